Source: an optimization exercise on an open RTL-to-GDS flow (aim: small area). Production flows keep margins and buffers that such runs may drop.
Where RTL was checked, it was by simulation tests only, not by an equivalence proof against the original.
The runs stand in the order in which they began. Some may have run side by side, so a run need not build on the results above it, and the first need not be the original design.
The series may have gaps, and a smaller design here may also do less where the tests do not look.
The RTL of runs 4 to 7, 11 to 23, 28, 29 and 34 was laid out without a check of its function.

**design.v**
```verilog
module decodeAndMap(drawX, drawY, drawColour, WE, resetn, clock, shapeselect, inputColour, vs_n, rotateX, rotateY, rotateZ, invert, pitch, roll, yaw, doneShape);
    input clock, resetn, vs_n, invert, rotateX, rotateY, rotateZ;
    input [1:0] shapeselect;
    input [2:0] inputColour;
    output [8:0] drawX, drawY;
    output [2:0] drawColour;
    output WE;
    output reg [7:0] pitch, roll, yaw;
    output doneShape;
    localparam S_CLEAR = 4'd0, S_CAPS = 4'd1, S_CAPE = 4'd2, S_INIT = 4'd3, S_DRAW = 4'd4,
               S_ROTW = 4'd5, S_ROT = 4'd6, S_WAIT = 4'd7, S_DONE = 4'd8;
    reg [3:0] st;
    reg [1:0] shp;
    reg lvs_n;
    wire restart = ~resetn | (shapeselect != shp);
    reg [3:0] bi, wi;
    wire bend = (bi == 4'd15);
    wire wend = (wi == 4'd11);
    reg load;
    reg [191:0] rx, ry, rz;
    wire [2:0] vbit;
    wire [3:0] ea, eb;
    wire elast;
    reg [4:0] ei;
    shapeTypeLUT lut(shp, wi, bi, ei, vbit, ea, eb, elast);
    reg [2:0] rs;         
    reg [1:0] wax;        
    reg win;              
    reg sa, sb;           
    reg [1:0] cA, cB;     
    reg coA, coB;         
    wire odd = rs[2] | (rs[1] & rs[0]);
    wire head = (wi[0] == odd);
    wire [4:0] ii = {~head, bi};
    reg a0, a2, a6, a11, b0, b2, b6, b11;
    always @(*) begin
        case (wax)
            2'd0: begin
                a0 = ry[0]; a2 = ry[2]; a6 = ry[6]; a11 = ry[11];
                b0 = rz[0]; b2 = rz[2]; b6 = rz[6]; b11 = rz[11];
            end
            2'd1: begin
                a0 = rz[0]; a2 = rz[2]; a6 = rz[6]; a11 = rz[11];
                b0 = rx[0]; b2 = rx[2]; b6 = rx[6]; b11 = rx[11];
            end
            default: begin
                a0 = rx[0]; a2 = rx[2]; a6 = rx[6]; a11 = rx[11];
                b0 = ry[0]; b2 = ry[2]; b6 = ry[6]; b11 = ry[11];
            end
        endcase
    end
    wire lt2 = (bi < 4'd2);
    wire lt6 = (bi < 4'd6);
    wire qA1 = head ? b0 : sb;
    wire qA4 = head ? (lt2 ? 1'b0 : b2) : (lt2 ? b2 : sb);
    wire qA64 = head ? (lt6 ? 1'b0 : b6) : (lt6 ? b6 : sb);
    wire pA = head ? a0 : sa;
    wire qB1 = head ? a0 : sa;
    wire qB4 = head ? (lt2 ? 1'b0 : a2) : (lt2 ? a2 : sa);
    wire qB64 = head ? (lt6 ? 1'b0 : a6) : (lt6 ? a6 : sa);
    wire pB = head ? b0 : sb;
    wire nA = ~invert;
    wire nB = invert;
    wire i0 = (ii == 5'd0);
    wire i11 = (ii == 5'd11);
    wire [1:0] cinA = i0 ? {1'b1, nA} : cA;
    wire [1:0] cinB = i0 ? {1'b1, nB} : cB;
    wire oA1 = qA64 ^ nA, oA2 = ~(qA4 ^ nA), oA3 = qA1 ^ nA, oA4 = ~pA;
    wire oB1 = qB64 ^ nB, oB2 = ~(qB4 ^ nB), oB3 = qB1 ^ nB, oB4 = ~pB;
    wire [2:0] sumA = oA1 + oA2 + oA3 + oA4 + cinA;
    wire [2:0] sumB = oB1 + oB2 + oB3 + oB4 + cinB;
    wire dA = sumA[0];
    wire dB = sumB[0];
    wire oinA = i11 ? 1'b0 : coA;
    wire oinB = i11 ? 1'b0 : coB;
    wire [1:0] outA = a11 + dA + oinA;
    wire [1:0] outB = b11 + dB + oinB;
    wire wact = win & (head ? (bi >= 4'd11) : (bi <= 4'd10));
    wire wrx = wact & (wax == 2'd1 | wax == 2'd2);
    wire wry = wact & (wax == 2'd0 | wax == 2'd2);
    wire wrz = wact & (wax == 2'd0 | wax == 2'd1);
    wire nbx = (wax == 2'd1) ? outB[0] : outA[0];
    wire nby = (wax == 2'd0) ? outA[0] : outB[0];
    wire nbz = (wax == 2'd0) ? outB[0] : outA[0];
    wire [3:0] nw = wend ? 4'd0 : wi + 4'd1;
    wire [2:0] rs_n = wend ? rs + 3'd1 : rs;
    wire odd_n = rs_n[2] | (rs_n[1] & rs_n[0]);
    wire next_head = (nw[0] == odd_n);
    wire [1:0] ax_n = (rs_n == 3'd0 || rs_n == 3'd3) ? 2'd0 : ((rs_n == 3'd1 || rs_n == 3'd4) ? 2'd1 : 2'd2);
    wire en_n = (ax_n == 2'd0) ? rotateX : ((ax_n == 2'd1) ? rotateY : rotateZ);
    reg [8:0] PX, PY, DX, DY, N;
    reg signed [10:0] ERR;
    reg XINC;
    wire [8:0] Ex = {rx[0], rx[1], rx[2], rx[3], rx[4], rx[5], rx[6], rx[7], rx[8]};
    wire [8:0] Ey = {ry[0], ry[1], ry[2], ry[3], ry[4], ry[5], ry[6], ry[7], ry[8]};
    wire [9:0] mxw = {1'b0, Ex} - {1'b0, PX};
    wire [9:0] myw = {1'b0, Ey} - {1'b0, PY};
    wire wEx = (Ex >= 9'd202), wSx = (PX >= 9'd202);
    wire wEy = (Ey >= 9'd242), wSy = (PY >= 9'd242);
    wire ltx = (wEx ^ wSx) ? wEx : mxw[9];
    wire lty = (wEy ^ wSy) ? wEy : myw[9];
    wire [8:0] adx = ltx ? (9'd0 - mxw[8:0]) : mxw[8:0];
    wire [8:0] ady = lty ? (9'd0 - myw[8:0]) : myw[8:0];
    wire signed [11:0] e2 = {ERR, 1'b0};
    wire signed [11:0] dx12 = {3'b000, DX};
    wire signed [11:0] dy12 = {3'b000, DY};
    wire signed [11:0] e2dy = e2 + dy12;
    wire mX = ~e2dy[11];
    wire mY = e2 <= dx12;
    wire signed [10:0] dxs = {2'b00, DX};
    wire signed [10:0] dys = {2'b00, DY};
    wire signed [10:0] errn = ERR + (mX ? -dys : 11'sd0) + (mY ? dxs : 11'sd0);
    wire signed [10:0] err0 = dxs - dys;
    wire cap = (bi == 4'd11);
    always @(posedge clock) begin
        lvs_n <= vs_n;
        rx <= {rx[190:12], wrx ? nbx : rx[11], rx[10:1], load ? vbit[2] : rx[0], rx[191]};
        ry <= {ry[190:12], wry ? nby : ry[11], ry[10:1], load ? vbit[1] : ry[0], ry[191]};
        rz <= {rz[190:12], wrz ? nbz : rz[11], rz[10:1], load ? vbit[0] : rz[0], rz[191]};
        if (head & (bi == 4'd15)) begin
            sa <= a0;
            sb <= b0;
        end
        cA <= sumA[2:1];
        cB <= sumB[2:1];
        coA <= outA[1];
        coB <= outB[1];
        if (restart) begin
            st <= S_CLEAR;
            shp <= shapeselect;
            bi <= 4'd0;
            wi <= 4'd0;
            load <= 1'b1;
            PX <= 9'd352;
            PY <= 9'd392;
            pitch <= 8'd0;
            roll <= 8'd0;
            yaw <= 8'd0;
            win <= 1'b0;
            ei <= 5'd0;
        end else begin
            bi <= bi + 4'd1;
            if (bend) wi <= nw;
            if (load & bend & wend) load <= 1'b0;
            case (st)
                S_CLEAR: begin
                    if (PX == 9'd159) begin
                        PX <= 9'd352;
                        if (PY == 9'd119) begin
                            st <= S_CAPS;
                            ei <= 5'd0;
                        end else
                            PY <= PY + 9'd1;
                    end else
                        PX <= PX + 9'd1;
                end
                S_CAPS: begin
                    if (cap && wi == ea) begin
                        PX <= Ex;
                        PY <= Ey;
                        st <= S_CAPE;
                    end
                end
                S_CAPE: begin
                    if (cap && wi == eb) begin
                        DX <= adx;
                        DY <= ady;
                        XINC <= ~(ltx ^ lty);
                        if (lty) begin
                            PX <= Ex;
                            PY <= Ey;
                        end
                        st <= S_INIT;
                    end
                end
                S_INIT: begin
                    ERR <= err0;
                    N <= err0[10] ? DY : DX;
                    st <= S_DRAW;
                end
                S_DRAW: begin
                    if (N == 9'd0) begin
                        if (elast) begin
                            st <= S_ROTW;
                            if (rotateX) pitch <= invert ? pitch - 8'd1 : pitch + 8'd1;
                            if (rotateY) roll <= invert ? roll - 8'd1 : roll + 8'd1;
                            if (rotateZ) yaw <= invert ? yaw - 8'd1 : yaw + 8'd1;
                        end else begin
                            ei <= ei + 5'd1;
                            st <= S_CAPS;
                        end
                    end else begin
                        N <= N - 9'd1;
                        ERR <= errn;
                        if (mX) PX <= XINC ? PX + 9'd1 : PX - 9'd1;
                        if (mY) PY <= PY + 9'd1;
                    end
                end
                S_ROTW: begin
                    if (bend & wend) begin
                        st <= S_ROT;
                        rs <= 3'd0;
                        win <= rotateX;
                        wax <= 2'd0;
                    end
                end
                S_ROT: begin
                    if (bend) begin
                        rs <= rs_n;
                        if (next_head) begin
                            win <= (rs_n <= 3'd5) & en_n;
                            wax <= ax_n;
                        end else if (!head)
                            win <= 1'b0;
                        if (rs_n == 3'd6 && nw == 4'd1)
                            st <= S_WAIT;
                    end
                end
                S_WAIT: begin
                    if (lvs_n & ~vs_n) st <= S_DONE;
                end
                default: begin  
                    st <= S_CLEAR;
                    PX <= 9'd352;
                    PY <= 9'd392;
                end
            endcase
        end
    end
    assign drawX = PX + 9'd160;
    assign drawY = PY + 9'd120;
    wire drawing = (st == S_DRAW);
    assign WE = (st == S_CLEAR) | (drawing & (drawX != 9'd0) & (drawY != 9'd0));
    assign drawColour = drawing ? inputColour : 3'd0;
    assign doneShape = (st == S_DONE);
endmodule
module shapeTypeLUT (
    input wire [1:0] shapeselect,
    input wire [3:0] vi,       
    input wire [3:0] bi,       
    input wire [4:0] ei,       
    output reg [2:0] vbit,     
    output reg [3:0] ea,       
    output reg [3:0] eb,       
    output reg elast           
);
    reg [47:0] w;
    always @(*) begin
        case ({shapeselect, vi})
            6'd0: w = 48'h0000000001A2;
            6'd1: w = 48'hFE00FED8FE5E;
            6'd2: w = 48'h0200FED8FE5E;
            6'd3: w = 48'h0000024FFE5E;
            6'd16: w = 48'h000000000200;
            6'd17: w = 48'h00000000FE00;
            6'd18: w = 48'h000002000000;
            6'd19: w = 48'h0000FE000000;
            6'd20: w = 48'h020000000000;
            6'd21: w = 48'hFE0000000000;
            6'd32: w = 48'hFE00FE00FE00;
            6'd33: w = 48'hFE00FE000200;
            6'd34: w = 48'hFE000200FE00;
            6'd35: w = 48'h0200FE00FE00;
            6'd36: w = 48'h02000200FE00;
            6'd37: w = 48'h0200FE000200;
            6'd38: w = 48'h020002000200;
            6'd39: w = 48'hFE0002000200;
            6'd48: w = 48'h020000000000;
            6'd49: w = 48'h00E501CA0000;
            6'd50: w = 48'h00E5008E01B4;
            6'd51: w = 48'h00E5FE8E010D;
            6'd52: w = 48'h00E5FE8EFEF3;
            6'd53: w = 48'h00E5008EFE4C;
            6'd54: w = 48'hFE0000000000;
            6'd55: w = 48'hFF1BFE360000;
            6'd56: w = 48'hFF1BFF73FE4C;
            6'd57: w = 48'hFF1B0172FEF3;
            6'd58: w = 48'hFF1B0172010D;
            6'd59: w = 48'hFF1BFF7301B4;
            default: w = 48'h0;
        endcase
        vbit = {w[32 + bi], w[16 + bi], w[bi]};
    end
    always @(*) begin
        case ({shapeselect, ei})
            7'd0: begin ea = 4'd0; eb = 4'd1; elast = 1'b0; end
            7'd1: begin ea = 4'd0; eb = 4'd2; elast = 1'b0; end
            7'd2: begin ea = 4'd0; eb = 4'd3; elast = 1'b0; end
            7'd3: begin ea = 4'd1; eb = 4'd2; elast = 1'b0; end
            7'd4: begin ea = 4'd1; eb = 4'd3; elast = 1'b0; end
            7'd5: begin ea = 4'd2; eb = 4'd3; elast = 1'b1; end
            7'd32: begin ea = 4'd0; eb = 4'd3; elast = 1'b0; end
            7'd33: begin ea = 4'd0; eb = 4'd2; elast = 1'b0; end
            7'd34: begin ea = 4'd0; eb = 4'd5; elast = 1'b0; end
            7'd35: begin ea = 4'd0; eb = 4'd4; elast = 1'b0; end
            7'd36: begin ea = 4'd1; eb = 4'd3; elast = 1'b0; end
            7'd37: begin ea = 4'd1; eb = 4'd5; elast = 1'b0; end
            7'd38: begin ea = 4'd1; eb = 4'd2; elast = 1'b0; end
            7'd39: begin ea = 4'd1; eb = 4'd4; elast = 1'b0; end
            7'd40: begin ea = 4'd3; eb = 4'd4; elast = 1'b0; end
            7'd41: begin ea = 4'd3; eb = 4'd5; elast = 1'b0; end
            7'd42: begin ea = 4'd2; eb = 4'd5; elast = 1'b0; end
            7'd43: begin ea = 4'd2; eb = 4'd4; elast = 1'b1; end
            7'd64: begin ea = 4'd0; eb = 4'd2; elast = 1'b0; end
            7'd65: begin ea = 4'd0; eb = 4'd3; elast = 1'b0; end
            7'd66: begin ea = 4'd0; eb = 4'd1; elast = 1'b0; end
            7'd67: begin ea = 4'd1; eb = 4'd7; elast = 1'b0; end
            7'd68: begin ea = 4'd1; eb = 4'd5; elast = 1'b0; end
            7'd69: begin ea = 4'd2; eb = 4'd4; elast = 1'b0; end
            7'd70: begin ea = 4'd2; eb = 4'd7; elast = 1'b0; end
            7'd71: begin ea = 4'd3; eb = 4'd4; elast = 1'b0; end
            7'd72: begin ea = 4'd3; eb = 4'd5; elast = 1'b0; end
            7'd73: begin ea = 4'd4; eb = 4'd6; elast = 1'b0; end
            7'd74: begin ea = 4'd5; eb = 4'd6; elast = 1'b0; end
            7'd75: begin ea = 4'd6; eb = 4'd7; elast = 1'b1; end
            7'd96: begin ea = 4'd0; eb = 4'd5; elast = 1'b0; end
            7'd97: begin ea = 4'd0; eb = 4'd4; elast = 1'b0; end
            7'd98: begin ea = 4'd0; eb = 4'd1; elast = 1'b0; end
            7'd99: begin ea = 4'd0; eb = 4'd2; elast = 1'b0; end
            7'd100: begin ea = 4'd0; eb = 4'd3; elast = 1'b0; end
            7'd101: begin ea = 4'd1; eb = 4'd5; elast = 1'b0; end
            7'd102: begin ea = 4'd1; eb = 4'd9; elast = 1'b0; end
            7'd103: begin ea = 4'd1; eb = 4'd10; elast = 1'b0; end
            7'd104: begin ea = 4'd1; eb = 4'd2; elast = 1'b0; end
            7'd105: begin ea = 4'd2; eb = 4'd3; elast = 1'b0; end
            7'd106: begin ea = 4'd2; eb = 4'd10; elast = 1'b0; end
            7'd107: begin ea = 4'd2; eb = 4'd11; elast = 1'b0; end
            7'd108: begin ea = 4'd3; eb = 4'd7; elast = 1'b0; end
            7'd109: begin ea = 4'd3; eb = 4'd11; elast = 1'b0; end
            7'd110: begin ea = 4'd3; eb = 4'd4; elast = 1'b0; end
            7'd111: begin ea = 4'd4; eb = 4'd7; elast = 1'b0; end
            7'd112: begin ea = 4'd4; eb = 4'd5; elast = 1'b0; end
            7'd113: begin ea = 4'd4; eb = 4'd8; elast = 1'b0; end
            7'd114: begin ea = 4'd5; eb = 4'd8; elast = 1'b0; end
            7'd115: begin ea = 4'd5; eb = 4'd9; elast = 1'b0; end
            7'd116: begin ea = 4'd6; eb = 4'd7; elast = 1'b0; end
            7'd117: begin ea = 4'd6; eb = 4'd8; elast = 1'b0; end
            7'd118: begin ea = 4'd6; eb = 4'd9; elast = 1'b0; end
            7'd119: begin ea = 4'd6; eb = 4'd10; elast = 1'b0; end
            7'd120: begin ea = 4'd6; eb = 4'd11; elast = 1'b0; end
            7'd121: begin ea = 4'd7; eb = 4'd8; elast = 1'b0; end
            7'd122: begin ea = 4'd7; eb = 4'd11; elast = 1'b0; end
            7'd123: begin ea = 4'd8; eb = 4'd9; elast = 1'b0; end
            7'd124: begin ea = 4'd9; eb = 4'd10; elast = 1'b0; end
            7'd125: begin ea = 4'd10; eb = 4'd11; elast = 1'b1; end
            default: begin ea = 4'd0; eb = 4'd0; elast = 1'b1; end
        endcase
    end
endmodule
```
**run.sh**
```bash
#!/bin/bash
# synth_recipe.tcl (not shown) runs the flow's synth.tcl, then flattens the netlist and writes it again
# the make line also repeats each setting of config.mk as NAME=value (left out here)
make -C /OpenROAD-flow-scripts/flow DESIGN_CONFIG=/design/flow/config.mk WORK_HOME=/design/flow/orfs CLKGATE_MAP_FILE= SYNTH_SCRIPT=/design/flow/synth_recipe.tcl finish
```
**config.mk**
```make
export PLATFORM = sky130hd
export DESIGN_NAME = decodeAndMap
export DESIGN_NICKNAME = decodeAndMap
export VERILOG_FILES = /design/flow/design.v
export SDC_FILE = /design/flow/constraint.sdc
export NUM_CORES = 8
export LEC_CHECK = 0
export CAP_MARGIN = 30
export CORE_MARGIN = 2
export CORE_UTILIZATION = 40
export SLEW_MARGIN = 20
```
**constraint.sdc**
```tcl
create_clock -name core_clock -period 12.0 [get_ports {clock}]
set_input_delay 2.4000 -clock core_clock [delete_from_list [all_inputs] [get_ports {clock}]]
set_output_delay 2.4000 -clock core_clock [all_outputs]
set_load 0.01 [all_outputs]
```
==> results of run 1 <==
[layer usage]
layer	GRT usage (%)	vias to the layer above	routed length, um
met2	24.0	401	20800
met1	22.3	7192	23000
li1	-	7427	-
met5	0	-	0
met3	3.11	83	2570
met4	5.44	0	1240
[sequential cells by signal, indices dropped and copies added, names as in the netlist, 2 cells and up]
signal / cells
st: 4
ERR: 11
ry: 192
rs: 3
shp: 2
N: 9
PX: 9
wax: 2
cA: 2
rx: 192
DY: 9
bi: 4
PY: 9
pitch: 8
DX: 9
ei: 5
yaw: 8
cB: 2
roll: 8
rz: 192
wi: 4
[worst max-delay path, cell delays in order]
cell and delay [ps]:
clkdlybuf4s50_1 460, and3_1 150, clkdlybuf4s50_1 540
[cell families after synthesis]
group	count (synthesis)	synth area share [%]
compound gates	442	12.3
xor+xnor	98	3.64
fa+ha+maj	138	8.09
buf+inv	202	3.47
flops	692	60.9
mux	21	0.924
simple gates	516	10.7
[cell type report]
| type | count | share of cell area [%] |
|---|---|---|
| clock inverters | 28 | 1.48 |
| multi-input cells | 1215 | 30.8 |
| well taps | 765 | 3.51 |
| flip-flops and latches | 692 | 52.5 |
| clock buffers | 102 | 7.53 |
| repair buffers | 75 | 2.62 |
| inverters | 112 | 1.54 |
[metrics by stage]
stage               area, sq um  hold slack (ps)  setup slack [ps]  utilization, %  std cells
CTS                       27300              317              6040            47.1       2988
global route              27300              327              6000            47.1       2989
detailed placement        24800              312              6040            42.9       2858
global placement          24800              312              6080            42.9       2858
finish                    27300              317              6050            47.1       2989
floorplan                 23600              310              6870               -       2109
[final timing paths]
| check | slack, ps | startpoint | end |
|---|---|---|---|
| setup / recovery | 6050 | inputColour[2] | drawColour[2] |
| hold / removal | 320 | rx[16]$_DFF_P_ | rx[17]$_DFF_P_ |
| setup reg to reg | 6640 | DX[3]$_DFFE_PP_ | ERR[10]$_DFFE_PP_ |
| hold reg to reg | 320 | rx[16]$_DFF_P_ | rx[17]$_DFF_P_ |
[cell usage in the layout (no fill, tap or decap), types with 16 or more instances in the layout]
cell type          n
dfxtp_1          644
inv_1            106
buf_4             16
nand2_1          113
clkdlybuf4s50_1   58
a31oi_1           22
nor3_1            44
a21oi_1          138
nor2_1           156
and3_1            20
clkbuf_1          18
o21ai_0           86
nand2b_1          16
a21o_1            16
nand3_1           39
clkbuf_16         74
xor2_1            17
xnor2_1           81
ha_1             113
nor2b_1           36
edfxtp_1          48
a22oi_1           17
fa_1              24
==> impl_metrics.ini, run 1 <==
[cts]
cts_buffers = 71
cts_tree = yes
cts.repair.resized = 0
cts_htree_levels = 3
clock-sinks = 692
cts-root-buf = clkbuf_16
clock_latency_ps = 610
cts_setup_buffers = 0
clockBufferDepth = 3
clk_pin_slew_ps = 60
hold_buffers = 0

[placement]
place.gp.congestion = 0.876
place.detailed.hpwl_mm = 31.6
port_buffers = 58

[sta]
fmax_ghz = 0.168
relSlewSlack_pct = 36.0
maxSlewViolCount = 0
fin_crit_ps = 5950
hold_viol = 0
rsz0062_at_grt = no
skew_ps = 29.2
tightestPinTransition_ps = 959
fin_crit_sh_pct = 49.6
setup_viol = 0
setup_tns_ps = 0

[die]
ios = 59
die_h_um = 247
dieArea_sq_um = 60800
die_w_um = 247
start_util_pct = 40.7
core_area_sq_um = 57900
num_rows = 88

[worst_setup_path]
end_kind = output port
worstPathMaxFanout = 1
crit_required_ps = 9600
cp.arrival_ps = 3550
path_class = in -> out
critPathLaunchType = input pin
rr_worst_depth = 19

[hold_path]
hold_path_depth = 0
min_path_type = reg -> reg

[synth]
ys_types = 80
synthTopCellsByArea = dfxtp_1 (55%), edfxtp_1 (6.1%), ha_1 (6.0%)
ys_dominant_reg_cell = dfxtp_1
synth_most_common_cell = dfxtp_1
syn_area_per_cell_sq_um = 11.2
yosys.area.top_type = dfxtp_1
syn_inst = 2109
synth_nets = 2258
synth.top_cell.area_share_pct = 54.7
mappedNetlistArea_sq_um = 23600
async_reset_ff_share_pct = 0
yosys_warnings = 2
ys_seq_elements = 692
synth_common_cells = dfxtp_1 (644), nor2_1 (156), a21oi_1 (138)
synth_edf_count = 48
ys_seq_area_share_pct = 60.9

[outcome]
status = no timing/DRC/antenna violations

[finish]
seqCellArea_sq_um = 14300
diodes = 0
syn_to_final_growth_pct = 15.9
drive_gt1_share_pct = 7.24
fin_nets = 2316
n_fill_cell = 5306
multi_input_area_sq_um = 8410

[global_routing]
grt_pass1_vias = 14900
grt_util_all_layers_pct = 15.8
overflow = 0
grt_pass1_wl_mm = 77.7
grt_antenna_before_repair = 0
grt_max_degree = 42

[route]
first_pass_iters = 6
drc = 0
drtIter0Drc = 978
routed_wl_mm = 47.7
vias = 15100
routedWlPerCell_um = 15.9
viasPerCell = 5.05
ant_nets = 0

[run]
max-cap-violations = 0
Power of run 1 is not shown: the default activity estimate is doubtful for this run.
==> run 2, diff against run 1 <==
--- a/config.mk
+++ b/config.mk
@@ -8,4 +8,5 @@
 export CAP_MARGIN = 30
 export CORE_MARGIN = 2
 export CORE_UTILIZATION = 40
+export CTS_BUF_LIST = sky130_fd_sc_hd__clkbuf_4
 export SLEW_MARGIN = 20
==> impl_metrics.ini, run 2 <==
[outcome]
status = no timing/DRC/antenna violations

[worst_setup_path]
slowest_stage = dfxtp_1
rrSetupSlack_ps = 6660
cp_slowest_stage_delay_ps = 670
path_class = reg -> out
end_kind = output port
regToRegStartpoint = DX[5]$_DFFE_PP_
crit_top_cell = o21ai_0
critPathLaunchType = flip-flop
cp.arrival_ps = 3600
crit_required_ps = 9600
r2r_end = ERR[10]$_DFFE_PP_
path_cells = inv_1 > ha_1 > or4_1 > o21ai_0 > o21ai_0 > clkdlybuf4s50_1
rr_worst_depth = 19
worstPathMaxFanout = 16

[cts]
clock_latency_ps = 950
clk_pin_slew_ps = 60
cts_tree = yes
cts_htree_levels = 4
cts.repair.resized = 0
cts_buffers = 167
cts_setup_buffers = 0
clock-sinks = 692
cts-root-buf = clkbuf_4
clockBufferDepth = 3
hold_buffers = 0

[sta]
hold_viol = 0
rsz0062_at_grt = no
tightestPinTransition_ps = 949
relSlewSlack_pct = 36.7
fin_crit_ps = 6000
setup_tns_ps = 0
setup_viol = 0
skew_ps = 99.9
fin_crit_sh_pct = 50.0
maxSlewViolCount = 0
fmax_ghz = 0.167

[route]
viasPerCell = 4.98
drc = 0
vias = 15700
ant_nets = 0
first_pass_iters = 5
drtIter0Drc = 995
routedWlPerCell_um = 15.4
routed_wl_mm = 48.7

[global_routing]
grt_util_all_layers_pct = 16.3
grt_antenna_before_repair = 2
grt_max_degree = 42
overflow = 0
grt_pass1_wl_mm = 79.9
grt_pass1_vias = 15800

[die]
core_area_sq_um = 57900
die_h_um = 247
num_rows = 88
start_util_pct = 40.7
dieArea_sq_um = 60800
die_w_um = 247
ios = 59

[finish]
fin_nets = 2412
drive_gt1_share_pct = 13.3
top_regs = rx: 192 flops, ry: 192 flops, rz: 192 flops
syn_to_final_growth_pct = 14.6
layout_commonest_cell = dfxtp_1
mostFrequentLayoutCells = dfxtp_1 (644), clkbuf_4 (254), nor2_1 (156)

[synth]
synth_most_common_cell = dfxtp_1
yosys.area.top_type = dfxtp_1
mappedNetlistArea_sq_um = 23600
synth_common_cells = dfxtp_1 (644), nor2_1 (156), a21oi_1 (138)
async_reset_ff_share_pct = 0
ys_types = 80
syn_inst = 2109
yosys_warnings = 2
synthTopCellsByArea = dfxtp_1 (55%), edfxtp_1 (6.1%), ha_1 (6.0%)
ys_dominant_reg_cell = dfxtp_1
syn_area_per_cell_sq_um = 11.2
ys_seq_area_share_pct = 60.9
ys_seq_elements = 692
synth_edf_count = 48
synth.top_cell.area_share_pct = 54.7
synth_nets = 2258

[placement]
place.detailed.hpwl_mm = 31.6
port_buffers = 58
place.gp.congestion = 0.876

[hold_path]
hp-start = ry[33]$_DFF_P_
hold_end = ry[34]$_DFF_P_
min_path_type = reg -> reg
hold_path_depth = 0

[run]
max-cap-violations = 0
[run 2: per-layer routing]
layer / vias to the layer above / global-route usage, % / part of all wire, %
met4: 0 / 7.64 / 2.9
li1: 7713 / - / -
met1: 7479 / 21.9 / 48
met3: 100 / 4.63 / 5.8
met2: 439 / 24.3 / 44
met5: - / 0 / 0
[run 2: cell type report]
cell class	count	area, sq um
fill	5461	30900
sequential	692	14300
multi-input combinational	1215	8410
clock buffer	254	1910
tap	765	957
timing repair buffer	75	716
inverter	112	420
clock inverter	46	239
antenna	1	2.50
[run 2: worst max-delay path by stage]
| stage | start | slack, ps | to |
|---|---|---|---|
| 2_1_floorplan | shapeselect[0] | 6870 | ERR[0]$_DFFE_PP_ |
| 3_3_place_gp | inputColour[0] | 6080 | drawColour[0] |
| 3_5_place_dp | inputColour[2] | 6040 | drawColour[2] |
| 4_1_cts | PX[5]$_SDFFE_PP1P_ | 5890 | WE |
| 5_1_grt | PX[5]$_SDFFE_PP1P_ | 5740 | WE |
| 6_report | PX[5]$_SDFFE_PP1P_ | 6000 | WE |
[run 2: cell families (layout without fill, tap and decap cells)]
logic type	Yosys count	count (layout)	synth area share, %
xor gates and xnor gates	98	98	3.64
other	0	1	0
adders and majority gates	138	138	8.09
AOI/OAI and AO/OA	442	442	12.3
buffers and inverters	202	487	3.47
DFF	692	692	60.9
muxes	21	21	0.924
and+or+nand+nor	516	516	10.7
[run 2: per-stage QoR]
stage	hold slack (ps)	util, %	area [sq um]	std cells	setup WS (ps)
after detailed placement	312	42.9	24800	2858	6040
after global placement	312	42.9	24800	2858	6080
after global routing	293	46.6	27000	3160	5740
final	285	46.6	27000	3160	6000
after CTS	285	46.6	27000	3158	5890
after floorplan	310	-	23600	2109	6870
[run 2: worst max-delay path, delay by kind of cell, from the launching register on]
family                   cells  cell delay [ps]
flip-flops                   1              670
AO/OA/AOI/OAI                2              350
AND/OR/NAND/NOR              1              500
adder cells (fa/ha/maj)      1              370
buffers and inverters        2              850
Power of run 2 is not shown: the default activity estimate is doubtful for this run.
==> run 3, diff against run 2 <==
--- a/config.mk
+++ b/config.mk
@@ -8,5 +8,5 @@
 export CAP_MARGIN = 30
 export CORE_MARGIN = 2
 export CORE_UTILIZATION = 40
-export CTS_BUF_LIST = sky130_fd_sc_hd__clkbuf_4
+export CTS_BUF_LIST = sky130_fd_sc_hd__clkbuf_8
 export SLEW_MARGIN = 20
==> impl_metrics.ini, run 3 <==
[finish]
fin_nets = 2349
drive_gt1_share_pct = 8.64
top_regs = rx: 192 flops, ry: 192 flops, rz: 192 flops
n_fill_cell = 5373
diodes = 0
layout_commonest_cell = dfxtp_1
syn_to_final_growth_pct = 14.8
mostFrequentLayoutCells = dfxtp_1 (644), nor2_1 (156), inv_1 (145)

[synth]
ys_types = 80
synth.top_cell.area_share_pct = 54.7
synth_nets = 2258
yosys.area.top_type = dfxtp_1
syn_area_per_cell_sq_um = 11.2
synth_most_common_cell = dfxtp_1
synth_edf_count = 48
mappedNetlistArea_sq_um = 23600
ys_seq_area_share_pct = 60.9
syn_inst = 2109
synth_common_cells = dfxtp_1 (644), nor2_1 (156), a21oi_1 (138)
ys_seq_elements = 692
async_reset_ff_share_pct = 0
synthTopCellsByArea = dfxtp_1 (55%), edfxtp_1 (6.1%), ha_1 (6.0%)
ys_dominant_reg_cell = dfxtp_1
yosys_warnings = 2

[global_routing]
grt_util_all_layers_pct = 15.8
grt_pass1_vias = 15200
grt_max_degree = 42
grt_antenna_before_repair = 0
overflow = 0
grt_pass1_wl_mm = 78.3

[sta]
tightestPinTransition_ps = 947
fin_crit_ps = 5950
maxSlewViolCount = 0
setup_tns_ps = 0
fin_crit_sh_pct = 49.6
fmax_ghz = 0.168
hold_viol = 0
skew_ps = 56.9
setup_viol = 0
whs_ps = 291
relSlewSlack_pct = 36.8
rsz0062_at_grt = no

[worst_setup_path]
crit_top_cell = clkdlybuf4s50_1
rrSetupSlack_ps = 6660
worstPathMaxFanout = 1
crit_required_ps = 9600
end_kind = output port
path_class = in -> out
cp.arrival_ps = 3550
cp_slowest_stage_delay_ps = 540
slowest_stage = clkdlybuf4s50_1
path_cells = clkdlybuf4s50_1 > and3_1 > clkdlybuf4s50_1
critPathLaunchType = input pin

[die]
dieArea_sq_um = 60800
ios = 59
start_util_pct = 40.7
core_area_sq_um = 57900
die_h_um = 247
die_w_um = 247
num_rows = 88

[cts]
clock_latency_ps = 710
cts.repair.resized = 0
clock-sinks = 692
cts_setup_buffers = 0
hold_buffers = 0
clk_pin_slew_ps = 60
clockBufferDepth = 3
cts_htree_levels = 3
cts_buffers = 104
cts_tree = yes
cts-root-buf = clkbuf_8

[route]
routedWlPerCell_um = 15.7
first_pass_iters = 6
drtIter0Drc = 993
routed_wl_mm = 48.0
ant_nets = 0
viasPerCell = 5.01
drc = 0
vias = 15300

[placement]
place.gp.congestion = 0.876
port_buffers = 58
place.detailed.hpwl_mm = 31.6

[outcome]
status = no timing/DRC/antenna violations

[hold_path]
min_path_type = reg -> reg

[run]
max-cap-violations = 0
==> run 3: cell counts after synthesis <==
Identical to the previous run, type by type.
==> run 3: metal layers <==
| metal | vias to the layer above | routed length (um) | GRT usage, % |
|---|---|---|---|
| met1 | 7271 | 23000 | 22.0 |
| met5 | - | 0 | 0 |
| li1 | 7506 | - | - |
| met3 | 94 | 2710 | 3.49 |
| met4 | 0 | 1130 | 5.85 |
| met2 | 382 | 21100 | 24.1 |
==> run 3: logic make-up after synthesis <==
logic type	Yosys count	synth area share, %
multiplexers	21	0.924
buffers and inverters	202	3.47
AND/OR/NAND/NOR	516	10.7
flip-flops	692	60.9
adder cells (fa/ha/maj)	138	8.09
AO/OA/AOI/OAI	442	12.3
XOR/XNOR	98	3.64
==> run 3: worst paths after layout <==
| check | start | endpoint | depth (start not counted) |
|---|---|---|---|
| setup / recovery | inputColour[2] | drawColour[2] | 3 |
| hold / removal | rz[13]$_DFF_P_ | rz[14]$_DFF_P_ | 0 |
| setup reg to reg | DX[3]$_DFFE_PP_ | ERR[10]$_DFFE_PP_ | 19 |
| hold reg to reg | rz[13]$_DFF_P_ | rz[14]$_DFF_P_ | 0 |
==> run 3: critical path, delay by kind of cell <==
family / cells / cell delay, ps
and+or+nand+nor: 1 / 150
buffers and inverters: 2 / 1000
==> run 3: area by class of cell <==
| type | instances | area, sq um | area share [%] |
|---|---|---|---|
| Clock buffer | 121 | 1670 | 6.16 |
| Multi-Input combinational cell | 1215 | 8410 | 31.1 |
| Sequential cell | 692 | 14300 | 53.0 |
| Clock inverter | 66 | 529 | 1.96 |
| Timing Repair Buffer | 75 | 716 | 2.65 |
| Tap cell | 765 | 957 | 3.54 |
| Inverter | 112 | 420 | 1.55 |
==> run 3: per-stage QoR <==
step	area, sq um	cells	worst slack, ps	util [%]
5_1_grt	27000	3046	6000	46.7
3_5_place_dp	24800	2858	6040	42.9
2_1_floorplan	23600	2109	6870	-
4_1_cts	27000	3045	6040	46.7
3_3_place_gp	24800	2858	6080	42.9
6_report	27000	3046	6050	46.7
Power of run 3 is not shown: the default activity estimate is doubtful for this run.
==> run 4, diff against run 3 <==
--- a/design.v
+++ b/design.v
@@ -7,8 +7,23 @@
     output WE;
     output reg [7:0] pitch, roll, yaw;
     output doneShape;
-    localparam S_CLEAR = 4'd0, S_CAPS = 4'd1, S_CAPE = 4'd2, S_INIT = 4'd3, S_DRAW = 4'd4,
-               S_ROTW = 4'd5, S_ROT = 4'd6, S_WAIT = 4'd7, S_DONE = 4'd8;
+    function [12:0] rca;
+        input [11:0] a, b;
+        input ci;
+        integer k;
+        reg c;
+        begin
+            c = ci;
+            for (k = 0; k < 12; k = k + 1) begin
+                rca[k] = a[k] ^ b[k] ^ c;
+                c = (a[k] & b[k]) | (a[k] & c) | (b[k] & c);
+            end
+            rca[12] = c;
+        end
+    endfunction
+    localparam S_CLEAR = 4'd0, S_CAPS = 4'd1, S_CAPE = 4'd2, S_INIT1 = 4'd3, S_INIT2 = 4'd4,
+               S_INIT3 = 4'd5, S_DRAW = 4'd6, S_ROTW = 4'd7, S_ROT = 4'd8, S_WAIT = 4'd9,
+               S_DONE = 4'd10;
     reg [3:0] st;
     reg [1:0] shp;
     reg lvs_n;
@@ -23,6 +38,9 @@
     wire elast;
     reg [4:0] ei;
     shapeTypeLUT lut(shp, wi, bi, ei, vbit, ea, eb, elast);
+    wire [12:0] bi_inc = rca({8'd0, bi}, 12'd0, 1'b1);
+    wire [12:0] wi_inc = rca({8'd0, wi}, 12'd0, 1'b1);
+    wire [3:0] nw = wend ? 4'd0 : wi_inc[3:0];
     reg [2:0] rs;         
     reg [1:0] wax;        
     reg win;              
@@ -31,7 +49,6 @@
     reg coA, coB;         
     wire odd = rs[2] | (rs[1] & rs[0]);
     wire head = (wi[0] == odd);
-    wire [4:0] ii = {~head, bi};
     reg a0, a2, a6, a11, b0, b2, b6, b11;
     always @(*) begin
         case (wax)
@@ -49,82 +66,91 @@
             end
         endcase
     end
-    wire lt2 = (bi < 4'd2);
-    wire lt6 = (bi < 4'd6);
+    wire lt2 = ~bi[3] & ~bi[2] & ~bi[1];
+    wire lt6 = ~bi[3] & ~(bi[2] & bi[1]);
     wire qA1 = head ? b0 : sb;
-    wire qA4 = head ? (lt2 ? 1'b0 : b2) : (lt2 ? b2 : sb);
-    wire qA64 = head ? (lt6 ? 1'b0 : b6) : (lt6 ? b6 : sb);
+    wire qA4 = head ? (~lt2 & b2) : (lt2 ? b2 : sb);
+    wire qA64 = head ? (~lt6 & b6) : (lt6 ? b6 : sb);
     wire pA = head ? a0 : sa;
     wire qB1 = head ? a0 : sa;
-    wire qB4 = head ? (lt2 ? 1'b0 : a2) : (lt2 ? a2 : sa);
-    wire qB64 = head ? (lt6 ? 1'b0 : a6) : (lt6 ? a6 : sa);
+    wire qB4 = head ? (~lt2 & a2) : (lt2 ? a2 : sa);
+    wire qB64 = head ? (~lt6 & a6) : (lt6 ? a6 : sa);
     wire pB = head ? b0 : sb;
     wire nA = ~invert;
     wire nB = invert;
-    wire i0 = (ii == 5'd0);
-    wire i11 = (ii == 5'd11);
+    wire i0 = head & (bi == 4'd0);
+    wire i11 = head & (bi == 4'd11);
     wire [1:0] cinA = i0 ? {1'b1, nA} : cA;
     wire [1:0] cinB = i0 ? {1'b1, nB} : cB;
     wire oA1 = qA64 ^ nA, oA2 = ~(qA4 ^ nA), oA3 = qA1 ^ nA, oA4 = ~pA;
     wire oB1 = qB64 ^ nB, oB2 = ~(qB4 ^ nB), oB3 = qB1 ^ nB, oB4 = ~pB;
-    wire [2:0] sumA = oA1 + oA2 + oA3 + oA4 + cinA;
-    wire [2:0] sumB = oB1 + oB2 + oB3 + oB4 + cinB;
-    wire dA = sumA[0];
-    wire dB = sumB[0];
-    wire oinA = i11 ? 1'b0 : coA;
-    wire oinB = i11 ? 1'b0 : coB;
-    wire [1:0] outA = a11 + dA + oinA;
-    wire [1:0] outB = b11 + dB + oinB;
-    wire wact = win & (head ? (bi >= 4'd11) : (bi <= 4'd10));
-    wire wrx = wact & (wax == 2'd1 | wax == 2'd2);
-    wire wry = wact & (wax == 2'd0 | wax == 2'd2);
-    wire wrz = wact & (wax == 2'd0 | wax == 2'd1);
-    wire nbx = (wax == 2'd1) ? outB[0] : outA[0];
-    wire nby = (wax == 2'd0) ? outA[0] : outB[0];
-    wire nbz = (wax == 2'd0) ? outB[0] : outA[0];
-    wire [3:0] nw = wend ? 4'd0 : wi + 4'd1;
+    wire sA1 = oA1 ^ oA2 ^ oA3, kA1 = (oA1 & oA2) | (oA1 & oA3) | (oA2 & oA3);
+    wire sA2 = sA1 ^ oA4 ^ cinA[0], kA2 = (sA1 & oA4) | (sA1 & cinA[0]) | (oA4 & cinA[0]);
+    wire dA = sA2;
+    wire [1:0] cAn = {kA1 & (kA2 | cinA[1]) | (kA2 & cinA[1]), kA1 ^ kA2 ^ cinA[1]};
+    wire sB1 = oB1 ^ oB2 ^ oB3, kB1 = (oB1 & oB2) | (oB1 & oB3) | (oB2 & oB3);
+    wire sB2 = sB1 ^ oB4 ^ cinB[0], kB2 = (sB1 & oB4) | (sB1 & cinB[0]) | (oB4 & cinB[0]);
+    wire dB = sB2;
+    wire [1:0] cBn = {kB1 & (kB2 | cinB[1]) | (kB2 & cinB[1]), kB1 ^ kB2 ^ cinB[1]};
+    wire oinA = ~i11 & coA;
+    wire oinB = ~i11 & coB;
+    wire nbA = a11 ^ dA ^ oinA, coAn = (a11 & dA) | (a11 & oinA) | (dA & oinA);
+    wire nbB = b11 ^ dB ^ oinB, coBn = (b11 & dB) | (b11 & oinB) | (dB & oinB);
+    wire wact = win & (head ? (bi[3] & (bi[2] | (bi[1] & bi[0]))) : ~(bi[3] & (bi[2] | (bi[1] & bi[0]))));
+    wire wrx = wact & (wax[1] | wax[0]);
+    wire wry = wact & ~wax[0];
+    wire wrz = wact & ~wax[1];
+    wire nbx = wax[1] ? nbA : nbB;
+    wire nby = wax[1] ? nbB : nbA;
+    wire nbz = wax[0] ? nbA : nbB;
     wire [2:0] rs_n = wend ? rs + 3'd1 : rs;
     wire odd_n = rs_n[2] | (rs_n[1] & rs_n[0]);
     wire next_head = (nw[0] == odd_n);
     wire [1:0] ax_n = (rs_n == 3'd0 || rs_n == 3'd3) ? 2'd0 : ((rs_n == 3'd1 || rs_n == 3'd4) ? 2'd1 : 2'd2);
     wire en_n = (ax_n == 2'd0) ? rotateX : ((ax_n == 2'd1) ? rotateY : rotateZ);
-    reg [8:0] PX, PY, DX, DY, N;
-    reg signed [10:0] ERR;
-    reg XINC;
+    reg [8:0] PX, PY, K, M, N;
+    reg [9:0] H;
+    reg XINC, MAJX, SWP;
     wire [8:0] Ex = {rx[0], rx[1], rx[2], rx[3], rx[4], rx[5], rx[6], rx[7], rx[8]};
     wire [8:0] Ey = {ry[0], ry[1], ry[2], ry[3], ry[4], ry[5], ry[6], ry[7], ry[8]};
-    wire [9:0] mxw = {1'b0, Ex} - {1'b0, PX};
-    wire [9:0] myw = {1'b0, Ey} - {1'b0, PY};
-    wire wEx = (Ex >= 9'd202), wSx = (PX >= 9'd202);
-    wire wEy = (Ey >= 9'd242), wSy = (PY >= 9'd242);
-    wire ltx = (wEx ^ wSx) ? wEx : mxw[9];
-    wire lty = (wEy ^ wSy) ? wEy : myw[9];
-    wire [8:0] adx = ltx ? (9'd0 - mxw[8:0]) : mxw[8:0];
-    wire [8:0] ady = lty ? (9'd0 - myw[8:0]) : myw[8:0];
-    wire signed [11:0] e2 = {ERR, 1'b0};
-    wire signed [11:0] dx12 = {3'b000, DX};
-    wire signed [11:0] dy12 = {3'b000, DY};
-    wire signed [11:0] e2dy = e2 + dy12;
-    wire mX = ~e2dy[11];
-    wire mY = e2 <= dx12;
-    wire signed [10:0] dxs = {2'b00, DX};
-    wire signed [10:0] dys = {2'b00, DY};
-    wire signed [10:0] errn = ERR + (mX ? -dys : 11'sd0) + (mY ? dxs : 11'sd0);
-    wire signed [10:0] err0 = dxs - dys;
+    wire [12:0] mxw = rca({3'd0, Ex}, {3'd0, ~PX}, 1'b1);
+    wire [12:0] myw = rca({3'd0, Ey}, {3'd0, ~PY}, 1'b1);
+    wire wEx = Ex[8] | (Ex[7] & Ex[6] & (Ex[5] | Ex[4] | (Ex[3] & (Ex[2] | Ex[1]))));    
+    wire wSx = PX[8] | (PX[7] & PX[6] & (PX[5] | PX[4] | (PX[3] & (PX[2] | PX[1]))));
+    wire wEy = Ey[8] | (Ey[7] & Ey[6] & Ey[5] & Ey[4] & (Ey[3] | Ey[2] | Ey[1]));       
+    wire wSy = PY[8] | (PY[7] & PY[6] & PY[5] & PY[4] & (PY[3] | PY[2] | PY[1]));
+    wire ltx = (wEx ^ wSx) ? wEx : ~mxw[9];
+    wire lty = (wEy ^ wSy) ? wEy : ~myw[9];
+    wire [12:0] adx = rca({3'd0, mxw[8:0] ^ {9{ltx}}}, 12'd0, ltx);
+    wire [12:0] ady = rca({3'd0, myw[8:0] ^ {9{lty}}}, 12'd0, lty);
+    wire minor = H[9];
+    wire drawing = (st == S_DRAW);
+    wire init3 = (st == S_INIT3);
+    wire [9:0] aop = drawing ? H : (init3 ? {2'b00, N[8:1]} : {1'b0, K});
+    wire [9:0] bop = (drawing & minor) ? {1'b0, K} : ~{1'b0, M};
+    wire aci = drawing ? ~minor : (init3 ? N[0] : 1'b1);
+    wire [12:0] asum = rca({2'b00, aop}, {2'b00, bop}, aci);
+    wire [12:0] pxs = rca({3'd0, PX}, {3'd0, {9{~XINC & drawing}}}, XINC | ~drawing);
+    wire [12:0] pys = rca({3'd0, PY}, 12'd0, 1'b1);
+    wire [12:0] nds = rca({3'd0, N}, 12'h1ff, 1'b0);
     wire cap = (bi == 4'd11);
+    wire [12:0] ei_inc = rca({7'd0, ei}, 12'd0, 1'b1);
+    wire [12:0] pitch_n = rca({4'd0, pitch}, {4'd0, {8{invert}}}, ~invert);
+    wire [12:0] roll_n = rca({4'd0, roll}, {4'd0, {8{invert}}}, ~invert);
+    wire [12:0] yaw_n = rca({4'd0, yaw}, {4'd0, {8{invert}}}, ~invert);
     always @(posedge clock) begin
         lvs_n <= vs_n;
         rx <= {rx[190:12], wrx ? nbx : rx[11], rx[10:1], load ? vbit[2] : rx[0], rx[191]};
         ry <= {ry[190:12], wry ? nby : ry[11], ry[10:1], load ? vbit[1] : ry[0], ry[191]};
         rz <= {rz[190:12], wrz ? nbz : rz[11], rz[10:1], load ? vbit[0] : rz[0], rz[191]};
-        if (head & (bi == 4'd15)) begin
+        if (head & bend) begin
             sa <= a0;
             sb <= b0;
         end
-        cA <= sumA[2:1];
-        cB <= sumB[2:1];
-        coA <= outA[1];
-        coB <= outB[1];
+        cA <= cAn;
+        cB <= cBn;
+        coA <= coAn;
+        coB <= coBn;
         if (restart) begin
             st <= S_CLEAR;
             shp <= shapeselect;
@@ -139,7 +165,7 @@
             win <= 1'b0;
             ei <= 5'd0;
         end else begin
-            bi <= bi + 4'd1;
+            bi <= bi_inc[3:0];
             if (bend) wi <= nw;
             if (load & bend & wend) load <= 1'b0;
             case (st)
@@ -150,9 +176,9 @@
                             st <= S_CAPS;
                             ei <= 5'd0;
                         end else
-                            PY <= PY + 9'd1;
+                            PY <= pys[8:0];
                     end else
-                        PX <= PX + 9'd1;
+                        PX <= pxs[8:0];
                 end
                 S_CAPS: begin
                     if (cap && wi == ea) begin
@@ -163,37 +189,49 @@
                 end
                 S_CAPE: begin
                     if (cap && wi == eb) begin
-                        DX <= adx;
-                        DY <= ady;
+                        K <= adx[8:0];
+                        M <= ady[8:0];
                         XINC <= ~(ltx ^ lty);
                         if (lty) begin
                             PX <= Ex;
                             PY <= Ey;
                         end
-                        st <= S_INIT;
+                        SWP <= 1'b0;
+                        st <= S_INIT1;
                     end
                 end
-                S_INIT: begin
-                    ERR <= err0;
-                    N <= err0[10] ? DY : DX;
+                S_INIT1: begin
+                    if (~asum[9]) begin
+                        N <= K;
+                        K <= asum[8:0];
+                        st <= S_INIT3;
+                    end else begin
+                        K <= M;
+                        M <= K;
+                        SWP <= 1'b1;
+                    end
+                    if (~SWP) MAJX <= ~asum[9];
+                end
+                S_INIT3: begin
+                    H <= asum[9:0];
                     st <= S_DRAW;
                 end
                 S_DRAW: begin
                     if (N == 9'd0) begin
                         if (elast) begin
                             st <= S_ROTW;
-                            if (rotateX) pitch <= invert ? pitch - 8'd1 : pitch + 8'd1;
-                            if (rotateY) roll <= invert ? roll - 8'd1 : roll + 8'd1;
-                            if (rotateZ) yaw <= invert ? yaw - 8'd1 : yaw + 8'd1;
+                            if (rotateX) pitch <= pitch_n[7:0];
+                            if (rotateY) roll <= roll_n[7:0];
+                            if (rotateZ) yaw <= yaw_n[7:0];
                         end else begin
-                            ei <= ei + 5'd1;
+                            ei <= ei_inc[4:0];
                             st <= S_CAPS;
                         end
                     end else begin
-                        N <= N - 9'd1;
-                        ERR <= errn;
-                        if (mX) PX <= XINC ? PX + 9'd1 : PX - 9'd1;
-                        if (mY) PY <= PY + 9'd1;
+                        N <= nds[8:0];
+                        H <= asum[9:0];
+                        if (MAJX | minor) PX <= pxs[8:0];
+                        if (~MAJX | minor) PY <= pys[8:0];
                     end
                 end
                 S_ROTW: begin
@@ -227,10 +265,11 @@
             endcase
         end
     end
-    assign drawX = PX + 9'd160;
-    assign drawY = PY + 9'd120;
-    wire drawing = (st == S_DRAW);
-    assign WE = (st == S_CLEAR) | (drawing & (drawX != 9'd0) & (drawY != 9'd0));
+    wire [12:0] sx = rca({3'd0, PX}, 12'd160, 1'b0);
+    wire [12:0] sy = rca({3'd0, PY}, 12'd120, 1'b0);
+    assign drawX = sx[8:0];
+    assign drawY = sy[8:0];
+    assign WE = (st == S_CLEAR) | (drawing & (PX != 9'd352) & (PY != 9'd392));
     assign drawColour = drawing ? inputColour : 3'd0;
     assign doneShape = (st == S_DONE);
 endmodule
--- a/config.mk
+++ b/config.mk
@@ -8,5 +8,7 @@
 export CAP_MARGIN = 30
 export CORE_MARGIN = 2
 export CORE_UTILIZATION = 40
-export CTS_BUF_LIST = sky130_fd_sc_hd__clkbuf_8
+export CTS_BUF_LIST = sky130_fd_sc_hd__clkbuf_4 sky130_fd_sc_hd__clkbuf_8 sky130_fd_sc_hd__clkbuf_16
+export CTS_CLUSTER_DIAMETER = 100
+export CTS_CLUSTER_SIZE = 30
 export SLEW_MARGIN = 20
==> impl_metrics.ini, run 4 <==
[outcome]
status = no timing/DRC/antenna violations

[synth]
synth_common_cells = dfxtp_1 (644), nand2_1 (137), nor2_1 (110)
yosys_warnings = 2
mappedNetlistArea_sq_um = 21900
syn_inst = 1773
async_reset_ff_share_pct = 0
synth_edf_count = 49
ys_seq_area_share_pct = 65.6
ys_types = 72
yosys.area.top_type = dfxtp_1
synth_nets = 1911
ys_dominant_reg_cell = dfxtp_1
syn_area_per_cell_sq_um = 12.3
synth.top_cell.area_share_pct = 58.9
synth_most_common_cell = dfxtp_1
synthTopCellsByArea = dfxtp_1 (59%), edfxtp_1 (6.7%), fa_1 (5.3%)
ys_seq_elements = 693

[placement]
dp.cells = 2458
placed_cell_area_sq_um = 23100
place.gp.congestion = 0.875
port_buffers = 58
place.detailed.hpwl_mm = 25.8

[cts]
clock-sinks = 693
cts-root-buf = clkbuf_16
clock_latency_ps = 630
hold_buffers = 0
cts_tree = yes
cts_htree_levels = 1
clockBufferDepth = 3
cts.repair.resized = 0
clk_pin_slew_ps = 100
cts_buffers = 30
cts_setup_buffers = 0

[sta]
tightestPinTransition_ps = 908
fmax_ghz = 0.149
relSlewSlack_pct = 39.4
fin_crit_sh_pct = 55.8
maxSlewViolCount = 0
rsz0062_at_grt = no
setup_tns_ps = 0
fin_crit_ps = 6690
setup_viol = 0
hold_viol = 0
skew_ps = 27.2

[route]
viasPerCell = 4.80
routedWlPerCell_um = 15.4
routed_wl_mm = 38.6
first_pass_iters = 5
vias = 12000
ant_nets = 0
drtIter0Drc = 700
drc = 0

[global_routing]
grt_antenna_before_repair = 0
overflow = 0
grt_util_all_layers_pct = 13.9
grt_pass1_wl_mm = 64.0
grt_pass1_vias = 11900
grt_max_degree = 56

[worst_setup_path]
path_depth = 20
cp_slowest_stage_delay_ps = 570
critPathTopFamily = adder cells
critPathBufInv = 2
rrSetupSlack_ps = 5310
crit_required_ps = 12540
crit_top_cell = fa_1
r2r_end = st[0]$_SDFFE_PP0P_
worstPathMaxFanout = 19
path_class = reg -> reg
cp-endpoint = st[0]$_SDFFE_PP0P_
cp.arrival_ps = 7230
critPathLaunchType = flip-flop
slowest_stage = dfxtp_1
rr_worst_depth = 20
regToRegStartpoint = st[1]$_SDFFE_PP0P_
end_kind = flip-flop
path_cells = nand2b_1 > nor2_2 > and2_1 > o21ai_0 > fa_1 > fa_1 > fa_1 > fa_1 > fa_1 > fa_1 > fa_1 > fa_1 > inv_1 > fa_1 > inv_1 > o22a_1 > nor3b_1 > nor4_2 > o2111a_1 > a211oi_1
startpoint = st[1]$_SDFFE_PP0P_

[finish]
drive_gt1_share_pct = 4.37
instances_no_fill = 2505
final_area_sq_um = 24100
diodes = 0
layout_commonest_cell = dfxtp_1
n_fill_cell = 4920
mostFrequentLayoutCells = dfxtp_1 (644), nand2_1 (137), nor2_1 (109)
fin_nets = 1937
syn_to_final_growth_pct = 10.2
top_regs = rx: 192 flops, ry: 192 flops, rz: 192 flops

[die]
core_area_sq_um = 53900
num_rows = 85
ios = 59
die_w_um = 238
die_h_um = 238
dieArea_sq_um = 56600
start_util_pct = 40.6

[run]
max-cap-violations = 0

[hold_path]
min_path_type = reg -> reg
==> run 4: cell count changes in the layout (fill, tap and decap cells not counted), moves of 45 or more <==
| cell | before | now |
|---|---|---|
| a21oi_1 | 138 | 58 |
| clkbuf_8 | 121 | 0 |
| ha_1 | 113 | 68 |
| inv_1 | 145 | 81 |
| mux2i_1 | 15 | 66 |
| nor2_1 | 156 | 109 |
| xnor2_1 | 81 | 31 |
==> run 4: metal layers <==
metal | track usage (%) | share of wire, % | up-vias
met5 | 0 | 0 | -
met4 | 3.53 | 2.0 | 0
met3 | 2.07 | 4.7 | 51
met2 | 21.2 | 43 | 268
met1 | 20.5 | 50 | 5759
li1 | - | - | 5951
==> run 4: stage by stage <==
stage / setup WS (ps) / util (%) / hold WS (ps)
after floorplan: 5620 / - / 310
after global placement: 5590 / 42.8 / 311
after detailed placement: 5350 / 42.8 / 312
after CTS: 5310 / 44.6 / 316
after global routing: 4770 / 44.7 / 322
final: 5310 / 44.7 / 316
==> run 4: kinds of logic (layout without fill, tap and decap cells) <==
| group | count (synthesis) | count (layout) | synth area share (%) |
|---|---|---|---|
| buffers and inverters | 166 | 202 | 3.12 |
| DFF | 693 | 693 | 65.6 |
| muxes | 74 | 74 | 3.60 |
| AOI/OAI and AO/OA | 270 | 270 | 7.90 |
| and+or+nand+nor | 385 | 385 | 8.22 |
| xor gates and xnor gates | 57 | 57 | 2.28 |
| adders and majority gates | 128 | 128 | 9.28 |
==> run 4: worst min path at each step <==
stage / end / start / slack [ps] / depth (start not counted)
final: rx[34]$_DFF_P_ / rx[33]$_DFF_P_ / 320 / 0
after global routing: rx[37]$_DFF_P_ / rx[36]$_DFF_P_ / 320 / 0
after CTS: rx[34]$_DFF_P_ / rx[33]$_DFF_P_ / 320 / 0
after detailed placement: rx[157]$_DFF_P_ / rx[156]$_DFF_P_ / 310 / 0
after global placement: rx[105]$_DFF_P_ / rx[104]$_DFF_P_ / 310 / 0
after floorplan: rx[0]$_DFF_P_ / rx[191]$_DFF_P_ / 310 / 0
==> run 4: worst register-to-register path: stages, from the launching register on <==
cell and delay, ps:
dfxtp_1 570, nand2b_1 240, nor2_2 170, and2_1 460, o21ai_0 200, fa_1 450, fa_1 390, fa_1 380
fa_1 390, fa_1 390, fa_1 380, fa_1 380, fa_1 360, inv_1 80, fa_1 560, inv_1 210
o22a_1 200, nor3b_1 260, nor4_2 140, o2111a_1 180, a211oi_1 200
==> run 4: cell type report <==
cell class                      instances  area, sq um  area share [%]
Sequential cell                       693        14400            59.5
Tap cell                              696          871            3.61
Inverter                               86          323            1.34
Timing Repair Buffer                   74          726            3.01
Clock inverter                         10          220           0.913
Clock buffer                           32          766            3.17
Multi-Input combinational cell        914         6850            28.4
Power of run 4 is not shown: the default activity estimate is doubtful for this run.
==> run 5, diff against run 4 <==
--- a/config.mk
+++ b/config.mk
@@ -8,7 +8,4 @@
 export CAP_MARGIN = 30
 export CORE_MARGIN = 2
 export CORE_UTILIZATION = 40
-export CTS_BUF_LIST = sky130_fd_sc_hd__clkbuf_4 sky130_fd_sc_hd__clkbuf_8 sky130_fd_sc_hd__clkbuf_16
-export CTS_CLUSTER_DIAMETER = 100
-export CTS_CLUSTER_SIZE = 30
 export SLEW_MARGIN = 20
==> impl_metrics.ini, run 5 <==
[outcome]
status = no timing/DRC/antenna violations

[hold_path]
min_path_type = reg -> reg
hold_path_depth = 0

[global_routing]
grt_max_degree = 56
overflow = 0
grt_util_all_layers_pct = 14.4
grt_pass1_vias = 12400
grt_pass1_wl_mm = 65.7
grt_antenna_before_repair = 0

[die]
ios = 59
start_util_pct = 40.6
die_w_um = 238
core_area_sq_um = 53900
dieArea_sq_um = 56600
num_rows = 85
die_h_um = 238

[cts]
cts_tree = yes
cts.repair.resized = 0
clk_pin_slew_ps = 60
clock_latency_ps = 590
clock-sinks = 693
cts_setup_buffers = 0
cts-root-buf = clkbuf_16
cts_buffers = 68
clockBufferDepth = 3
cts_htree_levels = 3
hold_buffers = 0

[synth]
ys_dominant_reg_cell = dfxtp_1
synth.top_cell.area_share_pct = 58.9
synth_nets = 1911
async_reset_ff_share_pct = 0
ys_seq_area_share_pct = 65.6
mappedNetlistArea_sq_um = 21900
synth_common_cells = dfxtp_1 (644), nand2_1 (137), nor2_1 (110)
syn_inst = 1773
syn_area_per_cell_sq_um = 12.3
synth_most_common_cell = dfxtp_1
ys_types = 72
yosys_warnings = 2
synth_edf_count = 49
ys_seq_elements = 693
yosys.area.top_type = dfxtp_1
synthTopCellsByArea = dfxtp_1 (59%), edfxtp_1 (6.7%), fa_1 (5.3%)

[route]
wl_met3_mm = 2.05
met2_wirelength_mm = 17.1
first_pass_iters = 5
routed_wl_mm = 39.7
routedWlPerCell_um = 15.4
vias = 12300
wl_met1_mm = 19.5
drc = 0
route.top_layer_used = met4
viasPerCell = 4.77
ant_nets = 0
drtIter0Drc = 725

[finish]
layout_commonest_cell = dfxtp_1
syn_to_final_growth_pct = 15.7
drive_gt1_share_pct = 7.31
mostFrequentLayoutCells = dfxtp_1 (644), nand2_1 (137), nor2_1 (109)
fin_nets = 1975
top_regs = rx: 192 flops, ry: 192 flops, rz: 192 flops
instances_no_fill = 2584
diodes = 0

[worst_setup_path]
path_depth = 20
critPathTopFamily = adder cells
crit_top_cell = fa_1
cp.arrival_ps = 7150
crit_required_ps = 12500
rr_worst_depth = 20
cp_slowest_stage_delay_ps = 560
slowest_stage = fa_1
critPathLaunchType = flip-flop
critPathBufInv = 2
worstPathMaxFanout = 19
path_cells = nand2b_1 > nor2_2 > and2_1 > o21ai_0 > fa_1 > fa_1 > fa_1 > fa_1 > fa_1 > fa_1 > fa_1 > fa_1 > inv_1 > fa_1 > inv_1 > o22a_1 > nor3b_1 > nor4_2 > o2111a_1 > a211oi_1
path_class = reg -> reg
end_kind = flip-flop

[sta]
hold_viol = 0
relSlewSlack_pct = 40.7
tightestPinTransition_ps = 890
setup_tns_ps = 0
fin_crit_ps = 6650
skew_ps = 17.0
setup_viol = 0
rsz0062_at_grt = no
fmax_ghz = 0.150
maxSlewViolCount = 0
fin_crit_sh_pct = 55.5

[placement]
port_buffers = 58
place.gp.congestion = 0.875
place.detailed.hpwl_mm = 25.8
dp.cells = 2458

[run]
max-cap-violations = 0
## run 5: metrics by stage
step | setup WS [ps] | hold WS, ps | util (%) | area, sq um
final | 5350 | 317 | 47.0 | 25300
after global placement | 5590 | 311 | 42.8 | 23100
after global routing | 4780 | 325 | 47.0 | 25300
after CTS | 5330 | 318 | 46.9 | 25300
after detailed placement | 5350 | 312 | 42.8 | 23100
after floorplan | 5620 | 310 | - | 21900
## run 5: logic make-up (layout without fill, tap and decap cells)
group | Yosys count | after routing | share of synthesized area (%)
AOI/OAI and AO/OA | 270 | 270 | 7.90
xor gates and xnor gates | 57 | 57 | 2.28
adders and majority gates | 128 | 128 | 9.28
buffers and inverters | 166 | 281 | 3.12
DFF | 693 | 693 | 65.6
muxes | 74 | 74 | 3.60
and+or+nand+nor | 385 | 385 | 8.22
## run 5: routing by layer
metal / GRT usage, % / vias to the layer above
met1: 20.3 / 5871
met4: 4.94 / 0
met2: 21.8 / 285
met3: 3.49 / 75
li1: - / 6083
met5: 0 / -
## run 5: cell type report
type	instances	area, sq um
clock buffer	93	1890
multi-input combinational	914	6850
clock inverter	28	322
fill	4821	28600
sequential	693	14400
inverter	86	323
timing repair buffer	74	726
tap	696	871
## run 5: path summary, 6_finish.rpt
kind                            from                  to  slack [ps]
hold reg to reg      ry[130]$_DFF_P_     ry[131]$_DFF_P_         320
setup / recovery  st[1]$_SDFFE_PP0P_  st[0]$_SDFFE_PP0P_        5350
hold / removal       ry[130]$_DFF_P_     ry[131]$_DFF_P_         320
setup reg to reg  st[1]$_SDFFE_PP0P_  st[0]$_SDFFE_PP0P_        5350
## run 5: worst reg2reg max path, stage by stage, from the launching register on
cell,delay (ps)
dfxtp_1,550
nand2b_1,230
nor2_2,160
and2_1,460
o21ai_0,200
fa_1,460
fa_1,390
fa_1,380
fa_1,390
fa_1,390
fa_1,380
fa_1,380
fa_1,360
inv_1,80
fa_1,560
inv_1,210
o22a_1,200
nor3b_1,260
nor4_2,140
o2111a_1,180
a211oi_1,200
Power of run 5 is not shown: the default activity estimate is doubtful for this run.
--- run 6: outline of the changes from run 5 ---
design.v: 388 -> 693 lines; modules unchanged: 0
  decodeAndMap: edited, 275 -> 352 lines, shown in part
  shapeTypeLUT: edited, 113 -> 341 lines, not shown
==> module decodeAndMap, changes in run 6, first 47 of 306 lines <==
@@ -5,7 +5,7 @@
     output [8:0] drawX, drawY;
     output [2:0] drawColour;
     output WE;
-    output reg [7:0] pitch, roll, yaw;
+    output [7:0] pitch, roll, yaw;
     output doneShape;
     function [12:0] rca;
         input [11:0] a, b;
@@ -21,9 +21,9 @@
             rca[12] = c;
         end
     endfunction
-    localparam S_CLEAR = 4'd0, S_CAPS = 4'd1, S_CAPE = 4'd2, S_INIT1 = 4'd3, S_INIT2 = 4'd4,
-               S_INIT3 = 4'd5, S_DRAW = 4'd6, S_ROTW = 4'd7, S_ROT = 4'd8, S_WAIT = 4'd9,
-               S_DONE = 4'd10;
+    localparam S_CLEAR = 4'd0, S_PAIR = 4'd1, S_W1 = 4'd2, S_C1 = 4'd3, S_W2 = 4'd4,
+               S_C2 = 4'd5, S_NEG = 4'd6, S_SWP = 4'd7, S_DRAW = 4'd8, S_ROTW = 4'd9,
+               S_ROT = 4'd10, S_WAIT = 4'd11, S_WAIT2 = 4'd12, S_DONE = 4'd13;
     reg [3:0] st;
     reg [1:0] shp;
     reg lvs_n;
@@ -33,14 +33,18 @@
     wire wend = (wi == 4'd11);
     reg load;
     reg [191:0] rx, ry, rz;
+    reg [3:0] ea, eb;
     wire [2:0] vbit;
-    wire [3:0] ea, eb;
-    wire elast;
-    reg [4:0] ei;
-    shapeTypeLUT lut(shp, wi, bi, ei, vbit, ea, eb, elast);
+    wire edge_ab;
+    shapeTypeLUT lut(shp, wi, bi, ea, eb, vbit, edge_ab);
     wire [12:0] bi_inc = rca({8'd0, bi}, 12'd0, 1'b1);
     wire [12:0] wi_inc = rca({8'd0, wi}, 12'd0, 1'b1);
     wire [3:0] nw = wend ? 4'd0 : wi_inc[3:0];
+    wire [12:0] ea_inc = rca({8'd0, ea}, 12'd0, 1'b1);
+    wire [12:0] eb_inc = rca({8'd0, eb}, 12'd0, 1'b1);
+    wire [12:0] ea_inc2 = rca({8'd0, ea}, 12'd1, 1'b1);
+    wire eb_last = (eb == 4'd11);
+    wire pair_last = eb_last & (ea == 4'd10);
     reg [2:0] rs;         
     reg [1:0] wax;        
     reg win;              
@@ -108,36 +112,52 @@
     wire next_head = (nw[0] == odd_n);
--- a/config.mk
+++ b/config.mk
@@ -8,4 +8,7 @@
 export CAP_MARGIN = 30
 export CORE_MARGIN = 2
 export CORE_UTILIZATION = 40
+export CTS_BUF_LIST = sky130_fd_sc_hd__clkbuf_4 sky130_fd_sc_hd__clkbuf_8 sky130_fd_sc_hd__clkbuf_16
+export CTS_CLUSTER_DIAMETER = 100
+export CTS_CLUSTER_SIZE = 30
 export SLEW_MARGIN = 20
==> impl_metrics.ini, run 6 <==
[finish]
top_regs = rx: 192 flops, ry: 192 flops, rz: 192 flops
diodes = 0
drive_gt1_share_pct = 4.44
syn_to_final_growth_pct = 9.32
n_fill_cell = 4718
fin_nets = 1751
mostFrequentLayoutCells = dfxtp_1 (642), nand2_1 (97), nor2_1 (91)
layout_commonest_cell = dfxtp_1

[synth]
synth_edf_count = 60
synth_nets = 1734
yosys_warnings = 2
ys_seq_elements = 702
ys_types = 84
synth_common_cells = dfxtp_1 (642), nand2_1 (97), nor2_1 (91)
ys_seq_area_share_pct = 70.1
yosys.area.top_type = dfxtp_1
synthTopCellsByArea = dfxtp_1 (61%), edfxtp_1 (8.6%), ha_1 (2.9%)
ys_dominant_reg_cell = dfxtp_1
synth.top_cell.area_share_pct = 61.5
async_reset_ff_share_pct = 0
mappedNetlistArea_sq_um = 20900
syn_inst = 1644
synth_most_common_cell = dfxtp_1
syn_area_per_cell_sq_um = 12.7

[global_routing]
grt_util_all_layers_pct = 13.1
grt_max_degree = 38
grt_antenna_before_repair = 0
overflow = 0
grt_pass1_wl_mm = 58.3
grt_pass1_vias = 11000

[worst_setup_path]
rrSetupSlack_ps = 7150
cp.arrival_ps = 3480
worstPathMaxFanout = 1
end_kind = output port
critPathLaunchType = input pin
crit_required_ps = 9600
path_class = in -> out
slowest_stage = clkdlybuf4s50_1
path_cells = clkdlybuf4s50_1 > and2_1 > clkdlybuf4s50_1
cp_slowest_stage_delay_ps = 520
crit_top_cell = clkdlybuf4s50_1

[sta]
fmax_ghz = 0.170
fin_crit_sh_pct = 49.0
relSlewSlack_pct = 46.5
fin_crit_ps = 5880
skew_ps = 20.3
hold_viol = 0
tightestPinTransition_ps = 795
setup_tns_ps = 0
setup_viol = 0
maxSlewViolCount = 0
rsz0062_at_grt = no

[die]
ios = 59
core_area_sq_um = 51500
num_rows = 83
die_w_um = 233
dieArea_sq_um = 54100
die_h_um = 233
start_util_pct = 40.6

[placement]
port_buffers = 58
place.detailed.hpwl_mm = 22.6
place.gp.congestion = 0.838

[route]
drc = 0
routedWlPerCell_um = 14.9
vias = 11200
first_pass_iters = 5
viasPerCell = 4.78
ant_nets = 0
drtIter0Drc = 782
routed_wl_mm = 34.9

[cts]
cts_htree_levels = 1
clockBufferDepth = 3
cts_setup_buffers = 0
hold_buffers = 0
cts-root-buf = clkbuf_16
cts_tree = yes
clk_pin_slew_ps = 110
cts.repair.resized = 0
cts_buffers = 28
clock_latency_ps = 600
clock-sinks = 702

[hold_path]
min_path_type = reg -> reg

[outcome]
status = no timing/DRC/antenna violations

[run]
max-cap-violations = 0
[run 6: changes by cell type after synthesis, sizes merged, moves of 7 or more]
cell    change
mux2i      -34
nor2b       -9
o21ai      -12
fa         -29
a31oi       +7
buf        +10
ha         -19
and2       +17
inv         -8
edfxtp     +11
nand2      -40
nor2       -18
[run 6: per-layer routing]
| metal | vias up | part of all wire (%) | global-route usage (%) |
|---|---|---|---|
| met2 | 255 | 41 | 19.2 |
| met4 | 0 | 1.8 | 2.67 |
| met5 | - | 0 | 0 |
| li1 | 5553 | - | - |
| met1 | 5359 | 52 | 20.3 |
| met3 | 45 | 5.1 | 2.30 |
[run 6: worst max-delay path, delay by kind of cell]
family / cells / cell delay, ps
buf+inv: 2 / 980
simple gates: 1 / 110
[run 6: worst paths after layout]
kind	startpoint	end	depth (start not counted)
max	inputColour[2]	drawColour[2]	3
min	ry[43]$_DFF_P_	ry[44]$_DFF_P_	0
max reg2reg	st[0]$_SDFFE_PP0P_	PX[8]$_SDFFE_PP1P_	15
min reg2reg	ry[43]$_DFF_P_	ry[44]$_DFF_P_	0
[run 6: through the flow]
| step | utilization (%) | hold slack, ps | area, sq um | worst slack (ps) | std cells |
|---|---|---|---|---|---|
| after floorplan | - | 310 | 20900 | 6530 | 1644 |
| after global placement | 42.7 | 311 | 22000 | 6110 | 2309 |
| after detailed placement | 42.7 | 312 | 22000 | 5900 | 2309 |
| after CTS | 44.3 | 328 | 22800 | 6110 | 2345 |
| after global routing | 44.4 | 336 | 22900 | 6070 | 2347 |
| final | 44.4 | 324 | 22900 | 6120 | 2347 |
[run 6: cell families after synthesis]
group / count (synthesis) / synth area share [%]
muxes: 34 / 1.64
adders and majority gates: 79 / 5.76
AOI/OAI and AO/OA: 270 / 8.55
DFF: 702 / 70.1
and+or+nand+nor: 349 / 8.47
xor gates and xnor gates: 48 / 2.08
buffers and inverters: 162 / 3.41
[run 6: layout make-up]
class	count	area (sq um)	area share, %
inverter	78	293	1.28
sequential	702	14700	64.1
tap	680	851	3.72
clock buffer	30	716	3.13
timing repair buffer	71	678	2.97
multi-input combinational	780	5560	24.3
clock inverter	6	100	0.438
Power of run 6 is not shown: the default activity estimate is doubtful for this run.
==> run 7, diff against run 6 <==
--- a/config.mk
+++ b/config.mk
@@ -7,7 +7,7 @@
 export LEC_CHECK = 0
 export CAP_MARGIN = 30
 export CORE_MARGIN = 2
-export CORE_UTILIZATION = 40
+export CORE_UTILIZATION = 60
 export CTS_BUF_LIST = sky130_fd_sc_hd__clkbuf_4 sky130_fd_sc_hd__clkbuf_8 sky130_fd_sc_hd__clkbuf_16
 export CTS_CLUSTER_DIAMETER = 100
 export CTS_CLUSTER_SIZE = 30
==> impl_metrics.ini, run 7 <==
[finish]
n_fill_cell = 2640
fin_nets = 1752
layout_commonest_cell = dfxtp_1
diodes = 0
mostFrequentLayoutCells = dfxtp_1 (642), nand2_1 (97), nor2_1 (91)
syn_to_final_growth_pct = 7.82
top_regs = rx: 192 flops, ry: 192 flops, rz: 192 flops
drive_gt1_share_pct = 4.38

[die]
die_w_um = 191
ios = 59
die_h_um = 191
start_util_pct = 60.7
dieArea_sq_um = 36400
core_area_sq_um = 34500
num_rows = 68

[cts]
clockBufferDepth = 3
hold_buffers = 0
clock_latency_ps = 590
clock-sinks = 702
cts-root-buf = clkbuf_16
cts.repair.resized = 0
cts_htree_levels = 1
cts_setup_buffers = 0
cts_tree = yes
clk_pin_slew_ps = 110
cts_buffers = 28

[worst_setup_path]
startpoint = inputColour[1]
crit_top_cell = clkdlybuf4s50_1
critPathLaunchType = input pin
cp-endpoint = drawColour[1]
critPathBufInv = 2
rr_worst_depth = 13
end_kind = output port
worstPathMaxFanout = 1
path_class = in -> out
cp.arrival_ps = 3500
critPathTopFamily = buffers and inverters
path_cells = clkdlybuf4s50_1 > and2_1 > clkdlybuf4s50_1
r2r_end = H[8]$_DFFE_PP_
regToRegStartpoint = H[9]$_DFFE_PP_
slowest_stage = clkdlybuf4s50_1
crit_required_ps = 9600
path_depth = 3
rrSetupSlack_ps = 7180
cp_slowest_stage_delay_ps = 530

[sta]
relSlewSlack_pct = 44.9
setup_tns_ps = 0
fin_crit_ps = 5900
hold_viol = 0
maxSlewViolCount = 0
fmax_ghz = 0.170
rsz0062_at_grt = no
fin_crit_sh_pct = 49.2
setup_viol = 0
skew_ps = 16.0
tightestPinTransition_ps = 823

[route]
routed_wl_mm = 34.3
routedWlPerCell_um = 16.1
drc = 0
viasPerCell = 5.27
vias = 11200
drtIter0Drc = 706
ant_nets = 0
first_pass_iters = 5

[synth]
synth_edf_count = 60
synth_most_common_cell = dfxtp_1
yosys.area.top_type = dfxtp_1
ys_types = 84
synth_common_cells = dfxtp_1 (642), nand2_1 (97), nor2_1 (91)
yosys_warnings = 2
async_reset_ff_share_pct = 0
synthTopCellsByArea = dfxtp_1 (61%), edfxtp_1 (8.6%), ha_1 (2.9%)
synth.top_cell.area_share_pct = 61.5
syn_inst = 1644
ys_seq_area_share_pct = 70.1
synth_nets = 1734
mappedNetlistArea_sq_um = 20900
syn_area_per_cell_sq_um = 12.7
ys_seq_elements = 702
ys_dominant_reg_cell = dfxtp_1

[hold_path]
hold_path_depth = 0
min_path_type = reg -> reg
hp-start = rz[3]$_DFF_P_

[placement]
place.detailed.hpwl_mm = 22.1
place.gp.congestion = 0.868
port_buffers = 58

[outcome]
status = no timing/DRC/antenna violations

[global_routing]
grt_util_all_layers_pct = 19.2
grt_pass1_wl_mm = 56.4
grt_antenna_before_repair = 0
grt_max_degree = 38
grt_pass1_vias = 10800
overflow = 0

[run]
max-cap-violations = 0
## run 7: how the worst min path moves through the flow
stage,end
final,rz[4]$_DFF_P_
after global routing,rz[4]$_DFF_P_
after CTS,rz[4]$_DFF_P_
after detailed placement,ry[39]$_DFF_P_
after global placement,rz[11]$_DFF_P_
after floorplan,rx[0]$_DFF_P_
## run 7: layout make-up
class / instances / area [sq um] / area share, %
clock buffer: 30 / 716 / 3.18
clock inverter: 5 / 70.1 / 0.311
inverter: 78 / 293 / 1.30
multi-input combinational: 780 / 5560 / 24.7
sequential: 702 / 14700 / 65.0
tap: 455 / 569 / 2.53
timing repair buffer: 72 / 681 / 3.02
## run 7: metrics by stage
stage | instance area (sq um) | util (%) | hold WS [ps] | cells | setup slack, ps
final | 22500 | 65.4 | 325 | 2122 | 6100
after global routing | 22500 | 65.4 | 329 | 2122 | 6060
after CTS | 22500 | 65.4 | 324 | 2120 | 6080
after floorplan | 20900 | - | 310 | 1644 | 6530
after detailed placement | 21700 | 63.1 | 312 | 2085 | 6080
after global placement | 21700 | 63.1 | 311 | 2084 | 6110
## run 7: cells by family (layout without fill, tap and decap cells)
kind of cell	after synthesis	in the layout	synth area share, %
muxes	34	34	1.64
buffers and inverters	162	185	3.41
and+or+nand+nor	349	349	8.47
AOI/OAI and AO/OA	270	270	8.55
DFF	702	702	70.1
xor gates and xnor gates	48	48	2.08
adders and majority gates	79	79	5.76
## run 7: per-layer routing
metal | track usage [%] | share of wire [%] | up-vias
met4 | 5.31 | 2.4 | 0
met2 | 29.3 | 44 | 264
li1 | - | - | 5566
met1 | 29.0 | 49 | 5301
met3 | 2.15 | 4.6 | 59
met5 | 0 | 0 | -
Power of run 7 is not shown: the default activity estimate is doubtful for this run.
==> run 8, diff against run 7 <==
--- a/design.v
+++ b/design.v
@@ -46,30 +46,15 @@
     wire eb_last = (eb == 4'd11);
     wire pair_last = eb_last & (ea == 4'd10);
     reg [2:0] rs;         
-    reg [1:0] wax;        
     reg win;              
+    reg wen;              
     reg sa, sb;           
     reg [1:0] cA, cB;     
     reg coA, coB;         
     wire odd = rs[2] | (rs[1] & rs[0]);
     wire head = (wi[0] == odd);
-    reg a0, a2, a6, a11, b0, b2, b6, b11;
-    always @(*) begin
-        case (wax)
-            2'd0: begin
-                a0 = ry[0]; a2 = ry[2]; a6 = ry[6]; a11 = ry[11];
-                b0 = rz[0]; b2 = rz[2]; b6 = rz[6]; b11 = rz[11];
-            end
-            2'd1: begin
-                a0 = rz[0]; a2 = rz[2]; a6 = rz[6]; a11 = rz[11];
-                b0 = rx[0]; b2 = rx[2]; b6 = rx[6]; b11 = rx[11];
-            end
-            default: begin
-                a0 = rx[0]; a2 = rx[2]; a6 = rx[6]; a11 = rx[11];
-                b0 = ry[0]; b2 = ry[2]; b6 = ry[6]; b11 = ry[11];
-            end
-        endcase
-    end
+    wire a0 = ry[0], a2 = ry[2], a6 = ry[6], a11 = ry[11];
+    wire b0 = rz[0], b2 = rz[2], b6 = rz[6], b11 = rz[11];
     wire lt2 = ~bi[3] & ~bi[2] & ~bi[1];
     wire lt6 = ~bi[3] & ~(bi[2] & bi[1]);
     wire qA1 = head ? b0 : sb;
@@ -90,23 +75,17 @@
     wire oB1 = qB64 ^ nB, oB2 = ~(qB4 ^ nB), oB3 = qB1 ^ nB, oB4 = ~pB;
     wire sA1 = oA1 ^ oA2 ^ oA3, kA1 = (oA1 & oA2) | (oA1 & oA3) | (oA2 & oA3);
     wire sA2 = sA1 ^ oA4 ^ cinA[0], kA2 = (sA1 & oA4) | (sA1 & cinA[0]) | (oA4 & cinA[0]);
-    wire dA = sA2;
+    wire dA = sA2 & wen;
     wire [1:0] cAn = {kA1 & (kA2 | cinA[1]) | (kA2 & cinA[1]), kA1 ^ kA2 ^ cinA[1]};
     wire sB1 = oB1 ^ oB2 ^ oB3, kB1 = (oB1 & oB2) | (oB1 & oB3) | (oB2 & oB3);
     wire sB2 = sB1 ^ oB4 ^ cinB[0], kB2 = (sB1 & oB4) | (sB1 & cinB[0]) | (oB4 & cinB[0]);
-    wire dB = sB2;
+    wire dB = sB2 & wen;
     wire [1:0] cBn = {kB1 & (kB2 | cinB[1]) | (kB2 & cinB[1]), kB1 ^ kB2 ^ cinB[1]};
     wire oinA = ~i11 & coA;
     wire oinB = ~i11 & coB;
     wire nbA = a11 ^ dA ^ oinA, coAn = (a11 & dA) | (a11 & oinA) | (dA & oinA);
     wire nbB = b11 ^ dB ^ oinB, coBn = (b11 & dB) | (b11 & oinB) | (dB & oinB);
     wire wact = win & (head ? (bi[3] & (bi[2] | (bi[1] & bi[0]))) : ~(bi[3] & (bi[2] | (bi[1] & bi[0]))));
-    wire wrx = wact & (wax[1] | wax[0]);
-    wire wry = wact & ~wax[0];
-    wire wrz = wact & ~wax[1];
-    wire nbx = wax[1] ? nbA : nbB;
-    wire nby = wax[1] ? nbB : nbA;
-    wire nbz = wax[0] ? nbA : nbB;
     wire [2:0] rs_n = wend ? rs + 3'd1 : rs;
     wire odd_n = rs_n[2] | (rs_n[1] & rs_n[0]);
     wire next_head = (nw[0] == odd_n);
@@ -160,9 +139,9 @@
     wire hit2 = (bi == 4'd3) & (wi == (fb ? ea : eb));
     always @(posedge clock) begin
         lvs_n <= vs_n;
-        rx <= {rx[190:12], wrx ? nbx : rx[11], rx[10:1], load ? vbit[2] : rx[0], rx[191]};
-        ry <= {ry[190:12], wry ? nby : ry[11], ry[10:1], load ? vbit[1] : ry[0], ry[191]};
-        rz <= {rz[190:12], wrz ? nbz : rz[11], rz[10:1], load ? vbit[0] : rz[0], rz[191]};
+        rx <= {rx[190:12], wact ? nbA : rx[11], rx[10:1], load ? vbit[2] : rx[0], rx[191]};
+        ry <= {ry[190:12], wact ? nbB : ry[11], ry[10:1], load ? vbit[1] : ry[0], ry[191]};
+        rz <= {rz[190:12], wact ? rx[11] : rz[11], rz[10:1], load ? vbit[0] : rz[0], rz[191]};
         if (head & bend) begin
             sa <= a0;
             sb <= b0;
@@ -312,16 +291,16 @@
                     if (bend & wend) begin
                         st <= S_ROT;
                         rs <= 3'd0;
-                        win <= rotateX;
-                        wax <= 2'd0;
+                        win <= 1'b1;
+                        wen <= rotateX;
                     end
                 end
                 S_ROT: begin
                     if (bend) begin
                         rs <= rs_n;
                         if (next_head) begin
-                            win <= (rs_n <= 3'd5) & en_n;
-                            wax <= ax_n;
+                            win <= (rs_n <= 3'd5);
+                            wen <= en_n;
                         end else if (!head)
                             win <= 1'b0;
                         if (rs_n == 3'd6 && nw == 4'd1)
==> impl_metrics.ini, run 8 <==
[outcome]
status = no timing/DRC/antenna violations

[worst_setup_path]
end_kind = output port
rrSetupSlack_ps = 7220
crit_required_ps = 9600
cp.arrival_ps = 3480
worstPathMaxFanout = 1
path_class = in -> out
critPathLaunchType = input pin

[sta]
maxSlewViolCount = 0
fin_crit_sh_pct = 49.0
rsz0062_at_grt = no
fmax_ghz = 0.170
relSlewSlack_pct = 40.8
fin_crit_ps = 5880
setup_tns_ps = 0
skew_ps = 23.1
tightestPinTransition_ps = 885
setup_viol = 0
hold_viol = 0

[placement]
place.detailed.hpwl_mm = 21.6
port_buffers = 58
place.gp.congestion = 0.875
placed_cell_area_sq_um = 21500

[route]
viasPerCell = 5.20
ant_nets = 0
routedWlPerCell_um = 16.1
first_pass_iters = 5
drtIter0Drc = 688
vias = 10900
drc = 0
routed_wl_mm = 33.5

[cts]
cts_tree = yes
clock_latency_ps = 600
cts_htree_levels = 1
clock-sinks = 701
clk_pin_slew_ps = 110
cts_buffers = 28
cts_setup_buffers = 0
cts.repair.resized = 0
hold_buffers = 0
cts-root-buf = clkbuf_16
clockBufferDepth = 3

[finish]
mostFrequentLayoutCells = dfxtp_1 (642), nand2_1 (91), nor2_1 (84)
top_regs = rx: 192 flops, ry: 192 flops, rz: 192 flops
fin_nets = 1725
drive_gt1_share_pct = 5.00
syn_to_final_growth_pct = 8.35
diodes = 0
n_fill_cell = 2544
final_area_sq_um = 22400
layout_commonest_cell = dfxtp_1

[synth]
yosys.area.top_type = dfxtp_1
ys_types = 74
synth_nets = 1703
synth_common_cells = dfxtp_1 (642), nand2_1 (91), nor2_1 (84)
synthTopCellsByArea = dfxtp_1 (62%), edfxtp_1 (8.6%), ha_1 (3.0%)
ys_seq_elements = 701
syn_area_per_cell_sq_um = 12.8
synth.top_cell.area_share_pct = 62.2
async_reset_ff_share_pct = 0
ys_dominant_reg_cell = dfxtp_1
syn_inst = 1613
synth_edf_count = 59
ys_seq_area_share_pct = 70.8
synth_most_common_cell = dfxtp_1
mappedNetlistArea_sq_um = 20700
yosys_warnings = 2

[die]
start_util_pct = 61.3
core_area_sq_um = 33700
die_w_um = 190
num_rows = 67
die_h_um = 190
ios = 59
dieArea_sq_um = 35900

[run]
max-cap-violations = 0

[global_routing]
overflow = 0
grt_util_all_layers_pct = 18.9
grt_max_degree = 41
grt_pass1_wl_mm = 55.2
grt_pass1_vias = 10500
grt_antenna_before_repair = 0

[hold_path]
min_path_type = reg -> reg
[run 8: routing by layer]
layer | global-route usage [%] | part of all wire [%]
met5 | 0 | 0
met4 | 4.20 | 2.2
met3 | 2.37 | 5.1
met2 | 28.8 | 42
met1 | 29.1 | 51
[run 8: area by class of cell]
cell class	instances	area (sq um)	area share [%]
clock buffer	32	748	3.34
clock inverter	4	87.6	0.391
inverter	85	319	1.43
multi-input combinational	747	5360	23.9
sequential	701	14600	65.4
tap	448	561	2.51
timing repair buffer	72	681	3.04
[run 8: metrics by stage]
| stage | hold slack (ps) | setup slack, ps | cells | utilization (%) |
|---|---|---|---|---|
| final | 325 | 6120 | 2089 | 66.4 |
| after global routing | 331 | 6080 | 2089 | 66.4 |
| after CTS | 325 | 6110 | 2089 | 66.4 |
| after detailed placement | 312 | 6110 | 2053 | 63.9 |
| after global placement | 311 | 6110 | 2051 | 63.9 |
| after floorplan | 310 | 6780 | 1613 | - |
[run 8: cell families (layout without fill, tap and decap cells)]
group | count (synthesis) | after routing | share of synthesized area, %
AND/OR/NAND/NOR | 347 | 347 | 8.63
adder cells (fa/ha/maj) | 80 | 80 | 5.90
flip-flops | 701 | 701 | 70.8
XOR/XNOR | 47 | 47 | 1.99
multiplexers | 30 | 30 | 1.48
buffers and inverters | 165 | 193 | 3.31
AO/OA/AOI/OAI | 243 | 243 | 7.88
[run 8: worst paths after layout]
path | from | endpoint | cells past startpoint
setup / recovery | inputColour[0] | drawColour[0] | 3
hold / removal | rx[168]$_DFF_P_ | rx[169]$_DFF_P_ | 0
setup reg to reg | H[9]$_DFFE_PP_ | H[8]$_DFFE_PP_ | 13
hold reg to reg | rx[168]$_DFF_P_ | rx[169]$_DFF_P_ | 0
[run 8: worst max-delay path, stage by stage]
cell,delay (ps)
clkdlybuf4s50_1,450
and2_1,110
clkdlybuf4s50_1,520
Power of run 8 is not shown: the default activity estimate is doubtful for this run.
==> run 9, diff against run 8 <==
--- a/config.mk
+++ b/config.mk
@@ -5,9 +5,10 @@
 export SDC_FILE = /design/flow/constraint.sdc
 export NUM_CORES = 8
 export LEC_CHECK = 0
+export ABC_AREA = 1
 export CAP_MARGIN = 30
 export CORE_MARGIN = 2
-export CORE_UTILIZATION = 60
+export CORE_UTILIZATION = 75
 export CTS_BUF_LIST = sky130_fd_sc_hd__clkbuf_4 sky130_fd_sc_hd__clkbuf_8 sky130_fd_sc_hd__clkbuf_16
 export CTS_CLUSTER_DIAMETER = 100
 export CTS_CLUSTER_SIZE = 30
==> impl_metrics.ini, run 9 <==
[die]
ios = 59
die_w_um = 170
start_util_pct = 76.6
die_h_um = 170
num_rows = 60
core_area_sq_um = 27000
dieArea_sq_um = 28900

[placement]
place.gp.congestion = 0.919
port_buffers = 58
place.detailed.hpwl_mm = 30.3

[worst_setup_path]
slowest_stage = clkdlybuf4s50_1
cp.arrival_ps = 3560
cp_slowest_stage_delay_ps = 560
worstPathMaxFanout = 1
path_cells = clkdlybuf4s50_1 > inv_1 > nor2_1 > clkdlybuf4s50_1
crit_required_ps = 9600
critPathLaunchType = input pin
rr_worst_depth = 15
path_class = in -> out
end_kind = output port
crit_top_cell = clkdlybuf4s50_1

[cts]
cts_setup_buffers = 0
clock-sinks = 701
clk_pin_slew_ps = 120
clockBufferDepth = 3
clock_latency_ps = 610
cts_htree_levels = 1
cts_buffers = 27
cts_tree = yes
hold_buffers = 0
cts-root-buf = clkbuf_16
cts.repair.resized = 0

[synth]
synth_nets = 1914
ys_seq_elements = 701
syn_inst = 1824
mappedNetlistArea_sq_um = 20600
synth_most_common_cell = dfxtp_1
ys_seq_area_share_pct = 70.8
synthTopCellsByArea = dfxtp_1 (62%), edfxtp_1 (8.6%), nand2_1 (5.2%)
synth_edf_count = 59
yosys.area.top_type = dfxtp_1
async_reset_ff_share_pct = 0
synth.top_cell.area_share_pct = 62.3
ys_dominant_reg_cell = dfxtp_1
synth_common_cells = dfxtp_1 (642), nand2_1 (288), inv_1 (189)
ys_types = 47
yosys_warnings = 2
syn_area_per_cell_sq_um = 11.3

[finish]
top_regs = rx: 192 flops, ry: 192 flops, rz: 192 flops
n_fill_cell = 1321
syn_to_final_growth_pct = 7.65
layout_commonest_cell = dfxtp_1
seqCellArea_sq_um = 14600
diodes = 0
mostFrequentLayoutCells = dfxtp_1 (642), nand2_1 (288), inv_1 (189)
multi_input_area_sq_um = 5010
fin_nets = 1969
drive_gt1_share_pct = 5.20

[global_routing]
grt_antenna_before_repair = 0
grt_util_all_layers_pct = 34.8
grt_pass1_wl_mm = 75.8
grt_max_degree = 46
grt_pass1_vias = 13200
overflow = 0

[route]
vias = 13000
first_pass_iters = 7
drc = 0
viasPerCell = 5.85
routed_wl_mm = 48.7
drtIter0Drc = 1474
routedWlPerCell_um = 21.9
ant_nets = 0

[hold_path]
min_path_type = reg -> reg
hold_path_depth = 0

[sta]
skew_ps = 20.5
tightestPinTransition_ps = 979
fin_crit_sh_pct = 49.6
maxSlewViolCount = 0
fin_crit_ps = 5960
relSlewSlack_pct = 34.2
setup_viol = 0
fmax_ghz = 0.168
hold_viol = 0
setup_tns_ps = 0
rsz0062_at_grt = no

[outcome]
status = no timing/DRC/antenna violations

[run]
max-cap-violations = 0
-- run 9: cell count changes in the layout (fill, tap and decap cells not counted), sizes merged, moves of 10 or more --
cell	previous run	this run
o21ai	59	118
and3	10	0
inv	84	212
a31oi	18	4
xnor2	26	10
nand2b	13	0
a211oi	19	4
mux2i	26	0
nand3	13	61
nor3	27	17
nor2	84	144
and2	35	0
nand2	91	298
nor2b	14	0
-- run 9: layout make-up --
type / instances / area share [%]
Inverter: 211 / 3.59
Tap cell: 341 / 1.92
Timing Repair Buffer: 64 / 2.80
Sequential cell: 701 / 65.8
Clock inverter: 3 / 0.203
Multi-Input combinational cell: 874 / 22.5
Clock buffer: 30 / 3.14
-- run 9: worst max-delay path, delay by kind of cell --
family	cells	cell delay, ps
and+or+nand+nor	1	100
buffers and inverters	3	1050
-- run 9: routing by layer --
metal | vias up | track usage [%] | share of wire, %
met1 | 6130 | 42.8 | 37
met2 | 806 | 59.7 | 49
li1 | 5860 | - | -
met5 | - | 0 | 0
met3 | 217 | 5.86 | 7.7
met4 | 0 | 17.5 | 5.7
-- run 9: stage by stage --
stage	std cells	util, %	hold WS [ps]	area (sq um)	setup WS, ps
2_1_floorplan	1824	-	310	20600	6850
3_3_place_gp	2189	79.6	311	21500	6070
3_5_place_dp	2190	79.7	312	21500	6020
4_1_cts	2223	82.4	327	22200	6020
5_1_grt	2224	82.4	329	22200	6020
6_report	2224	82.4	327	22200	6040
-- run 9: worst paths after layout --
path                                        to  slack (ps)          startpoint
worst max-delay path             drawColour[0]        6040      inputColour[0]
worst min-delay path            ry[30]$_DFF_P_         330      ry[29]$_DFF_P_
worst max register to register  ry[12]$_DFF_P_        6680  wi[0]$_SDFFE_PP0P_
worst min register to register  ry[30]$_DFF_P_         330      ry[29]$_DFF_P_
-- run 9: kinds of logic after synthesis --
family          share of synthesized area (%)
xor+xnor                                 1.32
simple gates                             11.2
fa+ha+maj                                5.83
compound gates                           5.90
buf+inv                                  4.93
flops                                    70.8
Power of run 9 is not shown: the default activity estimate is doubtful for this run.
==> run 10, diff against run 9 <==
--- a/design.v
+++ b/design.v
@@ -40,11 +40,8 @@
     wire [12:0] bi_inc = rca({8'd0, bi}, 12'd0, 1'b1);
     wire [12:0] wi_inc = rca({8'd0, wi}, 12'd0, 1'b1);
     wire [3:0] nw = wend ? 4'd0 : wi_inc[3:0];
-    wire [12:0] ea_inc = rca({8'd0, ea}, 12'd0, 1'b1);
-    wire [12:0] eb_inc = rca({8'd0, eb}, 12'd0, 1'b1);
-    wire [12:0] ea_inc2 = rca({8'd0, ea}, 12'd1, 1'b1);
-    wire eb_last = (eb == 4'd11);
-    wire pair_last = eb_last & (ea == 4'd10);
+    wire [12:0] pc_inc = rca({4'd0, ea, eb}, 12'd0, 1'b1);
+    wire pair_last = ({ea, eb} == 8'hAB);
     reg [2:0] rs;         
     reg win;              
     reg wen;              
@@ -135,8 +132,9 @@
     wire [12:0] pxs = rca({3'd0, PX}, {3'd0, {9{~xinc & drawing}}}, xinc | ~drawing);
     wire [12:0] pys = rca({3'd0, PY}, 12'd0, 1'b1);
     wire [12:0] nds = rca({3'd0, N}, 12'h1ff, 1'b0);
-    wire hit1 = (bi == 4'd3) & ((wi == ea) | (wi == eb));
-    wire hit2 = (bi == 4'd3) & (wi == (fb ? ea : eb));
+    wire mA = (wi == ea), mB = (wi == eb);
+    wire hit1 = (bi == 4'd3) & (mA | mB);
+    wire hit2 = (bi == 4'd3) & (fb ? mA : mB);
     always @(posedge clock) begin
         lvs_n <= vs_n;
         rx <= {rx[190:12], wact ? nbA : rx[11], rx[10:1], load ? vbit[2] : rx[0], rx[191]};
@@ -182,7 +180,7 @@
                         if (PY == 9'd119) begin
                             st <= S_PAIR;
                             ea <= 4'd0;
-                            eb <= 4'd1;
+                            eb <= 4'd0;
                         end else
                             PY <= pys[8:0];
                     end else
@@ -193,17 +191,14 @@
                         st <= S_W1;
                     else if (pair_last)
                         st <= S_ROTW;
-                    else if (eb_last) begin
-                        ea <= ea_inc[3:0];
-                        eb <= ea_inc2[3:0];
-                    end else
-                        eb <= eb_inc[3:0];
+                    else
+                        {ea, eb} <= pc_inc[7:0];
                 end
                 S_W1: begin
                     if (hit1) begin
                         K <= {tx, K[8:1]};
                         M <= {ty, M[8:1]};
-                        fb <= (wi == eb);
+                        fb <= mB;
                         st <= S_C1;
                     end
                 end
@@ -274,11 +269,7 @@
                             st <= S_ROTW;
                         else begin
                             st <= S_PAIR;
-                            if (eb_last) begin
-                                ea <= ea_inc[3:0];
-                                eb <= ea_inc2[3:0];
-                            end else
-                                eb <= eb_inc[3:0];
+                            {ea, eb} <= pc_inc[7:0];
                         end
                     end else begin
                         N <= nds[8:0];
@@ -414,34 +405,34 @@
             10'd525: vbit = 3'd7;
             10'd526: vbit = 3'd7;
             10'd527: vbit = 3'd7;
-            10'd537: vbit = 3'd7;
-            10'd538: vbit = 3'd6;
-            10'd539: vbit = 3'd6;
-            10'd540: vbit = 3'd6;
-            10'd541: vbit = 3'd6;
-            10'd542: vbit = 3'd6;
-            10'd543: vbit = 3'd6;
             10'd553: vbit = 3'd7;
-            10'd554: vbit = 3'd5;
-            10'd555: vbit = 3'd5;
-            10'd556: vbit = 3'd5;
-            10'd557: vbit = 3'd5;
-            10'd558: vbit = 3'd5;
-            10'd559: vbit = 3'd5;
-            10'd569: vbit = 3'd7;
-            10'd570: vbit = 3'd3;
-            10'd571: vbit = 3'd3;
-            10'd572: vbit = 3'd3;
-            10'd573: vbit = 3'd3;
-            10'd574: vbit = 3'd3;
-            10'd575: vbit = 3'd3;
+            10'd554: vbit = 3'd6;
+            10'd555: vbit = 3'd6;
+            10'd556: vbit = 3'd6;
+            10'd557: vbit = 3'd6;
+            10'd558: vbit = 3'd6;
+            10'd559: vbit = 3'd6;
             10'd585: vbit = 3'd7;
-            10'd586: vbit = 3'd1;
-            10'd587: vbit = 3'd1;
-            10'd588: vbit = 3'd1;
-            10'd589: vbit = 3'd1;
-            10'd590: vbit = 3'd1;
-            10'd591: vbit = 3'd1;
+            10'd586: vbit = 3'd5;
+            10'd587: vbit = 3'd5;
+            10'd588: vbit = 3'd5;
+            10'd589: vbit = 3'd5;
+            10'd590: vbit = 3'd5;
+            10'd591: vbit = 3'd5;
+            10'd617: vbit = 3'd7;
+            10'd618: vbit = 3'd3;
+            10'd619: vbit = 3'd3;
+            10'd620: vbit = 3'd3;
+            10'd621: vbit = 3'd3;
+            10'd622: vbit = 3'd3;
+            10'd623: vbit = 3'd3;
+            10'd569: vbit = 3'd7;
+            10'd570: vbit = 3'd1;
+            10'd571: vbit = 3'd1;
+            10'd572: vbit = 3'd1;
+            10'd573: vbit = 3'd1;
+            10'd574: vbit = 3'd1;
+            10'd575: vbit = 3'd1;
             10'd601: vbit = 3'd7;
             10'd602: vbit = 3'd2;
             10'd603: vbit = 3'd2;
@@ -449,7 +440,7 @@
             10'd605: vbit = 3'd2;
             10'd606: vbit = 3'd2;
             10'd607: vbit = 3'd2;
-            10'd617: vbit = 3'd7;
+            10'd537: vbit = 3'd7;
             10'd633: vbit = 3'd7;
             10'd634: vbit = 3'd4;
             10'd635: vbit = 3'd4;
@@ -458,133 +449,133 @@
             10'd638: vbit = 3'd4;
             10'd639: vbit = 3'd4;
             10'd777: vbit = 3'd4;
-            10'd784: vbit = 3'd4;
-            10'd785: vbit = 3'd2;
-            10'd786: vbit = 3'd4;
-            10'd787: vbit = 3'd2;
-            10'd789: vbit = 3'd4;
-            10'd790: vbit = 3'd6;
-            10'd791: vbit = 3'd6;
-            10'd792: vbit = 3'd2;
             10'd800: vbit = 3'd4;
             10'd801: vbit = 3'd2;
-            10'd802: vbit = 3'd7;
+            10'd802: vbit = 3'd4;
             10'd803: vbit = 3'd2;
-            10'd804: vbit = 3'd1;
-            10'd805: vbit = 3'd5;
-            10'd806: vbit = 3'd4;
-            10'd807: vbit = 3'd7;
-            10'd808: vbit = 3'd1;
-            10'd816: vbit = 3'd5;
-            10'd817: vbit = 3'd2;
-            10'd818: vbit = 3'd7;
-            10'd819: vbit = 3'd3;
-            10'd821: vbit = 3'd4;
-            10'd822: vbit = 3'd4;
-            10'd823: vbit = 3'd6;
-            10'd824: vbit = 3'd1;
-            10'd825: vbit = 3'd2;
-            10'd826: vbit = 3'd2;
-            10'd827: vbit = 3'd2;
-            10'd828: vbit = 3'd2;
-            10'd829: vbit = 3'd2;
-            10'd830: vbit = 3'd2;
-            10'd831: vbit = 3'd2;
-            10'd832: vbit = 3'd5;
-            10'd833: vbit = 3'd3;
-            10'd834: vbit = 3'd6;
+            10'd805: vbit = 3'd4;
+            10'd806: vbit = 3'd6;
+            10'd807: vbit = 3'd6;
+            10'd808: vbit = 3'd2;
+            10'd832: vbit = 3'd4;
+            10'd833: vbit = 3'd2;
+            10'd834: vbit = 3'd7;
             10'd835: vbit = 3'd2;
             10'd836: vbit = 3'd1;
             10'd837: vbit = 3'd5;
-            10'd838: vbit = 3'd5;
+            10'd838: vbit = 3'd4;
             10'd839: vbit = 3'd7;
-            10'd841: vbit = 3'd3;
-            10'd842: vbit = 3'd3;
-            10'd843: vbit = 3'd3;
-            10'd844: vbit = 3'd3;
-            10'd845: vbit = 3'd3;
-            10'd846: vbit = 3'd3;
-            10'd847: vbit = 3'd3;
-            10'd848: vbit = 3'd4;
-            10'd849: vbit = 3'd2;
-            10'd850: vbit = 3'd7;
-            10'd851: vbit = 3'd3;
-            10'd853: vbit = 3'd4;
-            10'd854: vbit = 3'd5;
-            10'd855: vbit = 3'd6;
-            10'd857: vbit = 3'd1;
-            10'd858: vbit = 3'd1;
-            10'd859: vbit = 3'd1;
-            10'd860: vbit = 3'd1;
-            10'd861: vbit = 3'd1;
-            10'd862: vbit = 3'd1;
-            10'd863: vbit = 3'd1;
-            10'd873: vbit = 3'd4;
-            10'd874: vbit = 3'd4;
-            10'd875: vbit = 3'd4;
-            10'd876: vbit = 3'd4;
-            10'd877: vbit = 3'd4;
-            10'd878: vbit = 3'd4;
-            10'd879: vbit = 3'd4;
-            10'd880: vbit = 3'd4;
-            10'd881: vbit = 3'd6;
-            10'd882: vbit = 3'd2;
+            10'd840: vbit = 3'd1;
+            10'd864: vbit = 3'd5;
+            10'd865: vbit = 3'd2;
+            10'd866: vbit = 3'd7;
+            10'd867: vbit = 3'd3;
+            10'd869: vbit = 3'd4;
+            10'd870: vbit = 3'd4;
+            10'd871: vbit = 3'd6;
+            10'd872: vbit = 3'd1;
+            10'd873: vbit = 3'd2;
+            10'd874: vbit = 3'd2;
+            10'd875: vbit = 3'd2;
+            10'd876: vbit = 3'd2;
+            10'd877: vbit = 3'd2;
+            10'd878: vbit = 3'd2;
+            10'd879: vbit = 3'd2;
+            10'd896: vbit = 3'd5;
+            10'd897: vbit = 3'd3;
+            10'd898: vbit = 3'd6;
+            10'd899: vbit = 3'd2;
+            10'd900: vbit = 3'd1;
+            10'd901: vbit = 3'd5;
+            10'd902: vbit = 3'd5;
+            10'd903: vbit = 3'd7;
+            10'd905: vbit = 3'd3;
+            10'd906: vbit = 3'd3;
+            10'd907: vbit = 3'd3;
+            10'd908: vbit = 3'd3;
+            10'd909: vbit = 3'd3;
+            10'd910: vbit = 3'd3;
+            10'd911: vbit = 3'd3;
+            10'd928: vbit = 3'd4;
+            10'd929: vbit = 3'd2;
+            10'd930: vbit = 3'd7;
+            10'd931: vbit = 3'd3;
+            10'd933: vbit = 3'd4;
+            10'd934: vbit = 3'd5;
+            10'd935: vbit = 3'd6;
+            10'd937: vbit = 3'd1;
+            10'd938: vbit = 3'd1;
+            10'd939: vbit = 3'd1;
+            10'd940: vbit = 3'd1;
+            10'd941: vbit = 3'd1;
+            10'd942: vbit = 3'd1;
+            10'd943: vbit = 3'd1;
+            10'd793: vbit = 3'd4;
+            10'd794: vbit = 3'd4;
+            10'd795: vbit = 3'd4;
+            10'd796: vbit = 3'd4;
+            10'd797: vbit = 3'd4;
+            10'd798: vbit = 3'd4;
+            10'd799: vbit = 3'd4;
+            10'd816: vbit = 3'd4;
+            10'd817: vbit = 3'd6;
+            10'd818: vbit = 3'd2;
+            10'd819: vbit = 3'd4;
+            10'd820: vbit = 3'd6;
+            10'd821: vbit = 3'd2;
+            10'd824: vbit = 3'd4;
+            10'd825: vbit = 3'd6;
+            10'd826: vbit = 3'd6;
+            10'd827: vbit = 3'd6;
+            10'd828: vbit = 3'd6;
+            10'd829: vbit = 3'd6;
+            10'd830: vbit = 3'd6;
+            10'd831: vbit = 3'd6;
+            10'd848: vbit = 3'd6;
+            10'd849: vbit = 3'd6;
+            10'd850: vbit = 3'd1;
+            10'd851: vbit = 3'd5;
+            10'd852: vbit = 3'd6;
+            10'd853: vbit = 3'd2;
+            10'd854: vbit = 3'd3;
+            10'd856: vbit = 3'd6;
+            10'd857: vbit = 3'd7;
+            10'd858: vbit = 3'd7;
+            10'd859: vbit = 3'd7;
+            10'd860: vbit = 3'd7;
+            10'd861: vbit = 3'd7;
+            10'd862: vbit = 3'd7;
+            10'd863: vbit = 3'd7;
+            10'd880: vbit = 3'd5;
+            10'd881: vbit = 3'd7;
             10'd883: vbit = 3'd4;
-            10'd884: vbit = 3'd6;
-            10'd885: vbit = 3'd2;
-            10'd888: vbit = 3'd4;
-            10'd889: vbit = 3'd6;
-            10'd890: vbit = 3'd6;
-            10'd891: vbit = 3'd6;
-            10'd892: vbit = 3'd6;
-            10'd893: vbit = 3'd6;
-            10'd894: vbit = 3'd6;
-            10'd895: vbit = 3'd6;
-            10'd896: vbit = 3'd6;
-            10'd897: vbit = 3'd6;
-            10'd898: vbit = 3'd1;
-            10'd899: vbit = 3'd5;
-            10'd900: vbit = 3'd6;
-            10'd901: vbit = 3'd2;
-            10'd902: vbit = 3'd3;
-            10'd904: vbit = 3'd6;
-            10'd905: vbit = 3'd7;
-            10'd906: vbit = 3'd7;
-            10'd907: vbit = 3'd7;
-            10'd908: vbit = 3'd7;
-            10'd909: vbit = 3'd7;
-            10'd910: vbit = 3'd7;
-            10'd911: vbit = 3'd7;
+            10'd884: vbit = 3'd7;
+            10'd885: vbit = 3'd3;
+            10'd886: vbit = 3'd3;
+            10'd887: vbit = 3'd1;
+            10'd888: vbit = 3'd6;
+            10'd889: vbit = 3'd5;
+            10'd890: vbit = 3'd5;
+            10'd891: vbit = 3'd5;
+            10'd892: vbit = 3'd5;
+            10'd893: vbit = 3'd5;
+            10'd894: vbit = 3'd5;
+            10'd895: vbit = 3'd5;
             10'd912: vbit = 3'd5;
-            10'd913: vbit = 3'd7;
-            10'd915: vbit = 3'd4;
-            10'd916: vbit = 3'd7;
-            10'd917: vbit = 3'd3;
-            10'd918: vbit = 3'd3;
-            10'd919: vbit = 3'd1;
-            10'd920: vbit = 3'd6;
-            10'd921: vbit = 3'd5;
-            10'd922: vbit = 3'd5;
-            10'd923: vbit = 3'd5;
-            10'd924: vbit = 3'd5;
-            10'd925: vbit = 3'd5;
-            10'd926: vbit = 3'd5;
-            10'd927: vbit = 3'd5;
-            10'd928: vbit = 3'd5;
-            10'd929: vbit = 3'd6;
-            10'd930: vbit = 3'd1;
-            10'd931: vbit = 3'd5;
-            10'd932: vbit = 3'd6;
-            10'd933: vbit = 3'd2;
-            10'd934: vbit = 3'd2;
-            10'd936: vbit = 3'd7;
-            10'd937: vbit = 3'd4;
-            10'd938: vbit = 3'd4;
-            10'd939: vbit = 3'd4;
-            10'd940: vbit = 3'd4;
-            10'd941: vbit = 3'd4;
-            10'd942: vbit = 3'd4;
-            10'd943: vbit = 3'd4;
+            10'd913: vbit = 3'd6;
+            10'd914: vbit = 3'd1;
+            10'd915: vbit = 3'd5;
+            10'd916: vbit = 3'd6;
+            10'd917: vbit = 3'd2;
+            10'd918: vbit = 3'd2;
+            10'd920: vbit = 3'd7;
+            10'd921: vbit = 3'd4;
+            10'd922: vbit = 3'd4;
+            10'd923: vbit = 3'd4;
+            10'd924: vbit = 3'd4;
+            10'd925: vbit = 3'd4;
+            10'd926: vbit = 3'd4;
+            10'd927: vbit = 3'd4;
             10'd944: vbit = 3'd6;
             10'd945: vbit = 3'd6;
             10'd946: vbit = 3'd1;
@@ -604,69 +595,17 @@
             default: vbit = 3'd0;
         endcase
     end
+    wire [2:0] pa = ea[3:1], pb = eb[3:1];
+    wire par = ea[0] ^ eb[0];
+    wire [2:0] d = pb - pa;
+    wire plt = pa < pb;
+    wire sgi = (pa != 3'd0) & ((d == 3'd2) | (d == 3'd3));
     always @(*) begin
-        case ({shapeselect, ea, eb})
-            10'd1: edge_ab = 1'b1;
-            10'd2: edge_ab = 1'b1;
-            10'd3: edge_ab = 1'b1;
-            10'd18: edge_ab = 1'b1;
-            10'd19: edge_ab = 1'b1;
-            10'd35: edge_ab = 1'b1;
-            10'd258: edge_ab = 1'b1;
-            10'd259: edge_ab = 1'b1;
-            10'd260: edge_ab = 1'b1;
-            10'd261: edge_ab = 1'b1;
-            10'd274: edge_ab = 1'b1;
-            10'd275: edge_ab = 1'b1;
-            10'd276: edge_ab = 1'b1;
-            10'd277: edge_ab = 1'b1;
-            10'd292: edge_ab = 1'b1;
-            10'd293: edge_ab = 1'b1;
-            10'd308: edge_ab = 1'b1;
-            10'd309: edge_ab = 1'b1;
-            10'd513: edge_ab = 1'b1;
-            10'd514: edge_ab = 1'b1;
-            10'd515: edge_ab = 1'b1;
-            10'd533: edge_ab = 1'b1;
-            10'd535: edge_ab = 1'b1;
-            10'd548: edge_ab = 1'b1;
-            10'd551: edge_ab = 1'b1;
-            10'd564: edge_ab = 1'b1;
-            10'd565: edge_ab = 1'b1;
-            10'd582: edge_ab = 1'b1;
-            10'd598: edge_ab = 1'b1;
-            10'd615: edge_ab = 1'b1;
-            10'd769: edge_ab = 1'b1;
-            10'd770: edge_ab = 1'b1;
-            10'd771: edge_ab = 1'b1;
-            10'd772: edge_ab = 1'b1;
-            10'd773: edge_ab = 1'b1;
-            10'd786: edge_ab = 1'b1;
-            10'd789: edge_ab = 1'b1;
-            10'd793: edge_ab = 1'b1;
-            10'd794: edge_ab = 1'b1;
-            10'd803: edge_ab = 1'b1;
-            10'd810: edge_ab = 1'b1;
-            10'd811: edge_ab = 1'b1;
-            10'd820: edge_ab = 1'b1;
-            10'd823: edge_ab = 1'b1;
-            10'd827: edge_ab = 1'b1;
-            10'd837: edge_ab = 1'b1;
-            10'd839: edge_ab = 1'b1;
-            10'd840: edge_ab = 1'b1;
-            10'd856: edge_ab = 1'b1;
-            10'd857: edge_ab = 1'b1;
-            10'd871: edge_ab = 1'b1;
-            10'd872: edge_ab = 1'b1;
-            10'd873: edge_ab = 1'b1;
-            10'd874: edge_ab = 1'b1;
-            10'd875: edge_ab = 1'b1;
-            10'd888: edge_ab = 1'b1;
-            10'd891: edge_ab = 1'b1;
-            10'd905: edge_ab = 1'b1;
-            10'd922: edge_ab = 1'b1;
-            10'd939: edge_ab = 1'b1;
-            default: edge_ab = 1'b0;
+        case (shapeselect)
+            2'd0: edge_ab = (ea < eb) & ~eb[3] & ~eb[2];
+            2'd1: edge_ab = plt & (pb < 3'd3);
+            2'd2: edge_ab = plt & ~eb[3] & (par == (pa != 3'd0));
+            default: edge_ab = plt & (pb < 3'd6) & (par == sgi);
         endcase
     end
 endmodule
--- a/config.mk
+++ b/config.mk
@@ -5,10 +5,9 @@
 export SDC_FILE = /design/flow/constraint.sdc
 export NUM_CORES = 8
 export LEC_CHECK = 0
-export ABC_AREA = 1
 export CAP_MARGIN = 30
 export CORE_MARGIN = 2
-export CORE_UTILIZATION = 75
+export CORE_UTILIZATION = 60
 export CTS_BUF_LIST = sky130_fd_sc_hd__clkbuf_4 sky130_fd_sc_hd__clkbuf_8 sky130_fd_sc_hd__clkbuf_16
 export CTS_CLUSTER_DIAMETER = 100
 export CTS_CLUSTER_SIZE = 30
==> impl_metrics.ini, run 10 <==
[outcome]
status = no timing/DRC/antenna violations

[placement]
place.gp.congestion = 0.881
place.detailed.hpwl_mm = 20.8
port_buffers = 58

[cts]
cts_buffers = 28
cts_tree = yes
cts_htree_levels = 1
hold_buffers = 0
clockBufferDepth = 3
cts-root-buf = clkbuf_16
cts.repair.resized = 0
clk_pin_slew_ps = 100
clock_latency_ps = 610
clock-sinks = 701
cts_setup_buffers = 0

[global_routing]
overflow = 0
grt_pass1_wl_mm = 52.7
grt_max_degree = 40
grt_antenna_before_repair = 0
grt_pass1_vias = 10000
grt_util_all_layers_pct = 18.4

[hold_path]
hold_path_depth = 0
hp-start = rx[47]$_DFF_P_
min_path_type = reg -> reg
hold_end = rx[48]$_DFF_P_

[synth]
async_reset_ff_share_pct = 0
syn_inst = 1540
synthTopCellsByArea = dfxtp_1 (64%), edfxtp_1 (8.8%), ha_1 (3.2%)
mappedNetlistArea_sq_um = 20100
ys_seq_elements = 701
synth.top_cell.area_share_pct = 63.8
synth_fa_ha_area_share_pct = 6.20
ys_dominant_reg_cell = dfxtp_1
synth_nets = 1633
synth_edf_count = 59
syn_area_per_cell_sq_um = 13.1
synthSimpleGateAreaFrac_pct = 7.93
synth_compound_area_share_pct = 7.33
ys_types = 75
yosys.area.top_type = dfxtp_1
yosys_warnings = 2
synth_common_cells = dfxtp_1 (642), inv_1 (84), nor2_1 (80)
synth_xor_area_share_pct = 1.83
synth_top_family_by_area = simple AND/OR/NAND/NOR gates
synth_most_common_cell = dfxtp_1
synth_mux_area_share_pct = 1.01
ys_seq_area_share_pct = 72.6

[run]
max-cap-violations = 0

[finish]
drive_gt1_share_pct = 4.36
mostFrequentLayoutCells = dfxtp_1 (642), inv_1 (84), nor2_1 (80)
layout_commonest_cell = dfxtp_1
fin_nets = 1670
top_regs = rx: 192 flops, ry: 192 flops, rz: 192 flops
syn_to_final_growth_pct = 8.71
diodes = 0

[die]
num_rows = 67
die_h_um = 187
die_w_um = 187
start_util_pct = 60.5
dieArea_sq_um = 35000
ios = 59
core_area_sq_um = 33300

[sta]
fin_crit_ps = 5900
fin_crit_sh_pct = 49.2
rsz0062_at_grt = no
relSlewSlack_pct = 42.6
fmax_ghz = 0.169
setup_viol = 0
setup_tns_ps = 0
tightestPinTransition_ps = 854
hold_viol = 0
skew_ps = 34.9
maxSlewViolCount = 0

[worst_setup_path]
cp.arrival_ps = 3500
rr_worst_depth = 13
path_class = in -> out
worstPathMaxFanout = 1
rrSetupSlack_ps = 7140
regToRegStartpoint = H[9]$_DFFE_PP_
critPathLaunchType = input pin
crit_required_ps = 9600
end_kind = output port
r2r_end = H[8]$_DFFE_PP_
startpoint = inputColour[1]

[route]
routedWlPerCell_um = 15.9
drc = 0
routed_wl_mm = 32.2
ant_nets = 0
drtIter0Drc = 696
viasPerCell = 5.13
vias = 10400
first_pass_iters = 6
## run 10: worst max path at each step
stage	to	slack, ps	cells after the start
2_1_floorplan	K[0]$_DFFE_PP_	6640	6
3_3_place_gp	drawColour[2]	6110	3
3_5_place_dp	drawColour[1]	6090	3
4_1_cts	drawColour[1]	6090	3
5_1_grt	drawColour[0]	6080	3
6_report	drawColour[1]	6100	3
## run 10: cell type report
class | instances | area [sq um]
Clock buffer | 30 | 716
Clock inverter | 5 | 93.8
Fill cell | 2525 | 11400
Inverter | 88 | 330
Multi-Input combinational cell | 689 | 4910
Sequential cell | 701 | 14600
Tap cell | 448 | 561
Timing Repair Buffer | 69 | 664
## run 10: cells by family (layout without fill, tap and decap cells)
kind of cell	Yosys count	after routing
buffers and inverters	150	192
multiplexers	20	20
AO/OA/AOI/OAI	230	230
XOR/XNOR	42	42
AND/OR/NAND/NOR	315	315
adder cells (fa/ha/maj)	82	82
flip-flops	701	701
## run 10: stage by stage
step	instances	setup slack (ps)	utilization, %	instance area, sq um	hold slack (ps)
detailed placement	1993	6090	63.3	21100	312
floorplan	1540	6640	-	20100	310
finish	2030	6100	65.8	21900	318
global placement	1993	6110	63.3	21100	311
global route	2030	6080	65.8	21900	325
CTS	2028	6090	65.7	21900	306
## run 10: per-layer routing
layer	GRT usage, %	part of all wire [%]	vias to the layer above
met5	0	0	-
met4	4.79	2.4	0
met3	2.63	4.6	52
met2	28.1	43	215
met1	27.9	50	4959
li1	-	-	5198
## run 10: critical path, cell delays in order
cell,delay (ps)
clkdlybuf4s50_1,450
and2_1,120
clkdlybuf4s50_1,530
Power of run 10 is not shown: the default activity estimate is doubtful for this run.
==> run 11, diff against run 10 <==
--- a/design.v
+++ b/design.v
@@ -148,15 +148,9 @@
         cB <= cBn;
         coA <= coAn;
         coB <= coBn;
-        if (restart) begin
-            rp <= 8'd0;
-            rr <= 8'd0;
-            ry8 <= 8'd0;
-        end else begin
-            rp <= {rp[0] ^ op ^ ip, rp[7:1]};
-            rr <= {rr[0] ^ or_ ^ ir, rr[7:1]};
-            ry8 <= {ry8[0] ^ oy ^ iy, ry8[7:1]};
-        end
+        rp <= {(rp[0] ^ op ^ ip) & ~load, rp[7:1]};
+        rr <= {(rr[0] ^ or_ ^ ir) & ~load, rr[7:1]};
+        ry8 <= {(ry8[0] ^ oy ^ iy) & ~load, ry8[7:1]};
         cp <= (rp[0] & op) | (rp[0] & ip) | (op & ip);
         cr <= (rr[0] & or_) | (rr[0] & ir) | (or_ & ir);
         cy <= (ry8[0] & oy) | (ry8[0] & iy) | (oy & iy);
==> impl_metrics.ini, run 11 <==
[outcome]
status = no timing/DRC/antenna violations

[finish]
drive_gt1_share_pct = 3.65
top_regs = rx: 192 flops, ry: 192 flops, rz: 192 flops
layout_commonest_cell = dfxtp_1
diodes = 0
n_fill_cell = 2512
final_area_sq_um = 21800
seqCellArea_sq_um = 14600
syn_to_final_growth_pct = 8.29
final_core_util_pct = 65.5
fin_nets = 1652
mostFrequentLayoutCells = dfxtp_1 (642), inv_1 (94), nand2_1 (80)
multi_input_area_sq_um = 4840

[route]
drc = 0
first_pass_iters = 6
routed_wl_mm = 31.8
vias = 10300
drtIter0Drc = 653
routedWlPerCell_um = 15.8
ant_nets = 0
viasPerCell = 5.10

[global_routing]
grt_max_degree = 40
grt_antenna_before_repair = 0
globalRouteMet1Util_pct = 27.7
grt_use_met2_pct = 27.6
grt_pass1_vias = 9842
grt_pass1_wl_mm = 52.3
use_met3_pct = 3.02
grt_util_all_layers_pct = 18.3
overflow = 0
grt.busiest_layer = met1

[hold_path]
min_path_type = reg -> reg
hp-start = rx[52]$_DFF_P_

[cts]
cts_tree = yes
cts-root-buf = clkbuf_16
clock-sinks = 701
cts.repair.resized = 0
hold_buffers = 0
cts_htree_levels = 1
clk_pin_slew_ps = 100
cts_setup_buffers = 0
cts_buffers = 27
clockBufferDepth = 3
clock_latency_ps = 600

[worst_setup_path]
regToRegStartpoint = st[0]$_SDFFE_PP0P_
crit_required_ps = 9600
cp.arrival_ps = 3520
path_class = in -> out
end_kind = output port
critPathLaunchType = input pin
worstPathMaxFanout = 1
startpoint = inputColour[1]

[sta]
maxSlewViolCount = 0
relSlewSlack_pct = 45.4
fin_crit_sh_pct = 49.3
fin_crit_ps = 5920
whs_ps = 324
setup_viol = 0
tightestPinTransition_ps = 816
skew_ps = 30.7
fmax_ghz = 0.169
hold_viol = 0
setup_tns_ps = 0
rsz0062_at_grt = no

[synth]
synthTopCellsByArea = dfxtp_1 (64%), edfxtp_1 (8.8%), ha_1 (3.2%)
ys_types = 77
synth_nets = 1620
ys_seq_elements = 701
mappedNetlistArea_sq_um = 20100
syn_inst = 1527
async_reset_ff_share_pct = 0
synth.top_cell.area_share_pct = 63.8
syn_area_per_cell_sq_um = 13.2
ys_dominant_reg_cell = dfxtp_1
synth_edf_count = 59
synth_common_cells = dfxtp_1 (642), inv_1 (94), nand2_1 (80)
synth_most_common_cell = dfxtp_1
yosys.area.top_type = dfxtp_1
ys_seq_area_share_pct = 72.7
yosys_warnings = 2

[die]
die_h_um = 187
ios = 59
core_area_sq_um = 33300
dieArea_sq_um = 35000
start_util_pct = 60.5
die_w_um = 187
num_rows = 67

[placement]
placed_cell_area_sq_um = 21100
port_buffers = 58
place.gp.congestion = 0.859
place.detailed.hpwl_mm = 20.8

[run]
max-cap-violations = 0
## run 11: cell types whose count changed in the layout (fill, tap and decap cells not counted), sizes merged, moves of 5 or more
cell and change:
inv +8, o21ai +6, a31oi -5, a21oi -11, nand2b +5, nor2 -11
xnor2 -10, nand4 -7, and2 -19, nor3 -9, or2 -5, xor2 +9
## run 11: cell families (layout without fill, tap and decap cells)
family          count (synthesis)  count (layout)  share of synthesized area (%)
compound gates                240             240                           8.03
xor+xnor                       41              41                           1.78
fa+ha+maj                      82              82                           6.20
buf+inv                       162             198                           3.33
flops                         701             701                           72.7
mux                            18              18                          0.907
simple gates                  283             283                           7.09
## run 11: per-stage QoR
| step | setup slack (ps) | cells |
|---|---|---|
| 3_3_place_gp | 6090 | 1978 |
| 2_1_floorplan | 6670 | 1527 |
| 3_5_place_dp | 6080 | 1978 |
| 4_1_cts | 6080 | 2011 |
| 6_report | 6080 | 2011 |
| 5_1_grt | 6060 | 2011 |
## run 11: routing by layer
layer	share of wire (%)	wire length (um)	up-vias
met2	43	13500	211
met3	5.6	1790	43
li1	-	-	5158
met1	50	15900	4838
met4	1.8	588	0
met5	0	0	-
## run 11: cell type report
type                    instances  area share [%]
repair buffers                 70            3.08
clock buffers                  30            3.23
multi-input cells             664            22.2
clock inverters                 3           0.189
flip-flops and latches        701            67.1
well taps                     448            2.57
inverters                      95            1.64
## run 11: worst paths after layout
| path | end | cells after the start | slack, ps |
|---|---|---|---|
| hold / removal | rx[53]$_DFF_P_ | 0 | 320 |
| hold reg to reg | rx[53]$_DFF_P_ | 0 | 320 |
| setup reg to reg | PX[8]$_SDFFE_PP1P_ | 15 | 6890 |
| setup / recovery | drawColour[1] | 3 | 6080 |
## run 11: worst max-delay path, cell delays in order
cell	delay, ps
clkdlybuf4s50_1	450
and3_1	130
clkdlybuf4s50_1	530
Power of run 11 is not shown: the default activity estimate is doubtful for this run.
==> run 12, diff against run 11 <==
--- a/config.mk
+++ b/config.mk
@@ -7,7 +7,7 @@
 export LEC_CHECK = 0
 export CAP_MARGIN = 30
 export CORE_MARGIN = 2
-export CORE_UTILIZATION = 60
+export CORE_UTILIZATION = 65
 export CTS_BUF_LIST = sky130_fd_sc_hd__clkbuf_4 sky130_fd_sc_hd__clkbuf_8 sky130_fd_sc_hd__clkbuf_16
 export CTS_CLUSTER_DIAMETER = 100
 export CTS_CLUSTER_SIZE = 30
==> impl_metrics.ini, run 12 <==
[route]
drc = 0
routedWlPerCell_um = 17.3
routed_wl_mm = 33.8
viasPerCell = 5.29
first_pass_iters = 5
vias = 10400
ant_nets = 0
drtIter0Drc = 580

[die]
core_area_sq_um = 30500
ios = 59
dieArea_sq_um = 32400
num_rows = 64
start_util_pct = 66.0
die_h_um = 180
die_w_um = 180

[worst_setup_path]
critPathLaunchType = input pin
cp.arrival_ps = 3530
regToRegStartpoint = st[0]$_SDFFE_PP0P_
r2r_end = PX[8]$_SDFFE_PP1P_
path_cells = clkdlybuf4s50_1 > and3_1 > clkdlybuf4s50_1
slowest_stage = clkdlybuf4s50_1
worstPathMaxFanout = 1
path_class = in -> out
critPathBufInv = 2
end_kind = output port
crit_required_ps = 9600
critPathTopFamily = buffers and inverters
rrSetupSlack_ps = 6870
rr_worst_depth = 15
cp_slowest_stage_delay_ps = 540
crit_top_cell = clkdlybuf4s50_1

[synth]
mappedNetlistArea_sq_um = 20100
synthTopCellsByArea = dfxtp_1 (64%), edfxtp_1 (8.8%), ha_1 (3.2%)
synth.top_cell.area_share_pct = 63.8
ys_dominant_reg_cell = dfxtp_1
syn_area_per_cell_sq_um = 13.2
synth_most_common_cell = dfxtp_1
synth_common_cells = dfxtp_1 (642), inv_1 (94), nand2_1 (80)
async_reset_ff_share_pct = 0
synth_edf_count = 59
yosys.area.top_type = dfxtp_1
synth_nets = 1620
yosys_warnings = 2
syn_inst = 1527
ys_types = 77
ys_seq_elements = 701
ys_seq_area_share_pct = 72.7

[sta]
relSlewSlack_pct = 44.2
setup_tns_ps = 0
layout_setup_ws_ps = 6070
tightestPinTransition_ps = 836
fmax_ghz = 0.169
maxSlewViolCount = 0
skew_ps = 19.2
hold_viol = 0
fin_crit_ps = 5930
fin_crit_sh_pct = 49.4
rsz0062_at_grt = no
setup_viol = 0

[hold_path]
hold_path_depth = 0
hp-start = ry[21]$_DFF_P_
min_path_type = reg -> reg
hold_end = ry[22]$_DFF_P_

[finish]
syn_to_final_growth_pct = 7.92
mostFrequentLayoutCells = dfxtp_1 (642), inv_1 (94), nand2_1 (80)
diodes = 0
layout_commonest_cell = dfxtp_1
top_regs = rx: 192 flops, ry: 192 flops, rz: 192 flops
fin_nets = 1650
drive_gt1_share_pct = 3.52

[cts]
clock-sinks = 701
cts_htree_levels = 1
clk_pin_slew_ps = 100
clockBufferDepth = 3
hold_buffers = 0
cts-root-buf = clkbuf_16
clock_latency_ps = 590
cts_buffers = 27
cts_tree = yes
cts.repair.resized = 0
cts_setup_buffers = 0

[global_routing]
grt_max_degree = 37
overflow = 0
grt_antenna_before_repair = 0
grt_util_all_layers_pct = 21.0
grt_pass1_wl_mm = 55.2
grt_pass1_vias = 10200

[placement]
place.gp.congestion = 0.885
place.detailed.hpwl_mm = 21.1
port_buffers = 58
pre_cts_slack_ps = 6080

[run]
max-cap-violations = 0

[outcome]
status = no timing/DRC/antenna violations
run 12: per-layer routing:
layer,track usage (%),up-vias,routed length (um)
li1,-,5145,-
met1,31.1,4952,16400
met2,32.8,216,15000
met3,3.53,48,1710
met4,4.55,0,655
met5,0,-,0
run 12: how the worst max path moves through the flow:
stage	start	to	slack [ps]	depth (start not counted)
2_1_floorplan	shapeselect[0]	K[0]$_DFFE_PP_	6670	6
3_3_place_gp	inputColour[0]	drawColour[0]	6090	3
3_5_place_dp	inputColour[1]	drawColour[1]	6080	3
4_1_cts	inputColour[1]	drawColour[1]	6070	3
5_1_grt	inputColour[1]	drawColour[1]	6030	3
6_report	inputColour[1]	drawColour[1]	6070	3
run 12: final cells by class:
cell class	instances	area, sq um
Timing Repair Buffer	68	663
Clock inverter	3	45.0
Sequential cell	701	14600
Tap cell	396	495
Fill cell	2076	8790
Clock buffer	30	698
Inverter	95	357
Multi-Input combinational cell	664	4840
run 12: cells by family after synthesis:
kind of cell / count (synthesis) / synth area share (%)
compound gates: 240 / 8.03
fa+ha+maj: 82 / 6.20
flops: 701 / 72.7
simple gates: 283 / 7.09
buf+inv: 162 / 3.33
xor+xnor: 41 / 1.78
mux: 18 / 0.907
run 12: stage by stage:
stage	cells	hold slack [ps]	area [sq um]	utilization (%)
CTS	1957	324	21700	71.2
global placement	1923	310	21000	68.7
finish	1957	319	21700	71.2
floorplan	1527	310	20100	-
global route	1957	321	21700	71.2
detailed placement	1924	312	21000	68.8
Power of run 12 is not shown: the default activity estimate is doubtful for this run.
==> run 13, diff against run 12 <==
==> config.mk (replaced) <==
export PLATFORM = sky130hd
export DESIGN_NAME = decodeAndMap
export DESIGN_NICKNAME = decodeAndMap
export VERILOG_FILES = /design/flow/design.v
export SDC_FILE = /design/flow/constraint.sdc
export NUM_CORES = 8
export LEC_CHECK = 0
export CAP_MARGIN = 30
export CORE_MARGIN = 2
export CORE_UTILIZATION = 60
export CTS_BUF_LIST = sky130_fd_sc_hd__clkbuf_16
export CTS_CLUSTER_DIAMETER = 60
export CTS_CLUSTER_SIZE = 30
export SLEW_MARGIN = 20
==> impl_metrics.ini, run 13 <==
[finish]
drive_gt1_share_pct = 4.67
layout_commonest_cell = dfxtp_1
fin_nets = 1661
syn_to_final_growth_pct = 10.2
mostFrequentLayoutCells = dfxtp_1 (642), inv_1 (98), nand2_1 (80)
top_regs = rx: 192 flops, ry: 192 flops, rz: 192 flops
diodes = 0

[route]
met2_wirelength_mm = 13.8
drc = 0
ant_nets = 0
first_pass_iters = 5
route.top_layer_used = met4
wl_met3_mm = 1.62
wl_met1_mm = 16.1
routed_wl_mm = 32.2
routedWlPerCell_um = 15.8
drtIter0Drc = 701
viasPerCell = 5.09
vias = 10400

[cts]
cts-root-buf = clkbuf_16
cts_htree_levels = 2
cts_setup_buffers = 0
cts.repair.resized = 0
clock_latency_ps = 540
clock-sinks = 701
clockBufferDepth = 3
hold_buffers = 0
clk_pin_slew_ps = 100
cts_tree = yes
cts_buffers = 36

[sta]
fmax_ghz = 0.169
setup_tns_ps = 0
fin_crit_sh_pct = 49.3
rsz0062_at_grt = no
tightestPinTransition_ps = 825
skew_ps = 51.3
setup_viol = 0
hold_viol = 0
fin_crit_ps = 5920
maxSlewViolCount = 0
relSlewSlack_pct = 44.8

[die]
num_rows = 67
dieArea_sq_um = 35000
core_area_sq_um = 33300
die_w_um = 187
ios = 59
start_util_pct = 60.5
die_h_um = 187

[synth]
syn_inst = 1527
synth_nets = 1620
ys_types = 77
ys_dominant_reg_cell = dfxtp_1
ys_seq_elements = 701
synth_edf_count = 59
mappedNetlistArea_sq_um = 20100
synth_most_common_cell = dfxtp_1
ys_seq_area_share_pct = 72.7
yosys.area.top_type = dfxtp_1
synthTopCellsByArea = dfxtp_1 (64%), edfxtp_1 (8.8%), ha_1 (3.2%)
synth.top_cell.area_share_pct = 63.8
syn_area_per_cell_sq_um = 13.2
async_reset_ff_share_pct = 0
yosys_warnings = 2
synth_common_cells = dfxtp_1 (642), inv_1 (94), nand2_1 (80)

[outcome]
status = no timing/DRC/antenna violations

[global_routing]
grt_max_degree = 40
grt_util_all_layers_pct = 18.5
grt_antenna_before_repair = 0
grt_pass1_vias = 10000
overflow = 0
grt_pass1_wl_mm = 52.8

[placement]
port_buffers = 58
place.gp.congestion = 0.859
place.detailed.hpwl_mm = 20.8

[worst_setup_path]
cp.arrival_ps = 3520
crit_required_ps = 9600
critPathLaunchType = input pin
worstPathMaxFanout = 1
path_class = in -> out
end_kind = output port

[run]
max-cap-violations = 0

[hold_path]
min_path_type = reg -> reg
==> run 13: cell counts after synthesis <==
No cell type changed its count.
==> run 13: final timing paths <==
path                      start                 end  slack (ps)  cells after the start
max              inputColour[1]       drawColour[1]        6080                      3
min             ry[149]$_DFF_P_     ry[150]$_DFF_P_         300                      0
max reg2reg  st[0]$_SDFFE_PP0P_  PX[8]$_SDFFE_PP1P_        6900                     15
min reg2reg     ry[149]$_DFF_P_     ry[150]$_DFF_P_         300                      0
==> run 13: layout make-up <==
class	count	area [sq um]
Multi-Input combinational cell	664	4840
Inverter	95	357
Tap cell	448	561
Timing Repair Buffer	70	671
Clock inverter	17	174
Clock buffer	38	951
Sequential cell	701	14600
Fill cell	2466	11100
==> run 13: per-stage QoR <==
| stage | instance area, sq um | hold WS, ps | setup slack, ps | utilization (%) | instances |
|---|---|---|---|---|---|
| 2_1_floorplan | 20100 | 310 | 6670 | - | 1527 |
| 3_3_place_gp | 21100 | 311 | 6090 | 63.3 | 1978 |
| 3_5_place_dp | 21100 | 312 | 6080 | 63.3 | 1978 |
| 4_1_cts | 22200 | 297 | 6080 | 66.6 | 2033 |
| 5_1_grt | 22200 | 297 | 6060 | 66.6 | 2033 |
| 6_report | 22200 | 300 | 6080 | 66.6 | 2033 |
==> run 13: critical path, cell delays in order <==
cell	delay, ps
clkdlybuf4s50_1	450
and3_1	130
clkdlybuf4s50_1	530
==> run 13: logic make-up after synthesis <==
group                      Yosys count  share of synthesized area (%)
adders and majority gates           82                           6.20
and+or+nand+nor                    283                           7.09
muxes                               18                          0.907
DFF                                701                           72.7
AOI/OAI and AO/OA                  240                           8.03
buffers and inverters              162                           3.33
xor gates and xnor gates            41                           1.78
==> run 13: per-layer routing <==
| metal | up-vias | track usage, % |
|---|---|---|
| li1 | 5196 | - |
| met1 | 4909 | 27.6 |
| met2 | 201 | 28.1 |
| met3 | 47 | 3.26 |
| met4 | 0 | 5.19 |
| met5 | - | 0 |
Power of run 13 is not shown: the default activity estimate is doubtful for this run.
==> run 14, diff against run 13 <==
--- a/config.mk
+++ b/config.mk
@@ -7,8 +7,8 @@
 export LEC_CHECK = 0
 export CAP_MARGIN = 30
 export CORE_MARGIN = 2
-export CORE_UTILIZATION = 60
-export CTS_BUF_LIST = sky130_fd_sc_hd__clkbuf_16
-export CTS_CLUSTER_DIAMETER = 60
-export CTS_CLUSTER_SIZE = 30
+export CORE_UTILIZATION = 65
+export CTS_BUF_LIST = sky130_fd_sc_hd__clkbuf_8 sky130_fd_sc_hd__clkbuf_16
+export CTS_CLUSTER_DIAMETER = 50
+export CTS_CLUSTER_SIZE = 20
 export SLEW_MARGIN = 20
==> impl_metrics.ini, run 14 <==
[outcome]
status = no timing/DRC/antenna violations

[route]
drc = 0
vias = 10600
ant_nets = 0
first_pass_iters = 5
routedWlPerCell_um = 18.1
drtIter0Drc = 606
routed_wl_mm = 36.0
viasPerCell = 5.34

[global_routing]
grt_util_all_layers_pct = 22.5
grt_pass1_wl_mm = 58.6
grt_pass1_vias = 10800
grt_antenna_before_repair = 0
grt_max_degree = 37
overflow = 0

[cts]
cts_setup_buffers = 0
hold_buffers = 0
cts_htree_levels = 2
cts.repair.resized = 0
clockBufferDepth = 3
cts_tree = yes
cts-root-buf = clkbuf_16
clock_latency_ps = 570
clock-sinks = 701
clk_pin_slew_ps = 80
cts_buffers = 48

[placement]
dp.cells = 1924
place.detailed.hpwl_mm = 21.1
place.gp.congestion = 0.885
port_buffers = 58

[worst_setup_path]
critPathLaunchType = input pin
critPathTopFamily = buffers and inverters
crit_required_ps = 9600
path_class = in -> out
cp_slowest_stage_delay_ps = 540
cp.arrival_ps = 3530
slowest_stage = clkdlybuf4s50_1
critPathBufInv = 2
worstPathMaxFanout = 1
end_kind = output port
path_cells = clkdlybuf4s50_1 > and3_1 > clkdlybuf4s50_1
crit_top_cell = clkdlybuf4s50_1

[die]
num_rows = 64
start_util_pct = 66.0
core_area_sq_um = 30500
dieArea_sq_um = 32400
ios = 59
die_h_um = 180
die_w_um = 180

[sta]
hold_viol = 0
setup_viol = 0
fmax_ghz = 0.169
relSlewSlack_pct = 44.0
tightestPinTransition_ps = 839
fin_crit_sh_pct = 49.4
rsz0062_at_grt = no
fin_crit_ps = 5930
maxSlewViolCount = 0
setup_tns_ps = 0
skew_ps = 40.2

[hold_path]
min_path_type = reg -> reg

[synth]
syn_inst = 1527
ys_types = 77
mappedNetlistArea_sq_um = 20100
yosys_warnings = 2
ys_seq_area_share_pct = 72.7
synthTopCellsByArea = dfxtp_1 (64%), edfxtp_1 (8.8%), ha_1 (3.2%)
ys_seq_elements = 701
syn_area_per_cell_sq_um = 13.2
synth_most_common_cell = dfxtp_1
synth.top_cell.area_share_pct = 63.8
synth_edf_count = 59
async_reset_ff_share_pct = 0
synth_nets = 1620
synth_common_cells = dfxtp_1 (642), inv_1 (94), nand2_1 (80)
ys_dominant_reg_cell = dfxtp_1
yosys.area.top_type = dfxtp_1

[finish]
n_fill_cell = 1962
seqCellArea_sq_um = 14600
mostFrequentLayoutCells = dfxtp_1 (642), inv_1 (96), nand2_1 (80)
layout_commonest_cell = dfxtp_1
fin_nets = 1671
instances_no_fill = 1990
top_regs = rx: 192 flops, ry: 192 flops, rz: 192 flops
drive_gt1_share_pct = 5.33
syn_to_final_growth_pct = 11.2
diodes = 0
multi_input_area_sq_um = 4840

[run]
max-cap-violations = 0
## run 14: cell families after synthesis
logic type | after synthesis | synth area share, %
flops | 701 | 72.7
simple gates | 283 | 7.09
compound gates | 240 | 8.03
buf+inv | 162 | 3.33
fa+ha+maj | 82 | 6.20
xor+xnor | 41 | 1.78
mux | 18 | 0.907
## run 14: stage by stage
| stage | util (%) | instance area (sq um) | setup slack (ps) | hold slack (ps) |
|---|---|---|---|---|
| after floorplan | - | 20100 | 6670 | 310 |
| after global placement | 68.7 | 21000 | 6090 | 310 |
| after detailed placement | 68.8 | 21000 | 6080 | 312 |
| after CTS | 73.4 | 22400 | 6070 | 294 |
| after global routing | 73.4 | 22400 | 6030 | 294 |
| final | 73.4 | 22400 | 6070 | 296 |
## run 14: final cells by class
| type | instances | area share (%) |
|---|---|---|
| Multi-Input combinational cell | 664 | 21.6 |
| Clock buffer | 50 | 5.54 |
| Tap cell | 396 | 2.21 |
| Timing Repair Buffer | 68 | 2.96 |
| Clock inverter | 16 | 0.760 |
| Inverter | 95 | 1.59 |
| Sequential cell | 701 | 65.3 |
## run 14: worst paths after layout
| kind | startpoint | endpoint | slack, ps | cells after the start |
|---|---|---|---|---|
| max reg2reg | st[0]$_SDFFE_PP0P_ | PX[8]$_SDFFE_PP1P_ | 6930 | 15 |
| min reg2reg | rx[186]$_DFF_P_ | rx[187]$_DFF_P_ | 300 | 0 |
| max | inputColour[1] | drawColour[1] | 6070 | 3 |
| min | rx[186]$_DFF_P_ | rx[187]$_DFF_P_ | 300 | 0 |
## run 14: routing by layer
metal  global-route usage [%]  vias up  share of wire, %
met4                     5.14        0               1.7
li1                         -     5208                 -
met5                        0        -                 0
met1                     31.8     5144                46
met2                     36.4      226                47
met3                     4.15       51               5.0
Power of run 14 is not shown: the default activity estimate is doubtful for this run.
==> run 15, diff against run 14 <==
--- a/config.mk
+++ b/config.mk
@@ -9,6 +9,6 @@
 export CORE_MARGIN = 2
 export CORE_UTILIZATION = 65
 export CTS_BUF_LIST = sky130_fd_sc_hd__clkbuf_8 sky130_fd_sc_hd__clkbuf_16
-export CTS_CLUSTER_DIAMETER = 50
-export CTS_CLUSTER_SIZE = 20
+export CTS_CLUSTER_DIAMETER = 60
+export CTS_CLUSTER_SIZE = 25
 export SLEW_MARGIN = 20
==> impl_metrics.ini, run 15 <==
[synth]
synth_most_common_cell = dfxtp_1
synth.top_cell.area_share_pct = 63.8
synth_mux_area_share_pct = 0.908
ys_seq_area_share_pct = 72.7
synth_xor_area_share_pct = 1.78
synth_fa_ha_area_share_pct = 6.20
synthSimpleGateAreaFrac_pct = 7.09
async_reset_ff_share_pct = 0
yosys.area.top_type = dfxtp_1
ys_types = 77
yosys_warnings = 2
synth_nets = 1620
ys_seq_elements = 701
synth_top_family_by_area = compound AO/OA/AOI/OAI gates
syn_area_per_cell_sq_um = 13.2
ys_dominant_reg_cell = dfxtp_1
synthTopCellsByArea = dfxtp_1 (64%), edfxtp_1 (8.8%), ha_1 (3.2%)
syn_inst = 1527
synth_common_cells = dfxtp_1 (642), inv_1 (94), nand2_1 (80)
synth_compound_area_share_pct = 8.03
synth_edf_count = 59
mappedNetlistArea_sq_um = 20100

[worst_setup_path]
critPathLaunchType = input pin
cp.arrival_ps = 3530
crit_required_ps = 9600
path_class = in -> out
end_kind = output port
worstPathMaxFanout = 1

[finish]
top_regs = rx: 192 flops, ry: 192 flops, rz: 192 flops
final_core_util_pct = 72.8
diodes = 0
fin_nets = 1663
instances_no_fill = 1979
drive_gt1_share_pct = 4.86
mostFrequentLayoutCells = dfxtp_1 (642), inv_1 (94), nand2_1 (80)
layout_commonest_cell = dfxtp_1
syn_to_final_growth_pct = 10.3

[cts]
cts-root-buf = clkbuf_16
clk_pin_slew_ps = 80
clockBufferDepth = 3
cts_buffers = 40
clock_latency_ps = 540
cts.repair.resized = 0
cts_htree_levels = 2
hold_buffers = 0
cts_tree = yes
clock-sinks = 701
cts_setup_buffers = 0

[route]
drc = 0
viasPerCell = 5.35
routedWlPerCell_um = 17.4
wl_met1_mm = 16.4
vias = 10600
met2_wirelength_mm = 15.4
drtIter0Drc = 597
wl_met3_mm = 1.78
route.top_layer_used = met4
ant_nets = 0
routed_wl_mm = 34.5
first_pass_iters = 6

[sta]
maxSlewViolCount = 0
setup_viol = 0
rsz0062_at_grt = no
setup_tns_ps = 0
tightestPinTransition_ps = 865
relSlewSlack_pct = 42.2
hold_viol = 0
fmax_ghz = 0.169
fin_crit_sh_pct = 49.4
fin_crit_ps = 5930
skew_ps = 27.1

[die]
start_util_pct = 66.0
die_w_um = 180
ios = 59
die_h_um = 180
dieArea_sq_um = 32400
num_rows = 64
core_area_sq_um = 30500

[global_routing]
grt_pass1_vias = 10600
grt_pass1_wl_mm = 56.5
overflow = 0
grt_util_all_layers_pct = 21.5
grt_max_degree = 37
grt_antenna_before_repair = 0

[placement]
place.detailed.hpwl_mm = 21.1
dp.cells = 1924
place.gp.congestion = 0.885
port_buffers = 58

[outcome]
status = no timing/DRC/antenna violations

[hold_path]
min_path_type = reg -> reg

[run]
max-cap-violations = 0
run 15: stage by stage:
step,cell area [sq um],setup WS [ps],hold WS [ps]
6_report,22200,6070,310
5_1_grt,22200,6030,293
4_1_cts,22200,6070,300
3_5_place_dp,21000,6080,312
3_3_place_gp,21000,6090,310
2_1_floorplan,20100,6670,310
run 15: path summary, 6_finish.rpt:
check / from / endpoint / slack, ps / cells after the start
max: inputColour[1] / drawColour[1] / 6070 / 3
min: rx[186]$_DFF_P_ / rx[187]$_DFF_P_ / 310 / 0
max reg2reg: st[0]$_SDFFE_PP0P_ / PX[8]$_SDFFE_PP1P_ / 6940 / 15
min reg2reg: rx[186]$_DFF_P_ / rx[187]$_DFF_P_ / 310 / 0
run 15: layout make-up:
class	instances	area [sq um]
Clock inverter	12	174
Tap cell	396	495
Timing Repair Buffer	68	663
Fill cell	2009	8300
Inverter	95	357
Sequential cell	701	14600
Multi-Input combinational cell	664	4840
Clock buffer	43	1050
run 15: cells by family (layout without fill, tap and decap cells):
kind of cell	count (synthesis)	after routing
AOI/OAI and AO/OA	240	240
xor gates and xnor gates	41	41
adders and majority gates	82	82
buffers and inverters	162	218
DFF	701	701
muxes	18	18
and+or+nand+nor	283	283
run 15: per-layer routing:
| metal | vias to the layer above | GRT usage (%) |
|---|---|---|
| li1 | 5204 | - |
| met2 | 227 | 33.3 |
| met3 | 69 | 4.09 |
| met1 | 5084 | 31.3 |
| met4 | 0 | 6.28 |
| met5 | - | 0 |
run 15: critical path, cell delays in order:
cell and delay [ps]:
clkdlybuf4s50_1 450, and3_1 140, clkdlybuf4s50_1 540
Power of run 15 is not shown: the default activity estimate is doubtful for this run.
==> run 16, diff against run 15 <==
--- a/config.mk
+++ b/config.mk
@@ -8,7 +8,7 @@
 export CAP_MARGIN = 30
 export CORE_MARGIN = 2
 export CORE_UTILIZATION = 65
-export CTS_BUF_LIST = sky130_fd_sc_hd__clkbuf_8 sky130_fd_sc_hd__clkbuf_16
-export CTS_CLUSTER_DIAMETER = 60
-export CTS_CLUSTER_SIZE = 25
+export CTS_BUF_LIST = sky130_fd_sc_hd__clkbuf_16
+export CTS_CLUSTER_DIAMETER = 40
+export CTS_CLUSTER_SIZE = 40
 export SLEW_MARGIN = 20
==> impl_metrics.ini, run 16 <==
[sta]
setup_tns_ps = 0
maxSlewViolCount = 0
layout_setup_ws_ps = 6070
fin_crit_sh_pct = 49.4
fmax_ghz = 0.169
rsz0062_at_grt = no
fin_crit_ps = 5930
tightestPinTransition_ps = 846
whs_ps = 280
setup_viol = 0
hold_viol = 0
skew_ps = 61.0
relSlewSlack_pct = 43.5

[die]
core_area_sq_um = 30500
dieArea_sq_um = 32400
ios = 59
num_rows = 64
start_util_pct = 66.0
die_w_um = 180
die_h_um = 180

[cts]
cts-root-buf = clkbuf_16
cts_setup_buffers = 0
clock-sinks = 701
clockBufferDepth = 3
cts_htree_levels = 2
cts_buffers = 51
cts_tree = yes
clk_pin_slew_ps = 90
cts.repair.resized = 0
hold_buffers = 0
clock_latency_ps = 600

[worst_setup_path]
path_cells = clkdlybuf4s50_1 > and3_1 > clkdlybuf4s50_1
critPathBufInv = 2
worstPathMaxFanout = 1
cp_slowest_stage_delay_ps = 540
critPathLaunchType = input pin
end_kind = output port
slowest_stage = clkdlybuf4s50_1
cp.arrival_ps = 3530
crit_top_cell = clkdlybuf4s50_1
path_class = in -> out
crit_required_ps = 9600
critPathTopFamily = buffers and inverters

[route]
routed_wl_mm = 36.8
vias = 10700
first_pass_iters = 5
drc = 0
viasPerCell = 5.30
drtIter0Drc = 555
routedWlPerCell_um = 18.2
ant_nets = 0

[synth]
syn_inst = 1527
yosys_warnings = 2
synthTopCellsByArea = dfxtp_1 (64%), edfxtp_1 (8.8%), ha_1 (3.2%)
synth.top_cell.area_share_pct = 63.8
synth_common_cells = dfxtp_1 (642), inv_1 (94), nand2_1 (80)
ys_dominant_reg_cell = dfxtp_1
ys_seq_elements = 701
ys_types = 77
synth_nets = 1620
yosys.area.top_type = dfxtp_1
synth_most_common_cell = dfxtp_1
syn_area_per_cell_sq_um = 13.2
synth_edf_count = 59
async_reset_ff_share_pct = 0
ys_seq_area_share_pct = 72.7
mappedNetlistArea_sq_um = 20100

[finish]
diodes = 0
instances_no_fill = 2020
layout_commonest_cell = dfxtp_1
mostFrequentLayoutCells = dfxtp_1 (642), inv_1 (94), nand2_1 (80)
drive_gt1_share_pct = 7.20
fin_nets = 1674
syn_to_final_growth_pct = 14.1
top_regs = rx: 192 flops, ry: 192 flops, rz: 192 flops

[placement]
port_buffers = 58
pre_cts_slack_ps = 6080
place.detailed.hpwl_mm = 21.1
place.gp.congestion = 0.885
dp.cells = 1924

[global_routing]
grt_util_all_layers_pct = 23.0
grt_antenna_before_repair = 1
grt_max_degree = 37
grt_pass1_vias = 11100
grt_pass1_wl_mm = 59.8
overflow = 0

[run]
max-cap-violations = 0

[outcome]
status = no timing/DRC/antenna violations

[hold_path]
min_path_type = reg -> reg
run 16: through the flow:
| step | util (%) | area (sq um) |
|---|---|---|
| after CTS | 75.3 | 23000 |
| final | 75.3 | 23000 |
| after floorplan | - | 20100 |
| after global placement | 68.7 | 21000 |
| after global routing | 75.3 | 23000 |
| after detailed placement | 68.8 | 21000 |
run 16: cells by family (layout without fill, tap and decap cells):
| kind of cell | after synthesis | count (layout) | share of synthesized area [%] |
|---|---|---|---|
| adders and majority gates | 82 | 82 | 6.20 |
| buffers and inverters | 162 | 259 | 3.33 |
| and+or+nand+nor | 283 | 283 | 7.09 |
| muxes | 18 | 18 | 0.907 |
| AOI/OAI and AO/OA | 240 | 240 | 8.03 |
| xor gates and xnor gates | 41 | 41 | 1.78 |
| DFF | 701 | 701 | 72.7 |
run 16: cell type report:
type	instances	area [sq um]
clock inverters	44	684
inverters	95	357
multi-input cells	664	4840
repair buffers	68	663
clock buffers	52	1300
flip-flops and latches	701	14600
well taps	396	495
fillers	1860	7540
run 16: worst register-to-register path: stages, from the launching register on:
cell	delay, ps
dfxtp_1	750
nor2_1	370
and2_1	320
nand2_1	200
inv_1	230
fa_1	460
fa_1	390
fa_1	400
fa_1	390
fa_1	390
fa_1	400
xnor2_1	180
xnor2_1	140
o22ai_1	90
mux2i_1	160
nand2_1	60
run 16: per-layer routing:
layer,vias to the layer above,GRT usage [%],share of wire (%)
met5,-,0,0.035
met4,2,6.73,2.5
met3,77,4.25,5.2
met2,261,36.7,46
met1,5107,32.5,46
li1,5263,-,-
run 16: final timing paths:
kind	slack, ps	to	from	cells after the start
setup / recovery	6070	drawColour[1]	inputColour[1]	3
hold / removal	280	rx[187]$_DFF_P_	rx[186]$_DFF_P_	0
setup reg to reg	6960	PX[8]$_SDFFE_PP1P_	st[0]$_SDFFE_PP0P_	15
hold reg to reg	280	rx[187]$_DFF_P_	rx[186]$_DFF_P_	0
Power of run 16 is not shown: the default activity estimate is doubtful for this run.
==> run 17, diff against run 16 <==
--- a/config.mk
+++ b/config.mk
@@ -9,6 +9,6 @@
 export CORE_MARGIN = 2
 export CORE_UTILIZATION = 65
 export CTS_BUF_LIST = sky130_fd_sc_hd__clkbuf_16
-export CTS_CLUSTER_DIAMETER = 40
-export CTS_CLUSTER_SIZE = 40
+export CTS_CLUSTER_DIAMETER = 50
+export CTS_CLUSTER_SIZE = 36
 export SLEW_MARGIN = 20
==> impl_metrics.ini, run 17 <==
[outcome]
status = no timing/DRC/antenna violations

[die]
ios = 59
die_h_um = 180
die_w_um = 180
num_rows = 64
dieArea_sq_um = 32400
start_util_pct = 66.0
core_area_sq_um = 30500

[route]
ant_nets = 0
drc = 0
drtIter0Drc = 596
routedWlPerCell_um = 17.6
routed_wl_mm = 35.1
first_pass_iters = 5
vias = 10600
viasPerCell = 5.31

[sta]
relSlewSlack_pct = 43.7
layout_setup_ws_ps = 6070
setup_tns_ps = 0
fin_crit_sh_pct = 49.4
hold_viol = 0
rsz0062_at_grt = no
fin_crit_ps = 5930
fmax_ghz = 0.169
tightestPinTransition_ps = 841
maxSlewViolCount = 0
setup_viol = 0
skew_ps = 70.4

[finish]
mostFrequentLayoutCells = dfxtp_1 (642), inv_1 (94), nand2_1 (80)
seqCellArea_sq_um = 14600
top_regs = rx: 192 flops, ry: 192 flops, rz: 192 flops
n_fill_cell = 1992
fin_nets = 1662
syn_to_final_growth_pct = 11.6
drive_gt1_share_pct = 5.75
multi_input_area_sq_um = 4840
layout_commonest_cell = dfxtp_1
diodes = 0
final_area_sq_um = 22500

[run]
max-cap-violations = 0

[synth]
mappedNetlistArea_sq_um = 20100
async_reset_ff_share_pct = 0
ys_types = 77
synth_common_cells = dfxtp_1 (642), inv_1 (94), nand2_1 (80)
syn_inst = 1527
ys_dominant_reg_cell = dfxtp_1
synth_edf_count = 59
ys_seq_area_share_pct = 72.7
syn_area_per_cell_sq_um = 13.2
yosys_warnings = 2
ys_seq_elements = 701
synth_nets = 1620
synth_most_common_cell = dfxtp_1
yosys.area.top_type = dfxtp_1
synthTopCellsByArea = dfxtp_1 (64%), edfxtp_1 (8.8%), ha_1 (3.2%)
synth.top_cell.area_share_pct = 63.8

[worst_setup_path]
regToRegStartpoint = st[0]$_SDFFE_PP0P_
critPathLaunchType = input pin
cp.arrival_ps = 3530
worstPathMaxFanout = 1
path_class = in -> out
crit_required_ps = 9600
rrSetupSlack_ps = 6930
end_kind = output port
startpoint = inputColour[1]

[global_routing]
overflow = 0
grt_util_all_layers_pct = 21.9
grt_antenna_before_repair = 0
grt_pass1_vias = 10600
grt_max_degree = 37
grt_pass1_wl_mm = 57.5

[cts]
clock-sinks = 701
cts_buffers = 39
cts-root-buf = clkbuf_16
cts_setup_buffers = 0
hold_buffers = 0
clock_latency_ps = 580
cts.repair.resized = 0
clk_pin_slew_ps = 120
cts_tree = yes
clockBufferDepth = 3
cts_htree_levels = 2

[placement]
pre_cts_slack_ps = 6080
place.detailed.hpwl_mm = 21.1
port_buffers = 58
placed_cell_area_sq_um = 21000
place.gp.congestion = 0.885

[hold_path]
min_path_type = reg -> reg
hp-start = ry[8]$_DFF_P_
[run 17: cell counts after synthesis]
No cell type changed its count.
[run 17: worst max-delay path: stages]
cell,delay [ps]
clkdlybuf4s50_1,450
and3_1,140
clkdlybuf4s50_1,540
[run 17: cells by family after synthesis]
| group | count (synthesis) | synth area share, % |
|---|---|---|
| adder cells (fa/ha/maj) | 82 | 6.20 |
| buffers and inverters | 162 | 3.33 |
| multiplexers | 18 | 0.907 |
| AND/OR/NAND/NOR | 283 | 7.09 |
| AO/OA/AOI/OAI | 240 | 8.03 |
| XOR/XNOR | 41 | 1.78 |
| flip-flops | 701 | 72.7 |
[run 17: final timing paths]
| path | to | cells after the start |
|---|---|---|
| hold / removal | ry[9]$_DFF_P_ | 0 |
| setup reg to reg | PX[8]$_SDFFE_PP1P_ | 15 |
| hold reg to reg | ry[9]$_DFF_P_ | 0 |
| setup / recovery | drawColour[1] | 3 |
[run 17: per-stage QoR]
stage                     instances  utilization (%)  hold slack (ps)
after floorplan                1527                -              310
after global placement         1923             68.7              310
after detailed placement       1924             68.8              312
after CTS                      1995             73.6              317
after global routing           1995             73.6              307
final                          1995             73.6              309
[run 17: cell type report]
type,count,share of cell area [%]
clock buffer,39,4.35
timing repair buffer,68,2.95
multi-input combinational,664,21.6
clock inverter,32,2.23
inverter,95,1.59
tap,396,2.21
sequential,701,65.1
[run 17: per-layer routing]
metal  vias to the layer above  global-route usage (%)  wire length [um]
met3                        54                    4.05              1760
met5                         -                       0                 0
met4                         0                    6.15               717
met2                       229                    34.3             16000
met1                      5091                    31.8             16700
li1                       5220                       -                 -
Power of run 17 is not shown: the default activity estimate is doubtful for this run.
==> run 18, diff against run 17 <==
==> config.mk (replaced) <==
export PLATFORM = sky130hd
export DESIGN_NAME = decodeAndMap
export DESIGN_NICKNAME = decodeAndMap
export VERILOG_FILES = /design/flow/design.v
export SDC_FILE = /design/flow/constraint.sdc
export NUM_CORES = 8
export LEC_CHECK = 0
export ABC_AREA = 1
export CAP_MARGIN = 30
export CORE_MARGIN = 2
export CORE_UTILIZATION = 65
export CTS_BUF_LIST = sky130_fd_sc_hd__clkbuf_4 sky130_fd_sc_hd__clkbuf_8 sky130_fd_sc_hd__clkbuf_16
export CTS_CLUSTER_DIAMETER = 100
export CTS_CLUSTER_SIZE = 30
export SLEW_MARGIN = 20
==> impl_metrics.ini, run 18 <==
[synth]
synth_nets = 1767
synth.top_cell.area_share_pct = 64.2
synth_common_cells = dfxtp_1 (642), nand2_1 (251), inv_1 (147)
synth_compound_area_share_pct = 5.62
async_reset_ff_share_pct = 0
synth_top_family_by_area = simple AND/OR/NAND/NOR gates
synth_xor_area_share_pct = 0.787
ys_dominant_reg_cell = dfxtp_1
ys_types = 52
synth_fa_ha_area_share_pct = 6.23
yosys.area.top_type = dfxtp_1
synthTopCellsByArea = dfxtp_1 (64%), edfxtp_1 (8.8%), nand2_1 (4.7%)
synth_most_common_cell = dfxtp_1
ys_seq_area_share_pct = 73.0
yosys_warnings = 2
synthSimpleGateAreaFrac_pct = 10.1
syn_inst = 1674
synth_mux_area_share_pct = 0.106
mappedNetlistArea_sq_um = 20000
ys_seq_elements = 701
synth_edf_count = 59
syn_area_per_cell_sq_um = 12.0

[global_routing]
grt_pass1_wl_mm = 57.1
grt_max_degree = 37
grt_antenna_before_repair = 1
grt_pass1_vias = 10600
overflow = 0
grt_util_all_layers_pct = 21.9

[sta]
rsz0062_at_grt = no
hold_viol = 0
maxSlewViolCount = 0
relSlewSlack_pct = 35.1
layout_setup_ws_ps = 6040
fin_crit_ps = 5960
setup_tns_ps = 0
skew_ps = 26.4
fin_crit_sh_pct = 49.6
setup_viol = 0
fmax_ghz = 0.168
tightestPinTransition_ps = 969
whs_ps = 318

[hold_path]
hp-start = ry[191]$_DFF_P_
min_path_type = reg -> reg

[finish]
syn_to_final_growth_pct = 8.31
seqCellArea_sq_um = 14600
layout_commonest_cell = dfxtp_1
fin_nets = 1824
instances_no_fill = 2133
mostFrequentLayoutCells = dfxtp_1 (642), nand2_1 (251), inv_1 (147)
top_regs = rx: 192 flops, ry: 192 flops, rz: 192 flops
diodes = 0
drive_gt1_share_pct = 5.24
multi_input_area_sq_um = 4590
n_fill_cell = 2093

[route]
drc = 0
viasPerCell = 5.11
wl_met3_mm = 1.35
routedWlPerCell_um = 16.4
vias = 10900
ant_nets = 0
routed_wl_mm = 35.0
route.top_layer_used = met4
wl_met1_mm = 16.4
drtIter0Drc = 753
met2_wirelength_mm = 16.6
first_pass_iters = 6

[cts]
cts-root-buf = clkbuf_16
clk_pin_slew_ps = 110
cts_buffers = 27
clockBufferDepth = 3
clock-sinks = 701
cts.repair.resized = 0
cts_setup_buffers = 0
cts_htree_levels = 1
hold_buffers = 0
cts_tree = yes
clock_latency_ps = 570

[die]
die_h_um = 180
die_w_um = 180
dieArea_sq_um = 32200
num_rows = 64
start_util_pct = 65.7
core_area_sq_um = 30500
ios = 59

[worst_setup_path]
crit_required_ps = 9600
cp.arrival_ps = 3560
critPathLaunchType = input pin
path_class = in -> out
regToRegStartpoint = H[9]$_DFFE_PP_
end_kind = output port
startpoint = inputColour[1]
worstPathMaxFanout = 1

[placement]
dp.cells = 2098
pre_cts_slack_ps = 6030
place.gp.congestion = 0.888
place.detailed.hpwl_mm = 22.3
port_buffers = 58

[run]
max-cap-violations = 0

[outcome]
status = no timing/DRC/antenna violations
-- run 18: area by class of cell --
| class | count | area share [%] |
|---|---|---|
| clock inverters | 3 | 0.127 |
| flip-flops and latches | 701 | 67.4 |
| clock buffers | 32 | 3.29 |
| well taps | 396 | 2.28 |
| inverters | 170 | 2.95 |
| repair buffers | 61 | 2.78 |
| multi-input cells | 770 | 21.2 |
-- run 18: through the flow --
step                cell area (sq um)  util, %
floorplan                       20000        -
global placement                21000     68.7
detailed placement              21000     68.7
CTS                             21700     71.1
global route                    21700     71.1
finish                          21700     71.1
-- run 18: path summary, 6_finish.rpt --
path                    endpoint  slack (ps)  cells after the start
setup / recovery   drawColour[1]        6040                      4
hold reg to reg    ry[0]$_DFF_P_         320                      0
hold / removal     ry[0]$_DFF_P_         320                      0
setup reg to reg  H[8]$_DFFE_PP_        7070                     14
-- run 18: cells by family (layout without fill, tap and decap cells) --
| logic type | count (synthesis) | count (layout) |
|---|---|---|
| buf+inv | 203 | 266 |
| compound gates | 199 | 199 |
| mux | 2 | 2 |
| simple gates | 469 | 469 |
| flops | 701 | 701 |
| fa+ha+maj | 82 | 82 |
| xor+xnor | 18 | 18 |
-- run 18: worst max-delay path, cell delays in order --
cell and delay (ps):
clkdlybuf4s50_1 460, inv_1 40, nor2_1 100, clkdlybuf4s50_1 560
-- run 18: layer usage --
metal,global-route usage [%],vias to the layer above
li1,-,5442
met1,31.4,5179
met2,36.2,220
met3,2.63,53
met4,4.52,0
met5,0,-
Power of run 18 is not shown: the default activity estimate is doubtful for this run.
==> run 19, diff against run 18 <==
--- a/design.v
+++ b/design.v
@@ -21,9 +21,9 @@
             rca[12] = c;
         end
     endfunction
-    localparam S_CLEAR = 4'd0, S_PAIR = 4'd1, S_W1 = 4'd2, S_C1 = 4'd3, S_W2 = 4'd4,
-               S_C2 = 4'd5, S_NEG = 4'd6, S_SWP = 4'd7, S_DRAW = 4'd8, S_ROTW = 4'd9,
-               S_ROT = 4'd10, S_WAIT = 4'd11, S_WAIT2 = 4'd12, S_DONE = 4'd13;
+    localparam S_CLEAR = 4'd0, S_PAIR = 4'd1, S_W1 = 4'd2, S_W2 = 4'd3,
+               S_NEG = 4'd4, S_SWP = 4'd5, S_DRAW = 4'd6, S_ROTW = 4'd7,
+               S_ROT = 4'd8, S_WAIT = 4'd9, S_WAIT2 = 4'd10, S_DONE = 4'd11;
     reg [3:0] st;
     reg [1:0] shp;
     reg lvs_n;
@@ -133,8 +133,9 @@
     wire [12:0] pys = rca({3'd0, PY}, 12'd0, 1'b1);
     wire [12:0] nds = rca({3'd0, N}, 12'h1ff, 1'b0);
     wire mA = (wi == ea), mB = (wi == eb);
-    wire hit1 = (bi == 4'd3) & (mA | mB);
-    wire hit2 = (bi == 4'd3) & (fb ? mA : mB);
+    wire cwin = bi[3] ? ~bi[2] : (bi[2] | (bi[1] & bi[0]));
+    wire hit1 = cwin & (mA | mB);
+    wire hit2 = cwin & (fb ? mA : mB);
     always @(posedge clock) begin
         lvs_n <= vs_n;
         rx <= {rx[190:12], wact ? nbA : rx[11], rx[10:1], load ? vbit[2] : rx[0], rx[191]};
@@ -181,8 +182,9 @@
                         PX <= pxs[8:0];
                 end
                 S_PAIR: begin
-                    if (edge_ab)
-                        st <= S_W1;
+                    if (edge_ab) begin
+                        if (bi == 4'd2) st <= S_W1;
+                    end
                     else if (pair_last)
                         st <= S_ROTW;
                     else
@@ -193,46 +195,34 @@
                         K <= {tx, K[8:1]};
                         M <= {ty, M[8:1]};
                         fb <= mB;
-                        st <= S_C1;
-                    end
-                end
-                S_C1: begin
-                    K <= {tx, K[8:1]};
-                    M <= {ty, M[8:1]};
-                    if (bi == 4'd11) begin
-                        PX <= Ex;
-                        PY <= Ey;
-                        st <= S_W2;
+                        if (bi == 4'd11) begin
+                            PX <= Ex;
+                            PY <= Ey;
+                            st <= S_W2;
+                        end
                     end
                 end
                 S_W2: begin
-                    if (hit2) begin
+                    if (~hit2) begin
+                        bx <= 1'b0;
+                        by <= 1'b0;
+                    end else begin
                         K <= {dxb, K[8:1]};
                         M <= {dyb, M[8:1]};
                         bx <= bxn;
                         by <= byn;
-                        st <= S_C2;
-                    end else begin
-                        bx <= 1'b0;
-                        by <= 1'b0;
-                    end
-                end
-                S_C2: begin
-                    K <= {dxb, K[8:1]};
-                    M <= {dyb, M[8:1]};
-                    bx <= bxn;
-                    by <= byn;
-                    if (bi == 4'd11) begin
-                        ltx <= ltx_n;
-                        lty <= lty_n;
-                        if (lty_n) begin
-                            PX <= Ex;
-                            PY <= Ey;
+                        if (bi == 4'd11) begin
+                            ltx <= ltx_n;
+                            lty <= lty_n;
+                            if (lty_n) begin
+                                PX <= Ex;
+                                PY <= Ey;
+                            end
+                            bx <= 1'b0;
+                            by <= 1'b0;
+                            ge <= 1'b1;
+                            st <= S_NEG;
                         end
-                        bx <= 1'b0;
-                        by <= 1'b0;
-                        ge <= 1'b1;
-                        st <= S_NEG;
                     end
                 end
                 S_NEG: begin
--- a/config.mk
+++ b/config.mk
@@ -5,7 +5,6 @@
 export SDC_FILE = /design/flow/constraint.sdc
 export NUM_CORES = 8
 export LEC_CHECK = 0
-export ABC_AREA = 1
 export CAP_MARGIN = 30
 export CORE_MARGIN = 2
 export CORE_UTILIZATION = 65
==> impl_metrics.ini, run 19 <==
[synth]
synth_edf_count = 59
ys_dominant_reg_cell = dfxtp_1
synth.top_cell.area_share_pct = 64.0
ys_seq_elements = 701
syn_area_per_cell_sq_um = 13.1
async_reset_ff_share_pct = 0
synth_most_common_cell = dfxtp_1
yosys.area.top_type = dfxtp_1
mappedNetlistArea_sq_um = 20100
ys_seq_area_share_pct = 72.9
synth_nets = 1622
synthTopCellsByArea = dfxtp_1 (64%), edfxtp_1 (8.8%), ha_1 (3.2%)
syn_inst = 1529
yosys_warnings = 2
ys_types = 76
synth_common_cells = dfxtp_1 (642), nand2_1 (92), inv_1 (81)

[global_routing]
grt_util_all_layers_pct = 20.1
grt_antenna_before_repair = 0
grt_pass1_wl_mm = 53.1
grt_max_degree = 37
grt_pass1_vias = 9920
overflow = 0

[route]
drc = 0
routedWlPerCell_um = 16.6
routed_wl_mm = 32.6
ant_nets = 0
wl_met3_mm = 1.28
viasPerCell = 5.22
vias = 10300
met2_wirelength_mm = 14.6
wl_met1_mm = 16.1
first_pass_iters = 5
drtIter0Drc = 642
route.top_layer_used = met4

[placement]
place.detailed.hpwl_mm = 20.4
pre_cts_slack_ps = 5830
place.gp.congestion = 0.854
dp.cells = 1925
port_buffers = 58

[sta]
layout_setup_ws_ps = 6110
setup_viol = 0
relSlewSlack_pct = 36.6
rsz0062_at_grt = no
setup_tns_ps = 0
tightestPinTransition_ps = 943
maxSlewViolCount = 0
fin_crit_sh_pct = 49.1
fin_crit_ps = 5890
hold_viol = 0
fmax_ghz = 0.170
skew_ps = 21.0

[worst_setup_path]
path_class = in -> out
critPathLaunchType = input pin
rrSetupSlack_ps = 7130
path_cells = clkdlybuf4s50_1 > and2_1 > clkdlybuf4s50_1
worstPathMaxFanout = 1
cp_slowest_stage_delay_ps = 530
end_kind = output port
cp.arrival_ps = 3490
critPathBufInv = 2
critPathTopFamily = buffers and inverters
crit_required_ps = 9600
crit_top_cell = clkdlybuf4s50_1
slowest_stage = clkdlybuf4s50_1

[finish]
multi_input_area_sq_um = 4870
top_regs = rx: 192 flops, ry: 192 flops, rz: 192 flops
drive_gt1_share_pct = 4.27
layout_commonest_cell = dfxtp_1
mostFrequentLayoutCells = dfxtp_1 (642), nand2_1 (92), inv_1 (81)
seqCellArea_sq_um = 14600
diodes = 0
n_fill_cell = 2078
syn_to_final_growth_pct = 8.26
fin_nets = 1654
instances_no_fill = 1964

[die]
die_w_um = 180
core_area_sq_um = 30500
ios = 59
start_util_pct = 65.8
die_h_um = 180
num_rows = 64
dieArea_sq_um = 32300

[cts]
cts_setup_buffers = 0
clk_pin_slew_ps = 110
cts_htree_levels = 1
clock-sinks = 701
hold_buffers = 0
cts_buffers = 27
clockBufferDepth = 3
clock_latency_ps = 600
cts.repair.resized = 0
cts_tree = yes
cts-root-buf = clkbuf_16

[outcome]
status = no timing/DRC/antenna violations

[run]
max-cap-violations = 0

[hold_path]
min_path_type = reg -> reg
[run 19: changes by cell type in the layout (fill, tap and decap cells not counted), moves of 16 or more]
cell      previous run  this run
xnor2_1              4        23
inv_2               20         1
nand2_1            251        92
a22oi_1              2        18
inv_1              147        81
a211oi_1             1        24
nand2b_1             0        20
nor2_1              91        73
nand3_1             55        27
o21ai_0             97        58
[run 19: cells by family (layout without fill, tap and decap cells)]
| kind of cell | after synthesis | count (layout) | synth area share (%) |
|---|---|---|---|
| mux | 18 | 18 | 0.910 |
| buf+inv | 149 | 188 | 2.99 |
| compound gates | 228 | 228 | 7.45 |
| flops | 701 | 701 | 72.9 |
| simple gates | 310 | 310 | 7.77 |
| fa+ha+maj | 82 | 82 | 6.22 |
| xor+xnor | 41 | 41 | 1.79 |
[run 19: cell type report]
class	count	share of cell area, %
sequential	701	67.3
multi-input combinational	679	22.4
clock buffer	34	3.35
timing repair buffer	68	3.01
tap	396	2.28
inverter	84	1.45
clock inverter	2	0.184
[run 19: per-layer routing]
metal | global-route usage, % | vias to the layer above
li1 | - | 5151
met1 | 30.3 | 4881
met2 | 31.5 | 179
met3 | 2.80 | 39
met4 | 4.10 | 0
met5 | 0 | -
[run 19: path summary, 6_finish.rpt]
kind,startpoint,to,cells past startpoint
min,rx[170]$_DFF_P_,rx[171]$_DFF_P_,0
max reg2reg,H[9]$_DFFE_PP_,H[8]$_DFFE_PP_,13
min reg2reg,rx[170]$_DFF_P_,rx[171]$_DFF_P_,0
max,inputColour[0],drawColour[0],3
[run 19: stage by stage]
stage	util (%)	instance area, sq um	hold slack [ps]
3_5_place_dp	68.6	20900	312
6_report	71.2	21700	321
4_1_cts	71.1	21700	325
2_1_floorplan	-	20100	310
5_1_grt	71.2	21700	325
3_3_place_gp	68.6	20900	310
Power of run 19 is not shown: the default activity estimate is doubtful for this run.
==> run 20, diff against run 19 <==
--- a/design.v
+++ b/design.v
@@ -40,8 +40,8 @@
     wire [12:0] bi_inc = rca({8'd0, bi}, 12'd0, 1'b1);
     wire [12:0] wi_inc = rca({8'd0, wi}, 12'd0, 1'b1);
     wire [3:0] nw = wend ? 4'd0 : wi_inc[3:0];
-    wire [12:0] pc_inc = rca({4'd0, ea, eb}, 12'd0, 1'b1);
-    wire pair_last = ({ea, eb} == 8'hAB);
+    wire [7:0] pc_inc = {ea[2:0], eb, ea[3] ^ ea[1] ^ ea[0] ^ eb[3]};
+    wire pair_last = ({ea, eb} == 8'h80);
     reg [2:0] rs;         
     reg win;              
     reg wen;              
@@ -175,7 +175,7 @@
                         if (PY == 9'd119) begin
                             st <= S_PAIR;
                             ea <= 4'd0;
-                            eb <= 4'd0;
+                            eb <= 4'd1;
                         end else
                             PY <= pys[8:0];
                     end else
@@ -188,7 +188,7 @@
                     else if (pair_last)
                         st <= S_ROTW;
                     else
-                        {ea, eb} <= pc_inc[7:0];
+                        {ea, eb} <= pc_inc;
                 end
                 S_W1: begin
                     if (hit1) begin
@@ -253,7 +253,7 @@
                             st <= S_ROTW;
                         else begin
                             st <= S_PAIR;
-                            {ea, eb} <= pc_inc[7:0];
+                            {ea, eb} <= pc_inc;
                         end
                     end else begin
                         N <= nds[8:0];
==> impl_metrics.ini, run 20 <==
[die]
die_h_um = 179
die_w_um = 179
ios = 59
num_rows = 64
start_util_pct = 65.6
core_area_sq_um = 30400
dieArea_sq_um = 32100

[worst_setup_path]
critPathLaunchType = input pin
worstPathMaxFanout = 1
end_kind = output port
rrSetupSlack_ps = 7100
crit_required_ps = 9600
path_cells = clkdlybuf4s50_1 > and2_1 > clkdlybuf4s50_1
cp_slowest_stage_delay_ps = 540
path_class = in -> out
crit_top_cell = clkdlybuf4s50_1
critPathTopFamily = buffers and inverters
slowest_stage = clkdlybuf4s50_1
cp.arrival_ps = 3510
critPathBufInv = 2

[synth]
ys_seq_elements = 701
syn_inst = 1527
ys_types = 66
ys_dominant_reg_cell = dfxtp_1
synth_common_cells = dfxtp_1 (642), nand2_1 (124), inv_1 (85)
synth_edf_count = 59
synthTopCellsByArea = dfxtp_1 (64%), edfxtp_1 (8.9%), fa_1 (3.0%)
mappedNetlistArea_sq_um = 20000
synth_most_common_cell = dfxtp_1
yosys.area.top_type = dfxtp_1
yosys_warnings = 2
syn_area_per_cell_sq_um = 13.1
async_reset_ff_share_pct = 0
synth_nets = 1614
ys_seq_area_share_pct = 73.2
synth.top_cell.area_share_pct = 64.3

[finish]
top_regs = rx: 192 flops, ry: 192 flops, rz: 192 flops
n_fill_cell = 2059
diodes = 0
drive_gt1_share_pct = 3.69
syn_to_final_growth_pct = 8.60
layout_commonest_cell = dfxtp_1
mostFrequentLayoutCells = dfxtp_1 (642), nand2_1 (124), inv_1 (85)
fin_nets = 1653

[global_routing]
grt_max_degree = 46
grt_util_all_layers_pct = 20.5
grt_pass1_wl_mm = 52.2
grt.busiest_layer = met2
globalRouteMet1Util_pct = 30.2
overflow = 0
use_met3_pct = 2.74
grt_use_met2_pct = 32.0
grt_pass1_vias = 9988
grt_antenna_before_repair = 0

[route]
ant_nets = 0
routed_wl_mm = 32.5
routedWlPerCell_um = 16.5
viasPerCell = 5.22
drtIter0Drc = 738
vias = 10300
drc = 0
first_pass_iters = 5

[sta]
rsz0062_at_grt = no
hold_viol = 0
relSlewSlack_pct = 42.4
fin_crit_sh_pct = 49.3
fmax_ghz = 0.169
skew_ps = 21.7
tightestPinTransition_ps = 861
maxSlewViolCount = 0
setup_viol = 0
setup_tns_ps = 0
fin_crit_ps = 5910

[placement]
place.gp.congestion = 0.878
place.detailed.hpwl_mm = 20.8
port_buffers = 58

[cts]
cts_setup_buffers = 0
cts_tree = yes
hold_buffers = 0
clockBufferDepth = 3
clock-sinks = 701
clock_latency_ps = 600
cts_buffers = 28
cts_htree_levels = 1
clk_pin_slew_ps = 110
cts-root-buf = clkbuf_16
cts.repair.resized = 0

[outcome]
status = no timing/DRC/antenna violations

[run]
max-cap-violations = 0

[hold_path]
min_path_type = reg -> reg
-- run 20: logic make-up after synthesis --
group / share of synthesized area [%]
flip-flops: 73.2
AND/OR/NAND/NOR: 7.51
AO/OA/AOI/OAI: 6.90
buffers and inverters: 2.99
adder cells (fa/ha/maj): 5.88
XOR/XNOR: 1.88
multiplexers: 1.62
-- run 20: final timing paths --
path	start	cells after the start	end
setup / recovery	inputColour[2]	3	drawColour[2]
hold / removal	ry[33]$_DFF_P_	0	ry[34]$_DFF_P_
setup reg to reg	H[9]$_DFFE_PP_	13	H[8]$_DFFE_PP_
hold reg to reg	ry[33]$_DFF_P_	0	ry[34]$_DFF_P_
-- run 20: stage by stage --
step                hold slack [ps]  cell area, sq um  util [%]  setup WS, ps  cells
CTS                             311             21700      71.3          6080   1968
floorplan                       310             20000         -          5680   1527
finish                          311             21700      71.3          6090   1968
global route                    319             21700      71.3          6040   1968
global placement                311             20900      68.5          6110   1931
detailed placement              312             20900      68.6          6090   1932
-- run 20: routing by layer --
metal | up-vias | share of wire [%]
li1 | 5129 | -
met1 | 4862 | 48
met2 | 227 | 44
met3 | 51 | 4.7
met4 | 0 | 3.0
met5 | - | 0
-- run 20: cell type report --
cell class	count	area [sq um]	share of cell area (%)
sequential	701	14600	67.4
multi-input combinational	682	4770	22.0
clock buffer	32	737	3.40
timing repair buffer	68	656	3.02
tap	396	495	2.28
inverter	85	319	1.47
clock inverter	4	92.6	0.427
-- run 20: worst register-to-register path, delay by kind of cell, from the launching register on --
family / cells / cell delay, ps
adder cells (fa/ha/maj): 9 / 3390
buffers and inverters: 2 / 130
flip-flops: 1 / 840
multiplexers: 1 / 220
AO/OA/AOI/OAI: 1 / 90
Power of run 20 is not shown: the default activity estimate is doubtful for this run.
==> run 21, diff against run 20 <==
--- a/config.mk
+++ b/config.mk
@@ -7,7 +7,7 @@
 export LEC_CHECK = 0
 export CAP_MARGIN = 30
 export CORE_MARGIN = 2
-export CORE_UTILIZATION = 65
+export CORE_UTILIZATION = 70
 export CTS_BUF_LIST = sky130_fd_sc_hd__clkbuf_4 sky130_fd_sc_hd__clkbuf_8 sky130_fd_sc_hd__clkbuf_16
 export CTS_CLUSTER_DIAMETER = 100
 export CTS_CLUSTER_SIZE = 30
==> impl_metrics.ini, run 21 <==
[outcome]
status = no timing/DRC/antenna violations

[synth]
synth_edf_count = 59
synth_most_common_cell = dfxtp_1
synth_nets = 1614
synth_compound_area_share_pct = 6.90
synthSimpleGateAreaFrac_pct = 7.51
synth.top_cell.area_share_pct = 64.3
syn_inst = 1527
async_reset_ff_share_pct = 0
yosys_warnings = 2
ys_types = 66
syn_area_per_cell_sq_um = 13.1
yosys.area.top_type = dfxtp_1
ys_seq_elements = 701
ys_dominant_reg_cell = dfxtp_1
synthTopCellsByArea = dfxtp_1 (64%), edfxtp_1 (8.9%), fa_1 (3.0%)
synth_xor_area_share_pct = 1.88
synth_top_family_by_area = simple AND/OR/NAND/NOR gates
mappedNetlistArea_sq_um = 20000
synth_mux_area_share_pct = 1.62
ys_seq_area_share_pct = 73.2
synth_fa_ha_area_share_pct = 5.88
synth_common_cells = dfxtp_1 (642), nand2_1 (124), inv_1 (85)

[global_routing]
grt_pass1_wl_mm = 59.9
grt_util_all_layers_pct = 25.3
grt_pass1_vias = 10800
grt_antenna_before_repair = 0
overflow = 0
grt_max_degree = 45

[sta]
maxSlewViolCount = 0
rsz0062_at_grt = no
relSlewSlack_pct = 43.3
setup_viol = 0
fin_crit_ps = 5900
skew_ps = 34.4
tightestPinTransition_ps = 850
fmax_ghz = 0.169
hold_viol = 0
fin_crit_sh_pct = 49.2
setup_tns_ps = 0

[worst_setup_path]
end_kind = output port
cp_slowest_stage_delay_ps = 530
path_class = in -> out
crit_top_cell = clkdlybuf4s50_1
critPathLaunchType = input pin
crit_required_ps = 9600
path_cells = clkdlybuf4s50_1 > and2_1 > clkdlybuf4s50_1
cp.arrival_ps = 3500
worstPathMaxFanout = 1
startpoint = inputColour[0]
slowest_stage = clkdlybuf4s50_1
critPathBufInv = 2
critPathTopFamily = buffers and inverters
regToRegStartpoint = H[9]$_DFFE_PP_

[finish]
fin_nets = 1653
drive_gt1_share_pct = 3.56
syn_to_final_growth_pct = 8.14
top_regs = rx: 192 flops, ry: 192 flops, rz: 192 flops
layout_commonest_cell = dfxtp_1
n_fill_cell = 1623
multi_input_area_sq_um = 4760
mostFrequentLayoutCells = dfxtp_1 (642), nand2_1 (124), inv_1 (85)
seqCellArea_sq_um = 14600
diodes = 0

[cts]
cts_tree = yes
cts-root-buf = clkbuf_16
clock-sinks = 701
cts_htree_levels = 1
clk_pin_slew_ps = 110
cts_setup_buffers = 0
clock_latency_ps = 600
clockBufferDepth = 3
cts.repair.resized = 0
hold_buffers = 0
cts_buffers = 27

[die]
dieArea_sq_um = 29900
num_rows = 61
start_util_pct = 71.5
die_h_um = 173
ios = 59
core_area_sq_um = 27900
die_w_um = 173

[route]
routedWlPerCell_um = 19.1
first_pass_iters = 5
ant_nets = 0
viasPerCell = 5.43
drc = 0
drtIter0Drc = 800
routed_wl_mm = 37.2
vias = 10600

[run]
max-cap-violations = 0

[hold_path]
hp-start = rz[150]$_DFF_P_
min_path_type = reg -> reg

[placement]
port_buffers = 58
place.detailed.hpwl_mm = 23.1
place.gp.congestion = 0.893
-- run 21: worst paths after layout --
check	depth (start not counted)	slack [ps]	to
worst max-delay path	3	6100	drawColour[0]
worst min-delay path	0	320	rz[151]$_DFF_P_
worst max register to register	13	7160	H[8]$_DFFE_PP_
worst min register to register	0	320	rz[151]$_DFF_P_
-- run 21: cells by family after synthesis --
group,after synthesis
AND/OR/NAND/NOR,316
AO/OA/AOI/OAI,216
flip-flops,701
multiplexers,32
adder cells (fa/ha/maj),76
buffers and inverters,144
XOR/XNOR,42
-- run 21: through the flow --
step / setup slack (ps) / utilization (%) / cell area, sq um / cells / hold WS, ps
after global routing: 6060 / 77.3 / 21600 / 1949 / 328
after global placement: 6110 / 74.6 / 20800 / 1913 / 310
after CTS: 6090 / 77.3 / 21600 / 1949 / 326
after detailed placement: 6100 / 74.6 / 20800 / 1915 / 312
final: 6100 / 77.3 / 21600 / 1949 / 322
after floorplan: 5680 / - / 20000 / 1527 / 310
-- run 21: per-layer routing --
metal	part of all wire, %	vias up	GRT usage (%)
met3	5.0	67	3.23
met2	49	311	43.4
met4	2.5	0	6.50
met1	43	5094	34.6
met5	0	-	0
li1	-	5114	-
-- run 21: area by class of cell --
class / instances / share of cell area, %
sequential: 701 / 67.7
clock buffer: 30 / 3.23
timing repair buffer: 69 / 3.06
multi-input combinational: 682 / 22.1
clock inverter: 4 / 0.290
inverter: 85 / 1.48
tap: 378 / 2.19
Power of run 21 is not shown: the default activity estimate is doubtful for this run.
==> run 22, diff against run 21 <==
--- a/config.mk
+++ b/config.mk
@@ -7,7 +7,7 @@
 export LEC_CHECK = 0
 export CAP_MARGIN = 30
 export CORE_MARGIN = 2
-export CORE_UTILIZATION = 70
+export CORE_UTILIZATION = 75
 export CTS_BUF_LIST = sky130_fd_sc_hd__clkbuf_4 sky130_fd_sc_hd__clkbuf_8 sky130_fd_sc_hd__clkbuf_16
 export CTS_CLUSTER_DIAMETER = 100
 export CTS_CLUSTER_SIZE = 30
==> impl_metrics.ini, run 22 <==
[die]
die_w_um = 167
core_area_sq_um = 26100
ios = 59
start_util_pct = 76.4
num_rows = 59
die_h_um = 167
dieArea_sq_um = 28000

[worst_setup_path]
rr_worst_depth = 14
r2r_end = PX[8]$_SDFFE_PP1P_
path_class = in -> out
crit_required_ps = 9600
rrSetupSlack_ps = 7080
worstPathMaxFanout = 1
critPathLaunchType = input pin
cp.arrival_ps = 3490
regToRegStartpoint = st[0]$_SDFFE_PP0P_
end_kind = output port

[global_routing]
grt_pass1_vias = 11400
grt_max_degree = 45
overflow = 0
grt_pass1_wl_mm = 67.0
grt_util_all_layers_pct = 31.3
grt_antenna_before_repair = 1

[sta]
maxSlewViolCount = 0
hold_viol = 0
setup_tns_ps = 0
fin_crit_ps = 5890
relSlewSlack_pct = 28.1
tightestPinTransition_ps = 1070
fmax_ghz = 0.170
fin_crit_sh_pct = 49.1
rsz0062_at_grt = no
skew_ps = 29.4
setup_viol = 0

[placement]
port_buffers = 58
place.detailed.hpwl_mm = 26.1
place.gp.congestion = 0.906

[synth]
synth_top_family_by_area = simple AND/OR/NAND/NOR gates
synth_compound_area_share_pct = 6.90
ys_seq_elements = 701
syn_inst = 1527
synthSimpleGateAreaFrac_pct = 7.51
synth_xor_area_share_pct = 1.88
async_reset_ff_share_pct = 0
yosys.area.top_type = dfxtp_1
synth_edf_count = 59
yosys_warnings = 2
synthTopCellsByArea = dfxtp_1 (64%), edfxtp_1 (8.9%), fa_1 (3.0%)
mappedNetlistArea_sq_um = 20000
synth_common_cells = dfxtp_1 (642), nand2_1 (124), inv_1 (85)
synth_mux_area_share_pct = 1.62
syn_area_per_cell_sq_um = 13.1
ys_seq_area_share_pct = 73.2
ys_dominant_reg_cell = dfxtp_1
synth_fa_ha_area_share_pct = 5.88
synth_most_common_cell = dfxtp_1
synth.top_cell.area_share_pct = 64.3
synth_nets = 1614
ys_types = 66

[hold_path]
min_path_type = reg -> reg
hp-start = rx[96]$_DFF_P_
hold_path_depth = 0
hold_end = rx[97]$_DFF_P_

[cts]
cts_setup_buffers = 0
hold_buffers = 0
cts.repair.resized = 0
cts_htree_levels = 1
cts_buffers = 27
clock_latency_ps = 610
clockBufferDepth = 3
clk_pin_slew_ps = 120
clock-sinks = 701
cts_tree = yes
cts-root-buf = clkbuf_16

[route]
routed_wl_mm = 43.4
ant_nets = 0
drtIter0Drc = 1171
viasPerCell = 5.93
routedWlPerCell_um = 22.7
first_pass_iters = 17
drc = 0
vias = 11300

[finish]
drive_gt1_share_pct = 3.63
layout_commonest_cell = dfxtp_1
diodes = 0
syn_to_final_growth_pct = 7.95
mostFrequentLayoutCells = dfxtp_1 (642), nand2_1 (124), inv_1 (85)
top_regs = rx: 192 flops, ry: 192 flops, rz: 192 flops
fin_nets = 1653
n_fill_cell = 1248

[run]
max-cap-violations = 0

[outcome]
status = no timing/DRC/antenna violations
-- run 22: cell counts after synthesis --
No cell type changed its count.
-- run 22: worst max path at each step --
| stage | from | end | slack [ps] | cells past startpoint |
|---|---|---|---|---|
| final | inputColour[2] | drawColour[2] | 6110 | 3 |
| after global routing | inputColour[0] | drawColour[0] | 6070 | 3 |
| after CTS | inputColour[2] | drawColour[2] | 6090 | 3 |
| after detailed placement | inputColour[2] | drawColour[2] | 6090 | 3 |
| after global placement | inputColour[1] | drawColour[1] | 6110 | 3 |
| after floorplan | shapeselect[0] | K[0]$_DFFE_PP_ | 5680 | 5 |
-- run 22: kinds of logic after synthesis --
logic type | Yosys count
adder cells (fa/ha/maj) | 76
XOR/XNOR | 42
AND/OR/NAND/NOR | 316
multiplexers | 32
flip-flops | 701
buffers and inverters | 144
AO/OA/AOI/OAI | 216
-- run 22: layer usage --
metal,routed length [um],GRT usage (%),part of all wire (%)
met5,12,0,0.028
met4,2160,13.4,5.0
met3,3110,4.87,7.2
met2,21500,54.5,50
met1,16600,39.3,38
-- run 22: cell type report --
type / count / area, sq um / share of cell area, %
clock buffer: 31 / 706 / 3.27
clock inverter: 4 / 70.1 / 0.325
inverter: 85 / 319 / 1.48
multi-input combinational: 682 / 4760 / 22.1
sequential: 701 / 14600 / 67.8
tap: 335 / 419 / 1.94
timing repair buffer: 69 / 661 / 3.06
-- run 22: stage by stage --
stage / hold WS [ps] / setup slack, ps / cell area [sq um] / util, % / instances
after floorplan: 310 / 5680 / 20000 / - / 1527
after global placement: 310 / 6110 / 20800 / 79.5 / 1870
after detailed placement: 312 / 6090 / 20800 / 79.5 / 1872
after CTS: 327 / 6090 / 21600 / 82.5 / 1907
after global routing: 334 / 6070 / 21600 / 82.5 / 1907
final: 318 / 6110 / 21600 / 82.5 / 1907
-- run 22: worst max-delay path, cell delays in order --
cell,delay (ps)
clkdlybuf4s50_1,450
and2_1,110
clkdlybuf4s50_1,530
Power of run 22 is not shown: the default activity estimate is doubtful for this run.
==> run 23, diff against run 22 <==
--- a/config.mk
+++ b/config.mk
@@ -7,8 +7,8 @@
 export LEC_CHECK = 0
 export CAP_MARGIN = 30
 export CORE_MARGIN = 2
-export CORE_UTILIZATION = 75
-export CTS_BUF_LIST = sky130_fd_sc_hd__clkbuf_4 sky130_fd_sc_hd__clkbuf_8 sky130_fd_sc_hd__clkbuf_16
+export CORE_UTILIZATION = 70
+export CTS_BUF_LIST = sky130_fd_sc_hd__clkbuf_16
 export CTS_CLUSTER_DIAMETER = 100
 export CTS_CLUSTER_SIZE = 30
 export SLEW_MARGIN = 20
==> impl_metrics.ini, run 23 <==
[outcome]
status = no timing/DRC/antenna violations

[cts]
clockBufferDepth = 3
hold_buffers = 0
cts_setup_buffers = 0
clk_pin_slew_ps = 110
cts_htree_levels = 1
clock_latency_ps = 600
cts_tree = yes
cts-root-buf = clkbuf_16
clock-sinks = 701
cts_buffers = 27
cts.repair.resized = 0

[finish]
fin_nets = 1653
drive_gt1_share_pct = 3.37
layout_commonest_cell = dfxtp_1
top_regs = rx: 192 flops, ry: 192 flops, rz: 192 flops
multi_input_area_sq_um = 4760
mostFrequentLayoutCells = dfxtp_1 (642), nand2_1 (124), inv_1 (88)
seqCellArea_sq_um = 14600
n_fill_cell = 1613
diodes = 0
syn_to_final_growth_pct = 8.09

[sta]
maxSlewViolCount = 0
skew_ps = 26.0
relSlewSlack_pct = 43.0
rsz0062_at_grt = no
fmax_ghz = 0.169
hold_viol = 0
tightestPinTransition_ps = 854
setup_tns_ps = 0
fin_crit_ps = 5900
fin_crit_sh_pct = 49.2
setup_viol = 0

[route]
viasPerCell = 5.49
drtIter0Drc = 779
drc = 0
first_pass_iters = 5
routedWlPerCell_um = 19.4
vias = 10700
routed_wl_mm = 37.8
ant_nets = 0

[global_routing]
grt_antenna_before_repair = 0
grt_pass1_wl_mm = 60.5
grt_util_all_layers_pct = 25.8
use_met3_pct = 3.89
grt.busiest_layer = met2
grt_max_degree = 45
overflow = 0
globalRouteMet1Util_pct = 35.1
grt_use_met2_pct = 43.5
grt_pass1_vias = 10800

[placement]
place.gp.congestion = 0.893
port_buffers = 58
place.detailed.hpwl_mm = 23.1

[hold_path]
min_path_type = reg -> reg

[worst_setup_path]
crit_required_ps = 9600
cp.arrival_ps = 3500
worstPathMaxFanout = 1
critPathLaunchType = input pin
path_class = in -> out
end_kind = output port
rrSetupSlack_ps = 7150

[die]
die_w_um = 173
start_util_pct = 71.5
ios = 59
die_h_um = 173
core_area_sq_um = 27900
num_rows = 61
dieArea_sq_um = 29900

[synth]
synth_compound_area_share_pct = 6.90
mappedNetlistArea_sq_um = 20000
yosys_warnings = 2
synth.top_cell.area_share_pct = 64.3
synth_fa_ha_area_share_pct = 5.88
ys_seq_elements = 701
ys_types = 66
synth_xor_area_share_pct = 1.88
synthSimpleGateAreaFrac_pct = 7.51
synthTopCellsByArea = dfxtp_1 (64%), edfxtp_1 (8.9%), fa_1 (3.0%)
syn_area_per_cell_sq_um = 13.1
yosys.area.top_type = dfxtp_1
synth_most_common_cell = dfxtp_1
async_reset_ff_share_pct = 0
synth_edf_count = 59
ys_dominant_reg_cell = dfxtp_1
synth_common_cells = dfxtp_1 (642), nand2_1 (124), inv_1 (85)
synth_top_family_by_area = simple AND/OR/NAND/NOR gates
synth_nets = 1614
ys_seq_area_share_pct = 73.2
synth_mux_area_share_pct = 1.62
syn_inst = 1527

[run]
max-cap-violations = 0
[run 23: cell counts after synthesis]
Identical to the previous run, type by type.
[run 23: worst paths after layout]
check,to,cells after the start,from
setup / recovery,drawColour[0],3,inputColour[0]
hold / removal,ry[24]$_DFF_P_,0,ry[23]$_DFF_P_
setup reg to reg,H[8]$_DFFE_PP_,13,H[9]$_DFFE_PP_
hold reg to reg,ry[24]$_DFF_P_,0,ry[23]$_DFF_P_
[run 23: area by class of cell]
class | count | share of cell area, %
tap | 378 | 2.19
multi-input combinational | 682 | 22.1
clock inverter | 7 | 0.342
timing repair buffer | 69 | 3.06
inverter | 85 | 1.48
sequential | 701 | 67.7
clock buffer | 27 | 3.13
[run 23: through the flow]
step	worst slack [ps]	utilization, %	cell area (sq um)	instances	hold WS [ps]
6_report	6100	77.3	21600	1949	323
5_1_grt	6060	77.3	21600	1949	328
4_1_cts	6090	77.3	21600	1949	324
3_5_place_dp	6100	74.6	20800	1915	312
3_3_place_gp	6110	74.6	20800	1913	310
2_1_floorplan	5680	-	20000	1527	310
[run 23: logic make-up after synthesis]
group / Yosys count
compound gates: 216
xor+xnor: 42
fa+ha+maj: 76
buf+inv: 144
flops: 701
mux: 32
simple gates: 316
[run 23: per-layer routing]
metal  vias up  wire length (um)
li1       5114                 -
met1      5166             16200
met2       336             18400
met3        82              2140
met4         0              1080
met5         -                 0
[run 23: critical path, cell delays in order]
cell	delay (ps)
clkdlybuf4s50_1	460
and2_1	120
clkdlybuf4s50_1	530
Power of run 23 is not shown: the default activity estimate is doubtful for this run.
==> run 24, diff against run 23 <==
--- a/design.v
+++ b/design.v
@@ -89,13 +89,17 @@
     wire [1:0] ax_n = (rs_n == 3'd0 || rs_n == 3'd3) ? 2'd0 : ((rs_n == 3'd1 || rs_n == 3'd4) ? 2'd1 : 2'd2);
     wire en_n = (ax_n == 2'd0) ? rotateX : ((ax_n == 2'd1) ? rotateY : rotateZ);
     reg [7:0] rp, rr, ry8;
-    reg cp, cr, cy;
-    wire upd = (st == S_ROT) & (rs == 3'd0) & (wi == 4'd0) & ~bi[3];
+    reg cc;
+    wire upd0 = (st == S_ROT) & (rs == 3'd0) & ~wi[3] & ~wi[2] & ~wi[1];
+    wire updP = upd0 & ~wi[0] & ~bi[3];
+    wire updR = upd0 & ~wi[0] & bi[3];
+    wire updY = upd0 & wi[0] & ~bi[3];
     wire lsb = (bi[2:0] == 3'd0);
-    wire op = upd & rotateX & invert, or_ = upd & rotateY & invert, oy = upd & rotateZ & invert;
-    wire ip = upd & (lsb ? (rotateX & ~invert) : cp);
-    wire ir = upd & (lsb ? (rotateY & ~invert) : cr);
-    wire iy = upd & (lsb ? (rotateZ & ~invert) : cy);
+    wire cen = (updP & rotateX) | (updR & rotateY) | (updY & rotateZ);
+    wire csrc = updP ? rp[0] : (updR ? rr[0] : ry8[0]);
+    wire co = cen & invert;
+    wire ci = cen & (lsb ? ~invert : cc);
+    wire csum = csrc ^ co ^ ci;
     assign pitch = rp;
     assign roll = rr;
     assign yaw = ry8;
@@ -145,16 +149,18 @@
             sa <= a0;
             sb <= b0;
         end
+        H <= (st == S_SWP) ? {hb, H[9:1]} : asum[9:0];
+        N <= ((st == S_SWP) & ~swp9) ? {mjb, N[8:1]} : nds[8:0];
         cA <= cAn;
         cB <= cBn;
         coA <= coAn;
         coB <= coBn;
-        rp <= {(rp[0] ^ op ^ ip) & ~load, rp[7:1]};
-        rr <= {(rr[0] ^ or_ ^ ir) & ~load, rr[7:1]};
-        ry8 <= {(ry8[0] ^ oy ^ iy) & ~load, ry8[7:1]};
-        cp <= (rp[0] & op) | (rp[0] & ip) | (op & ip);
-        cr <= (rr[0] & or_) | (rr[0] & ir) | (or_ & ir);
-        cy <= (ry8[0] & oy) | (ry8[0] & iy) | (oy & iy);
+        rp <= {(updP ? csum : rp[0]) & ~load, rp[7:1]};
+        rr <= {(updR ? csum : rr[0]) & ~load, rr[7:1]};
+        ry8 <= {(updY ? csum : ry8[0]) & ~load, ry8[7:1]};
+        cc <= (csrc & co) | (csrc & ci) | (co & ci);
+        bx <= 1'b0;
+        by <= 1'b0;
         if (restart) begin
             st <= S_CLEAR;
             shp <= shapeselect;
@@ -203,10 +209,7 @@
                     end
                 end
                 S_W2: begin
-                    if (~hit2) begin
-                        bx <= 1'b0;
-                        by <= 1'b0;
-                    end else begin
+                    if (hit2) begin
                         K <= {dxb, K[8:1]};
                         M <= {dyb, M[8:1]};
                         bx <= bxn;
@@ -240,15 +243,13 @@
                     if (~swp9) begin
                         K <= {dkb, K[8:1]};
                         M <= {mnb, M[8:1]};
-                        N <= {mjb, N[8:1]};
                     end
                     bx <= bkn;
                     by <= hcn;
-                    H <= {hb, H[9:1]};
                     if (swp9) st <= S_DRAW;
                 end
                 S_DRAW: begin
-                    if (N == 9'd0) begin
+                    if (&N) begin
                         if (pair_last)
                             st <= S_ROTW;
                         else begin
@@ -256,8 +257,6 @@
                             {ea, eb} <= pc_inc;
                         end
                     end else begin
-                        N <= nds[8:0];
-                        H <= asum[9:0];
                         if (ge | minor) PX <= pxs[8:0];
                         if (~ge | minor) PY <= pys[8:0];
                     end
==> impl_metrics.ini, run 24 <==
[placement]
place.detailed.hpwl_mm = 21.5
place.gp.congestion = 0.895
port_buffers = 58

[route]
vias = 10600
routedWlPerCell_um = 17.9
first_pass_iters = 5
ant_nets = 0
drc = 0
routed_wl_mm = 34.8
drtIter0Drc = 1073
viasPerCell = 5.48

[cts]
cts_buffers = 27
clk_pin_slew_ps = 110
cts_tree = yes
hold_buffers = 0
cts.repair.resized = 0
cts-root-buf = clkbuf_16
clock_latency_ps = 610
cts_htree_levels = 1
cts_setup_buffers = 0
clock-sinks = 699
clockBufferDepth = 3

[sta]
whs_ps = 307
hold_viol = 0
maxSlewViolCount = 0
tightestPinTransition_ps = 854
fmax_ghz = 0.169
fin_crit_sh_pct = 49.3
setup_tns_ps = 0
fin_crit_ps = 5920
setup_viol = 0
relSlewSlack_pct = 42.6
rsz0062_at_grt = no
skew_ps = 33.5

[synth]
synth_nets = 1602
ys_types = 71
synth_most_common_cell = dfxtp_1
synth_mux_area_share_pct = 1.24
mappedNetlistArea_sq_um = 19700
synth_common_cells = dfxtp_1 (661), nor2_1 (88), a21oi_1 (84)
synthTopCellsByArea = dfxtp_1 (67%), edfxtp_1 (5.8%), ha_1 (2.9%)
async_reset_ff_share_pct = 0
yosys_warnings = 2
ys_seq_area_share_pct = 73.1
synthSimpleGateAreaFrac_pct = 7.62
synth_top_family_by_area = simple AND/OR/NAND/NOR gates
synth_xor_area_share_pct = 1.87
synth_compound_area_share_pct = 7.48
ys_seq_elements = 699
synth_edf_count = 38
ys_dominant_reg_cell = dfxtp_1
yosys.area.top_type = dfxtp_1
syn_inst = 1517
synth_fa_ha_area_share_pct = 5.77
synth.top_cell.area_share_pct = 67.3
syn_area_per_cell_sq_um = 13.0

[worst_setup_path]
critPathLaunchType = input pin
cp_slowest_stage_delay_ps = 540
crit_required_ps = 9600
slowest_stage = clkdlybuf4s50_1
critPathTopFamily = buffers and inverters
critPathBufInv = 2
path_cells = clkdlybuf4s50_1 > and2_1 > clkdlybuf4s50_1
worstPathMaxFanout = 1
end_kind = output port
path_class = in -> out
crit_top_cell = clkdlybuf4s50_1
cp.arrival_ps = 3520

[finish]
top_regs = rx: 192 flops, ry: 192 flops, rz: 192 flops
drive_gt1_share_pct = 3.91
layout_commonest_cell = dfxtp_1
mostFrequentLayoutCells = dfxtp_1 (660), nor2_1 (88), inv_1 (86)
n_fill_cell = 1696
diodes = 0
syn_to_final_growth_pct = 8.38
fin_nets = 1639

[die]
core_area_sq_um = 27700
die_w_um = 172
die_h_um = 172
start_util_pct = 71.0
num_rows = 61
dieArea_sq_um = 29400
ios = 59

[global_routing]
grt_pass1_wl_mm = 55.5
grt_pass1_vias = 10600
grt_util_all_layers_pct = 24.2
overflow = 0
grt_antenna_before_repair = 0
grt_max_degree = 40

[hold_path]
min_path_type = reg -> reg

[run]
max-cap-violations = 0

[outcome]
status = no timing/DRC/antenna violations
run 24: cell count changes in the layout (fill, tap and decap cells not counted), moves of 9 or more:
cell and delta:
dfxtp_1 +18, a22oi_1 +9, nor2_1 +18, edfxtp_1 -21
a21oi_1 +26, nand2_1 -50, xor2_1 -11, o21ai_0 -17
a22o_1 -11, xnor2_1 +12
run 24: worst paths after layout:
check | to | start | slack, ps | depth (start not counted)
max | drawColour[1] | inputColour[1] | 6080 | 3
min | rz[42]$_DFF_P_ | rz[41]$_DFF_P_ | 310 | 0
max reg2reg | PX[8]$_SDFFE_PP1P_ | st[3]$_SDFFE_PP0P_ | 7090 | 14
min reg2reg | rz[42]$_DFF_P_ | rz[41]$_DFF_P_ | 310 | 0
run 24: layer usage:
metal  GRT usage (%)  wire length (um)  part of all wire (%)  vias to the layer above
met5               0                 0                     0                        -
met4            8.14              1140                   3.3                        0
met2            40.0             16200                    47                      404
met1            32.7             15200                    44                     4999
met3            4.10              2160                   6.2                       93
li1                -                 -                     -                     5122
run 24: stage by stage:
step / std cells / setup slack (ps) / instance area, sq um / utilization (%)
floorplan: 1517 / 6710 / 19700 / -
global placement: 1902 / 6120 / 20500 / 74.1
detailed placement: 1902 / 6100 / 20500 / 74.1
CTS: 1937 / 6080 / 21300 / 76.9
global route: 1938 / 6030 / 21300 / 76.9
finish: 1938 / 6080 / 21300 / 76.9
run 24: final cells by class:
| class | instances | area (sq um) | share of cell area (%) |
|---|---|---|---|
| multi-input cells | 674 | 4730 | 22.2 |
| inverters | 84 | 315 | 1.48 |
| repair buffers | 68 | 656 | 3.08 |
| clock inverters | 7 | 55.1 | 0.258 |
| well taps | 378 | 473 | 2.22 |
| flip-flops and latches | 699 | 14400 | 67.5 |
| clock buffers | 28 | 701 | 3.29 |
run 24: kinds of logic after synthesis:
group                      count (synthesis)
muxes                                     24
and+or+nand+nor                          302
AOI/OAI and AO/OA                        232
DFF                                      699
xor gates and xnor gates                  42
adders and majority gates                 74
buffers and inverters                    144
Power of run 24 is not shown: the default activity estimate is doubtful for this run.
==> run 25, diff against run 24 <==
--- a/design.v
+++ b/design.v
@@ -318,19 +318,6 @@
             10'd5: vbit = 3'd1;
             10'd7: vbit = 3'd1;
             10'd8: vbit = 3'd1;
-            10'd17: vbit = 3'd1;
-            10'd18: vbit = 3'd1;
-            10'd19: vbit = 3'd3;
-            10'd20: vbit = 3'd3;
-            10'd22: vbit = 3'd3;
-            10'd23: vbit = 3'd2;
-            10'd25: vbit = 3'd7;
-            10'd26: vbit = 3'd7;
-            10'd27: vbit = 3'd7;
-            10'd28: vbit = 3'd7;
-            10'd29: vbit = 3'd7;
-            10'd30: vbit = 3'd7;
-            10'd31: vbit = 3'd7;
             10'd33: vbit = 3'd1;
             10'd34: vbit = 3'd1;
             10'd35: vbit = 3'd3;
@@ -338,25 +325,38 @@
             10'd38: vbit = 3'd3;
             10'd39: vbit = 3'd2;
             10'd41: vbit = 3'd7;
-            10'd42: vbit = 3'd3;
-            10'd43: vbit = 3'd3;
-            10'd44: vbit = 3'd3;
-            10'd45: vbit = 3'd3;
-            10'd46: vbit = 3'd3;
-            10'd47: vbit = 3'd3;
-            10'd48: vbit = 3'd2;
-            10'd49: vbit = 3'd3;
-            10'd50: vbit = 3'd3;
-            10'd51: vbit = 3'd3;
-            10'd52: vbit = 3'd1;
-            10'd54: vbit = 3'd3;
-            10'd57: vbit = 3'd3;
-            10'd58: vbit = 3'd1;
-            10'd59: vbit = 3'd1;
-            10'd60: vbit = 3'd1;
-            10'd61: vbit = 3'd1;
-            10'd62: vbit = 3'd1;
-            10'd63: vbit = 3'd1;
+            10'd42: vbit = 3'd7;
+            10'd43: vbit = 3'd7;
+            10'd44: vbit = 3'd7;
+            10'd45: vbit = 3'd7;
+            10'd46: vbit = 3'd7;
+            10'd47: vbit = 3'd7;
+            10'd65: vbit = 3'd1;
+            10'd66: vbit = 3'd1;
+            10'd67: vbit = 3'd3;
+            10'd68: vbit = 3'd3;
+            10'd70: vbit = 3'd3;
+            10'd71: vbit = 3'd2;
+            10'd73: vbit = 3'd7;
+            10'd74: vbit = 3'd3;
+            10'd75: vbit = 3'd3;
+            10'd76: vbit = 3'd3;
+            10'd77: vbit = 3'd3;
+            10'd78: vbit = 3'd3;
+            10'd79: vbit = 3'd3;
+            10'd96: vbit = 3'd2;
+            10'd97: vbit = 3'd3;
+            10'd98: vbit = 3'd3;
+            10'd99: vbit = 3'd3;
+            10'd100: vbit = 3'd1;
+            10'd102: vbit = 3'd3;
+            10'd105: vbit = 3'd3;
+            10'd106: vbit = 3'd1;
+            10'd107: vbit = 3'd1;
+            10'd108: vbit = 3'd1;
+            10'd109: vbit = 3'd1;
+            10'd110: vbit = 3'd1;
+            10'd111: vbit = 3'd1;
             10'd265: vbit = 3'd1;
             10'd281: vbit = 3'd1;
             10'd282: vbit = 3'd1;
@@ -585,7 +585,7 @@
     wire sgi = (pa != 3'd0) & ((d == 3'd2) | (d == 3'd3));
     always @(*) begin
         case (shapeselect)
-            2'd0: edge_ab = (ea < eb) & ~eb[3] & ~eb[2];
+            2'd0: edge_ab = plt & ~pb[2] & ~ea[0] & ~eb[0];
             2'd1: edge_ab = plt & (pb < 3'd3);
             2'd2: edge_ab = plt & ~eb[3] & (par == (pa != 3'd0));
             default: edge_ab = plt & (pb < 3'd6) & (par == sgi);
--- a/config.mk
+++ b/config.mk
@@ -5,6 +5,7 @@
 export SDC_FILE = /design/flow/constraint.sdc
 export NUM_CORES = 8
 export LEC_CHECK = 0
+export ABC_AREA = 1
 export CAP_MARGIN = 30
 export CORE_MARGIN = 2
 export CORE_UTILIZATION = 70
==> impl_metrics.ini, run 25 <==
[outcome]
status = no timing/DRC/antenna violations

[run]
max-cap-violations = 0

[die]
num_rows = 61
die_w_um = 172
ios = 59
start_util_pct = 71.3
die_h_um = 172
core_area_sq_um = 27900
dieArea_sq_um = 29800

[route]
routedWlPerCell_um = 18.5
viasPerCell = 5.37
drtIter0Drc = 1028
ant_nets = 0
drc = 0
first_pass_iters = 7
vias = 11400
routed_wl_mm = 39.2

[synth]
ys_types = 54
synth.top_cell.area_share_pct = 66.6
synth_nets = 1756
yosys_warnings = 2
ys_seq_elements = 699
synthTopCellsByArea = dfxtp_1 (67%), edfxtp_1 (5.7%), nand2_1 (4.8%)
syn_area_per_cell_sq_um = 11.9
synth_common_cells = dfxtp_1 (661), nand2_1 (256), inv_1 (146)
syn_inst = 1675
synth_most_common_cell = dfxtp_1
ys_dominant_reg_cell = dfxtp_1
ys_seq_area_share_pct = 72.3
mappedNetlistArea_sq_um = 19900
async_reset_ff_share_pct = 0
yosys.area.top_type = dfxtp_1
synth_edf_count = 38

[finish]
syn_to_final_growth_pct = 8.24
fin_nets = 1819
top_regs = rx: 192 flops, ry: 192 flops, rz: 192 flops
drive_gt1_share_pct = 6.71
diodes = 0
layout_commonest_cell = dfxtp_1
mostFrequentLayoutCells = dfxtp_1 (661), nand2_1 (256), inv_1 (150)

[cts]
clk_pin_slew_ps = 120
cts_buffers = 27
cts.repair.resized = 0
clock-sinks = 699
cts_htree_levels = 1
cts_tree = yes
cts-root-buf = clkbuf_16
clockBufferDepth = 3
hold_buffers = 0
cts_setup_buffers = 0
clock_latency_ps = 600

[sta]
rsz0062_at_grt = no
skew_ps = 18.3
tightestPinTransition_ps = 854
setup_tns_ps = 0
maxSlewViolCount = 0
fin_crit_ps = 5930
fmax_ghz = 0.169
hold_viol = 0
relSlewSlack_pct = 42.4
fin_crit_sh_pct = 49.4
setup_viol = 0

[global_routing]
grt_util_all_layers_pct = 27.2
overflow = 0
grt_max_degree = 32
grt_pass1_wl_mm = 62.2
grt_pass1_vias = 11500
grt_antenna_before_repair = 0

[worst_setup_path]
critPathLaunchType = input pin
cp.arrival_ps = 3530
worstPathMaxFanout = 1
rrSetupSlack_ps = 7320
regToRegStartpoint = H[9]$_DFF_P_
r2r_end = H[8]$_DFF_P_
crit_required_ps = 9600
end_kind = output port
path_class = in -> out
rr_worst_depth = 15

[hold_path]
hold_end = ry[190]$_DFF_P_
min_path_type = reg -> reg
hp-start = ry[189]$_DFF_P_
hold_path_depth = 0

[placement]
port_buffers = 58
place.gp.congestion = 0.898
place.detailed.hpwl_mm = 24.2
==> run 25: kinds of logic (layout without fill, tap and decap cells) <==
| kind of cell | count (synthesis) | in the layout | share of synthesized area (%) |
|---|---|---|---|
| xor gates and xnor gates | 24 | 24 | 1.10 |
| AOI/OAI and AO/OA | 179 | 179 | 5.19 |
| adders and majority gates | 70 | 70 | 5.45 |
| DFF | 699 | 699 | 72.3 |
| and+or+nand+nor | 507 | 507 | 11.7 |
| buffers and inverters | 196 | 265 | 4.19 |
==> run 25: per-layer routing <==
| metal | wire length, um | track usage (%) | up-vias |
|---|---|---|---|
| li1 | - | - | 5413 |
| met1 | 16600 | 36.0 | 5409 |
| met2 | 18900 | 46.3 | 465 |
| met3 | 2340 | 3.89 | 115 |
| met4 | 1410 | 9.54 | 0 |
| met5 | 0 | 0 | - |
==> run 25: how the worst max path moves through the flow <==
| stage | startpoint | end | slack, ps | cells after the start |
|---|---|---|---|---|
| after floorplan | resetn | K[0]$_DFFE_PP_ | 6720 | 5 |
| after detailed placement | inputColour[1] | drawColour[1] | 6060 | 4 |
| after global routing | inputColour[2] | drawColour[2] | 5950 | 4 |
| final | inputColour[1] | drawColour[1] | 6070 | 4 |
| after CTS | inputColour[1] | drawColour[1] | 6070 | 4 |
| after global placement | inputColour[2] | drawColour[2] | 6090 | 4 |
==> run 25: through the flow <==
| step | hold slack, ps | cell area (sq um) | utilization [%] | cells | setup slack, ps |
|---|---|---|---|---|---|
| 3_3_place_gp | 311 | 20800 | 74.5 | 2086 | 6090 |
| 2_1_floorplan | 310 | 19900 | - | 1675 | 6720 |
| 4_1_cts | 324 | 21500 | 77.2 | 2121 | 6070 |
| 5_1_grt | 331 | 21500 | 77.2 | 2122 | 5950 |
| 6_report | 325 | 21500 | 77.2 | 2122 | 6070 |
| 3_5_place_dp | 312 | 20800 | 74.5 | 2086 | 6060 |
==> run 25: cell type report <==
cell class | count | area, sq um
clock buffers | 27 | 676
clock inverters | 8 | 63.8
fillers | 1633 | 6350
inverters | 169 | 649
multi-input cells | 780 | 4670
flip-flops and latches | 699 | 14400
well taps | 378 | 473
repair buffers | 61 | 601
==> run 25: critical path: stages <==
cell,delay (ps)
clkdlybuf4s50_1,450
inv_1,40
nor2_1,90
clkdlybuf4s50_1,540
Power of run 25 is not shown: the default activity estimate is doubtful for this run.
==> run 26, diff against run 25 <==
--- a/config.mk
+++ b/config.mk
@@ -5,10 +5,9 @@
 export SDC_FILE = /design/flow/constraint.sdc
 export NUM_CORES = 8
 export LEC_CHECK = 0
-export ABC_AREA = 1
 export CAP_MARGIN = 30
 export CORE_MARGIN = 2
-export CORE_UTILIZATION = 70
+export CORE_UTILIZATION = 75
 export CTS_BUF_LIST = sky130_fd_sc_hd__clkbuf_16
 export CTS_CLUSTER_DIAMETER = 100
 export CTS_CLUSTER_SIZE = 30
==> impl_metrics.ini, run 26 <==
[route]
first_pass_iters = 9
routed_wl_mm = 40.8
drtIter0Drc = 1329
ant_nets = 0
routedWlPerCell_um = 21.8
drc = 0
vias = 11100
viasPerCell = 5.94

[global_routing]
grt_pass1_wl_mm = 65.1
grt_antenna_before_repair = 1
grt_max_degree = 41
overflow = 0
grt_util_all_layers_pct = 30.0
grt_pass1_vias = 11300

[placement]
place.detailed.hpwl_mm = 23.4
pre_cts_slack_ps = 6100
place.gp.congestion = 0.902
port_buffers = 58

[cts]
clockBufferDepth = 3
cts_htree_levels = 1
cts_setup_buffers = 0
clock-sinks = 699
cts-root-buf = clkbuf_16
clk_pin_slew_ps = 100
cts.repair.resized = 0
cts_buffers = 27
cts_tree = yes
clock_latency_ps = 600
hold_buffers = 0

[sta]
rsz0062_at_grt = no
maxSlewViolCount = 0
tightestPinTransition_ps = 990
fin_crit_sh_pct = 49.1
layout_setup_ws_ps = 6100
setup_viol = 0
hold_viol = 0
skew_ps = 18.4
fmax_ghz = 0.170
fin_crit_ps = 5900
setup_tns_ps = 0
relSlewSlack_pct = 34.0

[synth]
mappedNetlistArea_sq_um = 19700
async_reset_ff_share_pct = 0
yosys.area.top_type = dfxtp_1
syn_inst = 1504
synth_mux_area_share_pct = 1.02
ys_seq_area_share_pct = 73.0
synth_edf_count = 38
synth.top_cell.area_share_pct = 67.2
ys_dominant_reg_cell = dfxtp_1
synth_top_family_by_area = compound AO/OA/AOI/OAI gates
ys_seq_elements = 699
synthTopCellsByArea = dfxtp_1 (67%), edfxtp_1 (5.8%), fa_1 (2.8%)
synth_xor_area_share_pct = 2.04
synthSimpleGateAreaFrac_pct = 7.33
synth_compound_area_share_pct = 7.84
syn_area_per_cell_sq_um = 13.1
synth_nets = 1585
synth_common_cells = dfxtp_1 (661), inv_1 (82), nor2_1 (81)
ys_types = 82
synth_most_common_cell = dfxtp_1
yosys_warnings = 2
synth_fa_ha_area_share_pct = 5.50

[finish]
syn_to_final_growth_pct = 7.42
layout_commonest_cell = dfxtp_1
fin_nets = 1610
drive_gt1_share_pct = 3.65
diodes = 0
mostFrequentLayoutCells = dfxtp_1 (661), inv_1 (87), nor2_1 (81)
top_regs = rx: 192 flops, ry: 192 flops, rz: 192 flops
n_fill_cell = 1219

[worst_setup_path]
path_cells = clkdlybuf4s50_1 > and2_1 > clkdlybuf4s50_1
crit_top_cell = clkdlybuf4s50_1
cp_slowest_stage_delay_ps = 530
crit_required_ps = 9600
rr_worst_depth = 15
critPathLaunchType = input pin
worstPathMaxFanout = 1
path_class = in -> out
slowest_stage = clkdlybuf4s50_1
end_kind = output port
cp.arrival_ps = 3500

[die]
core_area_sq_um = 25900
start_util_pct = 76.0
dieArea_sq_um = 27600
ios = 59
die_w_um = 166
die_h_um = 166
num_rows = 59

[outcome]
status = no timing/DRC/antenna violations

[run]
max-cap-violations = 0

[hold_path]
hold_path_depth = 0
min_path_type = reg -> reg
-- run 26: cell count changes in the layout (fill, tap and decap cells not counted), moves of 17 or more --
cell and delta:
nand3_1 -65, nor2_1 -21, o21ai_0 -43, nand2b_1 +19, a21oi_1 +30, mux2i_1 +19
inv_2 -17, nand2_1 -181, xnor2_1 +31, inv_1 -63
-- run 26: critical path, delay by kind of cell --
family | cells | cell delay (ps)
AND/OR/NAND/NOR | 1 | 110
buffers and inverters | 2 | 980
-- run 26: metal layers --
| metal | global-route usage [%] | routed length, um | up-vias |
|---|---|---|---|
| li1 | - | - | 5046 |
| met1 | 39.1 | 16000 | 5293 |
| met2 | 50.0 | 19800 | 596 |
| met3 | 6.05 | 3150 | 168 |
| met4 | 11.8 | 1860 | 2 |
| met5 | 0 | 13 | - |
-- run 26: layout make-up --
class,instances,area [sq um],share of cell area [%]
Sequential cell,699,14400,68.0
Multi-Input combinational cell,654,4680,22.1
Clock buffer,27,676,3.19
Timing Repair Buffer,64,626,2.96
Tap cell,335,419,1.98
Inverter,83,312,1.47
Clock inverter,9,65.1,0.308
-- run 26: per-stage QoR --
step | util, % | hold WS (ps) | instances | area, sq um
after floorplan | - | 310 | 1504 | 19700
after global placement | 78.7 | 310 | 1834 | 20400
after detailed placement | 78.8 | 312 | 1835 | 20400
after CTS | 81.6 | 331 | 1871 | 21200
after global routing | 81.6 | 338 | 1871 | 21200
final | 81.6 | 327 | 1871 | 21200
-- run 26: cell families after synthesis --
family                     Yosys count
adders and majority gates           70
muxes                               20
buffers and inverters              151
AOI/OAI and AO/OA                  232
DFF                                699
and+or+nand+nor                    287
xor gates and xnor gates            45
-- run 26: worst paths after layout --
kind / slack [ps] / to / start
hold / removal: 330 / rz[164]$_DFF_P_ / rz[163]$_DFF_P_
setup / recovery: 6100 / drawColour[0] / inputColour[0]
setup reg to reg: 7100 / PX[8]$_SDFFE_PP1P_ / st[0]$_SDFFE_PP0P_
hold reg to reg: 330 / rz[164]$_DFF_P_ / rz[163]$_DFF_P_
Power of run 26 is not shown: the default activity estimate is doubtful for this run.
==> run 27, diff against run 26 <==
--- a/config.mk
+++ b/config.mk
@@ -11,4 +11,5 @@
 export CTS_BUF_LIST = sky130_fd_sc_hd__clkbuf_16
 export CTS_CLUSTER_DIAMETER = 100
 export CTS_CLUSTER_SIZE = 30
+export PLACE_DENSITY = 0.85
 export SLEW_MARGIN = 20
==> impl_metrics.ini, run 27 <==
[global_routing]
overflow = 0
grt_max_degree = 40
grt_util_all_layers_pct = 31.7
grt_antenna_before_repair = 1
grt_pass1_vias = 11500
grt_pass1_wl_mm = 67.7

[synth]
synth.top_cell.area_share_pct = 67.2
synth_most_common_cell = dfxtp_1
async_reset_ff_share_pct = 0
syn_inst = 1504
ys_types = 82
synth_common_cells = dfxtp_1 (661), inv_1 (82), nor2_1 (81)
yosys.area.top_type = dfxtp_1
synthTopCellsByArea = dfxtp_1 (67%), edfxtp_1 (5.8%), fa_1 (2.8%)
ys_seq_elements = 699
syn_area_per_cell_sq_um = 13.1
mappedNetlistArea_sq_um = 19700
synth_edf_count = 38
ys_seq_area_share_pct = 73.0
yosys_warnings = 2
synth_nets = 1585
ys_dominant_reg_cell = dfxtp_1

[cts]
cts_tree = yes
clock_latency_ps = 600
clk_pin_slew_ps = 120
hold_buffers = 0
cts-root-buf = clkbuf_16
cts_setup_buffers = 0
cts.repair.resized = 0
clockBufferDepth = 3
clock-sinks = 699
cts_htree_levels = 1
cts_buffers = 27

[route]
routed_wl_mm = 43.3
drtIter0Drc = 1589
first_pass_iters = 8
vias = 11300
viasPerCell = 6.05
routedWlPerCell_um = 23.1
drc = 0
ant_nets = 0

[finish]
diodes = 0
drive_gt1_share_pct = 3.65
syn_to_final_growth_pct = 7.49
layout_commonest_cell = dfxtp_1
top_regs = rx: 192 flops, ry: 192 flops, rz: 192 flops
fin_nets = 1611
mostFrequentLayoutCells = dfxtp_1 (661), inv_1 (87), nor2_1 (81)
instances_no_fill = 1871

[die]
die_w_um = 166
core_area_sq_um = 25900
die_h_um = 166
ios = 59
num_rows = 59
start_util_pct = 76.0
dieArea_sq_um = 27600

[worst_setup_path]
worstPathMaxFanout = 1
cp.arrival_ps = 3500
rrSetupSlack_ps = 6710
critPathLaunchType = input pin
crit_required_ps = 9600
end_kind = output port
path_class = in -> out

[sta]
fin_crit_sh_pct = 49.1
layout_setup_ws_ps = 6100
tightestPinTransition_ps = 1090
relSlewSlack_pct = 27.1
maxSlewViolCount = 0
fin_crit_ps = 5900
whs_ps = 319
skew_ps = 22.0
setup_tns_ps = 0
rsz0062_at_grt = no
setup_viol = 0
hold_viol = 0
fmax_ghz = 0.170

[placement]
place.detailed.hpwl_mm = 25.3
dp.cells = 1836
pre_cts_slack_ps = 6100
port_buffers = 58
place.gp.congestion = 0.932

[outcome]
status = no timing/DRC/antenna violations

[hold_path]
min_path_type = reg -> reg

[run]
max-cap-violations = 0
==> run 27: cell types whose count changed in the layout (fill, tap and decap cells not counted) <==
| cell | before | now |
|---|---|---|
| clkinv_1 | 1 | 0 |
| nor3_2 | 1 | 0 |
| nor3_4 | 0 | 1 |
| clkdlybuf4s15_2 | 0 | 1 |
| clkinv_8 | 0 | 1 |
| a311oi_2 | 1 | 0 |
| a311oi_1 | 3 | 4 |
| inv_8 | 2 | 1 |
==> run 27: path summary, 6_finish.rpt <==
kind                        from        endpoint  cells past startpoint
max               inputColour[2]   drawColour[2]                      3
min               rz[63]$_DFF_P_  rz[64]$_DFF_P_                      0
max reg2reg  rs[0]$_SDFFCE_PN0P_  rx[12]$_DFF_P_                     14
min reg2reg       rz[63]$_DFF_P_  rz[64]$_DFF_P_                      0
==> run 27: kinds of logic (layout without fill, tap and decap cells) <==
group / count (synthesis) / count (layout) / synth area share, %
DFF: 699 / 699 / 73.0
muxes: 20 / 20 / 1.02
AOI/OAI and AO/OA: 232 / 232 / 7.84
buffers and inverters: 151 / 183 / 3.26
adders and majority gates: 70 / 70 / 5.50
and+or+nand+nor: 287 / 287 / 7.33
xor gates and xnor gates: 45 / 45 / 2.04
==> run 27: cell type report <==
class                           count  area, sq um
Sequential cell                   699        14400
Tap cell                          335          419
Inverter                           83          312
Timing Repair Buffer               65          637
Multi-Input combinational cell    654         4680
Fill cell                        1222         4750
Clock buffer                       27          676
Clock inverter                      8         66.3
==> run 27: metrics by stage <==
step	cell area, sq um	utilization (%)
2_1_floorplan	19700	-
3_3_place_gp	20400	78.7
3_5_place_dp	20400	78.8
4_1_cts	21200	81.7
5_1_grt	21200	81.7
6_report	21200	81.7
==> run 27: critical path, cell delays in order <==
cell and delay (ps):
clkdlybuf4s50_1 450, and2_1 110, clkdlybuf4s50_1 530
==> run 27: metal layers <==
metal  vias to the layer above  track usage (%)  routed length (um)  part of all wire (%)
met5                         -                0                   0                     0
met3                       201             6.22                3810                   8.8
met1                      5349             41.4               16700                    39
li1                       5045                -                   -                     -
met4                         0             13.5                2250                   5.2
met2                       727             52.6               20500                    47
Power of run 27 is not shown: the default activity estimate is doubtful for this run.
==> run 28, diff against run 27 <==
--- a/design.v
+++ b/design.v
@@ -33,15 +33,17 @@
     wire wend = (wi == 4'd11);
     reg load;
     reg [191:0] rx, ry, rz;
-    reg [3:0] ea, eb;
+    reg [7:0] pq;
+    wire [3:0] ea = {pq[5], pq[6], pq[0], pq[4]};
+    wire [3:0] eb = {pq[3], pq[7], pq[2], pq[1]};
     wire [2:0] vbit;
     wire edge_ab;
     shapeTypeLUT lut(shp, wi, bi, ea, eb, vbit, edge_ab);
     wire [12:0] bi_inc = rca({8'd0, bi}, 12'd0, 1'b1);
     wire [12:0] wi_inc = rca({8'd0, wi}, 12'd0, 1'b1);
     wire [3:0] nw = wend ? 4'd0 : wi_inc[3:0];
-    wire [7:0] pc_inc = {ea[2:0], eb, ea[3] ^ ea[1] ^ ea[0] ^ eb[3]};
-    wire pair_last = ({ea, eb} == 8'h80);
+    wire [7:0] pc_inc = {pq[6:0], pq[7] ^ pq[5] ^ pq[4] ^ pq[1]};
+    wire pair_last = (pq == 8'h80);
     reg [2:0] rs;         
     reg win;              
     reg wen;              
@@ -180,8 +182,7 @@
                         PX <= 9'd352;
                         if (PY == 9'd119) begin
                             st <= S_PAIR;
-                            ea <= 4'd0;
-                            eb <= 4'd1;
+                            pq <= 8'h01;
                         end else
                             PY <= pys[8:0];
                     end else
@@ -194,7 +195,7 @@
                     else if (pair_last)
                         st <= S_ROTW;
                     else
-                        {ea, eb} <= pc_inc;
+                        pq <= pc_inc;
                 end
                 S_W1: begin
                     if (hit1) begin
@@ -254,7 +255,7 @@
                             st <= S_ROTW;
                         else begin
                             st <= S_PAIR;
-                            {ea, eb} <= pc_inc;
+                            pq <= pc_inc;
                         end
                     end else begin
                         if (ge | minor) PX <= pxs[8:0];
--- a/config.mk
+++ b/config.mk
@@ -7,9 +7,8 @@
 export LEC_CHECK = 0
 export CAP_MARGIN = 30
 export CORE_MARGIN = 2
-export CORE_UTILIZATION = 75
+export CORE_UTILIZATION = 70
 export CTS_BUF_LIST = sky130_fd_sc_hd__clkbuf_16
 export CTS_CLUSTER_DIAMETER = 100
 export CTS_CLUSTER_SIZE = 30
-export PLACE_DENSITY = 0.85
 export SLEW_MARGIN = 20
==> impl_metrics.ini, run 28 <==
[outcome]
status = no timing/DRC/antenna violations

[die]
num_rows = 61
dieArea_sq_um = 29600
start_util_pct = 71.2
core_area_sq_um = 27800
ios = 59
die_w_um = 172
die_h_um = 172

[synth]
mappedNetlistArea_sq_um = 19800
synth_most_common_cell = dfxtp_1
ys_dominant_reg_cell = dfxtp_1
async_reset_ff_share_pct = 0
synthTopCellsByArea = dfxtp_1 (67%), edfxtp_1 (5.8%), fa_1 (2.8%)
syn_area_per_cell_sq_um = 13.1
synth_nets = 1594
ys_seq_elements = 699
yosys_warnings = 2
ys_types = 80
ys_seq_area_share_pct = 72.6
synth_edf_count = 38
syn_inst = 1513
synth_common_cells = dfxtp_1 (661), nor2_1 (91), inv_1 (81)
yosys.area.top_type = dfxtp_1
synth.top_cell.area_share_pct = 66.9

[worst_setup_path]
end_kind = output port
worstPathMaxFanout = 1
r2r_end = PX[8]$_SDFFE_PP1P_
rrSetupSlack_ps = 7010
crit_required_ps = 9600
rr_worst_depth = 15
cp.arrival_ps = 3530
path_class = in -> out
critPathLaunchType = input pin
regToRegStartpoint = st[3]$_SDFFE_PP0P_

[cts]
clockBufferDepth = 3
clock_latency_ps = 580
cts_buffers = 27
clk_pin_slew_ps = 110
cts_setup_buffers = 0
cts.repair.resized = 0
cts_htree_levels = 1
cts-root-buf = clkbuf_16
clock-sinks = 699
cts_tree = yes
hold_buffers = 0

[hold_path]
min_path_type = reg -> reg
hold_end = rz[175]$_DFF_P_
hp-start = rz[174]$_DFF_P_
hold_path_depth = 0

[route]
vias = 10400
first_pass_iters = 5
drc = 0
drtIter0Drc = 1073
routedWlPerCell_um = 18.8
viasPerCell = 5.45
ant_nets = 0
routed_wl_mm = 36.0

[sta]
maxSlewViolCount = 0
rsz0062_at_grt = no
skew_ps = 16.7
fmax_ghz = 0.169
tightestPinTransition_ps = 808
fin_crit_ps = 5930
fin_crit_sh_pct = 49.4
relSlewSlack_pct = 45.7
setup_tns_ps = 0
hold_viol = 0
setup_viol = 0

[finish]
fin_nets = 1614
syn_to_final_growth_pct = 7.42
instances_no_fill = 1916
diodes = 0
mostFrequentLayoutCells = dfxtp_1 (661), nor2_1 (91), inv_1 (84)
drive_gt1_share_pct = 4.03
top_regs = rx: 192 flops, ry: 192 flops, rz: 192 flops
layout_commonest_cell = dfxtp_1

[placement]
port_buffers = 58
dp.cells = 1882
place.detailed.hpwl_mm = 22.0
place.gp.congestion = 0.876

[global_routing]
grt_antenna_before_repair = 0
grt_pass1_wl_mm = 57.0
grt_pass1_vias = 10300
grt_max_degree = 39
overflow = 0
grt_util_all_layers_pct = 24.7

[run]
max-cap-violations = 0
-- run 28: cell count changes in the layout (fill, tap and decap cells not counted), sizes merged, moves of 7 or more --
cell and delta:
a21oi +8, nand4 -8, xnor2 -15, o21ai -14
xor2 +16, a221oi -7, nor2 +10
-- run 28: layout make-up --
type / instances / area (sq um)
Timing Repair Buffer: 65 / 633
Multi-Input combinational cell: 659 / 4750
Clock buffer: 27 / 676
Clock inverter: 7 / 47.5
Tap cell: 378 / 473
Sequential cell: 699 / 14400
Fill cell: 1681 / 6530
Inverter: 81 / 304
-- run 28: worst max path at each step --
stage                         startpoint  cells past startpoint  slack (ps)             to
after floorplan           inputColour[0]                      1        7030  drawColour[0]
after global placement    inputColour[1]                      3        6080  drawColour[1]
after detailed placement  inputColour[1]                      3        6060  drawColour[1]
after CTS                 inputColour[1]                      3        6060  drawColour[1]
after global routing      inputColour[1]                      3        6030  drawColour[1]
final                     inputColour[1]                      3        6070  drawColour[1]
-- run 28: per-stage QoR --
stage	area, sq um	setup WS, ps	util (%)	hold slack, ps
after global routing	21300	6030	76.5	337
after global placement	20500	6080	73.9	310
final	21300	6070	76.5	319
after floorplan	19800	7030	-	310
after detailed placement	20500	6060	73.9	312
after CTS	21300	6060	76.5	326
-- run 28: cells by family after synthesis --
logic type	after synthesis	share of synthesized area [%]
buf+inv	155	3.39
simple gates	289	7.42
xor+xnor	46	2.04
compound gates	229	7.75
mux	25	1.28
fa+ha+maj	70	5.48
flops	699	72.6
-- run 28: critical path, stage by stage --
cell and delay, ps:
clkdlybuf4s50_1 460, and3_1 140, clkdlybuf4s50_1 530
-- run 28: routing by layer --
layer	track usage (%)	vias up	wire, um
met1	34.7	5015	16100
li1	-	5052	-
met4	4.79	0	592
met3	3.30	45	1920
met2	41.9	337	17500
met5	0	-	0
Power of run 28 is not shown: the default activity estimate is doubtful for this run.
==> run 29, diff against run 28 <==
--- a/config.mk
+++ b/config.mk
@@ -7,7 +7,7 @@
 export LEC_CHECK = 0
 export CAP_MARGIN = 30
 export CORE_MARGIN = 2
-export CORE_UTILIZATION = 70
+export CORE_UTILIZATION = 75
 export CTS_BUF_LIST = sky130_fd_sc_hd__clkbuf_16
 export CTS_CLUSTER_DIAMETER = 100
 export CTS_CLUSTER_SIZE = 30
==> impl_metrics.ini, run 29 <==
[worst_setup_path]
rrSetupSlack_ps = 6780
startpoint = inputColour[1]
cp.arrival_ps = 3510
crit_required_ps = 9600
regToRegStartpoint = st[3]$_SDFFE_PP0P_
worstPathMaxFanout = 1
critPathLaunchType = input pin
path_class = in -> out
end_kind = output port

[sta]
relSlewSlack_pct = 46.2
rsz0062_at_grt = no
skew_ps = 21.8
setup_viol = 0
setup_tns_ps = 0
fmax_ghz = 0.169
tightestPinTransition_ps = 801
whs_ps = 316
fin_crit_sh_pct = 49.3
maxSlewViolCount = 0
hold_viol = 0
fin_crit_ps = 5910

[synth]
ys_dominant_reg_cell = dfxtp_1
yosys_warnings = 2
synth_edf_count = 38
mappedNetlistArea_sq_um = 19800
synthTopCellsByArea = dfxtp_1 (67%), edfxtp_1 (5.8%), fa_1 (2.8%)
synth_nets = 1594
synth_common_cells = dfxtp_1 (661), nor2_1 (91), inv_1 (81)
synth_most_common_cell = dfxtp_1
ys_seq_elements = 699
synth.top_cell.area_share_pct = 66.9
syn_inst = 1513
ys_types = 80
ys_seq_area_share_pct = 72.6
async_reset_ff_share_pct = 0
yosys.area.top_type = dfxtp_1
syn_area_per_cell_sq_um = 13.1

[cts]
cts_tree = yes
cts_buffers = 27
cts.repair.resized = 0
hold_buffers = 0
clock-sinks = 699
clock_latency_ps = 590
cts_htree_levels = 1
cts-root-buf = clkbuf_16
clk_pin_slew_ps = 110
cts_setup_buffers = 0
clockBufferDepth = 3

[placement]
port_buffers = 58
placed_cell_area_sq_um = 20500
place.gp.congestion = 0.913
place.detailed.hpwl_mm = 23.6

[route]
ant_nets = 0
first_pass_iters = 6
routed_wl_mm = 38.9
viasPerCell = 5.82
drc = 0
routedWlPerCell_um = 20.8
vias = 10900
drtIter0Drc = 1145

[finish]
n_fill_cell = 1313
diodes = 0
seqCellArea_sq_um = 14400
syn_to_final_growth_pct = 7.22
layout_commonest_cell = dfxtp_1
final_area_sq_um = 21200
mostFrequentLayoutCells = dfxtp_1 (661), nor2_1 (91), inv_1 (86)
fin_nets = 1613
drive_gt1_share_pct = 3.90
multi_input_area_sq_um = 4750
top_regs = rx: 192 flops, ry: 192 flops, rz: 192 flops
final_core_util_pct = 81.6

[die]
die_w_um = 166
die_h_um = 166
ios = 59
core_area_sq_um = 26000
dieArea_sq_um = 27700
num_rows = 59
start_util_pct = 76.1

[hold_path]
hp-start = rz[166]$_DFF_P_
min_path_type = reg -> reg

[global_routing]
grt_max_degree = 39
grt_antenna_before_repair = 0
overflow = 0
grt_pass1_vias = 11100
grt_util_all_layers_pct = 28.3
grt_pass1_wl_mm = 61.9

[run]
max-cap-violations = 0

[outcome]
status = no timing/DRC/antenna violations
[run 29: worst paths after layout]
kind / endpoint / cells after the start
max: drawColour[1] / 3
min reg2reg: rz[167]$_DFF_P_ / 0
min: rz[167]$_DFF_P_ / 0
max reg2reg: PX[8]$_SDFFE_PP1P_ / 15
[run 29: layout make-up]
cell class | count | area share, %
flip-flops and latches | 699 | 67.8
well taps | 335 | 1.98
inverters | 81 | 1.43
multi-input cells | 659 | 22.4
clock inverters | 8 | 0.301
repair buffers | 64 | 2.95
clock buffers | 27 | 3.18
[run 29: metrics by stage]
stage | instances | setup WS (ps)
2_1_floorplan | 1513 | 7030
3_3_place_gp | 1838 | 6080
3_5_place_dp | 1838 | 6080
4_1_cts | 1873 | 6080
5_1_grt | 1873 | 6050
6_report | 1873 | 6090
[run 29: cell families after synthesis]
logic type      Yosys count  share of synthesized area (%)
flops                   699                           72.6
simple gates            289                           7.42
compound gates          229                           7.75
buf+inv                 155                           3.39
fa+ha+maj                70                           5.48
xor+xnor                 46                           2.04
mux                      25                           1.28
[run 29: routing by layer]
| layer | share of wire, % | global-route usage (%) | vias up |
|---|---|---|---|
| met4 | 3.5 | 10.1 | 0 |
| met3 | 7.2 | 4.47 | 133 |
| met1 | 41 | 38.1 | 5157 |
| li1 | - | - | 5055 |
| met2 | 48 | 47.2 | 557 |
| met5 | 0 | 0 | - |
[run 29: worst max-delay path: stages]
cell and delay, ps:
clkdlybuf4s50_1 450, and3_1 140, clkdlybuf4s50_1 530
Power of run 29 is not shown: the default activity estimate is doubtful for this run.
==> run 30, diff against run 29 <==
--- a/design.v
+++ b/design.v
@@ -33,17 +33,15 @@
     wire wend = (wi == 4'd11);
     reg load;
     reg [191:0] rx, ry, rz;
-    reg [7:0] pq;
-    wire [3:0] ea = {pq[5], pq[6], pq[0], pq[4]};
-    wire [3:0] eb = {pq[3], pq[7], pq[2], pq[1]};
+    reg [3:0] ea, eb;
     wire [2:0] vbit;
     wire edge_ab;
     shapeTypeLUT lut(shp, wi, bi, ea, eb, vbit, edge_ab);
     wire [12:0] bi_inc = rca({8'd0, bi}, 12'd0, 1'b1);
     wire [12:0] wi_inc = rca({8'd0, wi}, 12'd0, 1'b1);
     wire [3:0] nw = wend ? 4'd0 : wi_inc[3:0];
-    wire [7:0] pc_inc = {pq[6:0], pq[7] ^ pq[5] ^ pq[4] ^ pq[1]};
-    wire pair_last = (pq == 8'h80);
+    wire [7:0] pc_inc = {ea[2:0], eb, ea[3] ^ ea[1] ^ ea[0] ^ eb[3]};
+    wire pair_last = ({ea, eb} == 8'h80);
     reg [2:0] rs;         
     reg win;              
     reg wen;              
@@ -182,7 +180,8 @@
                         PX <= 9'd352;
                         if (PY == 9'd119) begin
                             st <= S_PAIR;
-                            pq <= 8'h01;
+                            ea <= 4'd0;
+                            eb <= 4'd1;
                         end else
                             PY <= pys[8:0];
                     end else
@@ -195,7 +194,7 @@
                     else if (pair_last)
                         st <= S_ROTW;
                     else
-                        pq <= pc_inc;
+                        {ea, eb} <= pc_inc;
                 end
                 S_W1: begin
                     if (hit1) begin
@@ -255,7 +254,7 @@
                             st <= S_ROTW;
                         else begin
                             st <= S_PAIR;
-                            pq <= pc_inc;
+                            {ea, eb} <= pc_inc;
                         end
                     end else begin
                         if (ge | minor) PX <= pxs[8:0];
--- a/config.mk
+++ b/config.mk
@@ -6,6 +6,8 @@
 export NUM_CORES = 8
 export LEC_CHECK = 0
 export CAP_MARGIN = 30
+export CELL_PAD_IN_SITES_DETAIL_PLACEMENT = 0
+export CELL_PAD_IN_SITES_GLOBAL_PLACEMENT = 0
 export CORE_MARGIN = 2
 export CORE_UTILIZATION = 75
 export CTS_BUF_LIST = sky130_fd_sc_hd__clkbuf_16
==> impl_metrics.ini, run 30 <==
[worst_setup_path]
crit_required_ps = 9600
cp.arrival_ps = 3500
critPathLaunchType = input pin
crit_top_cell = clkdlybuf4s50_1
cp_slowest_stage_delay_ps = 530
r2r_end = PX[8]$_SDFFE_PP1P_
rrSetupSlack_ps = 7100
worstPathMaxFanout = 1
path_class = in -> out
path_cells = clkdlybuf4s50_1 > and2_1 > clkdlybuf4s50_1
rr_worst_depth = 15
slowest_stage = clkdlybuf4s50_1
end_kind = output port
regToRegStartpoint = st[0]$_SDFFE_PP0P_

[route]
routedWlPerCell_um = 21.8
first_pass_iters = 9
drtIter0Drc = 1329
vias = 11100
routed_wl_mm = 40.8
drc = 0
viasPerCell = 5.94
ant_nets = 0

[cts]
cts_htree_levels = 1
cts_setup_buffers = 0
clock-sinks = 699
cts_tree = yes
cts-root-buf = clkbuf_16
clockBufferDepth = 3
cts_buffers = 27
clk_pin_slew_ps = 100
clock_latency_ps = 600
hold_buffers = 0
cts.repair.resized = 0

[finish]
diodes = 0
layout_commonest_cell = dfxtp_1
top_regs = rx: 192 flops, ry: 192 flops, rz: 192 flops
drive_gt1_share_pct = 3.65
syn_to_final_growth_pct = 7.42
fin_nets = 1610
mostFrequentLayoutCells = dfxtp_1 (661), inv_1 (87), nor2_1 (81)
final_area_sq_um = 21200

[synth]
ys_seq_area_share_pct = 73.0
synth_nets = 1585
syn_area_per_cell_sq_um = 13.1
synth_edf_count = 38
synth.top_cell.area_share_pct = 67.2
synth_most_common_cell = dfxtp_1
yosys_warnings = 2
async_reset_ff_share_pct = 0
yosys.area.top_type = dfxtp_1
synthTopCellsByArea = dfxtp_1 (67%), edfxtp_1 (5.8%), fa_1 (2.8%)
syn_inst = 1504
ys_types = 82
ys_dominant_reg_cell = dfxtp_1
mappedNetlistArea_sq_um = 19700
ys_seq_elements = 699
synth_common_cells = dfxtp_1 (661), inv_1 (82), nor2_1 (81)

[die]
die_w_um = 166
dieArea_sq_um = 27600
die_h_um = 166
core_area_sq_um = 25900
start_util_pct = 76.0
num_rows = 59
ios = 59

[global_routing]
grt_util_all_layers_pct = 30.0
grt_pass1_wl_mm = 65.1
grt_antenna_before_repair = 1
overflow = 0
grt_pass1_vias = 11300
grt_max_degree = 41

[hold_path]
min_path_type = reg -> reg
hp-start = rz[163]$_DFF_P_
hold_path_depth = 0
hold_end = rz[164]$_DFF_P_

[sta]
fin_crit_sh_pct = 49.1
fin_crit_ps = 5900
rsz0062_at_grt = no
layout_setup_ws_ps = 6100
fmax_ghz = 0.170
whs_ps = 327
setup_viol = 0
hold_viol = 0
maxSlewViolCount = 0
tightestPinTransition_ps = 990
setup_tns_ps = 0
skew_ps = 18.4
relSlewSlack_pct = 34.0

[outcome]
status = no timing/DRC/antenna violations

[placement]
port_buffers = 58
placed_cell_area_sq_um = 20400
place.detailed.hpwl_mm = 23.4
pre_cts_slack_ps = 6100
place.gp.congestion = 0.902

[run]
max-cap-violations = 0
-- run 30: changes by cell type in the layout (fill, tap and decap cells not counted), sizes merged, moves of 7 or more --
| cell | delta |
|---|---|
| a21oi | -8 |
| a221oi | +7 |
| nand4 | +8 |
| nor2 | -10 |
| o21ai | +14 |
| xnor2 | +15 |
| xor2 | -16 |
-- run 30: kinds of logic (layout without fill, tap and decap cells) --
group	count (synthesis)	after routing	share of synthesized area, %
buf+inv	151	183	3.26
mux	20	20	1.02
xor+xnor	45	45	2.04
compound gates	232	232	7.84
fa+ha+maj	70	70	5.50
simple gates	287	287	7.33
flops	699	699	73.0
-- run 30: final cells by class --
| cell class | count | area, sq um |
|---|---|---|
| Fill cell | 1219 | 4760 |
| Multi-Input combinational cell | 654 | 4680 |
| Inverter | 83 | 312 |
| Tap cell | 335 | 419 |
| Clock inverter | 9 | 65.1 |
| Sequential cell | 699 | 14400 |
| Timing Repair Buffer | 64 | 626 |
| Clock buffer | 27 | 676 |
-- run 30: worst max path at each step --
stage	start	to	slack [ps]	depth (start not counted)
after global placement	inputColour[2]	drawColour[2]	6110	3
after CTS	inputColour[0]	drawColour[0]	6090	3
final	inputColour[0]	drawColour[0]	6100	3
after floorplan	inputColour[0]	drawColour[0]	7050	1
after detailed placement	inputColour[0]	drawColour[0]	6100	3
after global routing	inputColour[2]	drawColour[2]	6060	3
-- run 30: metal layers --
metal | part of all wire, % | vias up | global-route usage, % | routed length [um]
met5 | 0.032 | - | 0 | 13
met4 | 4.6 | 2 | 11.8 | 1860
met3 | 7.7 | 168 | 6.05 | 3150
met2 | 48 | 596 | 50.0 | 19800
met1 | 39 | 5293 | 39.1 | 16000
li1 | - | 5046 | - | -
-- run 30: metrics by stage --
step           utilization (%)  std cells
2_1_floorplan                -       1504
3_3_place_gp              78.7       1834
3_5_place_dp              78.8       1835
4_1_cts                   81.6       1871
5_1_grt                   81.6       1871
6_report                  81.6       1871
-- run 30: worst max-delay path, delay by kind of cell --
kind,cells,cell delay (ps)
buf+inv,2,980
simple gates,1,110
Power of run 30 is not shown: the default activity estimate is doubtful for this run.
==> run 31, diff against run 30 <==
--- a/design.v
+++ b/design.v
@@ -45,9 +45,8 @@
     reg [2:0] rs;         
     reg win;              
     reg wen;              
-    reg sa, sb;           
-    reg [1:0] cA, cB;     
-    reg coA, coB;         
+    wire sa, sb, coA, coB;
+    wire [1:0] cA, cB;
     wire odd = rs[2] | (rs[1] & rs[0]);
     wire head = (wi[0] == odd);
     wire a0 = ry[0], a2 = ry[2], a6 = ry[6], a11 = ry[11];
@@ -89,7 +88,7 @@
     wire [1:0] ax_n = (rs_n == 3'd0 || rs_n == 3'd3) ? 2'd0 : ((rs_n == 3'd1 || rs_n == 3'd4) ? 2'd1 : 2'd2);
     wire en_n = (ax_n == 2'd0) ? rotateX : ((ax_n == 2'd1) ? rotateY : rotateZ);
     reg [7:0] rp, rr, ry8;
-    reg cc;
+    wire cc;
     wire upd0 = (st == S_ROT) & (rs == 3'd0) & ~wi[3] & ~wi[2] & ~wi[1];
     wire updP = upd0 & ~wi[0] & ~bi[3];
     wire updR = upd0 & ~wi[0] & bi[3];
@@ -100,11 +99,15 @@
     wire co = cen & invert;
     wire ci = cen & (lsb ? ~invert : cc);
     wire csum = csrc ^ co ^ ci;
+    wire ccn = (csrc & co) | (csrc & ci) | (co & ci);
     assign pitch = rp;
     assign roll = rr;
     assign yaw = ry8;
     reg [8:0] PX, PY, K, M, N;
     reg [9:0] H;
+    assign {cc, coB, coA, cB, cA} = H[6:0];
+    assign {sb, sa} = N[1:0];
+    wire rot = (st == S_ROT);
     reg ltx, lty, ge, bx, by, fb;
     wire tx = rx[0], ty = ry[0];
     wire [8:0] Ex = {rx[0], rx[1], rx[2], rx[3], rx[4], rx[5], rx[6], rx[7], rx[8]};
@@ -145,20 +148,14 @@
         rx <= {rx[190:12], wact ? nbA : rx[11], rx[10:1], load ? vbit[2] : rx[0], rx[191]};
         ry <= {ry[190:12], wact ? nbB : ry[11], ry[10:1], load ? vbit[1] : ry[0], ry[191]};
         rz <= {rz[190:12], wact ? rx[11] : rz[11], rz[10:1], load ? vbit[0] : rz[0], rz[191]};
-        if (head & bend) begin
-            sa <= a0;
-            sb <= b0;
-        end
-        H <= (st == S_SWP) ? {hb, H[9:1]} : asum[9:0];
-        N <= ((st == S_SWP) & ~swp9) ? {mjb, N[8:1]} : nds[8:0];
-        cA <= cAn;
-        cB <= cBn;
-        coA <= coAn;
-        coB <= coBn;
+        H[9:7] <= (st == S_SWP) ? {hb, H[9:8]} : asum[9:7];
+        H[6:0] <= rot ? {ccn, coBn, coAn, cBn, cAn} : ((st == S_SWP) ? H[7:1] : asum[6:0]);
+        N[8:2] <= ((st == S_SWP) & ~swp9) ? {mjb, N[8:3]} : nds[8:2];
+        N[1:0] <= rot ? ((head & bend) ? {b0, a0} : {sb, sa}) :
+                  (((st == S_SWP) & ~swp9) ? N[2:1] : nds[1:0]);
         rp <= {(updP ? csum : rp[0]) & ~load, rp[7:1]};
         rr <= {(updR ? csum : rr[0]) & ~load, rr[7:1]};
         ry8 <= {(updY ? csum : ry8[0]) & ~load, ry8[7:1]};
-        cc <= (csrc & co) | (csrc & ci) | (co & ci);
         bx <= 1'b0;
         by <= 1'b0;
         if (restart) begin
--- a/config.mk
+++ b/config.mk
@@ -6,10 +6,8 @@
 export NUM_CORES = 8
 export LEC_CHECK = 0
 export CAP_MARGIN = 30
-export CELL_PAD_IN_SITES_DETAIL_PLACEMENT = 0
-export CELL_PAD_IN_SITES_GLOBAL_PLACEMENT = 0
 export CORE_MARGIN = 2
-export CORE_UTILIZATION = 75
+export CORE_UTILIZATION = 70
 export CTS_BUF_LIST = sky130_fd_sc_hd__clkbuf_16
 export CTS_CLUSTER_DIAMETER = 100
 export CTS_CLUSTER_SIZE = 30
==> impl_metrics.ini, run 31 <==
[cts]
cts-root-buf = clkbuf_16
cts_buffers = 27
clock-sinks = 690
cts_setup_buffers = 0
cts.repair.resized = 0
hold_buffers = 0
clk_pin_slew_ps = 110
clock_latency_ps = 590
clockBufferDepth = 3
cts_tree = yes
cts_htree_levels = 1

[synth]
ys_seq_elements = 690
yosys.area.top_type = dfxtp_1
mappedNetlistArea_sq_um = 19600
synth_nets = 1592
yosys_warnings = 2
syn_area_per_cell_sq_um = 13.0
ys_seq_area_share_pct = 72.5
syn_inst = 1511
synth_common_cells = dfxtp_1 (652), nand2_1 (87), nor2_1 (86)
async_reset_ff_share_pct = 0
synth_most_common_cell = dfxtp_1
ys_dominant_reg_cell = dfxtp_1
synth_edf_count = 38
ys_types = 81
synth.top_cell.area_share_pct = 66.7
synthTopCellsByArea = dfxtp_1 (67%), edfxtp_1 (5.8%), fa_1 (2.9%)

[sta]
fin_crit_sh_pct = 49.1
tightestPinTransition_ps = 937
fin_crit_ps = 5890
skew_ps = 18.4
setup_tns_ps = 0
hold_viol = 0
setup_viol = 0
relSlewSlack_pct = 37.4
maxSlewViolCount = 0
fmax_ghz = 0.170
rsz0062_at_grt = no

[route]
drc = 0
routedWlPerCell_um = 19.3
drtIter0Drc = 953
routed_wl_mm = 37.1
ant_nets = 0
first_pass_iters = 5
vias = 10700
viasPerCell = 5.57

[global_routing]
grt.busiest_layer = met2
globalRouteMet1Util_pct = 36.1
use_met3_pct = 2.69
grt_use_met2_pct = 42.8
grt_pass1_wl_mm = 57.9
grt_util_all_layers_pct = 25.7
grt_antenna_before_repair = 1
grt_max_degree = 38
overflow = 0
grt_pass1_vias = 10400

[worst_setup_path]
worstPathMaxFanout = 1
cp.arrival_ps = 3490
critPathTopFamily = buffers and inverters
rr_worst_depth = 14
startpoint = inputColour[1]
cp-endpoint = drawColour[1]
crit_top_cell = clkdlybuf4s50_1
cp_slowest_stage_delay_ps = 530
path_class = in -> out
crit_required_ps = 9600
path_depth = 3
path_cells = clkdlybuf4s50_1 > and2_1 > clkdlybuf4s50_1
end_kind = output port
r2r_end = PX[8]$_SDFFE_PP1P_
regToRegStartpoint = st[0]$_SDFFE_PP0P_
slowest_stage = clkdlybuf4s50_1
rrSetupSlack_ps = 6930
critPathLaunchType = input pin
critPathBufInv = 2

[die]
core_area_sq_um = 27600
die_w_um = 171
die_h_um = 171
num_rows = 61
ios = 59
dieArea_sq_um = 29300
start_util_pct = 70.9

[finish]
n_fill_cell = 1662
diodes = 0
drive_gt1_share_pct = 3.94
instances_no_fill = 1927
mostFrequentLayoutCells = dfxtp_1 (652), nand2_1 (87), nor2_1 (86)
multi_input_area_sq_um = 4840
seqCellArea_sq_um = 14200
fin_nets = 1622
layout_commonest_cell = dfxtp_1
syn_to_final_growth_pct = 8.07
top_regs = rx: 192 flops, ry: 192 flops, rz: 192 flops
final_area_sq_um = 21200

[placement]
place.detailed.hpwl_mm = 22.8
place.gp.congestion = 0.914
placed_cell_area_sq_um = 20400
port_buffers = 58
dp.cells = 1887

[hold_path]
min_path_type = reg -> reg

[outcome]
status = no timing/DRC/antenna violations

[run]
max-cap-violations = 0
run 31: area by class of cell:
| cell class | count | area share (%) |
|---|---|---|
| clock buffer | 27 | 3.19 |
| clock inverter | 10 | 0.319 |
| inverter | 66 | 1.17 |
| multi-input combinational | 687 | 22.9 |
| sequential | 690 | 67.1 |
| tap | 378 | 2.24 |
| timing repair buffer | 69 | 3.12 |
run 31: through the flow:
stage	worst slack, ps	hold WS, ps	utilization [%]
6_report	6110	324	76.6
3_5_place_dp	6110	312	73.8
5_1_grt	6070	335	76.6
4_1_cts	6100	332	76.5
2_1_floorplan	7050	310	-
3_3_place_gp	6110	310	73.8
run 31: metal layers:
layer | wire, um | vias up | share of wire (%)
met5 | 0 | - | 0
met4 | 1060 | 0 | 2.9
met3 | 2130 | 69 | 5.7
met2 | 17700 | 365 | 48
met1 | 16300 | 5189 | 44
li1 | - | 5103 | -
run 31: logic make-up (layout without fill, tap and decap cells):
family,after synthesis,count (layout),share of synthesized area [%]
AO/OA/AOI/OAI,237,237,8.06
XOR/XNOR,49,49,2.19
adder cells (fa/ha/maj),70,70,5.53
multiplexers,21,21,1.10
buffers and inverters,134,172,2.81
AND/OR/NAND/NOR,310,310,7.80
flip-flops,690,690,72.5
run 31: how the worst min path moves through the flow:
stage / cells after the start / end / from
after floorplan: 0 / rx[0]$_DFF_P_ / rx[191]$_DFF_P_
after global placement: 0 / rx[0]$_DFF_P_ / rx[191]$_DFF_P_
after detailed placement: 0 / rx[189]$_DFF_P_ / rx[188]$_DFF_P_
after CTS: 0 / rz[35]$_DFF_P_ / rz[34]$_DFF_P_
after global routing: 0 / ry[177]$_DFF_P_ / ry[176]$_DFF_P_
final: 0 / ry[177]$_DFF_P_ / ry[176]$_DFF_P_
run 31: worst reg2reg max path, cell delays in order (launching register included):
cell and delay (ps):
dfxtp_1 770, nor4bb_1 280, nand2_1 280, inv_1 260, fa_1 470, fa_1 400
fa_1 390, fa_1 420, fa_1 410, fa_1 400, xor2_1 250, xnor2_1 120
a221o_1 300, mux2i_1 140, nand2_1 60
Power of run 31 is not shown: the default activity estimate is doubtful for this run.
==> run 32, diff against run 31 <==
==> design.v: back to that of run 25 <==
--- a/config.mk
+++ b/config.mk
@@ -7,8 +7,9 @@
 export LEC_CHECK = 0
 export CAP_MARGIN = 30
 export CORE_MARGIN = 2
-export CORE_UTILIZATION = 70
+export CORE_UTILIZATION = 75
 export CTS_BUF_LIST = sky130_fd_sc_hd__clkbuf_16
 export CTS_CLUSTER_DIAMETER = 100
 export CTS_CLUSTER_SIZE = 30
+export GPL_ROUTABILITY_DRIVEN = 0
 export SLEW_MARGIN = 20
==> impl_metrics.ini, run 32 <==
[sta]
setup_viol = 0
layout_setup_ws_ps = 6090
skew_ps = 20.6
rsz0062_at_grt = no
hold_viol = 0
relSlewSlack_pct = 33.9
maxSlewViolCount = 0
fin_crit_ps = 5910
fmax_ghz = 0.169
fin_crit_sh_pct = 49.2
whs_ps = 324
tightestPinTransition_ps = 985
setup_tns_ps = 0

[die]
ios = 59
die_h_um = 166
start_util_pct = 76.0
die_w_um = 166
num_rows = 59
dieArea_sq_um = 27600
core_area_sq_um = 25900

[worst_setup_path]
worstPathMaxFanout = 1
critPathLaunchType = input pin
cp.arrival_ps = 3510
crit_required_ps = 9600
rrSetupSlack_ps = 6890
regToRegStartpoint = rs[0]$_SDFFCE_PN0P_
path_class = in -> out
r2r_end = rx[12]$_DFF_P_
rr_worst_depth = 14
end_kind = output port

[route]
ant_nets = 0
first_pass_iters = 8
routed_wl_mm = 40.6
viasPerCell = 5.89
drc = 0
routedWlPerCell_um = 21.7
drtIter0Drc = 1263
vias = 11000

[global_routing]
grt_util_all_layers_pct = 30.0
grt_antenna_before_repair = 1
grt_pass1_wl_mm = 65.1
overflow = 0
grt_max_degree = 41
grt_pass1_vias = 11200

[cts]
cts_htree_levels = 1
cts_buffers = 27
clock_latency_ps = 610
cts.repair.resized = 0
cts-root-buf = clkbuf_16
cts_tree = yes
clk_pin_slew_ps = 120
clock-sinks = 699
cts_setup_buffers = 0
clockBufferDepth = 3
hold_buffers = 0

[synth]
synth_nets = 1585
yosys.area.top_type = dfxtp_1
synthTopCellsByArea = dfxtp_1 (67%), edfxtp_1 (5.8%), fa_1 (2.8%)
synth_edf_count = 38
yosys_warnings = 2
async_reset_ff_share_pct = 0
syn_area_per_cell_sq_um = 13.1
ys_types = 82
synth.top_cell.area_share_pct = 67.2
ys_seq_area_share_pct = 73.0
mappedNetlistArea_sq_um = 19700
syn_inst = 1504
synth_most_common_cell = dfxtp_1
ys_dominant_reg_cell = dfxtp_1
synth_common_cells = dfxtp_1 (661), inv_1 (82), nor2_1 (81)
ys_seq_elements = 699

[placement]
dp.cells = 1834
port_buffers = 58
place.detailed.hpwl_mm = 22.5
pre_cts_slack_ps = 6080

[hold_path]
min_path_type = reg -> reg
hold_path_depth = 0
hold_end = rz[4]$_DFF_P_
hp-start = rz[3]$_DFF_P_

[finish]
instances_no_fill = 1870
layout_commonest_cell = dfxtp_1
fin_nets = 1609
top_regs = rx: 192 flops, ry: 192 flops, rz: 192 flops
drive_gt1_share_pct = 3.58
diodes = 0
mostFrequentLayoutCells = dfxtp_1 (661), inv_1 (88), nor2_1 (81)
syn_to_final_growth_pct = 7.42

[outcome]
status = no timing/DRC/antenna violations

[run]
max-cap-violations = 0
[run 32: through the flow]
step / utilization, % / cell area, sq um
6_report: 81.6 / 21100
5_1_grt: 81.6 / 21100
4_1_cts: 81.6 / 21100
3_5_place_dp: 78.7 / 20400
3_3_place_gp: 78.7 / 20400
2_1_floorplan: - / 19700
[run 32: layer usage]
layer / GRT usage (%) / share of wire, %
met1: 40.0 / 40
met3: 4.93 / 7.6
met2: 50.0 / 48
met4: 11.1 / 4.2
met5: 0 / 0
[run 32: worst max-delay path by stage]
stage                     cells after the start  slack, ps            end      startpoint
after global placement                        3       6110  drawColour[1]  inputColour[1]
after detailed placement                      3       6080  drawColour[2]  inputColour[2]
after floorplan                               1       7050  drawColour[0]  inputColour[0]
final                                         3       6090  drawColour[1]  inputColour[1]
after CTS                                     3       6070  drawColour[2]  inputColour[2]
after global routing                          3       6040  drawColour[1]  inputColour[1]
[run 32: kinds of logic after synthesis]
| family | synth area share (%) |
|---|---|
| flip-flops | 73.0 |
| adder cells (fa/ha/maj) | 5.50 |
| AND/OR/NAND/NOR | 7.33 |
| multiplexers | 1.02 |
| XOR/XNOR | 2.04 |
| buffers and inverters | 3.26 |
| AO/OA/AOI/OAI | 7.84 |
[run 32: final cells by class]
cell class              count  area, sq um
well taps                 335          419
inverters                  83          312
clock buffers              27          676
clock inverters             9         65.1
fillers                  1236         4760
multi-input cells         654         4690
repair buffers             63          618
flip-flops and latches    699        14400
[run 32: worst max-delay path, stage by stage]
cell and delay, ps:
clkdlybuf4s50_1 460, and2_1 120, clkdlybuf4s50_1 530
Power of run 32 is not shown: the default activity estimate is doubtful for this run.
==> run 33, diff against run 32 <==
==> design.v: back to that of run 31 <==
--- a/config.mk
+++ b/config.mk
@@ -11,5 +11,4 @@
 export CTS_BUF_LIST = sky130_fd_sc_hd__clkbuf_16
 export CTS_CLUSTER_DIAMETER = 100
 export CTS_CLUSTER_SIZE = 30
-export GPL_ROUTABILITY_DRIVEN = 0
 export SLEW_MARGIN = 20
==> impl_metrics.ini, run 33 <==
[outcome]
status = no timing/DRC/antenna violations

[finish]
fin_nets = 1620
layout_commonest_cell = dfxtp_1
n_fill_cell = 1385
mostFrequentLayoutCells = dfxtp_1 (652), nand2_1 (87), nor2_1 (86)
multi_input_area_sq_um = 4850
syn_to_final_growth_pct = 7.61
top_regs = rx: 192 flops, ry: 192 flops, rz: 192 flops
seqCellArea_sq_um = 14200
drive_gt1_share_pct = 3.76
diodes = 0

[worst_setup_path]
crit_top_cell = clkdlybuf4s50_1
path_cells = clkdlybuf4s50_1 > and2_1 > clkdlybuf4s50_1
cp.arrival_ps = 3610
worstPathMaxFanout = 1
critPathLaunchType = input pin
end_kind = output port
critPathTopFamily = buffers and inverters
crit_required_ps = 9600
path_class = in -> out
regToRegStartpoint = st[0]$_SDFFE_PP0P_
startpoint = inputColour[1]
slowest_stage = clkdlybuf4s50_1
cp_slowest_stage_delay_ps = 560
critPathBufInv = 2

[cts]
hold_buffers = 0
cts_setup_buffers = 0
cts_buffers = 26
cts_tree = yes
clock-sinks = 690
cts.repair.resized = 0
cts_htree_levels = 1
clk_pin_slew_ps = 100
clock_latency_ps = 580
cts-root-buf = clkbuf_16
clockBufferDepth = 3

[global_routing]
grt_max_degree = 38
grt_antenna_before_repair = 0
grt_util_all_layers_pct = 28.0
grt_pass1_vias = 10800
grt_pass1_wl_mm = 58.8
overflow = 0

[sta]
skew_ps = 14.6
setup_tns_ps = 0
rsz0062_at_grt = no
fin_crit_sh_pct = 50.1
tightestPinTransition_ps = 826
fin_crit_ps = 6010
fmax_ghz = 0.166
maxSlewViolCount = 0
setup_viol = 0
relSlewSlack_pct = 44.5
hold_viol = 0

[placement]
place.detailed.hpwl_mm = 23.0
place.gp.congestion = 0.940
port_buffers = 58

[die]
die_h_um = 166
dieArea_sq_um = 27400
start_util_pct = 75.8
die_w_um = 166
ios = 59
num_rows = 59
core_area_sq_um = 25800

[synth]
syn_area_per_cell_sq_um = 13.0
synth_most_common_cell = dfxtp_1
ys_types = 81
syn_inst = 1511
synth_nets = 1592
async_reset_ff_share_pct = 0
synth.top_cell.area_share_pct = 66.7
synthTopCellsByArea = dfxtp_1 (67%), edfxtp_1 (5.8%), fa_1 (2.9%)
synth_edf_count = 38
yosys_warnings = 2
mappedNetlistArea_sq_um = 19600
ys_seq_elements = 690
yosys.area.top_type = dfxtp_1
synth_common_cells = dfxtp_1 (652), nand2_1 (87), nor2_1 (86)
ys_dominant_reg_cell = dfxtp_1
ys_seq_area_share_pct = 72.5

[hold_path]
min_path_type = reg -> reg
hp-start = rz[58]$_DFF_P_

[route]
viasPerCell = 5.74
ant_nets = 0
first_pass_iters = 5
routed_wl_mm = 37.7
drtIter0Drc = 1055
vias = 10800
routedWlPerCell_um = 20.1
drc = 0

[run]
max-cap-violations = 0
run 33: cell count changes in the layout (fill, tap and decap cells not counted), sizes merged, moves of 5 or more:
cell	change
nand2b	-7
nand2	+12
a21oi	+5
inv	-20
a31oi	-5
nor3	+9
buf	+5
dfxtp	-9
o211ai	+7
nand3	+6
nand4	-5
nor2	+5
a221oi	-7
a211oi	-5
run 33: cell type report:
type / count / area share, %
Sequential cell: 690 / 67.4
Multi-Input combinational cell: 687 / 23.0
Timing Repair Buffer: 68 / 3.17
Clock buffer: 26 / 3.09
Tap cell: 335 / 1.99
Inverter: 66 / 1.18
Clock inverter: 7 / 0.184
run 33: stage by stage:
step / hold WS (ps) / instances / cell area, sq um / utilization, % / setup WS, ps
finish: 326 / 1879 / 21100 / 81.5 / 5990
floorplan: 310 / 1511 / 19600 / - / 7050
global route: 327 / 1879 / 21100 / 81.5 / 5960
global placement: 311 / 1843 / 20300 / 78.7 / 6000
detailed placement: 312 / 1844 / 20300 / 78.7 / 5990
CTS: 329 / 1877 / 21000 / 81.4 / 5990
run 33: cells by family after synthesis:
group / share of synthesized area [%]
DFF: 72.5
and+or+nand+nor: 7.80
AOI/OAI and AO/OA: 8.06
buffers and inverters: 2.81
adders and majority gates: 5.53
xor gates and xnor gates: 2.19
muxes: 1.10
run 33: layer usage:
metal | vias to the layer above | part of all wire, % | wire (um) | global-route usage, %
li1 | 5097 | - | - | -
met4 | 0 | 3.2 | 1200 | 9.21
met3 | 98 | 6.2 | 2330 | 3.87
met2 | 403 | 48 | 18000 | 46.7
met1 | 5183 | 43 | 16200 | 38.3
met5 | - | 0 | 0 | 0
run 33: worst register-to-register path, stage by stage, from the launching register on:
cell and delay (ps):
dfxtp_1 770, nor4bb_1 240, buf_4 220, nand2_1 190, inv_1 250, fa_1 470
fa_1 420, fa_1 420, fa_1 420, fa_1 410, fa_1 410, xor2_1 170
xnor2_1 140, a221o_1 300, mux2i_1 130, nand2_1 70
run 33: worst paths after layout:
check                  endpoint  slack (ps)  depth (start not counted)
min              rz[59]$_DFF_P_         330                          0
max               drawColour[1]        5990                          3
max reg2reg  PX[8]$_SDFFE_PP1P_        6860                         15
min reg2reg      rz[59]$_DFF_P_         330                          0
Power of run 33 is not shown: the default activity estimate is doubtful for this run.
==> run 34, diff against run 33 <==
--- a/design.v
+++ b/design.v
@@ -108,7 +108,8 @@
     assign {cc, coB, coA, cB, cA} = H[6:0];
     assign {sb, sa} = N[1:0];
     wire rot = (st == S_ROT);
-    reg ltx, lty, ge, bx, by, fb;
+    reg bx, by;
+    wire fb = rs[0], ltx = rs[1], lty = rs[2], ge = wen;
     wire tx = rx[0], ty = ry[0];
     wire [8:0] Ex = {rx[0], rx[1], rx[2], rx[3], rx[4], rx[5], rx[6], rx[7], rx[8]};
     wire [8:0] Ey = {ry[0], ry[1], ry[2], ry[3], ry[4], ry[5], ry[6], ry[7], ry[8]};
@@ -197,7 +198,7 @@
                     if (hit1) begin
                         K <= {tx, K[8:1]};
                         M <= {ty, M[8:1]};
-                        fb <= mB;
+                        rs[0] <= mB;
                         if (bi == 4'd11) begin
                             PX <= Ex;
                             PY <= Ey;
@@ -212,15 +213,15 @@
                         bx <= bxn;
                         by <= byn;
                         if (bi == 4'd11) begin
-                            ltx <= ltx_n;
-                            lty <= lty_n;
+                            rs[1] <= ltx_n;
+                            rs[2] <= lty_n;
                             if (lty_n) begin
                                 PX <= Ex;
                                 PY <= Ey;
                             end
                             bx <= 1'b0;
                             by <= 1'b0;
-                            ge <= 1'b1;
+                            wen <= 1'b1;
                             st <= S_NEG;
                         end
                     end
@@ -230,7 +231,7 @@
                     M <= {nmb, M[8:1]};
                     bx <= bx | K[0];
                     by <= by | M[0];
-                    if (nkb ^ nmb) ge <= nkb;
+                    if (nkb ^ nmb) wen <= nkb;
                     if (bi == 4'd4) begin
                         bx <= 1'b0;
                         st <= S_SWP;
--- a/config.mk
+++ b/config.mk
@@ -7,7 +7,7 @@
 export LEC_CHECK = 0
 export CAP_MARGIN = 30
 export CORE_MARGIN = 2
-export CORE_UTILIZATION = 75
+export CORE_UTILIZATION = 70
 export CTS_BUF_LIST = sky130_fd_sc_hd__clkbuf_16
 export CTS_CLUSTER_DIAMETER = 100
 export CTS_CLUSTER_SIZE = 30
==> impl_metrics.ini, run 34 <==
[global_routing]
overflow = 0
grt_util_all_layers_pct = 26.4
use_met3_pct = 4.35
grt.busiest_layer = met2
grt_max_degree = 37
grt_pass1_vias = 11000
grt_antenna_before_repair = 1
grt_pass1_wl_mm = 59.9
globalRouteMet1Util_pct = 35.8
grt_use_met2_pct = 44.1

[cts]
clock_latency_ps = 590
clock-sinks = 686
cts.repair.resized = 0
cts_buffers = 27
hold_buffers = 0
clockBufferDepth = 3
cts_tree = yes
cts-root-buf = clkbuf_16
cts_htree_levels = 1
clk_pin_slew_ps = 120
cts_setup_buffers = 0

[route]
routedWlPerCell_um = 19.6
vias = 10900
drtIter0Drc = 848
drc = 0
viasPerCell = 5.58
ant_nets = 0
routed_wl_mm = 38.1
first_pass_iters = 5

[worst_setup_path]
end_kind = output port
regToRegStartpoint = st[3]$_SDFFE_PP0P_
r2r_end = PX[8]$_SDFFE_PP1P_
crit_top_cell = clkdlybuf4s50_1
crit_required_ps = 9600
rrSetupSlack_ps = 6940
path_cells = clkdlybuf4s50_1 > and2_1 > clkdlybuf4s50_1
cp.arrival_ps = 3530
rr_worst_depth = 18
cp_slowest_stage_delay_ps = 530
path_depth = 3
cp-endpoint = drawColour[2]
startpoint = inputColour[2]
critPathBufInv = 2
path_class = in -> out
slowest_stage = clkdlybuf4s50_1
critPathLaunchType = input pin
worstPathMaxFanout = 1
critPathTopFamily = buffers and inverters

[placement]
place.detailed.hpwl_mm = 23.1
port_buffers = 58
place.gp.congestion = 0.921

[sta]
fmax_ghz = 0.169
setup_viol = 0
rsz0062_at_grt = no
hold_viol = 0
relSlewSlack_pct = 43.8
fin_crit_sh_pct = 49.4
tightestPinTransition_ps = 841
fin_crit_ps = 5930
setup_tns_ps = 0
maxSlewViolCount = 0
skew_ps = 20.4
whs_ps = 326

[die]
start_util_pct = 71.0
core_area_sq_um = 27700
die_w_um = 172
ios = 59
die_h_um = 172
dieArea_sq_um = 29500
num_rows = 61

[synth]
synth_edf_count = 34
yosys.area.top_type = dfxtp_1
ys_types = 79
mappedNetlistArea_sq_um = 19700
syn_inst = 1535
async_reset_ff_share_pct = 0
ys_seq_area_share_pct = 71.5
synth_nets = 1616
ys_dominant_reg_cell = dfxtp_1
synth_most_common_cell = dfxtp_1
synth.top_cell.area_share_pct = 66.3
yosys_warnings = 2
ys_seq_elements = 686
synthTopCellsByArea = dfxtp_1 (66%), edfxtp_1 (5.2%), fa_1 (2.8%)
syn_area_per_cell_sq_um = 12.8
synth_common_cells = dfxtp_1 (652), inv_1 (79), nand2_1 (79), nor2_1 (79), a21oi_1 (74)

[hold_path]
min_path_type = reg -> reg

[finish]
diodes = 0
drive_gt1_share_pct = 4.20
top_regs = rx: 192 flops, ry: 192 flops, rz: 192 flops
multi_input_area_sq_um = 4980
fin_nets = 1645
seqCellArea_sq_um = 14100
final_core_util_pct = 76.8
n_fill_cell = 1593
mostFrequentLayoutCells = dfxtp_1 (652), inv_1 (82), nor2_1 (79), nand2_1 (79), a21oi_1 (74)
syn_to_final_growth_pct = 8.16
layout_commonest_cell = dfxtp_1

[run]
max-cap-violations = 0

[outcome]
status = no timing/DRC/antenna violations
## run 34: cell types whose count changed after synthesis, moves of 8 or more
| cell | change |
|---|---|
| nand2b_1 | +9 |
| nand2_1 | -8 |
| a22oi_1 | -10 |
| nor3_1 | -10 |
| inv_1 | +15 |
| nor4_1 | +10 |
| mux2i_1 | +9 |
## run 34: kinds of logic after synthesis
group / after synthesis / synth area share, %
xor+xnor: 45 / 2.00
mux: 29 / 1.49
flops: 686 / 71.5
fa+ha+maj: 70 / 5.51
buf+inv: 152 / 3.29
compound gates: 245 / 8.28
simple gates: 308 / 7.91
## run 34: stage by stage
step	area [sq um]	cells	setup slack [ps]
floorplan	19700	1535	7020
global placement	20500	1911	6110
detailed placement	20500	1911	6060
CTS	21300	1946	6060
global route	21300	1948	6030
finish	21300	1948	6070
## run 34: how the worst min path moves through the flow
stage	startpoint	endpoint	slack, ps	depth (start not counted)
final	rx[71]$_DFF_P_	rx[72]$_DFF_P_	330	0
after global routing	rx[21]$_DFF_P_	rx[22]$_DFF_P_	330	0
after floorplan	rx[191]$_DFF_P_	rx[0]$_DFF_P_	310	0
after CTS	rx[21]$_DFF_P_	rx[22]$_DFF_P_	320	0
after detailed placement	rx[111]$_DFF_P_	rx[112]$_DFF_P_	310	0
after global placement	rz[190]$_DFF_P_	rz[191]$_DFF_P_	310	0
## run 34: routing by layer
layer  vias to the layer above  routed length (um)  part of all wire [%]
li1                       5190                   -                     -
met1                      5231               16300                    43
met2                       353               18500                    49
met3                        91                2280                   6.0
met4                         0                1070                   2.8
met5                         -                   0                     0
## run 34: final cells by class
| class | count | share of cell area, % |
|---|---|---|
| sequential | 686 | 66.1 |
| multi-input combinational | 697 | 23.4 |
| timing repair buffer | 72 | 3.21 |
| clock buffer | 27 | 3.17 |
| tap | 378 | 2.22 |
| inverter | 80 | 1.41 |
| clock inverter | 8 | 0.494 |
Power of run 34 is not shown: the default activity estimate is doubtful for this run.
==> run 35, diff against run 34 <==
--- a/design.v
+++ b/design.v
@@ -108,8 +108,7 @@
     assign {cc, coB, coA, cB, cA} = H[6:0];
     assign {sb, sa} = N[1:0];
     wire rot = (st == S_ROT);
-    reg bx, by;
-    wire fb = rs[0], ltx = rs[1], lty = rs[2], ge = wen;
+    reg ltx, lty, ge, bx, by, fb;
     wire tx = rx[0], ty = ry[0];
     wire [8:0] Ex = {rx[0], rx[1], rx[2], rx[3], rx[4], rx[5], rx[6], rx[7], rx[8]};
     wire [8:0] Ey = {ry[0], ry[1], ry[2], ry[3], ry[4], ry[5], ry[6], ry[7], ry[8]};
@@ -198,7 +197,7 @@
                     if (hit1) begin
                         K <= {tx, K[8:1]};
                         M <= {ty, M[8:1]};
-                        rs[0] <= mB;
+                        fb <= mB;
                         if (bi == 4'd11) begin
                             PX <= Ex;
                             PY <= Ey;
@@ -213,15 +212,15 @@
                         bx <= bxn;
                         by <= byn;
                         if (bi == 4'd11) begin
-                            rs[1] <= ltx_n;
-                            rs[2] <= lty_n;
+                            ltx <= ltx_n;
+                            lty <= lty_n;
                             if (lty_n) begin
                                 PX <= Ex;
                                 PY <= Ey;
                             end
                             bx <= 1'b0;
                             by <= 1'b0;
-                            wen <= 1'b1;
+                            ge <= 1'b1;
                             st <= S_NEG;
                         end
                     end
@@ -231,7 +230,7 @@
                     M <= {nmb, M[8:1]};
                     bx <= bx | K[0];
                     by <= by | M[0];
-                    if (nkb ^ nmb) wen <= nkb;
+                    if (nkb ^ nmb) ge <= nkb;
                     if (bi == 4'd4) begin
                         bx <= 1'b0;
                         st <= S_SWP;
--- a/config.mk
+++ b/config.mk
@@ -7,8 +7,8 @@
 export LEC_CHECK = 0
 export CAP_MARGIN = 30
 export CORE_MARGIN = 2
-export CORE_UTILIZATION = 70
+export CORE_UTILIZATION = 75
 export CTS_BUF_LIST = sky130_fd_sc_hd__clkbuf_16
-export CTS_CLUSTER_DIAMETER = 100
+export CTS_CLUSTER_DIAMETER = 150
 export CTS_CLUSTER_SIZE = 30
 export SLEW_MARGIN = 20
==> impl_metrics.ini, run 35 <==
[outcome]
status = no timing/DRC/antenna violations

[cts]
clock-sinks = 690
cts_htree_levels = 1
cts_buffers = 26
cts-root-buf = clkbuf_16
clk_pin_slew_ps = 100
cts_setup_buffers = 0
cts_tree = yes
clockBufferDepth = 3
clock_latency_ps = 580
cts.repair.resized = 0
hold_buffers = 0

[placement]
place.detailed.hpwl_mm = 23.0
port_buffers = 58
place.gp.congestion = 0.940
pre_cts_slack_ps = 5990

[die]
dieArea_sq_um = 27400
num_rows = 59
ios = 59
core_area_sq_um = 25800
die_w_um = 166
die_h_um = 166
start_util_pct = 75.8

[sta]
hold_viol = 0
setup_tns_ps = 0
setup_viol = 0
fmax_ghz = 0.166
fin_crit_ps = 6010
fin_crit_sh_pct = 50.1
rsz0062_at_grt = no
tightestPinTransition_ps = 831
layout_setup_ws_ps = 5990
maxSlewViolCount = 0
relSlewSlack_pct = 44.2
skew_ps = 21.9

[route]
vias = 10900
routed_wl_mm = 37.1
first_pass_iters = 8
viasPerCell = 5.80
drtIter0Drc = 1091
ant_nets = 0
drc = 0
routedWlPerCell_um = 19.8

[run]
max-cap-violations = 0

[finish]
drive_gt1_share_pct = 3.76
diodes = 0
final_core_util_pct = 81.5
n_fill_cell = 1376
syn_to_final_growth_pct = 7.61
mostFrequentLayoutCells = dfxtp_1 (652), nand2_1 (87), nor2_1 (86)
top_regs = rx: 192 flops, ry: 192 flops, rz: 192 flops
fin_nets = 1620
layout_commonest_cell = dfxtp_1

[worst_setup_path]
end_kind = output port
critPathTopFamily = buffers and inverters
rrSetupSlack_ps = 6820
crit_required_ps = 9600
rr_worst_depth = 15
regToRegStartpoint = st[0]$_SDFFE_PP0P_
worstPathMaxFanout = 1
critPathLaunchType = input pin
cp.arrival_ps = 3610
path_class = in -> out
crit_top_cell = clkdlybuf4s50_1
path_cells = clkdlybuf4s50_1 > and2_1 > clkdlybuf4s50_1
slowest_stage = clkdlybuf4s50_1
critPathBufInv = 2
r2r_end = PX[8]$_SDFFE_PP1P_
cp_slowest_stage_delay_ps = 560

[synth]
synthTopCellsByArea = dfxtp_1 (67%), edfxtp_1 (5.8%), fa_1 (2.9%)
async_reset_ff_share_pct = 0
synth_edf_count = 38
synth_mux_area_share_pct = 1.10
synth.top_cell.area_share_pct = 66.7
syn_area_per_cell_sq_um = 13.0
synth_most_common_cell = dfxtp_1
yosys.area.top_type = dfxtp_1
synth_common_cells = dfxtp_1 (652), nand2_1 (87), nor2_1 (86)
ys_seq_area_share_pct = 72.5
syn_inst = 1511
ys_dominant_reg_cell = dfxtp_1
synth_fa_ha_area_share_pct = 5.53
ys_seq_elements = 690
ys_types = 81
synthSimpleGateAreaFrac_pct = 7.80
synth_nets = 1592
synth_top_family_by_area = compound AO/OA/AOI/OAI gates
synth_compound_area_share_pct = 8.06
yosys_warnings = 2
mappedNetlistArea_sq_um = 19600
synth_xor_area_share_pct = 2.19

[hold_path]
hp-start = rz[51]$_DFF_P_
hold_path_depth = 0
min_path_type = reg -> reg
hold_end = rz[52]$_DFF_P_

[global_routing]
grt_antenna_before_repair = 1
grt_pass1_wl_mm = 57.7
overflow = 0
grt_pass1_vias = 10500
grt_util_all_layers_pct = 27.4
grt_max_degree = 38
-- run 35: changes by cell type after synthesis, sizes merged, moves of 5 or more --
cell and change:
clkbuf +6, inv -13, nand2 +8, buf -10, mux2i -9, nor4 -10
nand2b -10, nor3 +12, a22o -5, a22oi +10, o22ai -5, nor2 +7
-- run 35: area by class of cell --
type / instances / area (sq um) / area share, %
timing repair buffer: 68 / 667 / 3.17
multi-input combinational: 687 / 4850 / 23.0
inverter: 66 / 248 / 1.18
clock inverter: 7 / 38.8 / 0.184
clock buffer: 26 / 651 / 3.09
sequential: 690 / 14200 / 67.4
tap: 335 / 419 / 1.99
-- run 35: per-layer routing --
layer  global-route usage (%)  up-vias  routed length (um)
met2                     46.3      473               17900
met3                     3.57       87                2300
met5                        0        -                   0
li1                         -     5111                   -
met1                     38.0     5232               15900
met4                     6.90        0                1070
-- run 35: cells by family after synthesis --
logic type	Yosys count
muxes	21
and+or+nand+nor	310
adders and majority gates	70
xor gates and xnor gates	49
buffers and inverters	134
DFF	690
AOI/OAI and AO/OA	237
-- run 35: worst reg2reg max path, cell delays in order (launching register included) --
cell and delay [ps]:
dfxtp_1 780, nor4bb_1 250, buf_4 220, nand2_1 190
inv_1 260, fa_1 470, fa_1 410, fa_1 420
fa_1 430, fa_1 410, fa_1 410, xor2_1 160
xnor2_1 140, a221o_1 300, mux2i_1 140, nand2_1 70
-- run 35: worst max-delay path by stage --
stage / start / to / cells past startpoint
after floorplan: inputColour[0] / drawColour[0] / 1
after global placement: inputColour[0] / drawColour[0] / 3
after detailed placement: inputColour[2] / drawColour[2] / 3
after CTS: inputColour[2] / drawColour[2] / 3
after global routing: inputColour[2] / drawColour[2] / 3
final: inputColour[2] / drawColour[2] / 3
-- run 35: stage by stage --
step	cells	cell area, sq um	hold slack, ps
finish	1879	21100	329
global route	1879	21100	335
global placement	1843	20300	311
detailed placement	1844	20300	312
CTS	1877	21000	323
floorplan	1511	19600	310
Power of run 35 is not shown: the default activity estimate is doubtful for this run.
==> run 36, diff against run 35 <==
--- a/config.mk
+++ b/config.mk
@@ -9,6 +9,6 @@
 export CORE_MARGIN = 2
 export CORE_UTILIZATION = 75
 export CTS_BUF_LIST = sky130_fd_sc_hd__clkbuf_16
-export CTS_CLUSTER_DIAMETER = 150
+export CTS_CLUSTER_DIAMETER = 120
 export CTS_CLUSTER_SIZE = 30
 export SLEW_MARGIN = 20
==> impl_metrics.ini, run 36 <==
[worst_setup_path]
critPathBufInv = 2
path_cells = clkdlybuf4s50_1 > and2_1 > clkdlybuf4s50_1
cp.arrival_ps = 3610
critPathTopFamily = buffers and inverters
path_class = in -> out
crit_required_ps = 9600
slowest_stage = clkdlybuf4s50_1
worstPathMaxFanout = 1
end_kind = output port
critPathLaunchType = input pin
cp_slowest_stage_delay_ps = 560
crit_top_cell = clkdlybuf4s50_1

[finish]
n_fill_cell = 1376
fin_nets = 1620
drive_gt1_share_pct = 3.76
diodes = 0
layout_commonest_cell = dfxtp_1
syn_to_final_growth_pct = 7.61
top_regs = rx: 192 flops, ry: 192 flops, rz: 192 flops
mostFrequentLayoutCells = dfxtp_1 (652), nand2_1 (87), nor2_1 (86)
instances_no_fill = 1879

[hold_path]
min_path_type = reg -> reg

[cts]
cts-root-buf = clkbuf_16
cts.repair.resized = 0
clk_pin_slew_ps = 100
cts_htree_levels = 1
cts_setup_buffers = 0
clock-sinks = 690
clock_latency_ps = 580
hold_buffers = 0
clockBufferDepth = 3
cts_buffers = 26
cts_tree = yes

[global_routing]
grt_max_degree = 38
grt_util_all_layers_pct = 27.4
overflow = 0
grt_antenna_before_repair = 1
grt_pass1_vias = 10500
grt_pass1_wl_mm = 57.7

[route]
vias = 10900
ant_nets = 0
viasPerCell = 5.80
routedWlPerCell_um = 19.8
drc = 0
routed_wl_mm = 37.1
first_pass_iters = 8
drtIter0Drc = 1091

[sta]
tightestPinTransition_ps = 831
relSlewSlack_pct = 44.2
hold_viol = 0
layout_setup_ws_ps = 5990
fmax_ghz = 0.166
fin_crit_ps = 6010
rsz0062_at_grt = no
fin_crit_sh_pct = 50.1
setup_tns_ps = 0
skew_ps = 21.9
maxSlewViolCount = 0
setup_viol = 0

[die]
dieArea_sq_um = 27400
core_area_sq_um = 25800
die_h_um = 166
die_w_um = 166
start_util_pct = 75.8
ios = 59
num_rows = 59

[synth]
synth_nets = 1592
syn_area_per_cell_sq_um = 13.0
syn_inst = 1511
synth_edf_count = 38
async_reset_ff_share_pct = 0
yosys.area.top_type = dfxtp_1
synthTopCellsByArea = dfxtp_1 (67%), edfxtp_1 (5.8%), fa_1 (2.9%)
ys_types = 81
synth_common_cells = dfxtp_1 (652), nand2_1 (87), nor2_1 (86)
synth_most_common_cell = dfxtp_1
ys_dominant_reg_cell = dfxtp_1
yosys_warnings = 2
ys_seq_area_share_pct = 72.5
synth.top_cell.area_share_pct = 66.7
mappedNetlistArea_sq_um = 19600
ys_seq_elements = 690

[placement]
port_buffers = 58
dp.cells = 1844
place.gp.congestion = 0.940
place.detailed.hpwl_mm = 23.0
pre_cts_slack_ps = 5990

[outcome]
status = no timing/DRC/antenna violations

[run]
max-cap-violations = 0
run 36: cell counts in the layout (fill, tap and decap cells not counted):
No cell type changed its count.
run 36: per-stage QoR:
| stage | utilization, % | instance area [sq um] | hold slack [ps] |
|---|---|---|---|
| floorplan | - | 19600 | 310 |
| global placement | 78.7 | 20300 | 311 |
| detailed placement | 78.7 | 20300 | 312 |
| CTS | 81.4 | 21000 | 323 |
| global route | 81.5 | 21100 | 335 |
| finish | 81.5 | 21100 | 329 |
run 36: per-layer routing:
metal	vias up	wire (um)	part of all wire (%)	GRT usage, %
met4	0	1070	2.9	6.90
met5	-	0	0	0
met1	5232	15900	43	38.0
met3	87	2300	6.2	3.57
met2	473	17900	48	46.3
li1	5111	-	-	-
run 36: final cells by class:
class                   count  area, sq um  share of cell area [%]
well taps                 335          419                    1.99
clock inverters             7         38.8                   0.184
multi-input cells         687         4850                    23.0
inverters                  66          248                    1.18
flip-flops and latches    690        14200                    67.4
repair buffers             68          667                    3.17
clock buffers              26          651                    3.09
run 36: worst register-to-register path: cells and delay by family (launching register included):
| family | cells | cell delay [ps] |
|---|---|---|
| AO/OA/AOI/OAI | 1 | 300 |
| XOR/XNOR | 2 | 300 |
| adder cells (fa/ha/maj) | 6 | 2550 |
| flip-flops | 1 | 780 |
| multiplexers | 1 | 140 |
| AND/OR/NAND/NOR | 3 | 510 |
| buffers and inverters | 2 | 480 |
run 36: kinds of logic (layout without fill, tap and decap cells):
| logic type | Yosys count | after routing | synth area share (%) |
|---|---|---|---|
| xor+xnor | 49 | 49 | 2.19 |
| mux | 21 | 21 | 1.10 |
| compound gates | 237 | 237 | 8.06 |
| fa+ha+maj | 70 | 70 | 5.53 |
| flops | 690 | 690 | 72.5 |
| simple gates | 310 | 310 | 7.80 |
| buf+inv | 134 | 167 | 2.81 |
run 36: path summary, 6_finish.rpt:
check	from	to	slack [ps]	cells past startpoint
worst max-delay path	inputColour[2]	drawColour[2]	5990	3
worst min-delay path	rz[51]$_DFF_P_	rz[52]$_DFF_P_	330	0
worst max register to register	st[0]$_SDFFE_PP0P_	PX[8]$_SDFFE_PP1P_	6820	15
worst min register to register	rz[51]$_DFF_P_	rz[52]$_DFF_P_	330	0
Power of run 36 is not shown: the default activity estimate is doubtful for this run.
==> run 37, diff against run 36 <==
--- a/config.mk
+++ b/config.mk
@@ -6,9 +6,10 @@
 export NUM_CORES = 8
 export LEC_CHECK = 0
 export CAP_MARGIN = 30
+export CORE_ASPECT_RATIO = 0.6
 export CORE_MARGIN = 2
 export CORE_UTILIZATION = 75
 export CTS_BUF_LIST = sky130_fd_sc_hd__clkbuf_16
-export CTS_CLUSTER_DIAMETER = 120
+export CTS_CLUSTER_DIAMETER = 100
 export CTS_CLUSTER_SIZE = 30
 export SLEW_MARGIN = 20
==> impl_metrics.ini, run 37 <==
[placement]
pre_cts_slack_ps = 6090
place.gp.congestion = 0.931
place.detailed.hpwl_mm = 27.2
dp.cells = 1864
port_buffers = 58

[cts]
clock-sinks = 690
cts.repair.resized = 0
cts_tree = yes
clock_latency_ps = 600
clk_pin_slew_ps = 110
hold_buffers = 0
cts_htree_levels = 1
cts_setup_buffers = 0
clockBufferDepth = 3
cts-root-buf = clkbuf_16
cts_buffers = 26

[sta]
tightestPinTransition_ps = 941
rsz0062_at_grt = no
relSlewSlack_pct = 36.8
skew_ps = 36.8
whs_ps = 315
layout_setup_ws_ps = 6090
fin_crit_ps = 5910
setup_viol = 0
maxSlewViolCount = 0
fin_crit_sh_pct = 49.2
setup_tns_ps = 0
hold_viol = 0
fmax_ghz = 0.169

[synth]
async_reset_ff_share_pct = 0
syn_inst = 1511
synth_most_common_cell = dfxtp_1
yosys_warnings = 2
synthTopCellsByArea = dfxtp_1 (67%), edfxtp_1 (5.8%), fa_1 (2.9%)
synth_common_cells = dfxtp_1 (652), nand2_1 (87), nor2_1 (86)
synth_edf_count = 38
ys_seq_elements = 690
synth_nets = 1592
ys_seq_area_share_pct = 72.5
yosys.area.top_type = dfxtp_1
ys_dominant_reg_cell = dfxtp_1
synth.top_cell.area_share_pct = 66.7
syn_area_per_cell_sq_um = 13.0
mappedNetlistArea_sq_um = 19600
ys_types = 81

[route]
routed_wl_mm = 45.9
drtIter0Drc = 1502
viasPerCell = 6.18
drc = 0
routedWlPerCell_um = 24.2
first_pass_iters = 8
ant_nets = 0
vias = 11800

[worst_setup_path]
rrSetupSlack_ps = 6460
critPathLaunchType = input pin
end_kind = output port
regToRegStartpoint = H[9]$_DFF_P_
path_class = in -> out
worstPathMaxFanout = 1
cp.arrival_ps = 3510
crit_required_ps = 9600
startpoint = inputColour[0]

[die]
die_h_um = 129
ios = 59
dieArea_sq_um = 27500
num_rows = 45
die_w_um = 213
start_util_pct = 76.9
core_area_sq_um = 25400

[global_routing]
grt_max_degree = 37
overflow = 0
grt_pass1_vias = 11800
grt_pass1_wl_mm = 70.4
grt_antenna_before_repair = 1
grt_util_all_layers_pct = 34.3

[outcome]
status = no timing/DRC/antenna violations

[finish]
layout_commonest_cell = dfxtp_1
top_regs = rx: 192 flops, ry: 192 flops, rz: 192 flops
syn_to_final_growth_pct = 7.78
mostFrequentLayoutCells = dfxtp_1 (652), nand2_1 (87), nor2_1 (86)
instances_no_fill = 1901
fin_nets = 1624
drive_gt1_share_pct = 3.94
diodes = 0

[run]
max-cap-violations = 0

[hold_path]
hp-start = rz[65]$_DFF_P_
min_path_type = reg -> reg
run 37: per-layer routing:
layer,vias to the layer above,part of all wire (%),GRT usage (%)
li1,5099,-,-
met1,5527,39,45.2
met2,892,44,53.7
met3,230,11,9.62
met4,2,5.6,16.1
met5,-,0.015,0
run 37: cell families after synthesis:
logic type / Yosys count / synth area share (%)
xor+xnor: 49 / 2.19
simple gates: 310 / 7.80
buf+inv: 134 / 2.81
compound gates: 237 / 8.06
fa+ha+maj: 70 / 5.53
mux: 21 / 1.10
flops: 690 / 72.5
run 37: final timing paths:
kind,endpoint,depth (start not counted)
min,rz[66]$_DFF_P_,0
min reg2reg,rz[66]$_DFF_P_,0
max,drawColour[0],3
max reg2reg,H[8]$_DFF_P_,13
run 37: critical path, cell delays in order:
cell,delay [ps]
clkdlybuf4s50_1,460
and2_1,110
clkdlybuf4s50_1,540
run 37: cell type report:
cell class	instances	area, sq um
Tap cell	352	440
Clock buffer	26	651
Sequential cell	690	14200
Clock inverter	8	42.5
Fill cell	1205	4350
Multi-Input combinational cell	687	4840
Timing Repair Buffer	72	681
Inverter	66	248
run 37: stage by stage:
step	util [%]	area (sq um)
3_3_place_gp	80.1	20400
4_1_cts	82.8	21100
2_1_floorplan	-	19600
3_5_place_dp	80.1	20400
6_report	82.9	21100
5_1_grt	82.9	21100
Power of run 37 is not shown: the default activity estimate is doubtful for this run.
==> run 38, diff against run 37 <==
--- a/config.mk
+++ b/config.mk
@@ -6,7 +6,7 @@
 export NUM_CORES = 8
 export LEC_CHECK = 0
 export CAP_MARGIN = 30
-export CORE_ASPECT_RATIO = 0.6
+export CORE_ASPECT_RATIO = 1.6
 export CORE_MARGIN = 2
 export CORE_UTILIZATION = 75
 export CTS_BUF_LIST = sky130_fd_sc_hd__clkbuf_16
==> impl_metrics.ini, run 38 <==
[placement]
place.gp.congestion = 0.888
placed_cell_area_sq_um = 20400
port_buffers = 58
place.detailed.hpwl_mm = 24.1

[route]
vias = 11100
routedWlPerCell_um = 21.0
drtIter0Drc = 1038
ant_nets = 0
first_pass_iters = 6
viasPerCell = 5.87
drc = 0
routed_wl_mm = 39.6

[synth]
ys_seq_elements = 690
syn_area_per_cell_sq_um = 13.0
ys_types = 81
yosys_warnings = 2
ys_dominant_reg_cell = dfxtp_1
synth.top_cell.area_share_pct = 66.7
mappedNetlistArea_sq_um = 19600
async_reset_ff_share_pct = 0
ys_seq_area_share_pct = 72.5
synthTopCellsByArea = dfxtp_1 (67%), edfxtp_1 (5.8%), fa_1 (2.9%)
yosys.area.top_type = dfxtp_1
synth_most_common_cell = dfxtp_1
synth_common_cells = dfxtp_1 (652), nand2_1 (87), nor2_1 (86)
synth_edf_count = 38
synth_nets = 1592
syn_inst = 1511

[sta]
fin_crit_ps = 5920
relSlewSlack_pct = 40.2
whs_ps = 315
fmax_ghz = 0.169
rsz0062_at_grt = no
tightestPinTransition_ps = 884
maxSlewViolCount = 0
setup_viol = 0
hold_viol = 0
skew_ps = 28.0
setup_tns_ps = 0
fin_crit_sh_pct = 49.4

[cts]
clk_pin_slew_ps = 120
cts_tree = yes
cts_buffers = 26
cts_htree_levels = 1
cts_setup_buffers = 0
clockBufferDepth = 3
clock_latency_ps = 610
clock-sinks = 690
cts.repair.resized = 0
hold_buffers = 0
cts-root-buf = clkbuf_16

[finish]
fin_nets = 1618
diodes = 0
syn_to_final_growth_pct = 7.70
layout_commonest_cell = dfxtp_1
drive_gt1_share_pct = 3.69
final_area_sq_um = 21100
top_regs = rx: 192 flops, ry: 192 flops, rz: 192 flops
mostFrequentLayoutCells = dfxtp_1 (652), nand2_1 (87), nor2_1 (86)
final_core_util_pct = 82.2

[run]
max-cap-violations = 0

[hold_path]
min_path_type = reg -> reg
hp-start = rz[7]$_DFF_P_
hold_path_depth = 0
hold_end = rz[8]$_DFF_P_

[worst_setup_path]
rrSetupSlack_ps = 6790
end_kind = output port
cp.arrival_ps = 3520
path_class = in -> out
crit_required_ps = 9600
r2r_end = PX[8]$_SDFFE_PP1P_
critPathLaunchType = input pin
rr_worst_depth = 15
worstPathMaxFanout = 1
regToRegStartpoint = st[0]$_SDFFE_PP0P_

[global_routing]
overflow = 0
grt_antenna_before_repair = 2
grt_pass1_vias = 11300
grt_max_degree = 37
grt_util_all_layers_pct = 29.5
grt_pass1_wl_mm = 63.3

[outcome]
status = no timing/DRC/antenna violations

[die]
num_rows = 74
ios = 59
die_w_um = 132
die_h_um = 208
dieArea_sq_um = 27400
start_util_pct = 76.3
core_area_sq_um = 25600
run 38: worst max-delay path, stage by stage:
cell             delay (ps)
clkdlybuf4s50_1         460
and2_1                  120
clkdlybuf4s50_1         540
run 38: final cells by class:
cell class	count	area [sq um]
Sequential cell	690	14200
Clock buffer	27	676
Fill cell	1253	4560
Timing Repair Buffer	66	644
Tap cell	342	428
Multi-Input combinational cell	687	4870
Clock inverter	7	26.3
Inverter	66	248
run 38: metrics by stage:
step,setup slack [ps],instances
finish,6080,1885
global route,6040,1885
CTS,6070,1885
detailed placement,6070,1851
global placement,6110,1850
floorplan,7050,1511
run 38: worst max path at each step:
stage          depth (start not counted)       endpoint  slack (ps)      startpoint
3_3_place_gp                           3  drawColour[0]        6110  inputColour[0]
4_1_cts                                3  drawColour[2]        6070  inputColour[2]
5_1_grt                                3  drawColour[2]        6040  inputColour[2]
2_1_floorplan                          1  drawColour[0]        7050  inputColour[0]
6_report                               3  drawColour[2]        6080  inputColour[2]
3_5_place_dp                           3  drawColour[0]        6070  inputColour[0]
run 38: per-layer routing:
layer	up-vias	track usage, %	share of wire (%)	wire [um]
met3	143	3.61	5.4	2130
met5	-	0	0.018	7
met1	5359	37.4	39	15500
met4	2	14.7	5.4	2120
li1	5091	-	-	-
met2	462	50.3	50	19900
run 38: cell families (layout without fill, tap and decap cells):
| group | count (synthesis) | after routing | synth area share [%] |
|---|---|---|---|
| compound gates | 237 | 237 | 8.06 |
| xor+xnor | 49 | 49 | 2.19 |
| fa+ha+maj | 70 | 70 | 5.53 |
| buf+inv | 134 | 166 | 2.81 |
| flops | 690 | 690 | 72.5 |
| mux | 21 | 21 | 1.10 |
| simple gates | 310 | 310 | 7.80 |
Power of run 38 is not shown: the default activity estimate is doubtful for this run.
==> run 39, diff against run 38 <==
--- a/design.v
+++ b/design.v
@@ -22,8 +22,8 @@
         end
     endfunction
     localparam S_CLEAR = 4'd0, S_PAIR = 4'd1, S_W1 = 4'd2, S_W2 = 4'd3,
-               S_NEG = 4'd4, S_SWP = 4'd5, S_DRAW = 4'd6, S_ROTW = 4'd7,
-               S_ROT = 4'd8, S_WAIT = 4'd9, S_WAIT2 = 4'd10, S_DONE = 4'd11;
+               S_NEG = 4'd4, S_SWP = 4'd5, S_DRAW = 4'd6, S_CNT0 = 4'd7,
+               S_CNT1 = 4'd8, S_CNT2 = 4'd12, S_WAIT = 4'd9, S_WAIT2 = 4'd10, S_DONE = 4'd11;
     reg [3:0] st;
     reg [1:0] shp;
     reg lvs_n;
@@ -42,6 +42,9 @@
     wire [3:0] nw = wend ? 4'd0 : wi_inc[3:0];
     wire [7:0] pc_inc = {ea[2:0], eb, ea[3] ^ ea[1] ^ ea[0] ^ eb[3]};
     wire pair_last = ({ea, eb} == 8'h80);
+    reg rot;              
+    reg pend;             
+    reg lrx, lry, lrz, linv;
     reg [2:0] rs;         
     reg win;              
     reg wen;              
@@ -61,8 +64,8 @@
     wire qB4 = head ? (~lt2 & a2) : (lt2 ? a2 : sa);
     wire qB64 = head ? (~lt6 & a6) : (lt6 ? a6 : sa);
     wire pB = head ? b0 : sb;
-    wire nA = ~invert;
-    wire nB = invert;
+    wire nA = ~linv;
+    wire nB = linv;
     wire i0 = head & (bi == 4'd0);
     wire i11 = head & (bi == 4'd11);
     wire [1:0] cinA = i0 ? {1'b1, nA} : cA;
@@ -86,13 +89,12 @@
     wire odd_n = rs_n[2] | (rs_n[1] & rs_n[0]);
     wire next_head = (nw[0] == odd_n);
     wire [1:0] ax_n = (rs_n == 3'd0 || rs_n == 3'd3) ? 2'd0 : ((rs_n == 3'd1 || rs_n == 3'd4) ? 2'd1 : 2'd2);
-    wire en_n = (ax_n == 2'd0) ? rotateX : ((ax_n == 2'd1) ? rotateY : rotateZ);
+    wire en_n = (ax_n == 2'd0) ? lrx : ((ax_n == 2'd1) ? lry : lrz);
     reg [7:0] rp, rr, ry8;
     wire cc;
-    wire upd0 = (st == S_ROT) & (rs == 3'd0) & ~wi[3] & ~wi[2] & ~wi[1];
-    wire updP = upd0 & ~wi[0] & ~bi[3];
-    wire updR = upd0 & ~wi[0] & bi[3];
-    wire updY = upd0 & wi[0] & ~bi[3];
+    wire updP = (st == S_CNT1) & ~bi[3];
+    wire updR = (st == S_CNT1) & bi[3];
+    wire updY = (st == S_CNT2) & ~bi[3];
     wire lsb = (bi[2:0] == 3'd0);
     wire cen = (updP & rotateX) | (updR & rotateY) | (updY & rotateZ);
     wire csrc = updP ? rp[0] : (updR ? rr[0] : ry8[0]);
@@ -107,7 +109,7 @@
     reg [9:0] H;
     assign {cc, coB, coA, cB, cA} = H[6:0];
     assign {sb, sa} = N[1:0];
-    wire rot = (st == S_ROT);
+    wire hmode = rot | (st == S_CNT1) | (st == S_CNT2);
     reg ltx, lty, ge, bx, by, fb;
     wire tx = rx[0], ty = ry[0];
     wire [8:0] Ex = {rx[0], rx[1], rx[2], rx[3], rx[4], rx[5], rx[6], rx[7], rx[8]};
@@ -149,7 +151,7 @@
         ry <= {ry[190:12], wact ? nbB : ry[11], ry[10:1], load ? vbit[1] : ry[0], ry[191]};
         rz <= {rz[190:12], wact ? rx[11] : rz[11], rz[10:1], load ? vbit[0] : rz[0], rz[191]};
         H[9:7] <= (st == S_SWP) ? {hb, H[9:8]} : asum[9:7];
-        H[6:0] <= rot ? {ccn, coBn, coAn, cBn, cAn} : ((st == S_SWP) ? H[7:1] : asum[6:0]);
+        H[6:0] <= hmode ? {ccn, coBn, coAn, cBn, cAn} : ((st == S_SWP) ? H[7:1] : asum[6:0]);
         N[8:2] <= ((st == S_SWP) & ~swp9) ? {mjb, N[8:3]} : nds[8:2];
         N[1:0] <= rot ? ((head & bend) ? {b0, a0} : {sb, sa}) :
                   (((st == S_SWP) & ~swp9) ? N[2:1] : nds[1:0]);
@@ -167,10 +169,30 @@
             PX <= 9'd352;
             PY <= 9'd392;
             win <= 1'b0;
+            rot <= 1'b0;
+            pend <= 1'b0;
         end else begin
             bi <= bi_inc[3:0];
             if (bend) wi <= nw;
             if (load & bend & wend) load <= 1'b0;
+            if (~rot) begin
+                if (pend & (st == S_CLEAR) & bend & wend) begin
+                    rot <= 1'b1;
+                    pend <= 1'b0;
+                    rs <= 3'd0;
+                    win <= 1'b1;
+                    wen <= lrx;
+                end
+            end else if (bend) begin
+                rs <= rs_n;
+                if (next_head) begin
+                    win <= (rs_n <= 3'd5);
+                    wen <= en_n;
+                end else if (!head)
+                    win <= 1'b0;
+                if (rs_n == 3'd6 && nw == 4'd1)
+                    rot <= 1'b0;
+            end
             case (st)
                 S_CLEAR: begin
                     if (PX == 9'd159) begin
@@ -189,7 +211,7 @@
                         if (bi == 4'd2) st <= S_W1;
                     end
                     else if (pair_last)
-                        st <= S_ROTW;
+                        st <= S_CNT0;
                     else
                         {ea, eb} <= pc_inc;
                 end
@@ -248,7 +270,7 @@
                 S_DRAW: begin
                     if (&N) begin
                         if (pair_last)
-                            st <= S_ROTW;
+                            st <= S_CNT0;
                         else begin
                             st <= S_PAIR;
                             {ea, eb} <= pc_inc;
@@ -258,24 +280,20 @@
                         if (~ge | minor) PY <= pys[8:0];
                     end
                 end
-                S_ROTW: begin
-                    if (bend & wend) begin
-                        st <= S_ROT;
-                        rs <= 3'd0;
-                        win <= 1'b1;
-                        wen <= rotateX;
-                    end
+                S_CNT0: begin
+                    if (bend) st <= S_CNT1;
+                end
+                S_CNT1: begin
+                    if (bend) st <= S_CNT2;
                 end
-                S_ROT: begin
-                    if (bend) begin
-                        rs <= rs_n;
-                        if (next_head) begin
-                            win <= (rs_n <= 3'd5);
-                            wen <= en_n;
-                        end else if (!head)
-                            win <= 1'b0;
-                        if (rs_n == 3'd6 && nw == 4'd1)
-                            st <= S_WAIT;
+                S_CNT2: begin
+                    if (bi == 4'd7) begin
+                        st <= S_WAIT;
+                        pend <= 1'b1;
+                        lrx <= rotateX;
+                        lry <= rotateY;
+                        lrz <= rotateZ;
+                        linv <= invert;
                     end
                 end
                 S_WAIT: begin
--- a/config.mk
+++ b/config.mk
@@ -6,9 +6,8 @@
 export NUM_CORES = 8
 export LEC_CHECK = 0
 export CAP_MARGIN = 30
-export CORE_ASPECT_RATIO = 1.6
 export CORE_MARGIN = 2
-export CORE_UTILIZATION = 75
+export CORE_UTILIZATION = 70
 export CTS_BUF_LIST = sky130_fd_sc_hd__clkbuf_16
 export CTS_CLUSTER_DIAMETER = 100
 export CTS_CLUSTER_SIZE = 30
==> impl_metrics.ini, run 39 <==
[route]
routed_wl_mm = 36.3
ant_nets = 0
first_pass_iters = 5
vias = 10400
drtIter0Drc = 759
viasPerCell = 5.48
drc = 0
routedWlPerCell_um = 19.1

[synth]
ys_seq_elements = 696
mappedNetlistArea_sq_um = 19600
synthSimpleGateAreaFrac_pct = 7.04
synth_fa_ha_area_share_pct = 5.48
async_reset_ff_share_pct = 0
ys_types = 71
syn_area_per_cell_sq_um = 13.1
ys_seq_area_share_pct = 73.4
yosys.area.top_type = dfxtp_1
synth_most_common_cell = dfxtp_1
synth_xor_area_share_pct = 2.10
synthTopCellsByArea = dfxtp_1 (67%), edfxtp_1 (6.4%), fa_1 (2.9%)
synth_nets = 1568
synth_compound_area_share_pct = 7.30
syn_inst = 1488
synth_edf_count = 42
synth_mux_area_share_pct = 1.68
synth_top_family_by_area = compound AO/OA/AOI/OAI gates
yosys_warnings = 2
synth.top_cell.area_share_pct = 66.9
synth_common_cells = dfxtp_1 (654), nand2_1 (79), nor2_1 (78)
ys_dominant_reg_cell = dfxtp_1

[worst_setup_path]
cp_slowest_stage_delay_ps = 530
path_cells = clkdlybuf4s50_1 > and2_1 > clkdlybuf4s50_1
crit_required_ps = 9600
critPathTopFamily = buffers and inverters
worstPathMaxFanout = 1
end_kind = output port
path_class = in -> out
crit_top_cell = clkdlybuf4s50_1
critPathLaunchType = input pin
critPathBufInv = 2
cp.arrival_ps = 3490
slowest_stage = clkdlybuf4s50_1

[global_routing]
grt_util_all_layers_pct = 25.3
grt_pass1_wl_mm = 57.3
overflow = 0
grt_antenna_before_repair = 1
grt_max_degree = 40
grt_pass1_vias = 10500

[placement]
port_buffers = 58
place.detailed.hpwl_mm = 21.6
placed_cell_area_sq_um = 20400
place.gp.congestion = 0.882

[finish]
syn_to_final_growth_pct = 8.08
final_core_util_pct = 76.5
fin_nets = 1600
seqCellArea_sq_um = 14400
layout_commonest_cell = dfxtp_1
drive_gt1_share_pct = 3.99
n_fill_cell = 1602
final_area_sq_um = 21100
multi_input_area_sq_um = 4640
top_regs = rx: 192 flops, ry: 192 flops, rz: 192 flops
mostFrequentLayoutCells = dfxtp_1 (654), nand2_1 (79), nor2_1 (78)
diodes = 0

[cts]
clk_pin_slew_ps = 110
clockBufferDepth = 3
cts.repair.resized = 0
cts_setup_buffers = 0
cts_tree = yes
cts_buffers = 27
hold_buffers = 0
cts-root-buf = clkbuf_16
cts_htree_levels = 1
clock_latency_ps = 600
clock-sinks = 696

[sta]
fin_crit_ps = 5890
setup_tns_ps = 0
relSlewSlack_pct = 44.2
fin_crit_sh_pct = 49.0
skew_ps = 23.2
rsz0062_at_grt = no
tightestPinTransition_ps = 836
fmax_ghz = 0.170
maxSlewViolCount = 0
hold_viol = 0
setup_viol = 0

[die]
ios = 59
dieArea_sq_um = 29300
die_h_um = 171
die_w_um = 171
core_area_sq_um = 27600
num_rows = 61
start_util_pct = 70.8

[run]
max-cap-violations = 0

[outcome]
status = no timing/DRC/antenna violations

[hold_path]
min_path_type = reg -> reg
## run 39: worst reg2reg max path, stage by stage, from the launching register on
cell	delay, ps
dfxtp_1	870
mux2i_1	200
fa_1	440
fa_1	410
fa_1	390
fa_1	410
fa_1	420
fa_1	410
fa_1	390
fa_1	380
fa_1	370
nand2_1	80
o21ai_0	120
## run 39: logic make-up after synthesis
logic type / after synthesis
flip-flops: 696
AND/OR/NAND/NOR: 283
AO/OA/AOI/OAI: 223
buffers and inverters: 138
adder cells (fa/ha/maj): 69
XOR/XNOR: 47
multiplexers: 32
## run 39: worst paths after layout
kind                                      start               to  slack, ps  depth (start not counted)
worst max-delay path             inputColour[1]    drawColour[1]       6110                          3
worst min-delay path            rz[134]$_DFF_P_  rz[135]$_DFF_P_        310                          0
worst max register to register     H[9]$_DFF_P_     H[9]$_DFF_P_       6980                         12
worst min register to register  rz[134]$_DFF_P_  rz[135]$_DFF_P_        310                          0
## run 39: metal layers
| layer | routed length, um | GRT usage [%] | up-vias |
|---|---|---|---|
| met3 | 2000 | 3.19 | 79 |
| met5 | 0 | 0 | - |
| li1 | - | - | 5007 |
| met2 | 17300 | 41.7 | 382 |
| met4 | 1140 | 8.81 | 0 |
| met1 | 15800 | 34.9 | 4973 |
## run 39: through the flow
stage	setup WS, ps	instances	hold WS [ps]
floorplan	7050	1488	310
global placement	6110	1866	311
detailed placement	6110	1866	312
CTS	6110	1902	309
global route	6070	1905	315
finish	6110	1905	312
## run 39: layout make-up
type,instances,share of cell area (%)
clock buffers,27,3.20
clock inverters,9,0.320
inverters,73,1.30
multi-input cells,654,21.9
flip-flops and latches,696,67.9
well taps,378,2.24
repair buffers,68,3.11
Power of run 39 is not shown: the default activity estimate is doubtful for this run.
==> run 40, diff against run 39 <==
--- a/config.mk
+++ b/config.mk
@@ -7,8 +7,8 @@
 export LEC_CHECK = 0
 export CAP_MARGIN = 30
 export CORE_MARGIN = 2
-export CORE_UTILIZATION = 70
+export CORE_UTILIZATION = 75
 export CTS_BUF_LIST = sky130_fd_sc_hd__clkbuf_16
 export CTS_CLUSTER_DIAMETER = 100
-export CTS_CLUSTER_SIZE = 30
+export CTS_CLUSTER_SIZE = 28
 export SLEW_MARGIN = 20
==> impl_metrics.ini, run 40 <==
[outcome]
status = no timing/DRC/antenna violations

[route]
drc = 0
first_pass_iters = 5
drtIter0Drc = 1306
viasPerCell = 5.97
vias = 11100
ant_nets = 0
routedWlPerCell_um = 22.9
routed_wl_mm = 42.7

[cts]
cts.repair.resized = 0
cts_setup_buffers = 0
clock_latency_ps = 620
cts_buffers = 28
hold_buffers = 0
cts_tree = yes
clock-sinks = 696
clockBufferDepth = 3
cts_htree_levels = 1
cts-root-buf = clkbuf_16
clk_pin_slew_ps = 110

[sta]
rsz0062_at_grt = no
setup_tns_ps = 0
relSlewSlack_pct = 40.4
hold_viol = 0
fmax_ghz = 0.170
tightestPinTransition_ps = 893
skew_ps = 29.1
setup_viol = 0
maxSlewViolCount = 0
fin_crit_sh_pct = 49.1
fin_crit_ps = 5890

[worst_setup_path]
crit_required_ps = 9600
regToRegStartpoint = H[9]$_DFF_P_
cp.arrival_ps = 3490
worstPathMaxFanout = 1
startpoint = inputColour[2]
path_class = in -> out
critPathLaunchType = input pin
end_kind = output port

[finish]
layout_commonest_cell = dfxtp_1
final_core_util_pct = 81.8
syn_to_final_growth_pct = 8.06
multi_input_area_sq_um = 4650
mostFrequentLayoutCells = dfxtp_1 (654), inv_1 (79), nand2_1 (79)
top_regs = rx: 192 flops, ry: 192 flops, rz: 192 flops
drive_gt1_share_pct = 3.86
seqCellArea_sq_um = 14400
n_fill_cell = 1226
fin_nets = 1599

[synth]
synthTopCellsByArea = dfxtp_1 (67%), edfxtp_1 (6.4%), fa_1 (2.9%)
mappedNetlistArea_sq_um = 19600
async_reset_ff_share_pct = 0
ys_seq_area_share_pct = 73.4
ys_types = 71
synth_common_cells = dfxtp_1 (654), nand2_1 (79), nor2_1 (78)
yosys_warnings = 2
syn_area_per_cell_sq_um = 13.1
synth_nets = 1568
synth.top_cell.area_share_pct = 66.9
yosys.area.top_type = dfxtp_1
synth_edf_count = 42
syn_inst = 1488
ys_seq_elements = 696
ys_dominant_reg_cell = dfxtp_1
synth_most_common_cell = dfxtp_1

[die]
num_rows = 59
die_h_um = 165
dieArea_sq_um = 27400
ios = 59
die_w_um = 165
start_util_pct = 75.7
core_area_sq_um = 25800

[global_routing]
overflow = 0
grt_pass1_vias = 11100
grt_util_all_layers_pct = 31.9
grt_antenna_before_repair = 3
grt_pass1_wl_mm = 65.6
grt_max_degree = 40

[placement]
port_buffers = 58
place.detailed.hpwl_mm = 24.0
place.gp.congestion = 0.892

[hold_path]
min_path_type = reg -> reg
hp-start = rx[17]$_DFF_P_

[run]
max-cap-violations = 0
-- run 40: final cells by class --
cell class / instances / share of cell area, %
diodes: 1 / 0.0118
clock buffers: 28 / 3.32
clock inverters: 10 / 0.426
inverters: 73 / 1.30
multi-input cells: 654 / 22.0
flip-flops and latches: 696 / 67.9
well taps: 335 / 1.98
repair buffers: 66 / 3.05
-- run 40: final timing paths --
check / slack [ps] / endpoint / cells past startpoint
hold / removal: 310 / rx[18]$_DFF_P_ / 0
hold reg to reg: 310 / rx[18]$_DFF_P_ / 0
setup / recovery: 6110 / drawColour[2] / 3
setup reg to reg: 6840 / H[8]$_DFF_P_ / 11
-- run 40: metal layers --
layer	share of wire, %	GRT usage (%)	wire length (um)
met5	0.066	0	28
met4	4.8	13.4	2050
met3	8.8	6.57	3740
met2	48	53.5	20500
met1	38	40.8	16300
-- run 40: kinds of logic after synthesis --
family / count (synthesis) / synth area share [%]
simple gates: 283 / 7.04
xor+xnor: 47 / 2.10
mux: 32 / 1.68
buf+inv: 138 / 3.01
fa+ha+maj: 69 / 5.48
flops: 696 / 73.4
compound gates: 223 / 7.30
-- run 40: critical path, cell delays in order --
cell             delay [ps]
clkdlybuf4s50_1         450
and2_1                  110
clkdlybuf4s50_1         530
-- run 40: through the flow --
stage	cell area [sq um]	hold slack (ps)	instances	setup slack, ps
final	21100	314	1863	6110
after detailed placement	20300	312	1822	6100
after global placement	20300	310	1822	6100
after global routing	21100	322	1862	6050
after CTS	21100	320	1860	6100
after floorplan	19600	310	1488	7050
Power of run 40 is not shown: the default activity estimate is doubtful for this run.
==> run 41, diff against run 40 <==
--- a/design.v
+++ b/design.v
@@ -22,8 +22,8 @@
         end
     endfunction
     localparam S_CLEAR = 4'd0, S_PAIR = 4'd1, S_W1 = 4'd2, S_W2 = 4'd3,
-               S_NEG = 4'd4, S_SWP = 4'd5, S_DRAW = 4'd6, S_CNT0 = 4'd7,
-               S_CNT1 = 4'd8, S_CNT2 = 4'd12, S_WAIT = 4'd9, S_WAIT2 = 4'd10, S_DONE = 4'd11;
+               S_NEG = 4'd4, S_SWP = 4'd5, S_DRAW = 4'd6, S_ROTW = 4'd7,
+               S_ROT = 4'd8, S_WAIT = 4'd9, S_WAIT2 = 4'd10, S_DONE = 4'd11;
     reg [3:0] st;
     reg [1:0] shp;
     reg lvs_n;
@@ -33,18 +33,18 @@
     wire wend = (wi == 4'd11);
     reg load;
     reg [191:0] rx, ry, rz;
-    reg [3:0] ea, eb;
+    reg [6:0] pq;
+    wire [2:0] pa = pq[6:4], pb = pq[3:1];
     wire [2:0] vbit;
-    wire edge_ab;
-    shapeTypeLUT lut(shp, wi, bi, ea, eb, vbit, edge_ab);
+    wire edge_ab, ey;
+    shapeTypeLUT lut(shp, wi, bi, pa, pb, pq[0], vbit, ey, edge_ab);
+    wire [3:0] ea = {pa, pq[0]};
+    wire [3:0] eb = {pb, ey};
     wire [12:0] bi_inc = rca({8'd0, bi}, 12'd0, 1'b1);
     wire [12:0] wi_inc = rca({8'd0, wi}, 12'd0, 1'b1);
     wire [3:0] nw = wend ? 4'd0 : wi_inc[3:0];
-    wire [7:0] pc_inc = {ea[2:0], eb, ea[3] ^ ea[1] ^ ea[0] ^ eb[3]};
-    wire pair_last = ({ea, eb} == 8'h80);
-    reg rot;              
-    reg pend;             
-    reg lrx, lry, lrz, linv;
+    wire [6:0] pc_inc = {pq[5:0], pq[6] ^ pq[5]};
+    wire pair_last = (pq == 7'h40);
     reg [2:0] rs;         
     reg win;              
     reg wen;              
@@ -64,8 +64,8 @@
     wire qB4 = head ? (~lt2 & a2) : (lt2 ? a2 : sa);
     wire qB64 = head ? (~lt6 & a6) : (lt6 ? a6 : sa);
     wire pB = head ? b0 : sb;
-    wire nA = ~linv;
-    wire nB = linv;
+    wire nA = ~invert;
+    wire nB = invert;
     wire i0 = head & (bi == 4'd0);
     wire i11 = head & (bi == 4'd11);
     wire [1:0] cinA = i0 ? {1'b1, nA} : cA;
@@ -89,12 +89,13 @@
     wire odd_n = rs_n[2] | (rs_n[1] & rs_n[0]);
     wire next_head = (nw[0] == odd_n);
     wire [1:0] ax_n = (rs_n == 3'd0 || rs_n == 3'd3) ? 2'd0 : ((rs_n == 3'd1 || rs_n == 3'd4) ? 2'd1 : 2'd2);
-    wire en_n = (ax_n == 2'd0) ? lrx : ((ax_n == 2'd1) ? lry : lrz);
+    wire en_n = (ax_n == 2'd0) ? rotateX : ((ax_n == 2'd1) ? rotateY : rotateZ);
     reg [7:0] rp, rr, ry8;
     wire cc;
-    wire updP = (st == S_CNT1) & ~bi[3];
-    wire updR = (st == S_CNT1) & bi[3];
-    wire updY = (st == S_CNT2) & ~bi[3];
+    wire upd0 = (st == S_ROT) & (rs == 3'd0) & ~wi[3] & ~wi[2] & ~wi[1];
+    wire updP = upd0 & ~wi[0] & ~bi[3];
+    wire updR = upd0 & ~wi[0] & bi[3];
+    wire updY = upd0 & wi[0] & ~bi[3];
     wire lsb = (bi[2:0] == 3'd0);
     wire cen = (updP & rotateX) | (updR & rotateY) | (updY & rotateZ);
     wire csrc = updP ? rp[0] : (updR ? rr[0] : ry8[0]);
@@ -109,7 +110,7 @@
     reg [9:0] H;
     assign {cc, coB, coA, cB, cA} = H[6:0];
     assign {sb, sa} = N[1:0];
-    wire hmode = rot | (st == S_CNT1) | (st == S_CNT2);
+    wire rot = (st == S_ROT);
     reg ltx, lty, ge, bx, by, fb;
     wire tx = rx[0], ty = ry[0];
     wire [8:0] Ex = {rx[0], rx[1], rx[2], rx[3], rx[4], rx[5], rx[6], rx[7], rx[8]};
@@ -151,7 +152,7 @@
         ry <= {ry[190:12], wact ? nbB : ry[11], ry[10:1], load ? vbit[1] : ry[0], ry[191]};
         rz <= {rz[190:12], wact ? rx[11] : rz[11], rz[10:1], load ? vbit[0] : rz[0], rz[191]};
         H[9:7] <= (st == S_SWP) ? {hb, H[9:8]} : asum[9:7];
-        H[6:0] <= hmode ? {ccn, coBn, coAn, cBn, cAn} : ((st == S_SWP) ? H[7:1] : asum[6:0]);
+        H[6:0] <= rot ? {ccn, coBn, coAn, cBn, cAn} : ((st == S_SWP) ? H[7:1] : asum[6:0]);
         N[8:2] <= ((st == S_SWP) & ~swp9) ? {mjb, N[8:3]} : nds[8:2];
         N[1:0] <= rot ? ((head & bend) ? {b0, a0} : {sb, sa}) :
                   (((st == S_SWP) & ~swp9) ? N[2:1] : nds[1:0]);
@@ -169,38 +170,17 @@
             PX <= 9'd352;
             PY <= 9'd392;
             win <= 1'b0;
-            rot <= 1'b0;
-            pend <= 1'b0;
         end else begin
             bi <= bi_inc[3:0];
             if (bend) wi <= nw;
             if (load & bend & wend) load <= 1'b0;
-            if (~rot) begin
-                if (pend & (st == S_CLEAR) & bend & wend) begin
-                    rot <= 1'b1;
-                    pend <= 1'b0;
-                    rs <= 3'd0;
-                    win <= 1'b1;
-                    wen <= lrx;
-                end
-            end else if (bend) begin
-                rs <= rs_n;
-                if (next_head) begin
-                    win <= (rs_n <= 3'd5);
-                    wen <= en_n;
-                end else if (!head)
-                    win <= 1'b0;
-                if (rs_n == 3'd6 && nw == 4'd1)
-                    rot <= 1'b0;
-            end
             case (st)
                 S_CLEAR: begin
                     if (PX == 9'd159) begin
                         PX <= 9'd352;
                         if (PY == 9'd119) begin
                             st <= S_PAIR;
-                            ea <= 4'd0;
-                            eb <= 4'd1;
+                            pq <= 7'h01;
                         end else
                             PY <= pys[8:0];
                     end else
@@ -211,9 +191,9 @@
                         if (bi == 4'd2) st <= S_W1;
                     end
                     else if (pair_last)
-                        st <= S_CNT0;
+                        st <= S_ROTW;
                     else
-                        {ea, eb} <= pc_inc;
+                        pq <= pc_inc;
                 end
                 S_W1: begin
                     if (hit1) begin
@@ -270,30 +250,34 @@
                 S_DRAW: begin
                     if (&N) begin
                         if (pair_last)
-                            st <= S_CNT0;
+                            st <= S_ROTW;
                         else begin
                             st <= S_PAIR;
-                            {ea, eb} <= pc_inc;
+                            pq <= pc_inc;
                         end
                     end else begin
                         if (ge | minor) PX <= pxs[8:0];
                         if (~ge | minor) PY <= pys[8:0];
                     end
                 end
-                S_CNT0: begin
-                    if (bend) st <= S_CNT1;
-                end
-                S_CNT1: begin
-                    if (bend) st <= S_CNT2;
+                S_ROTW: begin
+                    if (bend & wend) begin
+                        st <= S_ROT;
+                        rs <= 3'd0;
+                        win <= 1'b1;
+                        wen <= rotateX;
+                    end
                 end
-                S_CNT2: begin
-                    if (bi == 4'd7) begin
-                        st <= S_WAIT;
-                        pend <= 1'b1;
-                        lrx <= rotateX;
-                        lry <= rotateY;
-                        lrz <= rotateZ;
-                        linv <= invert;
+                S_ROT: begin
+                    if (bend) begin
+                        rs <= rs_n;
+                        if (next_head) begin
+                            win <= (rs_n <= 3'd5);
+                            wen <= en_n;
+                        end else if (!head)
+                            win <= 1'b0;
+                        if (rs_n == 3'd6 && nw == 4'd1)
+                            st <= S_WAIT;
                     end
                 end
                 S_WAIT: begin
@@ -322,9 +306,11 @@
     input wire [1:0] shapeselect,
     input wire [3:0] vi,       
     input wire [3:0] bi,       
-    input wire [3:0] ea,       
-    input wire [3:0] eb,
+    input wire [2:0] pa,       
+    input wire [2:0] pb,       
+    input wire x,
     output reg [2:0] vbit,     
+    output wire y,             
     output reg edge_ab         
 );
     always @(*) begin
@@ -373,29 +359,29 @@
             10'd110: vbit = 3'd1;
             10'd111: vbit = 3'd1;
             10'd265: vbit = 3'd1;
-            10'd281: vbit = 3'd1;
-            10'd282: vbit = 3'd1;
-            10'd283: vbit = 3'd1;
-            10'd284: vbit = 3'd1;
-            10'd285: vbit = 3'd1;
-            10'd286: vbit = 3'd1;
-            10'd287: vbit = 3'd1;
-            10'd297: vbit = 3'd2;
-            10'd313: vbit = 3'd2;
-            10'd314: vbit = 3'd2;
-            10'd315: vbit = 3'd2;
-            10'd316: vbit = 3'd2;
-            10'd317: vbit = 3'd2;
-            10'd318: vbit = 3'd2;
-            10'd319: vbit = 3'd2;
-            10'd329: vbit = 3'd4;
-            10'd345: vbit = 3'd4;
-            10'd346: vbit = 3'd4;
-            10'd347: vbit = 3'd4;
-            10'd348: vbit = 3'd4;
-            10'd349: vbit = 3'd4;
-            10'd350: vbit = 3'd4;
-            10'd351: vbit = 3'd4;
+            10'd297: vbit = 3'd1;
+            10'd298: vbit = 3'd1;
+            10'd299: vbit = 3'd1;
+            10'd300: vbit = 3'd1;
+            10'd301: vbit = 3'd1;
+            10'd302: vbit = 3'd1;
+            10'd303: vbit = 3'd1;
+            10'd329: vbit = 3'd2;
+            10'd361: vbit = 3'd2;
+            10'd362: vbit = 3'd2;
+            10'd363: vbit = 3'd2;
+            10'd364: vbit = 3'd2;
+            10'd365: vbit = 3'd2;
+            10'd366: vbit = 3'd2;
+            10'd367: vbit = 3'd2;
+            10'd393: vbit = 3'd4;
+            10'd425: vbit = 3'd4;
+            10'd426: vbit = 3'd4;
+            10'd427: vbit = 3'd4;
+            10'd428: vbit = 3'd4;
+            10'd429: vbit = 3'd4;
+            10'd430: vbit = 3'd4;
+            10'd431: vbit = 3'd4;
             10'd521: vbit = 3'd7;
             10'd522: vbit = 3'd7;
             10'd523: vbit = 3'd7;
@@ -593,17 +579,16 @@
             default: vbit = 3'd0;
         endcase
     end
-    wire [2:0] pa = ea[3:1], pb = eb[3:1];
-    wire par = ea[0] ^ eb[0];
     wire [2:0] d = pb - pa;
     wire plt = pa < pb;
     wire sgi = (pa != 3'd0) & ((d == 3'd2) | (d == 3'd3));
+    assign y = x ^ (shapeselect[1] & (shapeselect[0] ? sgi : (pa != 3'd0)));
     always @(*) begin
         case (shapeselect)
-            2'd0: edge_ab = plt & ~pb[2] & ~ea[0] & ~eb[0];
-            2'd1: edge_ab = plt & (pb < 3'd3);
-            2'd2: edge_ab = plt & ~eb[3] & (par == (pa != 3'd0));
-            default: edge_ab = plt & (pb < 3'd6) & (par == sgi);
+            2'd0: edge_ab = plt & ~pb[2] & ~x;
+            2'd1: edge_ab = plt & (pb < 3'd6) & ~x & (pa[2:1] != pb[2:1]);
+            2'd2: edge_ab = plt & ~pb[2];
+            default: edge_ab = plt & (pb < 3'd6);
         endcase
     end
 endmodule
--- a/config.mk
+++ b/config.mk
@@ -7,8 +7,8 @@
 export LEC_CHECK = 0
 export CAP_MARGIN = 30
 export CORE_MARGIN = 2
-export CORE_UTILIZATION = 75
+export CORE_UTILIZATION = 70
 export CTS_BUF_LIST = sky130_fd_sc_hd__clkbuf_16
 export CTS_CLUSTER_DIAMETER = 100
-export CTS_CLUSTER_SIZE = 28
+export CTS_CLUSTER_SIZE = 30
 export SLEW_MARGIN = 20
==> impl_metrics.ini, run 41 <==
[synth]
synth_nets = 1582
ys_dominant_reg_cell = dfxtp_1
syn_area_per_cell_sq_um = 12.9
syn_inst = 1501
synthTopCellsByArea = dfxtp_1 (67%), edfxtp_1 (5.7%), fa_1 (2.9%)
mappedNetlistArea_sq_um = 19400
ys_seq_elements = 689
synth_common_cells = dfxtp_1 (652), nor2_1 (92), nand2_1 (88)
yosys.area.top_type = dfxtp_1
ys_types = 75
async_reset_ff_share_pct = 0
ys_seq_area_share_pct = 72.9
synth.top_cell.area_share_pct = 67.2
synth_edf_count = 37
synth_most_common_cell = dfxtp_1
yosys_warnings = 2

[sta]
hold_viol = 0
fin_crit_ps = 5900
fin_crit_sh_pct = 49.2
setup_viol = 0
tightestPinTransition_ps = 896
maxSlewViolCount = 0
rsz0062_at_grt = no
fmax_ghz = 0.169
skew_ps = 20.7
relSlewSlack_pct = 39.4
setup_tns_ps = 0

[finish]
diodes = 0
seqCellArea_sq_um = 14200
top_regs = rx: 192 flops, ry: 192 flops, rz: 192 flops
syn_to_final_growth_pct = 7.95
fin_nets = 1612
mostFrequentLayoutCells = dfxtp_1 (652), nor2_1 (92), nand2_1 (88)
multi_input_area_sq_um = 4700
drive_gt1_share_pct = 3.38
n_fill_cell = 1536
layout_commonest_cell = dfxtp_1

[placement]
port_buffers = 58
place.detailed.hpwl_mm = 22.0
place.gp.congestion = 0.883

[cts]
cts_setup_buffers = 0
cts_buffers = 26
clk_pin_slew_ps = 120
cts_tree = yes
clock_latency_ps = 600
cts-root-buf = clkbuf_16
hold_buffers = 0
cts_htree_levels = 1
clockBufferDepth = 3
cts.repair.resized = 0
clock-sinks = 689

[die]
dieArea_sq_um = 29100
die_w_um = 171
num_rows = 60
ios = 59
core_area_sq_um = 27100
die_h_um = 171
start_util_pct = 71.7

[worst_setup_path]
regToRegStartpoint = H[9]$_DFF_P_
cp.arrival_ps = 3500
end_kind = output port
path_class = in -> out
critPathLaunchType = input pin
r2r_end = H[8]$_DFF_P_
rrSetupSlack_ps = 6930
rr_worst_depth = 11
crit_required_ps = 9600
worstPathMaxFanout = 1

[route]
vias = 10500
routedWlPerCell_um = 19.2
drtIter0Drc = 826
routed_wl_mm = 36.6
first_pass_iters = 5
drc = 0
viasPerCell = 5.52
ant_nets = 0

[global_routing]
grt_pass1_wl_mm = 58.0
grt_pass1_vias = 10600
overflow = 0
grt_util_all_layers_pct = 25.7
grt_max_degree = 36
grt_antenna_before_repair = 2

[outcome]
status = no timing/DRC/antenna violations

[hold_path]
hold_path_depth = 0
min_path_type = reg -> reg
hp-start = ry[66]$_DFF_P_
hold_end = ry[67]$_DFF_P_

[run]
max-cap-violations = 0
## run 41: layer usage
layer  GRT usage, %  vias to the layer above  wire length, um
li1               -                     5038                -
met1           35.3                     5054            16000
met2           42.1                      367            17300
met3           4.83                       72             2310
met4           7.66                        0              983
met5              0                        -                0
## run 41: how the worst max path moves through the flow
stage	start	end	slack, ps	cells past startpoint
after floorplan	inputColour[0]	drawColour[0]	7050	1
after global placement	inputColour[2]	drawColour[2]	6100	3
after detailed placement	inputColour[2]	drawColour[2]	6090	3
after CTS	inputColour[1]	drawColour[1]	6090	3
after global routing	inputColour[2]	drawColour[2]	6040	3
final	inputColour[1]	drawColour[1]	6100	3
## run 41: kinds of logic after synthesis
group | after synthesis | share of synthesized area [%]
xor+xnor | 41 | 1.85
buf+inv | 140 | 2.95
simple gates | 302 | 7.40
compound gates | 233 | 7.92
fa+ha+maj | 70 | 5.58
mux | 26 | 1.37
flops | 689 | 72.9
## run 41: critical path, cell delays in order
cell	delay, ps
clkdlybuf4s50_1	460
and2_1	110
clkdlybuf4s50_1	530
## run 41: per-stage QoR
stage	cells	setup slack, ps	hold WS [ps]	instance area [sq um]	util, %
2_1_floorplan	1501	7050	310	19400	-
3_3_place_gp	1873	6100	310	20200	74.7
3_5_place_dp	1874	6090	312	20300	74.7
4_1_cts	1908	6090	320	21000	77.3
5_1_grt	1909	6040	323	21000	77.4
6_report	1909	6100	316	21000	77.4
## run 41: cell type report
class	count	share of cell area, %
Sequential cell	689	67.6
Multi-Input combinational cell	672	22.4
Timing Repair Buffer	69	3.14
Clock buffer	26	3.10
Tap cell	372	2.22
Inverter	73	1.31
Clock inverter	8	0.269
Power of run 41 is not shown: the default activity estimate is doubtful for this run.
==> run 42, diff against run 41 <==
--- a/design.v
+++ b/design.v
@@ -22,8 +22,8 @@
         end
     endfunction
     localparam S_CLEAR = 4'd0, S_PAIR = 4'd1, S_W1 = 4'd2, S_W2 = 4'd3,
-               S_NEG = 4'd4, S_SWP = 4'd5, S_DRAW = 4'd6, S_ROTW = 4'd7,
-               S_ROT = 4'd8, S_WAIT = 4'd9, S_WAIT2 = 4'd10, S_DONE = 4'd11;
+               S_NEG = 4'd4, S_SWP = 4'd5, S_DRAW = 4'd6, S_CNT0 = 4'd7,
+               S_CNT1 = 4'd8, S_CNT2 = 4'd12, S_WAIT = 4'd9, S_WAIT2 = 4'd10, S_DONE = 4'd11;
     reg [3:0] st;
     reg [1:0] shp;
     reg lvs_n;
@@ -45,6 +45,9 @@
     wire [3:0] nw = wend ? 4'd0 : wi_inc[3:0];
     wire [6:0] pc_inc = {pq[5:0], pq[6] ^ pq[5]};
     wire pair_last = (pq == 7'h40);
+    reg rot;              
+    reg pend;             
+    reg lrx, lry, lrz, linv;
     reg [2:0] rs;         
     reg win;              
     reg wen;              
@@ -64,8 +67,8 @@
     wire qB4 = head ? (~lt2 & a2) : (lt2 ? a2 : sa);
     wire qB64 = head ? (~lt6 & a6) : (lt6 ? a6 : sa);
     wire pB = head ? b0 : sb;
-    wire nA = ~invert;
-    wire nB = invert;
+    wire nA = ~linv;
+    wire nB = linv;
     wire i0 = head & (bi == 4'd0);
     wire i11 = head & (bi == 4'd11);
     wire [1:0] cinA = i0 ? {1'b1, nA} : cA;
@@ -89,13 +92,12 @@
     wire odd_n = rs_n[2] | (rs_n[1] & rs_n[0]);
     wire next_head = (nw[0] == odd_n);
     wire [1:0] ax_n = (rs_n == 3'd0 || rs_n == 3'd3) ? 2'd0 : ((rs_n == 3'd1 || rs_n == 3'd4) ? 2'd1 : 2'd2);
-    wire en_n = (ax_n == 2'd0) ? rotateX : ((ax_n == 2'd1) ? rotateY : rotateZ);
+    wire en_n = (ax_n == 2'd0) ? lrx : ((ax_n == 2'd1) ? lry : lrz);
     reg [7:0] rp, rr, ry8;
     wire cc;
-    wire upd0 = (st == S_ROT) & (rs == 3'd0) & ~wi[3] & ~wi[2] & ~wi[1];
-    wire updP = upd0 & ~wi[0] & ~bi[3];
-    wire updR = upd0 & ~wi[0] & bi[3];
-    wire updY = upd0 & wi[0] & ~bi[3];
+    wire updP = (st == S_CNT1) & ~bi[3];
+    wire updR = (st == S_CNT1) & bi[3];
+    wire updY = (st == S_CNT2) & ~bi[3];
     wire lsb = (bi[2:0] == 3'd0);
     wire cen = (updP & rotateX) | (updR & rotateY) | (updY & rotateZ);
     wire csrc = updP ? rp[0] : (updR ? rr[0] : ry8[0]);
@@ -110,7 +112,7 @@
     reg [9:0] H;
     assign {cc, coB, coA, cB, cA} = H[6:0];
     assign {sb, sa} = N[1:0];
-    wire rot = (st == S_ROT);
+    wire hmode = rot | (st == S_CNT1) | (st == S_CNT2);
     reg ltx, lty, ge, bx, by, fb;
     wire tx = rx[0], ty = ry[0];
     wire [8:0] Ex = {rx[0], rx[1], rx[2], rx[3], rx[4], rx[5], rx[6], rx[7], rx[8]};
@@ -152,7 +154,7 @@
         ry <= {ry[190:12], wact ? nbB : ry[11], ry[10:1], load ? vbit[1] : ry[0], ry[191]};
         rz <= {rz[190:12], wact ? rx[11] : rz[11], rz[10:1], load ? vbit[0] : rz[0], rz[191]};
         H[9:7] <= (st == S_SWP) ? {hb, H[9:8]} : asum[9:7];
-        H[6:0] <= rot ? {ccn, coBn, coAn, cBn, cAn} : ((st == S_SWP) ? H[7:1] : asum[6:0]);
+        H[6:0] <= hmode ? {ccn, coBn, coAn, cBn, cAn} : ((st == S_SWP) ? H[7:1] : asum[6:0]);
         N[8:2] <= ((st == S_SWP) & ~swp9) ? {mjb, N[8:3]} : nds[8:2];
         N[1:0] <= rot ? ((head & bend) ? {b0, a0} : {sb, sa}) :
                   (((st == S_SWP) & ~swp9) ? N[2:1] : nds[1:0]);
@@ -170,10 +172,30 @@
             PX <= 9'd352;
             PY <= 9'd392;
             win <= 1'b0;
+            rot <= 1'b0;
+            pend <= 1'b0;
         end else begin
             bi <= bi_inc[3:0];
             if (bend) wi <= nw;
             if (load & bend & wend) load <= 1'b0;
+            if (~rot) begin
+                if (pend & (st == S_CLEAR) & bend & wend) begin
+                    rot <= 1'b1;
+                    pend <= 1'b0;
+                    rs <= 3'd0;
+                    win <= 1'b1;
+                    wen <= lrx;
+                end
+            end else if (bend) begin
+                rs <= rs_n;
+                if (next_head) begin
+                    win <= (rs_n <= 3'd5);
+                    wen <= en_n;
+                end else if (!head)
+                    win <= 1'b0;
+                if (rs_n == 3'd6 && nw == 4'd1)
+                    rot <= 1'b0;
+            end
             case (st)
                 S_CLEAR: begin
                     if (PX == 9'd159) begin
@@ -191,7 +213,7 @@
                         if (bi == 4'd2) st <= S_W1;
                     end
                     else if (pair_last)
-                        st <= S_ROTW;
+                        st <= S_CNT0;
                     else
                         pq <= pc_inc;
                 end
@@ -250,7 +272,7 @@
                 S_DRAW: begin
                     if (&N) begin
                         if (pair_last)
-                            st <= S_ROTW;
+                            st <= S_CNT0;
                         else begin
                             st <= S_PAIR;
                             pq <= pc_inc;
@@ -260,24 +282,20 @@
                         if (~ge | minor) PY <= pys[8:0];
                     end
                 end
-                S_ROTW: begin
-                    if (bend & wend) begin
-                        st <= S_ROT;
-                        rs <= 3'd0;
-                        win <= 1'b1;
-                        wen <= rotateX;
-                    end
+                S_CNT0: begin
+                    if (bend) st <= S_CNT1;
+                end
+                S_CNT1: begin
+                    if (bend) st <= S_CNT2;
                 end
-                S_ROT: begin
-                    if (bend) begin
-                        rs <= rs_n;
-                        if (next_head) begin
-                            win <= (rs_n <= 3'd5);
-                            wen <= en_n;
-                        end else if (!head)
-                            win <= 1'b0;
-                        if (rs_n == 3'd6 && nw == 4'd1)
-                            st <= S_WAIT;
+                S_CNT2: begin
+                    if (bi == 4'd7) begin
+                        st <= S_WAIT;
+                        pend <= 1'b1;
+                        lrx <= rotateX;
+                        lry <= rotateY;
+                        lrz <= rotateZ;
+                        linv <= invert;
                     end
                 end
                 S_WAIT: begin
--- a/config.mk
+++ b/config.mk
@@ -7,7 +7,7 @@
 export LEC_CHECK = 0
 export CAP_MARGIN = 30
 export CORE_MARGIN = 2
-export CORE_UTILIZATION = 70
+export CORE_UTILIZATION = 65
 export CTS_BUF_LIST = sky130_fd_sc_hd__clkbuf_16
 export CTS_CLUSTER_DIAMETER = 100
 export CTS_CLUSTER_SIZE = 30
==> impl_metrics.ini, run 42 <==
[cts]
cts_tree = yes
cts_buffers = 27
cts_htree_levels = 1
cts_setup_buffers = 0
clk_pin_slew_ps = 100
hold_buffers = 0
clock-sinks = 695
clockBufferDepth = 3
clock_latency_ps = 600
cts.repair.resized = 0
cts-root-buf = clkbuf_16

[sta]
relSlewSlack_pct = 39.9
setup_tns_ps = 0
fin_crit_sh_pct = 49.3
fmax_ghz = 0.169
setup_viol = 0
skew_ps = 24.2
maxSlewViolCount = 0
rsz0062_at_grt = no
fin_crit_ps = 5910
tightestPinTransition_ps = 894
hold_viol = 0

[finish]
n_fill_cell = 1956
fin_nets = 1602
seqCellArea_sq_um = 14300
final_core_util_pct = 71.4
top_regs = rx: 192 flops, ry: 192 flops, rz: 192 flops
layout_commonest_cell = dfxtp_1
multi_input_area_sq_um = 4800
diodes = 0
instances_no_fill = 1917
mostFrequentLayoutCells = dfxtp_1 (654), nand2_1 (80), inv_1 (79)
syn_to_final_growth_pct = 7.94
drive_gt1_share_pct = 4.98

[route]
first_pass_iters = 5
ant_nets = 0
vias = 10200
routedWlPerCell_um = 17.6
routed_wl_mm = 33.8
drtIter0Drc = 779
drc = 0
viasPerCell = 5.32

[placement]
place.detailed.hpwl_mm = 21.3
place.gp.congestion = 0.856
port_buffers = 58
dp.cells = 1883

[synth]
synth.top_cell.area_share_pct = 66.4
syn_inst = 1488
ys_seq_elements = 695
async_reset_ff_share_pct = 0
ys_types = 89
synth_common_cells = dfxtp_1 (654), nand2_1 (80), inv_1 (75)
ys_dominant_reg_cell = dfxtp_1
synth_edf_count = 41
synth_nets = 1568
synth_most_common_cell = dfxtp_1
synthTopCellsByArea = dfxtp_1 (66%), edfxtp_1 (6.2%), fa_1 (2.8%)
syn_area_per_cell_sq_um = 13.3
mappedNetlistArea_sq_um = 19700
yosys.area.top_type = dfxtp_1
ys_seq_area_share_pct = 72.6
yosys_warnings = 2

[die]
die_w_um = 178
ios = 59
dieArea_sq_um = 31700
die_h_um = 178
core_area_sq_um = 29800
start_util_pct = 66.2
num_rows = 63

[worst_setup_path]
slowest_stage = clkdlybuf4s50_1
worstPathMaxFanout = 1
rrSetupSlack_ps = 7090
crit_required_ps = 9600
critPathBufInv = 2
critPathTopFamily = buffers and inverters
end_kind = output port
critPathLaunchType = input pin
cp_slowest_stage_delay_ps = 550
path_class = in -> out
crit_top_cell = clkdlybuf4s50_1
path_cells = clkdlybuf4s50_1 > and2_1 > clkdlybuf4s50_1
cp.arrival_ps = 3510

[global_routing]
grt_antenna_before_repair = 0
grt_max_degree = 35
grt_pass1_wl_mm = 54.5
overflow = 0
grt_pass1_vias = 10100
grt_util_all_layers_pct = 21.9

[hold_path]
min_path_type = reg -> reg

[run]
max-cap-violations = 0

[outcome]
status = no timing/DRC/antenna violations
-- run 42: cell count changes after synthesis, moves of 7 or more --
cell / before / now
a211oi_1: 26 / 10
a21oi_1: 66 / 55
buf_2: 13 / 6
buf_4: 8 / 16
nand2_1: 88 / 80
nor2_1: 92 / 65
-- run 42: routing by layer --
layer / share of wire, % / global-route usage [%] / vias up
li1: - / - / 5038
met1: 48 / 32.3 / 4862
met2: 45 / 34.4 / 235
met3: 4.5 / 2.83 / 54
met4: 2.4 / 5.69 / 0
met5: 0 / 0 / -
-- run 42: cell families after synthesis --
family | after synthesis | share of synthesized area [%]
mux | 27 | 1.50
simple gates | 288 | 7.59
xor+xnor | 43 | 1.91
buf+inv | 139 | 3.06
fa+ha+maj | 69 | 5.43
compound gates | 227 | 7.87
flops | 695 | 72.6
-- run 42: area by class of cell --
type	count	area share, %
flip-flops and latches	695	67.3
clock inverters	7	0.294
clock buffers	27	3.17
well taps	390	2.29
repair buffers	66	3.01
inverters	78	1.38
multi-input cells	654	22.6
-- run 42: worst paths after layout --
| kind | to | cells past startpoint | startpoint |
|---|---|---|---|
| setup / recovery | drawColour[2] | 3 | inputColour[2] |
| setup reg to reg | PX[8]$_SDFFE_PP1P_ | 15 | st[3]$_SDFFE_PP0P_ |
| hold / removal | rx[100]$_DFF_P_ | 0 | rx[99]$_DFF_P_ |
| hold reg to reg | rx[100]$_DFF_P_ | 0 | rx[99]$_DFF_P_ |
-- run 42: worst reg2reg max path, stage by stage, from the launching register on --
cell and delay, ps:
dfxtp_1 730, or2b_1 270, nor2_1 190, nand2_1 240
inv_1 250, fa_1 470, fa_1 390, fa_1 410
fa_1 400, fa_1 390, fa_1 400, xor2_1 170
nand3_1 110, o221ai_1 120, o21ai_1 140, o211ai_1 100
-- run 42: through the flow --
| stage | hold WS, ps | setup slack, ps | instance area [sq um] |
|---|---|---|---|
| global placement | 310 | 6110 | 20500 |
| detailed placement | 312 | 6080 | 20500 |
| global route | 316 | 6050 | 21300 |
| CTS | 320 | 6080 | 21300 |
| finish | 316 | 6090 | 21300 |
| floorplan | 310 | 7050 | 19700 |
Power of run 42 is not shown: the default activity estimate is doubtful for this run.
==> run 43, diff against run 42 <==
==> design.v: back to that of run 41 <==
--- a/config.mk
+++ b/config.mk
@@ -7,7 +7,7 @@
 export LEC_CHECK = 0
 export CAP_MARGIN = 30
 export CORE_MARGIN = 2
-export CORE_UTILIZATION = 65
+export CORE_UTILIZATION = 72
 export CTS_BUF_LIST = sky130_fd_sc_hd__clkbuf_16
 export CTS_CLUSTER_DIAMETER = 100
 export CTS_CLUSTER_SIZE = 30
==> impl_metrics.ini, run 43 <==
[global_routing]
grt_pass1_vias = 10600
grt_antenna_before_repair = 3
overflow = 0
grt_max_degree = 39
grt_pass1_wl_mm = 59.1
grt_util_all_layers_pct = 26.8

[worst_setup_path]
cp.arrival_ps = 3490
path_cells = clkdlybuf4s50_1 > and2_1 > clkdlybuf4s50_1
worstPathMaxFanout = 1
end_kind = output port
critPathLaunchType = input pin
slowest_stage = clkdlybuf4s50_1
startpoint = inputColour[1]
crit_top_cell = clkdlybuf4s50_1
cp_slowest_stage_delay_ps = 530
crit_required_ps = 9600
regToRegStartpoint = H[9]$_DFF_P_
path_class = in -> out

[sta]
hold_viol = 0
fin_crit_sh_pct = 49.1
rsz0062_at_grt = no
setup_viol = 0
skew_ps = 16.0
maxSlewViolCount = 0
fmax_ghz = 0.170
relSlewSlack_pct = 38.0
tightestPinTransition_ps = 930
layout_setup_ws_ps = 6110
setup_tns_ps = 0
whs_ps = 318
fin_crit_ps = 5890

[finish]
top_regs = rx: 192 flops, ry: 192 flops, rz: 192 flops
final_area_sq_um = 21000
syn_to_final_growth_pct = 8.01
mostFrequentLayoutCells = dfxtp_1 (652), nor2_1 (92), nand2_1 (88)
layout_commonest_cell = dfxtp_1
drive_gt1_share_pct = 3.57
fin_nets = 1612

[route]
routedWlPerCell_um = 19.8
ant_nets = 0
drtIter0Drc = 960
drc = 0
routed_wl_mm = 37.3
first_pass_iters = 5
vias = 10700
viasPerCell = 5.68

[cts]
cts_buffers = 27
cts.repair.resized = 0
cts_setup_buffers = 0
clock_latency_ps = 590
cts_tree = yes
hold_buffers = 0
cts-root-buf = clkbuf_16
cts_htree_levels = 1
clk_pin_slew_ps = 110
clockBufferDepth = 3
clock-sinks = 689

[synth]
syn_area_per_cell_sq_um = 12.9
synthTopCellsByArea = dfxtp_1 (67%), edfxtp_1 (5.7%), fa_1 (2.9%)
yosys.area.top_type = dfxtp_1
mappedNetlistArea_sq_um = 19400
ys_seq_area_share_pct = 72.9
synth_common_cells = dfxtp_1 (652), nor2_1 (92), nand2_1 (88)
synth_most_common_cell = dfxtp_1
synth_edf_count = 37
ys_dominant_reg_cell = dfxtp_1
syn_inst = 1501
async_reset_ff_share_pct = 0
ys_seq_elements = 689
synth.top_cell.area_share_pct = 67.2
yosys_warnings = 2
synth_nets = 1582
ys_types = 75

[placement]
place.gp.congestion = 0.873
placed_cell_area_sq_um = 20200
port_buffers = 58
pre_cts_slack_ps = 6110
place.detailed.hpwl_mm = 22.4

[die]
ios = 59
num_rows = 60
core_area_sq_um = 26700
start_util_pct = 72.7
die_h_um = 168
dieArea_sq_um = 28300
die_w_um = 168

[hold_path]
hp-start = rz[119]$_DFF_P_
min_path_type = reg -> reg

[run]
max-cap-violations = 0

[outcome]
status = no timing/DRC/antenna violations
## run 43: worst paths after layout
path                      to  slack, ps  cells after the start
max            drawColour[1]       6110                      3
min          rz[120]$_DFF_P_        320                      0
max reg2reg     H[8]$_DFF_P_       6800                     11
min reg2reg  rz[120]$_DFF_P_        320                      0
## run 43: cell type report
class	instances	area, sq um
Inverter	73	274
Clock inverter	10	80.1
Clock buffer	27	676
Antenna cell	1	2.50
Tap cell	341	427
Timing Repair Buffer	68	657
Fill cell	1485	5750
Multi-Input combinational cell	672	4700
Sequential cell	689	14200
## run 43: worst max-delay path, delay by kind of cell
kind                   cells  cell delay [ps]
buffers and inverters      2              970
and+or+nand+nor            1              110
## run 43: logic make-up (layout without fill, tap and decap cells)
logic type	after synthesis	after routing	share of synthesized area, %
buffers and inverters	140	178	2.95
multiplexers	26	26	1.37
AO/OA/AOI/OAI	233	233	7.92
AND/OR/NAND/NOR	302	302	7.40
XOR/XNOR	41	41	1.85
adder cells (fa/ha/maj)	70	70	5.58
flip-flops	689	689	72.9
other	0	1	0
## run 43: layer usage
| layer | vias to the layer above | GRT usage [%] | share of wire, % |
|---|---|---|---|
| met4 | 0 | 8.51 | 2.8 |
| li1 | 5041 | - | - |
| met1 | 5105 | 36.8 | 43 |
| met2 | 449 | 44.7 | 48 |
| met5 | - | 0 | 0 |
| met3 | 95 | 3.78 | 6.3 |
## run 43: through the flow
step	cells	utilization, %
2_1_floorplan	1501	-
3_3_place_gp	1841	75.6
3_5_place_dp	1842	75.6
4_1_cts	1879	78.4
5_1_grt	1880	78.5
6_report	1881	78.5
Power of run 43 is not shown: the default activity estimate is doubtful for this run.
==> run 44, diff against run 43 <==
--- a/config.mk
+++ b/config.mk
@@ -7,8 +7,8 @@
 export LEC_CHECK = 0
 export CAP_MARGIN = 30
 export CORE_MARGIN = 2
-export CORE_UTILIZATION = 72
+export CORE_UTILIZATION = 70
 export CTS_BUF_LIST = sky130_fd_sc_hd__clkbuf_16
 export CTS_CLUSTER_DIAMETER = 100
-export CTS_CLUSTER_SIZE = 30
+export CTS_CLUSTER_SIZE = 31
 export SLEW_MARGIN = 20
==> impl_metrics.ini, run 44 <==
[synth]
ys_seq_area_share_pct = 72.9
yosys_warnings = 2
yosys.area.top_type = dfxtp_1
syn_area_per_cell_sq_um = 12.9
syn_inst = 1501
synth_most_common_cell = dfxtp_1
synth.top_cell.area_share_pct = 67.2
synth_nets = 1582
mappedNetlistArea_sq_um = 19400
ys_seq_elements = 689
ys_types = 75
async_reset_ff_share_pct = 0
synth_edf_count = 37
ys_dominant_reg_cell = dfxtp_1
synth_common_cells = dfxtp_1 (652), nor2_1 (92), nand2_1 (88)
synthTopCellsByArea = dfxtp_1 (67%), edfxtp_1 (5.7%), fa_1 (2.9%)

[worst_setup_path]
crit_required_ps = 9600
rrSetupSlack_ps = 6850
worstPathMaxFanout = 1
startpoint = inputColour[1]
cp.arrival_ps = 3500
regToRegStartpoint = H[9]$_DFF_P_
r2r_end = H[8]$_DFF_P_
end_kind = output port
path_class = in -> out
critPathLaunchType = input pin
rr_worst_depth = 11

[sta]
skew_ps = 25.0
maxSlewViolCount = 0
setup_tns_ps = 0
relSlewSlack_pct = 38.9
fin_crit_sh_pct = 49.2
fmax_ghz = 0.169
setup_viol = 0
tightestPinTransition_ps = 909
hold_viol = 0
rsz0062_at_grt = no
fin_crit_ps = 5900

[cts]
clock_latency_ps = 600
cts.repair.resized = 0
cts-root-buf = clkbuf_16
cts_buffers = 26
cts_htree_levels = 1
clockBufferDepth = 3
clk_pin_slew_ps = 110
hold_buffers = 0
cts_setup_buffers = 0
cts_tree = yes
clock-sinks = 689

[placement]
placed_cell_area_sq_um = 20300
place.gp.congestion = 0.883
dp.cells = 1874
port_buffers = 58
place.detailed.hpwl_mm = 22.0

[global_routing]
grt_pass1_vias = 10400
grt_max_degree = 36
grt_pass1_wl_mm = 57.1
grt_antenna_before_repair = 3
grt_util_all_layers_pct = 25.3
overflow = 0

[route]
ant_nets = 0
drtIter0Drc = 795
viasPerCell = 5.52
vias = 10500
routedWlPerCell_um = 18.9
drc = 0
routed_wl_mm = 36.0
first_pass_iters = 9

[outcome]
status = no timing/DRC/antenna violations

[hold_path]
hold_end = ry[84]$_DFF_P_
min_path_type = reg -> reg
hold_path_depth = 0
hp-start = ry[83]$_DFF_P_

[finish]
layout_commonest_cell = dfxtp_1
mostFrequentLayoutCells = dfxtp_1 (652), nor2_1 (92), nand2_1 (88)
n_fill_cell = 1538
syn_to_final_growth_pct = 8.07
drive_gt1_share_pct = 3.51
multi_input_area_sq_um = 4700
fin_nets = 1612
instances_no_fill = 1910
top_regs = rx: 192 flops, ry: 192 flops, rz: 192 flops
final_area_sq_um = 21000
seqCellArea_sq_um = 14200
final_core_util_pct = 77.4

[die]
num_rows = 60
core_area_sq_um = 27100
start_util_pct = 71.7
ios = 59
die_h_um = 171
die_w_um = 171
dieArea_sq_um = 29100

[run]
max-cap-violations = 0
## run 44: layout make-up
cell class / count / area share [%]
tap: 372 / 2.22
inverter: 73 / 1.31
clock inverter: 8 / 0.370
timing repair buffer: 69 / 3.14
multi-input combinational: 672 / 22.4
antenna: 1 / 0.0119
clock buffer: 26 / 3.10
sequential: 689 / 67.5
## run 44: logic make-up after synthesis
| family | after synthesis | synth area share [%] |
|---|---|---|
| buffers and inverters | 140 | 2.95 |
| adders and majority gates | 70 | 5.58 |
| AOI/OAI and AO/OA | 233 | 7.92 |
| muxes | 26 | 1.37 |
| xor gates and xnor gates | 41 | 1.85 |
| DFF | 689 | 72.9 |
| and+or+nand+nor | 302 | 7.40 |
## run 44: how the worst max path moves through the flow
stage	to	slack, ps	cells after the start
after floorplan	drawColour[0]	7050	1
after global routing	drawColour[2]	6040	3
after global placement	drawColour[2]	6100	3
final	drawColour[1]	6100	3
after CTS	drawColour[1]	6090	3
after detailed placement	drawColour[2]	6090	3
## run 44: layer usage
metal | track usage [%] | wire length (um)
met3 | 3.79 | 1890
met5 | 0 | 13
met1 | 34.6 | 15700
met2 | 42.0 | 17400
met4 | 8.03 | 1040
## run 44: through the flow
stage               setup WS [ps]  hold slack (ps)
floorplan                    7050              310
global placement             6100              310
detailed placement           6090              312
CTS                          6090              320
global route                 6040              334
finish                       6100              325
## run 44: critical path, stage by stage
cell and delay, ps:
clkdlybuf4s50_1 460, and2_1 110, clkdlybuf4s50_1 530
Power of run 44 is not shown: the default activity estimate is doubtful for this run.
==> run 45, diff against run 44 <==
--- a/config.mk
+++ b/config.mk
@@ -5,10 +5,11 @@
 export SDC_FILE = /design/flow/constraint.sdc
 export NUM_CORES = 8
 export LEC_CHECK = 0
+export ABC_AREA = 1
 export CAP_MARGIN = 30
 export CORE_MARGIN = 2
 export CORE_UTILIZATION = 70
 export CTS_BUF_LIST = sky130_fd_sc_hd__clkbuf_16
 export CTS_CLUSTER_DIAMETER = 100
-export CTS_CLUSTER_SIZE = 31
+export CTS_CLUSTER_SIZE = 30
 export SLEW_MARGIN = 20
==> impl_metrics.ini, run 45 <==
[worst_setup_path]
rrSetupSlack_ps = 7130
crit_top_cell = clkdlybuf4s50_1
rr_worst_depth = 12
crit_required_ps = 9600
end_kind = output port
cp.arrival_ps = 3530
regToRegStartpoint = H[9]$_DFF_P_
r2r_end = H[8]$_DFF_P_
critPathLaunchType = input pin
path_cells = clkdlybuf4s50_1 > inv_1 > nor2_1 > clkdlybuf4s50_1
startpoint = inputColour[2]
slowest_stage = clkdlybuf4s50_1
worstPathMaxFanout = 1
path_class = in -> out
cp_slowest_stage_delay_ps = 540

[placement]
place.gp.congestion = 0.928
port_buffers = 58
place.detailed.hpwl_mm = 22.9

[sta]
fmax_ghz = 0.169
rsz0062_at_grt = no
hold_viol = 0
setup_viol = 0
maxSlewViolCount = 0
fin_crit_ps = 5930
setup_tns_ps = 0
fin_crit_sh_pct = 49.4
skew_ps = 25.3
relSlewSlack_pct = 47.6
tightestPinTransition_ps = 786

[finish]
mostFrequentLayoutCells = dfxtp_1 (652), nand2_1 (214), inv_1 (145)
top_regs = rx: 192 flops, ry: 192 flops, rz: 192 flops
layout_commonest_cell = dfxtp_1
syn_to_final_growth_pct = 8.46
diodes = 0
drive_gt1_share_pct = 5.88
fin_nets = 1759

[route]
routed_wl_mm = 36.4
routedWlPerCell_um = 17.7
drtIter0Drc = 923
drc = 0
ant_nets = 0
first_pass_iters = 6
vias = 10800
viasPerCell = 5.25

[die]
dieArea_sq_um = 29000
die_w_um = 170
start_util_pct = 71.5
num_rows = 60
die_h_um = 170
ios = 59
core_area_sq_um = 27100

[cts]
clockBufferDepth = 3
clock_latency_ps = 590
clk_pin_slew_ps = 100
cts-root-buf = clkbuf_16
hold_buffers = 0
clock-sinks = 689
cts_buffers = 27
cts_htree_levels = 1
cts.repair.resized = 0
cts_setup_buffers = 0
cts_tree = yes

[synth]
ys_seq_area_share_pct = 73.1
ys_seq_elements = 689
synth_most_common_cell = dfxtp_1
synthTopCellsByArea = dfxtp_1 (67%), edfxtp_1 (5.7%), nand2_1 (4.1%)
ys_types = 52
syn_area_per_cell_sq_um = 12.0
yosys_warnings = 2
synth_common_cells = dfxtp_1 (652), nand2_1 (214), inv_1 (140)
synth_edf_count = 37
yosys.area.top_type = dfxtp_1
synth_nets = 1701
ys_dominant_reg_cell = dfxtp_1
async_reset_ff_share_pct = 0
syn_inst = 1620
synth.top_cell.area_share_pct = 67.3
mappedNetlistArea_sq_um = 19400

[hold_path]
min_path_type = reg -> reg
hp-start = rx[115]$_DFF_P_
hold_path_depth = 0
hold_end = rx[116]$_DFF_P_

[run]
max-cap-violations = 0

[global_routing]
grt_antenna_before_repair = 0
grt_pass1_wl_mm = 58.7
grt_pass1_vias = 10800
overflow = 0
grt_util_all_layers_pct = 26.1
grt_max_degree = 32

[outcome]
status = no timing/DRC/antenna violations
-- run 45: cell types whose count changed after synthesis, moves of 23 or more --
cell,before,now
inv_1,72,140
nand3_1,21,50
mux2i_1,24,1
clkbuf_1,36,12
nand2_1,88,214
o21ai_0,44,92
-- run 45: cell type report --
| cell class | instances | area (sq um) |
|---|---|---|
| inverter | 157 | 589 |
| timing repair buffer | 63 | 618 |
| multi-input combinational | 740 | 4430 |
| clock inverter | 8 | 80.1 |
| clock buffer | 27 | 676 |
| sequential | 689 | 14200 |
| fill | 1603 | 6080 |
| tap | 372 | 465 |
-- run 45: cells by family (layout without fill, tap and decap cells) --
kind of cell,after synthesis,in the layout,synth area share [%]
and+or+nand+nor,448,448,10.3
xor gates and xnor gates,26,26,1.21
adders and majority gates,69,69,5.54
buffers and inverters,191,255,4.09
muxes,1,1,0.0516
DFF,689,689,73.1
AOI/OAI and AO/OA,196,196,5.69
-- run 45: worst max-delay path, delay by kind of cell --
| family | cells | cell delay [ps] |
|---|---|---|
| buf+inv | 3 | 1040 |
| simple gates | 1 | 90 |
-- run 45: worst max-delay path by stage --
| stage | to | cells after the start |
|---|---|---|
| after CTS | drawColour[1] | 4 |
| after global routing | drawColour[0] | 4 |
| after floorplan | drawColour[0] | 2 |
| final | drawColour[2] | 4 |
| after global placement | drawColour[1] | 4 |
| after detailed placement | drawColour[1] | 4 |
-- run 45: per-layer routing --
metal	wire, um	part of all wire [%]	track usage, %
met3	1970	5.4	3.33
met1	16000	44	36.3
met5	0	0	0
met4	987	2.7	6.58
met2	17400	48	43.7
-- run 45: through the flow --
step	instances	utilization (%)	hold WS (ps)	setup WS (ps)	area, sq um
floorplan	1620	-	310	7010	19400
global placement	2020	74.8	310	6080	20300
detailed placement	2021	74.8	312	6080	20300
CTS	2056	77.6	330	6060	21000
global route	2056	77.6	336	6000	21000
finish	2056	77.6	331	6070	21000
Power of run 45 is not shown: the default activity estimate is doubtful for this run.

[re-timing with driven ports]
The flow's constraints put no driver on any port. The routed layouts listed below were extracted and timed again, unchanged, in two steps.
Step 1: set_driving_cell puts a clkbuf_16 on clock and a buf_2 on each other input, an assumption about the parent block.
Step 2, shift: input delay + t, output delay - t, t = (earliest + latest rising clock arrival at the registers) / 2. This alone moves slack from input paths to output paths.
Slacks: ideal / step 1 / step 2; pairs: ideal / step 1.
run | t, ns | setup slack, ns | pins driven straight from the clock port
run 1 | 0.647 | 6.050 / 6.025 / 6.025 | 1
run 2 | 0.949 | 5.999 / 5.946 / 6.031 | 1
run 3 | 0.736 | 6.054 / 6.029 / 6.029 | 1
run 4 | 0.669 | 5.310 / 5.310 / 5.310 | 1
run 5 | 0.631 | 5.346 / 5.346 / 5.346 | 1
run 6 | 0.635 | 6.115 / 6.087 / 6.087 | 1
run 7 | 0.631 | 6.100 / 6.069 / 6.069 | 1
run 8 | 0.636 | 6.118 / 6.089 / 6.089 | 1
run 9 | 0.651 | 6.045 / 6.021 / 5.775 | 1
run 10 | 0.637 | 6.098 / 6.068 / 6.068 | 1
run 11 | 0.631 | 6.085 / 6.052 / 6.052 | 1
run 12 | 0.633 | 6.073 / 6.048 / 6.048 | 1
run 13 | 0.567 | 6.085 / 6.052 / 6.052 | 1
run 14 | 0.603 | 6.074 / 6.049 / 6.049 | 1
run 15 | 0.585 | 6.071 / 6.046 / 6.046 | 1
run 16 | 0.619 | 6.069 / 6.045 / 6.045 | 1
run 17 | 0.600 | 6.068 / 6.043 / 6.043 | 1
run 18 | 0.609 | 6.043 / 6.013 / 6.013 | 1
run 19 | 0.637 | 6.112 / 6.083 / 6.083 | 1
run 20 | 0.639 | 6.089 / 6.060 / 6.060 | 1
run 21 | 0.632 | 6.099 / 6.062 / 6.062 | 1
run 22 | 0.641 | 6.106 / 6.073 / 6.073 | 1
run 23 | 0.635 | 6.098 / 6.062 / 6.062 | 1
run 24 | 0.642 | 6.084 / 6.056 / 6.056 | 1
run 25 | 0.640 | 6.071 / 6.040 / 6.040 | 1
run 26 | 0.641 | 6.104 / 6.074 / 6.074 | 1
run 27 | 0.642 | 6.105 / 6.079 / 6.007 | 1
run 28 | 0.621 | 6.074 / 6.044 / 6.044 | 1
run 29 | 0.642 | 6.086 / 6.054 / 6.054 | 1
run 30 | 0.641 | 6.104 / 6.074 / 6.074 | 1
run 31 | 0.629 | 6.111 / 6.086 / 6.086 | 1
run 32 | 0.645 | 6.094 / 6.061 / 6.061 | 1
run 33 | 0.625 | 5.992 / 5.960 / 5.960 | 1
run 34 | 0.630 | 6.071 / 6.038 / 6.038 | 1
run 35 | 0.616 | 5.991 / 5.959 / 5.959 | 1
run 36 | 0.616 | 5.991 / 5.959 / 5.959 | 1
run 37 | 0.633 | 6.094 / 6.067 / 5.964 | 1
run 38 | 0.645 | 6.077 / 6.045 / 6.045 | 1
run 39 | 0.634 | 6.114 / 6.083 / 6.083 | 1
run 40 | 0.653 | 6.109 / 6.079 / 6.079 | 1
run 41 | 0.643 | 6.098 / 6.067 / 6.067 | 1
run 42 | 0.637 | 6.087 / 6.064 / 6.064 | 1
run 43 | 0.631 | 6.111 / 6.084 / 6.084 | 1
run 44 | 0.641 | 6.098 / 6.067 / 6.067 | 1
run 45 | 0.626 | 6.068 / 6.046 / 6.046 | 1
After both steps every run listed still meets setup and hold. For run 9, which loses most, drivers alone change the setup slack by -0.024 ns; drivers and shift together by -0.270 ns.
